Context: an optimization exercise on an open-source flow, tuned for small area, a short achievable clock period and few clock cycles. The choices shown serve that exercise and are no tape-out recipe.
RTL that was checked went through simulation tests only; none was proved equivalent to the original.
Order is by start time. A run may have started before the one above it ended, and the first run may already hold edits.
Not every run is shown, and edits may drop behaviour that the tests do not exercise.
No functional check of the RTL was part of runs 5 to 10, 12 to 14, 16, 17 and 28.

## flow/run.sh

```bash
#!/bin/bash
# synth_recipe.tcl (not shown) runs the flow's synth.tcl, then flattens the netlist and writes it again
# the make line also repeats each setting of config.mk as NAME=value (left out here)
make -C /OpenROAD-flow-scripts/flow DESIGN_CONFIG=/design/flow/config.mk WORK_HOME=/design/flow/orfs CLKGATE_MAP_FILE= SYNTH_SCRIPT=/design/flow/synth_recipe.tcl finish
```

## flow/config.mk

```make
export PLATFORM = sky130hd
export DESIGN_NAME = bellmanford
export DESIGN_NICKNAME = bellmanford
export VERILOG_FILES = /design/flow/design.v
export SDC_FILE = /design/flow/constraint.sdc
export NUM_CORES = 4
export LEC_CHECK = 0
export CAP_MARGIN = 20
export CORE_MARGIN = 2
export CORE_UTILIZATION = 40
export SLEW_MARGIN = 20
```

## flow/constraint.sdc

```tcl
create_clock -name core_clock -period 5.0 [get_ports {clock}]
set_input_delay 1.0000 -clock core_clock [delete_from_list [all_inputs] [get_ports {clock}]]
set_output_delay 1.0000 -clock core_clock [all_outputs]
set_load 0.01 [all_outputs]
```

## flow/design.v

```verilog
module bellmanford (reset, clock, GMAR1, GMDR1, GMAR2, GMDR2, IMAR, IMDR, WMAR1, WMAR2, WMDR1, WMDR2, WMWDR, WMWAR, WMWE, OMAR, OMDR, OMWAR, OMWDR, OMWE, NegCycle, Finish);
input clock,reset;
output reg [12:0] GMAR1;
input wire [127:0] GMDR1;
output reg [12:0] GMAR2;
input wire [127:0] GMDR2;
output reg [12:0] IMAR;
input wire [7:0] IMDR;
output reg [12:0] WMAR1;
input wire [127:0] WMDR1;
output reg [12:0] WMAR2;
input wire [127:0] WMDR2;
output reg [12:0] WMWAR;
output reg [127:0] WMWDR;
output reg WMWE;
output wire [12:0] OMAR;
output wire [15:0] OMDR;
assign OMAR = 13'b0;
assign OMDR = 16'b0;
output reg [12:0] OMWAR;
output reg [15:0] OMWDR;
output reg OMWE;
output reg NegCycle;
output reg Finish;
parameter [4:0]  
Init    = 4'b0000,
Init1   = 4'b0001,
Init2   = 4'b0010,
Init3   = 4'b0011,
Upd_S   = 4'b0100,
Upd_D   = 4'b0101, 
BFA1    = 4'b0110,
BFA_Stall1 = 4'b0111,
BFA2    = 4'b1000,
BFA_Stall2    = 4'b1001,
BFA3    = 4'b1010,
BFA_Stall3 = 4'b1011,
BFA4    = 4'b1100,
BFA5    = 4'b1101,
BFA_Stall4 = 4'b1110,
BFA6    = 4'b1111,
OP1     = 5'b10000,
OP_Stall1 = 5'b10001,
OP2     = 5'b10010,
OP3     = 5'b10011,
OP4     = 5'b10100,
OP_Stall2 = 5'b10101,
Refresh1 = 5'b10110,
Refresh2 = 5'b10111,
End1 = 5'b11000,
End2 = 5'b11001,
End3 = 5'b11010;
reg [127:0] GMDR1_reg;
reg [127:0] GMDR2_reg;
reg [7:0] IMDR_reg;
reg [127:0] WMDR1_reg;
reg [127:0] WMDR2_reg;
always@(posedge clock)
begin
    GMDR1_reg <= GMDR1;
    GMDR2_reg <= GMDR2;
    IMDR_reg <= IMDR;
    WMDR1_reg <= WMDR1;
    WMDR2_reg <= WMDR2;
end
reg [7:0] NumNodes;
reg [7:0] NodeCounter;
reg [7:0] Ureg;
reg [7:0] NumLinks;
reg [7:0] LinkCounter;
reg [7:0] Vreg[0:8];
reg signed [7:0] Wreg[0:8];
reg signed [7:0] NewWeight;
reg [7:0] Sub;
reg BFA_flag;
reg signed [7:0] DistU;
reg First_Node;
reg NegativeCycleCheck;
reg FirstLine;
reg MultiLine;
reg [4:0]   current_state, next_state;
always@(posedge clock)
begin
       current_state <= next_state;
end
always@(posedge clock)
begin
	if(reset)
	begin
		WMWE <= 1'b0;
		OMWE <= 1'b0;
		Finish <= 1'b0;
		NegCycle <= 1'b0;
		GMAR1 <= 0;
		GMAR2 <= 0;
		IMAR <= 0;
		WMAR1 <= 0;
		WMAR2 <= 0;
		WMWAR <= 0;
		OMWAR <= 0;
		WMWDR <= 0;
	end
	else
	begin
    		casex(current_state)
    		Init:
    		    begin
                    GMAR1 <= 0;
                    GMAR2 <= 0;
                    IMAR <= 0;
                    WMWAR <= 0;
                    OMWAR <= 13'h1fff;
                    NodeCounter <= 8'h81;
                end
            Init1:
                begin
                end
            Init2:
                begin
                    GMAR1 <= GMAR1 + 1'b1;
                    if (NodeCounter == 8'h81)
                        begin
                            NumNodes <= GMDR1_reg[63:0] - 1'b1;
                            NodeCounter <= GMDR1_reg[7:0] - 2'b10;
    		    		    WMWAR <= WMWAR + 1'b1;
    		    		    WMWE <= 1'b1;
    		    		    WMWDR[127:107] <= 21'b100000000111111110000;
                            WMWDR[106:94] <= GMDR1_reg[12:0];
                        end
    		        else if(NodeCounter != 0)
    		    	    begin
    		    		    WMWAR <= WMWAR + 1'b1;
    		    		    WMWE <= 1'b1;
    		    		    WMWDR[127:107] <= 21'b100000000111111110000;
                            WMWDR[106:94] <= GMDR1_reg[12:0];
    		    		    NodeCounter <= NodeCounter - 8'b00000001;
    		    	    end
			        else
                        begin
                            WMWE <= 1'b0;
                            GMAR1 <= IMDR_reg - 1'b1;
                        end
                end
            Init3:
                begin
                     NodeCounter <= NumNodes;
                     IMAR <= IMAR + 1'b1;
                     OMWE <= 1'b0;
                     WMWE <= 1'b0;
                     GMAR1 <= IMAR + 1'b1;
                end
    		Upd_S:
                begin
				    WMWAR <= IMDR_reg;
                    WMWDR[127] = 1'b0;
                    WMWDR[126:119] = 0;
                    WMWDR[118:111] = IMDR_reg;
                    WMWDR[110:107] <= 4'b0010;
				    WMWE <= 1'b1;
				    WMAR1 <= IMDR_reg;                                       
                    NumLinks <= 0;
                    WMWDR[106:94] <= GMDR1_reg[12:0];
                end
            Upd_D:
                begin
				    WMWAR <= IMDR_reg;
                    WMWDR[127] = 1'b1;
                    WMWDR[126:119] = 8'h00;
                    WMWDR[118:111] = 8'hff;
                    WMWDR[110:107] <= 4'b0001;
				    WMWE <= 1'b1;
			    	WMAR2 <= GMDR2_reg[111:104];
                    WMWDR[106:94] <= GMDR1_reg[12:0];
                end
            BFA1:
                begin
                    IMAR <= IMAR - 1'b1;                                               
                    WMWE <= 1'b0;
                    First_Node <= 0;
                    NegativeCycleCheck <= 0;
                end
            BFA_Stall1:
                begin
                end
            BFA2:
                begin
                    FirstLine <= 1'b1;
                    casex(First_Node)
                        0:
                            begin
                                Ureg <= IMDR_reg;
                                NegativeCycleCheck <= 1'b1;
                                WMAR1 <= IMDR_reg;                                              
                                GMAR1 <= IMDR_reg - 1'b1;                                       
                                IMAR <= IMAR + 1'b1;
                            end
                        1:
                            begin
                                if(GMDR2_reg[127:120] == 0)
                                    begin
                                        NegativeCycleCheck <= 1'b0;
                                        Ureg <= GMDR1_reg[71:64];
                                        WMAR1 <= GMDR1_reg[71:64];                                
                                        NodeCounter <= NodeCounter - 1'b1;
                                        GMAR2 <= GMDR1_reg[71:64] - 1'b1;
                                    end
                                else if(WMDR1_reg[127] == 1'b0)
                                    begin
                                        Ureg <= WMAR1[7:0];
                                        GMAR2 <= WMAR1 - 1'b1;                            
                                    end
                                else if (WMDR1_reg[127] == 1'b1)
                                    begin
                                        if(WMAR1[7:0] == NumNodes)
                                            WMAR1 <= 0;
                                        else
                                            WMAR1 <= WMAR1 + 1'b1;
                                    end
                            end
                    endcase
                end
            BFA_Stall2:
                begin
                end
            BFA3:
                begin
                    GMAR1 <= 0;
                    if(First_Node == 1'b0)
                        GMAR2 <= GMDR1_reg[12:0];
                    else if (First_Node == 1'b1 && WMDR1_reg[127] == 1'b0)
                        GMAR2 <= GMDR2_reg[12:0];
                end
            BFA_Stall3:
                begin
                end
            BFA4:
                begin
                    if(FirstLine == 1'b1)
                        begin
                            DistU <= WMDR1_reg[126:119];
                            NumLinks <= GMDR2_reg[119:112];
                            if(GMDR2_reg[119:112] < 7)
                                begin
                                    MultiLine <= 1'b0;
                                    LinkCounter <= GMDR2_reg[119:112];
                                end
                            else
                                begin
                                    LinkCounter <= 7;
                                    MultiLine <= 1'b1;
                                end
				            Vreg[1] <= GMDR2_reg[111:104];
				            Wreg[1] <= GMDR2_reg[103:96];
				            Vreg[2] <= GMDR2_reg[95:88];
				            Wreg[2] <= GMDR2_reg[87:80];
				            Vreg[3] <= GMDR2_reg[79:72];
				            Wreg[3] <= GMDR2_reg[71:64]; 
				            Vreg[4] <= GMDR2_reg[63:56];
				            Wreg[4] <= GMDR2_reg[55:48]; 
				            Vreg[5] <= GMDR2_reg[47:40];
				            Wreg[5] <= GMDR2_reg[39:32]; 
				            Vreg[6] <= GMDR2_reg[31:24];
				            Wreg[6] <= GMDR2_reg[23:16];
				            Vreg[7] <= GMDR2_reg[15:8];
				            Wreg[7] <= GMDR2_reg[7:0];
                            Vreg[8] <= 0;
                            Wreg[8] <= 0;
                        end
                    else
                        begin
                            if(NumLinks > 8)
                                begin
                                    MultiLine <= 1'b1;
                                    LinkCounter <= 8;
                                end
                            else
                                begin
                                    MultiLine <= 1'b0;
                                    LinkCounter <= NumLinks;
                                end
                            Vreg[1] <= GMDR2_reg[127:120];
                            Wreg[1] <= GMDR2_reg[119:112];
				            Vreg[2] <= GMDR2_reg[111:104];
				            Wreg[2] <= GMDR2_reg[103:96];
				            Vreg[3] <= GMDR2_reg[95:88];
				            Wreg[3] <= GMDR2_reg[87:80];
				            Vreg[4] <= GMDR2_reg[79:72];
				            Wreg[4] <= GMDR2_reg[71:64]; 
				            Vreg[5] <= GMDR2_reg[63:56];
				            Wreg[5] <= GMDR2_reg[55:48]; 
				            Vreg[6] <= GMDR2_reg[47:40];
				            Wreg[6] <= GMDR2_reg[39:32]; 
				            Vreg[7] <= GMDR2_reg[31:24];
				            Wreg[7] <= GMDR2_reg[23:16];
				            Vreg[8] <= GMDR2_reg[15:8];
				            Wreg[8] <= GMDR2_reg[7:0];
                        end
                    Sub <= 0;
                end
            BFA5:
                begin
                    WMWE <= 1'b0;
                    if(WMDR1_reg[127] == 1'b1)
                    begin
                        NumLinks <= 0;
                        LinkCounter <= 0;
                    end
                    if (NumLinks == 0)
                    begin
                       First_Node <= 1'b1;
                    end
                    if(LinkCounter == 0 )
                    begin
                       FirstLine <= 1'b0;
                       GMAR2 <= GMAR2 + 1'b1;
                    end
                    if(NumLinks == 0 && LinkCounter == 0)
                        WMAR1 <= WMAR1 + 1'b1;
                    case(Sub)
                        0: 
                            begin
                                WMAR2 <= Vreg[1];
                                NewWeight <= DistU + Wreg[1];
                            end
                        1: 
                            begin
                                WMAR2 <= Vreg[2];  
                                NewWeight <= DistU + Wreg[2];
                            end
                        2:  
                            begin
                                WMAR2 <= Vreg[3];  
                                NewWeight <= DistU + Wreg[3];
                            end
                        3:  
                            begin
                                WMAR2 <= Vreg[4];  
                                NewWeight <= DistU + Wreg[4];
                            end
                        4:  
                            begin
                                WMAR2 <= Vreg[5];  
                                NewWeight <= DistU + Wreg[5];
                            end
                        5:  
                            begin
                                WMAR2 <= Vreg[6];  
                                NewWeight <= DistU + Wreg[6];
                            end
                        6:  
                            begin
                                WMAR2 <= Vreg[7];  
                                NewWeight <= DistU + Wreg[7];
                            end
                        7:  
                            begin
                                WMAR2 <= Vreg[8];  
                                NewWeight <= DistU + Wreg[8];
                            end
                    endcase
                end
            BFA_Stall4:
                begin
                end
            BFA6:
                begin
                   if($signed(WMDR2_reg[126:119]) > NewWeight || WMDR2_reg[127] == 1)
                    begin
                        NegativeCycleCheck <= 1'b1;
                        casex(Sub)
                            0:  begin
                                    WMWAR <= Vreg[1]; 
                                end
                            1:  begin
                                    WMWAR <= Vreg[2]; 
                                end
                            2:  begin 
                                    WMWAR <= Vreg[3]; 
                                end
                            3:  begin 
                                    WMWAR <= Vreg[4]; 
                                end
                            4:  begin 
                                    WMWAR <= Vreg[5]; 
                                end
                            5:  begin 
                                    WMWAR <= Vreg[6]; 
                                end
                            6:  begin 
                                    WMWAR <= Vreg[7]; 
                                end
                            7:  begin 
                                    WMWAR <= Vreg[8]; 
                                end
                        endcase
                        WMWDR[127] = 1'b0;
                        WMWDR[126:119] <= NewWeight;
                        WMWDR[118:111] <= Ureg;
                        WMWDR[110:107] <= WMDR2_reg[110:107];
                        WMWDR[106:94] <= WMDR2_reg[106:94];
                        WMWE <= 1'b1;
                   end
                   LinkCounter <= LinkCounter - 1'b1;
                   NumLinks <= NumLinks - 1'b1;
                   Sub <= Sub + 1'b1;
                end
            OP1:
                begin
                    WMAR2 <= IMDR_reg;
                end
            OP_Stall1:
                begin
                end
            OP2:
                begin
                    OMWAR <= OMWAR + 1'b1;
                    OMWDR <= WMDR2_reg[126:119];
                    OMWE <= 1'b1;
                    WMAR2 <= WMDR2_reg[118:111];
                end
            OP3:
                begin
                    OMWAR <= OMWAR + 1'b1;
                    OMWDR <= IMDR_reg;
                    OMWE <= 1'b1;
                    IMAR <= IMAR + 1'b1;
                end
            OP4:
                begin
                    OMWDR <= WMAR2;
                    OMWE <= 1'b1;
                    OMWAR <= OMWAR + 1'b1;
                    WMAR2 <= WMDR2_reg[118:111];
                    WMAR1 <= NumNodes;
                end
            OP_Stall2:
                begin
                    OMWE <= 1'b0;
                end
            End1:
                begin
                    if(IMDR_reg == 8'hff)
                    begin
                        NodeCounter <= NumNodes;
                        OMWDR <= 16'hFFFF;
                        OMWE <= 1'b1;
                        OMWAR <= OMWAR + 1'b1;
                    end
                    else
                    begin
                        OMWDR <= 8'h0;
                        OMWE <= 1'b1;
                        OMWAR <= OMWAR + 1'b1;
                    end
                end
            Refresh1:
                begin
                    OMWE <= 1'b0;
                    WMWAR <= NumNodes;
                    WMWDR[127:107] <= 21'b100000000111111110000;
                    WMWDR[106:94] <= WMDR1_reg[104:96];
                    WMWE <= 1'b1;
                    IMAR <= IMAR + 1'b1;
                end
            Refresh2:
                begin
                    WMWAR <= WMWAR - 1'b1;
                    WMWDR[127:107] <= 21'b100000000111111110000;
                    WMWE <= 1'b1;
                end
            End2:
                begin
                    OMWE <= 1'b0;
                    WMWE <= 1'b0;
                    Finish <= 1'b1; 
                end
            End3:
                begin
                    NegCycle <= 1'b1; 
                end
        endcase
	end
end
always@(*)
begin
	if(reset)
		next_state = Init;
	else if(current_state == Init)
        next_state = Init1;
    else if(current_state == Init1)
        next_state = Init2;
    else if(current_state == Init2)
	begin
		if (NodeCounter == 0)
			next_state = Init3;
        else
            next_state <= Init1;
	end
	else if(current_state == Init3)
			next_state = Upd_S;
	else if(current_state == Upd_S)
			next_state = Upd_D;
    else if(current_state == Upd_D)
            next_state = BFA1;
	else if(current_state == BFA1)
            next_state = BFA_Stall1;
    else if(current_state == BFA_Stall1)
            next_state = BFA2;
	else if(current_state == BFA2)
    begin
        if (WMDR1_reg[127] == 1'b1)
            next_state = BFA_Stall1;
        else if(First_Node == 1)
        begin
            if ((NegativeCycleCheck == 1'b0) && GMDR2_reg[127:120] == 8'h00 )
                next_state = OP1;
            else if((NodeCounter == 8'h01) && (NegativeCycleCheck == 1'b0) && GMDR2_reg[127:120] == 8'h00)
                next_state = OP1;
            else if((NodeCounter == 8'h01) && (NegativeCycleCheck == 1'b1))
                next_state = End3;
            else
                next_state = BFA_Stall2;
            end
        else if (WMDR1_reg[127] == 1'b0 && First_Node == 1'b0)
            next_state = BFA_Stall2;
        else if (WMDR1_reg[127] == 1'b1)
            next_state = BFA_Stall1;
        else
            next_state = BFA_Stall2;
    end
	else if(current_state == BFA_Stall2)
            next_state = BFA3;
	else if(current_state == BFA3)
    begin
        if(WMDR1_reg[127] == 1'b1)
            next_state = BFA2;
        else
            next_state = BFA_Stall3;
    end
	else if(current_state == BFA_Stall3)
    begin
        if(WMDR1_reg[127] == 1'b1)
            next_state = BFA5;
        else
            next_state = BFA4;
    end
	else if(current_state == BFA4)
            next_state = BFA5;
	else if(current_state == BFA5)
    begin
        if (WMDR1_reg[127] == 1'b1)
            next_state = BFA_Stall1;
        else if(NumLinks == 0 && LinkCounter == 0)
            next_state = BFA_Stall1;
        else if (NumLinks != 0 && LinkCounter == 0)
            next_state = BFA_Stall3;
        else
            next_state = BFA_Stall4;
    end
	else if(current_state == BFA_Stall4)
            next_state = BFA6;
	else if(current_state == BFA6)
            next_state = BFA5;
    else if(current_state == OP1)
            next_state = OP_Stall1;
    else if(current_state == OP_Stall1)
            next_state = OP2;
    else if(current_state == OP2)
            next_state = OP3;
    else if(current_state == OP3)
            next_state = OP4;
    else if(current_state == OP4)
        begin
            if(WMDR2_reg[108] == 1'b1)
                next_state = End1;
            else
                next_state = OP_Stall2;
        end
    else if(current_state == OP_Stall2)
            next_state = OP4;
    else if(current_state == Refresh1)
        next_state = Refresh2;
    else if(current_state == Refresh2)
        begin
            if(WMWAR == 0)
                next_state = Init3;
            else
                next_state = Refresh2;
        end
    else if(current_state == End1)
        begin
            if(IMDR_reg == 8'hFF)
                next_state = Refresh1;
            else
                next_state = End2;
        end
    else
        next_state = current_state;
end
endmodule
```

==> notes.md, run 1 <==
count of state elements after synthesis -> 542
initial core utilization -> 0.4056
residual DRC count -> 0
total of hold buffers inserted after clock tree synthesis -> 0
fillers -> 5742
multi-input gate area in the final layout -> 11360 µm²
number of flip-flops in the largest register -> 128
RSZ-0062 raised after global routing -> false
Crit. End Element -> register
number of hold violations in the final report -> 0
max frequency -> 254.8 MHz
Post CTS Setup Buffer Count -> 0
Port Buffer Count -> 350
number of instances resized during post-cts repair -> 0
setup_tns -> 0 ns
final setup vio count -> 0
kind of critical path -> register to register
residual overflow from global routing -> 0
register area -> 12890 µm²
die span in y -> 257.1 µm
startpoint of the most critical register-to-register path -> Sub[3]
number of distinct library cells after synthesis -> 94
clock tree from TritonCTS -> done
end of the worst register-to-register path -> NewWeight[6]
overall fraction of global-route tracks in use -> 0.2469
Max Cap Violations -> 0
count of clock tree sinks -> 542
ANT cells -> 0
flip-flop cell with the highest count after synthesis -> sky130_fd_sc_hd__dfxtp_1
cell mode on critical path -> sky130_fd_sc_hd__a21oi_1
Die X -> 257.1 µm
status -> timing/DRC/antenna clean
CP peak stage delay -> 0.78 ns
total number of cells along the worst setup path -> 11
wire length of the first global-routing pass -> 125.4 mm
arrival time of the worst setup path -> 4.30 ns
total wirelength of the detailed-routed design -> 85.15 mm
post-route fraction of the period consumed by the critical path -> 0.7848
die outline area -> 66120 µm²
average wire length per cell after detail routing -> 23.08 µm
CTS buffer count -> 59
most common cell after layout, fill and taps aside -> sky130_fd_sc_hd__clkdlybuf4s50_1
fraction of final layout cells sized beyond drive strength 1 -> 0.1157
number of instances in the synthesized netlist -> 2485
clock skew after layout -> 0.04305 ns
deepest clock path buffer count -> 3
later-pin clock latency in the skew report -> 0.66 ns
layout overhead on the synthesized area -> 23.15%
core utilization of the finished layout -> 0.4995
GP Congestion -> 0.9239
# rows -> 92
list of cells traversed by the critical path -> or4_1 > or3_1 > a221oi_1 > nand2_1 > ha_1 > fa_1 > a21o_1 > a21oi_1 > o21bai_1 > a21oi_1 > xnor2_1
Final min period -> 3.924 ns
final worst setup slack -> 1.076 ns
H-tree levels -> 2
cell family contributing the most delay on the critical path -> simple AND/OR/NAND/NOR gates
hold crit path type -> register to register
area of the placeable core -> 63200 µm²
Slew Viols, Final -> 0
Post-layout nets -> 3365
Pre-Repair DR Iteration Count -> 9
average instance area after synthesis -> 10.31 µm²
proportion of synthesized flip-flops having asynchronous set or reset -> 0
critical path endpoint -> NewWeight[6]
via count of the first global-routing pass -> 19620
startpoint types -> register
worst slew margin relative to its limit -> 0.2703
Post-Place Setup Slack -> 1.086 ns
proportion of synthesized chip area in sequential cells -> 0.5030
slowest cell on the critical path -> sky130_fd_sc_hd__or4_1
cell area after synthesis -> 25630 µm²
number of synthesis warnings -> 3
via count -> 20570
antenna violations before repair -> 5
pin count of the biggest net entering global routing -> 136
Post-synth EDFFs -> 204
Max FO, Critical Path -> 9
setup slack, reg-to-reg -> 1.08 ns
half-perimeter wire length after detailed placement -> 62.39 mm
transition time at the pin with the least slew margin -> 1.086 ns
I/O pin count -> 790
logic depth of the worst register-to-register path -> 11
Clk pin slew, worst setup/hold paths -> 0.06 ns
DRC marker count from the first detailed-route iteration -> 1913
CTS Root Cell -> sky130_fd_sc_hd__clkbuf_16
count of buffering cells on the critical path with inverters included -> 0
antenna-violating nets left -> 0
beginning of the critical path -> Sub[3]
detail-routed via count per cell -> 5.577
Worst Path Required -> 5.38 ns
commonest cells after routing, fill and taps aside -> sky130_fd_sc_hd__clkdlybuf4s50_1 (349), sky130_fd_sc_hd__dfxtp_1 (338), sky130_fd_sc_hd__edfxtp_1 (204)
routing by layer:
layer / part of all wire / up-vias / GRT usage
met4: 0.025 / 6 / 0.07171
met5: 0.00042 / - / 0
met2: 0.47 / 846 / 0.3966
li1: - / 9558 / -
met1: 0.44 / 10040 / 0.3413
met3: 0.069 / 127 / 0.04186
cell type report:
type | instances | share of cell area
flip-flops and latches | 542 | 0.4085
repair buffers | 412 | 0.1268
clock buffers | 93 | 0.05894
multi-input cells | 1725 | 0.3599
clock inverters | 19 | 0.006184
well taps | 846 | 0.03354
inverters | 52 | 0.006184
worst min-delay path by stage:
stage / start / end / cells after the start
final: WMDR1_reg[121] / DistU[2] / 0
after global routing: WMDR1_reg[121] / DistU[2] / 0
after CTS: WMDR1_reg[121] / DistU[2] / 0
after detailed placement: WMDR1_reg[121] / DistU[2] / 0
after global placement: WMDR1_reg[123] / DistU[4] / 0
after floorplan: WMDR1_reg[119] / DistU[0] / 0
stage by stage:
stage / instances / hold slack [ns] / instance area [µm²]
after floorplan: 2612 / 0.3855 / 26110
after global placement: 3577 / 0.3887 / 29500
after detailed placement: 3577 / 0.3895 / 29500
after CTS: 3689 / 0.4036 / 31550
after global routing: 3689 / 0.4128 / 31560
final: 3689 / 0.4034 / 31560
worst register-to-register path, stage by stage (launching register included):
cell	delay [ns]
sky130_fd_sc_hd__edfxtp_1	0.46
sky130_fd_sc_hd__or4_1	0.78
sky130_fd_sc_hd__or3_1	0.59
sky130_fd_sc_hd__a221oi_1	0.29
sky130_fd_sc_hd__nand2_1	0.17
sky130_fd_sc_hd__ha_1	0.25
sky130_fd_sc_hd__fa_1	0.40
sky130_fd_sc_hd__a21o_1	0.17
sky130_fd_sc_hd__a21oi_1	0.21
sky130_fd_sc_hd__o21bai_1	0.09
sky130_fd_sc_hd__a21oi_1	0.17
sky130_fd_sc_hd__xnor2_1	0.08
cells by family after synthesis:
group,count (synthesis),share of synthesized area
AND/OR/NAND/NOR,694,0.1348
AO/OA/AOI/OAI,596,0.1633
flip-flops,542,0.5030
buffers and inverters,345,0.07372
multiplexers,130,0.05639
XOR/XNOR,126,0.04306
adder cells (fa/ha/maj),51,0.02548
other,1,0.0001463
cell usage after synthesis, types with 26 or more instances:
cell                         n  share of area
sky130_fd_sc_hd__nor3_1     64          0.012
sky130_fd_sc_hd__nand4_1    34         0.0083
sky130_fd_sc_hd__xnor2_1    76          0.026
sky130_fd_sc_hd__nand2_1   183          0.027
sky130_fd_sc_hd__nor2b_1    27         0.0066
sky130_fd_sc_hd__nor4_1     26         0.0063
sky130_fd_sc_hd__clkbuf_1  109          0.016
sky130_fd_sc_hd__buf_4     136          0.040
sky130_fd_sc_hd__dfxtp_1   338           0.26
sky130_fd_sc_hd__ha_1       49          0.024
sky130_fd_sc_hd__a21oi_1   143          0.028
sky130_fd_sc_hd__nor2_1    175          0.026
sky130_fd_sc_hd__inv_1      51         0.0075
sky130_fd_sc_hd__mux2_2    115          0.051
sky130_fd_sc_hd__o21ai_0   101          0.020
sky130_fd_sc_hd__a22oi_1    70          0.021
sky130_fd_sc_hd__edfxtp_1  204           0.24
sky130_fd_sc_hd__a311oi_1   28         0.0096
sky130_fd_sc_hd__a211oi_1   39          0.011
sky130_fd_sc_hd__xor2_1     50          0.017
sky130_fd_sc_hd__nand3_1    65          0.013
Testbench counts, summed over its fixed seeds: cycles 225,425.
Power of run 1 is not shown: the default activity estimate is doubtful for this run.
==> inputs of run 2 (changes only) <==
==> flow/design.v (replaced) <==
module bellmanford (reset, clock, GMAR1, GMDR1, GMAR2, GMDR2, IMAR, IMDR, WMAR1, WMAR2, WMDR1, WMDR2, WMWDR, WMWAR, WMWE, OMAR, OMDR, OMWAR, OMWDR, OMWE, NegCycle, Finish);
input clock,reset;
output wire [12:0] GMAR1;
input wire [127:0] GMDR1;
output wire [12:0] GMAR2;
input wire [127:0] GMDR2;
output reg [12:0] IMAR;
input wire [7:0] IMDR;
output wire [12:0] WMAR1;
input wire [127:0] WMDR1;
output wire [12:0] WMAR2;
input wire [127:0] WMDR2;
output wire [12:0] WMWAR;
output wire [127:0] WMWDR;
output reg WMWE;
output wire [12:0] OMAR;
output wire [15:0] OMDR;
assign OMAR = 13'b0;
assign OMDR = 16'b0;
output reg [12:0] OMWAR;
output reg [15:0] OMWDR;
output reg OMWE;
output reg NegCycle;
output reg Finish;
localparam [3:0] QS = 4'd0,    
                 NS = 4'd1,    
                 E  = 4'd2,    
                 NX = 4'd3,    
                 OA = 4'd4,    
                 OB = 4'd5,    
                 OC = 4'd6,    
                 OD = 4'd7,    
                 DN = 4'd8,    
                 NG = 4'd9;    
reg [3:0] st;
reg [6:0] N;           
reg [6:0] U;           
reg [6:0] src;
reg [7:0] DistU;
reg [6:0] iv;          
reg [7:0] iw;          
reg [5:0] icnt;        
reg [2:0] fslot;       
reg [12:0] fline;      
reg [6:0] pass;
reg ncc;               
reg nproc;             
reg [63:0] dirty;      
reg [6:0] wa;          
reg [7:0] wdist;
reg [6:0] wpred;
reg [6:0] X;           
wire [6:0] Um1 = U - 7'd1;
assign GMAR1 = (st == QS) ? 13'd0 : {6'd0, Um1};
assign GMAR2 = (st == NS) ? GMDR1[12:0] : fline;
assign WMAR1 = {6'd0, U};
wire [6:0] rd2 = (st == E) ? iv : X;
assign WMAR2 = {6'd0, rd2};
assign WMWAR = {6'd0, wa};
assign WMWDR = {99'd0, 1'b0, wpred, wdist, IMAR};
wire fwd2 = WMWE && (wa == rd2);
wire [7:0] rdist2 = fwd2 ? wdist : WMDR2[20:13];
wire [6:0] rpred2 = fwd2 ? wpred : WMDR2[27:21];
wire valid2 = fwd2 || (WMDR2[12:0] == IMAR);
wire [7:0] nw = DistU + iw;
wire relax = !valid2 || ($signed(rdist2) > $signed(nw));
wire relax_now = (st == E) && relax;
reg [15:0] slotw;
always @(*) begin
    case (fslot)
        3'd0: slotw = GMDR2[127:112];
        3'd1: slotw = GMDR2[111:96];
        3'd2: slotw = GMDR2[95:80];
        3'd3: slotw = GMDR2[79:64];
        3'd4: slotw = GMDR2[63:48];
        3'd5: slotw = GMDR2[47:32];
        3'd6: slotw = GMDR2[31:16];
        default: slotw = GMDR2[15:0];
    endcase
end
function [6:0] pe8;    
    input [7:0] x;
    begin
        casez (x)
            8'b???????1: pe8 = {1'b1, 3'b0, 3'd0};
            8'b??????10: pe8 = {1'b1, 3'b0, 3'd1};
            8'b?????100: pe8 = {1'b1, 3'b0, 3'd2};
            8'b????1000: pe8 = {1'b1, 3'b0, 3'd3};
            8'b???10000: pe8 = {1'b1, 3'b0, 3'd4};
            8'b??100000: pe8 = {1'b1, 3'b0, 3'd5};
            8'b?1000000: pe8 = {1'b1, 3'b0, 3'd6};
            8'b10000000: pe8 = {1'b1, 3'b0, 3'd7};
            default:     pe8 = 7'd0;
        endcase
    end
endfunction
function [6:0] pe64;   
    input [63:0] x;
    reg [7:0] g;
    reg [6:0] gi, li;
    integer k;
    begin
        for (k = 0; k < 8; k = k + 1) g[k] = |x[8*k +: 8];
        gi = pe8(g);
        li = pe8(x[8*gi[2:0] +: 8]);
        pe64 = {gi[6], gi[2:0], li[2:0]};
    end
endfunction
reg [63:0] gtU;        
integer p;
always @(*) for (p = 0; p < 64; p = p + 1) gtU[p] = (p >= U);
wire [6:0] pa = pe64(dirty & gtU);
wire [6:0] pn = pe64(dirty);
wire has_abv = pa[6];
wire has_any = pn[6];
wire [6:0] first_abv = {1'b0, pa[5:0]} + 7'd1;
wire [6:0] first_any = {1'b0, pn[5:0]} + 7'd1;
wire v_abv = relax_now && (iv > U);
wire n_abv_has = has_abv || v_abv;
wire [6:0] n_abv = (has_abv && !(v_abv && iv < first_abv)) ? first_abv : iv;
wire n_any_has = has_any || relax_now;
wire [6:0] n_any = (has_any && !(relax_now && iv < first_any)) ? first_any : iv;
wire ncc_eff = ncc || relax_now;
wire [7:0] L = GMDR2[119:112];
wire done = (st == NX) || (st == E && icnt == 6'd0);
always @(posedge clock) begin
    if (reset) begin
        st <= QS;
        IMAR <= 13'd0;
        OMWAR <= 13'h1fff;
        OMWE <= 1'b0;
        WMWE <= 1'b0;
        Finish <= 1'b0;
        NegCycle <= 1'b0;
    end else begin
        case (st)
        QS: begin
            N <= GMDR1[6:0] - 7'd1;
            U <= IMDR[6:0];
            src <= IMDR[6:0];
            WMWE <= 1'b1;
            wa <= IMDR[6:0];
            wdist <= 8'd0;
            wpred <= IMDR[6:0];
            dirty <= 64'd0;
            pass <= 7'd1;
            ncc <= 1'b1;
            nproc <= 1'b0;
            IMAR <= IMAR + 13'd1;
            OMWE <= 1'b0;
            st <= NS;
        end
        NS: begin
            DistU <= (WMWE && wa == U) ? wdist : WMDR1[20:13];
            dirty[Um1[5:0]] <= 1'b0;
            WMWE <= 1'b0;
            if (U == N) nproc <= 1'b1;
            iv <= GMDR2[110:104];
            iw <= GMDR2[103:96];
            icnt <= L[5:0] - 6'd1;
            fslot <= 3'd2;
            fline <= GMDR1[12:0];
            st <= (L == 8'd0) ? NX : E;
        end
        E: begin
            if (relax) begin
                WMWE <= 1'b1;
                wa <= iv;
                wdist <= nw;
                wpred <= U;
                dirty[iv - 7'd1] <= 1'b1;
                ncc <= 1'b1;
            end else
                WMWE <= 1'b0;
            if (icnt != 6'd0) begin
                iv <= slotw[14:8];
                iw <= slotw[7:0];
                icnt <= icnt - 6'd1;
                fslot <= fslot + 3'd1;
                if (fslot == 3'd7) fline <= fline + 13'd1;
            end
        end
        NX: begin
            WMWE <= 1'b0;
        end
        OA: begin
            OMWDR <= {8'd0, rdist2};
            OMWE <= 1'b1;
            OMWAR <= OMWAR + 13'd1;
            X <= rpred2;
            WMWE <= 1'b0;
            st <= OB;
        end
        OB: begin
            OMWDR <= {8'd0, IMDR};
            OMWAR <= OMWAR + 13'd1;
            IMAR <= IMAR + 13'd1;
            st <= OC;
        end
        OC: begin
            OMWDR <= {9'd0, X};
            OMWAR <= OMWAR + 13'd1;
            X <= rpred2;
            if (X == src) st <= OD;
        end
        OD: begin
            OMWDR <= (IMDR == 8'hff) ? 16'hffff : 16'h0000;
            OMWAR <= OMWAR + 13'd1;
            if (IMDR == 8'hff) begin
                IMAR <= IMAR + 13'd1;
                st <= QS;
            end else
                st <= DN;
        end
        DN: begin
            OMWE <= 1'b0;
            Finish <= 1'b1;
        end
        NG: begin
            WMWE <= 1'b0;
            NegCycle <= 1'b1;
        end
        default: st <= QS;
        endcase
        if (done) begin
            X <= IMDR[6:0];
            if (n_abv_has) begin
                U <= n_abv;
                st <= NS;
            end else if (pass == 7'd1 && !nproc && n_any_has) begin
                U <= n_any;
                st <= NS;
            end else if (!ncc_eff || !n_any_has) begin
                st <= OA;
            end else if (pass == N) begin
                st <= NG;
            end else begin
                pass <= pass + 7'd1;
                ncc <= 1'b0;
                U <= n_any;
                st <= NS;
            end
        end
    end
end
endmodule
==> run 2 against run 1 <==
  * The run now fails in I/O pin placement (3_2_place_iop)
  * Synthesized cell count fell by 16%
  * Area after synthesis is 30% lower
==> notes.md, run 2 <==
proportion of netlist area held by the largest area contributor -> 0.2971 (+0.03305)
post-synthesis share of cell area spent on and, or, nand and nor gates -> 0.1775 (+0.04265)
Die X -> 215.5 µm (-16%)
proportion of synthesized area in mux cells -> 0.03594 (-0.02044)
status -> aborted with a tool error
# rows -> 77 (-16%)
error text reported by the tool -> [ERROR PPL-0024] Number of IO pins (790) exceeds maximum number of available positions (774). Increase the die perimeter from 861.98um to 1074.40um.
proportion of synthesized chip area in sequential cells -> 0.3351 (-0.1679)
proportion of synthesized flip-flops having asynchronous set or reset -> 0 (unchanged)
cell area after synthesis -> 17890 µm² (-30%)
complex-gate fraction of the synthesized area -> 0.2324 (+0.06910)
die span in y -> 215.5 µm (-16%)
number of instances in the synthesized netlist -> 2079 (-16%)
average instance area after synthesis -> 8.606 µm² (-17%)
synthesized-area fraction occupied by xor and xnor cells -> 0.05923 (+0.01617)
Post-Synth Adder-Cell Area -> 0.04573 (+0.02025)
flip-flop cell with the highest count after synthesis -> sky130_fd_sc_hd__edfxtp_1
number of synthesis warnings -> 1 (-2)
Synth top cells by count -> sky130_fd_sc_hd__nand2_1 (199), sky130_fd_sc_hd__o21ai_0 (183), sky130_fd_sc_hd__buf_4 (179)
number of distinct library cells after synthesis -> 104 (+11%)
Synth area leaders -> sky130_fd_sc_hd__edfxtp_1 (30%), sky130_fd_sc_hd__buf_4 (7.5%), sky130_fd_sc_hd__o21ai_0 (5.1%)
largest family of logic cells by synthesized area -> compound AO/OA/AOI/OAI gates
most frequently used cell type in the post-synthesis netlist -> sky130_fd_sc_hd__nand2_1
last flow stage reached -> I/O pin placement (3_2_place_iop)
biggest area consumer among synthesized cells -> sky130_fd_sc_hd__edfxtp_1
count of state elements after synthesis -> 211 (-61%)
Post-synth EDFFs -> 177 (-13%)
initial core utilization -> 0.4046 (-0.0009532)
==> run 2: cell families after synthesis <==
| kind of cell | count (synthesis) |
|---|---|
| AOI/OAI and AO/OA | 623 |
| xor gates and xnor gates | 121 |
| adders and majority gates | 65 |
| buffers and inverters | 350 |
| DFF | 211 |
| muxes | 62 |
| other | 1 |
| and+or+nand+nor | 646 |
Testbench counts for the RTL of run 2, summed over its fixed seeds: cycles 26,344.
==> inputs of run 3 (changes only) <==
--- a/flow/design.v
+++ b/flow/design.v
@@ -50,6 +50,11 @@
 reg [7:0] wdist;
 reg [6:0] wpred;
 reg [6:0] X;           
+reg ep, rst_d;         
+always @(posedge clock) begin
+    rst_d <= reset;
+    if (reset && !rst_d) ep <= !ep;
+end
 wire [6:0] Um1 = U - 7'd1;
 assign GMAR1 = (st == QS) ? 13'd0 : {6'd0, Um1};
 assign GMAR2 = (st == NS) ? GMDR1[12:0] : fline;
@@ -57,11 +62,11 @@
 wire [6:0] rd2 = (st == E) ? iv : X;
 assign WMAR2 = {6'd0, rd2};
 assign WMWAR = {6'd0, wa};
-assign WMWDR = {99'd0, 1'b0, wpred, wdist, IMAR};
+assign WMWDR = {99'd0, wpred, wdist, ep, IMAR};
 wire fwd2 = WMWE && (wa == rd2);
-wire [7:0] rdist2 = fwd2 ? wdist : WMDR2[20:13];
-wire [6:0] rpred2 = fwd2 ? wpred : WMDR2[27:21];
-wire valid2 = fwd2 || (WMDR2[12:0] == IMAR);
+wire [7:0] rdist2 = fwd2 ? wdist : WMDR2[21:14];
+wire [6:0] rpred2 = fwd2 ? wpred : WMDR2[28:22];
+wire valid2 = fwd2 || (WMDR2[13:0] == {ep, IMAR});
 wire [7:0] nw = DistU + iw;
 wire relax = !valid2 || ($signed(rdist2) > $signed(nw));
 wire relax_now = (st == E) && relax;
@@ -151,7 +156,7 @@
             st <= NS;
         end
         NS: begin
-            DistU <= (WMWE && wa == U) ? wdist : WMDR1[20:13];
+            DistU <= (WMWE && wa == U) ? wdist : WMDR1[21:14];
             dirty[Um1[5:0]] <= 1'b0;
             WMWE <= 1'b0;
             if (U == N) nproc <= 1'b1;
--- a/flow/config.mk
+++ b/flow/config.mk
@@ -6,6 +6,6 @@
 export NUM_CORES = 4
 export LEC_CHECK = 0
 export CAP_MARGIN = 20
-export CORE_MARGIN = 2
-export CORE_UTILIZATION = 40
+export CORE_AREA = 5 5 275 275
+export DIE_AREA = 0 0 280 280
 export SLEW_MARGIN = 20
==> run 3 against run 2 <==
  * The layout now fails its checks (setup timing)
  * Area after synthesis about the same
  * Synthesized cell count down 1.1%
==> notes.md, run 3 <==
status -> failed layout checks
set of violated layout checks -> setup timing
detail-routed via count per cell -> 5.237
overall fraction of global-route tracks in use -> 0.2352
Slew Viols, Final -> 0
via count of the first global-routing pass -> 18310
beginning of the critical path -> U[1]
Cell Area, Placed -> 24240 µm²
Synth area leaders -> sky130_fd_sc_hd__edfxtp_1 (30%), sky130_fd_sc_hd__buf_4 (7.9%), sky130_fd_sc_hd__nand2_1 (5.0%)
cell area after synthesis -> 17900 µm² (about the same)
CTS buffer count -> 26
number of placed cells counting well taps -> 3608
setup_tns -> -6.574 ns
final setup vio count -> 10
die outline area -> 78400 µm²
Post-Synth Adder-Cell Area -> 0.04236 (-0.003371)
residual DRC count -> 0
max frequency -> 166.8 MHz
GP Congestion -> 1.021
count of state elements after synthesis -> 213 (+0.95%)
transition time at the pin with the least slew margin -> 0.9647 ns
H-tree levels -> 1
Crit. End Element -> register
total wirelength of the detailed-routed design -> 97.59 mm
most common cell after layout, fill and taps aside -> sky130_fd_sc_hd__buf_4
average instance area after synthesis -> 8.705 µm² (+1.2%)
kind of critical path -> register to register
later-pin clock latency in the skew report -> 0.57 ns
RSZ-0062 raised after global routing -> true
via count -> 19310
cell depth of the worst hold path -> 1
Hold Path Sink -> ep
Max Cap Violations -> 0
CP peak stage delay -> 0.48 ns
worst slew margin relative to its limit -> 0.3548
layout overhead on the synthesized area -> 44.28%
residual overflow from global routing -> 0
complex-gate fraction of the synthesized area -> 0.2308 (-0.001619)
final non-filler cell area -> 25820 µm²
synthesized-area fraction occupied by xor and xnor cells -> 0.06117 (+0.001937)
clock skew after layout -> 0.01658 ns
Max FO, Critical Path -> 7
slowest cell on the critical path -> sky130_fd_sc_hd__edfxtp_1
DRC marker count from the first detailed-route iteration -> 2237
die span in y -> 280 µm (+30%)
number of synthesis warnings -> 1 (unchanged)
clock tree from TritonCTS -> done
antenna-violating nets left -> 0
proportion of synthesized flip-flops having asynchronous set or reset -> 0 (unchanged)
initial core utilization -> 0.2466 (-0.1580)
proportion of synthesized chip area in sequential cells -> 0.3378 (+0.002679)
hold crit path type -> register to register
logic depth of the worst register-to-register path -> 30
most frequently used cell type in the post-synthesis netlist -> sky130_fd_sc_hd__nand2_1
average wire length per cell after detail routing -> 26.47 µm
area of the placeable core -> 72590 µm²
Post-layout nets -> 3292
Final min period -> 5.995 ns
fraction of final layout cells sized beyond drive strength 1 -> 0.2398
Post-synth EDFFs -> 178 (+0.56%)
Pre-Repair DR Iteration Count -> 10
Port Buffer Count -> 295
proportion of synthesized area in mux cells -> 0.03866 (+0.002714)
Worst Path Required -> 5.41 ns
biggest area consumer among synthesized cells -> sky130_fd_sc_hd__edfxtp_1
antenna violations before repair -> 13
Final Instance Count excl. Fillers -> 3687
end of the worst register-to-register path -> U[1]
Clk pin slew, worst setup/hold paths -> 0.06 ns
post-synthesis share of cell area spent on and, or, nand and nor gates -> 0.1797 (+0.002175)
number of distinct library cells after synthesis -> 104 (unchanged)
final worst setup slack -> -0.9951 ns
setup slack, reg-to-reg -> -1.0 ns
number of hold violations in the final report -> 0
Worst Min Path Start -> rst_d
CTS Root Cell -> sky130_fd_sc_hd__clkbuf_16
Min Hold Slack -> 0.5077 ns
half-perimeter wire length after detailed placement -> 80.44 mm
startpoint of the most critical register-to-register path -> U[1]
arrival time of the worst setup path -> 6.41 ns
# rows -> 99 (+29%)
pin count of the biggest net entering global routing -> 75
post-route fraction of the period consumed by the critical path -> 1.199
proportion of netlist area held by the largest area contributor -> 0.2986 (+0.001574)
number of instances in the synthesized netlist -> 2056 (-1.1%)
Die X -> 280 µm (+30%)
largest family of logic cells by synthesized area -> compound AO/OA/AOI/OAI gates
deepest clock path buffer count -> 3
count of clock tree sinks -> 213
flip-flop cell with the highest count after synthesis -> sky130_fd_sc_hd__edfxtp_1
startpoint types -> register
I/O pin count -> 790
commonest cells after routing, fill and taps aside -> sky130_fd_sc_hd__buf_4 (422), sky130_fd_sc_hd__clkdlybuf4s50_1 (295), sky130_fd_sc_hd__nand2_1 (232)
Synth top cells by count -> sky130_fd_sc_hd__nand2_1 (238), sky130_fd_sc_hd__buf_4 (188), sky130_fd_sc_hd__edfxtp_1 (178)
number of flip-flops in the largest register -> 64
wire length of the first global-routing pass -> 135.3 mm
[run 3: cell count changes after synthesis, moves of 10 or more]
| cell | before | now |
|---|---|---|
| sky130_fd_sc_hd__nand2_1 | 199 | 238 |
| sky130_fd_sc_hd__nor3_1 | 37 | 26 |
| sky130_fd_sc_hd__o21ai_0 | 183 | 173 |
| sky130_fd_sc_hd__a21oi_1 | 138 | 113 |
| sky130_fd_sc_hd__a21o_1 | 22 | 9 |
| sky130_fd_sc_hd__mux2_2 | 16 | 29 |
| sky130_fd_sc_hd__xor2_1 | 45 | 58 |
| sky130_fd_sc_hd__clkbuf_1 | 80 | 59 |
| sky130_fd_sc_hd__a22o_1 | 4 | 30 |
| sky130_fd_sc_hd__nor2b_1 | 26 | 11 |
[run 3: cell type report]
class | count | area [µm²]
Fill cell | 7582 | 46760
Multi-Input combinational cell | 1671 | 11080
Timing Repair Buffer | 747 | 6529
Sequential cell | 213 | 6046
Tap cell | 959 | 1200
Clock buffer | 38 | 723.2
Inverter | 51 | 198.9
Clock inverter | 7 | 47.55
Antenna cell | 1 | 2.502
[run 3: worst max-delay path by stage]
stage / to / depth (start not counted) / slack, ns
2_1_floorplan: U[1] / 29 / -0.85
3_3_place_gp: U[1] / 31 / -1.35
3_5_place_dp: U[1] / 31 / -1.40
4_1_cts: U[2] / 28 / -0.95
5_1_grt: U[1] / 29 / -1.19
6_report: U[1] / 30 / -1.0
[run 3: logic make-up (layout without fill, tap and decap cells)]
logic type	count (synthesis)	after routing
AO/OA/AOI/OAI	599	600
XOR/XNOR	125	125
multiplexers	65	65
other	1	153
AND/OR/NAND/NOR	669	669
buffers and inverters	324	843
adder cells (fa/ha/maj)	60	60
flip-flops	213	213
[run 3: layer usage]
layer,part of all wire,vias up,global-route usage,wire length (µm)
li1,-,8669,-,-
met1,0.41,9306,0.3127,40430
met2,0.44,1139,0.3655,42570
met3,0.094,182,0.05675,9186
met4,0.054,12,0.1019,5318
met5,0.00088,-,0,86
[run 3: per-stage QoR]
stage,utilization,worst slack [ns]
after floorplan,-,-0.8494
after global placement,0.3339,-1.346
after detailed placement,0.3339,-1.404
after CTS,0.3535,-0.9453
after global routing,0.3558,-1.193
final,0.3558,-0.9951
[run 3: critical path, delay by kind of cell (launching register included)]
family | cells | cell delay (ns)
AO/OA/AOI/OAI | 13 | 2.57
XOR/XNOR | 1 | 0.20
adder cells (fa/ha/maj) | 2 | 0.42
buffers and inverters | 6 | 0.79
flip-flops | 1 | 0.48
AND/OR/NAND/NOR | 8 | 1.38
[run 3: what timing repair did]
action                                  CTS  global route
hold endpoints to repair                  0             0
hold buffers                              0             0
endpoints found under the setup margin   15            15
pin swaps                                48            19
resized for setup                        83            30
setup buffers                            30             4
gates cloned                              1             0
Testbench counts for the RTL of run 3, summed over its fixed seeds: cycles 26,344.
Power of run 3 is not shown: the default activity estimate is doubtful for this run.
==> inputs of run 4 (changes only) <==
==> flow/design.v (replaced) <==
module bellmanford (reset, clock, GMAR1, GMDR1, GMAR2, GMDR2, IMAR, IMDR, WMAR1, WMAR2, WMDR1, WMDR2, WMWDR, WMWAR, WMWE, OMAR, OMDR, OMWAR, OMWDR, OMWE, NegCycle, Finish);
input clock,reset;
output wire [12:0] GMAR1;
input wire [127:0] GMDR1;
output wire [12:0] GMAR2;
input wire [127:0] GMDR2;
output reg [12:0] IMAR;
input wire [7:0] IMDR;
output wire [12:0] WMAR1;
input wire [127:0] WMDR1;
output wire [12:0] WMAR2;
input wire [127:0] WMDR2;
output wire [12:0] WMWAR;
output wire [127:0] WMWDR;
output reg WMWE;
output wire [12:0] OMAR;
output wire [15:0] OMDR;
assign OMAR = 13'b0;
assign OMDR = 16'b0;
output reg [12:0] OMWAR;
output reg [15:0] OMWDR;
output reg OMWE;
output reg NegCycle;
output reg Finish;
localparam [3:0] QS = 4'd0,    
                 NS = 4'd1,    
                 E  = 4'd2,    
                 NX = 4'd3,    
                 PK = 4'd4,    
                 OA = 4'd5,    
                 OB = 4'd6,    
                 OC = 4'd7,    
                 OD = 4'd8,    
                 DN = 4'd9,    
                 NG = 4'd10;   
reg [3:0] st;
reg [5:0] Nm1;         
reg [5:0] U;           
reg [5:0] src;
reg [7:0] DistU;
reg [5:0] iv;          
reg [7:0] iw;          
reg [5:0] icnt;        
reg [2:0] fslot;       
reg [12:0] fline;      
reg [5:0] passm1;      
reg ncc;               
reg nproc;             
reg [63:0] dirty;      
reg [5:0] nxt;         
reg nxt_has;
reg [5:0] wa;          
reg [7:0] wdist;
reg [5:0] wpred;
reg [5:0] X;           
reg ep, rst_d;         
always @(posedge clock) begin
    rst_d <= reset;
    if (reset && !rst_d) ep <= !ep;
end
wire fwd2 = WMWE && (wa == iv);
wire [7:0] rdist2 = fwd2 ? wdist : WMDR2[21:14];
wire valid2 = fwd2 || (WMDR2[13:0] == {ep, IMAR});
wire [7:0] nw = DistU + iw;
wire relax = (st == E) && (!valid2 || ($signed(rdist2) > $signed(nw)));
function [6:0] pe8;    
    input [7:0] x;
    begin
        casez (x)
            8'b???????1: pe8 = {1'b1, 3'b0, 3'd0};
            8'b??????10: pe8 = {1'b1, 3'b0, 3'd1};
            8'b?????100: pe8 = {1'b1, 3'b0, 3'd2};
            8'b????1000: pe8 = {1'b1, 3'b0, 3'd3};
            8'b???10000: pe8 = {1'b1, 3'b0, 3'd4};
            8'b??100000: pe8 = {1'b1, 3'b0, 3'd5};
            8'b?1000000: pe8 = {1'b1, 3'b0, 3'd6};
            8'b10000000: pe8 = {1'b1, 3'b0, 3'd7};
            default:     pe8 = 7'd0;
        endcase
    end
endfunction
function [6:0] pe64;   
    input [63:0] x;
    reg [7:0] g;
    reg [6:0] gi, li;
    integer k;
    begin
        for (k = 0; k < 8; k = k + 1) g[k] = |x[8*k +: 8];
        gi = pe8(g);
        li = pe8(x[8*gi[2:0] +: 8]);
        pe64 = {gi[6], gi[2:0], li[2:0]};
    end
endfunction
function [63:0] above;   
    input [5:0] a;
    integer k;
    begin
        for (k = 0; k < 64; k = k + 1) above[k] = (k > a);
    end
endfunction
wire [63:0] mask1 = (st == PK) ? 64'hffffffffffffffff : above(U);
wire [6:0] pe_u = pe64(dirty & mask1);        
wire [6:0] pe_n = pe64(dirty & above(nxt));   
wire wa_c = WMWE && (wa > U);
wire iv_c = relax && (iv > U);
wire wa_lt = !nxt_has || (wa < nxt);
wire iv_lt = !nxt_has || (iv < nxt);
wire iv_lt_wa = iv < wa;
wire keep_nxt = !(wa_c && wa_lt) && !(iv_c && iv_lt);   
wire abv_has = nxt_has || wa_c || iv_c;
wire [5:0] abv_alt = (iv_c && (!wa_c || iv_lt_wa)) ? iv : wa;
wire any_has = (|dirty) || relax;
wire ncc_eff = ncc || relax;
wire done = (st == NX) || (st == E && icnt == 6'd0);
wire ahead = (st == E) && (icnt == 6'd0);
wire [5:0] Ur = ahead ? nxt : U;
assign GMAR1 = (st == QS) ? 13'd0 : {7'd0, Ur};
assign GMAR2 = (st == NS || ahead) ? GMDR1[12:0] : fline;
assign WMAR1 = {7'd0, Ur};
assign WMAR2 = {7'd0, (st == E) ? iv : X};
assign WMWAR = {7'd0, wa};
assign WMWDR = {100'd0, wpred, wdist, ep, IMAR};
reg [13:0] slotw;
always @(*) begin
    case (fslot)
        3'd0: slotw = {GMDR2[125:120], GMDR2[119:112]};
        3'd1: slotw = {GMDR2[109:104], GMDR2[103:96]};
        3'd2: slotw = {GMDR2[93:88], GMDR2[87:80]};
        3'd3: slotw = {GMDR2[77:72], GMDR2[71:64]};
        3'd4: slotw = {GMDR2[61:56], GMDR2[55:48]};
        3'd5: slotw = {GMDR2[45:40], GMDR2[39:32]};
        3'd6: slotw = {GMDR2[29:24], GMDR2[23:16]};
        default: slotw = {GMDR2[13:8], GMDR2[7:0]};
    endcase
end
wire [5:0] L = GMDR2[117:112];
wire [5:0] v1 = GMDR2[109:104] - 6'd1;    
always @(posedge clock) begin
    if (reset) begin
        st <= QS;
        IMAR <= 13'd0;
        OMWAR <= 13'h1fff;
        OMWE <= 1'b0;
        WMWE <= 1'b0;
        Finish <= 1'b0;
        NegCycle <= 1'b0;
    end else begin
        case (st)
        QS: begin
            Nm1 <= GMDR1[5:0] - 6'd2;
            U <= IMDR[5:0] - 6'd1;
            src <= IMDR[5:0] - 6'd1;
            WMWE <= 1'b1;
            wa <= IMDR[5:0] - 6'd1;
            wdist <= 8'd0;
            wpred <= IMDR[5:0] - 6'd1;
            dirty <= 64'd0;
            passm1 <= 6'd0;
            ncc <= 1'b1;
            nproc <= 1'b0;
            IMAR <= IMAR + 13'd1;
            OMWE <= 1'b0;
            st <= NS;
        end
        NS: begin
            DistU <= (WMWE && wa == U) ? wdist : WMDR1[21:14];
            dirty[U] <= 1'b0;
            WMWE <= 1'b0;
            nxt <= pe_u[5:0];
            nxt_has <= pe_u[6];
            if (U == Nm1) nproc <= 1'b1;
            iv <= v1;
            iw <= GMDR2[103:96];
            icnt <= L - 6'd1;
            fslot <= 3'd2;
            fline <= GMDR1[12:0];
            st <= (L == 6'd0) ? NX : E;
        end
        E: begin
            nxt <= pe_u[5:0];
            nxt_has <= pe_u[6];
            if (relax) begin
                WMWE <= 1'b1;
                wa <= iv;
                wdist <= nw;
                wpred <= U;
                dirty[iv] <= 1'b1;
                ncc <= 1'b1;
            end else
                WMWE <= 1'b0;
            if (icnt != 6'd0) begin
                iv <= slotw[13:8] - 6'd1;
                iw <= slotw[7:0];
                icnt <= icnt - 6'd1;
                fslot <= fslot + 3'd1;
                if (fslot == 3'd7) fline <= fline + 13'd1;
            end
        end
        NX: begin
            WMWE <= 1'b0;
        end
        PK: begin
            U <= pe_u[5:0];
            st <= NS;
        end
        OA: begin
            OMWDR <= {8'd0, rdist2};
            OMWE <= 1'b1;
            OMWAR <= OMWAR + 13'd1;
            X <= fwd2 ? wpred : WMDR2[27:22];
            WMWE <= 1'b0;
            st <= OB;
        end
        OB: begin
            OMWDR <= {8'd0, IMDR};
            OMWAR <= OMWAR + 13'd1;
            IMAR <= IMAR + 13'd1;
            st <= OC;
        end
        OC: begin
            OMWDR <= {10'd0, X} + 16'd1;
            OMWAR <= OMWAR + 13'd1;
            X <= WMDR2[27:22];
            if (X == src) st <= OD;
        end
        OD: begin
            OMWDR <= (IMDR == 8'hff) ? 16'hffff : 16'h0000;
            OMWAR <= OMWAR + 13'd1;
            if (IMDR == 8'hff) begin
                IMAR <= IMAR + 13'd1;
                st <= QS;
            end else
                st <= DN;
        end
        DN: begin
            OMWE <= 1'b0;
            Finish <= 1'b1;
        end
        NG: begin
            WMWE <= 1'b0;
            NegCycle <= 1'b1;
        end
        default: st <= QS;
        endcase
        if (done) begin
            X <= IMDR[5:0] - 6'd1;
            if (abv_has) begin
                if (keep_nxt && nxt_has && st == E) begin
                    U <= nxt;
                    nxt <= pe_n[5:0];
                    nxt_has <= pe_n[6];
                    DistU <= (relax && iv == nxt) ? nw :
                             (WMWE && wa == nxt) ? wdist : WMDR1[21:14];
                    dirty[nxt] <= 1'b0;
                    if (nxt == Nm1) nproc <= 1'b1;
                    iv <= v1;
                    iw <= GMDR2[103:96];
                    icnt <= L - 6'd1;
                    fslot <= 3'd2;
                    fline <= GMDR1[12:0];
                    st <= (L == 6'd0) ? NX : E;
                end else begin
                    U <= keep_nxt ? nxt : abv_alt;
                    st <= NS;
                end
            end else if (passm1 == 6'd0 && !nproc && any_has) begin
                st <= PK;
            end else if (!ncc_eff || !any_has) begin
                st <= OA;
            end else if (passm1 == Nm1) begin
                st <= NG;
            end else begin
                passm1 <= passm1 + 6'd1;
                ncc <= 1'b0;
                st <= PK;
            end
        end
    end
end
endmodule
==> run 4 against run 3 <==
  * Now clean on timing, DRC and antenna
  * Clock-buffer cell count shrank 10
  * Routed wire length shrank 2.0%
  * Sequential share of layout area shrank 0.58 points
  * Cell area grew 2.0%
  * Utilization grew 0.73 points
  * Clock skew shrank 0.0022 ns
  * Critical path type unchanged
==> notes.md, run 4 <==
I/O pin count -> 790 (unchanged)
logic depth of the worst register-to-register path -> 20 (-33%)
Die X -> 280 µm (unchanged)
Synth top cells by count -> sky130_fd_sc_hd__nand2_1 (313), sky130_fd_sc_hd__o21ai_0 (215), sky130_fd_sc_hd__buf_4 (190)
worst slew margin relative to its limit -> 0.2829 (-0.07192)
arrival time of the worst setup path -> 5.18 ns (-1.23 ns)
hold crit path type -> register to register
residual overflow from global routing -> 0 (unchanged)
average wire length per cell after detail routing -> 24.36 µm (-8.0%)
final setup vio count -> 0 (-10)
Clk pin slew, worst setup/hold paths -> 0.06 ns (about the same)
DRC marker count from the first detailed-route iteration -> 2893 (+29%)
register area -> 6017 µm² (-0.48%)
fillers -> 7647 (+0.86%)
Worst Min Path Start -> NegCycle
cell depth of the worst hold path -> 2 (+1)
via count of the first global-routing pass -> 20680 (+13%)
clock tree from TritonCTS -> done
cell mode on critical path -> sky130_fd_sc_hd__buf_4
biggest area consumer among synthesized cells -> sky130_fd_sc_hd__edfxtp_1
number of distinct library cells after synthesis -> 105 (+0.96%)
number of synthesis warnings -> 1 (unchanged)
initial core utilization -> 0.2842 (+0.03758)
pin count of the biggest net entering global routing -> 113 (+51%)
list of cells traversed by the critical path -> inv_1 > ha_1 > nand4_1 > nor2_4 > mux2_2 > ha_1 > a21o_1 > a211oi_2 > buf_4 > a31oi_1 > o21ai_2 > a211o_1 > nand2_2 > a221oi_4 > and4_4 > buf_4 > nand3_2 > nor2_2 > buf_4 > a21oi_1
# rows -> 99 (unchanged)
CP peak stage delay -> 0.43 ns (-0.05 ns)
RSZ-0062 raised after global routing -> false
antenna violations before repair -> 3 (-10)
deepest clock path buffer count -> 3 (unchanged)
slowest cell on the critical path -> sky130_fd_sc_hd__edfxtp_1
Post-synth EDFFs -> 177 (-0.56%)
most frequently used cell type in the post-synthesis netlist -> sky130_fd_sc_hd__nand2_1
detail-routed via count per cell -> 5.630 (+7.5%)
multi-input gate area in the final layout -> 13030 µm² (+18%)
post-route fraction of the period consumed by the critical path -> 0.9770 (-0.2221)
flip-flop cell with the highest count after synthesis -> sky130_fd_sc_hd__edfxtp_1
clock skew after layout -> 0.01436 ns (-0.002214 ns)
CTS buffer count -> 27 (+3.8%)
startpoint types -> register
die outline area -> 78400 µm² (unchanged)
residual DRC count -> 0 (unchanged)
count of clock tree sinks -> 212 (-0.47%)
total wirelength of the detailed-routed design -> 95.68 mm (-2.0%)
count of state elements after synthesis -> 212 (-0.47%)
proportion of synthesized chip area in sequential cells -> 0.2917 (-0.04612)
H-tree levels -> 1 (unchanged)
CTS Root Cell -> sky130_fd_sc_hd__clkbuf_16
cell area after synthesis -> 20630 µm² (+15%)
Pre-Repair DR Iteration Count -> 8 (-2)
setup_tns -> 0 ns (+6.574 ns)
max frequency -> 204.7 MHz (+23%)
number of flip-flops in the largest register -> 64 (unchanged)
Hold Path Sink -> NegCycle
Final min period -> 4.885 ns (-1.110 ns)
transition time at the pin with the least slew margin -> 1.072 ns (+0.1069 ns)
GP Congestion -> 1.030 (+0.90%)
wire length of the first global-routing pass -> 136.5 mm (+0.87%)
average instance area after synthesis -> 8.066 µm² (-7.3%)
fraction of final layout cells sized beyond drive strength 1 -> 0.1462 (-0.09365)
number of hold violations in the final report -> 0 (unchanged)
later-pin clock latency in the skew report -> 0.58 ns (about the same)
status -> timing/DRC/antenna clean
setup slack, reg-to-reg -> 0.12 ns (+1.11 ns)
startpoint of the most critical register-to-register path -> wa[3]
Port Buffer Count -> 281 (-4.7%)
half-perimeter wire length after detailed placement -> 75.50 mm (-6.1%)
Crit. End Element -> register
proportion of synthesized flip-flops having asynchronous set or reset -> 0 (unchanged)
Max Cap Violations -> 0 (unchanged)
proportion of netlist area held by the largest area contributor -> 0.2577 (-0.04095)
Max FO, Critical Path -> 8 (+1)
area of the placeable core -> 72590 µm² (unchanged)
layout overhead on the synthesized area -> 27.75%
commonest cells after routing, fill and taps aside -> sky130_fd_sc_hd__nand2_1 (312), sky130_fd_sc_hd__clkdlybuf4s50_1 (281), sky130_fd_sc_hd__buf_4 (253)
overall fraction of global-route tracks in use -> 0.2267 (-0.008564)
number of instances in the synthesized netlist -> 2557 (+24%)
most common cell after layout, fill and taps aside -> sky130_fd_sc_hd__nand2_1
Post-layout nets -> 3548 (+7.8%)
Worst Path Required -> 5.30 ns (-0.11 ns)
end of the worst register-to-register path -> dirty[18]
via count -> 22120 (+15%)
kind of critical path -> register to register
Slew Viols, Final -> 0 (unchanged)
Synth area leaders -> sky130_fd_sc_hd__edfxtp_1 (26%), sky130_fd_sc_hd__buf_4 (6.9%), sky130_fd_sc_hd__nand2_1 (5.7%)
antenna-violating nets left -> 0 (unchanged)
ANT cells -> 0 (-1)
die span in y -> 280 µm (unchanged)
-- run 4: changes by cell type after synthesis, moves of 24 or more --
cell and change:
sky130_fd_sc_hd__a21oi_1 +71, sky130_fd_sc_hd__a222oi_1 -27, sky130_fd_sc_hd__a22oi_1 +84, sky130_fd_sc_hd__a31oi_1 -31
sky130_fd_sc_hd__clkbuf_1 +33, sky130_fd_sc_hd__mux2_2 +24, sky130_fd_sc_hd__nand2_1 +75, sky130_fd_sc_hd__nor3_1 +25
sky130_fd_sc_hd__o21ai_0 +42
-- run 4: area by class of cell --
type,count,share of cell area
Timing Repair Buffer,543,0.1859
Tap cell,959,0.04554
Clock buffer,28,0.02616
Sequential cell,212,0.2283
Inverter,69,0.01002
Clock inverter,22,0.009687
Multi-Input combinational cell,2095,0.4943
-- run 4: worst max-delay path, delay by kind of cell, from the launching register on --
| kind | cells | cell delay (ns) |
|---|---|---|
| and+or+nand+nor | 6 | 1.14 |
| adders and majority gates | 2 | 0.62 |
| buffers and inverters | 4 | 0.57 |
| AOI/OAI and AO/OA | 7 | 1.41 |
| DFF | 1 | 0.43 |
| muxes | 1 | 0.43 |
-- run 4: through the flow --
stage,cell area [µm²],hold slack [ns],instances,utilization,worst slack (ns)
2_1_floorplan,21240,0.4848,2713,-,-0.006348
3_3_place_gp,25230,0.4649,3869,0.3476,0.01754
3_5_place_dp,25230,0.4905,3869,0.3476,-0.03637
4_1_cts,26180,0.5094,3919,0.3606,0.03781
5_1_grt,26350,0.5251,3928,0.3630,0.003191
6_report,26350,0.5038,3928,0.3630,0.1152
-- run 4: cell families (layout without fill, tap and decap cells) --
logic type / after synthesis / count (layout) / synth area share
AO/OA/AOI/OAI: 810 / 810 / 0.2587
buffers and inverters: 407 / 662 / 0.1126
AND/OR/NAND/NOR: 860 / 861 / 0.2002
multiplexers: 89 / 89 / 0.04641
adder cells (fa/ha/maj): 80 / 80 / 0.04865
other: 1 / 157 / 0.0001818
XOR/XNOR: 98 / 98 / 0.04161
flip-flops: 212 / 212 / 0.2917
-- run 4: worst max path at each step --
| stage | startpoint | endpoint | slack (ns) | depth (start not counted) |
|---|---|---|---|---|
| finish | wa[3] | dirty[18] | 0.12 | 20 |
| floorplan | iv[0] | dirty[52] | -0.006 | 21 |
| global placement | DistU[0] | dirty[17] | 0.02 | 22 |
| detailed placement | iw[0] | dirty[18] | -0.04 | 22 |
| CTS | iw[0] | dirty[18] | 0.04 | 22 |
| global route | wa[3] | dirty[52] | 0.003 | 20 |
-- run 4: per-layer routing --
layer / GRT usage / up-vias / routed length [µm]
li1: - / 9987 / -
met1: 0.2853 / 10380 / 36290
met2: 0.3624 / 1432 / 42100
met3: 0.05026 / 312 / 10330
met4: 0.1230 / 2 / 6951
met5: 0 / - / 20
-- run 4: timing repair --
item	CTS	global route
setup endpoints to repair	9	107
pin swaps	0	9
cloned	0	1
resized for setup	1	18
buffers inserted	0	7
hold buffers	0	0
Testbench counts for the RTL of run 4, summed over its fixed seeds: cycles 23,190.
Power of run 4 is not shown: the default activity estimate is doubtful for this run.
==> inputs of run 5 (changes only) <==
--- a/flow/design.v
+++ b/flow/design.v
@@ -49,6 +49,8 @@
 reg [63:0] dirty;      
 reg [5:0] nxt;         
 reg nxt_has;
+reg fresh;             
+reg fwdf;              
 reg [5:0] wa;          
 reg [7:0] wdist;
 reg [5:0] wpred;
@@ -58,7 +60,7 @@
     rst_d <= reset;
     if (reset && !rst_d) ep <= !ep;
 end
-wire fwd2 = WMWE && (wa == iv);
+wire fwd2 = (st == E) ? fwdf : (WMWE && (wa == X));
 wire [7:0] rdist2 = fwd2 ? wdist : WMDR2[21:14];
 wire valid2 = fwd2 || (WMDR2[13:0] == {ep, IMAR});
 wire [7:0] nw = DistU + iw;
@@ -109,7 +111,8 @@
 wire keep_nxt = !(wa_c && wa_lt) && !(iv_c && iv_lt);   
 wire abv_has = nxt_has || wa_c || iv_c;
 wire [5:0] abv_alt = (iv_c && (!wa_c || iv_lt_wa)) ? iv : wa;
-wire any_has = (|dirty) || relax;
+wire [63:0] own = fresh ? (64'd1 << U) : 64'd0;
+wire any_has = (|(dirty & ~own)) || relax;
 wire ncc_eff = ncc || relax;
 wire done = (st == NX) || (st == E && icnt == 6'd0);
 wire ahead = (st == E) && (icnt == 6'd0);
@@ -166,6 +169,7 @@
             DistU <= (WMWE && wa == U) ? wdist : WMDR1[21:14];
             dirty[U] <= 1'b0;
             WMWE <= 1'b0;
+            fwdf <= 1'b0;
             nxt <= pe_u[5:0];
             nxt_has <= pe_u[6];
             if (U == Nm1) nproc <= 1'b1;
@@ -179,16 +183,17 @@
         E: begin
             nxt <= pe_u[5:0];
             nxt_has <= pe_u[6];
+            WMWE <= relax;
+            wa <= iv;
+            wdist <= nw;
+            wpred <= U;
+            if (fresh) dirty[U] <= 1'b0;
             if (relax) begin
-                WMWE <= 1'b1;
-                wa <= iv;
-                wdist <= nw;
-                wpred <= U;
                 dirty[iv] <= 1'b1;
                 ncc <= 1'b1;
-            end else
-                WMWE <= 1'b0;
+            end
             if (icnt != 6'd0) begin
+                fwdf <= relax && (slotw[13:8] - 6'd1 == iv);
                 iv <= slotw[13:8] - 6'd1;
                 iw <= slotw[7:0];
                 icnt <= icnt - 6'd1;
@@ -198,6 +203,7 @@
         end
         NX: begin
             WMWE <= 1'b0;
+            if (fresh) dirty[U] <= 1'b0;
         end
         PK: begin
             U <= pe_u[5:0];
@@ -242,22 +248,26 @@
         end
         default: st <= QS;
         endcase
+        fresh <= 1'b0;
+        if (ahead) begin
+            nxt <= pe_n[5:0];
+            nxt_has <= pe_n[6];
+            DistU <= (relax && iv == nxt) ? nw :
+                     (WMWE && wa == nxt) ? wdist : WMDR1[21:14];
+            if (nxt == Nm1 && nxt_has) nproc <= 1'b1;
+            fwdf <= relax && (v1 == iv);
+            iv <= v1;
+            iw <= GMDR2[103:96];
+            icnt <= L - 6'd1;
+            fslot <= 3'd2;
+            fline <= GMDR1[12:0];
+        end
         if (done) begin
             X <= IMDR[5:0] - 6'd1;
             if (abv_has) begin
                 if (keep_nxt && nxt_has && st == E) begin
                     U <= nxt;
-                    nxt <= pe_n[5:0];
-                    nxt_has <= pe_n[6];
-                    DistU <= (relax && iv == nxt) ? nw :
-                             (WMWE && wa == nxt) ? wdist : WMDR1[21:14];
-                    dirty[nxt] <= 1'b0;
-                    if (nxt == Nm1) nproc <= 1'b1;
-                    iv <= v1;
-                    iw <= GMDR2[103:96];
-                    icnt <= L - 6'd1;
-                    fslot <= 3'd2;
-                    fline <= GMDR1[12:0];
+                    fresh <= 1'b1;
                     st <= (L == 6'd0) ? NX : E;
                 end else begin
                     U <= keep_nxt ? nxt : abv_alt;
==> run 5 against run 4 <==
  * Now fails the layout checks on setup timing
  * Utilization decreased by 0.63 points
  * Setup slack got worse by 0.14 ns
  * Synthesized cell count fell by 3.6%
  * Die area stayed put
  * Register-to-register slack got worse by 0.14 ns
  * Via count fell by 2.8%
  * Non-clock buffer count increased by 10
  * Global-route usage rose by 0.69 points
  * Hold slack got worse by 0.012 ns
  * First-iteration DRC count shrank 8.6%
  * Cell area is 1.7% lower
  * Final cell count fell by 1.7%
==> notes.md, run 5 <==
detail-routed via count per cell -> 5.566 (-1.1%)
Clk pin slew, worst setup/hold paths -> 0.06 ns (about the same)
final setup vio count -> 1 (+1)
Pre-Repair DR Iteration Count -> 7 (-1)
Max FO, Critical Path -> 8 (unchanged)
total wirelength of the detailed-routed design -> 97.21 mm (+1.6%)
Worst Path Required -> 5.41 ns (+0.11 ns)
wire length of the first global-routing pass -> 138.7 mm (+1.6%)
post-route fraction of the period consumed by the critical path -> 1.004 (+0.02704)
CTS Root Cell -> sky130_fd_sc_hd__clkbuf_16
number of distinct library cells after synthesis -> 101 (-3.8%)
Post-layout nets -> 3478 (-2.0%)
max frequency -> 199.2 MHz (-2.7%)
residual overflow from global routing -> 0 (unchanged)
logic depth of the worst register-to-register path -> 16 (-20%)
die outline area -> 78400 µm² (unchanged)
Final min period -> 5.020 ns (+0.1352 ns)
transition time at the pin with the least slew margin -> 1.113 ns (+0.04106 ns)
end of the worst register-to-register path -> U[1]
count of clock tree sinks -> 214 (+0.94%)
clock tree from TritonCTS -> done
average instance area after synthesis -> 8.149 µm² (+1.0%)
setup slack, reg-to-reg -> -0.02 ns (-0.14 ns)
kind of critical path -> register to register
final worst setup slack -> -0.01997 ns (-0.1352 ns)
Final Instance Count excl. Fillers -> 3862 (-1.7%)
DRC marker count from the first detailed-route iteration -> 2644 (-8.6%)
Synth area leaders -> sky130_fd_sc_hd__edfxtp_1 (27%), sky130_fd_sc_hd__buf_4 (6.9%), sky130_fd_sc_hd__o21ai_0 (6.1%)
number of placed cells counting well taps -> 3809 (-1.6%)
CTS buffer count -> 25 (-7.4%)
later-pin clock latency in the skew report -> 0.57 ns (about the same)
startpoint of the most critical register-to-register path -> U[0]
average wire length per cell after detail routing -> 25.17 µm (+3.3%)
hold crit path type -> register to register
number of instances in the synthesized netlist -> 2466 (-3.6%)
H-tree levels -> 1 (unchanged)
pin count of the biggest net entering global routing -> 65 (-42%)
initial core utilization -> 0.2768 (-0.007309)
half-perimeter wire length after detailed placement -> 75.74 mm (+0.32%)
layout overhead on the synthesized area -> 28.87%
Max Cap Violations -> 0 (unchanged)
Min Hold Slack -> 0.4920 ns (-0.01187 ns)
most common cell after layout, fill and taps aside -> sky130_fd_sc_hd__nand2_1
proportion of netlist area held by the largest area contributor -> 0.2675 (+0.009791)
Slew Viols, Final -> 0 (unchanged)
I/O pin count -> 790 (unchanged)
clock skew after layout -> 0.03872 ns (+0.02435 ns)
deepest clock path buffer count -> 3 (unchanged)
Hold Path Sink -> OMWAR[12]
flip-flop cell with the highest count after synthesis -> sky130_fd_sc_hd__edfxtp_1
residual DRC count -> 0 (unchanged)
via count of the first global-routing pass -> 20780 (+0.49%)
number of flip-flops in the largest register -> 64 (unchanged)
Worst Min Path Start -> OMWAR[12]
cell depth of the worst hold path -> 2 (unchanged)
biggest area consumer among synthesized cells -> sky130_fd_sc_hd__edfxtp_1
overall fraction of global-route tracks in use -> 0.2336 (+0.006871)
startpoint types -> register
antenna-violating nets left -> 0 (unchanged)
number of synthesis warnings -> 1 (unchanged)
total of hold buffers inserted after clock tree synthesis -> 0 (unchanged)
proportion of synthesized flip-flops having asynchronous set or reset -> 0 (unchanged)
fraction of final layout cells sized beyond drive strength 1 -> 0.1394 (-0.006819)
Synth top cells by count -> sky130_fd_sc_hd__nand2_1 (288), sky130_fd_sc_hd__o21ai_0 (246), sky130_fd_sc_hd__buf_4 (185)
area of the placeable core -> 72590 µm² (unchanged)
Post-Place Setup Slack -> -0.05115 ns (-0.01478 ns)
number of hold violations in the final report -> 0 (unchanged)
Post-synth EDFFs -> 179 (+1.1%)
Port Buffer Count -> 281 (unchanged)
Crit. End Element -> register
arrival time of the worst setup path -> 5.43 ns (+0.25 ns)
count of state elements after synthesis -> 214 (+0.94%)
antenna violations before repair -> 11 (+8)
status -> failed layout checks
proportion of synthesized chip area in sequential cells -> 0.3023 (+0.01069)
set of violated layout checks -> setup timing
worst slew margin relative to its limit -> 0.2513 (-0.03157)
cell area after synthesis -> 20100 µm² (-2.6%)
Die X -> 280 µm (unchanged)
commonest cells after routing, fill and taps aside -> sky130_fd_sc_hd__nand2_1 (288), sky130_fd_sc_hd__clkdlybuf4s50_1 (281), sky130_fd_sc_hd__buf_4 (259)
die span in y -> 280 µm (unchanged)
# rows -> 99 (unchanged)
GP Congestion -> 1.018 (-1.2%)
most frequently used cell type in the post-synthesis netlist -> sky130_fd_sc_hd__nand2_1
via count -> 21500 (-2.8%)
run 5: changes by cell type in the layout (fill, tap and decap cells not counted), moves of 16 or more:
cell and delta:
sky130_fd_sc_hd__a22oi_1 -67, sky130_fd_sc_hd__o21ai_0 +31, sky130_fd_sc_hd__a21oi_1 -28, sky130_fd_sc_hd__xor2_1 +25, sky130_fd_sc_hd__nand2_1 -24, sky130_fd_sc_hd__a32oi_1 -16
run 5: kinds of logic after synthesis:
logic type	synth area share
AO/OA/AOI/OAI	0.2372
XOR/XNOR	0.05492
adder cells (fa/ha/maj)	0.04757
buffers and inverters	0.1103
flip-flops	0.3023
multiplexers	0.04620
other	0.0001866
AND/OR/NAND/NOR	0.2014
run 5: worst max path at each step:
stage / endpoint / cells past startpoint / slack [ns] / startpoint
global route: U[4] / 21 / -0.18 / DistU[0]
global placement: passm1[4] / 19 / -0.01 / st[0]
CTS: U[3] / 19 / 0.06 / st[0]
detailed placement: passm1[3] / 19 / -0.05 / st[0]
floorplan: U[1] / 22 / 0.14 / st[1]
finish: U[1] / 16 / -0.02 / U[0]
run 5: through the flow:
stage	setup TNS, ns	util	area (µm²)
after CTS	0	0.3558	25820
after floorplan	0	-	20680
after global routing	-0.7397	0.3567	25890
final	-0.01997	0.3568	25900
after detailed placement	-0.09978	0.3435	24930
after global placement	-0.02248	0.3435	24930
run 5: timing repair:
action | CTS | global route
endpoints found under the setup margin | 4 | 15
cloned | 0 | 1
gates resized for setup | 2 | 8
setup buffers | 0 | 3
pin swaps | 0 | 2
hold endpoints to repair | 0 | 0
run 5: cell type report:
cell class | instances | area, µm²
antenna | 4 | 10.01
tap | 959 | 1200
timing repair buffer | 553 | 5009
sequential | 214 | 6082
clock inverter | 15 | 245.2
inverter | 68 | 255.2
clock buffer | 30 | 644.4
fill | 7691 | 46690
multi-input combinational | 2019 | 12450
run 5: layer usage:
layer	vias up	track usage	wire, µm
li1	9643	-	-
met2	1307	0.3648	42740
met5	-	0	34
met4	4	0.1148	5719
met1	10270	0.2968	38080
met3	278	0.06657	10640
run 5: critical path: stages, from the launching register on:
cell and delay [ns]:
sky130_fd_sc_hd__edfxtp_1 0.50, sky130_fd_sc_hd__inv_1 0.10, sky130_fd_sc_hd__ha_1 0.34, sky130_fd_sc_hd__buf_4 0.22, sky130_fd_sc_hd__nor4_1 0.84, sky130_fd_sc_hd__or3_1 0.25
sky130_fd_sc_hd__a221oi_2 0.08, sky130_fd_sc_hd__nand4_2 0.22, sky130_fd_sc_hd__or2_1 0.19, sky130_fd_sc_hd__buf_4 0.15, sky130_fd_sc_hd__o311ai_0 0.12, sky130_fd_sc_hd__a222oi_1 0.45
sky130_fd_sc_hd__o221ai_1 0.28, sky130_fd_sc_hd__and4bb_1 0.28, sky130_fd_sc_hd__o21ai_1 0.25, sky130_fd_sc_hd__nand3_1 0.33, sky130_fd_sc_hd__a31oi_1 0.26
Power of run 5 is not shown: the default activity estimate is doubtful for this run.
==> inputs of run 6 (changes only) <==
--- a/flow/config.mk
+++ b/flow/config.mk
@@ -5,7 +5,9 @@
 export SDC_FILE = /design/flow/constraint.sdc
 export NUM_CORES = 4
 export LEC_CHECK = 0
+export ABC_CLOCK_PERIOD_IN_PS = 3000
 export CAP_MARGIN = 20
 export CORE_AREA = 5 5 275 275
 export DIE_AREA = 0 0 280 280
+export SETUP_SLACK_MARGIN = 1.5
 export SLEW_MARGIN = 20
==> run 6 against run 5 <==
  * The run now finishes clean
  * Cell area is 7.2% higher
  * Clock skew is 0.0047 ns lower
  * Die area stayed put
  * Clock-buffer cell count is 7 higher
  * Final cell count is 0.85% higher
  * First-iteration DRC count is 12% higher
  * Sequential cell count stayed put
  * Critical path type unchanged
  * Critical endpoint is now passm1[4]
==> notes.md, run 6 <==
fillers -> 7395 (-3.8%)
CTS buffer count -> 26 (+4.0%)
area of the placeable core -> 72590 µm² (unchanged)
Post-synth EDFFs -> 179 (unchanged)
antenna violations before repair -> 1 (-10)
flip-flop cell with the highest count after synthesis -> sky130_fd_sc_hd__edfxtp_1
via count of the first global-routing pass -> 20310 (-2.2%)
CP peak stage delay -> 0.40 ns (-0.44 ns)
RSZ-0062 raised after global routing -> true
initial core utilization -> 0.2768 (unchanged)
average wire length per cell after detail routing -> 24.91 µm (-1.0%)
number of distinct library cells after synthesis -> 101 (unchanged)
Max FO, Critical Path -> 5 (-3)
via count -> 21730 (+1.1%)
proportion of synthesized chip area in sequential cells -> 0.3023 (unchanged)
GP Congestion -> 1.016 (-0.21%)
proportion of synthesized flip-flops having asynchronous set or reset -> 0 (unchanged)
number of synthesis warnings -> 1 (unchanged)
worst slew margin relative to its limit -> 0.2854 (+0.03411)
Clk pin slew, worst setup/hold paths -> 0.06 ns (about the same)
Synth top cells by count -> sky130_fd_sc_hd__nand2_1 (288), sky130_fd_sc_hd__o21ai_0 (246), sky130_fd_sc_hd__buf_4 (185)
DRC marker count from the first detailed-route iteration -> 2971 (+12%)
later-pin clock latency in the skew report -> 0.57 ns (about the same)
cell area after synthesis -> 20100 µm² (unchanged)
kind of critical path -> register to register
total of hold buffers inserted after clock tree synthesis -> 0 (unchanged)
Synth area leaders -> sky130_fd_sc_hd__edfxtp_1 (27%), sky130_fd_sc_hd__buf_4 (6.9%), sky130_fd_sc_hd__o21ai_0 (6.1%)
clock tree from TritonCTS -> done
status -> timing/DRC/antenna clean
residual overflow from global routing -> 0 (unchanged)
Post-Place Setup Slack -> 0.1878 ns (+0.2389 ns)
average instance area after synthesis -> 8.149 µm² (unchanged)
number of instances in the synthesized netlist -> 2466 (unchanged)
met3 routing resource usage after global routing -> 0.05866 (-0.007905)
Worst Path Required -> 5.31 ns (-0.10 ns)
number of flip-flops in the largest register -> 64 (unchanged)
setup_tns -> 0 ns (+0.01997 ns)
most common cell after layout, fill and taps aside -> sky130_fd_sc_hd__clkdlybuf4s50_1
ANT cells -> 0 (-4)
die outline area -> 78400 µm² (unchanged)
proportion of synthesized area in mux cells -> 0.04620 (unchanged)
post-synthesis share of cell area spent on and, or, nand and nor gates -> 0.2014 (unchanged)
Final min period -> 4.411 ns (-0.6091 ns)
pin count of the biggest net entering global routing -> 65 (unchanged)
wire length of the first global-routing pass -> 136.1 mm (-1.9%)
final worst setup slack -> 0.5892 ns (+0.6091 ns)
startpoint types -> register
count of state elements after synthesis -> 214 (unchanged)
total wirelength of the detailed-routed design -> 97.02 mm (-0.20%)
met2 usage in global routing -> 0.3713 (+0.006552)
die span in y -> 280 µm (unchanged)
fraction of final layout cells sized beyond drive strength 1 -> 0.2337 (+0.09429)
transition time at the pin with the least slew margin -> 1.066 ns (-0.04671 ns)
Max Cap Violations -> 0 (unchanged)
Post-layout nets -> 3513 (+1.0%)
detail-routed via count per cell -> 5.578 (+0.21%)
most frequently used cell type in the post-synthesis netlist -> sky130_fd_sc_hd__nand2_1
Slew Viols, Final -> 0 (unchanged)
Port Buffer Count -> 281 (unchanged)
Most Used Layer, Global Route -> met2
list of cells traversed by the critical path -> ha_2 > fa_2 > a21o_1 > a21oi_2 > o21bai_1 > a21oi_1 > xor2_1 > buf_4 > ha_4 > and4_1 > nand4_1 > buf_4 > o2111ai_4 > buf_12 > a21o_1 > buf_4 > buf_6 > a21o_1 > nor2b_2 > nor2b_4 > nand4_1 > mux2i_1
count of clock tree sinks -> 214 (unchanged)
synthesized-area fraction occupied by xor and xnor cells -> 0.05492 (unchanged)
antenna-violating nets left -> 0 (unchanged)
largest family of logic cells by synthesized area -> compound AO/OA/AOI/OAI gates
proportion of netlist area held by the largest area contributor -> 0.2675 (unchanged)
max frequency -> 226.7 MHz (+14%)
cell family contributing the most delay on the critical path -> compound AO/OA/AOI/OAI gates
total number of cells along the worst setup path -> 22 (+6)
final setup vio count -> 0 (-1)
Die X -> 280 µm (unchanged)
Pre-Repair DR Iteration Count -> 8 (+1)
deepest clock path buffer count -> 3 (unchanged)
H-tree levels -> 1 (unchanged)
commonest cells after routing, fill and taps aside -> sky130_fd_sc_hd__clkdlybuf4s50_1 (256), sky130_fd_sc_hd__nand2_1 (234), sky130_fd_sc_hd__buf_4 (233)
biggest area consumer among synthesized cells -> sky130_fd_sc_hd__edfxtp_1
layout overhead on the synthesized area -> 38.20%
I/O pin count -> 790 (unchanged)
residual DRC count -> 0 (unchanged)
Post-Synth Adder-Cell Area -> 0.04757 (unchanged)
# rows -> 99 (unchanged)
arrival time of the worst setup path -> 4.72 ns (-0.71 ns)
number of hold violations in the final report -> 0 (unchanged)
half-perimeter wire length after detailed placement -> 73.78 mm (-2.6%)
count of buffering cells on the critical path with inverters included -> 5 (+2)
Crit. End Element -> register
hold crit path type -> register to register
complex-gate fraction of the synthesized area -> 0.2372 (unchanged)
met1 track demand over resource -> 0.2710 (-0.02583)
slowest cell on the critical path -> sky130_fd_sc_hd__edfxtp_1
cell depth of the worst hold path -> 2 (unchanged)
post-route fraction of the period consumed by the critical path -> 0.8822 (-0.1218)
overall fraction of global-route tracks in use -> 0.2276 (-0.005947)
clock skew after layout -> 0.03404 ns (-0.004674 ns)
CTS Root Cell -> sky130_fd_sc_hd__clkbuf_16
logic depth of the worst register-to-register path -> 22 (+6)
-- run 6: per-layer routing --
layer,vias to the layer above,wire length [µm]
met5,-,19
met4,2,7732
met3,313,10860
met2,1464,43940
met1,10240,34460
li1,9710,-
-- run 6: final cells by class --
cell class	count	area (µm²)	share of cell area
multi-input cells	2019	13750	0.4953
clock buffers	37	701.9	0.02527
repair inverters	1	7.507	0.0002703
well taps	959	1200	0.04321
flip-flops and latches	214	6086	0.2191
clock inverters	11	110.1	0.003965
repair buffers	586	5642	0.2031
inverters	68	270.3	0.009731
-- run 6: final timing paths --
| check | startpoint | to | slack (ns) |
|---|---|---|---|
| min reg2reg | OMWAR[12] | OMWAR[12] | 0.50 |
| min | OMWAR[12] | OMWAR[12] | 0.50 |
| max reg2reg | iw[0] | passm1[4] | 0.59 |
| max | iw[0] | passm1[4] | 0.59 |
-- run 6: cells by family after synthesis --
logic type | Yosys count
multiplexers | 87
flip-flops | 214
buffers and inverters | 389
AO/OA/AOI/OAI | 743
XOR/XNOR | 126
adder cells (fa/ha/maj) | 76
AND/OR/NAND/NOR | 830
other | 1
-- run 6: what timing repair did --
item	4_1_cts	5_1_grt
setup endpoints to repair	125	122
cloned	4	2
gates resized for setup	276	245
pin swaps	57	72
setup buffers	87	47
-- run 6: tightest hold or removal path, cell delays in order, from the launching register on --
cell                      delay, ns
sky130_fd_sc_hd__dfxtp_1       0.34
sky130_fd_sc_hd__xor2_1        0.07
sky130_fd_sc_hd__nand2_1       0.05
-- run 6: through the flow --
stage / utilization / hold slack [ns] / cell area [µm²] / instances
2_1_floorplan: - / 0.4848 / 20860 / 2622
3_5_place_dp: 0.3334 / 0.4845 / 24200 / 3707
3_3_place_gp: 0.3334 / 0.4819 / 24200 / 3707
5_1_grt: 0.3826 / 0.5253 / 27770 / 3895
4_1_cts: 0.3654 / 0.5034 / 26520 / 3846
6_report: 0.3826 / 0.4977 / 27770 / 3895
Power of run 6 is not shown: the default activity estimate is doubtful for this run.
==> inputs of run 7 (changes only) <==
--- a/flow/config.mk
+++ b/flow/config.mk
@@ -5,9 +5,9 @@
 export SDC_FILE = /design/flow/constraint.sdc
 export NUM_CORES = 4
 export LEC_CHECK = 0
-export ABC_CLOCK_PERIOD_IN_PS = 3000
+export ABC_CLOCK_PERIOD_IN_PS = 2000
 export CAP_MARGIN = 20
 export CORE_AREA = 5 5 275 275
 export DIE_AREA = 0 0 280 280
-export SETUP_SLACK_MARGIN = 1.5
+export SETUP_SLACK_MARGIN = 2.5
 export SLEW_MARGIN = 20
==> run 7 against run 6 <==
  * Still clean
  * Synthesized cell count did not move
  * Setup slack got worse by 0.038 ns
  * Die area did not move
  * First-iteration DRC count fell by 6.6%
  * Global-route usage rose by 1.7 points
  * Final cell count rose by 3.6%
  * Utilization rose by 2.1 points
  * Clock-buffer cell count fell by 5
  * Hold slack improved by 0.0057 ns
  * Register-to-register slack got worse by 0.04 ns
  * Critical endpoint is now U[0]
  * Largest cell class unchanged
==> notes.md, run 7 <==
status -> timing/DRC/antenna clean
wire length of the first global-routing pass -> 144.9 mm (+6.5%)
number of distinct library cells after synthesis -> 101 (unchanged)
Max FO, Critical Path -> 6 (+1)
cell area after synthesis -> 20100 µm² (unchanged)
fraction of final layout cells sized beyond drive strength 1 -> 0.2849 (+0.05127)
startpoint of the most critical register-to-register path -> X[3]
kind of critical path -> register to register
fillers -> 7297 (-1.3%)
half-perimeter wire length after detailed placement -> 77.80 mm (+5.4%)
detail-routed via count per cell -> 5.584 (+0.11%)
CTS buffer count -> 26 (unchanged)
total wirelength of the detailed-routed design -> 103.2 mm (+6.3%)
residual DRC count -> 0 (unchanged)
Post-synth EDFFs -> 179 (unchanged)
number of instances in the synthesized netlist -> 2466 (unchanged)
transition time at the pin with the least slew margin -> 1.090 ns (+0.02404 ns)
number of hold violations in the final report -> 0 (unchanged)
startpoint types -> register
max frequency -> 224.8 MHz (-0.86%)
met3 routing resource usage after global routing -> 0.06291 (+0.004244)
pin count of the biggest net entering global routing -> 65 (unchanged)
Post-layout nets -> 3655 (+4.0%)
number of flip-flops in the largest register -> 64 (unchanged)
GP Congestion -> 1.006 (-0.96%)
proportion of netlist area held by the largest area contributor -> 0.2675 (unchanged)
arrival time of the worst setup path -> 4.74 ns (+0.02 ns)
average wire length per cell after detail routing -> 25.55 µm (+2.6%)
Worst Path Required -> 5.29 ns (-0.02 ns)
Min Hold Slack -> 0.5035 ns (+0.005729 ns)
multi-input gate area in the final layout -> 13980 µm² (+1.6%)
proportion of synthesized chip area in sequential cells -> 0.3023 (unchanged)
deepest clock path buffer count -> 3 (unchanged)
later-pin clock latency in the skew report -> 0.56 ns (about the same)
# rows -> 99 (unchanged)
layout overhead on the synthesized area -> 45.81%
total of hold buffers inserted after clock tree synthesis -> 0 (unchanged)
Synth top cells by count -> sky130_fd_sc_hd__nand2_1 (288), sky130_fd_sc_hd__o21ai_0 (246), sky130_fd_sc_hd__buf_4 (185)
Die X -> 280 µm (unchanged)
Max Cap Violations -> 0 (unchanged)
clock skew after layout -> 0.01590 ns (-0.01815 ns)
ANT cells -> 0 (unchanged)
overall fraction of global-route tracks in use -> 0.2442 (+0.01661)
Clk pin slew, worst setup/hold paths -> 0.06 ns (about the same)
met1 track demand over resource -> 0.2979 (+0.02685)
count of state elements after synthesis -> 214 (unchanged)
Port Buffer Count -> 281 (unchanged)
flip-flop cell with the highest count after synthesis -> sky130_fd_sc_hd__edfxtp_1
worst slew margin relative to its limit -> 0.2717 (-0.01373)
Pre-Repair DR Iteration Count -> 6 (-2)
antenna violations before repair -> 2 (+1)
post-route fraction of the period consumed by the critical path -> 0.8898 (+0.007662)
met2 usage in global routing -> 0.3944 (+0.02309)
most frequently used cell type in the post-synthesis netlist -> sky130_fd_sc_hd__nand2_1
Slew Viols, Final -> 0 (unchanged)
RSZ-0062 raised after global routing -> true
final setup vio count -> 0 (unchanged)
Crit. End Element -> register
residual overflow from global routing -> 0 (unchanged)
count of clock tree sinks -> 214 (unchanged)
die outline area -> 78400 µm² (unchanged)
clock tree from TritonCTS -> done
I/O pin count -> 790 (unchanged)
average instance area after synthesis -> 8.149 µm² (unchanged)
beginning of the critical path -> X[3]
Most Used Layer, Global Route -> met2
initial core utilization -> 0.2768 (unchanged)
via count -> 22540 (+3.8%)
H-tree levels -> 1 (unchanged)
antenna-violating nets left -> 0 (unchanged)
most common cell after layout, fill and taps aside -> sky130_fd_sc_hd__buf_4
hold crit path type -> register to register
area of the placeable core -> 72590 µm² (unchanged)
setup_tns -> 0 ns (unchanged)
Final min period -> 4.449 ns (+0.03831 ns)
CTS Root Cell -> sky130_fd_sc_hd__clkbuf_16
number of synthesis warnings -> 1 (unchanged)
DRC marker count from the first detailed-route iteration -> 2774 (-6.6%)
die span in y -> 280 µm (unchanged)
biggest area consumer among synthesized cells -> sky130_fd_sc_hd__edfxtp_1
register area -> 6108 µm² (+0.37%)
Synth area leaders -> sky130_fd_sc_hd__edfxtp_1 (27%), sky130_fd_sc_hd__buf_4 (6.9%), sky130_fd_sc_hd__o21ai_0 (6.1%)
proportion of synthesized flip-flops having asynchronous set or reset -> 0 (unchanged)
commonest cells after routing, fill and taps aside -> sky130_fd_sc_hd__buf_4 (327), sky130_fd_sc_hd__nand2_1 (257), sky130_fd_sc_hd__o21ai_0 (211)
via count of the first global-routing pass -> 21690 (+6.8%)
Worst Min Path Start -> rst_d
==> run 7: cell counts after synthesis <==
Identical to the previous run, type by type.
==> run 7: what timing repair did <==
item                                    CTS  global route
endpoints found under the setup margin  358           243
gates resized for setup                 573           153
pin swaps                                92            58
gates cloned                              8             3
setup buffers                           165            50
==> run 7: stage by stage <==
stage                     worst slack [ns]  utilization  instance area, µm²  std cells
after floorplan                     0.7411            -               21120       2622
after CTS                           0.7148       0.3905               28350       3983
final                               0.5508       0.4037               29300       4037
after detailed placement            0.1323       0.3422               24840       3762
after global routing                0.3532       0.4037               29300       4037
after global placement              0.1536       0.3420               24830       3761
==> run 7: area by class of cell <==
| type | instances | area share |
|---|---|---|
| Inverter | 68 | 0.009822 |
| Timing Repair Buffer | 726 | 0.2351 |
| Sequential cell | 214 | 0.2085 |
| Timing Repair inverter | 1 | 0.0002562 |
| Tap cell | 959 | 0.04095 |
| Clock inverter | 16 | 0.004655 |
| Clock buffer | 32 | 0.02370 |
| Multi-Input combinational cell | 2021 | 0.4770 |
==> run 7: cells by family after synthesis <==
kind of cell | share of synthesized area
flip-flops | 0.3023
multiplexers | 0.04620
buffers and inverters | 0.1103
other | 0.0001866
XOR/XNOR | 0.05492
AND/OR/NAND/NOR | 0.2014
adder cells (fa/ha/maj) | 0.04757
AO/OA/AOI/OAI | 0.2372
==> run 7: routing by layer <==
metal	share of wire	routed length, µm
met2	0.45	46130
met4	0.075	7728
met1	0.37	38020
met5	0.00013	13
met3	0.11	11270
==> run 7: worst max-delay path, stage by stage (launching register included) <==
cell	delay [ns]
sky130_fd_sc_hd__edfxtp_1	0.43
sky130_fd_sc_hd__xor2_1	0.19
sky130_fd_sc_hd__nor4_4	0.27
sky130_fd_sc_hd__a32o_2	0.30
sky130_fd_sc_hd__mux2_4	0.34
sky130_fd_sc_hd__ha_4	0.22
sky130_fd_sc_hd__nor2b_1	0.12
sky130_fd_sc_hd__o21a_1	0.16
sky130_fd_sc_hd__o21a_1	0.16
sky130_fd_sc_hd__o21a_1	0.16
sky130_fd_sc_hd__o21a_1	0.21
sky130_fd_sc_hd__o2111ai_4	0.30
sky130_fd_sc_hd__a21o_1	0.22
sky130_fd_sc_hd__o21ai_1	0.08
sky130_fd_sc_hd__a222oi_1	0.36
sky130_fd_sc_hd__buf_4	0.24
sky130_fd_sc_hd__mux2_4	0.31
sky130_fd_sc_hd__nor2_2	0.08
sky130_fd_sc_hd__a31oi_1	0.04
==> run 7: final timing paths <==
path                              to  slack [ns]  depth (start not counted)
worst max-delay path            U[0]        0.55                         18
worst min-delay path              ep        0.50                          1
worst max register to register  U[0]        0.55                         18
worst min register to register    ep        0.50                          1
Power of run 7 is not shown: the default activity estimate is doubtful for this run.
==> inputs of run 8 (changes only) <==
--- a/flow/design.v
+++ b/flow/design.v
@@ -39,7 +39,7 @@
 reg [5:0] src;
 reg [7:0] DistU;
 reg [5:0] iv;          
-reg [7:0] iw;          
+reg [7:0] nw;          
 reg [5:0] icnt;        
 reg [2:0] fslot;       
 reg [12:0] fline;      
@@ -63,7 +63,6 @@
 wire fwd2 = (st == E) ? fwdf : (WMWE && (wa == X));
 wire [7:0] rdist2 = fwd2 ? wdist : WMDR2[21:14];
 wire valid2 = fwd2 || (WMDR2[13:0] == {ep, IMAR});
-wire [7:0] nw = DistU + iw;
 wire relax = (st == E) && (!valid2 || ($signed(rdist2) > $signed(nw)));
 function [6:0] pe8;    
     input [7:0] x;
@@ -111,9 +110,7 @@
 wire keep_nxt = !(wa_c && wa_lt) && !(iv_c && iv_lt);   
 wire abv_has = nxt_has || wa_c || iv_c;
 wire [5:0] abv_alt = (iv_c && (!wa_c || iv_lt_wa)) ? iv : wa;
-wire [63:0] own = fresh ? (64'd1 << U) : 64'd0;
-wire any_has = (|(dirty & ~own)) || relax;
-wire ncc_eff = ncc || relax;
+wire has_d = |dirty;
 wire done = (st == NX) || (st == E && icnt == 6'd0);
 wire ahead = (st == E) && (icnt == 6'd0);
 wire [5:0] Ur = ahead ? nxt : U;
@@ -137,6 +134,8 @@
     endcase
 end
 wire [5:0] L = GMDR2[117:112];
+wire [7:0] dU = (WMWE && wa == U) ? wdist : WMDR1[21:14];
+wire [7:0] dN = (WMWE && wa == nxt) ? wdist : WMDR1[21:14];
 wire [5:0] v1 = GMDR2[109:104] - 6'd1;    
 always @(posedge clock) begin
     if (reset) begin
@@ -166,7 +165,8 @@
             st <= NS;
         end
         NS: begin
-            DistU <= (WMWE && wa == U) ? wdist : WMDR1[21:14];
+            DistU <= dU;
+            nw <= dU + GMDR2[103:96];
             dirty[U] <= 1'b0;
             WMWE <= 1'b0;
             fwdf <= 1'b0;
@@ -174,7 +174,6 @@
             nxt_has <= pe_u[6];
             if (U == Nm1) nproc <= 1'b1;
             iv <= v1;
-            iw <= GMDR2[103:96];
             icnt <= L - 6'd1;
             fslot <= 3'd2;
             fline <= GMDR1[12:0];
@@ -195,7 +194,7 @@
             if (icnt != 6'd0) begin
                 fwdf <= relax && (slotw[13:8] - 6'd1 == iv);
                 iv <= slotw[13:8] - 6'd1;
-                iw <= slotw[7:0];
+                nw <= DistU + slotw[7:0];
                 icnt <= icnt - 6'd1;
                 fslot <= fslot + 3'd1;
                 if (fslot == 3'd7) fline <= fline + 13'd1;
@@ -206,8 +205,19 @@
             if (fresh) dirty[U] <= 1'b0;
         end
         PK: begin
+            X <= IMDR[5:0] - 6'd1;
             U <= pe_u[5:0];
-            st <= NS;
+            if (passm1 == 6'd0 && !nproc && has_d) begin
+                st <= NS;
+            end else if (!ncc || !has_d) begin
+                st <= OA;
+            end else if (passm1 == Nm1) begin
+                st <= NG;
+            end else begin
+                passm1 <= passm1 + 6'd1;
+                ncc <= 1'b0;
+                st <= NS;
+            end
         end
         OA: begin
             OMWDR <= {8'd0, rdist2};
@@ -252,18 +262,16 @@
         if (ahead) begin
             nxt <= pe_n[5:0];
             nxt_has <= pe_n[6];
-            DistU <= (relax && iv == nxt) ? nw :
-                     (WMWE && wa == nxt) ? wdist : WMDR1[21:14];
+            DistU <= (relax && iv == nxt) ? nw : dN;
+            nw <= (relax && iv == nxt) ? nw + GMDR2[103:96] : dN + GMDR2[103:96];
             if (nxt == Nm1 && nxt_has) nproc <= 1'b1;
             fwdf <= relax && (v1 == iv);
             iv <= v1;
-            iw <= GMDR2[103:96];
             icnt <= L - 6'd1;
             fslot <= 3'd2;
             fline <= GMDR1[12:0];
         end
         if (done) begin
-            X <= IMDR[5:0] - 6'd1;
             if (abv_has) begin
                 if (keep_nxt && nxt_has && st == E) begin
                     U <= nxt;
@@ -273,17 +281,8 @@
                     U <= keep_nxt ? nxt : abv_alt;
                     st <= NS;
                 end
-            end else if (passm1 == 6'd0 && !nproc && any_has) begin
+            end else
                 st <= PK;
-            end else if (!ncc_eff || !any_has) begin
-                st <= OA;
-            end else if (passm1 == Nm1) begin
-                st <= NG;
-            end else begin
-                passm1 <= passm1 + 6'd1;
-                ncc <= 1'b0;
-                st <= PK;
-            end
         end
     end
 end
--- a/flow/config.mk
+++ b/flow/config.mk
@@ -5,9 +5,9 @@
 export SDC_FILE = /design/flow/constraint.sdc
 export NUM_CORES = 4
 export LEC_CHECK = 0
-export ABC_CLOCK_PERIOD_IN_PS = 2000
+export ABC_CLOCK_PERIOD_IN_PS = 3000
 export CAP_MARGIN = 20
 export CORE_AREA = 5 5 275 275
 export DIE_AREA = 0 0 280 280
-export SETUP_SLACK_MARGIN = 2.5
+export SETUP_SLACK_MARGIN = 1.5
 export SLEW_MARGIN = 20
==> run 8 against run 7 <==
  * Final cell count decreased by 3.4%
  * Global-route usage decreased by 3.0 points
  * Synthesized cell count rose by 0.49%
  * Register-to-register slack worse by 0.77 ns
  * Now fails the layout checks on setup timing
  * Routed wire length is 12% lower
  * First-iteration DRC count decreased by 10%
==> notes.md, run 8 <==
status -> failed layout checks
set of violated layout checks -> setup timing
residual overflow from global routing -> 0 (unchanged)
I/O pin count -> 790 (unchanged)
proportion of netlist area held by the largest area contributor -> 0.2641 (-0.003355)
later-pin clock latency in the skew report -> 0.53 ns (-0.03 ns)
proportion of synthesized flip-flops having asynchronous set or reset -> 0 (unchanged)
Clk pin slew, worst setup/hold paths -> 0.07 ns (about the same)
Max FO, Critical Path -> 7 (+1)
average wire length per cell after detail routing -> 23.16 µm (-9.3%)
number of flip-flops in the largest register -> 64 (unchanged)
Synth area leaders -> sky130_fd_sc_hd__edfxtp_1 (26%), sky130_fd_sc_hd__buf_4 (7.1%), sky130_fd_sc_hd__ha_1 (5.4%)
detail-routed via count per cell -> 5.448 (-2.4%)
average instance area after synthesis -> 8.213 µm² (+0.78%)
GP Congestion -> 1.031 (+2.5%)
Max Cap Violations -> 0 (unchanged)
final worst setup slack -> -0.2220 ns (-0.7728 ns)
deepest clock path buffer count -> 3 (unchanged)
Synth top cells by count -> sky130_fd_sc_hd__nand2_1 (235), sky130_fd_sc_hd__nor2_1 (218), sky130_fd_sc_hd__o21ai_0 (213)
layout overhead on the synthesized area -> 35.54%
worst slew margin relative to its limit -> 0.2586 (-0.01314)
half-perimeter wire length after detailed placement -> 68.08 mm (-12%)
kind of critical path -> register to register
commonest cells after routing, fill and taps aside -> sky130_fd_sc_hd__clkdlybuf4s50_1 (249), sky130_fd_sc_hd__buf_4 (230), sky130_fd_sc_hd__nand2_1 (227)
Final min period -> 5.222 ns (+0.7728 ns)
via count -> 21250 (-5.7%)
# rows -> 99 (unchanged)
Post-layout nets -> 3536 (-3.3%)
DRC marker count from the first detailed-route iteration -> 2492 (-10%)
Pre-Repair DR Iteration Count -> 6 (unchanged)
pin count of the biggest net entering global routing -> 65 (unchanged)
clock skew after layout -> 0.01208 ns (-0.003816 ns)
fraction of final layout cells sized beyond drive strength 1 -> 0.2135 (-0.07139)
Port Buffer Count -> 281 (unchanged)
transition time at the pin with the least slew margin -> 1.104 ns (+0.01357 ns)
H-tree levels -> 1 (unchanged)
antenna violations before repair -> 1 (-1)
Slew Viols, Final -> 0 (unchanged)
Crit. End Element -> register
total wirelength of the detailed-routed design -> 90.37 mm (-12%)
CTS buffer count -> 24 (-7.7%)
residual DRC count -> 0 (unchanged)
number of instances in the synthesized netlist -> 2478 (+0.49%)
proportion of synthesized chip area in sequential cells -> 0.2986 (-0.003792)
Cell Area, Placed -> 24600 µm² (-0.96%)
antenna-violating nets left -> 0 (unchanged)
number of distinct library cells after synthesis -> 106 (+5.0%)
die span in y -> 280 µm (unchanged)
hold crit path type -> register to register
total of hold buffers inserted after clock tree synthesis -> 0 (unchanged)
biggest area consumer among synthesized cells -> sky130_fd_sc_hd__edfxtp_1
CTS Root Cell -> sky130_fd_sc_hd__clkbuf_16
post-route fraction of the period consumed by the critical path -> 1.044 (+0.1546)
Worst Path Required -> 5.28 ns (about the same)
number of hold violations in the final report -> 0 (unchanged)
initial core utilization -> 0.2804 (+0.003516)
Post-synth EDFFs -> 179 (unchanged)
area of the placeable core -> 72590 µm² (unchanged)
final setup vio count -> 4 (+4)
count of clock tree sinks -> 214 (unchanged)
die outline area -> 78400 µm² (unchanged)
via count of the first global-routing pass -> 20410 (-5.9%)
clock tree from TritonCTS -> done
arrival time of the worst setup path -> 5.50 ns (+0.76 ns)
count of state elements after synthesis -> 214 (unchanged)
overall fraction of global-route tracks in use -> 0.2143 (-0.02992)
wire length of the first global-routing pass -> 130.1 mm (-10%)
setup_tns -> -0.6318 ns (-0.6318 ns)
RSZ-0062 raised after global routing -> true
most frequently used cell type in the post-synthesis netlist -> sky130_fd_sc_hd__nand2_1
number of synthesis warnings -> 1 (unchanged)
flip-flop cell with the highest count after synthesis -> sky130_fd_sc_hd__edfxtp_1
most common cell after layout, fill and taps aside -> sky130_fd_sc_hd__clkdlybuf4s50_1
Die X -> 280 µm (unchanged)
startpoint types -> register
final non-filler cell area -> 27580 µm² (-5.9%)
max frequency -> 191.5 MHz (-15%)
cell area after synthesis -> 20350 µm² (+1.3%)
==> run 8: kinds of logic after synthesis <==
logic type,count (synthesis),synth area share
AO/OA/AOI/OAI,716,0.2219
XOR/XNOR,141,0.06068
adder cells (fa/ha/maj),92,0.05761
buffers and inverters,403,0.1131
flip-flops,214,0.2986
multiplexers,101,0.05343
other,1,0.0001843
AND/OR/NAND/NOR,810,0.1945
==> run 8: cell type report <==
type / count / area (µm²)
diodes: 1 / 2.502
clock buffers: 33 / 696.9
clock inverters: 11 / 108.9
fillers: 7528 / 45000
inverters: 86 / 342.8
multi-input cells: 2017 / 13690
flip-flops and latches: 214 / 6082
well taps: 959 / 1200
repair buffers: 579 / 5458
repair inverters: 1 / 6.256
==> run 8: metal layers <==
layer | track usage | vias to the layer above | wire length (µm)
met5 | 0 | - | 0
met4 | 0.1077 | 0 | 5651
met3 | 0.04576 | 288 | 9678
met2 | 0.3459 | 1356 | 40780
met1 | 0.2717 | 10010 | 34260
li1 | - | 9600 | -
==> run 8: what timing repair did <==
action,CTS,global route
setup buffers,75,28
gates resized for setup,240,172
cloned,6,1
endpoints found under the hold margin,0,0
endpoints found under the setup margin,130,128
pin swaps,58,46
==> run 8: worst max-delay path, cell delays in order (launching register included) <==
cell and delay (ns):
sky130_fd_sc_hd__edfxtp_1 0.41, sky130_fd_sc_hd__xor2_1 0.19, sky130_fd_sc_hd__nor4_2 0.30, sky130_fd_sc_hd__a32o_2 0.34, sky130_fd_sc_hd__mux2_4 0.35, sky130_fd_sc_hd__ha_4 0.21
sky130_fd_sc_hd__nor2b_1 0.12, sky130_fd_sc_hd__o21a_1 0.16, sky130_fd_sc_hd__o21a_1 0.16, sky130_fd_sc_hd__o21a_1 0.16, sky130_fd_sc_hd__o21a_1 0.17, sky130_fd_sc_hd__o21ai_2 0.17
sky130_fd_sc_hd__a31oi_4 0.12, sky130_fd_sc_hd__o211ai_1 0.19, sky130_fd_sc_hd__buf_4 0.21, sky130_fd_sc_hd__nor2_4 0.05, sky130_fd_sc_hd__a21oi_4 0.14, sky130_fd_sc_hd__ha_1 0.24
sky130_fd_sc_hd__a21o_1 0.16, sky130_fd_sc_hd__a21oi_2 0.14, sky130_fd_sc_hd__o21bai_1 0.11, sky130_fd_sc_hd__a21oi_2 0.16, sky130_fd_sc_hd__o21bai_1 0.10, sky130_fd_sc_hd__a21oi_2 0.19
sky130_fd_sc_hd__xnor2_1 0.15, sky130_fd_sc_hd__xnor2_1 0.10, sky130_fd_sc_hd__o21ai_1 0.12, sky130_fd_sc_hd__o21ai_1 0.08
==> run 8: through the flow <==
step | util | hold WS, ns | setup slack (ns) | std cells
after floorplan | - | 0.4848 | -0.2347 | 2634
after global placement | 0.3388 | 0.4645 | -0.4669 | 3746
after detailed placement | 0.3389 | 0.4660 | -0.4613 | 3746
after CTS | 0.3699 | 0.4799 | -0.1761 | 3871
after global routing | 0.3800 | 0.5094 | -0.5458 | 3900
final | 0.3800 | 0.4771 | -0.2220 | 3901
==> run 8: worst paths after layout <==
check | start | endpoint | cells after the start | slack, ns
setup / recovery | X[3] | nw[7] | 27 | -0.22
setup reg to reg | X[3] | nw[7] | 27 | -0.22
hold reg to reg | NegCycle | NegCycle | 2 | 0.48
hold / removal | NegCycle | NegCycle | 2 | 0.48
Power of run 8 is not shown: the default activity estimate is doubtful for this run.
==> inputs of run 9 (changes only) <==
--- a/flow/design.v
+++ b/flow/design.v
@@ -40,6 +40,12 @@
 reg [7:0] DistU;
 reg [5:0] iv;          
 reg [7:0] nw;          
+reg [5:0] jv;          
+reg [7:0] nwb;         
+reg pairB;             
+reg bubble;            
+reg [5:0] wbv;         
+reg [7:0] wbd;
 reg [5:0] icnt;        
 reg [2:0] fslot;       
 reg [12:0] fline;      
@@ -50,7 +56,7 @@
 reg [5:0] nxt;         
 reg nxt_has;
 reg fresh;             
-reg fwdf;              
+reg fwdf, fwdg;        
 reg [5:0] wa;          
 reg [7:0] wdist;
 reg [5:0] wpred;
@@ -60,10 +66,14 @@
     rst_d <= reset;
     if (reset && !rst_d) ep <= !ep;
 end
+wire proc = (st == E) && !bubble;
 wire fwd2 = (st == E) ? fwdf : (WMWE && (wa == X));
 wire [7:0] rdist2 = fwd2 ? wdist : WMDR2[21:14];
 wire valid2 = fwd2 || (WMDR2[13:0] == {ep, IMAR});
-wire relax = (st == E) && (!valid2 || ($signed(rdist2) > $signed(nw)));
+wire relax = proc && (!valid2 || ($signed(rdist2) > $signed(nw)));
+wire [7:0] rdist1 = fwdg ? wdist : WMDR1[21:14];
+wire valid1 = fwdg || (WMDR1[13:0] == {ep, IMAR});
+wire relaxb = proc && pairB && (!valid1 || ($signed(rdist1) > $signed(nwb)));
 function [6:0] pe8;    
     input [7:0] x;
     begin
@@ -111,12 +121,12 @@
 wire abv_has = nxt_has || wa_c || iv_c;
 wire [5:0] abv_alt = (iv_c && (!wa_c || iv_lt_wa)) ? iv : wa;
 wire has_d = |dirty;
-wire done = (st == NX) || (st == E && icnt == 6'd0);
-wire ahead = (st == E) && (icnt == 6'd0);
+wire done = (st == NX) || (proc && icnt == 6'd0);
+wire ahead = proc && (icnt == 6'd0);
 wire [5:0] Ur = ahead ? nxt : U;
 assign GMAR1 = (st == QS) ? 13'd0 : {7'd0, Ur};
 assign GMAR2 = (st == NS || ahead) ? GMDR1[12:0] : fline;
-assign WMAR1 = {7'd0, Ur};
+assign WMAR1 = {7'd0, (st == E && !ahead) ? jv : Ur};
 assign WMAR2 = {7'd0, (st == E) ? iv : X};
 assign WMWAR = {7'd0, wa};
 assign WMWDR = {100'd0, wpred, wdist, ep, IMAR};
@@ -133,10 +143,30 @@
         default: slotw = {GMDR2[13:8], GMDR2[7:0]};
     endcase
 end
+reg [13:0] slotx;
+always @(*) begin
+    case (fslot)
+        3'd7: slotx = {GMDR2[125:120], GMDR2[119:112]};
+        3'd0: slotx = {GMDR2[109:104], GMDR2[103:96]};
+        3'd1: slotx = {GMDR2[93:88], GMDR2[87:80]};
+        3'd2: slotx = {GMDR2[77:72], GMDR2[71:64]};
+        3'd3: slotx = {GMDR2[61:56], GMDR2[55:48]};
+        3'd4: slotx = {GMDR2[45:40], GMDR2[39:32]};
+        3'd5: slotx = {GMDR2[29:24], GMDR2[23:16]};
+        default: slotx = {GMDR2[13:8], GMDR2[7:0]};
+    endcase
+end
+wire [5:0] sav = slotw[13:8] - 6'd1;     
+wire [5:0] sbv = slotx[13:8] - 6'd1;     
+wire [5:0] n_after = icnt - {5'd0, pairB};
+wire [5:0] ncnt = n_after - 6'd1;
+wire npair = (ncnt >= 6'd2) && (fslot != 3'd7) && (sav != sbv);
 wire [5:0] L = GMDR2[117:112];
 wire [7:0] dU = (WMWE && wa == U) ? wdist : WMDR1[21:14];
 wire [7:0] dN = (WMWE && wa == nxt) ? wdist : WMDR1[21:14];
 wire [5:0] v1 = GMDR2[109:104] - 6'd1;    
+wire [5:0] v2 = GMDR2[93:88] - 6'd1;
+wire p1 = (L >= 6'd3) && (v1 != v2);
 always @(posedge clock) begin
     if (reset) begin
         st <= QS;
@@ -167,37 +197,55 @@
         NS: begin
             DistU <= dU;
             nw <= dU + GMDR2[103:96];
+            nwb <= dU + GMDR2[87:80];
             dirty[U] <= 1'b0;
             WMWE <= 1'b0;
             fwdf <= 1'b0;
+            fwdg <= 1'b0;
+            bubble <= 1'b0;
             nxt <= pe_u[5:0];
             nxt_has <= pe_u[6];
             if (U == Nm1) nproc <= 1'b1;
             iv <= v1;
+            jv <= v2;
+            pairB <= p1;
             icnt <= L - 6'd1;
-            fslot <= 3'd2;
+            fslot <= p1 ? 3'd3 : 3'd2;
             fline <= GMDR1[12:0];
             st <= (L == 6'd0) ? NX : E;
         end
         E: begin
             nxt <= pe_u[5:0];
             nxt_has <= pe_u[6];
-            WMWE <= relax;
-            wa <= iv;
-            wdist <= nw;
             wpred <= U;
             if (fresh) dirty[U] <= 1'b0;
-            if (relax) begin
-                dirty[iv] <= 1'b1;
-                ncc <= 1'b1;
-            end
-            if (icnt != 6'd0) begin
-                fwdf <= relax && (slotw[13:8] - 6'd1 == iv);
-                iv <= slotw[13:8] - 6'd1;
-                nw <= DistU + slotw[7:0];
-                icnt <= icnt - 6'd1;
-                fslot <= fslot + 3'd1;
-                if (fslot == 3'd7) fline <= fline + 13'd1;
+            if (bubble) begin
+                WMWE <= 1'b1;
+                wa <= wbv;
+                wdist <= wbd;
+                bubble <= 1'b0;
+            end else begin
+                WMWE <= relax || relaxb;
+                wa <= relax ? iv : jv;
+                wdist <= relax ? nw : nwb;
+                wbv <= jv;
+                wbd <= nwb;
+                bubble <= relax && relaxb;
+                if (relax) dirty[iv] <= 1'b1;
+                if (relaxb) dirty[jv] <= 1'b1;
+                if (relax || relaxb) ncc <= 1'b1;
+                if (icnt != 6'd0) begin
+                    fwdf <= relaxb ? (sav == jv) : (relax && sav == iv);
+                    fwdg <= relaxb ? (sbv == jv) : (relax && sbv == iv);
+                    iv <= sav;
+                    nw <= DistU + slotw[7:0];
+                    jv <= sbv;
+                    nwb <= DistU + slotx[7:0];
+                    pairB <= npair;
+                    icnt <= ncnt;
+                    fslot <= fslot + (npair ? 3'd2 : 3'd1);
+                    if (fslot == 3'd7 || (fslot == 3'd6 && npair)) fline <= fline + 13'd1;
+                end
             end
         end
         NX: begin
@@ -264,11 +312,15 @@
             nxt_has <= pe_n[6];
             DistU <= (relax && iv == nxt) ? nw : dN;
             nw <= (relax && iv == nxt) ? nw + GMDR2[103:96] : dN + GMDR2[103:96];
+            nwb <= (relax && iv == nxt) ? nw + GMDR2[87:80] : dN + GMDR2[87:80];
             if (nxt == Nm1 && nxt_has) nproc <= 1'b1;
             fwdf <= relax && (v1 == iv);
+            fwdg <= relax && (v2 == iv);
             iv <= v1;
+            jv <= v2;
+            pairB <= p1;
             icnt <= L - 6'd1;
-            fslot <= 3'd2;
+            fslot <= p1 ? 3'd3 : 3'd2;
             fline <= GMDR1[12:0];
         end
         if (done) begin
==> run 9 against run 8 <==
  * Still fails the layout checks on setup timing
  * Setup slack better by 0.16 ns
  * Utilization grew 11 points
  * Area after synthesis up 27%
  * Maximum frequency grew 3.3%
  * Synthesized cell count increased by 29%
  * Via count rose by 33%
  * Hold slack got worse by 0.034 ns
  * Critical path depth increased by 2
  * Critical path type unchanged
  * Critical endpoint unchanged
  * Largest cell class unchanged
==> notes.md, run 9 <==
CTS buffer count -> 35 (+46%)
wire length of the first global-routing pass -> 177.4 mm (+36%)
Cell Area, Placed -> 31230 µm² (+27%)
die span in y -> 280 µm (unchanged)
total of hold buffers inserted after clock tree synthesis -> 0 (unchanged)
average wire length per cell after detail routing -> 26.85 µm (+16%)
transition time at the pin with the least slew margin -> 1.205 ns (+0.1009 ns)
number of synthesis warnings -> 1 (unchanged)
Crit. End Element -> register
I/O pin count -> 790 (unchanged)
die outline area -> 78400 µm² (unchanged)
RSZ-0062 raised after global routing -> true
H-tree levels -> 2 (+1)
max frequency -> 197.7 MHz (+3.3%)
Synth area leaders -> sky130_fd_sc_hd__edfxtp_1 (24%), sky130_fd_sc_hd__ha_1 (5.7%), sky130_fd_sc_hd__o21ai_0 (5.6%)
residual overflow from global routing -> 0 (unchanged)
Die X -> 280 µm (unchanged)
proportion of synthesized chip area in sequential cells -> 0.2720 (-0.02659)
count of state elements after synthesis -> 245 (+14%)
count of clock tree sinks -> 245 (+14%)
via count of the first global-routing pass -> 26550 (+30%)
Synth top cells by count -> sky130_fd_sc_hd__nand2_1 (333), sky130_fd_sc_hd__nor2_1 (302), sky130_fd_sc_hd__o21ai_0 (286)
fraction of final layout cells sized beyond drive strength 1 -> 0.2396 (+0.02605)
core utilization of the finished layout -> 0.4894 (+0.1094)
DRC marker count from the first detailed-route iteration -> 3258 (+31%)
Post-synth EDFFs -> 210 (+17%)
Port Buffer Count -> 295 (+5.0%)
final setup vio count -> 2 (-2)
status -> failed layout checks
slowest cell on the critical path -> sky130_fd_sc_hd__edfxtp_1
Post-layout nets -> 4389 (+24%)
number of flip-flops in the largest register -> 64 (unchanged)
residual DRC count -> 0 (unchanged)
flip-flop cell with the highest count after synthesis -> sky130_fd_sc_hd__edfxtp_1
area of the placeable core -> 72590 µm² (unchanged)
Max Cap Violations -> 0 (unchanged)
Post-Place Setup Slack -> -0.3331 ns (+0.1282 ns)
number of hold violations in the final report -> 0 (unchanged)
startpoint types -> register
layout overhead on the synthesized area -> 37.89%
proportion of synthesized flip-flops having asynchronous set or reset -> 0 (unchanged)
pin count of the biggest net entering global routing -> 53 (-18%)
final non-filler cell area -> 35520 µm² (+29%)
proportion of netlist area held by the largest area contributor -> 0.2448 (-0.01936)
later-pin clock latency in the skew report -> 0.58 ns (+0.05 ns)
Pre-Repair DR Iteration Count -> 8 (+2)
clock skew after layout -> 0.03030 ns (+0.01822 ns)
GP Congestion -> 1.036 (+0.52%)
detail-routed via count per cell -> 5.979 (+9.8%)
worst slew margin relative to its limit -> 0.1912 (-0.06739)
# rows -> 99 (unchanged)
kind of critical path -> register to register
deepest clock path buffer count -> 3 (unchanged)
Max FO, Critical Path -> 6 (-1)
Clk pin slew, worst setup/hold paths -> 0.06 ns (about the same)
clock tree from TritonCTS -> done
CTS Root Cell -> sky130_fd_sc_hd__clkbuf_16
hold crit path type -> register to register
initial core utilization -> 0.3549 (+0.07457)
overall fraction of global-route tracks in use -> 0.2985 (+0.08420)
Worst Path Required -> 5.31 ns (+0.03 ns)
antenna-violating nets left -> 0 (unchanged)
average instance area after synthesis -> 8.079 µm² (-1.6%)
cell area after synthesis -> 25760 µm² (+27%)
commonest cells after routing, fill and taps aside -> sky130_fd_sc_hd__buf_4 (332), sky130_fd_sc_hd__nand2_1 (302), sky130_fd_sc_hd__nor2_1 (282)
half-perimeter wire length after detailed placement -> 94.63 mm (+39%)
Slew Viols, Final -> 0 (unchanged)
biggest area consumer among synthesized cells -> sky130_fd_sc_hd__edfxtp_1
post-route fraction of the period consumed by the critical path -> 1.012 (-0.03288)
Final min period -> 5.058 ns (-0.1644 ns)
via count -> 28280 (+33%)
most common cell after layout, fill and taps aside -> sky130_fd_sc_hd__buf_4
Min Hold Slack -> 0.4435 ns (-0.03360 ns)
arrival time of the worst setup path -> 5.37 ns (-0.13 ns)
antenna violations before repair -> 4 (+3)
number of distinct library cells after synthesis -> 109 (+2.8%)
final worst setup slack -> -0.05763 ns (+0.1644 ns)
most frequently used cell type in the post-synthesis netlist -> sky130_fd_sc_hd__nand2_1
CP peak stage delay -> 0.41 ns (about the same)
total wirelength of the detailed-routed design -> 127.0 mm (+41%)
set of violated layout checks -> setup timing
number of instances in the synthesized netlist -> 3189 (+29%)
## run 9: cell count changes in the layout (fill, tap and decap cells not counted), moves of 31 or more
cell / delta
sky130_fd_sc_hd__buf_4: +102
sky130_fd_sc_hd__nand2_1: +75
sky130_fd_sc_hd__nor2_1: +75
sky130_fd_sc_hd__o21ai_0: +59
sky130_fd_sc_hd__xnor2_1: +42
sky130_fd_sc_hd__mux2i_1: +33
sky130_fd_sc_hd__edfxtp_1: +31
## run 9: what timing repair did
item | CTS | global route
pin swaps | 34 | 106
resized for setup | 314 | 249
setup buffers | 55 | 75
endpoints found under the setup margin | 180 | 174
cloned | 8 | 6
## run 9: area by class of cell
type | instances | area, µm²
Sequential cell | 245 | 7017
Clock buffer | 42 | 902.1
Tap cell | 959 | 1200
Clock inverter | 22 | 237.7
Timing Repair inverter | 2 | 11.26
Multi-Input combinational cell | 2629 | 18780
Antenna cell | 1 | 2.502
Fill cell | 6976 | 37060
Timing Repair Buffer | 714 | 6913
Inverter | 115 | 459.2
## run 9: worst max-delay path: cells and delay by family, from the launching register on
kind / cells / cell delay (ns)
fa+ha+maj: 2 / 0.54
buf+inv: 6 / 0.71
compound gates: 12 / 1.46
flops: 1 / 0.41
mux: 1 / 0.32
xor+xnor: 3 / 0.52
simple gates: 5 / 0.82
## run 9: metrics by stage
stage / instances / TNS, ns
after floorplan: 3345 / 0
after global placement: 4520 / -1.480
after detailed placement: 4520 / -1.480
after CTS: 4647 / -0.09675
after global routing: 4728 / -1.278
final: 4729 / -0.1030
## run 9: per-layer routing
layer	up-vias	wire [µm]	GRT usage
met3	413	14760	0.09178
met1	13460	48500	0.3770
li1	12520	-	-
met5	-	34	0
met4	4	8225	0.1546
met2	1881	55470	0.4610
## run 9: worst paths after layout
| check | from | end | slack, ns | depth (start not counted) |
|---|---|---|---|---|
| max | X[2] | nw[7] | -0.06 | 29 |
| min | nwb[4] | wbd[4] | 0.44 | 0 |
| max reg2reg | X[2] | nw[7] | -0.06 | 29 |
| min reg2reg | nwb[4] | wbd[4] | 0.44 | 0 |
## run 9: cell families (layout without fill, tap and decap cells)
logic type               after synthesis  count (layout)  synth area share
AND/OR/NAND/NOR                     1000            1003            0.1813
AO/OA/AOI/OAI                        982             982            0.2458
buffers and inverters                474             895           0.09927
flip-flops                           245             245            0.2720
XOR/XNOR                             224             224           0.07615
multiplexers                         136             136           0.06182
adder cells (fa/ha/maj)              127             127           0.06357
other                                  1             158         0.0001456
Power of run 9 is not shown: the default activity estimate is doubtful for this run.
==> inputs of run 10 (changes only) <==
--- a/flow/design.v
+++ b/flow/design.v
@@ -40,12 +40,6 @@
 reg [7:0] DistU;
 reg [5:0] iv;          
 reg [7:0] nw;          
-reg [5:0] jv;          
-reg [7:0] nwb;         
-reg pairB;             
-reg bubble;            
-reg [5:0] wbv;         
-reg [7:0] wbd;
 reg [5:0] icnt;        
 reg [2:0] fslot;       
 reg [12:0] fline;      
@@ -56,7 +50,7 @@
 reg [5:0] nxt;         
 reg nxt_has;
 reg fresh;             
-reg fwdf, fwdg;        
+reg fwdf;              
 reg [5:0] wa;          
 reg [7:0] wdist;
 reg [5:0] wpred;
@@ -66,14 +60,10 @@
     rst_d <= reset;
     if (reset && !rst_d) ep <= !ep;
 end
-wire proc = (st == E) && !bubble;
-wire fwd2 = (st == E) ? fwdf : (WMWE && (wa == X));
+wire fwd2 = fwdf;
 wire [7:0] rdist2 = fwd2 ? wdist : WMDR2[21:14];
 wire valid2 = fwd2 || (WMDR2[13:0] == {ep, IMAR});
-wire relax = proc && (!valid2 || ($signed(rdist2) > $signed(nw)));
-wire [7:0] rdist1 = fwdg ? wdist : WMDR1[21:14];
-wire valid1 = fwdg || (WMDR1[13:0] == {ep, IMAR});
-wire relaxb = proc && pairB && (!valid1 || ($signed(rdist1) > $signed(nwb)));
+wire relax = (st == E) && (!valid2 || ($signed(rdist2) > $signed(nw)));
 function [6:0] pe8;    
     input [7:0] x;
     begin
@@ -109,9 +99,8 @@
         for (k = 0; k < 64; k = k + 1) above[k] = (k > a);
     end
 endfunction
-wire [63:0] mask1 = (st == PK) ? 64'hffffffffffffffff : above(U);
-wire [6:0] pe_u = pe64(dirty & mask1);        
-wire [6:0] pe_n = pe64(dirty & above(nxt));   
+wire [63:0] mask1 = (st == PK) ? 64'hffffffffffffffff : above((st == NS) ? U : nxt);
+wire [6:0] pe_u = pe64(dirty & mask1);
 wire wa_c = WMWE && (wa > U);
 wire iv_c = relax && (iv > U);
 wire wa_lt = !nxt_has || (wa < nxt);
@@ -121,12 +110,14 @@
 wire abv_has = nxt_has || wa_c || iv_c;
 wire [5:0] abv_alt = (iv_c && (!wa_c || iv_lt_wa)) ? iv : wa;
 wire has_d = |dirty;
-wire done = (st == NX) || (proc && icnt == 6'd0);
-wire ahead = proc && (icnt == 6'd0);
+wire [5:0] nmin = keep_nxt ? nxt : abv_alt;
+wire nmin_has = abv_has;
+wire done = (st == NX) || (st == E && icnt == 6'd0);
+wire ahead = (st == E) && (icnt == 6'd0);
 wire [5:0] Ur = ahead ? nxt : U;
 assign GMAR1 = (st == QS) ? 13'd0 : {7'd0, Ur};
 assign GMAR2 = (st == NS || ahead) ? GMDR1[12:0] : fline;
-assign WMAR1 = {7'd0, (st == E && !ahead) ? jv : Ur};
+assign WMAR1 = {7'd0, Ur};
 assign WMAR2 = {7'd0, (st == E) ? iv : X};
 assign WMWAR = {7'd0, wa};
 assign WMWDR = {100'd0, wpred, wdist, ep, IMAR};
@@ -143,30 +134,10 @@
         default: slotw = {GMDR2[13:8], GMDR2[7:0]};
     endcase
 end
-reg [13:0] slotx;
-always @(*) begin
-    case (fslot)
-        3'd7: slotx = {GMDR2[125:120], GMDR2[119:112]};
-        3'd0: slotx = {GMDR2[109:104], GMDR2[103:96]};
-        3'd1: slotx = {GMDR2[93:88], GMDR2[87:80]};
-        3'd2: slotx = {GMDR2[77:72], GMDR2[71:64]};
-        3'd3: slotx = {GMDR2[61:56], GMDR2[55:48]};
-        3'd4: slotx = {GMDR2[45:40], GMDR2[39:32]};
-        3'd5: slotx = {GMDR2[29:24], GMDR2[23:16]};
-        default: slotx = {GMDR2[13:8], GMDR2[7:0]};
-    endcase
-end
-wire [5:0] sav = slotw[13:8] - 6'd1;     
-wire [5:0] sbv = slotx[13:8] - 6'd1;     
-wire [5:0] n_after = icnt - {5'd0, pairB};
-wire [5:0] ncnt = n_after - 6'd1;
-wire npair = (ncnt >= 6'd2) && (fslot != 3'd7) && (sav != sbv);
 wire [5:0] L = GMDR2[117:112];
 wire [7:0] dU = (WMWE && wa == U) ? wdist : WMDR1[21:14];
 wire [7:0] dN = (WMWE && wa == nxt) ? wdist : WMDR1[21:14];
 wire [5:0] v1 = GMDR2[109:104] - 6'd1;    
-wire [5:0] v2 = GMDR2[93:88] - 6'd1;
-wire p1 = (L >= 6'd3) && (v1 != v2);
 always @(posedge clock) begin
     if (reset) begin
         st <= QS;
@@ -197,55 +168,37 @@
         NS: begin
             DistU <= dU;
             nw <= dU + GMDR2[103:96];
-            nwb <= dU + GMDR2[87:80];
             dirty[U] <= 1'b0;
             WMWE <= 1'b0;
             fwdf <= 1'b0;
-            fwdg <= 1'b0;
-            bubble <= 1'b0;
             nxt <= pe_u[5:0];
             nxt_has <= pe_u[6];
             if (U == Nm1) nproc <= 1'b1;
             iv <= v1;
-            jv <= v2;
-            pairB <= p1;
             icnt <= L - 6'd1;
-            fslot <= p1 ? 3'd3 : 3'd2;
+            fslot <= 3'd2;
             fline <= GMDR1[12:0];
             st <= (L == 6'd0) ? NX : E;
         end
         E: begin
-            nxt <= pe_u[5:0];
-            nxt_has <= pe_u[6];
+            nxt <= nmin;
+            nxt_has <= nmin_has;
+            WMWE <= relax;
+            wa <= iv;
+            wdist <= nw;
             wpred <= U;
             if (fresh) dirty[U] <= 1'b0;
-            if (bubble) begin
-                WMWE <= 1'b1;
-                wa <= wbv;
-                wdist <= wbd;
-                bubble <= 1'b0;
-            end else begin
-                WMWE <= relax || relaxb;
-                wa <= relax ? iv : jv;
-                wdist <= relax ? nw : nwb;
-                wbv <= jv;
-                wbd <= nwb;
-                bubble <= relax && relaxb;
-                if (relax) dirty[iv] <= 1'b1;
-                if (relaxb) dirty[jv] <= 1'b1;
-                if (relax || relaxb) ncc <= 1'b1;
-                if (icnt != 6'd0) begin
-                    fwdf <= relaxb ? (sav == jv) : (relax && sav == iv);
-                    fwdg <= relaxb ? (sbv == jv) : (relax && sbv == iv);
-                    iv <= sav;
-                    nw <= DistU + slotw[7:0];
-                    jv <= sbv;
-                    nwb <= DistU + slotx[7:0];
-                    pairB <= npair;
-                    icnt <= ncnt;
-                    fslot <= fslot + (npair ? 3'd2 : 3'd1);
-                    if (fslot == 3'd7 || (fslot == 3'd6 && npair)) fline <= fline + 13'd1;
-                end
+            if (relax) begin
+                dirty[iv] <= 1'b1;
+                ncc <= 1'b1;
+            end
+            if (icnt != 6'd0) begin
+                fwdf <= relax && (slotw[13:8] - 6'd1 == iv);
+                iv <= slotw[13:8] - 6'd1;
+                nw <= DistU + slotw[7:0];
+                icnt <= icnt - 6'd1;
+                fslot <= fslot + 3'd1;
+                if (fslot == 3'd7) fline <= fline + 13'd1;
             end
         end
         NX: begin
@@ -254,6 +207,8 @@
         end
         PK: begin
             X <= IMDR[5:0] - 6'd1;
+            WMWE <= 1'b0;
+            fwdf <= 1'b0;
             U <= pe_u[5:0];
             if (passm1 == 6'd0 && !nproc && has_d) begin
                 st <= NS;
@@ -308,24 +263,20 @@
         endcase
         fresh <= 1'b0;
         if (ahead) begin
-            nxt <= pe_n[5:0];
-            nxt_has <= pe_n[6];
-            DistU <= (relax && iv == nxt) ? nw : dN;
-            nw <= (relax && iv == nxt) ? nw + GMDR2[103:96] : dN + GMDR2[103:96];
-            nwb <= (relax && iv == nxt) ? nw + GMDR2[87:80] : dN + GMDR2[87:80];
+            nxt <= pe_u[5:0];
+            nxt_has <= pe_u[6];
+            DistU <= dN;
+            nw <= dN + GMDR2[103:96];
             if (nxt == Nm1 && nxt_has) nproc <= 1'b1;
             fwdf <= relax && (v1 == iv);
-            fwdg <= relax && (v2 == iv);
             iv <= v1;
-            jv <= v2;
-            pairB <= p1;
             icnt <= L - 6'd1;
-            fslot <= p1 ? 3'd3 : 3'd2;
+            fslot <= 3'd2;
             fline <= GMDR1[12:0];
         end
         if (done) begin
             if (abv_has) begin
-                if (keep_nxt && nxt_has && st == E) begin
+                if (keep_nxt && nxt_has && st == E && !(relax && iv == nxt)) begin
                     U <= nxt;
                     fresh <= 1'b1;
                     st <= (L == 6'd0) ? NX : E;
==> run 10 against run 9 <==
  * Now clean on timing, DRC and antenna
  * Via count down 30%
  * Global-route usage decreased by 9.8 points
  * Register-to-register slack better by 0.22 ns
  * Non-clock buffer count down 76
  * Clock skew decreased by 0.013 ns
  * Synthesized cell count decreased by 28%
  * First-iteration DRC count down 38%
  * Hold slack improved by 0.043 ns
  * Area after synthesis fell by 26%
  * Highest routed layer unchanged
  * Clock-buffer cell count down 4
==> notes.md, run 10 <==
antenna-violating nets left -> 0 (unchanged)
proportion of netlist area held by the largest area contributor -> 0.2821 (+0.03733)
half-perimeter wire length after detailed placement -> 65.35 mm (-31%)
number of distinct library cells after synthesis -> 86 (-21%)
count of state elements after synthesis -> 214 (-13%)
proportion of synthesized chip area in sequential cells -> 0.3189 (+0.04690)
residual overflow from global routing -> 0 (unchanged)
clock skew after layout -> 0.01695 ns (-0.01335 ns)
Post-layout nets -> 3421 (-22%)
CTS buffer count -> 26 (-26%)
average wire length per cell after detail routing -> 22.35 µm (-17%)
cell area after synthesis -> 19050 µm² (-26%)
commonest cells after routing, fill and taps aside -> sky130_fd_sc_hd__buf_4 (301), sky130_fd_sc_hd__clkdlybuf4s50_1 (242), sky130_fd_sc_hd__nand2_1 (235)
via count of the first global-routing pass -> 18720 (-29%)
Crit. End Element -> register
startpoint of the most critical register-to-register path -> st[3]
clock tree from TritonCTS -> done
most frequently used cell type in the post-synthesis netlist -> sky130_fd_sc_hd__nand2_1
number of flip-flops in the largest register -> 64 (unchanged)
Worst Min Path Start -> NegCycle
RSZ-0062 raised after global routing -> true
number of synthesis warnings -> 1 (unchanged)
antenna violations before repair -> 2 (-2)
die span in y -> 280 µm (unchanged)
status -> timing/DRC/antenna clean
hold crit path type -> register to register
area of the placeable core -> 72590 µm² (unchanged)
I/O pin count -> 790 (unchanged)
# rows -> 99 (unchanged)
residual DRC count -> 0 (unchanged)
CTS Root Cell -> sky130_fd_sc_hd__clkbuf_16
worst slew margin relative to its limit -> 0.1911 (about the same)
number of hold violations in the final report -> 0 (unchanged)
later-pin clock latency in the skew report -> 0.55 ns (-0.03 ns)
most common cell after layout, fill and taps aside -> sky130_fd_sc_hd__buf_4
initial core utilization -> 0.2625 (-0.09243)
post-route fraction of the period consumed by the critical path -> 0.9679 (-0.04360)
Clk pin slew, worst setup/hold paths -> 0.06 ns (about the same)
Die X -> 280 µm (unchanged)
flip-flop cell with the highest count after synthesis -> sky130_fd_sc_hd__edfxtp_1
deepest clock path buffer count -> 3 (unchanged)
number of instances in the synthesized netlist -> 2290 (-28%)
Post-synth EDFFs -> 179 (-15%)
arrival time of the worst setup path -> 5.21 ns (-0.16 ns)
startpoint types -> register
overall fraction of global-route tracks in use -> 0.2001 (-0.09835)
wire length of the first global-routing pass -> 121.0 mm (-32%)
average instance area after synthesis -> 8.321 µm² (+3.0%)
final setup vio count -> 0 (-2)
ANT cells -> 0 (-1)
pin count of the biggest net entering global routing -> 65 (+23%)
GP Congestion -> 0.9969 (-3.8%)
Port Buffer Count -> 281 (-4.7%)
Synth top cells by count -> sky130_fd_sc_hd__nand2_1 (242), sky130_fd_sc_hd__nor2_1 (212), sky130_fd_sc_hd__o21ai_0 (184)
Pre-Repair DR Iteration Count -> 6 (-2)
transition time at the pin with the least slew margin -> 1.201 ns (-0.003870 ns)
die outline area -> 78400 µm² (unchanged)
Max FO, Critical Path -> 5 (-1)
count of clock tree sinks -> 214 (-13%)
Worst Path Required -> 5.37 ns (+0.06 ns)
Slew Viols, Final -> 0 (unchanged)
Max Cap Violations -> 0 (unchanged)
total wirelength of the detailed-routed design -> 84.69 mm (-33%)
via count -> 19870 (-30%)
DRC marker count from the first detailed-route iteration -> 2017 (-38%)
total of hold buffers inserted after clock tree synthesis -> 0 (unchanged)
biggest area consumer among synthesized cells -> sky130_fd_sc_hd__edfxtp_1
max frequency -> 206.6 MHz (+4.5%)
detail-routed via count per cell -> 5.244 (-12%)
layout overhead on the synthesized area -> 41.39%
fraction of final layout cells sized beyond drive strength 1 -> 0.2382 (-0.001424)
kind of critical path -> register to register
proportion of synthesized flip-flops having asynchronous set or reset -> 0 (unchanged)
Final min period -> 4.840 ns (-0.2180 ns)
setup_tns -> 0 ns (+0.1030 ns)
beginning of the critical path -> st[3]
Synth area leaders -> sky130_fd_sc_hd__edfxtp_1 (28%), sky130_fd_sc_hd__buf_4 (7.1%), sky130_fd_sc_hd__ha_1 (5.6%)
H-tree levels -> 1 (-1)
run 10: changes by cell type in the layout (fill, tap and decap cells not counted), sizes merged, moves of 31 or more:
cell,delta
a21oi,-77
buf,-75
edfxtp,-31
ha,-32
inv,-32
nand2,-96
nor2,-90
o21ai,-108
xnor2,-57
run 10: final cells by class:
| class | instances | area, µm² |
|---|---|---|
| clock buffer | 38 | 747.0 |
| clock inverter | 10 | 106.4 |
| fill | 7475 | 45650 |
| inverter | 83 | 325.3 |
| multi-input combinational | 1847 | 12590 |
| sequential | 214 | 6080 |
| tap | 959 | 1200 |
| timing repair buffer | 638 | 5889 |
run 10: path summary, 6_finish.rpt:
path,depth (start not counted),to,slack [ns]
setup / recovery,15,U[2],0.16
hold / removal,2,NegCycle,0.49
setup reg to reg,15,U[2],0.16
hold reg to reg,2,NegCycle,0.49
run 10: routing by layer:
layer	wire, µm	vias to the layer above	GRT usage
li1	-	9054	-
met1	34800	9455	0.2664
met2	39110	1152	0.3320
met3	6990	204	0.03262
met4	3759	4	0.06699
met5	31	-	0
run 10: what timing repair did:
| action | CTS | global route |
|---|---|---|
| endpoints found under the setup margin | 111 | 91 |
| pin swaps | 68 | 54 |
| gates resized for setup | 226 | 142 |
| setup buffers | 80 | 36 |
| hold endpoints to repair | 0 | 0 |
| cloned | 8 | 2 |
run 10: kinds of logic after synthesis:
family | Yosys count | synth area share
AND/OR/NAND/NOR | 763 | 0.1887
XOR/XNOR | 138 | 0.06343
buffers and inverters | 386 | 0.1145
adder cells (fa/ha/maj) | 89 | 0.05962
flip-flops | 214 | 0.3189
multiplexers | 107 | 0.06061
other | 1 | 0.0001968
AO/OA/AOI/OAI | 592 | 0.1942
run 10: worst max-delay path: stages, from the launching register on:
cell,delay (ns)
sky130_fd_sc_hd__dfxtp_2,0.32
sky130_fd_sc_hd__or4b_4,0.64
sky130_fd_sc_hd__mux2i_4,0.33
sky130_fd_sc_hd__buf_4,0.18
sky130_fd_sc_hd__o211ai_1,0.15
sky130_fd_sc_hd__a222oi_1,0.37
sky130_fd_sc_hd__nand4_1,0.23
sky130_fd_sc_hd__o21bai_4,0.25
sky130_fd_sc_hd__a211o_1,0.33
sky130_fd_sc_hd__buf_12,0.14
sky130_fd_sc_hd__a222oi_1,0.41
sky130_fd_sc_hd__a21oi_1,0.08
sky130_fd_sc_hd__a211o_1,0.34
sky130_fd_sc_hd__or2_1,0.27
sky130_fd_sc_hd__a2111o_1,0.44
sky130_fd_sc_hd__o221ai_1,0.20
run 10: metrics by stage:
step | cell area [µm²] | worst slack, ns | util | cells | hold WS (ns)
floorplan | 19960 | 0.9767 | - | 2446 | 0.4848
finish | 26940 | 0.1604 | 0.3712 | 3789 | 0.4862
global placement | 23820 | -0.09154 | 0.3281 | 3615 | 0.4570
CTS | 26130 | 0.2263 | 0.3600 | 3751 | 0.4844
global route | 26940 | 0.06436 | 0.3712 | 3789 | 0.5274
detailed placement | 23820 | -0.02390 | 0.3282 | 3615 | 0.4671
Power of run 10 is not shown: the default activity estimate is doubtful for this run.
==> inputs of run 11 (changes only) <==
--- a/flow/design.v
+++ b/flow/design.v
@@ -19,7 +19,7 @@
 assign OMDR = 16'b0;
 output reg [12:0] OMWAR;
 output reg [15:0] OMWDR;
-output reg OMWE;
+output wire OMWE;
 output reg NegCycle;
 output reg Finish;
 localparam [3:0] QS = 4'd0,    
@@ -39,7 +39,7 @@
 reg [5:0] src;
 reg [7:0] DistU;
 reg [5:0] iv;          
-reg [7:0] nw;          
+reg [7:0] iw;          
 reg [5:0] icnt;        
 reg [2:0] fslot;       
 reg [12:0] fline;      
@@ -48,6 +48,7 @@
 reg nproc;             
 reg [63:0] dirty;      
 reg [5:0] nxt;         
+reg nxt_all;           
 reg nxt_has;
 reg fresh;             
 reg fwdf;              
@@ -63,7 +64,13 @@
 wire fwd2 = fwdf;
 wire [7:0] rdist2 = fwd2 ? wdist : WMDR2[21:14];
 wire valid2 = fwd2 || (WMDR2[13:0] == {ep, IMAR});
-wire relax = (st == E) && (!valid2 || ($signed(rdist2) > $signed(nw)));
+wire [7:0] nw = DistU + iw;
+wire [7:0] ca = rdist2 ^ 8'h80;
+wire [7:0] cb = nw ^ 8'h80;
+wire gt_hi = ca[7:4] > cb[7:4];
+wire eq_hi = ca[7:4] == cb[7:4];
+wire gt_lo = ca[3:0] > cb[3:0];
+wire relax = (st == E) && (!valid2 || gt_hi || (eq_hi && gt_lo));
 function [6:0] pe8;    
     input [7:0] x;
     begin
@@ -83,13 +90,18 @@
 function [6:0] pe64;   
     input [63:0] x;
     reg [7:0] g;
-    reg [6:0] gi, li;
+    reg [6:0] gi, t;
+    reg [2:0] li;
     integer k;
     begin
+        li = 3'd0;
         for (k = 0; k < 8; k = k + 1) g[k] = |x[8*k +: 8];
         gi = pe8(g);
-        li = pe8(x[8*gi[2:0] +: 8]);
-        pe64 = {gi[6], gi[2:0], li[2:0]};
+        for (k = 0; k < 8; k = k + 1) begin
+            t = pe8(x[8*k +: 8]);
+            if (gi[2:0] == k) li = t[2:0];
+        end
+        pe64 = {gi[6], gi[2:0], li};
     end
 endfunction
 function [63:0] above;   
@@ -99,7 +111,7 @@
         for (k = 0; k < 64; k = k + 1) above[k] = (k > a);
     end
 endfunction
-wire [63:0] mask1 = (st == PK) ? 64'hffffffffffffffff : above((st == NS) ? U : nxt);
+wire [63:0] mask1 = nxt_all ? 64'hffffffffffffffff : above(nxt);
 wire [6:0] pe_u = pe64(dirty & mask1);
 wire wa_c = WMWE && (wa > U);
 wire iv_c = relax && (iv > U);
@@ -110,6 +122,10 @@
 wire abv_has = nxt_has || wa_c || iv_c;
 wire [5:0] abv_alt = (iv_c && (!wa_c || iv_lt_wa)) ? iv : wa;
 wire has_d = |dirty;
+wire clr_u = (st == NS) || fresh;
+wire [63:0] dirty_n = (st == QS) ? 64'd0 :
+    ((dirty & ~({63'd0, clr_u} << U)) | ({63'd0, relax} << iv));
+always @(posedge clock) dirty <= dirty_n;
 wire [5:0] nmin = keep_nxt ? nxt : abv_alt;
 wire nmin_has = abv_has;
 wire done = (st == NX) || (st == E && icnt == 6'd0);
@@ -121,6 +137,15 @@
 assign WMAR2 = {7'd0, (st == E) ? iv : X};
 assign WMWAR = {7'd0, wa};
 assign WMWDR = {100'd0, wpred, wdist, ep, IMAR};
+assign OMWE = (st == OA) || (st == OB) || (st == OC) || (st == OD);
+always @(*) begin
+    case (st)
+        OA: OMWDR = {8'd0, rdist2};
+        OB: OMWDR = {8'd0, IMDR};
+        OC: OMWDR = {10'd0, X} + 16'd1;
+        default: OMWDR = (IMDR == 8'hff) ? 16'hffff : 16'h0000;
+    endcase
+end
 reg [13:0] slotw;
 always @(*) begin
     case (fslot)
@@ -142,8 +167,7 @@
     if (reset) begin
         st <= QS;
         IMAR <= 13'd0;
-        OMWAR <= 13'h1fff;
-        OMWE <= 1'b0;
+        OMWAR <= 13'd0;
         WMWE <= 1'b0;
         Finish <= 1'b0;
         NegCycle <= 1'b0;
@@ -152,23 +176,22 @@
         QS: begin
             Nm1 <= GMDR1[5:0] - 6'd2;
             U <= IMDR[5:0] - 6'd1;
+            nxt <= IMDR[5:0] - 6'd1;
+            nxt_all <= 1'b0;
             src <= IMDR[5:0] - 6'd1;
             WMWE <= 1'b1;
             wa <= IMDR[5:0] - 6'd1;
             wdist <= 8'd0;
             wpred <= IMDR[5:0] - 6'd1;
-            dirty <= 64'd0;
             passm1 <= 6'd0;
             ncc <= 1'b1;
             nproc <= 1'b0;
             IMAR <= IMAR + 13'd1;
-            OMWE <= 1'b0;
             st <= NS;
         end
         NS: begin
             DistU <= dU;
-            nw <= dU + GMDR2[103:96];
-            dirty[U] <= 1'b0;
+            iw <= GMDR2[103:96];
             WMWE <= 1'b0;
             fwdf <= 1'b0;
             nxt <= pe_u[5:0];
@@ -187,15 +210,13 @@
             wa <= iv;
             wdist <= nw;
             wpred <= U;
-            if (fresh) dirty[U] <= 1'b0;
             if (relax) begin
-                dirty[iv] <= 1'b1;
                 ncc <= 1'b1;
             end
             if (icnt != 6'd0) begin
                 fwdf <= relax && (slotw[13:8] - 6'd1 == iv);
                 iv <= slotw[13:8] - 6'd1;
-                nw <= DistU + slotw[7:0];
+                iw <= slotw[7:0];
                 icnt <= icnt - 6'd1;
                 fslot <= fslot + 3'd1;
                 if (fslot == 3'd7) fline <= fline + 13'd1;
@@ -203,13 +224,14 @@
         end
         NX: begin
             WMWE <= 1'b0;
-            if (fresh) dirty[U] <= 1'b0;
         end
         PK: begin
             X <= IMDR[5:0] - 6'd1;
             WMWE <= 1'b0;
             fwdf <= 1'b0;
             U <= pe_u[5:0];
+            nxt <= pe_u[5:0];
+            nxt_all <= 1'b0;
             if (passm1 == 6'd0 && !nproc && has_d) begin
                 st <= NS;
             end else if (!ncc || !has_d) begin
@@ -223,37 +245,32 @@
             end
         end
         OA: begin
-            OMWDR <= {8'd0, rdist2};
-            OMWE <= 1'b1;
             OMWAR <= OMWAR + 13'd1;
             X <= fwd2 ? wpred : WMDR2[27:22];
             WMWE <= 1'b0;
             st <= OB;
         end
         OB: begin
-            OMWDR <= {8'd0, IMDR};
             OMWAR <= OMWAR + 13'd1;
             IMAR <= IMAR + 13'd1;
             st <= OC;
         end
         OC: begin
-            OMWDR <= {10'd0, X} + 16'd1;
             OMWAR <= OMWAR + 13'd1;
             X <= WMDR2[27:22];
             if (X == src) st <= OD;
         end
         OD: begin
-            OMWDR <= (IMDR == 8'hff) ? 16'hffff : 16'h0000;
             OMWAR <= OMWAR + 13'd1;
             if (IMDR == 8'hff) begin
                 IMAR <= IMAR + 13'd1;
                 st <= QS;
-            end else
+            end else begin
+                Finish <= 1'b1;
                 st <= DN;
+            end
         end
         DN: begin
-            OMWE <= 1'b0;
-            Finish <= 1'b1;
         end
         NG: begin
             WMWE <= 1'b0;
@@ -266,7 +283,7 @@
             nxt <= pe_u[5:0];
             nxt_has <= pe_u[6];
             DistU <= dN;
-            nw <= dN + GMDR2[103:96];
+            iw <= GMDR2[103:96];
             if (nxt == Nm1 && nxt_has) nproc <= 1'b1;
             fwdf <= relax && (v1 == iv);
             iv <= v1;
@@ -282,10 +299,13 @@
                     st <= (L == 6'd0) ? NX : E;
                 end else begin
                     U <= keep_nxt ? nxt : abv_alt;
+                    nxt <= keep_nxt ? nxt : abv_alt;
                     st <= NS;
                 end
-            end else
+            end else begin
+                nxt_all <= 1'b1;
                 st <= PK;
+            end
         end
     end
 end
==> run 11 against run 10 <==
  * Hold slack got worse by 0.013 ns
  * Die area is the same
  * Clock skew increased by 0.0076 ns
  * Via count is 17% lower
  * Non-clock buffer count decreased by 174
  * Sequential cell count down 9
  * Setup slack better by 0.29 ns
  * Critical endpoint is now nxt[0]
==> notes.md, run 11 <==
status -> timing/DRC/antenna clean
Post-synth EDFFs -> 107 (-40%)
slowest cell on the critical path -> sky130_fd_sc_hd__edfxtp_1
average wire length per cell after detail routing -> 19.39 µm (-13%)
Top Metal Used -> met5
CTS Root Cell -> sky130_fd_sc_hd__clkbuf_16
Pre-Repair DR Iteration Count -> 7 (+1)
logic depth of the worst register-to-register path -> 20 (+5)
GP Congestion -> 0.9583 (-3.9%)
initial core utilization -> 0.2250 (-0.03754)
via count -> 16550 (-17%)
worst slew margin relative to its limit -> 0.2010 (+0.009885)
average instance area after synthesis -> 8.108 µm² (-2.6%)
Crit. End Element -> register
proportion of synthesized flip-flops having asynchronous set or reset -> 0 (unchanged)
Clk pin slew, worst setup/hold paths -> 0.06 ns (about the same)
commonest cells after routing, fill and taps aside -> sky130_fd_sc_hd__clkdlybuf4s50_1 (225), sky130_fd_sc_hd__nand2_1 (184), sky130_fd_sc_hd__o21ai_0 (161)
Worst Path Required -> 5.28 ns (-0.09 ns)
Slew Viols, Final -> 0 (unchanged)
max frequency -> 219.9 MHz (+6.4%)
CTS buffer count -> 24 (-7.7%)
setup_tns -> 0 ns (unchanged)
I/O pin count -> 790 (unchanged)
number of instances in the synthesized netlist -> 2014 (-12%)
number of synthesis warnings -> 1 (unchanged)
DRC marker count from the first detailed-route iteration -> 1291 (-36%)
most frequently used cell type in the post-synthesis netlist -> sky130_fd_sc_hd__nand2_1
startpoint types -> register
hold crit path type -> register to register
number of placed cells counting well taps -> 3201 (-11%)
flip-flop cell with the highest count after synthesis -> sky130_fd_sc_hd__edfxtp_1
number of flip-flops in the largest register -> 64 (unchanged)
core utilization of the finished layout -> 0.3085 (-0.06267)
die outline area -> 78400 µm² (unchanged)
antenna violations before repair -> 1 (-1)
later-pin clock latency in the skew report -> 0.56 ns (about the same)
die span in y -> 280 µm (unchanged)
proportion of netlist area held by the largest area contributor -> 0.1968 (-0.08533)
residual overflow from global routing -> 0 (unchanged)
Final min period -> 4.548 ns (-0.2915 ns)
post-route fraction of the period consumed by the critical path -> 0.9096 (-0.05830)
Post-layout nets -> 2969 (-13%)
cell area after synthesis -> 16330 µm² (-14%)
final setup vio count -> 0 (unchanged)
deepest clock path buffer count -> 3 (unchanged)
total of hold buffers inserted after clock tree synthesis -> 0 (unchanged)
layout overhead on the synthesized area -> 37.13%
fraction of final layout cells sized beyond drive strength 1 -> 0.1971 (-0.04108)
startpoint of the most critical register-to-register path -> iw[1]
kind of critical path -> register to register
RSZ-0062 raised after global routing -> true
routed length on met3 -> 5.732 mm (-18%)
half-perimeter wire length after detailed placement -> 48.76 mm (-25%)
overall fraction of global-route tracks in use -> 0.1513 (-0.04884)
count of state elements after synthesis -> 205 (-4.2%)
wire length of the first global-routing pass -> 94.59 mm (-22%)
total wirelength of the detailed-routed design -> 65.13 mm (-23%)
cell family contributing the most delay on the critical path -> compound AO/OA/AOI/OAI gates
ANT cells -> 0 (unchanged)
total number of cells along the worst setup path -> 20 (+5)
Synth area leaders -> sky130_fd_sc_hd__edfxtp_1 (20%), sky130_fd_sc_hd__dfxtp_1 (12%), sky130_fd_sc_hd__buf_4 (8.2%)
number of hold violations in the final report -> 0 (unchanged)
H-tree levels -> 1 (unchanged)
biggest area consumer among synthesized cells -> sky130_fd_sc_hd__edfxtp_1
count of buffering cells on the critical path with inverters included -> 2 (unchanged)
Die X -> 280 µm (unchanged)
transition time at the pin with the least slew margin -> 1.196 ns (-0.004724 ns)
wire length on met2 -> 30.49 mm (-22%)
residual DRC count -> 0 (unchanged)
CP peak stage delay -> 0.47 ns (-0.17 ns)
Max FO, Critical Path -> 4 (-1)
fillers -> 7667 (+2.6%)
final worst setup slack -> 0.4519 ns (+0.2915 ns)
arrival time of the worst setup path -> 4.83 ns (-0.38 ns)
area of the placeable core -> 72590 µm² (unchanged)
most common cell after layout, fill and taps aside -> sky130_fd_sc_hd__clkdlybuf4s50_1
Max Cap Violations -> 0 (unchanged)
Post-Place Setup Slack -> 0.3571 ns (+0.3810 ns)
Port Buffer Count -> 281 (unchanged)
via count of the first global-routing pass -> 15500 (-17%)
proportion of synthesized chip area in sequential cells -> 0.3169 (-0.001955)
# rows -> 99 (unchanged)
Synth top cells by count -> sky130_fd_sc_hd__nand2_1 (222), sky130_fd_sc_hd__a21oi_1 (187), sky130_fd_sc_hd__buf_4 (178)
count of clock tree sinks -> 205 (-4.2%)
detail-routed via count per cell -> 4.927 (-6.0%)
cell mode on critical path -> sky130_fd_sc_hd__a21oi_2
clock tree from TritonCTS -> done
setup slack, reg-to-reg -> 0.45 ns (+0.29 ns)
beginning of the critical path -> iw[1]
antenna-violating nets left -> 0 (unchanged)
sum of routed wire segments on met1 -> 26.60 mm (-24%)
number of distinct library cells after synthesis -> 82 (-4.7%)
pin count of the biggest net entering global routing -> 67 (+3.1%)
list of cells traversed by the critical path -> ha_1 > a21o_1 > a21oi_2 > o21bai_1 > a21oi_2 > o21bai_1 > a21oi_1 > xnor2_1 > ha_1 > o21a_1 > a21oi_2 > o32a_1 > or3_4 > buf_4 > a21oi_4 > buf_6 > mux2i_4 > mux2i_2 > a21oi_2 > o221ai_1
clock skew after layout -> 0.02458 ns (+0.007625 ns)
critical path endpoint -> nxt[0]
end of the worst register-to-register path -> nxt[0]
Final Instance Count excl. Fillers -> 3359 (-11%)
-- run 11: cell types whose count changed after synthesis, moves of 23 or more --
cell,before,now
sky130_fd_sc_hd__ha_1,86,63
sky130_fd_sc_hd__edfxtp_1,179,107
sky130_fd_sc_hd__nand3_1,63,39
sky130_fd_sc_hd__a21oi_1,158,187
sky130_fd_sc_hd__dfxtp_1,35,98
sky130_fd_sc_hd__nor2_1,212,153
-- run 11: worst min-delay path by stage --
stage | end | slack [ns] | depth (start not counted) | start
after floorplan | dirty[12] | 0.46 | 2 | dirty[12]
after global placement | Finish | 0.46 | 2 | Finish
after detailed placement | Finish | 0.46 | 2 | Finish
after CTS | Finish | 0.48 | 2 | Finish
after global routing | dirty[56] | 0.52 | 2 | dirty[56]
final | Finish | 0.47 | 2 | Finish
-- run 11: worst register-to-register path: cells and delay by family, from the launching register on --
kind | cells | cell delay, ns
DFF | 1 | 0.47
buffers and inverters | 2 | 0.30
muxes | 2 | 0.36
AOI/OAI and AO/OA | 12 | 1.95
adders and majority gates | 2 | 0.66
xor gates and xnor gates | 1 | 0.12
and+or+nand+nor | 1 | 0.41
-- run 11: what timing repair did --
action | 4_1_cts | 5_1_grt
pin swaps | 42 | 41
resized for setup | 221 | 168
cloned | 1 | 2
endpoints found under the setup margin | 132 | 117
setup buffers | 88 | 24
-- run 11: layout make-up --
class	instances	area, µm²	area share
inverter	64	250.2	0.01118
timing repair buffer	464	4433	0.1980
multi-input combinational	1624	10530	0.4702
clock inverter	15	152.6	0.006817
sequential	205	5181	0.2314
clock buffer	28	645.6	0.02883
tap	959	1200	0.05358
-- run 11: through the flow --
stage | hold WS [ns] | cell area (µm²)
final | 0.4732 | 22390
after global placement | 0.4565 | 19780
after floorplan | 0.4629 | 17000
after detailed placement | 0.4649 | 19790
after CTS | 0.4784 | 21680
after global routing | 0.5206 | 22390
-- run 11: logic make-up (layout without fill, tap and decap cells) --
kind of cell | Yosys count | after routing | synth area share
DFF | 205 | 205 | 0.3169
adders and majority gates | 64 | 64 | 0.04950
and+or+nand+nor | 654 | 655 | 0.1931
other | 1 | 157 | 0.0002296
xor gates and xnor gates | 114 | 114 | 0.06114
buffers and inverters | 342 | 571 | 0.1217
muxes | 73 | 73 | 0.04827
AOI/OAI and AO/OA | 561 | 561 | 0.2092
-- run 11: metal layers --
metal,vias up,global-route usage
li1,7706,-
met1,7853,0.2001
met2,865,0.2498
met3,125,0.02604
met4,2,0.05337
met5,-,0
Testbench counts for the RTL of run 11, summed over its fixed seeds: cycles 23,209.
Power of run 11 is not shown: the default activity estimate is doubtful for this run.
==> inputs of run 12 (changes only) <==
--- a/flow/design.v
+++ b/flow/design.v
@@ -61,16 +61,37 @@
     rst_d <= reset;
     if (reset && !rst_d) ep <= !ep;
 end
+function [7:0] add8;
+    input [7:0] a, b;
+    reg [8:0] c;
+    integer k;
+    begin
+        c[0] = 1'b0;
+        for (k = 0; k < 8; k = k + 1)
+            c[k+1] = (a[k] & b[k]) | ((a[k] ^ b[k]) & c[k]);
+        add8 = a ^ b ^ c[7:0];
+    end
+endfunction
+function lt8;          
+    input [7:0] a, b;
+    integer k;
+    begin
+        lt8 = 1'b0;
+        for (k = 0; k < 8; k = k + 1)
+            lt8 = (!a[k] && b[k]) || (!(a[k] ^ b[k]) && lt8);
+    end
+endfunction
+function lt6;          
+    input [5:0] a, b;
+    begin
+        lt6 = lt8({2'b00, a}, {2'b00, b});
+    end
+endfunction
 wire fwd2 = fwdf;
 wire [7:0] rdist2 = fwd2 ? wdist : WMDR2[21:14];
 wire valid2 = fwd2 || (WMDR2[13:0] == {ep, IMAR});
-wire [7:0] nw = DistU + iw;
-wire [7:0] ca = rdist2 ^ 8'h80;
-wire [7:0] cb = nw ^ 8'h80;
-wire gt_hi = ca[7:4] > cb[7:4];
-wire eq_hi = ca[7:4] == cb[7:4];
-wire gt_lo = ca[3:0] > cb[3:0];
-wire relax = (st == E) && (!valid2 || gt_hi || (eq_hi && gt_lo));
+wire [7:0] nw = add8(DistU, iw);
+wire relax = (st == E) && (!valid2 || lt8(nw ^ 8'h80, rdist2 ^ 8'h80));
 function [6:0] pe8;    
     input [7:0] x;
     begin
@@ -113,11 +134,11 @@
 endfunction
 wire [63:0] mask1 = nxt_all ? 64'hffffffffffffffff : above(nxt);
 wire [6:0] pe_u = pe64(dirty & mask1);
-wire wa_c = WMWE && (wa > U);
-wire iv_c = relax && (iv > U);
-wire wa_lt = !nxt_has || (wa < nxt);
-wire iv_lt = !nxt_has || (iv < nxt);
-wire iv_lt_wa = iv < wa;
+wire wa_c = WMWE && lt6(U, wa);
+wire iv_c = relax && lt6(U, iv);
+wire wa_lt = !nxt_has || lt6(wa, nxt);
+wire iv_lt = !nxt_has || lt6(iv, nxt);
+wire iv_lt_wa = lt6(iv, wa);
 wire keep_nxt = !(wa_c && wa_lt) && !(iv_c && iv_lt);   
 wire abv_has = nxt_has || wa_c || iv_c;
 wire [5:0] abv_alt = (iv_c && (!wa_c || iv_lt_wa)) ? iv : wa;
==> run 12 against run 11 <==
  * Now fails the layout checks on setup timing
  * Non-clock buffer count fell by 31
  * Final cell count down 1.5%
  * Utilization up 0.31 points
  * Clock-buffer cell count grew 4
  * Synthesized cell count shrank 0.74%
  * Sequential share of layout area decreased by 0.21 points
  * Die area unchanged
  * Clock skew increased by 0.0025 ns
  * Via count is 2.4% higher
  * Routed wire length is 18% higher
  * Area after synthesis rose by 0.54%
  * Critical path type unchanged
==> notes.md, run 12 <==
proportion of synthesized flip-flops having asynchronous set or reset -> 0 (unchanged)
average instance area after synthesis -> 8.213 µm² (+1.3%)
count of clock tree sinks -> 205 (unchanged)
worst slew margin relative to its limit -> 0.2780 (+0.07707)
average wire length per cell after detail routing -> 23.33 µm (+20%)
proportion of netlist area held by the largest area contributor -> 0.1957 (-0.001065)
die span in y -> 280 µm (unchanged)
Port Buffer Count -> 281 (unchanged)
number of distinct library cells after synthesis -> 93 (+13%)
Clk pin slew, worst setup/hold paths -> 0.06 ns (about the same)
total wirelength of the detailed-routed design -> 77.17 mm (+18%)
CP peak stage delay -> 0.36 ns (-0.11 ns)
status -> failed layout checks
H-tree levels -> 1 (unchanged)
overall fraction of global-route tracks in use -> 0.1824 (+0.03110)
slowest cell on the critical path -> sky130_fd_sc_hd__edfxtp_1
Post-synth EDFFs -> 107 (unchanged)
Pre-Repair DR Iteration Count -> 8 (+1)
CTS Root Cell -> sky130_fd_sc_hd__clkbuf_16
via count of the first global-routing pass -> 15490 (-0.12%)
cell mode on critical path -> sky130_fd_sc_hd__fa_2
Final Instance Count excl. Fillers -> 3308 (-1.5%)
clock tree from TritonCTS -> done
Post-layout nets -> 2913 (-1.9%)
detail-routed via count per cell -> 5.125 (+4.0%)
total of hold buffers inserted after clock tree synthesis -> 0 (unchanged)
via count -> 16950 (+2.4%)
antenna-violating nets left -> 0 (unchanged)
wire length of the first global-routing pass -> 107.3 mm (+13%)
number of placed cells counting well taps -> 3187 (-0.44%)
number of synthesis warnings -> 1 (unchanged)
number of instances in the synthesized netlist -> 1999 (-0.74%)
proportion of synthesized chip area in sequential cells -> 0.3152 (-0.001715)
Synth top cells by count -> sky130_fd_sc_hd__nand2_1 (181), sky130_fd_sc_hd__buf_4 (179), sky130_fd_sc_hd__o21ai_0 (176)
startpoint types -> register
fraction of final layout cells sized beyond drive strength 1 -> 0.2287 (+0.03162)
biggest area consumer among synthesized cells -> sky130_fd_sc_hd__edfxtp_1
Worst Path Required -> 5.29 ns (about the same)
area of the placeable core -> 72590 µm² (unchanged)
I/O pin count -> 790 (unchanged)
commonest cells after routing, fill and taps aside -> sky130_fd_sc_hd__clkdlybuf4s50_1 (223), sky130_fd_sc_hd__conb_1 (157), sky130_fd_sc_hd__o21ai_0 (154)
clock skew after layout -> 0.02708 ns (+0.002505 ns)
most frequently used cell type in the post-synthesis netlist -> sky130_fd_sc_hd__nand2_1
cell depth of the worst hold path -> 2 (unchanged)
GP Congestion -> 0.9720 (+1.4%)
final worst setup slack -> -0.08057 ns (-0.5325 ns)
final setup vio count -> 7 (+7)
most common cell after layout, fill and taps aside -> sky130_fd_sc_hd__clkdlybuf4s50_1
initial core utilization -> 0.2262 (+0.001224)
Slew Viols, Final -> 0 (unchanged)
flip-flop cell with the highest count after synthesis -> sky130_fd_sc_hd__edfxtp_1
antenna violations before repair -> 2 (+1)
residual overflow from global routing -> 0 (unchanged)
Crit. End Element -> register
Synth area leaders -> sky130_fd_sc_hd__edfxtp_1 (20%), sky130_fd_sc_hd__dfxtp_1 (12%), sky130_fd_sc_hd__buf_4 (8.2%)
number of flip-flops in the largest register -> 64 (unchanged)
count of state elements after synthesis -> 205 (unchanged)
transition time at the pin with the least slew margin -> 1.083 ns (-0.1130 ns)
max frequency -> 196.8 MHz (-10%)
DRC marker count from the first detailed-route iteration -> 1737 (+35%)
list of cells traversed by the critical path -> ha_2 > inv_2 > fa_2 > inv_2 > fa_2 > fa_2 > fa_2 > fa_2 > fa_2 > xnor2_2 > xnor2_2 > ha_4 > and2_4 > o221a_4 > o21ai_4 > nand2_4 > buf_6 > o211ai_1 > buf_4 > nor3_4 > a21oi_1 > o211a_1 > a311o_1
Max Cap Violations -> 0 (unchanged)
RSZ-0062 raised after global routing -> true
Final min period -> 5.081 ns (+0.5325 ns)
Post-Place Setup Slack -> -0.3128 ns (-0.6699 ns)
hold crit path type -> register to register
set of violated layout checks -> setup timing
later-pin clock latency in the skew report -> 0.55 ns (about the same)
# rows -> 99 (unchanged)
cell area after synthesis -> 16420 µm² (+0.54%)
post-route fraction of the period consumed by the critical path -> 1.016 (+0.1065)
pin count of the biggest net entering global routing -> 68 (+1.5%)
kind of critical path -> register to register
half-perimeter wire length after detailed placement -> 60.76 mm (+25%)
number of hold violations in the final report -> 0 (unchanged)
Max FO, Critical Path -> 2 (-2)
die outline area -> 78400 µm² (unchanged)
arrival time of the worst setup path -> 5.37 ns (+0.54 ns)
logic depth of the worst register-to-register path -> 23 (+15%)
Min Hold Slack -> 0.4599 ns (-0.01327 ns)
residual DRC count -> 0 (unchanged)
CTS buffer count -> 25 (+4.2%)
layout overhead on the synthesized area -> 37.76%
Die X -> 280 µm (unchanged)
deepest clock path buffer count -> 3 (unchanged)
## run 12: changes by cell type in the layout (fill, tap and decap cells not counted), sizes merged, moves of 8 or more
cell / delta
a21oi: -31
a22oi: +14
buf: -10
clkbuf: -8
dlygate4sd2: -10
inv: +8
mux2i: -19
nand2: -43
nand3: +15
nor4: +15
o22ai: -8
or3: -10
xnor2: -13
## run 12: through the flow
| step | TNS (ns) | area (µm²) | utilization |
|---|---|---|---|
| 6_report | -0.2006 | 22620 | 0.3116 |
| 5_1_grt | -3.113 | 22620 | 0.3116 |
| 4_1_cts | -0.04702 | 22010 | 0.3032 |
| 3_5_place_dp | -2.841 | 20040 | 0.2760 |
| 3_3_place_gp | -2.637 | 20040 | 0.2760 |
| 2_1_floorplan | 0 | 17230 | - |
## run 12: worst paths after layout
path / startpoint / end / slack, ns
max: DistU[0] / nxt[2] / -0.08
min reg2reg: Finish / Finish / 0.46
max reg2reg: DistU[0] / nxt[2] / -0.08
min: Finish / Finish / 0.46
## run 12: layout make-up
class                           count  area (µm²)
Fill cell                        7676       49970
Multi-Input combinational cell   1591       10970
Sequential cell                   205        5186
Timing Repair Buffer              433        4180
Tap cell                          959        1200
Clock buffer                       32       661.9
Inverter                           73       280.3
Clock inverter                     14       133.9
Antenna cell                        1       2.502
## run 12: timing repair
item / 4_1_cts / 5_1_grt
gates cloned: 1 / 1
endpoints found under the hold margin: 0 / 0
pin swaps: 48 / 33
endpoints found under the setup margin: 133 / 133
gates resized for setup: 416 / 120
setup buffers: 49 / 23
## run 12: worst max-delay path, delay by kind of cell (launching register included)
family,cells,cell delay [ns]
adder cells (fa/ha/maj),8,2.39
AND/OR/NAND/NOR,3,0.45
flip-flops,1,0.36
XOR/XNOR,2,0.33
AO/OA/AOI/OAI,6,0.95
buffers and inverters,4,0.37
## run 12: metal layers
layer	up-vias	routed length (µm)	GRT usage
met5	-	0	0
met1	8256	32500	0.2522
met2	963	34510	0.2850
met3	100	8303	0.05167
met4	0	1860	0.03911
li1	7634	-	-
## run 12: cell families after synthesis
| group | Yosys count | share of synthesized area |
|---|---|---|
| fa+ha+maj | 62 | 0.04999 |
| buf+inv | 359 | 0.1250 |
| xor+xnor | 108 | 0.05929 |
| compound gates | 578 | 0.2224 |
| mux | 55 | 0.03711 |
| other cells | 1 | 0.0002284 |
| flops | 205 | 0.3152 |
| simple gates | 631 | 0.1908 |
Power of run 12 is not shown: the default activity estimate is doubtful for this run.
==> inputs of run 13 (changes only) <==
--- a/flow/design.v
+++ b/flow/design.v
@@ -61,24 +61,44 @@
     rst_d <= reset;
     if (reset && !rst_d) ep <= !ep;
 end
-function [7:0] add8;
+function [7:0] add8;   
     input [7:0] a, b;
-    reg [8:0] c;
+    reg [7:0] g, p, g1, p1, g2, p2, g3;
     integer k;
     begin
-        c[0] = 1'b0;
+        g = a & b;
+        p = a ^ b;
+        for (k = 0; k < 8; k = k + 1) begin
+            g1[k] = (k >= 1) ? (g[k] | (p[k] & g[k-1])) : g[k];
+            p1[k] = (k >= 1) ? (p[k] & p[k-1]) : p[k];
+        end
+        for (k = 0; k < 8; k = k + 1) begin
+            g2[k] = (k >= 2) ? (g1[k] | (p1[k] & g1[k-2])) : g1[k];
+            p2[k] = (k >= 2) ? (p1[k] & p1[k-2]) : p1[k];
+        end
         for (k = 0; k < 8; k = k + 1)
-            c[k+1] = (a[k] & b[k]) | ((a[k] ^ b[k]) & c[k]);
-        add8 = a ^ b ^ c[7:0];
+            g3[k] = (k >= 4) ? (g2[k] | (p2[k] & g2[k-4])) : g2[k];
+        add8 = p ^ {g3[6:0], 1'b0};
     end
 endfunction
 function lt8;          
     input [7:0] a, b;
+    reg [7:0] l, e;
+    reg [3:0] l1, e1;
+    reg [1:0] l2, e2;
     integer k;
     begin
-        lt8 = 1'b0;
-        for (k = 0; k < 8; k = k + 1)
-            lt8 = (!a[k] && b[k]) || (!(a[k] ^ b[k]) && lt8);
+        l = ~a & b;
+        e = ~(a ^ b);
+        for (k = 0; k < 4; k = k + 1) begin
+            l1[k] = l[2*k+1] | (e[2*k+1] & l[2*k]);
+            e1[k] = e[2*k+1] & e[2*k];
+        end
+        for (k = 0; k < 2; k = k + 1) begin
+            l2[k] = l1[2*k+1] | (e1[2*k+1] & l1[2*k]);
+            e2[k] = e1[2*k+1] & e1[2*k];
+        end
+        lt8 = l2[1] | (e2[1] & l2[0]);
     end
 endfunction
 function lt6;          
==> run 13 against run 12 <==
  * Now clean on timing, DRC and antenna
  * Sequential share of layout area rose by 0.91 points
  * Highest routed layer is now met5
  * Clock skew is 0.0092 ns lower
  * Setup slack improved by 1.1 ns
==> notes.md, run 13 <==
wire length of the first global-routing pass -> 104.8 mm (-2.3%)
via count of the first global-routing pass -> 15240 (-1.6%)
antenna violations before repair -> 10 (+8)
residual DRC count -> 0 (unchanged)
clock skew after layout -> 0.01791 ns (-0.009168 ns)
antenna-violating nets left -> 0 (unchanged)
H-tree levels -> 1 (unchanged)
number of hold violations in the final report -> 0 (unchanged)
half-perimeter wire length after detailed placement -> 57.35 mm (-5.6%)
residual overflow from global routing -> 0 (unchanged)
die outline area -> 78400 µm² (unchanged)
worst slew margin relative to its limit -> 0.2648 (-0.01327)
total wirelength of the detailed-routed design -> 75.04 mm (-2.8%)
Pre-Repair DR Iteration Count -> 8 (unchanged)
Die X -> 280 µm (unchanged)
deepest clock path buffer count -> 3 (unchanged)
commonest cells after routing, fill and taps aside -> sky130_fd_sc_hd__clkdlybuf4s50_1 (225), sky130_fd_sc_hd__nand2_1 (211), sky130_fd_sc_hd__o21ai_0 (161)
detail-routed via count per cell -> 4.985 (-2.7%)
number of synthesis warnings -> 1 (unchanged)
Synth top cells by count -> sky130_fd_sc_hd__nand2_1 (217), sky130_fd_sc_hd__buf_4 (183), sky130_fd_sc_hd__o21ai_0 (175)
setup_tns -> 0 ns (+0.2006 ns)
I/O pin count -> 790 (unchanged)
kind of critical path -> register to register
overall fraction of global-route tracks in use -> 0.1775 (-0.004872)
CTS Root Cell -> sky130_fd_sc_hd__clkbuf_16
cell area after synthesis -> 16130 µm² (-1.8%)
core utilization of the finished layout -> 0.2995 (-0.01210)
layout overhead on the synthesized area -> 34.79%
Cell Area, Placed -> 19590 µm² (-2.2%)
biggest area consumer among synthesized cells -> sky130_fd_sc_hd__edfxtp_1
slowest cell on the critical path -> sky130_fd_sc_hd__edfxtp_1
max frequency -> 254.4 MHz (+29%)
Post-layout nets -> 2899 (-0.48%)
Final min period -> 3.931 ns (-1.149 ns)
hold crit path type -> register to register
cell mode on critical path -> sky130_fd_sc_hd__a21oi_2
startpoint types -> register
pin count of the biggest net entering global routing -> 68 (unchanged)
average wire length per cell after detail routing -> 22.77 µm (-2.4%)
Slew Viols, Final -> 0 (unchanged)
fraction of final layout cells sized beyond drive strength 1 -> 0.1703 (-0.05839)
most common cell after layout, fill and taps aside -> sky130_fd_sc_hd__clkdlybuf4s50_1
number of flip-flops in the largest register -> 64 (unchanged)
RSZ-0062 raised after global routing -> true
initial core utilization -> 0.2222 (-0.003999)
Worst Path Required -> 5.27 ns (-0.02 ns)
status -> timing/DRC/antenna clean
cell family contributing the most delay on the critical path -> compound AO/OA/AOI/OAI gates
count of clock tree sinks -> 205 (unchanged)
clock tree from TritonCTS -> done
wire length on met2 -> 33.04 mm (-4.2%)
list of cells traversed by the critical path -> buf_4 > inv_1 > fa_2 > inv_2 > a21oi_2 > o21bai_1 > a21o_1 > a21oi_2 > xor2_1 > ha_1 > a21o_1 > a21oi_2 > o21ai_2 > buf_4 > nor2_4 > o311ai_4 > o211a_1 > or2_4 > a221o_1
number of instances in the synthesized netlist -> 1964 (-1.8%)
sum of routed wire segments on met1 -> 30.40 mm (-6.5%)
routed length on met3 -> 8.064 mm (-2.9%)
# rows -> 99 (unchanged)
CTS buffer count -> 23 (-8.0%)
number of distinct library cells after synthesis -> 88 (-5.4%)
transition time at the pin with the least slew margin -> 1.102 ns (+0.01873 ns)
average instance area after synthesis -> 8.212 µm² (about the same)
flip-flop cell with the highest count after synthesis -> sky130_fd_sc_hd__edfxtp_1
area of the placeable core -> 72590 µm² (unchanged)
arrival time of the worst setup path -> 4.20 ns (-1.17 ns)
final setup vio count -> 0 (-7)
Top Metal Used -> met5
Max Cap Violations -> 0 (unchanged)
proportion of netlist area held by the largest area contributor -> 0.1992 (+0.003522)
via count -> 16430 (-3.1%)
final non-filler cell area -> 21740 µm² (-3.9%)
later-pin clock latency in the skew report -> 0.53 ns (-0.02 ns)
count of state elements after synthesis -> 205 (unchanged)
proportion of synthesized flip-flops having asynchronous set or reset -> 0 (unchanged)
post-route fraction of the period consumed by the critical path -> 0.7863 (-0.2299)
most frequently used cell type in the post-synthesis netlist -> sky130_fd_sc_hd__nand2_1
GP Congestion -> 0.9500 (-2.3%)
Clk pin slew, worst setup/hold paths -> 0.06 ns (about the same)
Crit. End Element -> register
proportion of synthesized chip area in sequential cells -> 0.3209 (+0.005673)
Port Buffer Count -> 281 (unchanged)
DRC marker count from the first detailed-route iteration -> 1829 (+5.3%)
count of buffering cells on the critical path with inverters included -> 4 (unchanged)
die span in y -> 280 µm (unchanged)
Post-synth EDFFs -> 107 (unchanged)
Synth area leaders -> sky130_fd_sc_hd__edfxtp_1 (20%), sky130_fd_sc_hd__dfxtp_1 (12%), sky130_fd_sc_hd__buf_4 (8.5%)
Max FO, Critical Path -> 5 (+3)
CP peak stage delay -> 0.43 ns (+0.07 ns)
-- run 13: changes by cell type in the layout (fill, tap and decap cells not counted), sizes merged, moves of 13 or more --
cell         delta
o211ai         -14
nand2          +37
xnor2          +15
dlygate4sd2    +13
buf            -18
a22oi          -14
-- run 13: repair_timing --
action                     in CTS  in global routing
pin swaps                      31                 32
gates resized for setup       167                115
hold buffers                    0                  0
setup buffers                  69                 21
setup endpoints to repair      64                118
cloned                          3                  3
-- run 13: path summary, 6_finish.rpt --
| check | startpoint | to | slack [ns] | depth (start not counted) |
|---|---|---|---|---|
| setup / recovery | iw[1] | nxt[1] | 1.07 | 19 |
| hold / removal | OMWAR[7] | OMWAR[7] | 0.51 | 2 |
| setup reg to reg | iw[1] | nxt[1] | 1.07 | 19 |
| hold reg to reg | OMWAR[7] | OMWAR[7] | 0.51 | 2 |
-- run 13: routing by layer --
layer	up-vias	track usage
li1	7496	-
met1	7791	0.2291
met2	962	0.2807
met3	166	0.05567
met4	12	0.06346
met5	-	0
-- run 13: final cells by class --
class | count | area (µm²)
Fill cell | 7781 | 50850
Multi-Input combinational cell | 1579 | 10290
Sequential cell | 205 | 5182
Timing Repair Buffer | 438 | 4040
Tap cell | 959 | 1200
Clock buffer | 34 | 679.4
Inverter | 66 | 256.5
Clock inverter | 8 | 73.82
Antenna cell | 5 | 12.51
Timing Repair inverter | 1 | 8.758
-- run 13: worst register-to-register path, cell delays in order, from the launching register on --
cell and delay, ns:
sky130_fd_sc_hd__edfxtp_1 0.43, sky130_fd_sc_hd__buf_4 0.16, sky130_fd_sc_hd__inv_1 0.06, sky130_fd_sc_hd__fa_2 0.21
sky130_fd_sc_hd__inv_2 0.04, sky130_fd_sc_hd__a21oi_2 0.13, sky130_fd_sc_hd__o21bai_1 0.10, sky130_fd_sc_hd__a21o_1 0.20
sky130_fd_sc_hd__a21oi_2 0.14, sky130_fd_sc_hd__xor2_1 0.21, sky130_fd_sc_hd__ha_1 0.31, sky130_fd_sc_hd__a21o_1 0.18
sky130_fd_sc_hd__a21oi_2 0.13, sky130_fd_sc_hd__o21ai_2 0.09, sky130_fd_sc_hd__buf_4 0.15, sky130_fd_sc_hd__nor2_4 0.16
sky130_fd_sc_hd__o311ai_4 0.11, sky130_fd_sc_hd__o211a_1 0.25, sky130_fd_sc_hd__or2_4 0.27, sky130_fd_sc_hd__a221o_1 0.36
-- run 13: logic make-up (layout without fill, tap and decap cells) --
group	count (synthesis)	in the layout	synth area share
AO/OA/AOI/OAI	552	553	0.2130
XOR/XNOR	115	115	0.06245
adder cells (fa/ha/maj)	63	63	0.04934
buffers and inverters	338	547	0.1224
flip-flops	205	205	0.3209
multiplexers	66	66	0.04484
other	1	162	0.0002325
AND/OR/NAND/NOR	624	625	0.1868
-- run 13: per-stage QoR --
step	setup WS, ns	instances	hold slack, ns
after CTS	1.075	3266	0.5051
final	1.069	3295	0.5082
after detailed placement	0.5292	3152	0.4931
after global placement	0.5244	3151	0.4739
after global routing	0.9228	3290	0.5225
after floorplan	1.300	2120	0.4629
Power of run 13 is not shown: the default activity estimate is doubtful for this run.
==> inputs of run 14 (changes only) <==
--- a/flow/design.v
+++ b/flow/design.v
@@ -12,7 +12,7 @@
 input wire [127:0] WMDR2;
 output wire [12:0] WMWAR;
 output wire [127:0] WMWDR;
-output reg WMWE;
+output wire WMWE;
 output wire [12:0] OMAR;
 output wire [15:0] OMDR;
 assign OMAR = 13'b0;
@@ -36,7 +36,6 @@
 reg [3:0] st;
 reg [5:0] Nm1;         
 reg [5:0] U;           
-reg [5:0] src;
 reg [7:0] DistU;
 reg [5:0] iv;          
 reg [7:0] iw;          
@@ -48,14 +47,12 @@
 reg nproc;             
 reg [63:0] dirty;      
 reg [5:0] nxt;         
-reg nxt_all;           
+reg nxt_all;
+reg qfirst;            
 reg nxt_has;
 reg fresh;             
-reg fwdf;              
 reg [5:0] wa;          
-reg [7:0] wdist;
-reg [5:0] wpred;
-reg [5:0] X;           
+reg wv;                
 reg ep, rst_d;         
 always @(posedge clock) begin
     rst_d <= reset;
@@ -107,9 +104,8 @@
         lt6 = lt8({2'b00, a}, {2'b00, b});
     end
 endfunction
-wire fwd2 = fwdf;
-wire [7:0] rdist2 = fwd2 ? wdist : WMDR2[21:14];
-wire valid2 = fwd2 || (WMDR2[13:0] == {ep, IMAR});
+wire [7:0] rdist2 = WMDR2[21:14];
+wire valid2 = WMDR2[13:0] == {ep, IMAR};
 wire [7:0] nw = add8(DistU, iw);
 wire relax = (st == E) && (!valid2 || lt8(nw ^ 8'h80, rdist2 ^ 8'h80));
 function [6:0] pe8;    
@@ -154,7 +150,7 @@
 endfunction
 wire [63:0] mask1 = nxt_all ? 64'hffffffffffffffff : above(nxt);
 wire [6:0] pe_u = pe64(dirty & mask1);
-wire wa_c = WMWE && lt6(U, wa);
+wire wa_c = wv && lt6(U, wa);
 wire iv_c = relax && lt6(U, iv);
 wire wa_lt = !nxt_has || lt6(wa, nxt);
 wire iv_lt = !nxt_has || lt6(iv, nxt);
@@ -175,15 +171,16 @@
 assign GMAR1 = (st == QS) ? 13'd0 : {7'd0, Ur};
 assign GMAR2 = (st == NS || ahead) ? GMDR1[12:0] : fline;
 assign WMAR1 = {7'd0, Ur};
-assign WMAR2 = {7'd0, (st == E) ? iv : X};
-assign WMWAR = {7'd0, wa};
-assign WMWDR = {100'd0, wpred, wdist, ep, IMAR};
+assign WMAR2 = {7'd0, iv};
+assign WMWE = relax || (st == NS && qfirst);
+assign WMWAR = {7'd0, (st == E) ? iv : U};
+assign WMWDR = {100'd0, U, (st == E) ? nw : 8'd0, ep, IMAR};
 assign OMWE = (st == OA) || (st == OB) || (st == OC) || (st == OD);
 always @(*) begin
     case (st)
         OA: OMWDR = {8'd0, rdist2};
         OB: OMWDR = {8'd0, IMDR};
-        OC: OMWDR = {10'd0, X} + 16'd1;
+        OC: OMWDR = {10'd0, iv} + 16'd1;
         default: OMWDR = (IMDR == 8'hff) ? 16'hffff : 16'h0000;
     endcase
 end
@@ -201,15 +198,13 @@
     endcase
 end
 wire [5:0] L = GMDR2[117:112];
-wire [7:0] dU = (WMWE && wa == U) ? wdist : WMDR1[21:14];
-wire [7:0] dN = (WMWE && wa == nxt) ? wdist : WMDR1[21:14];
+wire [7:0] dN = WMDR1[21:14];
 wire [5:0] v1 = GMDR2[109:104] - 6'd1;    
 always @(posedge clock) begin
     if (reset) begin
         st <= QS;
         IMAR <= 13'd0;
         OMWAR <= 13'd0;
-        WMWE <= 1'b0;
         Finish <= 1'b0;
         NegCycle <= 1'b0;
     end else begin
@@ -219,11 +214,7 @@
             U <= IMDR[5:0] - 6'd1;
             nxt <= IMDR[5:0] - 6'd1;
             nxt_all <= 1'b0;
-            src <= IMDR[5:0] - 6'd1;
-            WMWE <= 1'b1;
-            wa <= IMDR[5:0] - 6'd1;
-            wdist <= 8'd0;
-            wpred <= IMDR[5:0] - 6'd1;
+            qfirst <= 1'b1;
             passm1 <= 6'd0;
             ncc <= 1'b1;
             nproc <= 1'b0;
@@ -231,10 +222,10 @@
             st <= NS;
         end
         NS: begin
-            DistU <= dU;
+            DistU <= qfirst ? 8'd0 : WMDR1[21:14];
+            qfirst <= 1'b0;
+            wv <= 1'b0;
             iw <= GMDR2[103:96];
-            WMWE <= 1'b0;
-            fwdf <= 1'b0;
             nxt <= pe_u[5:0];
             nxt_has <= pe_u[6];
             if (U == Nm1) nproc <= 1'b1;
@@ -247,15 +238,12 @@
         E: begin
             nxt <= nmin;
             nxt_has <= nmin_has;
-            WMWE <= relax;
+            wv <= relax;
             wa <= iv;
-            wdist <= nw;
-            wpred <= U;
             if (relax) begin
                 ncc <= 1'b1;
             end
             if (icnt != 6'd0) begin
-                fwdf <= relax && (slotw[13:8] - 6'd1 == iv);
                 iv <= slotw[13:8] - 6'd1;
                 iw <= slotw[7:0];
                 icnt <= icnt - 6'd1;
@@ -264,12 +252,10 @@
             end
         end
         NX: begin
-            WMWE <= 1'b0;
+            wv <= 1'b0;
         end
         PK: begin
-            X <= IMDR[5:0] - 6'd1;
-            WMWE <= 1'b0;
-            fwdf <= 1'b0;
+            iv <= IMDR[5:0] - 6'd1;
             U <= pe_u[5:0];
             nxt <= pe_u[5:0];
             nxt_all <= 1'b0;
@@ -287,8 +273,7 @@
         end
         OA: begin
             OMWAR <= OMWAR + 13'd1;
-            X <= fwd2 ? wpred : WMDR2[27:22];
-            WMWE <= 1'b0;
+            iv <= WMDR2[27:22];
             st <= OB;
         end
         OB: begin
@@ -298,8 +283,8 @@
         end
         OC: begin
             OMWAR <= OMWAR + 13'd1;
-            X <= WMDR2[27:22];
-            if (X == src) st <= OD;
+            iv <= WMDR2[27:22];
+            if (WMDR2[27:22] == iv) st <= OD;    
         end
         OD: begin
             OMWAR <= OMWAR + 13'd1;
@@ -314,7 +299,6 @@
         DN: begin
         end
         NG: begin
-            WMWE <= 1'b0;
             NegCycle <= 1'b1;
         end
         default: st <= QS;
@@ -326,7 +310,6 @@
             DistU <= dN;
             iw <= GMDR2[103:96];
             if (nxt == Nm1 && nxt_has) nproc <= 1'b1;
-            fwdf <= relax && (v1 == iv);
             iv <= v1;
             icnt <= L - 6'd1;
             fslot <= 3'd2;
==> run 14 against run 13 <==
  * Global-route usage down 1.7 points
  * Hold slack got worse by 0.026 ns
  * Clock skew down 0.0047 ns
  * Sequential share of layout area decreased by 2.6 points
  * Final cell count shrank 2.8%
  * Register-to-register slack worse by 0.85 ns
  * Sequential cell count down 26
  * Non-clock buffer count shrank 20
  * Clock-buffer cell count is 16 lower
  * Critical path depth shrank 4
  * Critical endpoint is now WMWE
==> notes.md, run 14 <==
die outline area -> 78400 µm² (unchanged)
clock skew after layout -> 0.01318 ns (-0.004734 ns)
Post-synth EDFFs -> 82 (-23%)
via count of the first global-routing pass -> 15420 (+1.2%)
Port Buffer Count -> 281 (unchanged)
most frequently used cell type in the post-synthesis netlist -> sky130_fd_sc_hd__buf_4
clock tree from TritonCTS -> done
startpoint of the most critical register-to-register path -> iw[1]
CTS Root Cell -> sky130_fd_sc_hd__clkbuf_16
number of instances in the synthesized netlist -> 1922 (-2.1%)
Pre-Repair DR Iteration Count -> 6 (-2)
number of placed cells counting well taps -> 3097 (-1.7%)
DRC marker count from the first detailed-route iteration -> 1812 (-0.93%)
area of the placeable core -> 72590 µm² (unchanged)
Synth area leaders -> sky130_fd_sc_hd__edfxtp_1 (16%), sky130_fd_sc_hd__dfxtp_1 (13%), sky130_fd_sc_hd__buf_4 (9.1%)
count of state elements after synthesis -> 179 (-13%)
detail-routed via count per cell -> 5.097 (+2.2%)
number of hold violations in the final report -> 0 (unchanged)
biggest area consumer among synthesized cells -> sky130_fd_sc_hd__edfxtp_1
die span in y -> 280 µm (unchanged)
largest family of logic cells by synthesized area -> compound AO/OA/AOI/OAI gates
proportion of netlist area held by the largest area contributor -> 0.1612 (-0.03799)
startpoint types -> register
cell area after synthesis -> 15270 µm² (-5.3%)
beginning of the critical path -> iw[1]
average wire length per cell after detail routing -> 21.34 µm (-6.3%)
post-route fraction of the period consumed by the critical path -> 0.9603 (+0.1740)
average instance area after synthesis -> 7.946 µm² (-3.2%)
final setup vio count -> 0 (unchanged)
Crit. End Element -> output port
setup_tns -> 0 ns (unchanged)
I/O pin count -> 790 (unchanged)
flip-flop cell with the highest count after synthesis -> sky130_fd_sc_hd__dfxtp_1
antenna violations before repair -> 7 (-3)
hold crit path type -> register to register
GP Congestion -> 0.9621 (+1.3%)
# rows -> 99 (unchanged)
number of synthesis warnings -> 1 (unchanged)
most common cell after layout, fill and taps aside -> sky130_fd_sc_hd__clkdlybuf4s50_1
Post-Synth Adder-Cell Area -> 0.05129 (+0.001946)
arrival time of the worst setup path -> 3.80 ns (-0.40 ns)
routed length on met3 -> 6.700 mm (-17%)
RSZ-0062 raised after global routing -> true
Max FO, Critical Path -> 3 (-2)
synthesized-area fraction occupied by xor and xnor cells -> 0.05907 (-0.003382)
pin count of the biggest net entering global routing -> 65 (-4.4%)
Die X -> 280 µm (unchanged)
max frequency -> 208.3 MHz (-18%)
fraction of final layout cells sized beyond drive strength 1 -> 0.1712 (+0.0008983)
proportion of synthesized flip-flops having asynchronous set or reset -> 0 (unchanged)
Synth top cells by count -> sky130_fd_sc_hd__buf_4 (186), sky130_fd_sc_hd__a21oi_1 (176), sky130_fd_sc_hd__o21ai_0 (169)
Slew Viols, Final -> 0 (unchanged)
residual DRC count -> 0 (unchanged)
number of flip-flops in the largest register -> 64 (unchanged)
core utilization of the finished layout -> 0.2859 (-0.01364)
CTS buffer count -> 17 (-26%)
total wirelength of the detailed-routed design -> 68.34 mm (-8.9%)
antenna-violating nets left -> 0 (unchanged)
wire length on met2 -> 32.35 mm (-2.1%)
proportion of synthesized area in mux cells -> 0.02376 (-0.02108)
half-perimeter wire length after detailed placement -> 51.60 mm (-10%)
Worst Min Path Start -> NegCycle
complex-gate fraction of the synthesized area -> 0.2331 (+0.02005)
Max Cap Violations -> 0 (unchanged)
later-pin clock latency in the skew report -> 0.46 ns (-0.07 ns)
residual overflow from global routing -> 0 (unchanged)
Top Metal Used -> met5
initial core utilization -> 0.2104 (-0.01179)
wire length of the first global-routing pass -> 97.89 mm (-6.6%)
count of clock tree sinks -> 179 (-13%)
sum of routed wire segments on met1 -> 26.68 mm (-12%)
status -> timing/DRC/antenna clean
Post-layout nets -> 2808 (-3.1%)
H-tree levels -> 4 (+3)
overall fraction of global-route tracks in use -> 0.1610 (-0.01657)
Min Hold Slack -> 0.4823 ns (-0.02584 ns)
deepest clock path buffer count -> 2 (-1)
commonest cells after routing, fill and taps aside -> sky130_fd_sc_hd__clkdlybuf4s50_1 (223), sky130_fd_sc_hd__conb_1 (157), sky130_fd_sc_hd__a21oi_1 (151)
Clk pin slew, worst setup/hold paths -> 0.08 ns (+0.02 ns)
transition time at the pin with the least slew margin -> 1.126 ns (+0.02385 ns)
layout overhead on the synthesized area -> 35.87%
worst slew margin relative to its limit -> 0.2427 (-0.02203)
post-synthesis share of cell area spent on and, or, nand and nor gates -> 0.2090 (+0.02218)
Final Instance Count excl. Fillers -> 3202 (-2.8%)
via count -> 16320 (-0.65%)
proportion of synthesized chip area in sequential cells -> 0.2884 (-0.03249)
Worst Path Required -> 4.00 ns (-1.27 ns)
Final min period -> 4.801 ns (+0.8702 ns)
kind of critical path -> register to output port
number of distinct library cells after synthesis -> 91 (+3.4%)
run 14: changes by cell type after synthesis, moves of 9 or more:
cell / delta
sky130_fd_sc_hd__nand2_1: -87
sky130_fd_sc_hd__nand4_1: +56
sky130_fd_sc_hd__mux2_2: -32
sky130_fd_sc_hd__edfxtp_1: -25
sky130_fd_sc_hd__clkbuf_1: +13
sky130_fd_sc_hd__a21oi_1: +11
sky130_fd_sc_hd__nand2b_1: -10
sky130_fd_sc_hd__nor2_1: +9
sky130_fd_sc_hd__or3_1: +9
sky130_fd_sc_hd__xnor2_1: -9
run 14: logic make-up (layout without fill, tap and decap cells):
logic type | after synthesis | count (layout)
other | 1 | 163
AOI/OAI and AO/OA | 572 | 572
buffers and inverters | 355 | 514
and+or+nand+nor | 616 | 616
adders and majority gates | 62 | 62
DFF | 179 | 179
muxes | 34 | 34
xor gates and xnor gates | 103 | 103
run 14: worst paths after layout:
| path | endpoint | slack [ns] | cells past startpoint |
|---|---|---|---|
| max | WMWE | 0.20 | 15 |
| min | NegCycle | 0.48 | 2 |
| max reg2reg | U[0] | 0.22 | 23 |
| min reg2reg | NegCycle | 0.48 | 2 |
run 14: cell type report:
| type | instances | area (µm²) |
|---|---|---|
| Tap cell | 959 | 1200 |
| Antenna cell | 6 | 15.01 |
| Inverter | 64 | 256.5 |
| Fill cell | 7758 | 51840 |
| Timing Repair Buffer | 418 | 4048 |
| Clock inverter | 14 | 160.2 |
| Clock buffer | 18 | 430.4 |
| Multi-Input combinational cell | 1544 | 10230 |
| Sequential cell | 179 | 4409 |
run 14: per-stage QoR:
stage	instance area [µm²]	worst slack (ns)
6_report	20750	0.1985
5_1_grt	20730	0.07071
4_1_cts	19970	0.1910
3_5_place_dp	18670	0.01473
3_3_place_gp	18660	0.03354
2_1_floorplan	15930	1.059
run 14: per-layer routing:
layer,vias up,global-route usage
li1,7369,-
met1,7795,0.2032
met2,994,0.2712
met3,156,0.04119
met4,6,0.04857
met5,-,0
run 14: critical path, stage by stage, from the launching register on:
cell and delay, ns:
sky130_fd_sc_hd__edfxtp_1 0.44, sky130_fd_sc_hd__ha_1 0.31, sky130_fd_sc_hd__a21o_1 0.19, sky130_fd_sc_hd__a21oi_2 0.13
sky130_fd_sc_hd__o21bai_1 0.09, sky130_fd_sc_hd__a21oi_2 0.15, sky130_fd_sc_hd__o21bai_1 0.10, sky130_fd_sc_hd__a21oi_2 0.17
sky130_fd_sc_hd__xnor2_2 0.19, sky130_fd_sc_hd__ha_4 0.28, sky130_fd_sc_hd__a21oi_4 0.17, sky130_fd_sc_hd__nand4_1 0.13
sky130_fd_sc_hd__or4_4 0.49, sky130_fd_sc_hd__o21ai_4 0.21, sky130_fd_sc_hd__nand2_4 0.12, sky130_fd_sc_hd__buf_6 0.14
run 14: repair_timing:
action,4_1_cts,5_1_grt
cloned,5,2
setup endpoints to repair,147,145
resized for setup,165,202
buffers inserted,36,22
pin swaps,25,44
hold buffers,0,0
Power of run 14 is not shown: the default activity estimate is doubtful for this run.
==> inputs of run 15 (changes only) <==
--- a/flow/design.v
+++ b/flow/design.v
@@ -38,7 +38,7 @@
 reg [5:0] U;           
 reg [7:0] DistU;
 reg [5:0] iv;          
-reg [7:0] iw;          
+reg [7:0] nw;          
 reg [5:0] icnt;        
 reg [2:0] fslot;       
 reg [12:0] fline;      
@@ -106,7 +106,6 @@
 endfunction
 wire [7:0] rdist2 = WMDR2[21:14];
 wire valid2 = WMDR2[13:0] == {ep, IMAR};
-wire [7:0] nw = add8(DistU, iw);
 wire relax = (st == E) && (!valid2 || lt8(nw ^ 8'h80, rdist2 ^ 8'h80));
 function [6:0] pe8;    
     input [7:0] x;
@@ -199,6 +198,9 @@
 end
 wire [5:0] L = GMDR2[117:112];
 wire [7:0] dN = WMDR1[21:14];
+wire nfirst = (st != E) || ahead;
+wire [7:0] nwn = add8(nfirst ? ((st == NS && qfirst) ? 8'd0 : dN) : DistU,
+                      nfirst ? GMDR2[103:96] : slotw[7:0]);
 wire [5:0] v1 = GMDR2[109:104] - 6'd1;    
 always @(posedge clock) begin
     if (reset) begin
@@ -223,9 +225,9 @@
         end
         NS: begin
             DistU <= qfirst ? 8'd0 : WMDR1[21:14];
+            nw <= nwn;
             qfirst <= 1'b0;
             wv <= 1'b0;
-            iw <= GMDR2[103:96];
             nxt <= pe_u[5:0];
             nxt_has <= pe_u[6];
             if (U == Nm1) nproc <= 1'b1;
@@ -245,7 +247,7 @@
             end
             if (icnt != 6'd0) begin
                 iv <= slotw[13:8] - 6'd1;
-                iw <= slotw[7:0];
+                nw <= nwn;
                 icnt <= icnt - 6'd1;
                 fslot <= fslot + 3'd1;
                 if (fslot == 3'd7) fline <= fline + 13'd1;
@@ -308,7 +310,7 @@
             nxt <= pe_u[5:0];
             nxt_has <= pe_u[6];
             DistU <= dN;
-            iw <= GMDR2[103:96];
+            nw <= nwn;
             if (nxt == Nm1 && nxt_has) nproc <= 1'b1;
             iv <= v1;
             icnt <= L - 6'd1;
--- a/flow/config.mk
+++ b/flow/config.mk
@@ -5,7 +5,7 @@
 export SDC_FILE = /design/flow/constraint.sdc
 export NUM_CORES = 4
 export LEC_CHECK = 0
-export ABC_CLOCK_PERIOD_IN_PS = 3000
+export ABC_CLOCK_PERIOD_IN_PS = 1500
 export CAP_MARGIN = 20
 export CORE_AREA = 5 5 275 275
 export DIE_AREA = 0 0 280 280
==> run 15 against run 14 <==
  * Still clean on timing, DRC and antenna
  * Utilization down 0.18 points
  * Via count down 3.3%
  * Critical path depth down 5
  * Global-route usage down 0.23 points
  * Sequential cell count unchanged
  * Final cell count up 1.2%
  * Clock-buffer cell count up 1
  * Cell area down 0.64%
  * Maximum frequency up 36%
  * Non-clock buffer count up 16
  * Synthesized cell count up 0.94%
  * Largest cell class unchanged
  * Highest routed layer unchanged
==> notes.md, run 15 <==
status -> timing/DRC/antenna clean
average instance area after synthesis -> 7.994 µm² (+0.61%)
startpoint types -> input port
kind of critical path -> input port to output port
hold crit path type -> register to register
GP Congestion -> 0.9578 (-0.45%)
max frequency -> 282.9 MHz (+36%)
Synth area leaders -> sky130_fd_sc_hd__edfxtp_1 (16%), sky130_fd_sc_hd__dfxtp_1 (13%), sky130_fd_sc_hd__buf_4 (8.9%)
pin count of the biggest net entering global routing -> 67 (+3.1%)
cell family contributing the most delay on the critical path -> simple AND/OR/NAND/NOR gates
count of buffering cells on the critical path with inverters included -> 4 (+3)
Port Buffer Count -> 281 (unchanged)
count of state elements after synthesis -> 179 (unchanged)
half-perimeter wire length after detailed placement -> 50.73 mm (-1.7%)
die outline area -> 78400 µm² (unchanged)
I/O pin count -> 790 (unchanged)
RSZ-0062 raised after global routing -> true
die span in y -> 280 µm (unchanged)
number of hold violations in the final report -> 0 (unchanged)
antenna-violating nets left -> 0 (unchanged)
detail-routed via count per cell -> 4.871 (-4.4%)
proportion of synthesized flip-flops having asynchronous set or reset -> 0 (unchanged)
Worst Path Required -> 4.00 ns (about the same)
cell area after synthesis -> 15510 µm² (+1.5%)
most frequently used cell type in the post-synthesis netlist -> sky130_fd_sc_hd__nand2_1
Pre-Repair DR Iteration Count -> 6 (unchanged)
CTS buffer count -> 17 (unchanged)
Clk pin slew, worst setup/hold paths -> 0.07 ns (about the same)
cell mode on critical path -> sky130_fd_sc_hd__buf_6
CTS Root Cell -> sky130_fd_sc_hd__clkbuf_16
total wirelength of the detailed-routed design -> 66.04 mm (-3.4%)
Die X -> 280 µm (unchanged)
Slew Viols, Final -> 0 (unchanged)
proportion of netlist area held by the largest area contributor -> 0.1588 (-0.002458)
most common cell after layout, fill and taps aside -> sky130_fd_sc_hd__clkdlybuf4s50_1
Max Cap Violations -> 0 (unchanged)
number of distinct library cells after synthesis -> 94 (+3.3%)
via count of the first global-routing pass -> 15190 (-1.5%)
number of synthesis warnings -> 1 (unchanged)
overall fraction of global-route tracks in use -> 0.1587 (-0.002311)
Synth top cells by count -> sky130_fd_sc_hd__nand2_1 (191), sky130_fd_sc_hd__buf_4 (184), sky130_fd_sc_hd__o21ai_0 (171)
wire length of the first global-routing pass -> 95.93 mm (-2.0%)
transition time at the pin with the least slew margin -> 1.062 ns (-0.06388 ns)
number of flip-flops in the largest register -> 64 (unchanged)
antenna violations before repair -> 1 (-6)
Final min period -> 3.535 ns (-1.267 ns)
via count -> 15790 (-3.3%)
area of the placeable core -> 72590 µm² (unchanged)
setup_tns -> 0 ns (unchanged)
number of instances in the synthesized netlist -> 1940 (+0.94%)
proportion of synthesized chip area in sequential cells -> 0.2840 (-0.004397)
average wire length per cell after detail routing -> 20.38 µm (-4.5%)
Crit. End Element -> output port
multi-input gate area in the final layout -> 10170 µm² (-0.64%)
Post-synth EDFFs -> 82 (unchanged)
clock tree from TritonCTS -> done
later-pin clock latency in the skew report -> 0.47 ns (about the same)
Min Hold Slack -> 0.4942 ns (+0.01190 ns)
biggest area consumer among synthesized cells -> sky130_fd_sc_hd__edfxtp_1
slowest cell on the critical path -> sky130_fd_sc_hd__or4_4
clock skew after layout -> 0.02112 ns (+0.007942 ns)
final worst setup slack -> 1.465 ns (+1.267 ns)
residual overflow from global routing -> 0 (unchanged)
post-route fraction of the period consumed by the critical path -> 0.7069 (-0.2534)
residual DRC count -> 0 (unchanged)
count of clock tree sinks -> 179 (unchanged)
worst slew margin relative to its limit -> 0.2868 (+0.04406)
commonest cells after routing, fill and taps aside -> sky130_fd_sc_hd__clkdlybuf4s50_1 (213), sky130_fd_sc_hd__nand2_1 (188), sky130_fd_sc_hd__o21ai_0 (159)
layout overhead on the synthesized area -> 32.94%
deepest clock path buffer count -> 2 (unchanged)
DRC marker count from the first detailed-route iteration -> 1853 (+2.3%)
register area -> 4415 µm² (+0.14%)
fillers -> 7891 (+1.7%)
CP peak stage delay -> 0.55 ns (+0.06 ns)
H-tree levels -> 4 (unchanged)
# rows -> 99 (unchanged)
arrival time of the worst setup path -> 2.53 ns (-1.27 ns)
Post-Place Setup Slack -> 0.3840 ns (+0.3693 ns)
flip-flop cell with the highest count after synthesis -> sky130_fd_sc_hd__dfxtp_1
total of hold buffers inserted after clock tree synthesis -> 0 (unchanged)
Max FO, Critical Path -> 2 (-1)
Post-layout nets -> 2852 (+1.6%)
fraction of final layout cells sized beyond drive strength 1 -> 0.1600 (-0.01119)
initial core utilization -> 0.2137 (+0.003258)
final setup vio count -> 0 (unchanged)
list of cells traversed by the critical path -> buf_8 > inv_4 > ha_4 > buf_6 > nand3_4 > nand4_1 > or4_4 > o21ai_4 > nand2_2 > buf_6
-- run 15: changes by cell type after synthesis, moves of 8 or more --
cell	previous run	this run
sky130_fd_sc_hd__mux2_2	18	50
sky130_fd_sc_hd__a21oi_1	176	150
sky130_fd_sc_hd__a222oi_1	9	18
sky130_fd_sc_hd__nand4_1	79	23
sky130_fd_sc_hd__nand3_1	49	58
sky130_fd_sc_hd__nand2_1	130	191
sky130_fd_sc_hd__nor2_1	154	146
sky130_fd_sc_hd__xnor2_1	53	62
sky130_fd_sc_hd__xor2_1	50	42
-- run 15: logic make-up after synthesis --
kind of cell / Yosys count / synth area share
multiplexers: 64 / 0.04534
other: 1 / 0.0002418
buffers and inverters: 345 / 0.1308
adder cells (fa/ha/maj): 62 / 0.05050
flip-flops: 179 / 0.2840
XOR/XNOR: 104 / 0.05873
AO/OA/AOI/OAI: 547 / 0.2241
AND/OR/NAND/NOR: 638 / 0.2063
-- run 15: layout make-up --
type                            count  area share
Sequential cell                   179      0.2142
Clock buffer                       19     0.02100
Inverter                           63     0.01171
Clock inverter                     13    0.005826
Antenna cell                        1   0.0001214
Multi-Input combinational cell   1573      0.4931
Timing Repair Buffer              434      0.1959
Tap cell                          959     0.05820
-- run 15: tightest hold or removal path, delay by kind of cell, from the launching register on --
family           cells  cell delay (ns)
flip-flops           1             0.34
AND/OR/NAND/NOR      2             0.12
-- run 15: metrics by stage --
stage	area, µm²	instances	utilization
4_1_cts	20150	3212	0.2777
6_report	20620	3241	0.2840
3_3_place_gp	18900	3122	0.2604
3_5_place_dp	18900	3122	0.2604
5_1_grt	20610	3240	0.2840
2_1_floorplan	16160	2096	-
-- run 15: metal layers --
layer | part of all wire | wire, µm | vias up | global-route usage
li1 | - | - | 7378 | -
met1 | 0.40 | 26230 | 7462 | 0.1988
met2 | 0.48 | 31600 | 820 | 0.2658
met3 | 0.085 | 5645 | 124 | 0.03653
met4 | 0.039 | 2547 | 2 | 0.06081
met5 | 0.00018 | 12 | - | 0
-- run 15: repair_timing --
action / in CTS / in global routing
gates cloned: 2 / 0
gates resized for setup: 164 / 78
endpoints found under the setup margin: 77 / 47
pin swaps: 38 / 34
hold endpoints to repair: 0 / 0
buffers inserted: 56 / 28
-- run 15: final timing paths --
check	start	to	slack, ns	cells past startpoint
worst min register to register	Finish	Finish	0.49	2
worst max register to register	nxt[5]	U[0]	1.51	11
worst min-delay path	Finish	Finish	0.49	2
worst max-delay path	WMDR2[21]	WMWE	1.47	10
Testbench counts for the RTL of run 15, summed over its fixed seeds: cycles 23,209.
Power of run 15 is not shown: the default activity estimate is doubtful for this run.
==> inputs of run 16 (changes only) <==
--- a/flow/design.v
+++ b/flow/design.v
@@ -148,7 +148,8 @@
     end
 endfunction
 wire [63:0] mask1 = nxt_all ? 64'hffffffffffffffff : above(nxt);
-wire [6:0] pe_u = pe64(dirty & mask1);
+wire [63:0] dirty_e = dirty | ({63'd0, wv} << wa);
+wire [6:0] pe_u = pe64(dirty_e & mask1);
 wire wa_c = wv && lt6(U, wa);
 wire iv_c = relax && lt6(U, iv);
 wire wa_lt = !nxt_has || lt6(wa, nxt);
@@ -157,10 +158,9 @@
 wire keep_nxt = !(wa_c && wa_lt) && !(iv_c && iv_lt);   
 wire abv_has = nxt_has || wa_c || iv_c;
 wire [5:0] abv_alt = (iv_c && (!wa_c || iv_lt_wa)) ? iv : wa;
-wire has_d = |dirty;
+wire has_d = |dirty_e;
 wire clr_u = (st == NS) || fresh;
-wire [63:0] dirty_n = (st == QS) ? 64'd0 :
-    ((dirty & ~({63'd0, clr_u} << U)) | ({63'd0, relax} << iv));
+wire [63:0] dirty_n = (st == QS) ? 64'd0 : (dirty_e & ~({63'd0, clr_u} << U));
 always @(posedge clock) dirty <= dirty_n;
 wire [5:0] nmin = keep_nxt ? nxt : abv_alt;
 wire nmin_has = abv_has;
@@ -210,8 +210,10 @@
         Finish <= 1'b0;
         NegCycle <= 1'b0;
     end else begin
+        if (wv) ncc <= 1'b1;
         case (st)
         QS: begin
+            wv <= 1'b0;
             Nm1 <= GMDR1[5:0] - 6'd2;
             U <= IMDR[5:0] - 6'd1;
             nxt <= IMDR[5:0] - 6'd1;
@@ -242,9 +244,6 @@
             nxt_has <= nmin_has;
             wv <= relax;
             wa <= iv;
-            if (relax) begin
-                ncc <= 1'b1;
-            end
             if (icnt != 6'd0) begin
                 iv <= slotw[13:8] - 6'd1;
                 nw <= nwn;
@@ -258,12 +257,13 @@
         end
         PK: begin
             iv <= IMDR[5:0] - 6'd1;
+            wv <= 1'b0;
             U <= pe_u[5:0];
             nxt <= pe_u[5:0];
             nxt_all <= 1'b0;
             if (passm1 == 6'd0 && !nproc && has_d) begin
                 st <= NS;
-            end else if (!ncc || !has_d) begin
+            end else if (!(ncc || wv) || !has_d) begin
                 st <= OA;
             end else if (passm1 == Nm1) begin
                 st <= NG;
--- a/flow/config.mk
+++ b/flow/config.mk
@@ -5,9 +5,8 @@
 export SDC_FILE = /design/flow/constraint.sdc
 export NUM_CORES = 4
 export LEC_CHECK = 0
-export ABC_CLOCK_PERIOD_IN_PS = 1500
 export CAP_MARGIN = 20
 export CORE_AREA = 5 5 275 275
 export DIE_AREA = 0 0 280 280
-export SETUP_SLACK_MARGIN = 1.5
+export SETUP_SLACK_MARGIN = 2.5
 export SLEW_MARGIN = 20
==> run 16 against run 15 <==
  * Sequential share of layout area fell by 3.4 points
  * Routed wire length grew 13%
  * Setup slack lost 0.19 ns
  * Final cell count up 4.5%
  * Cell area grew 19%
  * Largest cell class unchanged
==> notes.md, run 16 <==
antenna violations before repair -> 7 (+6)
DRC marker count from the first detailed-route iteration -> 1669 (-9.9%)
slowest cell on the critical path -> sky130_fd_sc_hd__or4_4
total of hold buffers inserted after clock tree synthesis -> 0 (unchanged)
later-pin clock latency in the skew report -> 0.47 ns (about the same)
overall fraction of global-route tracks in use -> 0.1707 (+0.01205)
H-tree levels -> 4 (unchanged)
flip-flop cell with the highest count after synthesis -> sky130_fd_sc_hd__dfxtp_1
max frequency -> 268.4 MHz (-5.1%)
cell family contributing the most delay on the critical path -> simple AND/OR/NAND/NOR gates
clock skew after layout -> 0.01222 ns (-0.008899 ns)
number of flip-flops in the largest register -> 64 (unchanged)
count of state elements after synthesis -> 179 (unchanged)
detail-routed via count per cell -> 5.076 (+4.2%)
transition time at the pin with the least slew margin -> 1.187 ns (+0.1258 ns)
cell area after synthesis -> 15400 µm² (-0.70%)
Worst Min Path Start -> OMWAR[12]
proportion of synthesized flip-flops having asynchronous set or reset -> 0 (unchanged)
list of cells traversed by the critical path -> buf_12 > clkinv_8 > ha_4 > a21oi_4 > buf_6 > nand4_1 > or4_4 > o21ai_4 > nand2_2 > buf_6
multi-input gate area in the final layout -> 11690 µm² (+15%)
Post-layout nets -> 2996 (+5.0%)
most frequently used cell type in the post-synthesis netlist -> sky130_fd_sc_hd__buf_4
deepest clock path buffer count -> 2 (unchanged)
post-route fraction of the period consumed by the critical path -> 0.7450 (+0.03813)
Port Buffer Count -> 281 (unchanged)
area of the placeable core -> 72590 µm² (unchanged)
average instance area after synthesis -> 8.253 µm² (+3.2%)
GP Congestion -> 1.009 (+5.4%)
Max Cap Violations -> 0 (unchanged)
Clk pin slew, worst setup/hold paths -> 0.07 ns (about the same)
via count of the first global-routing pass -> 16510 (+8.7%)
Synth top cells by count -> sky130_fd_sc_hd__buf_4 (188), sky130_fd_sc_hd__nor2_1 (184), sky130_fd_sc_hd__a21oi_1 (153)
end of the worst register-to-register path -> nxt[1]
setup_tns -> 0 ns (unchanged)
Crit. End Element -> output port
setup slack, reg-to-reg -> 1.53 ns (+0.02 ns)
number of hold violations in the final report -> 0 (unchanged)
CTS Root Cell -> sky130_fd_sc_hd__clkbuf_16
proportion of synthesized chip area in sequential cells -> 0.2860 (+0.002007)
wire length of the first global-routing pass -> 102.7 mm (+7.1%)
Post-synth EDFFs -> 82 (unchanged)
pin count of the biggest net entering global routing -> 66 (-1.5%)
CP peak stage delay -> 0.57 ns (+0.02 ns)
cell depth of the worst hold path -> 2 (unchanged)
biggest area consumer among synthesized cells -> sky130_fd_sc_hd__edfxtp_1
die outline area -> 78400 µm² (unchanged)
count of buffering cells on the critical path with inverters included -> 4 (unchanged)
startpoint types -> input port
proportion of netlist area held by the largest area contributor -> 0.1599 (+0.001122)
layout overhead on the synthesized area -> 59.84%
most common cell after layout, fill and taps aside -> sky130_fd_sc_hd__buf_4
Die X -> 280 µm (unchanged)
fillers -> 7391 (-6.3%)
count of clock tree sinks -> 179 (unchanged)
kind of critical path -> input port to output port
initial core utilization -> 0.2122 (-0.001500)
startpoint of the most critical register-to-register path -> wa[5]
number of synthesis warnings -> 1 (unchanged)
arrival time of the worst setup path -> 2.73 ns (+0.20 ns)
number of distinct library cells after synthesis -> 100 (+6.4%)
RSZ-0062 raised after global routing -> true
Synth area leaders -> sky130_fd_sc_hd__edfxtp_1 (16%), sky130_fd_sc_hd__dfxtp_1 (13%), sky130_fd_sc_hd__buf_4 (9.2%)
Hold Path Sink -> OMWAR[12]
commonest cells after routing, fill and taps aside -> sky130_fd_sc_hd__buf_4 (243), sky130_fd_sc_hd__clkdlybuf4s50_1 (172), sky130_fd_sc_hd__conb_1 (157)
die span in y -> 280 µm (unchanged)
Final min period -> 3.725 ns (+0.1907 ns)
status -> timing/DRC/antenna clean
core utilization of the finished layout -> 0.3391 (+0.05507)
residual DRC count -> 0 (unchanged)
via count -> 17190 (+8.9%)
number of instances in the synthesized netlist -> 1866 (-3.8%)
logic depth of the worst register-to-register path -> 11 (unchanged)
final setup vio count -> 0 (unchanged)
fraction of final layout cells sized beyond drive strength 1 -> 0.3575 (+0.1975)
total number of cells along the worst setup path -> 10 (unchanged)
Slew Viols, Final -> 0 (unchanged)
hold crit path type -> register to register
Max FO, Critical Path -> 2 (unchanged)
I/O pin count -> 790 (unchanged)
antenna-violating nets left -> 0 (unchanged)
# rows -> 99 (unchanged)
cell mode on critical path -> sky130_fd_sc_hd__buf_6
Worst Path Required -> 4.00 ns (about the same)
half-perimeter wire length after detailed placement -> 51.26 mm (+1.0%)
Pre-Repair DR Iteration Count -> 6 (unchanged)
Min Hold Slack -> 0.4913 ns (-0.002918 ns)
average wire length per cell after detail routing -> 22.07 µm (+8.3%)
worst slew margin relative to its limit -> 0.2023 (-0.08449)
total wirelength of the detailed-routed design -> 74.73 mm (+13%)
CTS buffer count -> 17 (unchanged)
register area -> 4446 µm² (+0.68%)
residual overflow from global routing -> 0 (unchanged)
clock tree from TritonCTS -> done
## run 16: worst max-delay path by stage
stage	startpoint	endpoint	slack, ns
6_report	WMDR2[21]	WMWE	1.27
5_1_grt	WMDR2[21]	WMWE	1.23
4_1_cts	WMDR2[21]	WMWE	1.24
3_5_place_dp	WMDR2[21]	WMWE	0.35
3_3_place_gp	WMDR2[21]	WMWE	0.34
2_1_floorplan	fslot[2]	nw[7]	1.60
## run 16: timing repair
| item | in CTS | in global routing |
|---|---|---|
| cloned | 8 | 3 |
| buffers inserted | 192 | 92 |
| endpoints found under the setup margin | 170 | 138 |
| pin swaps | 107 | 107 |
| gates resized for setup | 724 | 232 |
## run 16: kinds of logic (layout without fill, tap and decap cells)
logic type	after synthesis	count (layout)	share of synthesized area
xor+xnor	110	110	0.06256
mux	63	63	0.04477
buf+inv	346	746	0.1380
other cells	1	159	0.0002435
simple gates	563	565	0.1826
flops	179	179	0.2860
fa+ha+maj	62	62	0.05086
compound gates	542	543	0.2350
## run 16: cell type report
class                           count  share of cell area
Timing Repair inverter              2           0.0008641
Clock inverter                     11            0.003914
Antenna cell                        2           0.0002033
Inverter                           65             0.01184
Tap cell                          959             0.04875
Clock buffer                       21             0.01830
Multi-Input combinational cell   1500              0.4748
Sequential cell                   179              0.1806
Timing Repair Buffer              647              0.2607
## run 16: tightest hold or removal path, delay by kind of cell (launching register included)
kind / cells / cell delay [ns]
flops: 1 / 0.32
compound gates: 2 / 0.13
## run 16: layer usage
metal | up-vias | global-route usage | wire length [µm]
li1 | 7655 | - | -
met1 | 8216 | 0.1944 | 26800
met2 | 1015 | 0.2959 | 35980
met3 | 290 | 0.05417 | 7845
met4 | 10 | 0.07103 | 4044
met5 | - | 0 | 56
## run 16: stage by stage
| stage | instances | cell area, µm² | setup slack, ns |
|---|---|---|---|
| floorplan | 2022 | 16530 | 1.599 |
| finish | 3386 | 24610 | 1.275 |
| global placement | 3057 | 19090 | 0.3356 |
| detailed placement | 3057 | 19100 | 0.3459 |
| CTS | 3289 | 22870 | 1.245 |
| global route | 3384 | 24610 | 1.232 |
Power of run 16 is not shown: the default activity estimate is doubtful for this run.
==> inputs of run 17 (changes only) <==
--- a/flow/config.mk
+++ b/flow/config.mk
@@ -5,8 +5,9 @@
 export SDC_FILE = /design/flow/constraint.sdc
 export NUM_CORES = 4
 export LEC_CHECK = 0
+export ABC_CLOCK_PERIOD_IN_PS = 3000
 export CAP_MARGIN = 20
 export CORE_AREA = 5 5 275 275
 export DIE_AREA = 0 0 280 280
-export SETUP_SLACK_MARGIN = 2.5
+export SETUP_SLACK_MARGIN = 1.5
 export SLEW_MARGIN = 20
==> run 17 against run 16 <==
  * Cell area down 13%
  * Die area is the same
  * Clock-buffer cell count down 2
  * Sequential share of layout area rose by 2.5 points
  * Global-route usage decreased by 0.72 points
  * Utilization fell by 4.3 points
  * Non-clock buffer count decreased by 166
  * Area after synthesis unchanged
  * Register-to-register slack worse by 0.08 ns
  * Final cell count fell by 4.9%
  * Setup slack improved by 0.047 ns
  * Hold slack lost 0.016 ns
  * Critical path type unchanged
==> notes.md, run 17 <==
status -> timing/DRC/antenna clean
die outline area -> 78400 µm² (unchanged)
Die X -> 280 µm (unchanged)
later-pin clock latency in the skew report -> 0.47 ns (about the same)
Max Cap Violations -> 0 (unchanged)
Final min period -> 3.678 ns (-0.04738 ns)
Pre-Repair DR Iteration Count -> 8 (+2)
number of distinct library cells after synthesis -> 100 (unchanged)
proportion of synthesized chip area in sequential cells -> 0.2860 (unchanged)
Synth area leaders -> sky130_fd_sc_hd__edfxtp_1 (16%), sky130_fd_sc_hd__dfxtp_1 (13%), sky130_fd_sc_hd__buf_4 (9.2%)
flip-flop cell with the highest count after synthesis -> sky130_fd_sc_hd__dfxtp_1
count of clock tree sinks -> 179 (unchanged)
Clk pin slew, worst setup/hold paths -> 0.07 ns (about the same)
area of the placeable core -> 72590 µm² (unchanged)
pin count of the biggest net entering global routing -> 66 (unchanged)
hold crit path type -> register to register
Port Buffer Count -> 281 (unchanged)
Post-synth EDFFs -> 82 (unchanged)
proportion of synthesized flip-flops having asynchronous set or reset -> 0 (unchanged)
wire length of the first global-routing pass -> 97.77 mm (-4.8%)
setup slack, reg-to-reg -> 1.45 ns (-0.08 ns)
biggest area consumer among synthesized cells -> sky130_fd_sc_hd__edfxtp_1
startpoint types -> input port
cell area after synthesis -> 15400 µm² (unchanged)
residual overflow from global routing -> 0 (unchanged)
count of state elements after synthesis -> 179 (unchanged)
antenna violations before repair -> 12 (+5)
Slew Viols, Final -> 0 (unchanged)
number of synthesis warnings -> 1 (unchanged)
transition time at the pin with the least slew margin -> 1.099 ns (-0.08837 ns)
final setup vio count -> 0 (unchanged)
initial core utilization -> 0.2122 (unchanged)
overall fraction of global-route tracks in use -> 0.1635 (-0.007164)
die span in y -> 280 µm (unchanged)
max frequency -> 271.9 MHz (+1.3%)
number of instances in the synthesized netlist -> 1866 (unchanged)
RSZ-0062 raised after global routing -> true
Max FO, Critical Path -> 2 (unchanged)
most frequently used cell type in the post-synthesis netlist -> sky130_fd_sc_hd__buf_4
# rows -> 99 (unchanged)
number of flip-flops in the largest register -> 64 (unchanged)
kind of critical path -> input port to output port
arrival time of the worst setup path -> 2.68 ns (-0.05 ns)
residual DRC count -> 0 (unchanged)
layout overhead on the synthesized area -> 39.34%
Worst Path Required -> 4.00 ns (about the same)
I/O pin count -> 790 (unchanged)
via count of the first global-routing pass -> 15120 (-8.5%)
Synth top cells by count -> sky130_fd_sc_hd__buf_4 (188), sky130_fd_sc_hd__nor2_1 (184), sky130_fd_sc_hd__a21oi_1 (153)
setup_tns -> 0 ns (unchanged)
clock skew after layout -> 0.01529 ns (+0.003064 ns)
number of hold violations in the final report -> 0 (unchanged)
clock tree from TritonCTS -> done
fillers -> 7780 (+5.3%)
Cell Area, Placed -> 18890 µm² (-1.1%)
most common cell after layout, fill and taps aside -> sky130_fd_sc_hd__clkdlybuf4s50_1
antenna-violating nets left -> 0 (unchanged)
fraction of final layout cells sized beyond drive strength 1 -> 0.2303 (-0.1272)
Post-layout nets -> 2829 (-5.6%)
DRC marker count from the first detailed-route iteration -> 1468 (-12%)
H-tree levels -> 4 (unchanged)
final non-filler cell area -> 21460 µm² (-13%)
average wire length per cell after detail routing -> 21.46 µm (-2.7%)
average instance area after synthesis -> 8.253 µm² (unchanged)
total of hold buffers inserted after clock tree synthesis -> 0 (unchanged)
total wirelength of the detailed-routed design -> 69.14 mm (-7.5%)
proportion of netlist area held by the largest area contributor -> 0.1599 (unchanged)
Crit. End Element -> output port
post-route fraction of the period consumed by the critical path -> 0.7356 (-0.009476)
GP Congestion -> 0.9714 (-3.7%)
half-perimeter wire length after detailed placement -> 52.36 mm (+2.1%)
CTS buffer count -> 17 (unchanged)
deepest clock path buffer count -> 2 (unchanged)
detail-routed via count per cell -> 4.954 (-2.4%)
CTS Root Cell -> sky130_fd_sc_hd__clkbuf_16
via count -> 15960 (-7.2%)
worst slew margin relative to its limit -> 0.2646 (+0.06229)
commonest cells after routing, fill and taps aside -> sky130_fd_sc_hd__clkdlybuf4s50_1 (203), sky130_fd_sc_hd__buf_4 (175), sky130_fd_sc_hd__nor2_1 (170)
-- run 17: cell counts after synthesis --
Identical to the previous run, type by type.
-- run 17: final timing paths --
check	cells after the start	to	start
hold / removal	2	Finish	Finish
setup reg to reg	13	nxt[1]	nxt[3]
setup / recovery	7	WMWE	WMDR2[13]
hold reg to reg	2	Finish	Finish
-- run 17: logic make-up (layout without fill, tap and decap cells) --
| group | Yosys count | count (layout) | synth area share |
|---|---|---|---|
| compound gates | 542 | 543 | 0.2350 |
| mux | 63 | 63 | 0.04477 |
| buf+inv | 346 | 578 | 0.1380 |
| xor+xnor | 110 | 110 | 0.06256 |
| other cells | 1 | 161 | 0.0002435 |
| fa+ha+maj | 62 | 62 | 0.05086 |
| flops | 179 | 179 | 0.2860 |
| simple gates | 563 | 566 | 0.1826 |
-- run 17: what timing repair did --
item / CTS / global route
cloned: 4 / 1
resized for setup: 236 / 173
setup buffers: 73 / 36
endpoints found under the setup margin: 85 / 74
pin swaps: 51 / 60
-- run 17: cell type report --
cell class,instances,area [µm²],area share
multi-input combinational,1501,10560,0.4920
timing repair buffer,481,4419,0.2059
sequential,179,4412,0.2056
tap,959,1200,0.05592
clock buffer,19,432.9,0.02017
inverter,65,255.2,0.01190
clock inverter,13,171.4,0.007988
antenna,4,10.01,0.0004665
-- run 17: worst max-delay path, cell delays in order --
cell and delay (ns):
sky130_fd_sc_hd__clkdlybuf4s50_1 0.47, sky130_fd_sc_hd__xnor2_1 0.11, sky130_fd_sc_hd__nand4_1 0.16, sky130_fd_sc_hd__or4_4 0.51, sky130_fd_sc_hd__o21ai_4 0.20, sky130_fd_sc_hd__nand2_2 0.10
sky130_fd_sc_hd__buf_6 0.13
-- run 17: layer usage --
| layer | up-vias | share of wire | GRT usage |
|---|---|---|---|
| met5 | - | 0.0010 | 0 |
| met4 | 12 | 0.039 | 0.05349 |
| met3 | 159 | 0.091 | 0.04418 |
| met2 | 831 | 0.49 | 0.2802 |
| met1 | 7646 | 0.38 | 0.1996 |
| li1 | 7308 | - | - |
-- run 17: through the flow --
stage	hold WS (ns)	setup slack [ns]	std cells	util
4_1_cts	0.4803	1.201	3180	0.2829
5_1_grt	0.5286	1.261	3220	0.2956
3_5_place_dp	0.4616	0.1329	3071	0.2602
2_1_floorplan	0.4696	1.503	2022	-
3_3_place_gp	0.4377	0.1007	3071	0.2601
6_report	0.4753	1.322	3221	0.2956
Power of run 17 is not shown: the default activity estimate is doubtful for this run.
==> inputs of run 18 (changes only) <==
--- a/flow/design.v
+++ b/flow/design.v
@@ -148,8 +148,7 @@
     end
 endfunction
 wire [63:0] mask1 = nxt_all ? 64'hffffffffffffffff : above(nxt);
-wire [63:0] dirty_e = dirty | ({63'd0, wv} << wa);
-wire [6:0] pe_u = pe64(dirty_e & mask1);
+wire [6:0] pe_u = pe64(dirty & mask1);
 wire wa_c = wv && lt6(U, wa);
 wire iv_c = relax && lt6(U, iv);
 wire wa_lt = !nxt_has || lt6(wa, nxt);
@@ -158,9 +157,10 @@
 wire keep_nxt = !(wa_c && wa_lt) && !(iv_c && iv_lt);   
 wire abv_has = nxt_has || wa_c || iv_c;
 wire [5:0] abv_alt = (iv_c && (!wa_c || iv_lt_wa)) ? iv : wa;
-wire has_d = |dirty_e;
+wire has_d = |dirty;
 wire clr_u = (st == NS) || fresh;
-wire [63:0] dirty_n = (st == QS) ? 64'd0 : (dirty_e & ~({63'd0, clr_u} << U));
+wire [63:0] dirty_n = (st == QS) ? 64'd0 :
+    ((dirty & ~({63'd0, clr_u} << U)) | ({63'd0, relax} << iv));
 always @(posedge clock) dirty <= dirty_n;
 wire [5:0] nmin = keep_nxt ? nxt : abv_alt;
 wire nmin_has = abv_has;
@@ -210,10 +210,8 @@
         Finish <= 1'b0;
         NegCycle <= 1'b0;
     end else begin
-        if (wv) ncc <= 1'b1;
         case (st)
         QS: begin
-            wv <= 1'b0;
             Nm1 <= GMDR1[5:0] - 6'd2;
             U <= IMDR[5:0] - 6'd1;
             nxt <= IMDR[5:0] - 6'd1;
@@ -244,6 +242,9 @@
             nxt_has <= nmin_has;
             wv <= relax;
             wa <= iv;
+            if (relax) begin
+                ncc <= 1'b1;
+            end
             if (icnt != 6'd0) begin
                 iv <= slotw[13:8] - 6'd1;
                 nw <= nwn;
@@ -257,13 +258,12 @@
         end
         PK: begin
             iv <= IMDR[5:0] - 6'd1;
-            wv <= 1'b0;
             U <= pe_u[5:0];
             nxt <= pe_u[5:0];
             nxt_all <= 1'b0;
             if (passm1 == 6'd0 && !nproc && has_d) begin
                 st <= NS;
-            end else if (!(ncc || wv) || !has_d) begin
+            end else if (!ncc || !has_d) begin
                 st <= OA;
             end else if (passm1 == Nm1) begin
                 st <= NG;
==> run 18 against run 17 <==
  * Sequential cell count stayed put
  * First-iteration DRC count is 26% higher
  * Largest cell class unchanged
  * Register-to-register slack improved by 0.06 ns
  * Hold slack better by 0.019 ns
  * Highest routed layer unchanged
  * Final cell count increased by 0.62%
  * Via count decreased by 1.1%
  * Utilization decreased by 1.2 points
  * Still clean
==> notes.md, run 18 <==
CP peak stage delay -> 0.55 ns (+0.04 ns)
worst slew margin relative to its limit -> 0.2868 (+0.02219)
kind of critical path -> input port to output port
wire length of the first global-routing pass -> 95.93 mm (-1.9%)
die outline area -> 78400 µm² (unchanged)
via count -> 15790 (-1.1%)
Die X -> 280 µm (unchanged)
number of distinct library cells after synthesis -> 94 (-6.0%)
residual DRC count -> 0 (unchanged)
Worst Min Path Start -> Finish
H-tree levels -> 4 (unchanged)
Synth top cells by count -> sky130_fd_sc_hd__nand2_1 (191), sky130_fd_sc_hd__buf_4 (184), sky130_fd_sc_hd__o21ai_0 (171)
detail-routed via count per cell -> 4.871 (-1.7%)
number of hold violations in the final report -> 0 (unchanged)
number of synthesis warnings -> 1 (unchanged)
number of flip-flops in the largest register -> 64 (unchanged)
initial core utilization -> 0.2137 (+0.001500)
list of cells traversed by the critical path -> buf_8 > inv_4 > ha_4 > buf_6 > nand3_4 > nand4_1 > or4_4 > o21ai_4 > nand2_2 > buf_6
setup slack, reg-to-reg -> 1.51 ns (+0.06 ns)
Synth area leaders -> sky130_fd_sc_hd__edfxtp_1 (16%), sky130_fd_sc_hd__dfxtp_1 (13%), sky130_fd_sc_hd__buf_4 (8.9%)
DRC marker count from the first detailed-route iteration -> 1853 (+26%)
Pre-Repair DR Iteration Count -> 6 (-2)
antenna-violating nets left -> 0 (unchanged)
final setup vio count -> 0 (unchanged)
GP Congestion -> 0.9578 (-1.4%)
count of clock tree sinks -> 179 (unchanged)
clock skew after layout -> 0.02112 ns (+0.005835 ns)
clock tree from TritonCTS -> done
# rows -> 99 (unchanged)
startpoint types -> input port
pin count of the biggest net entering global routing -> 67 (+1.5%)
fraction of final layout cells sized beyond drive strength 1 -> 0.1600 (-0.07027)
residual overflow from global routing -> 0 (unchanged)
max frequency -> 282.9 MHz (+4.1%)
RSZ-0062 raised after global routing -> true
count of state elements after synthesis -> 179 (unchanged)
average wire length per cell after detail routing -> 20.38 µm (-5.1%)
commonest cells after routing, fill and taps aside -> sky130_fd_sc_hd__clkdlybuf4s50_1 (213), sky130_fd_sc_hd__nand2_1 (188), sky130_fd_sc_hd__o21ai_0 (159)
Clk pin slew, worst setup/hold paths -> 0.07 ns (about the same)
Max FO, Critical Path -> 2 (unchanged)
Final min period -> 3.535 ns (-0.1433 ns)
Hold Path Sink -> Finish
layout overhead on the synthesized area -> 32.94%
CTS buffer count -> 17 (unchanged)
number of instances in the synthesized netlist -> 1940 (+4.0%)
Post-layout nets -> 2852 (+0.81%)
biggest area consumer among synthesized cells -> sky130_fd_sc_hd__edfxtp_1
Post-synth EDFFs -> 82 (unchanged)
most common cell after layout, fill and taps aside -> sky130_fd_sc_hd__clkdlybuf4s50_1
proportion of synthesized flip-flops having asynchronous set or reset -> 0 (unchanged)
half-perimeter wire length after detailed placement -> 50.73 mm (-3.1%)
via count of the first global-routing pass -> 15190 (+0.50%)
Worst Path Required -> 4.00 ns (about the same)
end of the worst register-to-register path -> U[0]
hold crit path type -> register to register
area of the placeable core -> 72590 µm² (unchanged)
startpoint of the most critical register-to-register path -> nxt[5]
post-route fraction of the period consumed by the critical path -> 0.7069 (-0.02866)
flip-flop cell with the highest count after synthesis -> sky130_fd_sc_hd__dfxtp_1
status -> timing/DRC/antenna clean
deepest clock path buffer count -> 2 (unchanged)
beginning of the critical path -> WMDR2[21]
Slew Viols, Final -> 0 (unchanged)
setup_tns -> 0 ns (unchanged)
die span in y -> 280 µm (unchanged)
I/O pin count -> 790 (unchanged)
logic depth of the worst register-to-register path -> 11 (-2)
overall fraction of global-route tracks in use -> 0.1587 (-0.004889)
Port Buffer Count -> 281 (unchanged)
total wirelength of the detailed-routed design -> 66.04 mm (-4.5%)
antenna violations before repair -> 1 (-11)
average instance area after synthesis -> 7.994 µm² (-3.1%)
cell depth of the worst hold path -> 2 (unchanged)
Crit. End Element -> output port
most frequently used cell type in the post-synthesis netlist -> sky130_fd_sc_hd__nand2_1
proportion of netlist area held by the largest area contributor -> 0.1588 (-0.001122)
slowest cell on the critical path -> sky130_fd_sc_hd__or4_4
transition time at the pin with the least slew margin -> 1.062 ns (-0.03740 ns)
later-pin clock latency in the skew report -> 0.47 ns (about the same)
Max Cap Violations -> 0 (unchanged)
proportion of synthesized chip area in sequential cells -> 0.2840 (-0.002007)
CTS Root Cell -> sky130_fd_sc_hd__clkbuf_16
cell area after synthesis -> 15510 µm² (+0.71%)
arrival time of the worst setup path -> 2.53 ns (-0.15 ns)
cell mode on critical path -> sky130_fd_sc_hd__buf_6
total of hold buffers inserted after clock tree synthesis -> 0 (unchanged)
[run 18: cells by family after synthesis]
family,Yosys count,synth area share
compound gates,547,0.2241
xor+xnor,104,0.05873
fa+ha+maj,62,0.05050
buf+inv,345,0.1308
flops,179,0.2840
mux,64,0.04534
other cells,1,0.0002418
simple gates,638,0.2063
[run 18: stage by stage]
stage          area, µm²  hold slack (ns)    util  setup WS [ns]  cells
2_1_floorplan      16160           0.4618       -          1.476   2096
3_3_place_gp       18900           0.4616  0.2604         0.3728   3122
3_5_place_dp       18900           0.4873  0.2604         0.3840   3122
4_1_cts            20150           0.5065  0.2777          1.346   3212
5_1_grt            20610           0.5330  0.2840          1.415   3240
6_report           20620           0.4942  0.2840          1.465   3241
[run 18: final cells by class]
class,count,area [µm²]
repair buffers,434,4039
well taps,959,1200
fillers,7891,51970
clock buffers,19,432.9
diodes,1,2.502
multi-input cells,1573,10170
flip-flops and latches,179,4415
clock inverters,13,120.1
inverters,63,241.5
[run 18: critical path: cells and delay by family]
kind	cells	cell delay, ns
AO/OA/AOI/OAI	1	0.16
buffers and inverters	4	0.39
AND/OR/NAND/NOR	4	0.79
adder cells (fa/ha/maj)	1	0.19
[run 18: how the worst max path moves through the flow]
stage,endpoint,slack (ns),cells past startpoint
after floorplan,nw[7],1.48,16
after global placement,OMWDR[3],0.37,9
after detailed placement,OMWDR[3],0.38,9
after CTS,WMWE,1.35,10
after global routing,WMWE,1.42,10
final,WMWE,1.47,10
[run 18: layer usage]
layer  track usage  up-vias  part of all wire
met4       0.06081        2             0.039
met5             0        -           0.00018
met3       0.03653      124             0.085
met1        0.1988     7462              0.40
li1              -     7378                 -
met2        0.2658      820              0.48
[run 18: repair_timing]
action / CTS / global route
setup buffers: 56 / 28
setup endpoints to repair: 77 / 47
gates cloned: 2 / 0
pin swaps: 38 / 34
endpoints found under the hold margin: 0 / 0
resized for setup: 164 / 78
Testbench counts for the RTL of run 18, summed over its fixed seeds: cycles 23,209.
Power of run 18 is not shown: the default activity estimate is doubtful for this run.
==> inputs of run 19 (changes only) <==
--- a/flow/config.mk
+++ b/flow/config.mk
@@ -5,9 +5,8 @@
 export SDC_FILE = /design/flow/constraint.sdc
 export NUM_CORES = 4
 export LEC_CHECK = 0
-export ABC_CLOCK_PERIOD_IN_PS = 3000
 export CAP_MARGIN = 20
 export CORE_AREA = 5 5 275 275
 export DIE_AREA = 0 0 280 280
-export SETUP_SLACK_MARGIN = 1.5
+export SETUP_SLACK_MARGIN = 0.5
 export SLEW_MARGIN = 20
==> run 19 against run 18 <==
  * Still clean on timing, DRC and antenna
  * Hold slack improved by 0.0049 ns
  * Cell area fell by 5.5%
  * Global-route usage fell by 0.45 points
  * Clock-buffer cell count fell by 2
  * Area after synthesis did not move
  * Die area did not move
  * Setup slack got worse by 0.86 ns
  * Utilization fell by 1.6 points
  * First-iteration DRC count fell by 4.7%
  * Critical endpoint is now OMWDR[7]
  * Highest routed layer is now met4
==> notes.md, run 19 <==
status -> timing/DRC/antenna clean
average instance area after synthesis -> 7.994 µm² (unchanged)
via count of the first global-routing pass -> 14710 (-3.2%)
max frequency -> 227.6 MHz (-20%)
Crit. End Element -> output port
commonest cells after routing, fill and taps aside -> sky130_fd_sc_hd__clkdlybuf4s50_1 (279), sky130_fd_sc_hd__nand2_1 (190), sky130_fd_sc_hd__o21ai_0 (170)
number of synthesis warnings -> 1 (unchanged)
via count -> 15440 (-2.2%)
total wirelength of the detailed-routed design -> 64.14 mm (-2.9%)
final setup vio count -> 0 (unchanged)
total of hold buffers inserted after clock tree synthesis -> 0 (unchanged)
Worst Min Path Start -> Finish
# rows -> 99 (unchanged)
residual overflow from global routing -> 0 (unchanged)
GP Congestion -> 0.9787 (+2.2%)
startpoint of the most critical register-to-register path -> nxt[0]
CTS buffer count -> 17 (unchanged)
layout overhead on the synthesized area -> 25.59%
startpoint types -> input port
hold crit path type -> register to register
final non-filler cell area -> 19480 µm² (-5.5%)
arrival time of the worst setup path -> 3.39 ns (+0.86 ns)
Die X -> 280 µm (unchanged)
Max Cap Violations -> 0 (unchanged)
proportion of synthesized area in mux cells -> 0.04534 (unchanged)
overall fraction of global-route tracks in use -> 0.1541 (-0.004546)
proportion of synthesized flip-flops having asynchronous set or reset -> 0 (unchanged)
transition time at the pin with the least slew margin -> 1.113 ns (+0.05140 ns)
wire length of the first global-routing pass -> 93.32 mm (-2.7%)
worst slew margin relative to its limit -> 0.2523 (-0.03453)
average wire length per cell after detail routing -> 20.34 µm (-0.20%)
post-route fraction of the period consumed by the critical path -> 0.8788 (+0.1719)
I/O pin count -> 790 (unchanged)
number of flip-flops in the largest register -> 64 (unchanged)
Worst Path Required -> 4.00 ns (about the same)
die outline area -> 78400 µm² (unchanged)
setup_tns -> 0 ns (unchanged)
end of the worst register-to-register path -> nxt[0]
later-pin clock latency in the skew report -> 0.46 ns (about the same)
most common cell after layout, fill and taps aside -> sky130_fd_sc_hd__clkdlybuf4s50_1
detail-routed via count per cell -> 4.896 (+0.53%)
Port Buffer Count -> 281 (unchanged)
number of instances in the synthesized netlist -> 1940 (unchanged)
antenna-violating nets left -> 0 (unchanged)
H-tree levels -> 4 (unchanged)
Pre-Repair DR Iteration Count -> 9 (+3)
flip-flop cell with the highest count after synthesis -> sky130_fd_sc_hd__dfxtp_1
Cell Area, Placed -> 18850 µm² (-0.25%)
count of state elements after synthesis -> 179 (unchanged)
antenna violations before repair -> 0 (-1)
largest family of logic cells by synthesized area -> compound AO/OA/AOI/OAI gates
Synth top cells by count -> sky130_fd_sc_hd__nand2_1 (191), sky130_fd_sc_hd__buf_4 (184), sky130_fd_sc_hd__o21ai_0 (171)
biggest area consumer among synthesized cells -> sky130_fd_sc_hd__edfxtp_1
Final min period -> 4.394 ns (+0.8594 ns)
pin count of the biggest net entering global routing -> 67 (unchanged)
post-synthesis share of cell area spent on and, or, nand and nor gates -> 0.2063 (unchanged)
Post-Synth Adder-Cell Area -> 0.05050 (unchanged)
CTS Root Cell -> sky130_fd_sc_hd__clkbuf_16
residual DRC count -> 0 (unchanged)
setup slack, reg-to-reg -> 0.97 ns (-0.54 ns)
Post CTS Setup Buffer Count -> 0 (-100%)
Clk pin slew, worst setup/hold paths -> 0.08 ns (about the same)
Hold Path Sink -> Finish
die span in y -> 280 µm (unchanged)
Max FO, Critical Path -> 9 (+7)
DRC marker count from the first detailed-route iteration -> 1765 (-4.7%)
area of the placeable core -> 72590 µm² (unchanged)
count of clock tree sinks -> 179 (unchanged)
initial core utilization -> 0.2137 (unchanged)
proportion of netlist area held by the largest area contributor -> 0.1588 (unchanged)
Synth area leaders -> sky130_fd_sc_hd__edfxtp_1 (16%), sky130_fd_sc_hd__dfxtp_1 (13%), sky130_fd_sc_hd__buf_4 (8.9%)
most frequently used cell type in the post-synthesis netlist -> sky130_fd_sc_hd__nand2_1
Post-synth EDFFs -> 82 (unchanged)
synthesized-area fraction occupied by xor and xnor cells -> 0.05873 (unchanged)
half-perimeter wire length after detailed placement -> 50.50 mm (-0.46%)
clock skew after layout -> 0.02299 ns (+0.001871 ns)
RSZ-0062 raised after global routing -> false
multi-input gate area in the final layout -> 9706 µm² (-4.5%)
Post-layout nets -> 2765 (-3.1%)
complex-gate fraction of the synthesized area -> 0.2241 (unchanged)
number of distinct library cells after synthesis -> 94 (unchanged)
logic depth of the worst register-to-register path -> 10 (-1)
fillers -> 7998 (+1.4%)
cell area after synthesis -> 15510 µm² (unchanged)
register area -> 4404 µm² (-0.26%)
kind of critical path -> input port to output port
clock tree from TritonCTS -> done
proportion of synthesized chip area in sequential cells -> 0.2840 (unchanged)
deepest clock path buffer count -> 2 (unchanged)
number of hold violations in the final report -> 0 (unchanged)
fraction of final layout cells sized beyond drive strength 1 -> 0.08706 (-0.07296)
Slew Viols, Final -> 0 (unchanged)
cell depth of the worst hold path -> 2 (unchanged)
run 19: cell counts after synthesis:
Identical to the previous run, type by type.
run 19: metal layers:
layer | wire length [µm] | GRT usage | vias to the layer above
li1 | - | - | 7195
met1 | 25450 | 0.1919 | 7321
met2 | 30770 | 0.2621 | 814
met3 | 5517 | 0.03636 | 113
met4 | 2401 | 0.05274 | 0
met5 | 0 | 0 | -
run 19: cell families after synthesis:
logic type / count (synthesis)
AO/OA/AOI/OAI: 547
XOR/XNOR: 104
adder cells (fa/ha/maj): 62
buffers and inverters: 345
flip-flops: 179
multiplexers: 64
other: 1
AND/OR/NAND/NOR: 638
run 19: worst max-delay path, cell delays in order:
cell and delay, ns:
sky130_fd_sc_hd__clkdlybuf4s50_1 0.58, sky130_fd_sc_hd__ha_1 0.19, sky130_fd_sc_hd__nand4_1 0.12, sky130_fd_sc_hd__nor2_1 0.24, sky130_fd_sc_hd__o21ai_2 0.17, sky130_fd_sc_hd__inv_1 0.12
sky130_fd_sc_hd__buf_4 0.23, sky130_fd_sc_hd__a221o_1 0.16, sky130_fd_sc_hd__clkdlybuf4s50_1 0.57
run 19: area by class of cell:
type                       instances  share of cell area
multi-input combinational       1572              0.4983
sequential                       179              0.2261
timing repair buffer             348              0.1707
tap                              959             0.06160
clock buffer                      17             0.02184
inverter                          63             0.01214
clock inverter                    15            0.009122
antenna                            1           0.0001285
run 19: worst max path at each step:
stage | start | to | slack, ns | depth (start not counted)
floorplan | fslot[2] | nw[7] | 0.71 | 16
global placement | WMDR2[21] | nxt[2] | 0.24 | 15
detailed placement | WMDR2[21] | nxt[2] | 0.19 | 15
CTS | WMDR2[21] | WMWE | 0.53 | 10
global route | WMDR2[21] | WMWE | 0.51 | 10
finish | IMDR[1] | OMWDR[7] | 0.61 | 9
run 19: through the flow:
step                utilization  hold slack (ns)  instances  worst slack, ns
detailed placement       0.2597           0.4661       3121           0.1859
finish                   0.2683           0.4992       3154           0.6060
global route             0.2683           0.5100       3153           0.5089
CTS                      0.2680           0.5008       3153           0.5282
global placement         0.2597           0.4670       3121           0.2382
floorplan                     -           0.4618       2096           0.7150
run 19: repair_timing:
action | CTS | global route
resized for setup | 3 | 5
gates cloned | 0 | 0
pin swaps | 0 | 1
setup endpoints to repair | 2 | 9
Power of run 19 is not shown: the default activity estimate is doubtful for this run.
==> inputs of run 20 (changes only) <==
--- a/flow/config.mk
+++ b/flow/config.mk
@@ -8,5 +8,6 @@
 export CAP_MARGIN = 20
 export CORE_AREA = 5 5 275 275
 export DIE_AREA = 0 0 280 280
-export SETUP_SLACK_MARGIN = 0.5
+export PLACE_DENSITY = 0.35
+export SETUP_SLACK_MARGIN = 1.5
 export SLEW_MARGIN = 20
==> run 20 against run 19 <==
  * Still clean on timing, DRC and antenna
  * Utilization increased by 2.2 points
  * Via count increased by 2.9%
  * Die area unchanged
  * Hold slack got worse by 0.020 ns
  * First-iteration DRC count decreased by 29%
  * Clock skew decreased by 0.0047 ns
  * Setup slack improved by 0.74 ns
  * Non-clock buffer count increased by 117
  * Register-to-register slack improved by 0.52 ns
  * Area after synthesis unchanged
  * Critical endpoint is now WMWE
==> notes.md, run 20 <==
status -> timing/DRC/antenna clean
end of the worst register-to-register path -> U[0]
Post-synth EDFFs -> 82 (unchanged)
number of flip-flops in the largest register -> 64 (unchanged)
I/O pin count -> 790 (unchanged)
clock skew after layout -> 0.01829 ns (-0.004704 ns)
via count -> 15890 (+2.9%)
hold crit path type -> register to register
setup_tns -> 0 ns (unchanged)
most common cell after layout, fill and taps aside -> sky130_fd_sc_hd__clkdlybuf4s50_1
slowest cell on the critical path -> sky130_fd_sc_hd__or4_4
DRC marker count from the first detailed-route iteration -> 1260 (-29%)
worst slew margin relative to its limit -> 0.2866 (+0.03429)
antenna-violating nets left -> 0 (unchanged)
overall fraction of global-route tracks in use -> 0.1773 (+0.02319)
most frequently used cell type in the post-synthesis netlist -> sky130_fd_sc_hd__nand2_1
Max Cap Violations -> 0 (unchanged)
Post-layout nets -> 2882 (+4.2%)
commonest cells after routing, fill and taps aside -> sky130_fd_sc_hd__clkdlybuf4s50_1 (215), sky130_fd_sc_hd__nand2_1 (187), sky130_fd_sc_hd__buf_4 (159)
count of clock tree sinks -> 179 (unchanged)
register area -> 4419 µm² (+0.34%)
arrival time of the worst setup path -> 2.65 ns (-0.74 ns)
Worst Path Required -> 4.00 ns (about the same)
transition time at the pin with the least slew margin -> 1.062 ns (-0.05104 ns)
RSZ-0062 raised after global routing -> true
later-pin clock latency in the skew report -> 0.50 ns (+0.04 ns)
list of cells traversed by the critical path -> buf_6 > inv_4 > ha_4 > buf_4 > nand3_4 > nand4_1 > or4_4 > o21ai_4 > nand2_2 > buf_6
multi-input gate area in the final layout -> 10300 µm² (+6.1%)
CP peak stage delay -> 0.55 ns (-0.03 ns)
pin count of the biggest net entering global routing -> 67 (unchanged)
setup slack, reg-to-reg -> 1.49 ns (+0.52 ns)
Port Buffer Count -> 281 (unchanged)
Worst Min Path Start -> Finish
startpoint types -> input port
# rows -> 99 (unchanged)
number of synthesis warnings -> 1 (unchanged)
layout overhead on the synthesized area -> 36.12%
antenna violations before repair -> 14 (+14)
GP Congestion -> 0.8724 (-11%)
half-perimeter wire length after detailed placement -> 56.26 mm (+11%)
fraction of final layout cells sized beyond drive strength 1 -> 0.1809 (+0.09382)
kind of critical path -> input port to output port
Clk pin slew, worst setup/hold paths -> 0.07 ns (about the same)
count of state elements after synthesis -> 179 (unchanged)
cell area after synthesis -> 15510 µm² (unchanged)
die outline area -> 78400 µm² (unchanged)
total wirelength of the detailed-routed design -> 73.27 mm (+14%)
Slew Viols, Final -> 0 (unchanged)
via count of the first global-routing pass -> 15670 (+6.6%)
max frequency -> 273.9 MHz (+20%)
initial core utilization -> 0.2137 (unchanged)
number of distinct library cells after synthesis -> 94 (unchanged)
startpoint of the most critical register-to-register path -> nxt[2]
deepest clock path buffer count -> 2 (unchanged)
total of hold buffers inserted after clock tree synthesis -> 0 (unchanged)
number of hold violations in the final report -> 0 (unchanged)
final setup vio count -> 0 (unchanged)
flip-flop cell with the highest count after synthesis -> sky130_fd_sc_hd__dfxtp_1
Synth area leaders -> sky130_fd_sc_hd__edfxtp_1 (16%), sky130_fd_sc_hd__dfxtp_1 (13%), sky130_fd_sc_hd__buf_4 (8.9%)
wire length of the first global-routing pass -> 104.2 mm (+12%)
residual overflow from global routing -> 0 (unchanged)
cell depth of the worst hold path -> 2 (unchanged)
Synth top cells by count -> sky130_fd_sc_hd__nand2_1 (191), sky130_fd_sc_hd__buf_4 (184), sky130_fd_sc_hd__o21ai_0 (171)
clock tree from TritonCTS -> done
Max FO, Critical Path -> 2 (-7)
number of instances in the synthesized netlist -> 1940 (unchanged)
proportion of synthesized chip area in sequential cells -> 0.2840 (unchanged)
average wire length per cell after detail routing -> 22.36 µm (+9.9%)
residual DRC count -> 0 (unchanged)
logic depth of the worst register-to-register path -> 12 (+2)
CTS Root Cell -> sky130_fd_sc_hd__clkbuf_16
fillers -> 7889 (-1.4%)
proportion of synthesized flip-flops having asynchronous set or reset -> 0 (unchanged)
post-route fraction of the period consumed by the critical path -> 0.7303 (-0.1485)
Pre-Repair DR Iteration Count -> 7 (-2)
Hold Path Sink -> Finish
proportion of netlist area held by the largest area contributor -> 0.1588 (unchanged)
CTS buffer count -> 17 (unchanged)
cell mode on critical path -> sky130_fd_sc_hd__buf_6
Crit. End Element -> output port
die span in y -> 280 µm (unchanged)
Die X -> 280 µm (unchanged)
Final min period -> 3.652 ns (-0.7424 ns)
area of the placeable core -> 72590 µm² (unchanged)
biggest area consumer among synthesized cells -> sky130_fd_sc_hd__edfxtp_1
average instance area after synthesis -> 7.994 µm² (unchanged)
detail-routed via count per cell -> 4.850 (-0.94%)
H-tree levels -> 4 (unchanged)
-- run 20: cell counts after synthesis --
No cell type changed its count.
-- run 20: metal layers --
| metal | share of wire | global-route usage | wire, µm |
|---|---|---|---|
| met1 | 0.42 | 0.2180 | 30420 |
| met2 | 0.48 | 0.2981 | 35170 |
| met3 | 0.070 | 0.04560 | 5153 |
| met4 | 0.033 | 0.06876 | 2418 |
| met5 | 0.0014 | 0 | 103 |
-- run 20: area by class of cell --
type                    instances  share of cell area
clock inverters                13            0.007112
multi-input cells            1572              0.4877
flip-flops and latches        179              0.2093
clock buffers                  19             0.02051
well taps                     959             0.05684
inverters                      63             0.01132
repair buffers                465              0.2063
diodes                          7           0.0008298
-- run 20: critical path: cells and delay by family --
kind	cells	cell delay, ns
compound gates	1	0.20
simple gates	4	0.83
buf+inv	4	0.43
fa+ha+maj	1	0.20
-- run 20: logic make-up after synthesis --
logic type | count (synthesis) | synth area share
compound gates | 547 | 0.2241
simple gates | 638 | 0.2063
xor+xnor | 104 | 0.05873
buf+inv | 345 | 0.1308
flops | 179 | 0.2840
other cells | 1 | 0.0002418
mux | 64 | 0.04534
fa+ha+maj | 62 | 0.05050
-- run 20: per-stage QoR --
step	area (µm²)	hold WS, ns	utilization	cells	worst slack, ns
2_1_floorplan	16160	0.4618	-	2096	1.476
3_3_place_gp	18940	0.4636	0.2609	3128	0.1917
3_5_place_dp	18940	0.4648	0.2609	3128	0.1853
4_1_cts	20610	0.4880	0.2839	3244	1.249
5_1_grt	21100	0.5135	0.2906	3271	1.292
6_report	21110	0.4787	0.2908	3277	1.348
-- run 20: worst max path at each step --
stage               startpoint  endpoint  cells after the start
floorplan             fslot[2]     nw[7]                     16
global placement       IMDR[1]  OMWDR[3]                      9
detailed placement     IMDR[1]  OMWDR[3]                      9
CTS                  WMDR2[21]      WMWE                     10
global route         WMDR2[19]      WMWE                      8
finish               WMDR2[21]      WMWE                     10
-- run 20: timing repair --
| item | in CTS | in global routing |
|---|---|---|
| pin swaps | 39 | 34 |
| cloned | 4 | 1 |
| setup endpoints to repair | 87 | 35 |
| gates resized for setup | 204 | 106 |
| buffers inserted | 80 | 25 |
Power of run 20 is not shown: the default activity estimate is doubtful for this run.
==> inputs of run 21 (changes only) <==
--- a/flow/config.mk
+++ b/flow/config.mk
@@ -8,6 +8,5 @@
 export CAP_MARGIN = 20
 export CORE_AREA = 5 5 275 275
 export DIE_AREA = 0 0 280 280
-export PLACE_DENSITY = 0.35
-export SETUP_SLACK_MARGIN = 1.5
+export SETUP_SLACK_MARGIN = 2.0
 export SLEW_MARGIN = 20
==> run 21 against run 20 <==
  * Still clean
  * Routed wire length down 3.6%
  * Register-to-register slack worse by 0.03 ns
  * Synthesized cell count unchanged
  * Critical path depth up 2
  * Cell area up 7.3%
  * Die area unchanged
==> notes.md, run 21 <==
RSZ-0062 raised after global routing -> true
layout overhead on the synthesized area -> 46.00%
wire length of the first global-routing pass -> 100.8 mm (-3.2%)
CP peak stage delay -> 0.48 ns (-0.07 ns)
setup_tns -> 0 ns (unchanged)
fraction of final layout cells sized beyond drive strength 1 -> 0.2569 (+0.07600)
# rows -> 99 (unchanged)
Port Buffer Count -> 281 (unchanged)
count of state elements after synthesis -> 179 (unchanged)
CTS Root Cell -> sky130_fd_sc_hd__clkbuf_16
I/O pin count -> 790 (unchanged)
cell family contributing the most delay on the critical path -> simple AND/OR/NAND/NOR gates
Post-layout nets -> 2973 (+3.2%)
Post-Place Setup Slack -> 0.4453 ns (+0.2599 ns)
most common cell after layout, fill and taps aside -> sky130_fd_sc_hd__buf_4
clock tree from TritonCTS -> done
clock skew after layout -> 0.01795 ns (-0.0003410 ns)
deepest clock path buffer count -> 2 (unchanged)
Die X -> 280 µm (unchanged)
flip-flop cell with the highest count after synthesis -> sky130_fd_sc_hd__dfxtp_1
average wire length per cell after detail routing -> 21.01 µm (-6.0%)
number of placed cells counting well taps -> 3111 (-0.54%)
Final min period -> 3.541 ns (-0.1104 ns)
biggest area consumer among synthesized cells -> sky130_fd_sc_hd__edfxtp_1
DRC marker count from the first detailed-route iteration -> 1871 (+48%)
overall fraction of global-route tracks in use -> 0.1671 (-0.01025)
via count of the first global-routing pass -> 16030 (+2.3%)
die outline area -> 78400 µm² (unchanged)
antenna violations before repair -> 9 (-5)
count of buffering cells on the critical path with inverters included -> 3 (-1)
later-pin clock latency in the skew report -> 0.47 ns (-0.03 ns)
proportion of synthesized chip area in sequential cells -> 0.2840 (unchanged)
number of flip-flops in the largest register -> 64 (unchanged)
total of hold buffers inserted after clock tree synthesis -> 0 (unchanged)
total wirelength of the detailed-routed design -> 70.66 mm (-3.6%)
transition time at the pin with the least slew margin -> 0.8573 ns (-0.2047 ns)
commonest cells after routing, fill and taps aside -> sky130_fd_sc_hd__buf_4 (199), sky130_fd_sc_hd__clkdlybuf4s50_1 (187), sky130_fd_sc_hd__nand2_1 (182)
core utilization of the finished layout -> 0.3119 (+0.02112)
arrival time of the worst setup path -> 3.76 ns (+1.11 ns)
final setup vio count -> 0 (unchanged)
pin count of the biggest net entering global routing -> 48 (-28%)
detail-routed via count per cell -> 4.987 (+2.8%)
half-perimeter wire length after detailed placement -> 51.31 mm (-8.8%)
post-route fraction of the period consumed by the critical path -> 0.7082 (-0.02209)
die span in y -> 280 µm (unchanged)
status -> timing/DRC/antenna clean
Max FO, Critical Path -> 8 (+6)
initial core utilization -> 0.2137 (unchanged)
final worst setup slack -> 1.459 ns (+0.1104 ns)
cell area after synthesis -> 15510 µm² (unchanged)
Post-synth EDFFs -> 82 (unchanged)
Slew Viols, Final -> 0 (unchanged)
most frequently used cell type in the post-synthesis netlist -> sky130_fd_sc_hd__nand2_1
proportion of synthesized flip-flops having asynchronous set or reset -> 0 (unchanged)
number of hold violations in the final report -> 0 (unchanged)
Synth top cells by count -> sky130_fd_sc_hd__nand2_1 (191), sky130_fd_sc_hd__buf_4 (184), sky130_fd_sc_hd__o21ai_0 (171)
Final Instance Count excl. Fillers -> 3364 (+2.7%)
hold crit path type -> register to register
area of the placeable core -> 72590 µm² (unchanged)
number of instances in the synthesized netlist -> 1940 (unchanged)
Worst Path Required -> 5.22 ns (+1.22 ns)
CTS buffer count -> 17 (unchanged)
Crit. End Element -> register
Max Cap Violations -> 0 (unchanged)
antenna-violating nets left -> 0 (unchanged)
via count -> 16780 (+5.5%)
average instance area after synthesis -> 7.994 µm² (unchanged)
slowest cell on the critical path -> sky130_fd_sc_hd__edfxtp_1
worst slew margin relative to its limit -> 0.4285 (+0.1419)
proportion of netlist area held by the largest area contributor -> 0.1588 (unchanged)
H-tree levels -> 4 (unchanged)
number of synthesis warnings -> 1 (unchanged)
residual DRC count -> 0 (unchanged)
Synth area leaders -> sky130_fd_sc_hd__edfxtp_1 (16%), sky130_fd_sc_hd__dfxtp_1 (13%), sky130_fd_sc_hd__buf_4 (8.9%)
number of distinct library cells after synthesis -> 94 (unchanged)
Pre-Repair DR Iteration Count -> 8 (+1)
GP Congestion -> 0.9507 (+9.0%)
list of cells traversed by the critical path -> buf_6 > buf_4 > buf_4 > nand3_1 > a21oi_1 > o211ai_1 > nor2_1 > o211ai_4 > o211ai_1 > nand3_1 > and4bb_2 > o31ai_2
count of clock tree sinks -> 179 (unchanged)
startpoint types -> register
kind of critical path -> register to register
Clk pin slew, worst setup/hold paths -> 0.08 ns (about the same)
max frequency -> 282.4 MHz (+3.1%)
residual overflow from global routing -> 0 (unchanged)
run 21: cell count changes in the layout (fill, tap and decap cells not counted), moves of 8 or more:
cell / change
sky130_fd_sc_hd__buf_12: +9
sky130_fd_sc_hd__buf_2: +8
sky130_fd_sc_hd__buf_4: +40
sky130_fd_sc_hd__buf_6: +70
sky130_fd_sc_hd__buf_8: +9
sky130_fd_sc_hd__clkdlybuf4s50_1: -28
sky130_fd_sc_hd__ha_1: -8
sky130_fd_sc_hd__mux2_2: -13
sky130_fd_sc_hd__mux2_4: +13
sky130_fd_sc_hd__nor2_1: -11
run 21: stage by stage:
| stage | hold slack (ns) | instance area [µm²] |
|---|---|---|
| 2_1_floorplan | 0.4618 | 16280 |
| 3_3_place_gp | 0.4635 | 18900 |
| 3_5_place_dp | 0.4724 | 18900 |
| 4_1_cts | 0.4981 | 21810 |
| 5_1_grt | 0.5220 | 22640 |
| 6_report | 0.4922 | 22640 |
run 21: cells by family (layout without fill, tap and decap cells):
logic type	Yosys count	count (layout)	synth area share
AO/OA/AOI/OAI	547	547	0.2241
XOR/XNOR	104	104	0.05873
adder cells (fa/ha/maj)	62	62	0.05050
buffers and inverters	345	649	0.1308
flip-flops	179	179	0.2840
multiplexers	64	64	0.04534
other	1	160	0.0002418
AND/OR/NAND/NOR	638	640	0.2063
run 21: path summary, 6_finish.rpt:
kind              cells after the start      to  startpoint  slack, ns
setup / recovery                     12  nxt[0]      nxt[0]       1.46
setup reg to reg                     12  nxt[0]      nxt[0]       1.46
hold reg to reg                       2  Finish      Finish       0.49
hold / removal                        2  Finish      Finish       0.49
run 21: tightest hold or removal path, delay by kind of cell (launching register included):
family           cells  cell delay [ns]
AND/OR/NAND/NOR      2             0.12
flip-flops           1             0.34
run 21: routing by layer:
metal  vias to the layer above  wire (µm)  global-route usage
met5                         -         31                   0
met4                         6       3849             0.07444
met3                       201       6803             0.04477
met2                      1003      33490              0.2832
met1                      7936      26480              0.1985
li1                       7629          -                   -
run 21: final cells by class:
type / count / area, µm²
fillers: 7649 / 49940
multi-input cells: 1574 / 10860
repair buffers: 554 / 5301
flip-flops and latches: 179 / 4419
well taps: 959 / 1200
clock buffers: 19 / 464.2
inverters: 63 / 254.0
clock inverters: 13 / 132.6
diodes: 3 / 7.507
run 21: repair_timing:
item | in CTS | in global routing
setup endpoints to repair | 152 | 122
gates resized for setup | 559 | 127
cloned | 3 | 1
buffers inserted | 174 | 40
pin swaps | 86 | 66
Power of run 21 is not shown: the default activity estimate is doubtful for this run.
==> inputs of run 22 (changes only) <==
--- a/flow/config.mk
+++ b/flow/config.mk
@@ -6,7 +6,7 @@
 export NUM_CORES = 4
 export LEC_CHECK = 0
 export CAP_MARGIN = 20
-export CORE_AREA = 5 5 275 275
-export DIE_AREA = 0 0 280 280
-export SETUP_SLACK_MARGIN = 2.0
+export CORE_AREA = 3 3 269 269
+export DIE_AREA = 0 0 272 272
+export SETUP_SLACK_MARGIN = 1.5
 export SLEW_MARGIN = 20
==> run 22 against run 21 <==
  * Area after synthesis unchanged
  * Global-route usage increased by 0.27 points
  * Critical path depth increased by 11
  * Non-clock buffer count decreased by 85
  * Setup slack got worse by 0.063 ns
  * Sequential share of layout area increased by 1.3 points
  * Highest routed layer unchanged
==> notes.md, run 22 <==
status -> timing/DRC/antenna clean
post-route fraction of the period consumed by the critical path -> 0.7208 (+0.01258)
die span in y -> 272 µm (-2.9%)
antenna-violating nets left -> 0 (unchanged)
Port Buffer Count -> 281 (unchanged)
worst slew margin relative to its limit -> 0.4048 (-0.02363)
Post-Place Setup Slack -> 0.2019 ns (-0.2434 ns)
Slew Viols, Final -> 0 (unchanged)
most frequently used cell type in the post-synthesis netlist -> sky130_fd_sc_hd__nand2_1
Synth top cells by count -> sky130_fd_sc_hd__nand2_1 (191), sky130_fd_sc_hd__buf_4 (184), sky130_fd_sc_hd__o21ai_0 (171)
area of the placeable core -> 69310 µm² (-4.5%)
die outline area -> 73980 µm² (-5.6%)
beginning of the critical path -> IMDR[0]
setup_tns -> 0 ns (unchanged)
average instance area after synthesis -> 7.994 µm² (unchanged)
end of the worst register-to-register path -> nw[7]
CTS Root Cell -> sky130_fd_sc_hd__clkbuf_16
setup slack, reg-to-reg -> 1.51 ns (+0.05 ns)
Worst Min Path Start -> Finish
antenna violations before repair -> 2 (-7)
Clk pin slew, worst setup/hold paths -> 0.08 ns (about the same)
CP peak stage delay -> 0.36 ns (-0.12 ns)
overall fraction of global-route tracks in use -> 0.1698 (+0.002738)
list of cells traversed by the critical path -> buf_6 > ha_4 > nand4_1 > buf_4 > nor2_4 > buf_6 > buf_4 > buf_4 > buf_4 > buf_4 > buf_4 > buf_4 > buf_4 > buf_4 > buf_4 > buf_4 > buf_4 > a21oi_2 > nor2_2 > nand4_1 > buf_6 > or3_4 > a21oi_2
fraction of final layout cells sized beyond drive strength 1 -> 0.1827 (-0.07415)
startpoint types -> input port
Worst Path Required -> 5.40 ns (+0.18 ns)
biggest area consumer among synthesized cells -> sky130_fd_sc_hd__edfxtp_1
total wirelength of the detailed-routed design -> 67.58 mm (-4.4%)
Crit. End Element -> register
CTS buffer count -> 17 (unchanged)
half-perimeter wire length after detailed placement -> 50.71 mm (-1.2%)
later-pin clock latency in the skew report -> 0.47 ns (about the same)
transition time at the pin with the least slew margin -> 0.8846 ns (+0.02728 ns)
pin count of the biggest net entering global routing -> 67 (+40%)
number of distinct library cells after synthesis -> 94 (unchanged)
via count -> 16130 (-3.9%)
max frequency -> 277.5 MHz (-1.7%)
flip-flop cell with the highest count after synthesis -> sky130_fd_sc_hd__dfxtp_1
number of flip-flops in the largest register -> 64 (unchanged)
number of synthesis warnings -> 1 (unchanged)
number of placed cells counting well taps -> 3094 (-0.55%)
Post-layout nets -> 2886 (-2.9%)
total of hold buffers inserted after clock tree synthesis -> 0 (unchanged)
slowest cell on the critical path -> sky130_fd_sc_hd__or3_4
Synth area leaders -> sky130_fd_sc_hd__edfxtp_1 (16%), sky130_fd_sc_hd__dfxtp_1 (13%), sky130_fd_sc_hd__buf_4 (8.9%)
most common cell after layout, fill and taps aside -> sky130_fd_sc_hd__clkdlybuf4s50_1
count of clock tree sinks -> 179 (unchanged)
residual overflow from global routing -> 0 (unchanged)
clock tree from TritonCTS -> done
detail-routed via count per cell -> 4.966 (-0.41%)
startpoint of the most critical register-to-register path -> icnt[0]
final worst setup slack -> 1.396 ns (-0.06288 ns)
hold crit path type -> register to register
critical path endpoint -> IMAR[9]
count of state elements after synthesis -> 179 (unchanged)
clock skew after layout -> 0.01586 ns (-0.002091 ns)
# rows -> 96 (-3.0%)
proportion of synthesized flip-flops having asynchronous set or reset -> 0 (unchanged)
cell area after synthesis -> 15510 µm² (unchanged)
layout overhead on the synthesized area -> 36.34%
final non-filler cell area -> 21140 µm² (-6.6%)
GP Congestion -> 0.9708 (+2.1%)
I/O pin count -> 790 (unchanged)
number of hold violations in the final report -> 0 (unchanged)
Cell Area, Placed -> 18900 µm² (about the same)
Post-synth EDFFs -> 82 (unchanged)
Max FO, Critical Path -> 8 (unchanged)
Final min period -> 3.604 ns (+0.06288 ns)
cell mode on critical path -> sky130_fd_sc_hd__buf_4
Die X -> 272 µm (-2.9%)
initial core utilization -> 0.2238 (+0.01011)
H-tree levels -> 4 (unchanged)
number of instances in the synthesized netlist -> 1940 (unchanged)
final setup vio count -> 0 (unchanged)
kind of critical path -> input port to register
average wire length per cell after detail routing -> 20.81 µm (-0.92%)
DRC marker count from the first detailed-route iteration -> 1812 (-3.2%)
proportion of synthesized chip area in sequential cells -> 0.2840 (unchanged)
Max Cap Violations -> 0 (unchanged)
arrival time of the worst setup path -> 4.01 ns (+0.25 ns)
deepest clock path buffer count -> 2 (unchanged)
Pre-Repair DR Iteration Count -> 6 (-2)
residual DRC count -> 0 (unchanged)
RSZ-0062 raised after global routing -> true
commonest cells after routing, fill and taps aside -> sky130_fd_sc_hd__clkdlybuf4s50_1 (208), sky130_fd_sc_hd__nand2_1 (185), sky130_fd_sc_hd__o21ai_0 (157), sky130_fd_sc_hd__conb_1 (157), sky130_fd_sc_hd__buf_4 (147)
logic depth of the worst register-to-register path -> 16 (+4)
Final Instance Count excl. Fillers -> 3247 (-3.5%)
via count of the first global-routing pass -> 14960 (-6.7%)
wire length of the first global-routing pass -> 95.36 mm (-5.4%)
proportion of netlist area held by the largest area contributor -> 0.1588 (unchanged)
[run 22: area by class of cell]
| cell class | count | area, µm² |
|---|---|---|
| antenna | 1 | 2.502 |
| clock buffer | 18 | 429.2 |
| clock inverter | 14 | 172.7 |
| fill | 7384 | 48160 |
| inverter | 63 | 246.5 |
| multi-input combinational | 1572 | 10280 |
| sequential | 179 | 4412 |
| tap | 931 | 1165 |
| timing repair buffer | 469 | 4438 |
[run 22: kinds of logic (layout without fill, tap and decap cells)]
logic type,after synthesis,count (layout),share of synthesized area
buffers and inverters,345,564,0.1308
and+or+nand+nor,638,638,0.2063
muxes,64,64,0.04534
DFF,179,179,0.2840
adders and majority gates,62,62,0.05050
xor gates and xnor gates,104,104,0.05873
AOI/OAI and AO/OA,547,547,0.2241
other,1,158,0.0002418
[run 22: per-stage QoR]
stage	utilization	hold WS [ns]
floorplan	-	0.4618
global placement	0.2727	0.4600
detailed placement	0.2727	0.4643
CTS	0.2952	0.4908
global route	0.3050	0.5223
finish	0.3051	0.5030
[run 22: how the worst min path moves through the flow]
| stage | end | slack [ns] | cells past startpoint |
|---|---|---|---|
| global route | dirty[5] | 0.52 | 2 |
| detailed placement | Finish | 0.46 | 2 |
| finish | Finish | 0.50 | 2 |
| global placement | Finish | 0.46 | 2 |
| floorplan | dirty[46] | 0.46 | 2 |
| CTS | NegCycle | 0.49 | 2 |
[run 22: layer usage]
layer  global-route usage  part of all wire  vias up
met5                    0           0.00031        -
met2               0.2925              0.48      909
met3              0.04360             0.091      168
li1                     -                 -     7451
met1               0.1996              0.38     7593
met4              0.07187             0.048        4
[run 22: worst max-delay path: cells and delay by family]
kind / cells / cell delay (ns)
buf+inv: 15 / 1.66
simple gates: 5 / 1.05
compound gates: 2 / 0.18
fa+ha+maj: 1 / 0.11
[run 22: repair_timing]
action | 4_1_cts | 5_1_grt
gates cloned | 1 | 0
setup endpoints to repair | 89 | 56
pin swaps | 41 | 49
setup buffers | 81 | 38
resized for setup | 181 | 140
Power of run 22 is not shown: the default activity estimate is doubtful for this run.
==> inputs of run 23 (changes only) <==
--- a/flow/config.mk
+++ b/flow/config.mk
@@ -6,7 +6,8 @@
 export NUM_CORES = 4
 export LEC_CHECK = 0
 export CAP_MARGIN = 20
-export CORE_AREA = 3 3 269 269
-export DIE_AREA = 0 0 272 272
+export CORE_AREA = 5 5 275 275
+export DIE_AREA = 0 0 280 280
+export PLACE_DENSITY = 0.8
 export SETUP_SLACK_MARGIN = 1.5
 export SLEW_MARGIN = 20
==> run 23 against run 22 <==
  * Still clean on timing, DRC and antenna
  * Clock skew fell by 0.0037 ns
  * Area after synthesis stayed put
  * Hold slack worse by 0.013 ns
  * Sequential cell count unchanged
  * Global-route usage fell by 1.6 points
  * Register-to-register slack got worse by 0.05 ns
  * Critical path type is now register to register
  * Largest cell class unchanged
==> notes.md, run 23 <==
average instance area after synthesis -> 7.994 µm² (unchanged)
kind of critical path -> register to register
Max Cap Violations -> 0 (unchanged)
startpoint types -> register
Min Hold Slack -> 0.4897 ns (-0.01321 ns)
residual DRC count -> 0 (unchanged)
H-tree levels -> 4 (unchanged)
proportion of synthesized flip-flops having asynchronous set or reset -> 0 (unchanged)
final setup vio count -> 0 (unchanged)
clock skew after layout -> 0.01220 ns (-0.003657 ns)
half-perimeter wire length after detailed placement -> 49.18 mm (-3.0%)
wire length of the first global-routing pass -> 93.96 mm (-1.5%)
Slew Viols, Final -> 0 (unchanged)
antenna-violating nets left -> 0 (unchanged)
via count of the first global-routing pass -> 15300 (+2.3%)
Synth top cells by count -> sky130_fd_sc_hd__nand2_1 (191), sky130_fd_sc_hd__buf_4 (184), sky130_fd_sc_hd__o21ai_0 (171)
# rows -> 99 (+3.1%)
Port Buffer Count -> 281 (unchanged)
count of state elements after synthesis -> 179 (unchanged)
Max FO, Critical Path -> 8 (unchanged)
proportion of netlist area held by the largest area contributor -> 0.1588 (unchanged)
Final min period -> 3.542 ns (-0.06196 ns)
initial core utilization -> 0.2137 (-0.01011)
Pre-Repair DR Iteration Count -> 7 (+1)
area of the placeable core -> 72590 µm² (+4.7%)
average wire length per cell after detail routing -> 20.41 µm (-2.0%)
fraction of final layout cells sized beyond drive strength 1 -> 0.1574 (-0.02531)
clock tree from TritonCTS -> done
arrival time of the worst setup path -> 3.80 ns (-0.21 ns)
layout overhead on the synthesized area -> 33.11%
deepest clock path buffer count -> 2 (unchanged)
pin count of the biggest net entering global routing -> 65 (-3.0%)
detail-routed via count per cell -> 5.094 (+2.6%)
cell area after synthesis -> 15510 µm² (unchanged)
Crit. End Element -> register
status -> timing/DRC/antenna clean
transition time at the pin with the least slew margin -> 0.8213 ns (-0.06328 ns)
Post-synth EDFFs -> 82 (unchanged)
GP Congestion -> 1.019 (+5.0%)
CTS Root Cell -> sky130_fd_sc_hd__clkbuf_16
DRC marker count from the first detailed-route iteration -> 2059 (+14%)
number of distinct library cells after synthesis -> 94 (unchanged)
most frequently used cell type in the post-synthesis netlist -> sky130_fd_sc_hd__nand2_1
Worst Path Required -> 5.26 ns (-0.14 ns)
die outline area -> 78400 µm² (+6.0%)
biggest area consumer among synthesized cells -> sky130_fd_sc_hd__edfxtp_1
most common cell after layout, fill and taps aside -> sky130_fd_sc_hd__clkdlybuf4s50_1
number of instances in the synthesized netlist -> 1940 (unchanged)
commonest cells after routing, fill and taps aside -> sky130_fd_sc_hd__clkdlybuf4s50_1 (206), sky130_fd_sc_hd__nand2_1 (188), sky130_fd_sc_hd__o21ai_0 (161)
via count -> 16440 (+2.0%)
cell depth of the worst hold path -> 2 (unchanged)
final non-filler cell area -> 20640 µm² (-2.4%)
die span in y -> 280 µm (+2.9%)
Synth area leaders -> sky130_fd_sc_hd__edfxtp_1 (16%), sky130_fd_sc_hd__dfxtp_1 (13%), sky130_fd_sc_hd__buf_4 (8.9%)
CTS buffer count -> 17 (unchanged)
logic depth of the worst register-to-register path -> 11 (-5)
Die X -> 280 µm (+2.9%)
total of hold buffers inserted after clock tree synthesis -> 0 (unchanged)
residual overflow from global routing -> 0 (unchanged)
Post-layout nets -> 2840 (-1.6%)
number of flip-flops in the largest register -> 64 (unchanged)
Clk pin slew, worst setup/hold paths -> 0.07 ns (about the same)
hold crit path type -> register to register
setup_tns -> 0 ns (unchanged)
I/O pin count -> 790 (unchanged)
multi-input gate area in the final layout -> 10250 µm² (-0.23%)
RSZ-0062 raised after global routing -> true
max frequency -> 282.3 MHz (+1.7%)
number of synthesis warnings -> 1 (unchanged)
post-route fraction of the period consumed by the critical path -> 0.7084 (-0.01239)
worst slew margin relative to its limit -> 0.4474 (+0.04257)
total wirelength of the detailed-routed design -> 65.87 mm (-2.5%)
number of hold violations in the final report -> 0 (unchanged)
fillers -> 7709 (+4.4%)
register area -> 4417 µm² (+0.11%)
proportion of synthesized chip area in sequential cells -> 0.2840 (unchanged)
flip-flop cell with the highest count after synthesis -> sky130_fd_sc_hd__dfxtp_1
overall fraction of global-route tracks in use -> 0.1541 (-0.01569)
Cell Area, Placed -> 18770 µm² (-0.66%)
later-pin clock latency in the skew report -> 0.47 ns (about the same)
count of clock tree sinks -> 179 (unchanged)
antenna violations before repair -> 0 (-2)
==> run 23: cell counts after synthesis <==
No cell type changed its count.
==> run 23: layout make-up <==
| type | count | share of cell area |
|---|---|---|
| sequential | 179 | 0.2140 |
| clock inverter | 11 | 0.005758 |
| timing repair buffer | 423 | 0.1910 |
| clock buffer | 20 | 0.02267 |
| tap | 959 | 0.05812 |
| multi-input combinational | 1572 | 0.4968 |
| inverter | 63 | 0.01158 |
| antenna | 1 | 0.0001212 |
==> run 23: kinds of logic after synthesis <==
kind of cell    count (synthesis)  synth area share
simple gates                  638            0.2063
compound gates                547            0.2241
buf+inv                       345            0.1308
flops                         179            0.2840
xor+xnor                      104           0.05873
mux                            64           0.04534
fa+ha+maj                      62           0.05050
other cells                     1         0.0002418
==> run 23: critical path: stages, from the launching register on <==
cell                       delay, ns
sky130_fd_sc_hd__edfxtp_1       0.48
sky130_fd_sc_hd__buf_6          0.18
sky130_fd_sc_hd__or4b_4         0.53
sky130_fd_sc_hd__o32ai_4        0.30
sky130_fd_sc_hd__o211ai_1       0.23
sky130_fd_sc_hd__nor3_4         0.39
sky130_fd_sc_hd__buf_4          0.18
sky130_fd_sc_hd__and3_4         0.20
sky130_fd_sc_hd__o211ai_1       0.16
sky130_fd_sc_hd__nand3_1        0.18
sky130_fd_sc_hd__and4bb_2       0.29
sky130_fd_sc_hd__o41ai_2        0.24
==> run 23: layer usage <==
metal | share of wire | up-vias | wire length (µm) | track usage
met5 | 0 | - | 0 | 0
met4 | 0.073 | 0 | 4838 | 0.08857
met3 | 0.11 | 251 | 7000 | 0.03653
met2 | 0.45 | 1187 | 29870 | 0.2484
met1 | 0.37 | 7660 | 24160 | 0.1885
li1 | - | 7345 | - | -
==> run 23: path summary, 6_finish.rpt <==
check,start,end,slack [ns]
max,nxt[0],U[0],1.46
min,Finish,Finish,0.49
max reg2reg,nxt[0],U[0],1.46
min reg2reg,Finish,Finish,0.49
==> run 23: stage by stage <==
| step | utilization | std cells | setup WS, ns |
|---|---|---|---|
| finish | 0.2844 | 3228 | 1.458 |
| global route | 0.2844 | 3227 | 1.395 |
| CTS | 0.2751 | 3183 | 1.261 |
| detailed placement | 0.2586 | 3108 | 0.3006 |
| global placement | 0.2586 | 3108 | 0.2980 |
| floorplan | - | 2096 | 1.476 |
==> run 23: timing repair <==
action,4_1_cts,5_1_grt
gates resized for setup,148,110
setup buffers,43,44
cloned,1,0
pin swaps,17,50
endpoints found under the setup margin,95,49
Power of run 23 is not shown: the default activity estimate is doubtful for this run.
==> inputs of run 24 (changes only) <==
--- a/flow/config.mk
+++ b/flow/config.mk
@@ -8,6 +8,5 @@
 export CAP_MARGIN = 20
 export CORE_AREA = 5 5 275 275
 export DIE_AREA = 0 0 280 280
-export PLACE_DENSITY = 0.8
-export SETUP_SLACK_MARGIN = 1.5
+export SETUP_SLACK_MARGIN = 1.2
 export SLEW_MARGIN = 20
==> run 24 against run 23 <==
  * Still clean
  * Critical path type is now input port to register
  * First-iteration DRC count is 25% lower
  * Non-clock buffer count is 46 lower
  * Sequential cell count stayed put
  * Critical endpoint is now nxt[0]
  * Cell area down 4.0%
  * Global-route usage about the same
  * Die area stayed put
  * Clock skew increased by 0.012 ns
  * Area after synthesis did not move
  * Sequential share of layout area increased by 0.85 points
==> notes.md, run 24 <==
kind of critical path -> input port to register
overall fraction of global-route tracks in use -> 0.1542 (about the same)
count of clock tree sinks -> 179 (unchanged)
I/O pin count -> 790 (unchanged)
commonest cells after routing, fill and taps aside -> sky130_fd_sc_hd__clkdlybuf4s50_1 (254), sky130_fd_sc_hd__nand2_1 (190), sky130_fd_sc_hd__o21ai_0 (166)
die span in y -> 280 µm (unchanged)
worst slew margin relative to its limit -> 0.3747 (-0.07273)
DRC marker count from the first detailed-route iteration -> 1540 (-25%)
Post-synth EDFFs -> 82 (unchanged)
max frequency -> 265.6 MHz (-5.9%)
Post-layout nets -> 2794 (-1.6%)
Final min period -> 3.765 ns (+0.2232 ns)
area of the placeable core -> 72590 µm² (unchanged)
CTS Root Cell -> sky130_fd_sc_hd__clkbuf_16
deepest clock path buffer count -> 2 (unchanged)
Cell Area, Placed -> 18880 µm² (+0.55%)
pin count of the biggest net entering global routing -> 67 (+3.1%)
Pre-Repair DR Iteration Count -> 6 (-1)
Max FO, Critical Path -> 12 (+4)
later-pin clock latency in the skew report -> 0.47 ns (about the same)
status -> timing/DRC/antenna clean
biggest area consumer among synthesized cells -> sky130_fd_sc_hd__edfxtp_1
detail-routed via count per cell -> 4.882 (-4.2%)
number of instances in the synthesized netlist -> 1940 (unchanged)
proportion of netlist area held by the largest area contributor -> 0.1588 (unchanged)
cell area after synthesis -> 15510 µm² (unchanged)
Crit. End Element -> register
clock skew after layout -> 0.02446 ns (+0.01226 ns)
count of state elements after synthesis -> 179 (unchanged)
GP Congestion -> 0.9505 (-6.7%)
arrival time of the worst setup path -> 4.03 ns (+0.23 ns)
Synth area leaders -> sky130_fd_sc_hd__edfxtp_1 (16%), sky130_fd_sc_hd__dfxtp_1 (13%), sky130_fd_sc_hd__buf_4 (8.9%)
proportion of synthesized chip area in sequential cells -> 0.2840 (unchanged)
final non-filler cell area -> 19830 µm² (-4.0%)
most frequently used cell type in the post-synthesis netlist -> sky130_fd_sc_hd__nand2_1
via count -> 15530 (-5.6%)
transition time at the pin with the least slew margin -> 0.9294 ns (+0.1081 ns)
fraction of final layout cells sized beyond drive strength 1 -> 0.1157 (-0.04175)
Post-Place Setup Slack -> 0.2571 ns (-0.04350 ns)
number of flip-flops in the largest register -> 64 (unchanged)
Synth top cells by count -> sky130_fd_sc_hd__nand2_1 (191), sky130_fd_sc_hd__buf_4 (184), sky130_fd_sc_hd__o21ai_0 (171)
via count of the first global-routing pass -> 14670 (-4.1%)
clock tree from TritonCTS -> done
half-perimeter wire length after detailed placement -> 50.39 mm (+2.4%)
initial core utilization -> 0.2137 (unchanged)
average instance area after synthesis -> 7.994 µm² (unchanged)
startpoint types -> input port
final worst setup slack -> 1.235 ns (-0.2232 ns)
ANT cells -> 0 (-1)
RSZ-0062 raised after global routing -> true
setup_tns -> 0 ns (unchanged)
# rows -> 99 (unchanged)
total of hold buffers inserted after clock tree synthesis -> 0 (unchanged)
final setup vio count -> 0 (unchanged)
die outline area -> 78400 µm² (unchanged)
wire length of the first global-routing pass -> 93.03 mm (-0.99%)
residual overflow from global routing -> 0 (unchanged)
antenna-violating nets left -> 0 (unchanged)
number of hold violations in the final report -> 0 (unchanged)
number of distinct library cells after synthesis -> 94 (unchanged)
average wire length per cell after detail routing -> 20.25 µm (-0.77%)
number of synthesis warnings -> 1 (unchanged)
antenna violations before repair -> 1 (+1)
hold crit path type -> register to register
layout overhead on the synthesized area -> 27.85%
proportion of synthesized flip-flops having asynchronous set or reset -> 0 (unchanged)
Port Buffer Count -> 281 (unchanged)
residual DRC count -> 0 (unchanged)
H-tree levels -> 4 (unchanged)
post-route fraction of the period consumed by the critical path -> 0.7531 (+0.04465)
total wirelength of the detailed-routed design -> 64.41 mm (-2.2%)
CTS buffer count -> 17 (unchanged)
core utilization of the finished layout -> 0.2732 (-0.01124)
Worst Path Required -> 5.26 ns (about the same)
flip-flop cell with the highest count after synthesis -> sky130_fd_sc_hd__dfxtp_1
Die X -> 280 µm (unchanged)
Clk pin slew, worst setup/hold paths -> 0.07 ns (about the same)
Slew Viols, Final -> 0 (unchanged)
most common cell after layout, fill and taps aside -> sky130_fd_sc_hd__clkdlybuf4s50_1
Max Cap Violations -> 0 (unchanged)
==> run 24: cell counts after synthesis <==
Identical to the previous run, type by type.
==> run 24: cell type report <==
class / instances / area, µm²
well taps: 959 / 1200
flip-flops and latches: 179 / 4410
inverters: 63 / 236.5
clock inverters: 14 / 118.9
repair buffers: 377 / 3560
fillers: 7974 / 52760
multi-input cells: 1572 / 9877
clock buffers: 17 / 425.4
==> run 24: routing by layer <==
metal | share of wire | up-vias | GRT usage
met5 | 0 | - | 0
met4 | 0.034 | 0 | 0.05148
met3 | 0.084 | 124 | 0.03803
met2 | 0.48 | 766 | 0.2632
met1 | 0.40 | 7385 | 0.1906
li1 | - | 7254 | -
==> run 24: what timing repair did <==
item / 4_1_cts / 5_1_grt
pin swaps: 9 / 7
buffers inserted: 17 / 10
endpoints found under the hold margin: 0 / 0
setup endpoints to repair: 61 / 43
resized for setup: 65 / 26
==> run 24: kinds of logic after synthesis <==
| kind of cell | Yosys count | synth area share |
|---|---|---|
| AOI/OAI and AO/OA | 547 | 0.2241 |
| DFF | 179 | 0.2840 |
| other | 1 | 0.0002418 |
| buffers and inverters | 345 | 0.1308 |
| xor gates and xnor gates | 104 | 0.05873 |
| adders and majority gates | 62 | 0.05050 |
| and+or+nand+nor | 638 | 0.2063 |
| muxes | 64 | 0.04534 |
==> run 24: worst paths after layout <==
check | end | slack [ns] | cells after the start | startpoint
worst min register to register | Finish | 0.49 | 2 | Finish
worst max register to register | nxt[0] | 1.27 | 11 | nxt[2]
worst max-delay path | nxt[0] | 1.23 | 14 | WMDR2[15]
worst min-delay path | Finish | 0.49 | 2 | Finish
==> run 24: worst max-delay path, cell delays in order <==
cell and delay [ns]:
sky130_fd_sc_hd__clkdlybuf4s50_1 0.53, sky130_fd_sc_hd__ha_1 0.34, sky130_fd_sc_hd__nand4b_1 0.09, sky130_fd_sc_hd__a21o_1 0.17
sky130_fd_sc_hd__a21oi_2 0.16, sky130_fd_sc_hd__o21ai_2 0.07, sky130_fd_sc_hd__buf_4 0.14, sky130_fd_sc_hd__buf_4 0.14
sky130_fd_sc_hd__buf_6 0.14, sky130_fd_sc_hd__or4_1 0.52, sky130_fd_sc_hd__a31oi_4 0.27, sky130_fd_sc_hd__a21bo_2 0.25
sky130_fd_sc_hd__o221a_2 0.12, sky130_fd_sc_hd__o31ai_1 0.09
==> run 24: through the flow <==
| stage | hold WS, ns | std cells |
|---|---|---|
| after global routing | 0.5152 | 3181 |
| after global placement | 0.4538 | 3123 |
| after floorplan | 0.4618 | 2096 |
| after detailed placement | 0.4721 | 3123 |
| after CTS | 0.5023 | 3171 |
| final | 0.4932 | 3181 |
Power of run 24 is not shown: the default activity estimate is doubtful for this run.
==> inputs of run 25 (changes only) <==
--- a/flow/config.mk
+++ b/flow/config.mk
@@ -8,5 +8,5 @@
 export CAP_MARGIN = 20
 export CORE_AREA = 5 5 275 275
 export DIE_AREA = 0 0 280 280
-export SETUP_SLACK_MARGIN = 1.2
+export SETUP_SLACK_MARGIN = 1.8
 export SLEW_MARGIN = 20
==> run 25 against run 24 <==
  * Largest cell class unchanged
  * Die area unchanged
  * Maximum frequency up 6.7%
  * Non-clock buffer count up 118
==> notes.md, run 25 <==
number of instances in the synthesized netlist -> 1940 (unchanged)
clock tree from TritonCTS -> done
overall fraction of global-route tracks in use -> 0.1623 (+0.008101)
# rows -> 99 (unchanged)
core utilization of the finished layout -> 0.3011 (+0.02796)
list of cells traversed by the critical path -> clkdlybuf4s15_1 > xnor2_2 > nand4_1 > or4_4 > o21ai_4 > nand2_4 > buf_8
deepest clock path buffer count -> 2 (unchanged)
arrival time of the worst setup path -> 2.53 ns (-1.50 ns)
Post-Place Setup Slack -> 0.3552 ns (+0.09816 ns)
half-perimeter wire length after detailed placement -> 51.46 mm (+2.1%)
die outline area -> 78400 µm² (unchanged)
Clk pin slew, worst setup/hold paths -> 0.08 ns (about the same)
CTS buffer count -> 17 (unchanged)
area of the placeable core -> 72590 µm² (unchanged)
pin count of the biggest net entering global routing -> 67 (unchanged)
Worst Path Required -> 4.00 ns (-1.26 ns)
kind of critical path -> input port to output port
worst slew margin relative to its limit -> 0.4416 (+0.06690)
count of clock tree sinks -> 179 (unchanged)
Max Cap Violations -> 0 (unchanged)
setup slack, reg-to-reg -> 1.54 ns (+0.27 ns)
DRC marker count from the first detailed-route iteration -> 1923 (+25%)
count of state elements after synthesis -> 179 (unchanged)
total wirelength of the detailed-routed design -> 68.84 mm (+6.9%)
hold crit path type -> register to register
logic depth of the worst register-to-register path -> 12 (+1)
cell area after synthesis -> 15510 µm² (unchanged)
flip-flop cell with the highest count after synthesis -> sky130_fd_sc_hd__dfxtp_1
startpoint of the most critical register-to-register path -> nxt_all
antenna-violating nets left -> 0 (unchanged)
biggest area consumer among synthesized cells -> sky130_fd_sc_hd__edfxtp_1
most common cell after layout, fill and taps aside -> sky130_fd_sc_hd__clkdlybuf4s50_1
layout overhead on the synthesized area -> 40.94%
number of hold violations in the final report -> 0 (unchanged)
end of the worst register-to-register path -> U[0]
antenna violations before repair -> 8 (+7)
Final min period -> 3.529 ns (-0.2362 ns)
setup_tns -> 0 ns (unchanged)
Synth top cells by count -> sky130_fd_sc_hd__nand2_1 (191), sky130_fd_sc_hd__buf_4 (184), sky130_fd_sc_hd__o21ai_0 (171)
proportion of synthesized flip-flops having asynchronous set or reset -> 0 (unchanged)
proportion of synthesized chip area in sequential cells -> 0.2840 (unchanged)
Synth area leaders -> sky130_fd_sc_hd__edfxtp_1 (16%), sky130_fd_sc_hd__dfxtp_1 (13%), sky130_fd_sc_hd__buf_4 (8.9%)
Die X -> 280 µm (unchanged)
via count of the first global-routing pass -> 15220 (+3.7%)
average instance area after synthesis -> 7.994 µm² (unchanged)
Post-layout nets -> 2913 (+4.3%)
wire length of the first global-routing pass -> 97.41 mm (+4.7%)
Pre-Repair DR Iteration Count -> 9 (+3)
post-route fraction of the period consumed by the critical path -> 0.7058 (-0.04724)
status -> timing/DRC/antenna clean
fraction of final layout cells sized beyond drive strength 1 -> 0.2310 (+0.1153)
number of synthesis warnings -> 1 (unchanged)
clock skew after layout -> 0.01914 ns (-0.005323 ns)
via count -> 16440 (+5.9%)
most frequently used cell type in the post-synthesis netlist -> sky130_fd_sc_hd__nand2_1
residual overflow from global routing -> 0 (unchanged)
proportion of netlist area held by the largest area contributor -> 0.1588 (unchanged)
Slew Viols, Final -> 0 (unchanged)
Worst Min Path Start -> Finish
final setup vio count -> 0 (unchanged)
Port Buffer Count -> 281 (unchanged)
GP Congestion -> 0.9476 (-0.31%)
initial core utilization -> 0.2137 (unchanged)
commonest cells after routing, fill and taps aside -> sky130_fd_sc_hd__clkdlybuf4s50_1 (196), sky130_fd_sc_hd__nand2_1 (183), sky130_fd_sc_hd__buf_4 (165)
number of distinct library cells after synthesis -> 94 (unchanged)
cell depth of the worst hold path -> 2 (unchanged)
slowest cell on the critical path -> sky130_fd_sc_hd__or4_4
I/O pin count -> 790 (unchanged)
CTS Root Cell -> sky130_fd_sc_hd__clkbuf_16
startpoint types -> input port
number of flip-flops in the largest register -> 64 (unchanged)
average wire length per cell after detail routing -> 20.85 µm (+3.0%)
residual DRC count -> 0 (unchanged)
Max FO, Critical Path -> 2 (-10)
H-tree levels -> 4 (unchanged)
transition time at the pin with the least slew margin -> 0.8300 ns (-0.09944 ns)
Hold Path Sink -> Finish
final worst setup slack -> 1.471 ns (+0.2362 ns)
later-pin clock latency in the skew report -> 0.47 ns (about the same)
Crit. End Element -> output port
max frequency -> 283.4 MHz (+6.7%)
detail-routed via count per cell -> 4.980 (+2.0%)
RSZ-0062 raised after global routing -> true
Post-synth EDFFs -> 82 (unchanged)
CP peak stage delay -> 0.58 ns (+0.05 ns)
die span in y -> 280 µm (unchanged)
==> run 25: changes by cell type in the layout (fill, tap and decap cells not counted), sizes merged <==
cell and delta:
clkdlybuf4s50 -58, clkbuf +14, nand2 +1, clkdlybuf4s18 +1
bufinv +2, dlymetal6s2s -11, clkdlybuf4s15 +10, clkinv +2
diode +1, buf +156, clkinvlp -2, dlygate4sd2 +8
inv -3
==> run 25: cell families after synthesis <==
logic type	share of synthesized area
DFF	0.2840
adders and majority gates	0.05050
buffers and inverters	0.1308
AOI/OAI and AO/OA	0.2241
muxes	0.04534
other	0.0002418
xor gates and xnor gates	0.05873
and+or+nand+nor	0.2063
==> run 25: layout make-up <==
type | count | area [µm²]
diodes | 1 | 2.502
clock buffers | 19 | 464.2
clock inverters | 13 | 183.9
fillers | 7765 | 50730
inverters | 63 | 252.7
multi-input cells | 1573 | 10640
flip-flops and latches | 179 | 4419
well taps | 959 | 1200
repair buffers | 495 | 4692
==> run 25: metal layers <==
layer / share of wire / vias to the layer above / global-route usage
li1: - / 7511 / -
met1: 0.37 / 7779 / 0.1929
met2: 0.48 / 971 / 0.2781
met3: 0.10 / 174 / 0.04710
met4: 0.047 / 8 / 0.06056
met5: 0.00070 / - / 0
==> run 25: worst max-delay path, delay by kind of cell <==
family	cells	cell delay (ns)
buffers and inverters	2	0.34
XOR/XNOR	1	0.20
AO/OA/AOI/OAI	1	0.20
AND/OR/NAND/NOR	3	0.77
==> run 25: what timing repair did <==
| item | CTS | global route |
|---|---|---|
| pin swaps | 71 | 54 |
| endpoints found under the hold margin | 0 | 0 |
| gates cloned | 2 | 1 |
| gates resized for setup | 441 | 143 |
| buffers inserted | 113 | 40 |
| setup endpoints to repair | 126 | 88 |
| hold buffers | 0 | 0 |
==> run 25: worst max-delay path by stage <==
stage	cells past startpoint	from	endpoint
2_1_floorplan	13	WMDR2[21]	nxt[2]
3_3_place_gp	8	WMDR2[20]	WMWE
3_5_place_dp	8	WMDR2[20]	WMWE
4_1_cts	9	WMDR2[21]	WMWE
5_1_grt	14	nxt[5]	U[0]
6_report	7	WMDR2[1]	WMWE
==> run 25: through the flow <==
step           area [µm²]  instances  hold WS [ns]
6_report            21860       3302        0.4948
4_1_cts             21060       3260        0.4947
5_1_grt             21850       3301        0.5159
2_1_floorplan       16240       2096        0.4618
3_3_place_gp        18880       3113        0.4570
3_5_place_dp        18880       3113        0.4770
Power of run 25 is not shown: the default activity estimate is doubtful for this run.
==> inputs of run 26 (changes only) <==
--- a/flow/config.mk
+++ b/flow/config.mk
@@ -8,5 +8,6 @@
 export CAP_MARGIN = 20
 export CORE_AREA = 5 5 275 275
 export DIE_AREA = 0 0 280 280
-export SETUP_SLACK_MARGIN = 1.8
+export SETUP_SLACK_MARGIN = 1.5
 export SLEW_MARGIN = 20
+export TNS_END_PERCENT = 100
==> run 26 against run 25 <==
  * Still clean on timing, DRC and antenna
  * Area after synthesis stayed put
  * Maximum frequency is 0.16% lower
  * Register-to-register slack worse by 0.03 ns
  * Critical path type unchanged
  * Largest cell class unchanged
==> notes.md, run 26 <==
RSZ-0062 raised after global routing -> true
antenna violations before repair -> 1 (-7)
later-pin clock latency in the skew report -> 0.47 ns (about the same)
number of flip-flops in the largest register -> 64 (unchanged)
most common cell after layout, fill and taps aside -> sky130_fd_sc_hd__clkdlybuf4s50_1
Port Buffer Count -> 281 (unchanged)
number of distinct library cells after synthesis -> 94 (unchanged)
antenna-violating nets left -> 0 (unchanged)
number of instances in the synthesized netlist -> 1940 (unchanged)
cell mode on critical path -> sky130_fd_sc_hd__buf_6
Post-layout nets -> 2852 (-2.1%)
count of buffering cells on the critical path with inverters included -> 4 (+2)
count of clock tree sinks -> 179 (unchanged)
Slew Viols, Final -> 0 (unchanged)
fraction of final layout cells sized beyond drive strength 1 -> 0.1600 (-0.07098)
flip-flop cell with the highest count after synthesis -> sky130_fd_sc_hd__dfxtp_1
die outline area -> 78400 µm² (unchanged)
post-route fraction of the period consumed by the critical path -> 0.7069 (+0.001104)
kind of critical path -> input port to output port
overall fraction of global-route tracks in use -> 0.1587 (-0.003597)
cell area after synthesis -> 15510 µm² (unchanged)
setup_tns -> 0 ns (unchanged)
H-tree levels -> 4 (unchanged)
# rows -> 99 (unchanged)
CTS Root Cell -> sky130_fd_sc_hd__clkbuf_16
register area -> 4415 µm² (about the same)
detail-routed via count per cell -> 4.871 (-2.2%)
half-perimeter wire length after detailed placement -> 50.73 mm (-1.4%)
Synth area leaders -> sky130_fd_sc_hd__edfxtp_1 (16%), sky130_fd_sc_hd__dfxtp_1 (13%), sky130_fd_sc_hd__buf_4 (8.9%)
via count -> 15790 (-4.0%)
residual overflow from global routing -> 0 (unchanged)
commonest cells after routing, fill and taps aside -> sky130_fd_sc_hd__clkdlybuf4s50_1 (213), sky130_fd_sc_hd__nand2_1 (188), sky130_fd_sc_hd__o21ai_0 (159)
slowest cell on the critical path -> sky130_fd_sc_hd__or4_4
multi-input gate area in the final layout -> 10170 µm² (-4.5%)
total wirelength of the detailed-routed design -> 66.04 mm (-4.1%)
Pre-Repair DR Iteration Count -> 6 (-3)
biggest area consumer among synthesized cells -> sky130_fd_sc_hd__edfxtp_1
Die X -> 280 µm (unchanged)
Synth top cells by count -> sky130_fd_sc_hd__nand2_1 (191), sky130_fd_sc_hd__buf_4 (184), sky130_fd_sc_hd__o21ai_0 (171)
via count of the first global-routing pass -> 15190 (-0.15%)
status -> timing/DRC/antenna clean
startpoint types -> input port
residual DRC count -> 0 (unchanged)
transition time at the pin with the least slew margin -> 1.062 ns (+0.2317 ns)
list of cells traversed by the critical path -> buf_8 > inv_4 > ha_4 > buf_6 > nand3_4 > nand4_1 > or4_4 > o21ai_4 > nand2_2 > buf_6
number of hold violations in the final report -> 0 (unchanged)
GP Congestion -> 0.9578 (+1.1%)
Max Cap Violations -> 0 (unchanged)
Final min period -> 3.535 ns (+0.005520 ns)
startpoint of the most critical register-to-register path -> nxt[5]
proportion of synthesized chip area in sequential cells -> 0.2840 (unchanged)
cell family contributing the most delay on the critical path -> simple AND/OR/NAND/NOR gates
die span in y -> 280 µm (unchanged)
initial core utilization -> 0.2137 (unchanged)
arrival time of the worst setup path -> 2.53 ns (about the same)
number of synthesis warnings -> 1 (unchanged)
proportion of netlist area held by the largest area contributor -> 0.1588 (unchanged)
average wire length per cell after detail routing -> 20.38 µm (-2.3%)
Hold Path Sink -> Finish
CP peak stage delay -> 0.55 ns (-0.03 ns)
Worst Min Path Start -> Finish
area of the placeable core -> 72590 µm² (unchanged)
pin count of the biggest net entering global routing -> 67 (unchanged)
max frequency -> 282.9 MHz (-0.16%)
Clk pin slew, worst setup/hold paths -> 0.07 ns (about the same)
worst slew margin relative to its limit -> 0.2868 (-0.1548)
setup slack, reg-to-reg -> 1.51 ns (-0.03 ns)
Crit. End Element -> output port
deepest clock path buffer count -> 2 (unchanged)
cell depth of the worst hold path -> 2 (unchanged)
layout overhead on the synthesized area -> 32.94%
count of state elements after synthesis -> 179 (unchanged)
I/O pin count -> 790 (unchanged)
hold crit path type -> register to register
clock skew after layout -> 0.02112 ns (+0.001984 ns)
fillers -> 7891 (+1.6%)
proportion of synthesized flip-flops having asynchronous set or reset -> 0 (unchanged)
Max FO, Critical Path -> 2 (unchanged)
final setup vio count -> 0 (unchanged)
end of the worst register-to-register path -> U[0]
Worst Path Required -> 4.00 ns (about the same)
wire length of the first global-routing pass -> 95.93 mm (-1.5%)
Cell Area, Placed -> 18900 µm² (about the same)
clock tree from TritonCTS -> done
Post-synth EDFFs -> 82 (unchanged)
DRC marker count from the first detailed-route iteration -> 1853 (-3.6%)
most frequently used cell type in the post-synthesis netlist -> sky130_fd_sc_hd__nand2_1
logic depth of the worst register-to-register path -> 11 (-1)
CTS buffer count -> 17 (unchanged)
final non-filler cell area -> 20620 µm² (-5.7%)
average instance area after synthesis -> 7.994 µm² (unchanged)
## run 26: cell counts after synthesis
Identical to the previous run, type by type.
## run 26: layout make-up
type,count,area share
diodes,1,0.0001214
repair buffers,434,0.1959
clock inverters,13,0.005826
clock buffers,19,0.02100
well taps,959,0.05820
multi-input cells,1573,0.4931
inverters,63,0.01171
flip-flops and latches,179,0.2142
## run 26: per-stage QoR
stage / std cells / worst slack, ns / utilization / hold WS (ns)
2_1_floorplan: 2096 / 1.476 / - / 0.4618
4_1_cts: 3212 / 1.346 / 0.2777 / 0.5065
3_5_place_dp: 3122 / 0.3840 / 0.2604 / 0.4873
6_report: 3241 / 1.465 / 0.2840 / 0.4942
5_1_grt: 3240 / 1.415 / 0.2840 / 0.5330
3_3_place_gp: 3122 / 0.3728 / 0.2604 / 0.4616
## run 26: metal layers
metal  vias up  GRT usage  wire, µm
li1       7378          -         -
met1      7462     0.1988     26230
met2       820     0.2658     31600
met3       124    0.03653      5645
met4         2    0.06081      2547
met5         -          0        12
## run 26: cells by family after synthesis
group                      share of synthesized area
other                                      0.0002418
DFF                                           0.2840
buffers and inverters                         0.1308
adders and majority gates                    0.05050
xor gates and xnor gates                     0.05873
and+or+nand+nor                               0.2063
AOI/OAI and AO/OA                             0.2241
muxes                                        0.04534
## run 26: worst max-delay path by stage
stage	start	to	slack, ns	depth (start not counted)
final	WMDR2[21]	WMWE	1.47	10
after global routing	WMDR2[21]	WMWE	1.42	10
after CTS	WMDR2[21]	WMWE	1.35	10
after detailed placement	IMDR[0]	OMWDR[3]	0.38	9
after global placement	IMDR[0]	OMWDR[3]	0.37	9
after floorplan	fslot[2]	nw[7]	1.48	16
## run 26: timing repair
item / CTS / global route
pin swaps: 38 / 34
hold buffers: 0 / 0
resized for setup: 164 / 78
buffers inserted: 56 / 28
setup endpoints to repair: 77 / 47
gates cloned: 2 / 0
## run 26: worst min-delay path, cell delays in order (launching register included)
cell                      delay (ns)
sky130_fd_sc_hd__dfxtp_1        0.34
sky130_fd_sc_hd__nor2_1         0.05
sky130_fd_sc_hd__nor2_1         0.07
Power of run 26 is not shown: the default activity estimate is doubtful for this run.
==> inputs of run 27 (changes only) <==
--- a/flow/config.mk
+++ b/flow/config.mk
@@ -6,8 +6,9 @@
 export NUM_CORES = 4
 export LEC_CHECK = 0
 export CAP_MARGIN = 20
+export CELL_PAD_IN_SITES_DETAIL_PLACEMENT = 0
+export CELL_PAD_IN_SITES_GLOBAL_PLACEMENT = 0
 export CORE_AREA = 5 5 275 275
 export DIE_AREA = 0 0 280 280
 export SETUP_SLACK_MARGIN = 1.5
 export SLEW_MARGIN = 20
-export TNS_END_PERCENT = 100
==> run 27 against run 26 <==
  * Still clean on timing, DRC and antenna
  * Clock skew stayed put
  * Sequential share of layout area stayed put
  * Register-to-register slack hardly changed
  * Cell area stayed put
  * Maximum frequency stayed put
  * Highest routed layer unchanged
==> notes.md, run 27 <==
status -> timing/DRC/antenna clean
initial core utilization -> 0.2137 (unchanged)
kind of critical path -> input port to output port
number of instances in the synthesized netlist -> 1940 (unchanged)
Post-synth EDFFs -> 82 (unchanged)
most common cell after layout, fill and taps aside -> sky130_fd_sc_hd__clkdlybuf4s50_1
Clk pin slew, worst setup/hold paths -> 0.07 ns (about the same)
detail-routed via count per cell -> 4.871 (unchanged)
worst slew margin relative to its limit -> 0.2868 (unchanged)
Slew Viols, Final -> 0 (unchanged)
Crit. End Element -> output port
fraction of final layout cells sized beyond drive strength 1 -> 0.1600 (unchanged)
Pre-Repair DR Iteration Count -> 6 (unchanged)
wire length on met2 -> 31.60 mm (unchanged)
Die X -> 280 µm (unchanged)
CTS Root Cell -> sky130_fd_sc_hd__clkbuf_16
CTS buffer count -> 17 (unchanged)
startpoint types -> input port
Max FO, Critical Path -> 2 (unchanged)
I/O pin count -> 790 (unchanged)
sum of routed wire segments on met1 -> 26.23 mm (unchanged)
# rows -> 99 (unchanged)
setup_tns -> 0 ns (unchanged)
wire length of the first global-routing pass -> 95.93 mm (unchanged)
Post-layout nets -> 2852 (unchanged)
max frequency -> 282.9 MHz (unchanged)
routed length on met3 -> 5.645 mm (unchanged)
half-perimeter wire length after detailed placement -> 50.73 mm (unchanged)
GP Congestion -> 0.9578 (unchanged)
antenna violations before repair -> 1 (unchanged)
Synth area leaders -> sky130_fd_sc_hd__edfxtp_1 (16%), sky130_fd_sc_hd__dfxtp_1 (13%), sky130_fd_sc_hd__buf_4 (8.9%)
number of hold violations in the final report -> 0 (unchanged)
most frequently used cell type in the post-synthesis netlist -> sky130_fd_sc_hd__nand2_1
average wire length per cell after detail routing -> 20.38 µm (unchanged)
H-tree levels -> 4 (unchanged)
residual overflow from global routing -> 0 (unchanged)
later-pin clock latency in the skew report -> 0.47 ns (about the same)
residual DRC count -> 0 (unchanged)
Min Hold Slack -> 0.4942 ns (unchanged)
number of flip-flops in the largest register -> 64 (unchanged)
arrival time of the worst setup path -> 2.53 ns (about the same)
biggest area consumer among synthesized cells -> sky130_fd_sc_hd__edfxtp_1
via count of the first global-routing pass -> 15190 (unchanged)
Final min period -> 3.535 ns (unchanged)
number of synthesis warnings -> 1 (unchanged)
deepest clock path buffer count -> 2 (unchanged)
overall fraction of global-route tracks in use -> 0.1587 (unchanged)
count of state elements after synthesis -> 179 (unchanged)
post-route fraction of the period consumed by the critical path -> 0.7069 (unchanged)
via count -> 15790 (unchanged)
DRC marker count from the first detailed-route iteration -> 1853 (unchanged)
transition time at the pin with the least slew margin -> 1.062 ns (unchanged)
Top Metal Used -> met5
Worst Path Required -> 4.00 ns (about the same)
Max Cap Violations -> 0 (unchanged)
clock tree from TritonCTS -> done
clock skew after layout -> 0.02112 ns (unchanged)
proportion of synthesized flip-flops having asynchronous set or reset -> 0 (unchanged)
Port Buffer Count -> 281 (unchanged)
commonest cells after routing, fill and taps aside -> sky130_fd_sc_hd__clkdlybuf4s50_1 (213), sky130_fd_sc_hd__nand2_1 (188), sky130_fd_sc_hd__o21ai_0 (159)
die span in y -> 280 µm (unchanged)
final setup vio count -> 0 (unchanged)
hold crit path type -> register to register
average instance area after synthesis -> 7.994 µm² (unchanged)
total wirelength of the detailed-routed design -> 66.04 mm (unchanged)
cell area after synthesis -> 15510 µm² (unchanged)
number of distinct library cells after synthesis -> 94 (unchanged)
pin count of the biggest net entering global routing -> 67 (unchanged)
Synth top cells by count -> sky130_fd_sc_hd__nand2_1 (191), sky130_fd_sc_hd__buf_4 (184), sky130_fd_sc_hd__o21ai_0 (171)
RSZ-0062 raised after global routing -> true
proportion of netlist area held by the largest area contributor -> 0.1588 (unchanged)
antenna-violating nets left -> 0 (unchanged)
flip-flop cell with the highest count after synthesis -> sky130_fd_sc_hd__dfxtp_1
count of clock tree sinks -> 179 (unchanged)
proportion of synthesized chip area in sequential cells -> 0.2840 (unchanged)
die outline area -> 78400 µm² (unchanged)
area of the placeable core -> 72590 µm² (unchanged)
layout overhead on the synthesized area -> 32.94% (unchanged)
-- run 27: cell counts in the layout (fill, tap and decap cells not counted) --
Identical to the previous run, type by type.
-- run 27: layout make-up --
class | instances | area, µm²
diodes | 1 | 2.502
multi-input cells | 1573 | 10170
well taps | 959 | 1200
clock buffers | 19 | 432.9
flip-flops and latches | 179 | 4415
fillers | 7891 | 51970
repair buffers | 434 | 4039
inverters | 63 | 241.5
clock inverters | 13 | 120.1
-- run 27: cell families (layout without fill, tap and decap cells) --
| family | Yosys count | count (layout) | synth area share |
|---|---|---|---|
| simple gates | 638 | 638 | 0.2063 |
| compound gates | 547 | 548 | 0.2241 |
| buf+inv | 345 | 529 | 0.1308 |
| flops | 179 | 179 | 0.2840 |
| xor+xnor | 104 | 104 | 0.05873 |
| mux | 64 | 64 | 0.04534 |
| fa+ha+maj | 62 | 62 | 0.05050 |
| other cells | 1 | 158 | 0.0002418 |
-- run 27: stage by stage --
step | util | cell area [µm²] | std cells | setup slack (ns)
6_report | 0.2840 | 20620 | 3241 | 1.465
5_1_grt | 0.2840 | 20610 | 3240 | 1.415
4_1_cts | 0.2777 | 20150 | 3212 | 1.346
3_5_place_dp | 0.2604 | 18900 | 3122 | 0.3840
3_3_place_gp | 0.2604 | 18900 | 3122 | 0.3728
2_1_floorplan | - | 16160 | 2096 | 1.476
-- run 27: worst max-delay path, cell delays in order --
cell and delay, ns:
sky130_fd_sc_hd__buf_8 0.10, sky130_fd_sc_hd__inv_4 0.04, sky130_fd_sc_hd__ha_4 0.19, sky130_fd_sc_hd__buf_6 0.12, sky130_fd_sc_hd__nand3_4 0.10, sky130_fd_sc_hd__nand4_1 0.08
sky130_fd_sc_hd__or4_4 0.55, sky130_fd_sc_hd__o21ai_4 0.16, sky130_fd_sc_hd__nand2_2 0.06, sky130_fd_sc_hd__buf_6 0.13
-- run 27: worst paths after layout --
| kind | start | endpoint | slack [ns] | depth (start not counted) |
|---|---|---|---|---|
| worst max-delay path | WMDR2[21] | WMWE | 1.47 | 10 |
| worst min-delay path | Finish | Finish | 0.49 | 2 |
| worst max register to register | nxt[5] | U[0] | 1.51 | 11 |
| worst min register to register | Finish | Finish | 0.49 | 2 |
-- run 27: what timing repair did --
item	CTS	global route
endpoints found under the hold margin	0	0
gates resized for setup	164	78
cloned	2	0
pin swaps	38	34
hold buffers	0	0
setup buffers	56	28
endpoints found under the setup margin	77	47
-- run 27: layer usage --
| metal | global-route usage | up-vias |
|---|---|---|
| met5 | 0 | - |
| met4 | 0.06081 | 2 |
| met3 | 0.03653 | 124 |
| met2 | 0.2658 | 820 |
| met1 | 0.1988 | 7462 |
| li1 | - | 7378 |
Power of run 27 is not shown: the default activity estimate is doubtful for this run.
==> inputs of run 28 (changes only) <==
--- a/flow/design.v
+++ b/flow/design.v
@@ -201,6 +201,8 @@
 wire nfirst = (st != E) || ahead;
 wire [7:0] nwn = add8(nfirst ? ((st == NS && qfirst) ? 8'd0 : dN) : DistU,
                       nfirst ? GMDR2[103:96] : slotw[7:0]);
+wire [7:0] nwr = add8(nw, GMDR2[103:96]);
+wire selfn = relax && (iv == nxt);
 wire [5:0] v1 = GMDR2[109:104] - 6'd1;    
 always @(posedge clock) begin
     if (reset) begin
@@ -309,8 +311,8 @@
         if (ahead) begin
             nxt <= pe_u[5:0];
             nxt_has <= pe_u[6];
-            DistU <= dN;
-            nw <= nwn;
+            DistU <= selfn ? nw : dN;
+            nw <= selfn ? nwr : nwn;
             if (nxt == Nm1 && nxt_has) nproc <= 1'b1;
             iv <= v1;
             icnt <= L - 6'd1;
@@ -319,7 +321,7 @@
         end
         if (done) begin
             if (abv_has) begin
-                if (keep_nxt && nxt_has && st == E && !(relax && iv == nxt)) begin
+                if (keep_nxt && nxt_has && st == E) begin
                     U <= nxt;
                     fresh <= 1'b1;
                     st <= (L == 6'd0) ? NX : E;
--- a/flow/config.mk
+++ b/flow/config.mk
@@ -5,9 +5,8 @@
 export SDC_FILE = /design/flow/constraint.sdc
 export NUM_CORES = 4
 export LEC_CHECK = 0
+export ABC_CLOCK_PERIOD_IN_PS = 3000
 export CAP_MARGIN = 20
-export CELL_PAD_IN_SITES_DETAIL_PLACEMENT = 0
-export CELL_PAD_IN_SITES_GLOBAL_PLACEMENT = 0
 export CORE_AREA = 5 5 275 275
 export DIE_AREA = 0 0 280 280
 export SETUP_SLACK_MARGIN = 1.5
==> run 28 against run 27 <==
  * Global-route usage grew 0.40 points
  * Still clean
  * Cell area grew 2.3%
  * Non-clock buffer count grew 25
  * Critical endpoint unchanged
  * Setup slack lost 0.0056 ns
  * Highest routed layer unchanged
  * Sequential cell count is the same
  * Utilization grew 0.66 points
  * Clock skew shrank 0.0033 ns
  * Area after synthesis grew 0.80%
==> notes.md, run 28 <==
Clk pin slew, worst setup/hold paths -> 0.08 ns (about the same)
wire length of the first global-routing pass -> 98.19 mm (+2.4%)
startpoint types -> input port
status -> timing/DRC/antenna clean
antenna violations before repair -> 10 (+9)
clock skew after layout -> 0.01781 ns (-0.003314 ns)
deepest clock path buffer count -> 2 (unchanged)
H-tree levels -> 4 (unchanged)
number of synthesis warnings -> 1 (unchanged)
average wire length per cell after detail routing -> 20.52 µm (+0.71%)
synthesized-area fraction occupied by xor and xnor cells -> 0.06163 (+0.002896)
die span in y -> 280 µm (unchanged)
count of state elements after synthesis -> 179 (unchanged)
fraction of final layout cells sized beyond drive strength 1 -> 0.1772 (+0.01718)
Synth area leaders -> sky130_fd_sc_hd__edfxtp_1 (16%), sky130_fd_sc_hd__dfxtp_1 (12%), sky130_fd_sc_hd__buf_4 (8.6%)
Synth top cells by count -> sky130_fd_sc_hd__nand2_1 (227), sky130_fd_sc_hd__o21ai_0 (190), sky130_fd_sc_hd__buf_4 (179)
proportion of netlist area held by the largest area contributor -> 0.1575 (-0.001258)
total of hold buffers inserted after clock tree synthesis -> 0 (unchanged)
number of distinct library cells after synthesis -> 87 (-7.4%)
Worst Path Required -> 4.00 ns (about the same)
most common cell after layout, fill and taps aside -> sky130_fd_sc_hd__nand2_1
overall fraction of global-route tracks in use -> 0.1627 (+0.004039)
# rows -> 99 (unchanged)
proportion of synthesized area in mux cells -> 0.04410 (-0.001240)
initial core utilization -> 0.2154 (+0.001706)
antenna-violating nets left -> 0 (unchanged)
total wirelength of the detailed-routed design -> 68.16 mm (+3.2%)
proportion of synthesized chip area in sequential cells -> 0.2817 (-0.002250)
biggest area consumer among synthesized cells -> sky130_fd_sc_hd__edfxtp_1
Max FO, Critical Path -> 2 (unchanged)
die outline area -> 78400 µm² (unchanged)
Pre-Repair DR Iteration Count -> 7 (+1)
max frequency -> 282.5 MHz (-0.16%)
layout overhead on the synthesized area -> 34.95%
Port Buffer Count -> 281 (unchanged)
average instance area after synthesis -> 7.867 µm² (-1.6%)
GP Congestion -> 0.9525 (-0.55%)
via count -> 16370 (+3.7%)
detail-routed via count per cell -> 4.930 (+1.2%)
hold crit path type -> register to register
post-synthesis share of cell area spent on and, or, nand and nor gates -> 0.2076 (+0.001327)
count of clock tree sinks -> 179 (unchanged)
number of instances in the synthesized netlist -> 1987 (+2.4%)
clock tree from TritonCTS -> done
cell area after synthesis -> 15630 µm² (+0.80%)
DRC marker count from the first detailed-route iteration -> 1769 (-4.5%)
proportion of synthesized flip-flops having asynchronous set or reset -> 0 (unchanged)
Die X -> 280 µm (unchanged)
half-perimeter wire length after detailed placement -> 52.12 mm (+2.7%)
number of flip-flops in the largest register -> 64 (unchanged)
final setup vio count -> 0 (unchanged)
CTS Root Cell -> sky130_fd_sc_hd__clkbuf_16
post-route fraction of the period consumed by the critical path -> 0.7080 (+0.001126)
CTS buffer count -> 17 (unchanged)
I/O pin count -> 790 (unchanged)
Post-Synth Adder-Cell Area -> 0.05619 (+0.005683)
residual overflow from global routing -> 0 (unchanged)
residual DRC count -> 0 (unchanged)
Max Cap Violations -> 0 (unchanged)
worst slew margin relative to its limit -> 0.2651 (-0.02172)
Slew Viols, Final -> 0 (unchanged)
via count of the first global-routing pass -> 15480 (+1.9%)
transition time at the pin with the least slew margin -> 1.098 ns (+0.03669 ns)
Post-synth EDFFs -> 82 (unchanged)
later-pin clock latency in the skew report -> 0.48 ns (about the same)
commonest cells after routing, fill and taps aside -> sky130_fd_sc_hd__nand2_1 (222), sky130_fd_sc_hd__clkdlybuf4s50_1 (198), sky130_fd_sc_hd__o21ai_0 (174)
setup_tns -> 0 ns (unchanged)
Final min period -> 3.540 ns (+0.005630 ns)
most frequently used cell type in the post-synthesis netlist -> sky130_fd_sc_hd__nand2_1
largest family of logic cells by synthesized area -> compound AO/OA/AOI/OAI gates
Post-layout nets -> 2937 (+3.0%)
Crit. End Element -> output port
complex-gate fraction of the synthesized area -> 0.2203 (-0.003777)
area of the placeable core -> 72590 µm² (unchanged)
flip-flop cell with the highest count after synthesis -> sky130_fd_sc_hd__dfxtp_1
RSZ-0062 raised after global routing -> true
pin count of the biggest net entering global routing -> 67 (unchanged)
number of hold violations in the final report -> 0 (unchanged)
kind of critical path -> input port to output port
arrival time of the worst setup path -> 2.54 ns (about the same)
## run 28: metrics by stage
stage,setup WS [ns],hold slack (ns),cell area [µm²],instances,utilization
final,1.460,0.4846,21100,3321,0.2906
after CTS,1.297,0.4869,20540,3285,0.2829
after detailed placement,0.2213,0.4620,19070,3180,0.2627
after floorplan,1.501,0.4629,16240,2143,-
after global placement,0.2048,0.4563,19070,3180,0.2627
after global routing,1.348,0.5190,21090,3319,0.2906
## run 28: critical path: stages
cell,delay [ns]
sky130_fd_sc_hd__clkdlybuf4s15_1,0.23
sky130_fd_sc_hd__ha_2,0.22
sky130_fd_sc_hd__nand3_4,0.08
sky130_fd_sc_hd__nand4_1,0.15
sky130_fd_sc_hd__nor4_4,0.33
sky130_fd_sc_hd__buf_4,0.19
sky130_fd_sc_hd__a21oi_4,0.06
sky130_fd_sc_hd__nand2b_4,0.16
sky130_fd_sc_hd__buf_6,0.12
## run 28: cell type report
type | instances | area [µm²]
fill | 7776 | 51490
multi-input combinational | 1617 | 10410
sequential | 179 | 4409
timing repair buffer | 459 | 4193
tap | 959 | 1200
clock buffer | 20 | 467.9
inverter | 72 | 275.3
clock inverter | 12 | 133.9
antenna | 3 | 7.507
## run 28: final timing paths
check,from,end,slack (ns),cells after the start
max,WMDR2[19],WMWE,1.46,9
max reg2reg,nxt[5],nxt[0],1.46,11
min reg2reg,Finish,Finish,0.48,2
min,Finish,Finish,0.48,2
## run 28: what timing repair did
| action | 4_1_cts | 5_1_grt |
|---|---|---|
| endpoints found under the setup margin | 97 | 67 |
| hold endpoints to repair | 0 | 0 |
| resized for setup | 213 | 156 |
| pin swaps | 29 | 50 |
| gates cloned | 2 | 0 |
| buffers inserted | 71 | 33 |
## run 28: routing by layer
layer / vias to the layer above / GRT usage / routed length, µm
met4: 14 / 0.04630 / 1817
li1: 7589 / - / -
met3: 141 / 0.04160 / 6337
met1: 7727 / 0.2088 / 27750
met5: - / 0 / 99
met2: 902 / 0.2714 / 32150
## run 28: cell families after synthesis
family | Yosys count
AND/OR/NAND/NOR | 664
AO/OA/AOI/OAI | 554
buffers and inverters | 347
flip-flops | 179
XOR/XNOR | 110
adder cells (fa/ha/maj) | 69
multiplexers | 63
other | 1
Power of run 28 is not shown: the default activity estimate is doubtful for this run.
==> inputs of run 29 (changes only) <==
--- a/flow/design.v
+++ b/flow/design.v
@@ -201,8 +201,6 @@
 wire nfirst = (st != E) || ahead;
 wire [7:0] nwn = add8(nfirst ? ((st == NS && qfirst) ? 8'd0 : dN) : DistU,
                       nfirst ? GMDR2[103:96] : slotw[7:0]);
-wire [7:0] nwr = add8(nw, GMDR2[103:96]);
-wire selfn = relax && (iv == nxt);
 wire [5:0] v1 = GMDR2[109:104] - 6'd1;    
 always @(posedge clock) begin
     if (reset) begin
@@ -311,8 +309,8 @@
         if (ahead) begin
             nxt <= pe_u[5:0];
             nxt_has <= pe_u[6];
-            DistU <= selfn ? nw : dN;
-            nw <= selfn ? nwr : nwn;
+            DistU <= dN;
+            nw <= nwn;
             if (nxt == Nm1 && nxt_has) nproc <= 1'b1;
             iv <= v1;
             icnt <= L - 6'd1;
@@ -321,7 +319,7 @@
         end
         if (done) begin
             if (abv_has) begin
-                if (keep_nxt && nxt_has && st == E) begin
+                if (keep_nxt && nxt_has && st == E && !(relax && iv == nxt)) begin
                     U <= nxt;
                     fresh <= 1'b1;
                     st <= (L == 6'd0) ? NX : E;
==> flow/config.mk (replaced) <==
export PLATFORM = sky130hd
export DESIGN_NAME = bellmanford
export DESIGN_NICKNAME = bellmanford
export VERILOG_FILES = /design/flow/design.v
export SDC_FILE = /design/flow/constraint.sdc
export NUM_CORES = 4
export LEC_CHECK = 0
export CAP_MARGIN = 20
export CORE_AREA = 5 5 355 195
export DIE_AREA = 0 0 360 200
export SETUP_SLACK_MARGIN = 1.5
export SLEW_MARGIN = 20
==> run 29 against run 28 <==
  * Still clean
  * Sequential cell count unchanged
  * Global-route usage up 3.0 points
  * First-iteration DRC count rose by 35%
  * Maximum frequency down 5.6%
  * Synthesized cell count decreased by 2.4%
  * Register-to-register slack got worse by 0.21 ns
  * Die area is 8.2% lower
  * Final cell count decreased by 2.8%
  * Clock skew up 0.0068 ns
  * Hold slack better by 0.032 ns
  * Critical path type is now register to register
  * Critical endpoint is now nxt[4]
  * Largest cell class unchanged
==> notes.md, run 29 <==
Port Buffer Count -> 281 (unchanged)
Min Hold Slack -> 0.5161 ns (+0.03158 ns)
most frequently used cell type in the post-synthesis netlist -> sky130_fd_sc_hd__nand2_1
proportion of netlist area held by the largest area contributor -> 0.1588 (+0.001258)
die span in y -> 200 µm (-29%)
final non-filler cell area -> 21090 µm² (about the same)
startpoint types -> register
startpoint of the most critical register-to-register path -> nxt[5]
logic depth of the worst register-to-register path -> 13 (+2)
biggest area consumer among synthesized cells -> sky130_fd_sc_hd__edfxtp_1
deepest clock path buffer count -> 2 (unchanged)
average wire length per cell after detail routing -> 23.06 µm (+12%)
end of the worst register-to-register path -> nxt[4]
Post-layout nets -> 2907 (-1.0%)
die outline area -> 72000 µm² (-8.2%)
clock tree from TritonCTS -> done
Synth top cells by count -> sky130_fd_sc_hd__nand2_1 (191), sky130_fd_sc_hd__buf_4 (184), sky130_fd_sc_hd__o21ai_0 (171)
count of state elements after synthesis -> 179 (unchanged)
hold crit path type -> register to register
residual overflow from global routing -> 0 (unchanged)
Max Cap Violations -> 0 (unchanged)
CTS buffer count -> 17 (unchanged)
number of distinct library cells after synthesis -> 94 (+8.0%)
CTS Root Cell -> sky130_fd_sc_hd__clkbuf_16
cell area after synthesis -> 15510 µm² (-0.79%)
Synth area leaders -> sky130_fd_sc_hd__edfxtp_1 (16%), sky130_fd_sc_hd__dfxtp_1 (13%), sky130_fd_sc_hd__buf_4 (8.9%)
status -> timing/DRC/antenna clean
Slew Viols, Final -> 0 (unchanged)
H-tree levels -> 4 (unchanged)
number of hold violations in the final report -> 0 (unchanged)
layout overhead on the synthesized area -> 35.97%
average instance area after synthesis -> 7.994 µm² (+1.6%)
via count -> 16550 (+1.1%)
overall fraction of global-route tracks in use -> 0.1931 (+0.03037)
area of the placeable core -> 65610 µm² (-9.6%)
worst slew margin relative to its limit -> 0.4384 (+0.1733)
Crit. End Element -> register
count of clock tree sinks -> 179 (unchanged)
Max FO, Critical Path -> 13 (+11)
proportion of synthesized flip-flops having asynchronous set or reset -> 0 (unchanged)
GP Congestion -> 1.024 (+7.5%)
commonest cells after routing, fill and taps aside -> sky130_fd_sc_hd__clkdlybuf4s50_1 (199), sky130_fd_sc_hd__nand2_1 (188), sky130_fd_sc_hd__buf_4 (181)
most common cell after layout, fill and taps aside -> sky130_fd_sc_hd__clkdlybuf4s50_1
total wirelength of the detailed-routed design -> 74.42 mm (+9.2%)
initial core utilization -> 0.2364 (+0.02100)
transition time at the pin with the least slew margin -> 0.8424 ns (-0.2559 ns)
critical path endpoint -> nxt[4]
residual DRC count -> 0 (unchanged)
number of instances in the synthesized netlist -> 1940 (-2.4%)
# rows -> 69 (-30%)
later-pin clock latency in the skew report -> 0.46 ns (-0.02 ns)
proportion of synthesized chip area in sequential cells -> 0.2840 (+0.002250)
number of synthesis warnings -> 1 (unchanged)
number of flip-flops in the largest register -> 64 (unchanged)
arrival time of the worst setup path -> 3.93 ns (+1.39 ns)
final setup vio count -> 0 (unchanged)
kind of critical path -> register to register
I/O pin count -> 790 (unchanged)
detail-routed via count per cell -> 5.127 (+4.0%)
Die X -> 360 µm (+29%)
via count of the first global-routing pass -> 14870 (-3.9%)
wire length of the first global-routing pass -> 102.8 mm (+4.7%)
Final min period -> 3.749 ns (+0.2091 ns)
post-route fraction of the period consumed by the critical path -> 0.7499 (+0.04181)
Cell Area, Placed -> 18940 µm² (-0.70%)
Pre-Repair DR Iteration Count -> 8 (+1)
Worst Path Required -> 5.18 ns (+1.18 ns)
setup_tns -> 0 ns (unchanged)
Clk pin slew, worst setup/hold paths -> 0.08 ns (about the same)
pin count of the biggest net entering global routing -> 67 (unchanged)
setup slack, reg-to-reg -> 1.25 ns (-0.21 ns)
fraction of final layout cells sized beyond drive strength 1 -> 0.1880 (+0.01081)
flip-flop cell with the highest count after synthesis -> sky130_fd_sc_hd__dfxtp_1
Post-synth EDFFs -> 82 (unchanged)
DRC marker count from the first detailed-route iteration -> 2390 (+35%)
clock skew after layout -> 0.02463 ns (+0.006824 ns)
half-perimeter wire length after detailed placement -> 57.44 mm (+10%)
max frequency -> 266.7 MHz (-5.6%)
RSZ-0062 raised after global routing -> true
beginning of the critical path -> nxt[5]
antenna-violating nets left -> 0 (unchanged)
antenna violations before repair -> 1 (-9)
[run 29: area by class of cell]
cell class | instances | area [µm²]
Fill cell | 6978 | 44530
Multi-Input combinational cell | 1572 | 10240
Timing Repair Buffer | 490 | 4491
Sequential cell | 179 | 4415
Tap cell | 887 | 1110
Clock buffer | 17 | 425.4
Inverter | 63 | 251.5
Clock inverter | 14 | 143.9
Antenna cell | 5 | 12.51
[run 29: kinds of logic (layout without fill, tap and decap cells)]
group | Yosys count | after routing | share of synthesized area
muxes | 64 | 64 | 0.04534
other | 1 | 162 | 0.0002418
DFF | 179 | 179 | 0.2840
AOI/OAI and AO/OA | 547 | 547 | 0.2241
adders and majority gates | 62 | 62 | 0.05050
and+or+nand+nor | 638 | 638 | 0.2063
xor gates and xnor gates | 104 | 104 | 0.05873
buffers and inverters | 345 | 584 | 0.1308
[run 29: timing repair]
item,in CTS,in global routing
setup endpoints to repair,86,60
hold buffers,0,0
resized for setup,210,118
cloned,2,2
setup buffers,59,61
pin swaps,49,59
[run 29: worst min path at each step]
stage,from,end,slack (ns),depth (start not counted)
detailed placement,rst_d,ep,0.49,1
global placement,dirty[5],dirty[5],0.49,2
CTS,OMWAR[10],OMWAR[10],0.52,2
finish,OMWAR[10],OMWAR[10],0.52,2
global route,rst_d,ep,0.52,1
floorplan,dirty[46],dirty[46],0.46,2
[run 29: critical path: stages, from the launching register on]
cell and delay (ns):
sky130_fd_sc_hd__edfxtp_1 0.53, sky130_fd_sc_hd__buf_4 0.18, sky130_fd_sc_hd__buf_8 0.17, sky130_fd_sc_hd__nor3_2 0.11, sky130_fd_sc_hd__o21ai_1 0.36, sky130_fd_sc_hd__nand4_1 0.34, sky130_fd_sc_hd__nor4_4 0.51, sky130_fd_sc_hd__buf_4 0.21
sky130_fd_sc_hd__buf_4 0.11, sky130_fd_sc_hd__o21a_1 0.16, sky130_fd_sc_hd__buf_4 0.13, sky130_fd_sc_hd__buf_4 0.12, sky130_fd_sc_hd__a222oi_1 0.09, sky130_fd_sc_hd__o21ai_0 0.45
[run 29: routing by layer]
metal  share of wire  GRT usage  wire length (µm)  vias to the layer above
li1                -          -                 -                     7505
met1            0.45     0.2784             33250                     7825
met2            0.37     0.2445             27570                     1138
met3            0.17     0.1145             12610                       71
met4           0.010    0.02566               741                        6
met5          0.0034    0.02404               255                        -
[run 29: stage by stage]
stage	util	setup slack (ns)	instances
after floorplan	-	1.476	2096
after global placement	0.2885	0.1938	3066
after detailed placement	0.2887	0.1968	3067
after CTS	0.3074	1.316	3159
after global routing	0.3212	1.199	3223
final	0.3214	1.251	3227
Testbench counts for the RTL of run 29, summed over its fixed seeds: cycles 23,209.
Power of run 29 is not shown: the default activity estimate is doubtful for this run.
==> inputs of run 30 (changes only) <==
--- a/flow/config.mk
+++ b/flow/config.mk
@@ -6,7 +6,8 @@
 export NUM_CORES = 4
 export LEC_CHECK = 0
 export CAP_MARGIN = 20
-export CORE_AREA = 5 5 355 195
-export DIE_AREA = 0 0 360 200
+export CORE_AREA = 5 5 275 275
+export DIE_AREA = 0 0 280 280
+export GPL_ROUTABILITY_DRIVEN = 0
 export SETUP_SLACK_MARGIN = 1.5
 export SLEW_MARGIN = 20
==> run 30 against run 29 <==
  * Setup slack better by 0.14 ns
  * Non-clock buffer count fell by 25
  * Still clean on timing, DRC and antenna
  * Sequential cell count unchanged
  * Critical path type is now input port to output port
==> notes.md, run 30 <==
antenna-violating nets left -> 0 (unchanged)
area of the placeable core -> 72590 µm² (+11%)
Die X -> 280 µm (-22%)
cell area after synthesis -> 15510 µm² (unchanged)
routed length on met3 -> 5.995 mm (-52%)
CTS Root Cell -> sky130_fd_sc_hd__clkbuf_16
via count -> 16240 (-1.9%)
count of clock tree sinks -> 179 (unchanged)
transition time at the pin with the least slew margin -> 1.145 ns (+0.3021 ns)
average instance area after synthesis -> 7.994 µm² (unchanged)
pin count of the biggest net entering global routing -> 67 (unchanged)
number of hold violations in the final report -> 0 (unchanged)
clock skew after layout -> 0.01789 ns (-0.006737 ns)
overall fraction of global-route tracks in use -> 0.1573 (-0.03576)
Pre-Repair DR Iteration Count -> 7 (-1)
total of hold buffers inserted after clock tree synthesis -> 0 (unchanged)
Clk pin slew, worst setup/hold paths -> 0.08 ns (about the same)
commonest cells after routing, fill and taps aside -> sky130_fd_sc_hd__clkdlybuf4s50_1 (211), sky130_fd_sc_hd__nand2_1 (187), sky130_fd_sc_hd__conb_1 (157)
RSZ-0062 raised after global routing -> true
hold crit path type -> register to register
average wire length per cell after detail routing -> 20.45 µm (-11%)
number of instances in the synthesized netlist -> 1940 (unchanged)
proportion of synthesized chip area in sequential cells -> 0.2840 (unchanged)
via count of the first global-routing pass -> 15200 (+2.2%)
DRC marker count from the first detailed-route iteration -> 1892 (-21%)
wire length of the first global-routing pass -> 95.33 mm (-7.3%)
proportion of netlist area held by the largest area contributor -> 0.1588 (unchanged)
Port Buffer Count -> 281 (unchanged)
most common cell after layout, fill and taps aside -> sky130_fd_sc_hd__clkdlybuf4s50_1
number of flip-flops in the largest register -> 64 (unchanged)
clock tree from TritonCTS -> done
half-perimeter wire length after detailed placement -> 50.50 mm (-12%)
biggest area consumer among synthesized cells -> sky130_fd_sc_hd__edfxtp_1
I/O pin count -> 790 (unchanged)
Synth top cells by count -> sky130_fd_sc_hd__nand2_1 (191), sky130_fd_sc_hd__buf_4 (184), sky130_fd_sc_hd__o21ai_0 (171)
Post-layout nets -> 2882 (-0.86%)
setup_tns -> 0 ns (unchanged)
# rows -> 99 (+43%)
initial core utilization -> 0.2137 (-0.02271)
H-tree levels -> 4 (unchanged)
post-route fraction of the period consumed by the critical path -> 0.7218 (-0.02803)
Crit. End Element -> output port
status -> timing/DRC/antenna clean
flip-flop cell with the highest count after synthesis -> sky130_fd_sc_hd__dfxtp_1
register area -> 4415 µm² (unchanged)
multi-input gate area in the final layout -> 10290 µm² (+0.48%)
Post-synth EDFFs -> 82 (unchanged)
final setup vio count -> 0 (unchanged)
Top Metal Used -> met5
deepest clock path buffer count -> 2 (unchanged)
Max FO, Critical Path -> 2 (-11)
proportion of synthesized flip-flops having asynchronous set or reset -> 0 (unchanged)
number of distinct library cells after synthesis -> 94 (unchanged)
Final min period -> 3.609 ns (-0.1402 ns)
fillers -> 7853 (+13%)
number of synthesis warnings -> 1 (unchanged)
sum of routed wire segments on met1 -> 25.98 mm (-22%)
Synth area leaders -> sky130_fd_sc_hd__edfxtp_1 (16%), sky130_fd_sc_hd__dfxtp_1 (13%), sky130_fd_sc_hd__buf_4 (8.9%)
CTS buffer count -> 17 (unchanged)
most frequently used cell type in the post-synthesis netlist -> sky130_fd_sc_hd__nand2_1
worst slew margin relative to its limit -> 0.2311 (-0.2072)
kind of critical path -> input port to output port
startpoint types -> input port
Slew Viols, Final -> 0 (unchanged)
residual overflow from global routing -> 0 (unchanged)
arrival time of the worst setup path -> 2.61 ns (-1.32 ns)
antenna violations before repair -> 5 (+4)
die outline area -> 78400 µm² (+8.9%)
fraction of final layout cells sized beyond drive strength 1 -> 0.1839 (-0.004105)
count of state elements after synthesis -> 179 (unchanged)
max frequency -> 277.1 MHz (+3.9%)
Max Cap Violations -> 0 (unchanged)
Worst Path Required -> 4.00 ns (-1.18 ns)
wire length on met2 -> 32.04 mm (+16%)
layout overhead on the synthesized area -> 36.85%
detail-routed via count per cell -> 4.962 (-3.2%)
die span in y -> 280 µm (+40%)
residual DRC count -> 0 (unchanged)
later-pin clock latency in the skew report -> 0.46 ns (about the same)
total wirelength of the detailed-routed design -> 66.91 mm (-10%)
## run 30: cell count changes in the layout (fill, tap and decap cells not counted), sizes merged, moves of 4 or more
cell,previous run,this run
clkdlybuf4s15,16,12
buf,222,189
dlygate4sd2,37,31
clkdlybuf4s50,199,211
bufinv,0,4
clkbuf,23,29
## run 30: logic make-up after synthesis
logic type	share of synthesized area
muxes	0.04534
AOI/OAI and AO/OA	0.2241
buffers and inverters	0.1308
adders and majority gates	0.05050
xor gates and xnor gates	0.05873
other	0.0002418
DFF	0.2840
and+or+nand+nor	0.2063
## run 30: metal layers
layer	GRT usage	vias to the layer above
met2	0.2644	917
li1	-	7458
met3	0.03952	165
met4	0.06144	6
met1	0.1939	7691
met5	0	-
## run 30: final timing paths
| path | from | to | slack (ns) | cells after the start |
|---|---|---|---|---|
| min | Finish | Finish | 0.49 | 2 |
| max reg2reg | nxt[5] | nxt[0] | 1.45 | 14 |
| min reg2reg | Finish | Finish | 0.49 | 2 |
| max | WMDR2[21] | WMWE | 1.39 | 10 |
## run 30: metrics by stage
stage / cell area (µm²) / setup slack [ns] / utilization / hold slack [ns] / cells
after floorplan: 16160 / 1.476 / - / 0.4618 / 2096
after global placement: 18930 / 0.3062 / 0.2608 / 0.4588 / 3126
after detailed placement: 18930 / 0.2715 / 0.2608 / 0.4857 / 3126
after CTS: 20420 / 1.297 / 0.2813 / 0.5077 / 3222
after global routing: 21220 / 1.358 / 0.2923 / 0.5268 / 3270
final: 21220 / 1.391 / 0.2924 / 0.4921 / 3272
## run 30: critical path, cell delays in order
cell and delay [ns]:
sky130_fd_sc_hd__buf_8 0.10, sky130_fd_sc_hd__inv_4 0.05, sky130_fd_sc_hd__ha_4 0.20, sky130_fd_sc_hd__a21oi_2 0.13, sky130_fd_sc_hd__buf_4 0.16, sky130_fd_sc_hd__nand4_1 0.09, sky130_fd_sc_hd__or4_4 0.49, sky130_fd_sc_hd__o21ai_4 0.18
sky130_fd_sc_hd__nand2_1 0.08, sky130_fd_sc_hd__buf_6 0.13
## run 30: what timing repair did
item                       4_1_cts  5_1_grt
setup endpoints to repair       94       50
buffers inserted                62       45
gates resized for setup        209      125
cloned                           2        3
pin swaps                       33       46
## run 30: layout make-up
type | count | share of cell area
clock inverter | 14 | 0.009492
tap | 959 | 0.05654
timing repair buffer | 465 | 0.2093
inverter | 63 | 0.01144
sequential | 179 | 0.2081
multi-input combinational | 1572 | 0.4847
antenna | 2 | 0.0002358
clock buffer | 18 | 0.02022
Power of run 30 is not shown: the default activity estimate is doubtful for this run.

[afterwards: timing with drivers on the ports]
How much do the figures lean on ideal ports? The routed layouts below were timed once more, with nothing changed but the port constraints.
Step 1: set_driving_cell puts a clkbuf_16 on clock and a buf_2 on each other input, an assumption about the parent block.
Step 2 times the ports against the registers' clock, not the clock port: input delays grow and output delays shrink by t, the midpoint of the rising clock arrivals with the driver on.
Slacks: no drivers / after step 1 / after step 2; pairs: no drivers / after step 1.
run	shift t [ns]	setup WS [ns]	hold WS [ns]	slew at the worst register clock pin (ns)
run 1	0.701	1.076 / 1.076 / 1.076	0.403 / 0.403 / 0.403	0.07 / 0.07
run 3	0.625	-0.995 / -0.995 / -0.995	0.508 / 0.508 / 0.508	0.06 / 0.06
run 4	0.623	0.115 / 0.115 / 0.059	0.504 / 0.504 / 0.504	0.07 / 0.07
run 5	0.619	-0.020 / -0.020 / -0.020	0.492 / 0.492 / 0.492	0.07 / 0.07
run 6	0.608	0.589 / 0.589 / 0.362	0.498 / 0.498 / 0.498	0.06 / 0.06
run 7	0.599	0.551 / 0.551 / 0.296	0.503 / 0.503 / 0.503	0.07 / 0.07
run 8	0.584	-0.222 / -0.222 / -0.408	0.477 / 0.477 / 0.477	0.07 / 0.07
run 9	0.625	-0.058 / -0.058 / -0.337	0.443 / 0.443 / 0.443	0.06 / 0.06
run 10	0.597	0.160 / 0.160 / 0.160	0.486 / 0.486 / 0.486	0.07 / 0.07
run 11	0.593	0.452 / 0.452 / 0.437	0.473 / 0.473 / 0.473	0.07 / 0.07
run 12	0.601	-0.081 / -0.081 / -0.081	0.460 / 0.460 / 0.460	0.06 / 0.06
run 13	0.591	1.069 / 1.069 / 0.694	0.508 / 0.508 / 0.508	0.06 / 0.06
run 14	0.506	0.199 / 0.145 / 0.218	0.482 / 0.482 / 0.482	0.08 / 0.08
run 15	0.509	1.465 / 1.412 / 1.107	0.494 / 0.494 / 0.494	0.08 / 0.08
run 16	0.516	1.275 / 1.184 / 0.966	0.491 / 0.491 / 0.491	0.08 / 0.08
run 17	0.516	1.322 / 1.282 / 1.046	0.475 / 0.475 / 0.475	0.08 / 0.08
run 18	0.509	1.465 / 1.412 / 1.107	0.494 / 0.494 / 0.494	0.08 / 0.08
run 19	0.507	0.606 / 0.573 / 0.294	0.499 / 0.499 / 0.499	0.08 / 0.08
run 20	0.548	1.348 / 1.263 / 0.957	0.479 / 0.479 / 0.479	0.08 / 0.08
run 21	0.514	1.459 / 1.433 / 1.058	0.492 / 0.492 / 0.492	0.08 / 0.08
run 22	0.519	1.396 / 1.345 / 0.863	0.503 / 0.503 / 0.503	0.09 / 0.09
run 23	0.506	1.458 / 1.414 / 1.038	0.490 / 0.490 / 0.490	0.08 / 0.08
run 24	0.519	1.235 / 1.219 / 0.744	0.493 / 0.493 / 0.493	0.09 / 0.09
run 25	0.514	1.471 / 1.428 / 0.993	0.495 / 0.495 / 0.495	0.09 / 0.09
run 26	0.509	1.465 / 1.412 / 1.107	0.494 / 0.494 / 0.494	0.08 / 0.08
run 27	0.509	1.465 / 1.412 / 1.107	0.494 / 0.494 / 0.494	0.08 / 0.08
run 28	0.531	1.460 / 1.406 / 1.096	0.485 / 0.485 / 0.485	0.08 / 0.08
run 29	0.509	1.251 / 1.251 / 0.884	0.516 / 0.516 / 0.516	0.09 / 0.09
run 30	0.506	1.391 / 1.324 / 0.997	0.492 / 0.492 / 0.492	0.08 / 0.08
For run 22, which loses most, drivers alone change the setup slack by -0.051 ns; drivers and shift together by -0.533 ns.
